From an optimization exercise on the open Yosys and OpenROAD flow, aimed at small area and a short achievable clock period; shortcuts taken in it are not production practice.
RTL that was checked went through simulation tests only; none was proved equivalent to the original.
Order is by start time. A run may have started before the one above it ended, and the first run may already hold edits.
Not every run is shown, and edits may drop behaviour that the tests do not exercise.
No functional check of the RTL was part of runs 7, 8, 11, 12, 14, 15, 17 and 18.

==> flow/design.v <==
module alu_d #(parameter N = 32)
(
  input clk, rst,
  input [1:0] inp_valid,
  input mode, 
  input [3:0] cmd,
  input ce, cin,
  input [N-1:0] opa, opb,
  output reg err, oflow, cout, g, l, e,
  output reg [(2*N-1):0] res
);
  reg signed [N-1:0] signed_a, signed_b;
  reg signed [N:0] signed_res;
  localparam rotate_N = $clog2(N);
  reg [rotate_N-1:0] rotate_amt;
  reg invalid_rotate;
  reg [(2*N-1):0] res_t;
  reg err_t, oflow_t, cout_t, g_t, l_t, e_t;
  reg [N-1:0] opa_reg, opb_reg;
  reg mode_reg, ce_reg, cin_reg;
  reg [1:0] inp_valid_reg;
  reg [3:0] cmd_reg;
  reg [(2*N-1):0] temp1, temp2;
  parameter add       = 4'b0000;
  parameter sub       = 4'b0001;
  parameter add_cin   = 4'b0010;
  parameter sub_cin   = 4'b0011;
  parameter inc_a     = 4'b0100;
  parameter dec_a     = 4'b0101;
  parameter inc_b     = 4'b0110;
  parameter dec_b     = 4'b0111;
  parameter cmp       = 4'b1000;
  parameter mult      = 4'b1001;
  parameter mult1     = 4'b1010;
  parameter signed_add = 4'b1011;
  parameter signed_sub = 4'b1100;
  parameter and1      = 4'b0000;
  parameter nand1     = 4'b0001;
  parameter or1       = 4'b0010;
  parameter nor1      = 4'b0011;
  parameter xor1      = 4'b0100;
  parameter xnor1     = 4'b0101;
  parameter not_a     = 4'b0110;
  parameter not_b     = 4'b0111;
  parameter shr1_a    = 4'b1000;
  parameter shr1_b    = 4'b1001;
  parameter shl1_a    = 4'b1010;
  parameter shl1_b    = 4'b1011;
  parameter rol_a_b   = 4'b1100;
  parameter ror_a_b   = 4'b1101;
  always @(posedge clk) begin
    if (rst) begin
      opa_reg <= 0;
      opb_reg <= 0; 
      cmd_reg <= 0;
      mode_reg <= 0; 
      ce_reg <= 0; 
      cin_reg <= 0;
      inp_valid_reg <= 0;
    end 
    else begin
      opa_reg <= opa;
      opb_reg <= opb;
      cmd_reg <= cmd;
      mode_reg <= mode;
      ce_reg <= ce;
      cin_reg <= cin;
      inp_valid_reg <= inp_valid;
    end
  end
  always @(*) begin
    signed_a = 0;
    signed_b = 0;
    signed_res = 0;
    rotate_amt = 0;
    res_t = 0;
    err_t = 0;
    oflow_t = 0;
    cout_t = 0;
    g_t = 0;
    l_t = 0;
    e_t = 0;
    if (ce_reg) begin
      res_t = 0;
      err_t = 0;
      oflow_t = 0;
      cout_t = 0;
      g_t = 0;
      l_t = 0;
      e_t = 0;
      if (mode_reg) begin
        case (cmd_reg)
          add: if (inp_valid_reg == 2'b11) begin
            res_t = opa_reg + opb_reg;
            cout_t = res_t[N];
          end
          sub: if (inp_valid_reg == 2'b11) begin
            res_t = opa_reg - opb_reg;
            oflow_t = (opa_reg < opb_reg);
          end
          add_cin: if (inp_valid_reg == 2'b11) begin
            res_t = opa_reg + opb_reg + cin_reg;
            cout_t = res_t[N];
          end
          sub_cin: if (inp_valid_reg == 2'b11) begin
            res_t = opa_reg - opb_reg - cin_reg;
            cout_t = res_t[N];
          end
          inc_a: if (inp_valid_reg == 2'b11 || inp_valid_reg == 2'b01) begin
            res_t = opa_reg + 1;
          end
          dec_a: if (inp_valid_reg == 2'b11 || inp_valid_reg == 2'b01) begin
            res_t = opa_reg - 1;
          end
          inc_b: if (inp_valid_reg == 2'b11 || inp_valid_reg == 2'b10) begin
            res_t = opb_reg + 1;
          end
          dec_b: if (inp_valid_reg == 2'b11 || inp_valid_reg == 2'b10) begin
            res_t = opb_reg - 1;
          end
          cmp: if (inp_valid_reg == 2'b11) begin
            g_t = (opa_reg > opb_reg);
            l_t = (opa_reg < opb_reg);
            e_t = (opa_reg == opb_reg);
          end
          mult: if (inp_valid_reg == 2'b11) begin
            res_t = (opa_reg + 1) * (opb_reg + 1);
          end    
          mult1: if (inp_valid_reg == 2'b11) begin
            res_t = (opa_reg << 1) * opb_reg;
          end
          signed_add: if (inp_valid_reg == 2'b11) begin
            signed_a = $signed(opa_reg);
            signed_b = $signed(opb_reg);
            signed_res = signed_a + signed_b;
            res_t = signed_res;
            cout_t = signed_res[N];
            oflow_t = (signed_a[N-1] == signed_b[N-1]) && (signed_res[N-1] != signed_a[N-1]);
            g_t = (signed_a > signed_b);
            l_t = (signed_a < signed_b);
            e_t = (signed_a == signed_b);
          end
          signed_sub: if (inp_valid_reg == 2'b11) begin
            signed_a = $signed(opa_reg);
            signed_b = $signed(opb_reg);
            signed_res = signed_a - signed_b;
            res_t = signed_res;
            cout_t = signed_res[N];
            oflow_t = (signed_a[N-1] == signed_b[N-1]) && (signed_res[N-1] != signed_a[N-1]);
            g_t = (signed_a > signed_b);
            l_t = (signed_a < signed_b);
            e_t = (signed_a == signed_b);
          end
        endcase
      end else begin
        case (cmd_reg)
          and1: if (inp_valid_reg == 2'b11) 
                res_t = opa_reg & opb_reg;
          nand1: if (inp_valid_reg == 2'b11) 
                 res_t = ~(opa_reg & opb_reg);
          or1: if (inp_valid_reg == 2'b11) 
               res_t = opa_reg | opb_reg;
          nor1: if (inp_valid_reg == 2'b11) 
                res_t = ~(opa_reg | opb_reg);
          xor1: if (inp_valid_reg == 2'b11)  
                res_t = opa_reg ^ opb_reg;
          xnor1: if (inp_valid_reg == 2'b11) 
                 res_t = ~(opa_reg ^ opb_reg);
          not_a: if (inp_valid_reg[0])
                 res_t = ~opa_reg;
          not_b: if (inp_valid_reg[1])
                 res_t = ~opb_reg;
          shr1_a: if (inp_valid_reg[0])  
                  res_t = {{N{1'b0}}, opa_reg >> 1};
          shr1_b: if (inp_valid_reg[1]) 
                  res_t = {{N{1'b0}}, opb_reg >> 1};
          shl1_a: if (inp_valid_reg[0]) 
                  res_t = {{N{1'b0}}, opa_reg << 1};
          shl1_b: if (inp_valid_reg[1])
                  res_t = {{N{1'b0}}, opb_reg << 1};
          rol_a_b: if (inp_valid_reg == 2'b11) begin
                   rotate_amt = opb_reg[rotate_N-1:0];
                   if (|opb_reg[N-1:rotate_N])
                     err_t = 1'b1;
                   else if (rotate_amt == 0) begin
                     res_t = opa_reg;
                     res_t = ((opa_reg << rotate_amt) | (opa_reg >> (N - rotate_amt))) & {(N){1'b1}};
                   end else
                     res_t = ((opa_reg << rotate_amt) | (opa_reg >> (N - rotate_amt))) & {(N){1'b1}};
                 end
          ror_a_b: if (inp_valid_reg == 2'b11) begin
                    rotate_amt = opb_reg[rotate_N-1:0];
                    if (|opb_reg[N-1:rotate_N]) begin
                      err_t = 1'b1;
                      res_t = ((opa_reg >> rotate_amt) | (opa_reg << (N - rotate_amt))) & {(N){1'b1}};
                    end else if (rotate_amt == 0)
                      res_t = opa_reg;
                    else
                      res_t = ((opa_reg >> rotate_amt) | (opa_reg << (N - rotate_amt))) & {(N){1'b1}};
                  end
        endcase
      end
    end
  end
  always @(posedge clk) begin
    if (rst) begin
      res <= 0;
      err <= 0;
      oflow <= 0;
      cout <= 0;
      g <= 0;
      l <= 0;
      e <= 0;
    end else begin
      res <= res_t;
      err <= err_t;
      oflow <= oflow_t;
      cout <= cout_t;
      g <= g_t;
      l <= l_t;
      e <= e_t;
    end
  end
endmodule
==> flow/run.sh <==
#!/bin/bash
# synth_recipe.tcl (not shown) runs the flow's synth.tcl, then flattens the netlist and writes it again
# the make line also repeats each setting of config.mk as NAME=value (left out here)
make -C /OpenROAD-flow-scripts/flow DESIGN_CONFIG=/design/flow/config.mk WORK_HOME=/design/flow/orfs CLKGATE_MAP_FILE= SYNTH_SCRIPT=/design/flow/synth_recipe.tcl finish
==> flow/config.mk <==
export PLATFORM = sky130hd
export DESIGN_NAME = alu_d
export DESIGN_NICKNAME = alu_d
export VERILOG_FILES = /design/flow/design.v
export SDC_FILE = /design/flow/constraint.sdc
export NUM_CORES = 4
export LEC_CHECK = 0
export CAP_MARGIN = 20
export CORE_MARGIN = 2
export CORE_UTILIZATION = 40
export CTS_CLUSTER_DIAMETER = 60
export CTS_CLUSTER_SIZE = 10
export PLACE_DENSITY = 0.6
export SLEW_MARGIN = 20
==> flow/constraint.sdc <==
create_clock -name core_clock -period 11.0 [get_ports {clk}]
set_input_delay 2.2000 -clock core_clock [delete_from_list [all_inputs] [get_ports {clk}]]
set_output_delay 2.2000 -clock core_clock [all_outputs]
set_load 0.01 [all_outputs]
==> run_results.csv, run 1 <==
group,metric,value,unit
timing,worst_hold_slack,767,ps
critical_path,critPathSlowestCell,"sky130_fd_sc_hd__fa_1",
logic_synthesis,mean_instance_size_in_the_synthesized_netlist,7.99,sq um
layout,final_cell_mix,"sky130_fd_sc_hd__inv_1 (2065), sky130_fd_sc_hd__fa_1 (1854), sky130_fd_sc_hd__nand2_1 (1791)",
clock_tree,inserted_clock_buffers,17,
clock_tree,clkSlewWorstSetupHoldPaths,130,ps
clock_tree,tritoncts_clock_tree,"yes",
layout,post-route-cell-area,97800,sq um
critical_path,worst-r2r-setup-slack,210,ps
floorplanning,core_region_area,223000,sq um
layout,layout.cells.non_filler,14200,
logic_synthesis,post_synth_inst_count,11200,
placed_design,hpwlAfterDp,375000,um
layout,drive_above_1_share,7.85,%
logic_synthesis,mappedNetlistNets,13800,
logic_synthesis,synth_enable_flop_cells,0,
clock_tree,worstSkewPairLatency,590,ps
logic_synthesis,synth.yosys.seq_area_share,3.19,%
critical_path,rr_endpoint,"res[63]",
route,wl_met1,182000,um
critical_path,crit_type,"reg2reg",
timing,setup_repair_after_global_routing_missed_its_margin,"false",
critical_path,r2r.worst_path.cells,32,
grt,track_usage,40.2,%
route,ant_nets,0,
grt,wire_length_of_the_first_global_routing_pass,657000,um
logic_synthesis,synth_flop_cell,"sky130_fd_sc_hd__dfxtp_1",
clock_tree,postCtsSetupBuffers,0,
grt,global_route.overflow_total,0,
timing,worst_tran_pin_value,1280,ps
timing,finalCritPeriodShare,98.1,%
timing,number_of_setup_violations_in_the_final_report,0,
route,post_drt_via_cell_ratio,6.03,
layout,post-route-util,43.9,%
layout,nets,13700,
placed_design,place_inst,14100,
layout,largest_register_ffs,64,
route,num_vias,85500,
grt,first_global_vias,88000,
critical_path,crit_path_max_incr_delay,600,ps
placed_design,dpl-instance-area,97100,sq um
clock_tree,clock_tree_root_buffer_cell,"sky130_fd_sc_hd__clkbuf_16",
route,route.detailed.wl_per_inst,32.5,um
floorplanning,row_count,173,
worst_hold_path,hold_depth,2,
timing,fin_worst_skew,58.6,ps
floorplanning,die_x,478,um
floorplanning,design.die.area,228000,sq um
critical_path,critPathLaunchType,"flip-flop",
timing,timing.fmax,0.0927,GHz
critical_path,setup.worst_path.start,"opb_reg[10]",
placed_design,place.gp.congestion,1.09,
critical_path,setup.worst_path.end_class,"flip-flop",
run,drv_cap,0,
worst_hold_path,timing.hold.worst.class,"reg2reg",
critical_path,r2r-start,"opb_reg[10]",
worst_hold_path,timing.hold.worst.start,"cmd_reg[3]",
critical_path,path_max_fanout,34,
logic_synthesis,synth_cell_type_count,107,
floorplanning,start_util,40.3,%
route,wl_met3,47500,um
timing,slew_violations,0,
floorplanning,io-pin-count,145,
clock_tree,clockBufferDepth,2,
timing,final_hold_viol_count,0,
clock_tree,cts.sink_count,143,
critical_path,cp.arrival,11260,ps
grt,grt_antenna_before_repair,37,
grt,pin_count_of_the_biggest_net_entering_global_routing,98,
logic_synthesis,netlist_area,89800,sq um
critical_path,crit_path_frequent_cell,"sky130_fd_sc_hd__fa_1",
logic_synthesis,post-synth-top-area-cell,"sky130_fd_sc_hd__fa_1",
placed_design,numPortBuffers,144,
clock_tree,holdBufCountCts,0,
route,top_signal_layer_used,"met5",
clock_tree,htree_levels,4,
status,run_status,"timing/DRC/antenna clean",
timing,timing.final.crit_period,10790,ps
route,first_iter_violations,10100,
floorplanning,die_h,478,um
layout,layout.cells.most_common,"sky130_fd_sc_hd__inv_1",
logic_synthesis,ys_seq_elements,143,
logic_synthesis,yosysWarnings,1,
logic_synthesis,ys_async_sr_fraction,0,%
route,wirelength,462000,um
route,drt_pre_antenna_iters,9,
logic_synthesis,netlist_top_cells_area,"sky130_fd_sc_hd__fa_1 (41%), sky130_fd_sc_hd__inv_1 (8.6%), sky130_fd_sc_hd__ha_1 (8.6%)",
route,met2RoutedLength,196000,um
worst_hold_path,hold_end,"g",
logic_synthesis,synth_top_area_share,41.3,%
critical_path,worstPathRequired,11480,ps
timing,max-slew-margin-rel,14.2,%
route,drcViolationCount,0,
layout,syn2layout_area_growth,8.96,%
per-stage QoR:
stage,setup TNS (ps),setup slack [ps]
floorplan,0,126
global placement,-14.5,-14.5
detailed placement,0,57.3
CTS,0,92.1
global route,0,14.1
finish,0,214
Yosys cell counts (18+ instances only):
| cell type | instances |
|---|---|
| sky130_fd_sc_hd__inv_1 | 2066 |
| sky130_fd_sc_hd__fa_1 | 1854 |
| sky130_fd_sc_hd__nand2_1 | 1794 |
| sky130_fd_sc_hd__nor2_1 | 1105 |
| sky130_fd_sc_hd__ha_1 | 614 |
| sky130_fd_sc_hd__clkbuf_1 | 544 |
| sky130_fd_sc_hd__a21oi_1 | 402 |
| sky130_fd_sc_hd__xnor2_1 | 342 |
| sky130_fd_sc_hd__o21ai_0 | 316 |
| sky130_fd_sc_hd__buf_1 | 160 |
| sky130_fd_sc_hd__dfxtp_1 | 143 |
| sky130_fd_sc_hd__nand3_1 | 119 |
| sky130_fd_sc_hd__nor2b_1 | 112 |
| sky130_fd_sc_hd__mux2i_1 | 103 |
| sky130_fd_sc_hd__xor2_1 | 103 |
| sky130_fd_sc_hd__nor3_1 | 102 |
| sky130_fd_sc_hd__a21o_1 | 88 |
| sky130_fd_sc_hd__o22ai_1 | 88 |
| sky130_fd_sc_hd__a22oi_1 | 83 |
| sky130_fd_sc_hd__a221oi_1 | 76 |
| sky130_fd_sc_hd__a211oi_1 | 72 |
| sky130_fd_sc_hd__nand4_1 | 65 |
| sky130_fd_sc_hd__o221ai_1 | 62 |
| sky130_fd_sc_hd__and2_1 | 60 |
| sky130_fd_sc_hd__o211ai_1 | 59 |
| sky130_fd_sc_hd__a31oi_1 | 52 |
| sky130_fd_sc_hd__nor4_1 | 40 |
| sky130_fd_sc_hd__nand2b_1 | 37 |
| sky130_fd_sc_hd__and3_1 | 35 |
| sky130_fd_sc_hd__mux2_2 | 33 |
| sky130_fd_sc_hd__a221o_1 | 32 |
| sky130_fd_sc_hd__or3_1 | 29 |
| sky130_fd_sc_hd__o21a_1 | 27 |
| sky130_fd_sc_hd__clkinv_1 | 25 |
| sky130_fd_sc_hd__o21bai_1 | 23 |
| sky130_fd_sc_hd__buf_2 | 22 |
| sky130_fd_sc_hd__o31ai_1 | 21 |
| sky130_fd_sc_hd__mux4_2 | 18 |
layout make-up:
class                   count  area [sq um]
clock inverters            14           119
fillers                 22500        125000
diodes                     25          62.6
inverters                2106          7910
well taps                2975          3720
repair buffers            654          5480
clock buffers              18           429
flip-flops and latches    143          2950
multi-input cells        8249         77100
critical path: cells and delay by family (launching register included):
kind	cells	cell delay, ps
xor+xnor	1	130
buf+inv	5	780
simple gates	7	2460
compound gates	10	2270
fa+ha+maj	9	4450
flops	1	460
per-layer routing:
layer / GRT usage, % / vias to the layer above
li1: - / 34900
met1: 52.6 / 43800
met4: 25.8 / 28
met2: 60.1 / 5454
met5: 0 / -
met3: 9.09 / 1353
repair_timing:
item | 4_1_cts | 5_1_grt
resized for setup | 4 | 23
pin swaps | 0 | 0
endpoints found under the setup margin | 4 | 15
worst max path at each step:
stage | endpoint
detailed placement | res[58]
global placement | res[58]
finish | res[63]
floorplan | res[63]
CTS | res[63]
global route | res[56]
logic make-up (layout without fill, tap and decap cells):
family | Yosys count | after routing | synth area share, %
buffers and inverters | 2838 | 2792 | 11.9
muxes | 154 | 154 | 2.01
and+or+nand+nor | 3585 | 3585 | 16.8
adders and majority gates | 2468 | 2468 | 49.9
DFF | 143 | 143 | 3.19
other | 0 | 25 | 0
xor gates and xnor gates | 446 | 446 | 4.36
AOI/OAI and AO/OA | 1596 | 1596 | 11.8
Power of run 1 is not shown: the default activity estimate is doubtful for this run.
--- run 2: outline of the changes from run 1 ---
flow/design.v: 224 -> 2520 lines; modules unchanged: 0
  alu_d: edited, 224 -> 2520 lines, shown in part
==> module alu_d, changes in run 2, first 57 of 2728 lines <==
@@ -2,223 +2,2519 @@
 (
   input clk, rst,
   input [1:0] inp_valid,
-  input mode, 
+  input mode,
   input [3:0] cmd,
   input ce, cin,
   input [N-1:0] opa, opb,
   output reg err, oflow, cout, g, l, e,
   output reg [(2*N-1):0] res
 );
-  reg signed [N-1:0] signed_a, signed_b;
-  reg signed [N:0] signed_res;
-  localparam rotate_N = $clog2(N);
-  reg [rotate_N-1:0] rotate_amt;
-  reg invalid_rotate;
-  reg [(2*N-1):0] res_t;
-  reg err_t, oflow_t, cout_t, g_t, l_t, e_t;
-  reg [N-1:0] opa_reg, opb_reg;
-  reg mode_reg, ce_reg, cin_reg;
-  reg [1:0] inp_valid_reg;
-  reg [3:0] cmd_reg;
-  reg [(2*N-1):0] temp1, temp2;
-  parameter add       = 4'b0000;
-  parameter sub       = 4'b0001;
-  parameter add_cin   = 4'b0010;
-  parameter sub_cin   = 4'b0011;
-  parameter inc_a     = 4'b0100;
-  parameter dec_a     = 4'b0101;
-  parameter inc_b     = 4'b0110;
-  parameter dec_b     = 4'b0111;
-  parameter cmp       = 4'b1000;
-  parameter mult      = 4'b1001;
-  parameter mult1     = 4'b1010;
-  parameter signed_add = 4'b1011;
-  parameter signed_sub = 4'b1100;
-  parameter and1      = 4'b0000;
-  parameter nand1     = 4'b0001;
-  parameter or1       = 4'b0010;
-  parameter nor1      = 4'b0011;
-  parameter xor1      = 4'b0100;
-  parameter xnor1     = 4'b0101;
-  parameter not_a     = 4'b0110;
-  parameter not_b     = 4'b0111;
-  parameter shr1_a    = 4'b1000;
-  parameter shr1_b    = 4'b1001;
-  parameter shl1_a    = 4'b1010;
-  parameter shl1_b    = 4'b1011;
-  parameter rol_a_b   = 4'b1100;
-  parameter ror_a_b   = 4'b1101;
+  wire go   = ce & ~rst;
+  wire v3   = inp_valid[0] & inp_valid[1];
+  wire va   = inp_valid[0];
+  wire vb   = inp_valid[1];
+  wire am   = go & mode;
+  wire lm   = go & ~mode;
==> run_results.csv, run 2 <==
group,metric,value,unit
grt,global_route.overflow_total,0,
route,route.detailed.wl_per_inst,28.1,um
route,top_signal_layer_used,"met5",
floorplanning,die_h,303,um
timing,finalCritPeriodShare,77.0,%
logic_synthesis,synth_top_area_share,29.7,%
critical_path,r2r-start,"dneg[6]",
critical_path,r2r.worst_path.cells,21,
logic_synthesis,mappedNetlistNets,4694,
layout,sequential_cell_area,4050,sq um
critical_path,cp.arrival,8950,ps
clock_tree,clkSlewWorstSetupHoldPaths,60,ps
route,drcViolationCount,0,
placed_design,dpl-instance-area,37900,sq um
placed_design,place.gp.congestion,0.973,
timing,timing.final.crit_period,8470,ps
timing,setup_repair_after_global_routing_missed_its_margin,"false",
logic_synthesis,post-synth-top-area-cell,"sky130_fd_sc_hd__fa_1",
clock_tree,inserted_clock_buffers,28,
worst_hold_path,timing.hold.worst.start,"sel_t32",
layout,multi_input_comb_area,28000,sq um
critical_path,rr_endpoint,"res[63]",
critical_path,crit_buf_inv,2,
critical_path,timing.critical_path.max_delay_family,"adder cells",
critical_path,crit_type,"reg2reg",
timing,fin_worst_skew,17.0,ps
worst_hold_path,timing.hold.worst.class,"reg2reg",
worst_hold_path,hold_end,"res[32]",
floorplanning,row_count,109,
floorplanning,design.die.area,91700,sq um
logic_synthesis,synth.yosys.seq_area_share,11.3,%
floorplanning,start_util,40.4,%
logic_synthesis,post-synth-top-count-cell,"sky130_fd_sc_hd__inv_1",
logic_synthesis,netlist_top_cells_count,"sky130_fd_sc_hd__inv_1 (594), sky130_fd_sc_hd__a22oi_1 (538), sky130_fd_sc_hd__fa_1 (530)",
route,ant_nets,0,
layout,final_cell_mix,"sky130_fd_sc_hd__inv_1 (594), sky130_fd_sc_hd__a22oi_1 (538), sky130_fd_sc_hd__fa_1 (530)",
grt,pin_count_of_the_biggest_net_entering_global_routing,36,
status,run_status,"timing/DRC/antenna clean",
floorplanning,io-pin-count,145,
logic_synthesis,synth_flop_cell,"sky130_fd_sc_hd__dfxtp_1",
grt,first_global_vias,30700,
logic_synthesis,netlist_top_cells_area,"sky130_fd_sc_hd__fa_1 (30%), sky130_fd_sc_hd__a22oi_1 (11%), sky130_fd_sc_hd__dfxtp_1 (11%)",
clock_tree,htree_levels,1,
critical_path,setup.worst_path.end_class,"flip-flop",
route,num_vias,30400,
logic_synthesis,netlist_area,35700,sq um
layout,top_register,"res",
logic_synthesis,mean_instance_size_in_the_synthesized_netlist,9.12,sq um
route,met2RoutedLength,59400,um
route,post_drt_via_cell_ratio,6.09,
timing,worst_tran_pin_value,1160,ps
logic_synthesis,ys_async_sr_fraction,0,%
route,wl_met1,55800,um
layout,largest_register_ffs,64,
logic_synthesis,synth_enable_flop_cells,0,
timing,max-slew-margin-rel,22.5,%
route,wirelength,140000,um
critical_path,ordered_list_of_cells_on_the_worst_path,"inv_2 -> xnor2_1 -> fa_1 -> fa_1 -> fa_1 -> fa_1 -> fa_1 -> inv_1 -> fa_1 -> fa_1 -> ha_1 -> a21o_1 -> a21o_1 -> a21oi_1 -> nand2_1 -> a2111oi_1 -> o2111ai_1 -> nand2_1 -> o31a_2 -> mux2i_1 -> or2_1",
critical_path,worst-r2r-setup-slack,2530,ps
logic_synthesis,post_synth_inst_count,3915,
critical_path,worstPathRequired,11470,ps
clock_tree,worstSkewPairLatency,590,ps
worst_hold_path,hold_depth,1,
placed_design,hpwlAfterDp,100000,um
clock_tree,holdBufCountCts,0,
run,drv_cap,0,
critical_path,crit_path_max_incr_delay,970,ps
layout,layout.cells.most_common,"sky130_fd_sc_hd__inv_1",
route,first_iter_violations,3834,
clock_tree,clockBufferDepth,3,
floorplanning,core_region_area,88500,sq um
logic_synthesis,ys_seq_elements,201,
layout,nets,4594,
logic_synthesis,yosysWarnings,1,
critical_path,path_max_fanout,23,
critical_path,critPathLaunchType,"flip-flop",
timing,number_of_setup_violations_in_the_final_report,0,
grt,grt_antenna_before_repair,3,
route,wl_met3,19600,um
layout,post-route-cell-area,38800,sq um
clock_tree,postCtsSetupBuffers,0,
layout,drive_above_1_share,5.81,%
placed_design,numPortBuffers,144,
timing,setup_tns,0,ps
route,drt_pre_antenna_iters,30,
clock_tree,clock_tree_root_buffer_cell,"sky130_fd_sc_hd__clkbuf_16",
timing,final_hold_viol_count,0,
timing,timing.fmax,0.118,GHz
critical_path,crit_path_frequent_cell,"sky130_fd_sc_hd__fa_1",
layout,syn2layout_area_growth,8.49,%
critical_path,critPathSlowestCell,"sky130_fd_sc_hd__dfxtp_1",
grt,wire_length_of_the_first_global_routing_pass,207000,um
clock_tree,tritoncts_clock_tree,"yes",
floorplanning,die_x,303,um
clock_tree,cts_resized,0,
layout,nFillCells,8697,
clock_tree,cts.sink_count,201,
timing,slew_violations,0,
grt,track_usage,30.4,%
logic_synthesis,synth_cell_type_count,92,
run 2: cell types whose count changed after synthesis, moves of 290 or more:
cell,before,now
sky130_fd_sc_hd__nand2_1,1794,127
sky130_fd_sc_hd__inv_1,2066,594
sky130_fd_sc_hd__fa_1,1854,530
sky130_fd_sc_hd__nor2_1,1105,84
sky130_fd_sc_hd__a22oi_1,83,538
sky130_fd_sc_hd__ha_1,614,174
sky130_fd_sc_hd__a21oi_1,402,112
run 2: layer usage:
| layer | global-route usage, % | up-vias |
|---|---|---|
| li1 | - | 12900 |
| met1 | 40.5 | 15000 |
| met2 | 45.2 | 2145 |
| met3 | 11.6 | 370 |
| met4 | 10.4 | 4 |
| met5 | 0 | - |
run 2: final cells by class:
cell class,instances,share of cell area (%)
Tap cell,1165,3.76
Antenna cell,3,0.0194
Sequential cell,201,10.4
Multi-Input combinational cell,2742,72.2
Clock inverter,9,0.300
Clock buffer,30,1.85
Inverter,603,5.84
Timing Repair Buffer,239,5.56
run 2: worst max path at each step:
stage / cells past startpoint / from / slack (ps) / to
3_5_place_dp: 21 / dneg[6] / 2770 / res[27]
6_report: 21 / dneg[6] / 2530 / res[63]
4_1_cts: 21 / dneg[6] / 2750 / res[27]
3_3_place_gp: 21 / dneg[6] / 2940 / res[63]
5_1_grt: 21 / dneg[6] / 2290 / res[51]
2_1_floorplan: 24 / dneg[3] / 3910 / res[58]
run 2: logic make-up (layout without fill, tap and decap cells):
logic type	after synthesis	count (layout)	share of synthesized area (%)
AO/OA/AOI/OAI	1005	1005	20.2
XOR/XNOR	594	594	14.6
adder cells (fa/ha/maj)	704	704	35.8
buffers and inverters	972	881	10.4
flip-flops	201	201	11.3
multiplexers	40	40	2.25
other	0	3	0
AND/OR/NAND/NOR	399	399	5.46
run 2: through the flow:
stage	util (%)	worst slack [ps]	std cells	hold slack, ps
2_1_floorplan	-	3910	3915	406
5_1_grt	43.8	2290	4989	455
3_5_place_dp	42.8	2770	4950	429
4_1_cts	43.8	2750	4989	434
6_report	43.8	2530	4992	439
3_3_place_gp	42.8	2940	4950	428
Power of run 2 is not shown: the default activity estimate is doubtful for this run.
==> run 3, diff against run 2 <==
--- a/flow/design.v
+++ b/flow/design.v
@@ -6,8 +6,9 @@
   input [3:0] cmd,
   input ce, cin,
   input [N-1:0] opa, opb,
-  output reg err, oflow, cout, g, l, e,
-  output reg [(2*N-1):0] res
+  output reg err, g, l, e,
+  output oflow, cout,
+  output [(2*N-1):0] res
 );
   wire go   = ce & ~rst;
   wire v3   = inp_valid[0] & inp_valid[1];
@@ -2502,19 +2503,480 @@
   assign k1186 = (~dneg[15] & pp[16][31]) | (~dneg[15] & k1182) | (pp[16][31] & k1182);
   wire [63:0] ts = {k1184, k1180, k1176, k1170, k1164, k1156, k1148, k1138, k1128, k1116, k1104, k1090, k1076, k1060, k1044, k1026, k1008, k988, k968, k946, k924, k900, k876, k850, k824, k796, k768, k738, k708, k676, k642, k608, k574, k540, k508, k476, k446, k416, k388, k360, k334, k308, k284, k260, k238, k216, k196, s193, k158, k140, k124, k108, k94, k80, k68, k56, k46, k36, k28, k20, s17, s11, s5, pp[0][0]};
   wire [63:0] tc = {s1185, s1183, s1179, s1175, s1169, s1163, s1155, s1147, s1137, s1127, s1115, s1103, s1089, s1075, s1059, s1043, s1025, s1007, s987, s967, s945, s923, s899, s875, s849, s823, s795, s767, s737, s707, s675, s641, s607, s573, s539, s507, s475, s445, s415, s387, s359, s333, s307, s283, s259, s237, s215, s195, s175, s157, s139, s123, s107, s93, s79, s67, s55, s45, s35, s27, s19, s13, s7, s3};
-  wire [63:0] t = ts + tc;
   wire nr = ~rst;
-  wire [63:0] res_next;
-  assign res_next[31:0]  = ({32{sel_lo & nr}} & t[31:0]) | ({32{sel_hi & nr}} & t[63:32]);
-  assign res_next[32]    = sel_t32 & nr & t[32];
-  assign res_next[63:33] = ({31{sel_mul & nr}} & t[63:33]) | ({31{sel_ext & nr}} & {31{t[32]}});
+  reg [63:0] s_r, c_r;
+  reg o_lo, o_hi, o_t32, o_mul, o_ext, o_cout, o_subov, o_sov, o_sova;
   always @(posedge clk) begin
-    res   <= res_next;
-    cout  <= sel_cout & nr & t[32];
-    oflow <= nr & ((sel_subov & t[32]) | (sel_sov & (t[31] ^ a_r[N-1])));
+    s_r <= ts;
+    c_r <= tc;
+    o_lo    <= sel_lo & nr;
+    o_hi    <= sel_hi & nr;
+    o_t32   <= sel_t32 & nr;
+    o_mul   <= sel_mul & nr;
+    o_ext   <= sel_ext & nr;
+    o_cout  <= sel_cout & nr;
+    o_subov <= sel_subov & nr;
+    o_sov   <= sel_sov & nr;
+    o_sova  <= a_r[N-1];
     g     <= g_r & nr;
     l     <= l_r & nr;
     e     <= e_r & nr;
     err   <= err_r & nr;
   end
+  wire [63:0] t;
+  wire [63:0] pg_p = s_r ^ c_r;
+  wire [63:0] pg_g = s_r & c_r;
+  wire sg0_1 = pg_g[1] | (pg_p[1] & pg_g[0]);
+  wire sp0_1 = pg_p[1] & pg_p[0];
+  wire sg0_3 = pg_g[3] | (pg_p[3] & pg_g[2]);
+  wire sp0_3 = pg_p[3] & pg_p[2];
+  wire sg0_5 = pg_g[5] | (pg_p[5] & pg_g[4]);
+  wire sp0_5 = pg_p[5] & pg_p[4];
+  wire sg0_7 = pg_g[7] | (pg_p[7] & pg_g[6]);
+  wire sp0_7 = pg_p[7] & pg_p[6];
+  wire sg0_9 = pg_g[9] | (pg_p[9] & pg_g[8]);
+  wire sp0_9 = pg_p[9] & pg_p[8];
+  wire sg0_11 = pg_g[11] | (pg_p[11] & pg_g[10]);
+  wire sp0_11 = pg_p[11] & pg_p[10];
+  wire sg0_13 = pg_g[13] | (pg_p[13] & pg_g[12]);
+  wire sp0_13 = pg_p[13] & pg_p[12];
+  wire sg0_15 = pg_g[15] | (pg_p[15] & pg_g[14]);
+  wire sp0_15 = pg_p[15] & pg_p[14];
+  wire sg0_17 = pg_g[17] | (pg_p[17] & pg_g[16]);
+  wire sp0_17 = pg_p[17] & pg_p[16];
+  wire sg0_19 = pg_g[19] | (pg_p[19] & pg_g[18]);
+  wire sp0_19 = pg_p[19] & pg_p[18];
+  wire sg0_21 = pg_g[21] | (pg_p[21] & pg_g[20]);
+  wire sp0_21 = pg_p[21] & pg_p[20];
+  wire sg0_23 = pg_g[23] | (pg_p[23] & pg_g[22]);
+  wire sp0_23 = pg_p[23] & pg_p[22];
+  wire sg0_25 = pg_g[25] | (pg_p[25] & pg_g[24]);
+  wire sp0_25 = pg_p[25] & pg_p[24];
+  wire sg0_27 = pg_g[27] | (pg_p[27] & pg_g[26]);
+  wire sp0_27 = pg_p[27] & pg_p[26];
+  wire sg0_29 = pg_g[29] | (pg_p[29] & pg_g[28]);
+  wire sp0_29 = pg_p[29] & pg_p[28];
+  wire sg0_31 = pg_g[31] | (pg_p[31] & pg_g[30]);
+  wire sp0_31 = pg_p[31] & pg_p[30];
+  wire sg0_33 = pg_g[33] | (pg_p[33] & pg_g[32]);
+  wire sp0_33 = pg_p[33] & pg_p[32];
+  wire sg0_35 = pg_g[35] | (pg_p[35] & pg_g[34]);
+  wire sp0_35 = pg_p[35] & pg_p[34];
+  wire sg0_37 = pg_g[37] | (pg_p[37] & pg_g[36]);
+  wire sp0_37 = pg_p[37] & pg_p[36];
+  wire sg0_39 = pg_g[39] | (pg_p[39] & pg_g[38]);
+  wire sp0_39 = pg_p[39] & pg_p[38];
+  wire sg0_41 = pg_g[41] | (pg_p[41] & pg_g[40]);
+  wire sp0_41 = pg_p[41] & pg_p[40];
+  wire sg0_43 = pg_g[43] | (pg_p[43] & pg_g[42]);
+  wire sp0_43 = pg_p[43] & pg_p[42];
+  wire sg0_45 = pg_g[45] | (pg_p[45] & pg_g[44]);
+  wire sp0_45 = pg_p[45] & pg_p[44];
+  wire sg0_47 = pg_g[47] | (pg_p[47] & pg_g[46]);
+  wire sp0_47 = pg_p[47] & pg_p[46];
+  wire sg0_49 = pg_g[49] | (pg_p[49] & pg_g[48]);
+  wire sp0_49 = pg_p[49] & pg_p[48];
+  wire sg0_51 = pg_g[51] | (pg_p[51] & pg_g[50]);
+  wire sp0_51 = pg_p[51] & pg_p[50];
+  wire sg0_53 = pg_g[53] | (pg_p[53] & pg_g[52]);
+  wire sp0_53 = pg_p[53] & pg_p[52];
+  wire sg0_55 = pg_g[55] | (pg_p[55] & pg_g[54]);
+  wire sp0_55 = pg_p[55] & pg_p[54];
+  wire sg0_57 = pg_g[57] | (pg_p[57] & pg_g[56]);
+  wire sp0_57 = pg_p[57] & pg_p[56];
+  wire sg0_59 = pg_g[59] | (pg_p[59] & pg_g[58]);
+  wire sp0_59 = pg_p[59] & pg_p[58];
+  wire sg0_61 = pg_g[61] | (pg_p[61] & pg_g[60]);
+  wire sp0_61 = pg_p[61] & pg_p[60];
+  wire sg0_63 = pg_g[63] | (pg_p[63] & pg_g[62]);
+  wire sp0_63 = pg_p[63] & pg_p[62];
+  wire sg1_2 = pg_g[2] | (pg_p[2] & sg0_1);
+  wire sp1_2 = pg_p[2] & sp0_1;
+  wire sg1_3 = sg0_3 | (sp0_3 & sg0_1);
+  wire sp1_3 = sp0_3 & sp0_1;
+  wire sg1_6 = pg_g[6] | (pg_p[6] & sg0_5);
+  wire sp1_6 = pg_p[6] & sp0_5;
+  wire sg1_7 = sg0_7 | (sp0_7 & sg0_5);
+  wire sp1_7 = sp0_7 & sp0_5;
+  wire sg1_10 = pg_g[10] | (pg_p[10] & sg0_9);
+  wire sp1_10 = pg_p[10] & sp0_9;
+  wire sg1_11 = sg0_11 | (sp0_11 & sg0_9);
+  wire sp1_11 = sp0_11 & sp0_9;
+  wire sg1_14 = pg_g[14] | (pg_p[14] & sg0_13);
+  wire sp1_14 = pg_p[14] & sp0_13;
+  wire sg1_15 = sg0_15 | (sp0_15 & sg0_13);
+  wire sp1_15 = sp0_15 & sp0_13;
+  wire sg1_18 = pg_g[18] | (pg_p[18] & sg0_17);
+  wire sp1_18 = pg_p[18] & sp0_17;
+  wire sg1_19 = sg0_19 | (sp0_19 & sg0_17);
+  wire sp1_19 = sp0_19 & sp0_17;
+  wire sg1_22 = pg_g[22] | (pg_p[22] & sg0_21);
+  wire sp1_22 = pg_p[22] & sp0_21;
+  wire sg1_23 = sg0_23 | (sp0_23 & sg0_21);
+  wire sp1_23 = sp0_23 & sp0_21;
+  wire sg1_26 = pg_g[26] | (pg_p[26] & sg0_25);
+  wire sp1_26 = pg_p[26] & sp0_25;
+  wire sg1_27 = sg0_27 | (sp0_27 & sg0_25);
+  wire sp1_27 = sp0_27 & sp0_25;
+  wire sg1_30 = pg_g[30] | (pg_p[30] & sg0_29);
+  wire sp1_30 = pg_p[30] & sp0_29;
+  wire sg1_31 = sg0_31 | (sp0_31 & sg0_29);
+  wire sp1_31 = sp0_31 & sp0_29;
+  wire sg1_34 = pg_g[34] | (pg_p[34] & sg0_33);
+  wire sp1_34 = pg_p[34] & sp0_33;
+  wire sg1_35 = sg0_35 | (sp0_35 & sg0_33);
+  wire sp1_35 = sp0_35 & sp0_33;
+  wire sg1_38 = pg_g[38] | (pg_p[38] & sg0_37);
+  wire sp1_38 = pg_p[38] & sp0_37;
+  wire sg1_39 = sg0_39 | (sp0_39 & sg0_37);
+  wire sp1_39 = sp0_39 & sp0_37;
+  wire sg1_42 = pg_g[42] | (pg_p[42] & sg0_41);
+  wire sp1_42 = pg_p[42] & sp0_41;
+  wire sg1_43 = sg0_43 | (sp0_43 & sg0_41);
+  wire sp1_43 = sp0_43 & sp0_41;
+  wire sg1_46 = pg_g[46] | (pg_p[46] & sg0_45);
+  wire sp1_46 = pg_p[46] & sp0_45;
+  wire sg1_47 = sg0_47 | (sp0_47 & sg0_45);
+  wire sp1_47 = sp0_47 & sp0_45;
+  wire sg1_50 = pg_g[50] | (pg_p[50] & sg0_49);
+  wire sp1_50 = pg_p[50] & sp0_49;
+  wire sg1_51 = sg0_51 | (sp0_51 & sg0_49);
+  wire sp1_51 = sp0_51 & sp0_49;
+  wire sg1_54 = pg_g[54] | (pg_p[54] & sg0_53);
+  wire sp1_54 = pg_p[54] & sp0_53;
+  wire sg1_55 = sg0_55 | (sp0_55 & sg0_53);
+  wire sp1_55 = sp0_55 & sp0_53;
+  wire sg1_58 = pg_g[58] | (pg_p[58] & sg0_57);
+  wire sp1_58 = pg_p[58] & sp0_57;
+  wire sg1_59 = sg0_59 | (sp0_59 & sg0_57);
+  wire sp1_59 = sp0_59 & sp0_57;
+  wire sg1_62 = pg_g[62] | (pg_p[62] & sg0_61);
+  wire sp1_62 = pg_p[62] & sp0_61;
+  wire sg1_63 = sg0_63 | (sp0_63 & sg0_61);
+  wire sp1_63 = sp0_63 & sp0_61;
+  wire sg2_4 = pg_g[4] | (pg_p[4] & sg1_3);
+  wire sp2_4 = pg_p[4] & sp1_3;
+  wire sg2_5 = sg0_5 | (sp0_5 & sg1_3);
+  wire sp2_5 = sp0_5 & sp1_3;
+  wire sg2_6 = sg1_6 | (sp1_6 & sg1_3);
+  wire sp2_6 = sp1_6 & sp1_3;
+  wire sg2_7 = sg1_7 | (sp1_7 & sg1_3);
+  wire sp2_7 = sp1_7 & sp1_3;
+  wire sg2_12 = pg_g[12] | (pg_p[12] & sg1_11);
+  wire sp2_12 = pg_p[12] & sp1_11;
+  wire sg2_13 = sg0_13 | (sp0_13 & sg1_11);
+  wire sp2_13 = sp0_13 & sp1_11;
+  wire sg2_14 = sg1_14 | (sp1_14 & sg1_11);
+  wire sp2_14 = sp1_14 & sp1_11;
+  wire sg2_15 = sg1_15 | (sp1_15 & sg1_11);
+  wire sp2_15 = sp1_15 & sp1_11;
+  wire sg2_20 = pg_g[20] | (pg_p[20] & sg1_19);
+  wire sp2_20 = pg_p[20] & sp1_19;
+  wire sg2_21 = sg0_21 | (sp0_21 & sg1_19);
+  wire sp2_21 = sp0_21 & sp1_19;
+  wire sg2_22 = sg1_22 | (sp1_22 & sg1_19);
+  wire sp2_22 = sp1_22 & sp1_19;
+  wire sg2_23 = sg1_23 | (sp1_23 & sg1_19);
+  wire sp2_23 = sp1_23 & sp1_19;
+  wire sg2_28 = pg_g[28] | (pg_p[28] & sg1_27);
+  wire sp2_28 = pg_p[28] & sp1_27;
+  wire sg2_29 = sg0_29 | (sp0_29 & sg1_27);
+  wire sp2_29 = sp0_29 & sp1_27;
+  wire sg2_30 = sg1_30 | (sp1_30 & sg1_27);
+  wire sp2_30 = sp1_30 & sp1_27;
+  wire sg2_31 = sg1_31 | (sp1_31 & sg1_27);
+  wire sp2_31 = sp1_31 & sp1_27;
+  wire sg2_36 = pg_g[36] | (pg_p[36] & sg1_35);
+  wire sp2_36 = pg_p[36] & sp1_35;
+  wire sg2_37 = sg0_37 | (sp0_37 & sg1_35);
+  wire sp2_37 = sp0_37 & sp1_35;
+  wire sg2_38 = sg1_38 | (sp1_38 & sg1_35);
+  wire sp2_38 = sp1_38 & sp1_35;
+  wire sg2_39 = sg1_39 | (sp1_39 & sg1_35);
+  wire sp2_39 = sp1_39 & sp1_35;
+  wire sg2_44 = pg_g[44] | (pg_p[44] & sg1_43);
+  wire sp2_44 = pg_p[44] & sp1_43;
+  wire sg2_45 = sg0_45 | (sp0_45 & sg1_43);
+  wire sp2_45 = sp0_45 & sp1_43;
+  wire sg2_46 = sg1_46 | (sp1_46 & sg1_43);
+  wire sp2_46 = sp1_46 & sp1_43;
+  wire sg2_47 = sg1_47 | (sp1_47 & sg1_43);
+  wire sp2_47 = sp1_47 & sp1_43;
+  wire sg2_52 = pg_g[52] | (pg_p[52] & sg1_51);
+  wire sp2_52 = pg_p[52] & sp1_51;
+  wire sg2_53 = sg0_53 | (sp0_53 & sg1_51);
+  wire sp2_53 = sp0_53 & sp1_51;
+  wire sg2_54 = sg1_54 | (sp1_54 & sg1_51);
+  wire sp2_54 = sp1_54 & sp1_51;
+  wire sg2_55 = sg1_55 | (sp1_55 & sg1_51);
+  wire sp2_55 = sp1_55 & sp1_51;
+  wire sg2_60 = pg_g[60] | (pg_p[60] & sg1_59);
+  wire sp2_60 = pg_p[60] & sp1_59;
+  wire sg2_61 = sg0_61 | (sp0_61 & sg1_59);
+  wire sp2_61 = sp0_61 & sp1_59;
+  wire sg2_62 = sg1_62 | (sp1_62 & sg1_59);
+  wire sp2_62 = sp1_62 & sp1_59;
+  wire sg2_63 = sg1_63 | (sp1_63 & sg1_59);
+  wire sp2_63 = sp1_63 & sp1_59;
+  wire sg3_8 = pg_g[8] | (pg_p[8] & sg2_7);
+  wire sp3_8 = pg_p[8] & sp2_7;
+  wire sg3_9 = sg0_9 | (sp0_9 & sg2_7);
+  wire sp3_9 = sp0_9 & sp2_7;
+  wire sg3_10 = sg1_10 | (sp1_10 & sg2_7);
+  wire sp3_10 = sp1_10 & sp2_7;
+  wire sg3_11 = sg1_11 | (sp1_11 & sg2_7);
+  wire sp3_11 = sp1_11 & sp2_7;
+  wire sg3_12 = sg2_12 | (sp2_12 & sg2_7);
+  wire sp3_12 = sp2_12 & sp2_7;
+  wire sg3_13 = sg2_13 | (sp2_13 & sg2_7);
+  wire sp3_13 = sp2_13 & sp2_7;
+  wire sg3_14 = sg2_14 | (sp2_14 & sg2_7);
+  wire sp3_14 = sp2_14 & sp2_7;
+  wire sg3_15 = sg2_15 | (sp2_15 & sg2_7);
+  wire sp3_15 = sp2_15 & sp2_7;
+  wire sg3_24 = pg_g[24] | (pg_p[24] & sg2_23);
+  wire sp3_24 = pg_p[24] & sp2_23;
+  wire sg3_25 = sg0_25 | (sp0_25 & sg2_23);
+  wire sp3_25 = sp0_25 & sp2_23;
+  wire sg3_26 = sg1_26 | (sp1_26 & sg2_23);
+  wire sp3_26 = sp1_26 & sp2_23;
+  wire sg3_27 = sg1_27 | (sp1_27 & sg2_23);
+  wire sp3_27 = sp1_27 & sp2_23;
+  wire sg3_28 = sg2_28 | (sp2_28 & sg2_23);
+  wire sp3_28 = sp2_28 & sp2_23;
+  wire sg3_29 = sg2_29 | (sp2_29 & sg2_23);
+  wire sp3_29 = sp2_29 & sp2_23;
+  wire sg3_30 = sg2_30 | (sp2_30 & sg2_23);
+  wire sp3_30 = sp2_30 & sp2_23;
+  wire sg3_31 = sg2_31 | (sp2_31 & sg2_23);
+  wire sp3_31 = sp2_31 & sp2_23;
+  wire sg3_40 = pg_g[40] | (pg_p[40] & sg2_39);
+  wire sp3_40 = pg_p[40] & sp2_39;
+  wire sg3_41 = sg0_41 | (sp0_41 & sg2_39);
+  wire sp3_41 = sp0_41 & sp2_39;
+  wire sg3_42 = sg1_42 | (sp1_42 & sg2_39);
+  wire sp3_42 = sp1_42 & sp2_39;
+  wire sg3_43 = sg1_43 | (sp1_43 & sg2_39);
+  wire sp3_43 = sp1_43 & sp2_39;
+  wire sg3_44 = sg2_44 | (sp2_44 & sg2_39);
+  wire sp3_44 = sp2_44 & sp2_39;
+  wire sg3_45 = sg2_45 | (sp2_45 & sg2_39);
+  wire sp3_45 = sp2_45 & sp2_39;
+  wire sg3_46 = sg2_46 | (sp2_46 & sg2_39);
+  wire sp3_46 = sp2_46 & sp2_39;
+  wire sg3_47 = sg2_47 | (sp2_47 & sg2_39);
+  wire sp3_47 = sp2_47 & sp2_39;
+  wire sg3_56 = pg_g[56] | (pg_p[56] & sg2_55);
+  wire sp3_56 = pg_p[56] & sp2_55;
+  wire sg3_57 = sg0_57 | (sp0_57 & sg2_55);
+  wire sp3_57 = sp0_57 & sp2_55;
+  wire sg3_58 = sg1_58 | (sp1_58 & sg2_55);
+  wire sp3_58 = sp1_58 & sp2_55;
+  wire sg3_59 = sg1_59 | (sp1_59 & sg2_55);
+  wire sp3_59 = sp1_59 & sp2_55;
+  wire sg3_60 = sg2_60 | (sp2_60 & sg2_55);
+  wire sp3_60 = sp2_60 & sp2_55;
+  wire sg3_61 = sg2_61 | (sp2_61 & sg2_55);
+  wire sp3_61 = sp2_61 & sp2_55;
+  wire sg3_62 = sg2_62 | (sp2_62 & sg2_55);
+  wire sp3_62 = sp2_62 & sp2_55;
+  wire sg3_63 = sg2_63 | (sp2_63 & sg2_55);
+  wire sp3_63 = sp2_63 & sp2_55;
+  wire sg4_16 = pg_g[16] | (pg_p[16] & sg3_15);
+  wire sp4_16 = pg_p[16] & sp3_15;
+  wire sg4_17 = sg0_17 | (sp0_17 & sg3_15);
+  wire sp4_17 = sp0_17 & sp3_15;
+  wire sg4_18 = sg1_18 | (sp1_18 & sg3_15);
+  wire sp4_18 = sp1_18 & sp3_15;
+  wire sg4_19 = sg1_19 | (sp1_19 & sg3_15);
+  wire sp4_19 = sp1_19 & sp3_15;
+  wire sg4_20 = sg2_20 | (sp2_20 & sg3_15);
+  wire sp4_20 = sp2_20 & sp3_15;
+  wire sg4_21 = sg2_21 | (sp2_21 & sg3_15);
+  wire sp4_21 = sp2_21 & sp3_15;
+  wire sg4_22 = sg2_22 | (sp2_22 & sg3_15);
+  wire sp4_22 = sp2_22 & sp3_15;
+  wire sg4_23 = sg2_23 | (sp2_23 & sg3_15);
+  wire sp4_23 = sp2_23 & sp3_15;
+  wire sg4_24 = sg3_24 | (sp3_24 & sg3_15);
+  wire sp4_24 = sp3_24 & sp3_15;
+  wire sg4_25 = sg3_25 | (sp3_25 & sg3_15);
+  wire sp4_25 = sp3_25 & sp3_15;
+  wire sg4_26 = sg3_26 | (sp3_26 & sg3_15);
+  wire sp4_26 = sp3_26 & sp3_15;
+  wire sg4_27 = sg3_27 | (sp3_27 & sg3_15);
+  wire sp4_27 = sp3_27 & sp3_15;
+  wire sg4_28 = sg3_28 | (sp3_28 & sg3_15);
+  wire sp4_28 = sp3_28 & sp3_15;
+  wire sg4_29 = sg3_29 | (sp3_29 & sg3_15);
+  wire sp4_29 = sp3_29 & sp3_15;
+  wire sg4_30 = sg3_30 | (sp3_30 & sg3_15);
+  wire sp4_30 = sp3_30 & sp3_15;
+  wire sg4_31 = sg3_31 | (sp3_31 & sg3_15);
+  wire sp4_31 = sp3_31 & sp3_15;
+  wire sg4_48 = pg_g[48] | (pg_p[48] & sg3_47);
+  wire sp4_48 = pg_p[48] & sp3_47;
+  wire sg4_49 = sg0_49 | (sp0_49 & sg3_47);
+  wire sp4_49 = sp0_49 & sp3_47;
+  wire sg4_50 = sg1_50 | (sp1_50 & sg3_47);
+  wire sp4_50 = sp1_50 & sp3_47;
+  wire sg4_51 = sg1_51 | (sp1_51 & sg3_47);
+  wire sp4_51 = sp1_51 & sp3_47;
+  wire sg4_52 = sg2_52 | (sp2_52 & sg3_47);
+  wire sp4_52 = sp2_52 & sp3_47;
+  wire sg4_53 = sg2_53 | (sp2_53 & sg3_47);
+  wire sp4_53 = sp2_53 & sp3_47;
+  wire sg4_54 = sg2_54 | (sp2_54 & sg3_47);
+  wire sp4_54 = sp2_54 & sp3_47;
+  wire sg4_55 = sg2_55 | (sp2_55 & sg3_47);
+  wire sp4_55 = sp2_55 & sp3_47;
+  wire sg4_56 = sg3_56 | (sp3_56 & sg3_47);
+  wire sp4_56 = sp3_56 & sp3_47;
+  wire sg4_57 = sg3_57 | (sp3_57 & sg3_47);
+  wire sp4_57 = sp3_57 & sp3_47;
+  wire sg4_58 = sg3_58 | (sp3_58 & sg3_47);
+  wire sp4_58 = sp3_58 & sp3_47;
+  wire sg4_59 = sg3_59 | (sp3_59 & sg3_47);
+  wire sp4_59 = sp3_59 & sp3_47;
+  wire sg4_60 = sg3_60 | (sp3_60 & sg3_47);
+  wire sp4_60 = sp3_60 & sp3_47;
+  wire sg4_61 = sg3_61 | (sp3_61 & sg3_47);
+  wire sp4_61 = sp3_61 & sp3_47;
+  wire sg4_62 = sg3_62 | (sp3_62 & sg3_47);
+  wire sp4_62 = sp3_62 & sp3_47;
+  wire sg4_63 = sg3_63 | (sp3_63 & sg3_47);
+  wire sp4_63 = sp3_63 & sp3_47;
+  wire sg5_32 = pg_g[32] | (pg_p[32] & sg4_31);
+  wire sp5_32 = pg_p[32] & sp4_31;
+  wire sg5_33 = sg0_33 | (sp0_33 & sg4_31);
+  wire sp5_33 = sp0_33 & sp4_31;
+  wire sg5_34 = sg1_34 | (sp1_34 & sg4_31);
+  wire sp5_34 = sp1_34 & sp4_31;
+  wire sg5_35 = sg1_35 | (sp1_35 & sg4_31);
+  wire sp5_35 = sp1_35 & sp4_31;
+  wire sg5_36 = sg2_36 | (sp2_36 & sg4_31);
+  wire sp5_36 = sp2_36 & sp4_31;
+  wire sg5_37 = sg2_37 | (sp2_37 & sg4_31);
+  wire sp5_37 = sp2_37 & sp4_31;
+  wire sg5_38 = sg2_38 | (sp2_38 & sg4_31);
+  wire sp5_38 = sp2_38 & sp4_31;
+  wire sg5_39 = sg2_39 | (sp2_39 & sg4_31);
+  wire sp5_39 = sp2_39 & sp4_31;
+  wire sg5_40 = sg3_40 | (sp3_40 & sg4_31);
+  wire sp5_40 = sp3_40 & sp4_31;
+  wire sg5_41 = sg3_41 | (sp3_41 & sg4_31);
+  wire sp5_41 = sp3_41 & sp4_31;
+  wire sg5_42 = sg3_42 | (sp3_42 & sg4_31);
+  wire sp5_42 = sp3_42 & sp4_31;
+  wire sg5_43 = sg3_43 | (sp3_43 & sg4_31);
+  wire sp5_43 = sp3_43 & sp4_31;
+  wire sg5_44 = sg3_44 | (sp3_44 & sg4_31);
+  wire sp5_44 = sp3_44 & sp4_31;
+  wire sg5_45 = sg3_45 | (sp3_45 & sg4_31);
+  wire sp5_45 = sp3_45 & sp4_31;
+  wire sg5_46 = sg3_46 | (sp3_46 & sg4_31);
+  wire sp5_46 = sp3_46 & sp4_31;
+  wire sg5_47 = sg3_47 | (sp3_47 & sg4_31);
+  wire sp5_47 = sp3_47 & sp4_31;
+  wire sg5_48 = sg4_48 | (sp4_48 & sg4_31);
+  wire sp5_48 = sp4_48 & sp4_31;
+  wire sg5_49 = sg4_49 | (sp4_49 & sg4_31);
+  wire sp5_49 = sp4_49 & sp4_31;
+  wire sg5_50 = sg4_50 | (sp4_50 & sg4_31);
+  wire sp5_50 = sp4_50 & sp4_31;
+  wire sg5_51 = sg4_51 | (sp4_51 & sg4_31);
+  wire sp5_51 = sp4_51 & sp4_31;
+  wire sg5_52 = sg4_52 | (sp4_52 & sg4_31);
+  wire sp5_52 = sp4_52 & sp4_31;
+  wire sg5_53 = sg4_53 | (sp4_53 & sg4_31);
+  wire sp5_53 = sp4_53 & sp4_31;
+  wire sg5_54 = sg4_54 | (sp4_54 & sg4_31);
+  wire sp5_54 = sp4_54 & sp4_31;
+  wire sg5_55 = sg4_55 | (sp4_55 & sg4_31);
+  wire sp5_55 = sp4_55 & sp4_31;
+  wire sg5_56 = sg4_56 | (sp4_56 & sg4_31);
+  wire sp5_56 = sp4_56 & sp4_31;
+  wire sg5_57 = sg4_57 | (sp4_57 & sg4_31);
+  wire sp5_57 = sp4_57 & sp4_31;
+  wire sg5_58 = sg4_58 | (sp4_58 & sg4_31);
+  wire sp5_58 = sp4_58 & sp4_31;
+  wire sg5_59 = sg4_59 | (sp4_59 & sg4_31);
+  wire sp5_59 = sp4_59 & sp4_31;
+  wire sg5_60 = sg4_60 | (sp4_60 & sg4_31);
+  wire sp5_60 = sp4_60 & sp4_31;
+  wire sg5_61 = sg4_61 | (sp4_61 & sg4_31);
+  wire sp5_61 = sp4_61 & sp4_31;
+  wire sg5_62 = sg4_62 | (sp4_62 & sg4_31);
+  wire sp5_62 = sp4_62 & sp4_31;
+  wire sg5_63 = sg4_63 | (sp4_63 & sg4_31);
+  wire sp5_63 = sp4_63 & sp4_31;
+  assign t[0] = pg_p[0];
+  assign t[1] = pg_p[1] ^ pg_g[0];
+  assign t[2] = pg_p[2] ^ sg0_1;
+  assign t[3] = pg_p[3] ^ sg1_2;
+  assign t[4] = pg_p[4] ^ sg1_3;
+  assign t[5] = pg_p[5] ^ sg2_4;
+  assign t[6] = pg_p[6] ^ sg2_5;
+  assign t[7] = pg_p[7] ^ sg2_6;
+  assign t[8] = pg_p[8] ^ sg2_7;
+  assign t[9] = pg_p[9] ^ sg3_8;
+  assign t[10] = pg_p[10] ^ sg3_9;
+  assign t[11] = pg_p[11] ^ sg3_10;
+  assign t[12] = pg_p[12] ^ sg3_11;
+  assign t[13] = pg_p[13] ^ sg3_12;
+  assign t[14] = pg_p[14] ^ sg3_13;
+  assign t[15] = pg_p[15] ^ sg3_14;
+  assign t[16] = pg_p[16] ^ sg3_15;
+  assign t[17] = pg_p[17] ^ sg4_16;
+  assign t[18] = pg_p[18] ^ sg4_17;
+  assign t[19] = pg_p[19] ^ sg4_18;
+  assign t[20] = pg_p[20] ^ sg4_19;
+  assign t[21] = pg_p[21] ^ sg4_20;
+  assign t[22] = pg_p[22] ^ sg4_21;
+  assign t[23] = pg_p[23] ^ sg4_22;
+  assign t[24] = pg_p[24] ^ sg4_23;
+  assign t[25] = pg_p[25] ^ sg4_24;
+  assign t[26] = pg_p[26] ^ sg4_25;
+  assign t[27] = pg_p[27] ^ sg4_26;
+  assign t[28] = pg_p[28] ^ sg4_27;
+  assign t[29] = pg_p[29] ^ sg4_28;
+  assign t[30] = pg_p[30] ^ sg4_29;
+  assign t[31] = pg_p[31] ^ sg4_30;
+  assign t[32] = pg_p[32] ^ sg4_31;
+  assign t[33] = pg_p[33] ^ sg5_32;
+  assign t[34] = pg_p[34] ^ sg5_33;
+  assign t[35] = pg_p[35] ^ sg5_34;
+  assign t[36] = pg_p[36] ^ sg5_35;
+  assign t[37] = pg_p[37] ^ sg5_36;
+  assign t[38] = pg_p[38] ^ sg5_37;
+  assign t[39] = pg_p[39] ^ sg5_38;
+  assign t[40] = pg_p[40] ^ sg5_39;
+  assign t[41] = pg_p[41] ^ sg5_40;
+  assign t[42] = pg_p[42] ^ sg5_41;
+  assign t[43] = pg_p[43] ^ sg5_42;
+  assign t[44] = pg_p[44] ^ sg5_43;
+  assign t[45] = pg_p[45] ^ sg5_44;
+  assign t[46] = pg_p[46] ^ sg5_45;
+  assign t[47] = pg_p[47] ^ sg5_46;
+  assign t[48] = pg_p[48] ^ sg5_47;
+  assign t[49] = pg_p[49] ^ sg5_48;
+  assign t[50] = pg_p[50] ^ sg5_49;
+  assign t[51] = pg_p[51] ^ sg5_50;
+  assign t[52] = pg_p[52] ^ sg5_51;
+  assign t[53] = pg_p[53] ^ sg5_52;
+  assign t[54] = pg_p[54] ^ sg5_53;
+  assign t[55] = pg_p[55] ^ sg5_54;
+  assign t[56] = pg_p[56] ^ sg5_55;
+  assign t[57] = pg_p[57] ^ sg5_56;
+  assign t[58] = pg_p[58] ^ sg5_57;
+  assign t[59] = pg_p[59] ^ sg5_58;
+  assign t[60] = pg_p[60] ^ sg5_59;
+  assign t[61] = pg_p[61] ^ sg5_60;
+  assign t[62] = pg_p[62] ^ sg5_61;
+  assign t[63] = pg_p[63] ^ sg5_62;
+  assign res[31:0]  = ({32{o_lo}} & t[31:0]) | ({32{o_hi}} & t[63:32]);
+  assign res[32]    = o_t32 & t[32];
+  assign res[63:33] = ({31{o_mul}} & t[63:33]) | ({31{o_ext}} & {31{t[32]}});
+  assign cout  = o_cout & t[32];
+  assign oflow = (o_subov & t[32]) | (o_sov & (t[31] ^ o_sova));
 endmodule
==> run_results.csv, run 3 <==
group,metric,value,unit
logic_synthesis,netlist_top_cells_count,"sky130_fd_sc_hd__inv_1 (591), sky130_fd_sc_hd__fa_1 (535), sky130_fd_sc_hd__a22oi_1 (533)",
logic_synthesis,ys_async_sr_fraction,0,%
route,ant_nets,0,
logic_synthesis,mappedNetlistNets,4564,
timing,final_hold_viol_count,0,
run,drv_cap,0,
timing,setup_repair_after_global_routing_missed_its_margin,"false",
critical_path,crit_path_max_incr_delay,730,ps
layout,syn2layout_area_growth,9.96,%
clock_tree,worstSkewPairLatency,590,ps
clock_tree,cts.sink_count,272,
critical_path,worstPathRequired,8800,ps
logic_synthesis,netlist_area,36200,sq um
floorplanning,start_util,40.3,%
logic_synthesis,post_synth_inst_count,3781,
floorplanning,io-pin-count,145,
route,num_vias,29700,
critical_path,crit_type,"reg2out",
worst_hold_path,timing.hold.worst.class,"reg2reg",
grt,track_usage,29.5,%
logic_synthesis,post-synth-top-count-cell,"sky130_fd_sc_hd__inv_1",
layout,ant_diodes,0,
clock_tree,clock_tree_root_buffer_cell,"sky130_fd_sc_hd__clkbuf_16",
timing,finalCritPeriodShare,65.4,%
critical_path,timing.critical_path.max_delay_family,"compound AO/OA/AOI/OAI gates",
grt,grt_antenna_before_repair,3,
floorplanning,die_x,305,um
route,route.detailed.wl_per_inst,28.1,um
clock_tree,holdBufCountCts,0,
placed_design,place.gp.congestion,0.922,
layout,final_cell_mix,"sky130_fd_sc_hd__inv_1 (590), sky130_fd_sc_hd__fa_1 (535), sky130_fd_sc_hd__a22oi_1 (533)",
critical_path,critPathSlowestCell,"sky130_fd_sc_hd__fa_1",
critical_path,crit_buf_inv,1,
timing,slew_violations,0,
floorplanning,row_count,110,
route,drt_pre_antenna_iters,6,
critical_path,path_max_fanout,25,
route,drcViolationCount,0,
logic_synthesis,netlist_top_cells_area,"sky130_fd_sc_hd__fa_1 (30%), sky130_fd_sc_hd__dfxtp_1 (15%), sky130_fd_sc_hd__xnor2_1 (12%)",
grt,pin_count_of_the_biggest_net_entering_global_routing,37,
placed_design,hpwlAfterDp,92100,um
logic_synthesis,synth_top_area_share,29.6,%
placed_design,numPortBuffers,144,
critical_path,setup.worst_path.end_class,"output port",
timing,timing.final.crit_period,7190,ps
critical_path,ordered_list_of_cells_on_the_worst_path,"ha_1 -> a21oi_1 -> o21ai_0 -> a221oi_1 -> nand2_1 -> o21ai_0 -> nand2_1 -> a21oi_1 -> fa_1 -> nor2b_4 -> a31oi_1 -> o211ai_1 -> clkdlybuf4s50_1",
timing,worst_tran_pin_value,1110,ps
timing,fin_worst_skew,28.4,ps
route,first_iter_violations,3754,
logic_synthesis,synth_cell_type_count,75,
timing,number_of_setup_violations_in_the_final_report,0,
clock_tree,inserted_clock_buffers,38,
grt,global_route.overflow_total,0,
timing,timing.fmax,0.139,GHz
floorplanning,core_region_area,89900,sq um
timing,setup_tns,0,ps
route,wirelength,138000,um
clock_tree,clockBufferDepth,3,
clock_tree,clkSlewWorstSetupHoldPaths,60,ps
grt,first_global_vias,30500,
critical_path,cp.arrival,4990,ps
layout,layout.cells.most_common,"sky130_fd_sc_hd__inv_1",
logic_synthesis,mean_instance_size_in_the_synthesized_netlist,9.57,sq um
clock_tree,cts_resized,0,
status,run_status,"timing/DRC/antenna clean",
grt,wire_length_of_the_first_global_routing_pass,204000,um
layout,drive_above_1_share,6.61,%
clock_tree,tritoncts_clock_tree,"yes",
floorplanning,design.die.area,92900,sq um
logic_synthesis,synth.yosys.seq_area_share,15.0,%
floorplanning,die_h,305,um
timing,max-slew-margin-rel,25.7,%
route,post_drt_via_cell_ratio,6.05,
layout,nets,4506,
logic_synthesis,synth_enable_flop_cells,0,
logic_synthesis,synth_flop_cell,"sky130_fd_sc_hd__dfxtp_1",
critical_path,critPathLaunchType,"flip-flop",
clock_tree,htree_levels,2,
logic_synthesis,ys_seq_elements,272,
logic_synthesis,yosysWarnings,1,
logic_synthesis,post-synth-top-area-cell,"sky130_fd_sc_hd__fa_1",
clock_tree,postCtsSetupBuffers,0,
run 3: cell count changes after synthesis, sizes merged, moves of 20 or more:
cell   before  now
xor2      173   61
xnor2     421  512
dfxtp     201  272
o21ai      86   40
a21oi     115   74
nand2     127   97
nor2       84   61
o22ai      24    2
a22o       21   41
run 3: final cells by class:
type	instances	area, sq um
Fill cell	8701	50100
Multi-Input combinational cell	2565	27200
Sequential cell	272	5460
Inverter	601	2260
Timing Repair Buffer	245	2200
Tap cell	1176	1470
Clock buffer	42	976
Clock inverter	12	198
run 3: path summary, 6_finish.rpt:
check / cells after the start / to / start / slack, ps
setup / recovery: 13 / res[63] / s_r[15] / 3810
hold / removal: 1 / err / err_r / 430
setup reg to reg: 12 / c_r[34] / dneg[6] / 5520
hold reg to reg: 1 / err / err_r / 430
run 3: cell families (layout without fill, tap and decap cells):
| family | after synthesis | after routing | synth area share, % |
|---|---|---|---|
| buffers and inverters | 944 | 900 | 9.79 |
| AO/OA/AOI/OAI | 917 | 917 | 19.1 |
| adder cells (fa/ha/maj) | 708 | 708 | 35.6 |
| XOR/XNOR | 573 | 573 | 13.9 |
| AND/OR/NAND/NOR | 330 | 330 | 4.52 |
| flip-flops | 272 | 272 | 15.0 |
| multiplexers | 37 | 37 | 2.07 |
run 3: per-stage QoR:
step / utilization (%) / instance area, sq um / std cells / hold WS, ps / setup slack (ps)
after floorplan: - / 36200 / 3781 / 329 / 5550
after global placement: 43.0 / 38600 / 4859 / 417 / 4120
after detailed placement: 43.0 / 38600 / 4859 / 422 / 4110
after CTS: 44.3 / 39800 / 4913 / 436 / 3500
after global routing: 44.3 / 39800 / 4913 / 445 / 3410
final: 44.3 / 39800 / 4913 / 435 / 3810
run 3: layer usage:
| metal | up-vias | share of wire [%] | global-route usage (%) |
|---|---|---|---|
| li1 | 12400 | - | - |
| met5 | - | 0.020 | 0 |
| met3 | 405 | 14 | 10.5 |
| met4 | 4 | 4.3 | 10.8 |
| met1 | 14700 | 40 | 39.4 |
| met2 | 2206 | 42 | 43.8 |
Power of run 3 is not shown: the default activity estimate is doubtful for this run.
==> run 4, diff against run 3 <==
--- a/flow/config.mk
+++ b/flow/config.mk
@@ -5,10 +5,12 @@
 export SDC_FILE = /design/flow/constraint.sdc
 export NUM_CORES = 4
 export LEC_CHECK = 0
+export ABC_CLOCK_PERIOD_IN_PS = 5000
 export CAP_MARGIN = 20
 export CORE_MARGIN = 2
 export CORE_UTILIZATION = 40
 export CTS_CLUSTER_DIAMETER = 60
 export CTS_CLUSTER_SIZE = 10
 export PLACE_DENSITY = 0.6
+export SETUP_SLACK_MARGIN = 5
 export SLEW_MARGIN = 20
==> run_results.csv, run 4 <==
group,metric,value,unit
critical_path,crit_path_max_incr_delay,490,ps
logic_synthesis,post_synth_inst_count,3781,
critical_path,critPathLaunchType,"flip-flop",
grt,most_congested_layer_reported_by_global_routing,"met2",
logic_synthesis,synth_enable_flop_cells,0,
floorplanning,io-pin-count,145,
critical_path,destination_of_the_critical_timing_path,"res[10]",
route,wirelength,140000,um
route,num_vias,30100,
critical_path,cp.arrival,3890,ps
grt,track_usage,29.8,%
layout,ant_diodes,0,
placed_design,place.gp.congestion,0.922,
logic_synthesis,ys_async_sr_fraction,0,%
critical_path,crit_type,"reg2out",
grt,pin_count_of_the_biggest_net_entering_global_routing,37,
critical_path,r2r.worst_path.cells,12,
clock_tree,clock_tree_root_buffer_cell,"sky130_fd_sc_hd__clkbuf_16",
grt,first_global_vias,30900,
clock_tree,clkSlewWorstSetupHoldPaths,60,ps
status,run_status,"timing/DRC/antenna clean",
clock_tree,inserted_clock_buffers,38,
logic_synthesis,netlist_area,36200,sq um
timing,finalCritPeriodShare,55.3,%
placed_design,hpwlAfterDp,92100,um
logic_synthesis,synth_cell_type_count,75,
critical_path,setup.worst_path.end_class,"output port",
floorplanning,start_util,40.3,%
grt,use_met3,10.4,%
logic_synthesis,netlist_top_cells_area,"sky130_fd_sc_hd__fa_1 (30%), sky130_fd_sc_hd__dfxtp_1 (15%), sky130_fd_sc_hd__xnor2_1 (12%)",
grt,wire_length_of_the_first_global_routing_pass,207000,um
worst_hold_path,timing.hold.worst.class,"reg2reg",
route,route.detailed.wl_per_inst,28.2,um
layout,nFillCells,8606,
timing,fin_worst_skew,31.2,ps
timing,number_of_setup_violations_in_the_final_report,0,
floorplanning,design.die.area,92900,sq um
logic_synthesis,yosysWarnings,1,
grt,grt_antenna_before_repair,2,
logic_synthesis,mappedNetlistNets,4564,
critical_path,setup.worst_path.start,"c_r[0]",
grt,global_route.overflow_total,0,
grt,met1_usage,39.7,%
floorplanning,row_count,110,
layout,final_cell_mix,"sky130_fd_sc_hd__inv_1 (589), sky130_fd_sc_hd__a22oi_1 (533), sky130_fd_sc_hd__fa_1 (532)",
clock_tree,cts.sink_count,272,
placed_design,numPortBuffers,144,
timing,timing.final.crit_period,6090,ps
logic_synthesis,synth.yosys.seq_area_share,15.0,%
clock_tree,worstSkewPairLatency,590,ps
logic_synthesis,mean_instance_size_in_the_synthesized_netlist,9.57,sq um
critical_path,critPathSlowestCell,"sky130_fd_sc_hd__clkdlybuf4s50_1",
timing,setup_tns,0,ps
logic_synthesis,netlist_top_cells_count,"sky130_fd_sc_hd__inv_1 (591), sky130_fd_sc_hd__fa_1 (535), sky130_fd_sc_hd__a22oi_1 (533)",
critical_path,worst-r2r-setup-slack,5510,ps
route,ant_nets,0,
logic_synthesis,post-synth-top-count-cell,"sky130_fd_sc_hd__inv_1",
logic_synthesis,ys_seq_elements,272,
clock_tree,holdBufCountCts,0,
floorplanning,die_x,305,um
critical_path,r2r-start,"dneg[7]",
run,drv_cap,0,
timing,timing.fmax,0.164,GHz
layout,syn2layout_area_growth,13.2,%
layout,post-route-cell-area,41000,sq um
clock_tree,htree_levels,2,
timing,max-slew-margin-rel,24.8,%
route,first_iter_violations,3904,
route,drt_pre_antenna_iters,8,
timing,setup_repair_after_global_routing_missed_its_margin,"true",
timing,worst_tran_pin_value,1130,ps
critical_path,worstPathRequired,8800,ps
grt,groute.layer.met2.usage,44.4,%
floorplanning,core_region_area,89900,sq um
floorplanning,die_h,305,um
clock_tree,tritoncts_clock_tree,"yes",
logic_synthesis,synth_top_area_share,29.6,%
layout,nets,4569,
timing,slew_violations,0,
logic_synthesis,synth_flop_cell,"sky130_fd_sc_hd__dfxtp_1",
route,post_drt_via_cell_ratio,6.04,
layout,drive_above_1_share,11.5,%
timing,final_hold_viol_count,0,
critical_path,ordered_list_of_cells_on_the_worst_path,"ha_4 -> fa_2 -> a211oi_2 -> o21ai_2 -> o211ai_4 -> a21oi_4 -> o21ai_4 -> nand2_4 -> a21o_4 -> a211o_1 -> a32o_1 -> clkdlybuf4s50_1",
critical_path,path_max_fanout,5,
layout,layout.cells.most_common,"sky130_fd_sc_hd__inv_1",
logic_synthesis,post-synth-top-area-cell,"sky130_fd_sc_hd__fa_1",
clock_tree,clockBufferDepth,3,
critical_path,rr_endpoint,"c_r[34]",
placed_design,dpl-instance-area,38600,sq um
route,drcViolationCount,0,
==> run 4: cell count changes in the layout (fill, tap and decap cells not counted), sizes merged <==
cell and change:
nor2b +1, clkdlybuf4s50 -55, clkdlybuf4s15 +3, clkbuf +6
dlymetal6s2s +6, dlygate4sd2 +3, buf +99
==> run 4: worst min-delay path by stage <==
stage | slack [ps] | to | start | depth (start not counted)
after CTS | 440 | err | err_r | 1
after global routing | 440 | err | err_r | 1
after floorplan | 330 | o_sova | a_r[31] | 0
final | 430 | err | err_r | 1
after global placement | 420 | o_cout | sel_cout | 1
after detailed placement | 420 | err | err_r | 1
==> run 4: per-stage QoR <==
step | instances | setup slack (ps) | utilization [%] | hold slack, ps
3_3_place_gp | 4859 | 4120 | 43.0 | 417
5_1_grt | 4976 | 4780 | 45.6 | 445
2_1_floorplan | 3781 | 5550 | - | 329
3_5_place_dp | 4859 | 4110 | 43.0 | 422
4_1_cts | 4959 | 4790 | 45.1 | 436
6_report | 4976 | 4910 | 45.6 | 434
==> run 4: area by class of cell <==
class	instances	area [sq um]	share of cell area [%]
inverter	601	2260	5.50
tap	1176	1470	3.59
sequential	272	5470	13.3
timing repair buffer	307	2670	6.52
clock inverter	12	198	0.482
multi-input combinational	2566	27900	68.2
clock buffer	42	976	2.38
==> run 4: cells by family after synthesis <==
logic type	after synthesis	synth area share (%)
DFF	272	15.0
AOI/OAI and AO/OA	917	19.1
xor gates and xnor gates	573	13.9
and+or+nand+nor	330	4.52
buffers and inverters	944	9.79
muxes	37	2.07
adders and majority gates	708	35.6
==> run 4: what timing repair did <==
item | 4_1_cts | 5_1_grt
gates resized for setup | 214 | 123
buffers inserted | 44 | 16
endpoints found under the setup margin | 65 | 64
pin swaps | 36 | 32
endpoints found under the hold margin | 0 | 0
gates cloned | 2 | 1
==> run 4: critical path: cells and delay by family (launching register included) <==
family | cells | cell delay, ps
AND/OR/NAND/NOR | 1 | 110
adder cells (fa/ha/maj) | 2 | 520
AO/OA/AOI/OAI | 8 | 1830
buffers and inverters | 1 | 490
flip-flops | 1 | 320
==> run 4: routing by layer <==
metal / vias up / wire length, um
li1: 12600 / -
met1: 14900 / 55500
met2: 2195 / 58700
met3: 421 / 19500
met4: 2 / 6570
met5: - / 13
Power of run 4 is not shown: the default activity estimate is doubtful for this run.
==> run 5, diff against run 4 <==
==> flow/flow/run.sh (new file) <==
#!/bin/bash
# The standard layout, with the port buffers made of a plain buffer cell
# (buf_2) instead of the delay-cell buffers buffer_ports picks by default.
set -o pipefail
export BUFFER_PORTS_ARGS="-buffer_cell sky130_fd_sc_hd__buf_2"
bash standard.sh > standard.log 2>&1
==> flow/standard.sh (new file) <==
#!/bin/bash
# synth_recipe.tcl (not shown) runs the flow's synth.tcl, then flattens the netlist and writes it again
# the make line also repeats each setting of config.mk as NAME=value (left out here)
make -C /OpenROAD-flow-scripts/flow DESIGN_CONFIG=/design/flow/config.mk WORK_HOME=/design/flow/orfs CLKGATE_MAP_FILE= SYNTH_SCRIPT=/design/flow/synth_recipe.tcl "${@:-finish}"
removed: flow/run.sh
==> run_results.csv, run 5 <==
group,metric,value,unit
route,post_drt_via_cell_ratio,6.07,
worst_hold_path,hold_end,"o_t32",
critical_path,critPathLaunchType,"flip-flop",
timing,timing.fmax,0.168,GHz
route,ant_nets,0,
logic_synthesis,synth_flop_cell,"sky130_fd_sc_hd__dfxtp_1",
timing,timing.final.crit_period,5950,ps
layout,drive_above_1_share,12.2,%
placed_design,hpwlAfterDp,91900,um
logic_synthesis,mappedNetlistNets,4564,
grt,pin_count_of_the_biggest_net_entering_global_routing,37,
critical_path,ordered_list_of_cells_on_the_worst_path,"ha_4 -> fa_2 -> a211oi_2 -> o21ai_2 -> o211ai_4 -> a21oi_4 -> o21ai_1 -> nand2_1 -> a21oi_2 -> fa_2 -> buf_12 -> o21ai_0 -> buf_2",
layout,multi_input_comb_area,27600,sq um
critical_path,path_max_fanout,5,
logic_synthesis,synth_enable_flop_cells,0,
logic_synthesis,netlist_area,36200,sq um
route,drcViolationCount,0,
clock_tree,inserted_clock_buffers,38,
floorplanning,design.die.area,92900,sq um
timing,worst_tran_pin_value,1060,ps
grt,global_route.overflow_total,0,
grt,wire_length_of_the_first_global_routing_pass,209000,um
logic_synthesis,synth_top_area_share,29.6,%
logic_synthesis,ys_async_sr_fraction,0,%
logic_synthesis,yosysWarnings,1,
layout,final_cell_mix,"sky130_fd_sc_hd__inv_1 (591), sky130_fd_sc_hd__a22oi_1 (533), sky130_fd_sc_hd__fa_1 (533)",
critical_path,cp.arrival,3750,ps
logic_synthesis,mean_instance_size_in_the_synthesized_netlist,9.57,sq um
timing,finalCritPeriodShare,54.1,%
timing,setup_repair_after_global_routing_missed_its_margin,"true",
placed_design,place.gp.congestion,0.942,
clock_tree,cts.sink_count,272,
worst_hold_path,timing.hold.worst.class,"reg2reg",
timing,final_hold_viol_count,0,
critical_path,setup.worst_path.end_class,"output port",
timing,max-slew-margin-rel,29.4,%
critical_path,worst-r2r-setup-slack,5520,ps
grt,track_usage,30.0,%
floorplanning,core_region_area,89900,sq um
grt,grt_antenna_before_repair,4,
status,run_status,"timing/DRC/antenna clean",
route,num_vias,29900,
grt,first_global_vias,31100,
logic_synthesis,netlist_top_cells_count,"sky130_fd_sc_hd__inv_1 (591), sky130_fd_sc_hd__fa_1 (535), sky130_fd_sc_hd__a22oi_1 (533)",
critical_path,rr_endpoint,"c_r[29]",
clock_tree,worstSkewPairLatency,590,ps
run,drv_cap,0,
critical_path,setup.worst_path.start,"s_r[0]",
floorplanning,die_x,305,um
critical_path,r2r.worst_path.cells,12,
critical_path,critPathSlowestCell,"sky130_fd_sc_hd__fa_2",
logic_synthesis,synth.yosys.seq_area_share,15.0,%
layout,syn2layout_area_growth,9.53,%
clock_tree,clock_tree_root_buffer_cell,"sky130_fd_sc_hd__clkbuf_16",
timing,number_of_setup_violations_in_the_final_report,0,
clock_tree,clockBufferDepth,3,
route,first_iter_violations,4189,
timing,fin_worst_skew,23.7,ps
timing,slew_violations,0,
logic_synthesis,synth_cell_type_count,75,
logic_synthesis,post-synth-top-count-cell,"sky130_fd_sc_hd__inv_1",
floorplanning,row_count,110,
logic_synthesis,post_synth_inst_count,3781,
logic_synthesis,ys_seq_elements,272,
floorplanning,die_h,305,um
logic_synthesis,post-synth-top-area-cell,"sky130_fd_sc_hd__fa_1",
layout,nFillCells,8681,
floorplanning,start_util,40.3,%
clock_tree,clkSlewWorstSetupHoldPaths,50,ps
layout,nets,4522,
critical_path,r2r-start,"dneg[10]",
placed_design,numPortBuffers,144,
logic_synthesis,netlist_top_cells_area,"sky130_fd_sc_hd__fa_1 (30%), sky130_fd_sc_hd__dfxtp_1 (15%), sky130_fd_sc_hd__xnor2_1 (12%)",
layout,sequential_cell_area,5460,sq um
critical_path,crit_buf_inv,2,
floorplanning,io-pin-count,145,
route,drt_pre_antenna_iters,7,
critical_path,worstPathRequired,8800,ps
critical_path,crit_type,"reg2out",
critical_path,timing.critical_path.max_delay_family,"compound AO/OA/AOI/OAI gates",
worst_hold_path,timing.hold.worst.start,"sel_t32",
clock_tree,tritoncts_clock_tree,"yes",
route,route.detailed.wl_per_inst,28.5,um
timing,setup_tns,0,ps
worst_hold_path,hold_depth,1,
layout,layout.cells.most_common,"sky130_fd_sc_hd__inv_1",
critical_path,crit_path_max_incr_delay,520,ps
clock_tree,htree_levels,2,
route,wirelength,141000,um
critical_path,crit_path_frequent_cell,"sky130_fd_sc_hd__fa_2",
run 5: cell counts after synthesis:
Identical to the previous run, type by type.
run 5: per-layer routing:
metal	global-route usage, %	wire length [um]	up-vias
li1	-	-	12500
met1	40.0	55800	14700
met2	43.7	57400	2254
met3	10.8	19900	525
met4	13.1	7440	0
met5	0	0	-
run 5: cells by family after synthesis:
logic type | share of synthesized area (%)
XOR/XNOR | 13.9
flip-flops | 15.0
AND/OR/NAND/NOR | 4.52
buffers and inverters | 9.79
adder cells (fa/ha/maj) | 35.6
multiplexers | 2.07
AO/OA/AOI/OAI | 19.1
run 5: cell type report:
cell class                 count  share of cell area [%]
inverter                     601                    5.69
multi-input combinational   2566                    69.7
tap                         1176                    3.71
antenna                        2                  0.0126
sequential                   272                    13.8
clock buffer                  41                    2.45
clock inverter                13                   0.511
timing repair buffer         260                    4.17
run 5: worst max path at each step:
stage / to / slack (ps) / depth (start not counted)
final: res[0] / 5050 / 13
after global routing: res[39] / 4920 / 15
after CTS: res[19] / 4970 / 12
after detailed placement: res[63] / 4570 / 14
after global placement: res[63] / 4620 / 14
after floorplan: res[42] / 5550 / 14
run 5: per-stage QoR:
step	util [%]	setup WS, ps	area (sq um)	cells	hold WS [ps]
after global placement	42.1	4620	37900	4855	418
after global routing	44.1	4920	39600	4929	461
after CTS	43.8	4970	39300	4923	435
after floorplan	-	5550	36200	3781	329
final	44.1	5050	39600	4931	433
after detailed placement	42.1	4570	37900	4855	422
run 5: what timing repair did:
item,4_1_cts,5_1_grt
buffers inserted,13,6
endpoints found under the setup margin,57,53
resized for setup,29,40
hold buffers,0,0
pin swaps,11,21
gates cloned,1,0
Power of run 5 is not shown: the default activity estimate is doubtful for this run.
==> run 6, diff against run 5 <==
==> flow/flow/run.sh (replaced) <==
#!/bin/bash
# The standard layout, with the port buffers made of a plain buffer cell
# (buf_2) instead of the delay-cell buffers buffer_ports picks by default,
# and timing repair aimed at a larger setup slack.
set -o pipefail
export BUFFER_PORTS_ARGS="-buffer_cell sky130_fd_sc_hd__buf_2"
export SETUP_SLACK_MARGIN=6.5
bash standard.sh > standard.log 2>&1
--- a/flow/config.mk
+++ b/flow/config.mk
@@ -12,5 +12,4 @@
 export CTS_CLUSTER_DIAMETER = 60
 export CTS_CLUSTER_SIZE = 10
 export PLACE_DENSITY = 0.6
-export SETUP_SLACK_MARGIN = 5
 export SLEW_MARGIN = 20
==> run_results.csv, run 6 <==
group,metric,value,unit
floorplanning,io-pin-count,145,
layout,final_cell_mix,"sky130_fd_sc_hd__inv_1 (575), sky130_fd_sc_hd__a22oi_1 (517), sky130_fd_sc_hd__xnor2_1 (488)",
critical_path,timing.critical_path.max_delay_family,"compound AO/OA/AOI/OAI gates",
logic_synthesis,ys_async_sr_fraction,0,%
logic_synthesis,post_synth_inst_count,3781,
timing,worst_tran_pin_value,935,ps
floorplanning,start_util,40.3,%
logic_synthesis,synth_cell_type_count,75,
logic_synthesis,synth_compound_gate_area_share,19.1,%
logic_synthesis,yosysWarnings,1,
logic_synthesis,post_synth_mux_area_share,2.07,%
layout,syn2layout_area_growth,21.2,%
timing,timing.fmax,0.165,GHz
floorplanning,die_h,305,um
clock_tree,inserted_clock_buffers,38,
timing,setup_repair_after_global_routing_missed_its_margin,"true",
grt,wire_length_of_the_first_global_routing_pass,215000,um
route,drt_pre_antenna_iters,8,
logic_synthesis,post-synth-top-count-cell,"sky130_fd_sc_hd__inv_1",
timing,slew_violations,0,
floorplanning,die_x,305,um
critical_path,crit_type,"reg2out",
timing,setup_tns,0,ps
logic_synthesis,netlist_top_cells_count,"sky130_fd_sc_hd__inv_1 (591), sky130_fd_sc_hd__fa_1 (535), sky130_fd_sc_hd__a22oi_1 (533)",
timing,timing.final.crit_period,6060,ps
route,drcViolationCount,0,
grt,pin_count_of_the_biggest_net_entering_global_routing,37,
clock_tree,cts.sink_count,272,
grt,groute.layer.met2.usage,45.7,%
floorplanning,row_count,110,
critical_path,setup.worst_path.end_class,"output port",
clock_tree,clkSlewWorstSetupHoldPaths,60,ps
floorplanning,design.die.area,92900,sq um
critical_path,crit_buf_inv,3,
critical_path,cp.arrival,3860,ps
route,first_iter_violations,4739,
logic_synthesis,mappedNetlistNets,4564,
floorplanning,core_region_area,89900,sq um
route,ant_nets,0,
critical_path,path_max_fanout,13,
logic_synthesis,synth.yosys.seq_area_share,15.0,%
status,run_status,"timing/DRC/antenna clean",
logic_synthesis,main_combinational_cell_family_by_area_after_synthesis,"adder cells",
logic_synthesis,yosys.area_share.adder,35.6,%
route,post_drt_via_cell_ratio,6.18,
clock_tree,worstSkewPairLatency,600,ps
route,num_vias,31400,
grt,track_usage,31.3,%
critical_path,worstPathRequired,8800,ps
layout,drive_above_1_share,20.9,%
clock_tree,clockBufferDepth,3,
grt,first_global_vias,31500,
run,drv_cap,0,
logic_synthesis,synth_top_area_share,29.6,%
logic_synthesis,post-synth-top-area-cell,"sky130_fd_sc_hd__fa_1",
layout,layout.cells.most_common,"sky130_fd_sc_hd__inv_1",
grt,most_congested_layer_reported_by_global_routing,"met2",
clock_tree,htree_levels,2,
critical_path,critPathLaunchType,"flip-flop",
critical_path,crit_path_max_incr_delay,500,ps
placed_design,numPortBuffers,144,
grt,use_met3,11.4,%
logic_synthesis,ys_seq_elements,272,
logic_synthesis,netlist_area,36200,sq um
worst_hold_path,timing.hold.worst.class,"reg2reg",
placed_design,place.gp.congestion,0.939,
route,wirelength,154000,um
critical_path,ordered_list_of_cells_on_the_worst_path,"ha_4 -> fa_2 -> a211oi_2 -> o21ai_2 -> o211ai_4 -> a21oi_4 -> o21ai_2 -> nand2_2 -> a21oi_4 -> fa_2 -> buf_8 -> nor2b_4 -> buf_12 -> a31oi_1 -> o211ai_1 -> buf_2",
timing,fin_worst_skew,36.6,ps
logic_synthesis,xor_xnor_fraction_of_synth_area,13.9,%
grt,met1_usage,41.2,%
logic_synthesis,synth_flop_cell,"sky130_fd_sc_hd__dfxtp_1",
timing,final_hold_viol_count,0,
grt,global_route.overflow_total,0,
clock_tree,clock_tree_root_buffer_cell,"sky130_fd_sc_hd__clkbuf_16",
logic_synthesis,synth-simple-area-share,4.52,%
timing,max-slew-margin-rel,37.2,%
logic_synthesis,mean_instance_size_in_the_synthesized_netlist,9.57,sq um
route,route.detailed.wl_per_inst,30.3,um
clock_tree,tritoncts_clock_tree,"yes",
logic_synthesis,netlist_top_cells_area,"sky130_fd_sc_hd__fa_1 (30%), sky130_fd_sc_hd__dfxtp_1 (15%), sky130_fd_sc_hd__xnor2_1 (12%)",
clock_tree,holdBufCountCts,0,
critical_path,critPathSlowestCell,"sky130_fd_sc_hd__fa_2",
layout,nets,4683,
critical_path,worst-r2r-setup-slack,6470,ps
logic_synthesis,synth_enable_flop_cells,0,
timing,finalCritPeriodShare,55.1,%
grt,grt_antenna_before_repair,2,
placed_design,hpwlAfterDp,92100,um
timing,number_of_setup_violations_in_the_final_report,0,
layout,nFillCells,8220,
[run 6: final cells by class]
class	count	area, sq um	area share, %
multi-input combinational	2566	28400	64.8
sequential	272	5620	12.8
timing repair buffer	420	4780	10.9
inverter	601	2360	5.38
tap	1176	1470	3.36
clock buffer	43	1000	2.28
clock inverter	12	195	0.445
timing repair inverter	1	11.3	0.0257
antenna	1	2.50	0.00571
[run 6: final timing paths]
kind	start	end	cells past startpoint
worst min-delay path	sel_sov	o_sov	1
worst min register to register	sel_sov	o_sov	1
worst max register to register	dneg[15]	c_r[34]	12
worst max-delay path	s_r[0]	res[63]	16
[run 6: logic make-up after synthesis]
group | after synthesis
buffers and inverters | 944
and+or+nand+nor | 330
adders and majority gates | 708
muxes | 37
xor gates and xnor gates | 573
AOI/OAI and AO/OA | 917
DFF | 272
[run 6: layer usage]
metal  share of wire, %  vias to the layer above
li1                   -                    12800
met1                 37                    15400
met2                 40                     2607
met3                 15                      655
met4                7.0                        0
met5                  0                        -
[run 6: repair_timing]
| item | in CTS | in global routing |
|---|---|---|
| setup buffers | 101 | 47 |
| pin swaps | 50 | 94 |
| cloned | 19 | 19 |
| setup endpoints to repair | 181 | 134 |
| gates resized for setup | 367 | 205 |
[run 6: per-stage QoR]
| step | util [%] | setup WS (ps) | hold slack [ps] | cells | cell area (sq um) |
|---|---|---|---|---|---|
| 6_report | 48.8 | 4940 | 435 | 5092 | 43800 |
| 5_1_grt | 48.8 | 4850 | 460 | 5091 | 43800 |
| 4_1_cts | 46.9 | 4990 | 436 | 5025 | 42200 |
| 3_5_place_dp | 42.3 | 4720 | 424 | 4850 | 38000 |
| 3_3_place_gp | 42.3 | 4810 | 419 | 4850 | 38000 |
| 2_1_floorplan | - | 5940 | 329 | 3781 | 36500 |
Power of run 6 is not shown: the default activity estimate is doubtful for this run.
==> run 7: too many edits to list; what changed since run 6 <==
flow/design.v: 2982 -> 2994 lines; modules unchanged: 0
  alu_d: edited, 2982 -> 2994 lines, shown in part
==> module alu_d, changes in run 7, first 42 of 2553 lines <==
@@ -14,67 +14,74 @@
   wire v3   = inp_valid[0] & inp_valid[1];
   wire va   = inp_valid[0];
   wire vb   = inp_valid[1];
-  wire am   = go & mode;
-  wire lm   = go & ~mode;
   wire c0   = (cmd == 4'd0),  c1 = (cmd == 4'd1),  c2 = (cmd == 4'd2),  c3 = (cmd == 4'd3);
   wire c4   = (cmd == 4'd4),  c5 = (cmd == 4'd5),  c6 = (cmd == 4'd6),  c7 = (cmd == 4'd7);
   wire c8   = (cmd == 4'd8),  c9 = (cmd == 4'd9),  c10 = (cmd == 4'd10), c11 = (cmd == 4'd11);
   wire c12  = (cmd == 4'd12), c13 = (cmd == 4'd13);
-  wire m_add  = am & c0 & v3;
-  wire m_sub  = am & c1 & v3;
-  wire m_adc  = am & c2 & v3;
-  wire m_sbc  = am & c3 & v3;
-  wire m_inca = am & c4 & va;
-  wire m_deca = am & c5 & va;
-  wire m_incb = am & c6 & vb;
-  wire m_decb = am & c7 & vb;
-  wire m_cmp  = am & c8 & v3;
-  wire m_mul  = am & c9 & v3;
-  wire m_mul1 = am & c10 & v3;
-  wire m_sadd = am & c11 & v3;
-  wire m_ssub = am & c12 & v3;
-  wire l_and  = lm & c0 & v3;
-  wire l_nand = lm & c1 & v3;
-  wire l_or   = lm & c2 & v3;
-  wire l_nor  = lm & c3 & v3;
-  wire l_xor  = lm & c4 & v3;
-  wire l_xnor = lm & c5 & v3;
-  wire l_nota = lm & c6 & va;
-  wire l_notb = lm & c7 & vb;
-  wire l_shra = lm & c8 & va;
-  wire l_shrb = lm & c9 & vb;
-  wire l_shla = lm & c10 & va;
-  wire l_shlb = lm & c11 & vb;
-  wire l_rol  = lm & c12 & v3;
-  wire l_ror  = lm & c13 & v3;
+  wire u_add  = mode & c0,   u_sub  = mode & c1,   u_adc  = mode & c2,   u_sbc  = mode & c3;
+  wire u_inca = mode & c4,   u_deca = mode & c5,   u_incb = mode & c6,   u_decb = mode & c7;
+  wire u_cmp  = mode & c8,   u_mul  = mode & c9,   u_mul1 = mode & c10,  u_sadd = mode & c11;
+  wire u_ssub = mode & c12;
+  wire u_and  = ~mode & c0,  u_nand = ~mode & c1,  u_or   = ~mode & c2,  u_nor  = ~mode & c3;
==> flow/flow/run.sh (replaced) <==
#!/bin/bash
# The standard layout, with the port buffers made of a plain buffer cell
# (buf_2) instead of the delay-cell buffers buffer_ports picks by default.
set -o pipefail
export BUFFER_PORTS_ARGS="-buffer_cell sky130_fd_sc_hd__buf_2"
bash standard.sh > standard.log 2>&1
--- a/flow/config.mk
+++ b/flow/config.mk
@@ -12,4 +12,5 @@
 export CTS_CLUSTER_DIAMETER = 60
 export CTS_CLUSTER_SIZE = 10
 export PLACE_DENSITY = 0.6
+export SETUP_SLACK_MARGIN = 5
 export SLEW_MARGIN = 20
==> run_results.csv, run 7 <==
group,metric,value,unit
logic_synthesis,synth_cell_type_count,73,
floorplanning,row_count,110,
grt,wire_length_of_the_first_global_routing_pass,206000,um
timing,setup_repair_after_global_routing_missed_its_margin,"true",
run,drv_cap,0,
critical_path,crit_path_frequent_cell,"sky130_fd_sc_hd__a21oi_4",
logic_synthesis,netlist_top_cells_count,"sky130_fd_sc_hd__inv_1 (719), sky130_fd_sc_hd__fa_1 (534), sky130_fd_sc_hd__a22oi_1 (529)",
logic_synthesis,post-synth-top-count-cell,"sky130_fd_sc_hd__inv_1",
layout,top_register,"s_r",
grt,grt_antenna_before_repair,2,
placed_design,place.gp.congestion,0.927,
timing,setup_tns,0,ps
timing,slew_violations,0,
timing,number_of_setup_violations_in_the_final_report,0,
logic_synthesis,xor_xnor_fraction_of_synth_area,14.0,%
timing,timing.final.crit_period,5920,ps
route,num_vias,30000,
floorplanning,die_h,306,um
clock_tree,cts.sink_count,271,
placed_design,dpl-instance-area,38200,sq um
critical_path,critPathSlowestCell,"sky130_fd_sc_hd__a211o_1",
logic_synthesis,synth-simple-area-share,4.55,%
layout,largest_register_ffs,64,
floorplanning,die_x,306,um
critical_path,path_max_fanout,4,
grt,global_route.overflow_total,0,
route,ant_nets,0,
layout,ant_diodes,0,
clock_tree,worstSkewPairLatency,580,ps
placed_design,place_ws,5110,ps
logic_synthesis,netlist_top_cells_area,"sky130_fd_sc_hd__fa_1 (29%), sky130_fd_sc_hd__dfxtp_1 (15%), sky130_fd_sc_hd__xnor2_1 (12%)",
route,post_drt_via_cell_ratio,5.93,
clock_tree,clkSlewWorstSetupHoldPaths,50,ps
logic_synthesis,ys_async_sr_fraction,0,%
logic_synthesis,ys_seq_elements,271,
layout,layout.cells.most_common,"sky130_fd_sc_hd__inv_1",
critical_path,worstPathRequired,8800,ps
timing,fin_worst_skew,29.1,ps
logic_synthesis,synth.yosys.seq_area_share,14.8,%
critical_path,r2r-start,"dneg[4]",
layout,final_cell_mix,"sky130_fd_sc_hd__inv_1 (719), sky130_fd_sc_hd__fa_1 (534), sky130_fd_sc_hd__a22oi_1 (529)",
critical_path,r2r.worst_path.cells,13,
layout,drive_above_1_share,10.3,%
route,wirelength,139000,um
grt,first_global_vias,30800,
logic_synthesis,synth_top_area_share,29.3,%
placed_design,numPortBuffers,144,
floorplanning,io-pin-count,145,
logic_synthesis,mappedNetlistNets,4702,
layout,nets,4645,
critical_path,crit_type,"reg2out",
floorplanning,design.die.area,93800,sq um
logic_synthesis,mean_instance_size_in_the_synthesized_netlist,9.32,sq um
critical_path,critPathLaunchType,"flip-flop",
grt,pin_count_of_the_biggest_net_entering_global_routing,38,
route,route.detailed.wl_per_inst,27.5,um
timing,timing.fmax,0.169,GHz
clock_tree,tritoncts_clock_tree,"yes",
critical_path,worst-r2r-setup-slack,5640,ps
logic_synthesis,post_synth_inst_count,3922,
route,drt_pre_antenna_iters,6,
critical_path,setup.worst_path.end_class,"output port",
placed_design,hpwlAfterDp,94100,um
logic_synthesis,netlist_area,36500,sq um
clock_tree,inserted_clock_buffers,38,
critical_path,cp.arrival,3720,ps
layout,syn2layout_area_growth,8.24,%
timing,max-slew-margin-rel,28.2,%
clock_tree,clock_tree_root_buffer_cell,"sky130_fd_sc_hd__clkbuf_16",
route,drcViolationCount,0,
grt,track_usage,29.6,%
critical_path,ordered_list_of_cells_on_the_worst_path,"ha_1 -> o211ai_1 -> a21boi_1 -> a211o_1 -> a21oi_4 -> inv_2 -> a21oi_4 -> buf_4 -> o21ai_2 -> a221oi_4 -> o21ai_1 -> xor2_1 -> a22o_1 -> buf_2",
logic_synthesis,synth_compound_gate_area_share,18.4,%
floorplanning,core_region_area,90300,sq um
timing,final_hold_viol_count,0,
logic_synthesis,yosysWarnings,1,
critical_path,setup.worst_path.start,"c_r[0]",
logic_synthesis,main_combinational_cell_family_by_area_after_synthesis,"adder cells",
logic_synthesis,post_synth_mux_area_share,2.05,%
logic_synthesis,synth_flop_cell,"sky130_fd_sc_hd__dfxtp_1",
clock_tree,htree_levels,2,
logic_synthesis,synth_enable_flop_cells,0,
timing,worst_tran_pin_value,1080,ps
critical_path,destination_of_the_critical_timing_path,"res[26]",
timing,postLayoutSetupSlackWorst,5080,ps
logic_synthesis,yosys.area_share.adder,35.1,%
critical_path,crit_path_max_incr_delay,350,ps
floorplanning,start_util,40.5,%
route,first_iter_violations,3986,
logic_synthesis,post-synth-top-area-cell,"sky130_fd_sc_hd__fa_1",
layout,post-route-util,43.8,%
layout,post-route-cell-area,39600,sq um
clock_tree,clockBufferDepth,3,
timing,finalCritPeriodShare,53.8,%
status,run_status,"timing/DRC/antenna clean",
critical_path,rr_endpoint,"s_r[30]",
worst_hold_path,timing.hold.worst.class,"reg2reg",
-- run 7: changes by cell type after synthesis, moves of 6 or more --
cell	before	now
sky130_fd_sc_hd__nor3_1	26	17
sky130_fd_sc_hd__nand2_1	97	123
sky130_fd_sc_hd__xnor2_1	512	519
sky130_fd_sc_hd__buf_1	35	41
sky130_fd_sc_hd__clkbuf_1	308	301
sky130_fd_sc_hd__inv_1	591	719
sky130_fd_sc_hd__nor2b_1	32	23
sky130_fd_sc_hd__a21o_1	62	54
sky130_fd_sc_hd__nor2_1	60	69
sky130_fd_sc_hd__a22o_1	41	58
sky130_fd_sc_hd__a32oi_1	6	0
-- run 7: logic make-up (layout without fill, tap and decap cells) --
| group | count (synthesis) | after routing |
|---|---|---|
| xor+xnor | 582 | 582 |
| fa+ha+maj | 705 | 705 |
| buf+inv | 1079 | 1037 |
| mux | 37 | 37 |
| simple gates | 348 | 348 |
| flops | 271 | 271 |
| compound gates | 900 | 900 |
-- run 7: cell type report --
type	instances	area [sq um]
clock inverters	14	254
fillers	8797	50700
clock buffers	41	972
well taps	1176	1470
flip-flops and latches	271	5450
multi-input cells	2572	27100
repair buffers	248	1500
inverters	734	2760
-- run 7: worst max-delay path, delay by kind of cell (launching register included) --
kind | cells | cell delay [ps]
AO/OA/AOI/OAI | 9 | 1910
buffers and inverters | 3 | 380
XOR/XNOR | 1 | 340
flip-flops | 1 | 300
adder cells (fa/ha/maj) | 1 | 190
-- run 7: what timing repair did --
action                     4_1_cts  5_1_grt
pin swaps                        3        3
setup endpoints to repair       32       13
setup buffers                    1        2
resized for setup                3        5
hold buffers                     0        0
-- run 7: worst min-delay path by stage --
stage          startpoint     end  cells after the start
3_3_place_gp       sel_lo    o_lo                      1
3_5_place_dp     sel_cout  o_cout                      1
5_1_grt            sel_lo    o_lo                      1
4_1_cts          sel_cout  o_cout                      1
6_report         sel_cout  o_cout                      1
2_1_floorplan     a_r[31]  o_sova                      0
-- run 7: metal layers --
layer,vias up,global-route usage [%],part of all wire [%]
met2,2250,42.9,41
met3,422,11.3,14
met4,2,11.5,4.5
li1,12700,-,-
met5,-,0,0.0050
met1,14700,39.6,40
-- run 7: per-stage QoR --
stage | instances | hold WS, ps
floorplan | 3922 | 329
global placement | 4998 | 423
detailed placement | 4998 | 423
CTS | 5054 | 436
global route | 5056 | 465
finish | 5056 | 435
Power of run 7 is not shown: the default activity estimate is doubtful for this run.
==> run 8, diff against run 7 <==
--- a/flow/config.mk
+++ b/flow/config.mk
@@ -12,5 +12,5 @@
 export CTS_CLUSTER_DIAMETER = 60
 export CTS_CLUSTER_SIZE = 10
 export PLACE_DENSITY = 0.6
-export SETUP_SLACK_MARGIN = 5
+export SETUP_SLACK_MARGIN = 4
 export SLEW_MARGIN = 20
==> run_results.csv, run 8 <==
group,metric,value,unit
status,run_status,"timing/DRC/antenna clean",
timing,finalCritPeriodShare,59.6,%
clock_tree,clock_tree_root_buffer_cell,"sky130_fd_sc_hd__clkbuf_16",
logic_synthesis,netlist_area,36500,sq um
clock_tree,holdBufCountCts,0,
logic_synthesis,synth_flop_cell,"sky130_fd_sc_hd__dfxtp_1",
timing,setup_repair_after_global_routing_missed_its_margin,"false",
route,route.detailed.wl_per_inst,27.6,um
route,drt_pre_antenna_iters,6,
layout,final_cell_mix,"sky130_fd_sc_hd__inv_1 (719), sky130_fd_sc_hd__fa_1 (534), sky130_fd_sc_hd__a22oi_1 (529)",
timing,setup_tns,0,ps
clock_tree,inserted_clock_buffers,38,
timing,timing.final.crit_period,6550,ps
grt,pin_count_of_the_biggest_net_entering_global_routing,38,
worst_hold_path,timing.hold.worst.class,"reg2reg",
logic_synthesis,synth_cell_type_count,73,
critical_path,r2r.worst_path.cells,13,
placed_design,numPortBuffers,144,
clock_tree,cts.sink_count,271,
placed_design,place.gp.congestion,0.927,
floorplanning,design.die.area,93800,sq um
logic_synthesis,ys_seq_elements,271,
layout,nets,4642,
grt,wire_length_of_the_first_global_routing_pass,206000,um
critical_path,cp.arrival,4350,ps
layout,ant_diodes,0,
layout,syn2layout_area_growth,8.06,%
logic_synthesis,ys_async_sr_fraction,0,%
placed_design,place_ws,5110,ps
logic_synthesis,netlist_top_cells_area,"sky130_fd_sc_hd__fa_1 (29%), sky130_fd_sc_hd__dfxtp_1 (15%), sky130_fd_sc_hd__xnor2_1 (12%)",
critical_path,setup.worst_path.end_class,"output port",
clock_tree,clockBufferDepth,3,
grt,track_usage,29.6,%
clock_tree,cts_resized,0,
grt,global_route.overflow_total,0,
placed_design,hpwlAfterDp,94100,um
critical_path,critPathLaunchType,"flip-flop",
logic_synthesis,post-synth-top-area-cell,"sky130_fd_sc_hd__fa_1",
layout,top_register,"s_r",
clock_tree,worstSkewPairLatency,590,ps
timing,number_of_setup_violations_in_the_final_report,0,
route,drcViolationCount,0,
floorplanning,start_util,40.5,%
route,ant_nets,0,
layout,drive_above_1_share,10.1,%
run,drv_cap,0,
route,first_iter_violations,4046,
clock_tree,clkSlewWorstSetupHoldPaths,50,ps
timing,fin_worst_skew,30.4,ps
critical_path,path_max_fanout,20,
floorplanning,row_count,110,
route,wirelength,139000,um
logic_synthesis,synth.yosys.seq_area_share,14.8,%
clock_tree,htree_levels,2,
timing,postLayoutSetupSlackWorst,4450,ps
grt,first_global_vias,30800,
timing,timing.fmax,0.153,GHz
timing,worst_hold_slack,435,ps
timing,max-slew-margin-rel,27.7,%
floorplanning,io-pin-count,145,
logic_synthesis,yosysWarnings,1,
clock_tree,tritoncts_clock_tree,"yes",
timing,slew_violations,0,
logic_synthesis,mean_instance_size_in_the_synthesized_netlist,9.32,sq um
placed_design,dpl-instance-area,38200,sq um
floorplanning,die_x,306,um
timing,final_hold_viol_count,0,
floorplanning,die_h,306,um
logic_synthesis,netlist_top_cells_count,"sky130_fd_sc_hd__inv_1 (719), sky130_fd_sc_hd__fa_1 (534), sky130_fd_sc_hd__a22oi_1 (529)",
logic_synthesis,post-synth-top-count-cell,"sky130_fd_sc_hd__inv_1",
clock_tree,postCtsSetupBuffers,0,
floorplanning,core_region_area,90300,sq um
timing,worst_tran_pin_value,1080,ps
logic_synthesis,synth_top_area_share,29.3,%
logic_synthesis,mappedNetlistNets,4702,
route,post_drt_via_cell_ratio,5.95,
grt,grt_antenna_before_repair,2,
logic_synthesis,synth_enable_flop_cells,0,
critical_path,crit_type,"reg2out",
layout,largest_register_ffs,64,
route,num_vias,30100,
layout,nFillCells,8806,
logic_synthesis,post_synth_inst_count,3922,
worst_hold_path,hold_depth,1,
layout,post-route-cell-area,39500,sq um
critical_path,worstPathRequired,8800,ps
layout,layout.cells.most_common,"sky130_fd_sc_hd__inv_1",
==> run 8: layout make-up <==
class | count | area, sq um | area share (%)
Multi-Input combinational cell | 2572 | 27100 | 68.6
Sequential cell | 271 | 5450 | 13.8
Inverter | 734 | 2760 | 6.98
Timing Repair Buffer | 245 | 1480 | 3.75
Tap cell | 1176 | 1470 | 3.73
Clock buffer | 41 | 972 | 2.46
Clock inverter | 14 | 254 | 0.643
==> run 8: critical path: stages (launching register included) <==
cell and delay, ps:
sky130_fd_sc_hd__dfxtp_1 300, sky130_fd_sc_hd__ha_1 190, sky130_fd_sc_hd__o211ai_1 200, sky130_fd_sc_hd__a21boi_1 140
sky130_fd_sc_hd__a211o_1 350, sky130_fd_sc_hd__a21oi_4 240, sky130_fd_sc_hd__inv_2 90, sky130_fd_sc_hd__a21oi_4 250
sky130_fd_sc_hd__inv_1 100, sky130_fd_sc_hd__ha_1 760, sky130_fd_sc_hd__nand2_1 600, sky130_fd_sc_hd__o311a_1 260
sky130_fd_sc_hd__o211ai_1 100, sky130_fd_sc_hd__buf_2 160
==> run 8: logic make-up after synthesis <==
logic type	share of synthesized area, %
xor gates and xnor gates	14.0
buffers and inverters	11.1
and+or+nand+nor	4.55
adders and majority gates	35.1
muxes	2.05
DFF	14.8
AOI/OAI and AO/OA	18.4
==> run 8: layer usage <==
metal / GRT usage [%] / wire, um
met1: 39.6 / 55500
met2: 43.1 / 57400
met3: 11.2 / 20400
met4: 11.3 / 6020
met5: 0 / 7
==> run 8: final timing paths <==
path                               start  endpoint  slack (ps)
worst max-delay path              c_r[0]   res[63]        4450
worst max register to register   dneg[4]   s_r[30]        5650
worst min register to register  sel_cout    o_cout         440
worst min-delay path            sel_cout    o_cout         440
==> run 8: through the flow <==
stage | util, % | std cells
after floorplan | - | 3922
after global placement | 42.4 | 4998
after detailed placement | 42.4 | 4998
after CTS | 43.7 | 5053
after global routing | 43.7 | 5053
final | 43.7 | 5053
Power of run 8 is not shown: the default activity estimate is doubtful for this run.
--- run 9: outline of the changes from run 8 ---
flow/design.v: 2994 -> 4086 lines; modules unchanged: 0
  alu_d: edited, 2994 -> 4086 lines, shown in part
==> module alu_d, changes in run 9, first 138 of 5412 lines <==
@@ -143,218 +143,218 @@
   wire k4;
   wire s5;
   wire k6;
-  wire s7;
-  wire k8;
-  wire s9;
-  wire k10;
-  wire s11;
-  wire k12;
+  wire p7;
+  wire s8;
+  wire k9;
+  wire s10;
+  wire k11;
+  wire p12;
   wire s13;
   wire k14;
   wire s15;
   wire k16;
-  wire s17;
-  wire k18;
-  wire s19;
-  wire k20;
+  wire p17;
+  wire s18;
+  wire k19;
+  wire p20;
   wire s21;
   wire k22;
   wire s23;
   wire k24;
-  wire s25;
-  wire k26;
-  wire s27;
-  wire k28;
+  wire p25;
+  wire s26;
+  wire k27;
+  wire p28;
   wire s29;
   wire k30;
   wire s31;
   wire k32;
-  wire s33;
-  wire k34;
-  wire s35;
-  wire k36;
+  wire p33;
+  wire s34;
+  wire k35;
+  wire p36;
   wire s37;
   wire k38;
-  wire s39;
-  wire k40;
-  wire s41;
-  wire k42;
-  wire s43;
-  wire k44;
+  wire p39;
+  wire s40;
+  wire k41;
+  wire s42;
+  wire k43;
+  wire p44;
   wire s45;
   wire k46;
-  wire s47;
-  wire k48;
-  wire s49;
-  wire k50;
+  wire p47;
+  wire s48;
+  wire k49;
+  wire p50;
   wire s51;
   wire k52;
   wire s53;
   wire k54;
-  wire s55;
-  wire k56;
-  wire s57;
-  wire k58;
+  wire p55;
+  wire s56;
+  wire k57;
+  wire p58;
   wire s59;
   wire k60;
-  wire s61;
-  wire k62;
-  wire s63;
-  wire k64;
+  wire p61;
+  wire s62;
+  wire k63;
+  wire p64;
   wire s65;
   wire k66;
   wire s67;
   wire k68;
-  wire s69;
-  wire k70;
-  wire s71;
-  wire k72;
+  wire p69;
+  wire s70;
+  wire k71;
+  wire p72;
   wire s73;
   wire k74;
-  wire s75;
-  wire k76;
-  wire s77;
-  wire k78;
+  wire p75;
+  wire s76;
+  wire k77;
+  wire p78;
   wire s79;
   wire k80;
   wire s81;
   wire k82;
-  wire s83;
-  wire k84;
-  wire s85;
-  wire k86;
+  wire p83;
+  wire s84;
+  wire k85;
+  wire p86;
   wire s87;
   wire k88;
-  wire s89;
-  wire k90;
-  wire s91;
-  wire k92;
--- a/flow/config.mk
+++ b/flow/config.mk
@@ -12,5 +12,5 @@
 export CTS_CLUSTER_DIAMETER = 60
 export CTS_CLUSTER_SIZE = 10
 export PLACE_DENSITY = 0.6
-export SETUP_SLACK_MARGIN = 4
+export SETUP_SLACK_MARGIN = 5
 export SLEW_MARGIN = 20
==> run_results.csv, run 9 <==
group,metric,value,unit
clock_tree,clkSlewWorstSetupHoldPaths,50,ps
floorplanning,start_util,40.5,%
logic_synthesis,post_synth_mux_area_share,2.04,%
grt,grt_antenna_before_repair,7,
timing,number_of_setup_violations_in_the_final_report,0,
logic_synthesis,netlist_top_cells_area,"sky130_fd_sc_hd__fa_1 (30%), sky130_fd_sc_hd__dfxtp_1 (15%), sky130_fd_sc_hd__a22oi_1 (11%)",
clock_tree,worstSkewPairLatency,560,ps
layout,nets,4276,
timing,finalCritPeriodShare,53.3,%
worst_hold_path,timing.hold.worst.class,"reg2reg",
route,route.detailed.wl_per_inst,28.7,um
run,drv_cap,0,
grt,wire_length_of_the_first_global_routing_pass,198000,um
critical_path,r2r-start,"dneg[9]",
route,wirelength,134000,um
logic_synthesis,ys_async_sr_fraction,0,%
grt,first_global_vias,29400,
route,drt_pre_antenna_iters,8,
clock_tree,tritoncts_clock_tree,"yes",
clock_tree,cts.sink_count,271,
timing,final_hold_viol_count,0,
logic_synthesis,netlist_top_cells_count,"sky130_fd_sc_hd__fa_1 (534), sky130_fd_sc_hd__a22oi_1 (531), sky130_fd_sc_hd__xnor2_1 (380)",
layout,drive_above_1_share,10.7,%
critical_path,crit_type,"reg2out",
floorplanning,io-pin-count,145,
logic_synthesis,synth_cell_type_count,75,
logic_synthesis,synth.yosys.seq_area_share,15.4,%
logic_synthesis,synth_flop_cell,"sky130_fd_sc_hd__dfxtp_1",
timing,fin_worst_skew,30.0,ps
logic_synthesis,post-synth-top-area-cell,"sky130_fd_sc_hd__fa_1",
logic_synthesis,synth-simple-area-share,5.15,%
clock_tree,clock_tree_root_buffer_cell,"sky130_fd_sc_hd__clkbuf_16",
timing,timing.final.crit_period,5870,ps
floorplanning,design.die.area,90300,sq um
critical_path,setup.worst_path.start,"c_r[0]",
logic_synthesis,netlist_area,35200,sq um
logic_synthesis,xor_xnor_fraction_of_synth_area,14.6,%
logic_synthesis,post_synth_inst_count,3574,
timing,setup_tns,0,ps
grt,global_route.overflow_total,0,
critical_path,setup.worst_path.end_class,"output port",
timing,worst_tran_pin_value,1060,ps
grt,track_usage,29.6,%
logic_synthesis,mean_instance_size_in_the_synthesized_netlist,9.84,sq um
critical_path,worst-r2r-setup-slack,5130,ps
logic_synthesis,post-synth-top-count-cell,"sky130_fd_sc_hd__fa_1",
route,ant_nets,0,
status,run_status,"timing/DRC/antenna clean",
layout,layout.cells.most_common,"sky130_fd_sc_hd__fa_1",
timing,slew_violations,0,
placed_design,place_inst,4611,
critical_path,path_max_fanout,4,
logic_synthesis,synth_enable_flop_cells,0,
logic_synthesis,yosys.area_share.adder,36.5,%
logic_synthesis,yosysWarnings,1,
route,drcViolationCount,0,
route,first_iter_violations,3568,
layout,top_register,"s_r",
critical_path,cp.arrival,3670,ps
floorplanning,row_count,108,
layout,largest_register_ffs,64,
critical_path,worstPathRequired,8800,ps
floorplanning,die_h,300,um
worst_hold_path,timing.hold.worst.start,"sel_subov",
logic_synthesis,mappedNetlistNets,4354,
layout,final_cell_mix,"sky130_fd_sc_hd__fa_1 (534), sky130_fd_sc_hd__a22oi_1 (531), sky130_fd_sc_hd__xnor2_1 (376)",
timing,max-slew-margin-rel,28.9,%
route,num_vias,28600,
layout,layout.cells.non_filler,4668,
layout,sequential_cell_area,5450,sq um
floorplanning,die_x,300,um
timing,setup_repair_after_global_routing_missed_its_margin,"true",
clock_tree,holdBufCountCts,0,
grt,pin_count_of_the_biggest_net_entering_global_routing,38,
layout,multi_input_comb_area,27100,sq um
layout,nFillCells,8349,
floorplanning,core_region_area,86900,sq um
clock_tree,htree_levels,2,
placed_design,hpwlAfterDp,91000,um
placed_design,numPortBuffers,144,
logic_synthesis,ys_seq_elements,271,
logic_synthesis,synth_top_area_share,30.4,%
clock_tree,inserted_clock_buffers,37,
clock_tree,clockBufferDepth,3,
critical_path,critPathLaunchType,"flip-flop",
timing,timing.fmax,0.170,GHz
route,post_drt_via_cell_ratio,6.13,
layout,syn2layout_area_growth,7.62,%
logic_synthesis,synth_compound_gate_area_share,18.7,%
logic_synthesis,main_combinational_cell_family_by_area_after_synthesis,"adder cells",
placed_design,place.gp.congestion,0.943,
## run 9: area by class of cell
type	instances	area share, %
diodes	4	0.0265
clock buffers	42	2.52
clock inverters	10	0.314
inverters	361	3.58
multi-input cells	2595	71.7
flip-flops and latches	271	14.4
well taps	1155	3.82
repair buffers	230	3.61
## run 9: metal layers
| metal | GRT usage, % | wire [um] |
|---|---|---|
| met5 | 0.635 | 97 |
| met4 | 10.3 | 5270 |
| met3 | 14.3 | 21500 |
| met2 | 41.1 | 53900 |
| met1 | 39.7 | 53400 |
## run 9: timing repair
action,CTS,global route
endpoints found under the hold margin,0,0
pin swaps,0,1
endpoints found under the setup margin,29,34
buffers inserted,0,1
resized for setup,3,4
## run 9: stage by stage
step | setup slack [ps] | util, % | hold slack (ps) | instance area, sq um
floorplan | 5960 | - | 329 | 35200
global route | 4900 | 43.5 | 449 | 37800
detailed placement | 5180 | 42.2 | 422 | 36700
finish | 5130 | 43.5 | 434 | 37800
global placement | 5300 | 42.2 | 422 | 36700
CTS | 4990 | 43.5 | 435 | 37800
## run 9: worst paths after layout
kind         endpoint  cells after the start
max             oflow                     11
min           o_subov                      1
max reg2reg   s_r[36]                     11
min reg2reg   o_subov                      1
## run 9: kinds of logic (layout without fill, tap and decap cells)
family / count (synthesis) / after routing
AO/OA/AOI/OAI: 883 / 883
flip-flops: 271 / 271
buffers and inverters: 708 / 643
other: 0 / 4
adder cells (fa/ha/maj): 705 / 705
AND/OR/NAND/NOR: 388 / 388
XOR/XNOR: 585 / 585
multiplexers: 34 / 34
## run 9: critical path, cell delays in order (launching register included)
cell and delay, ps:
sky130_fd_sc_hd__dfxtp_1 310, sky130_fd_sc_hd__ha_1 150, sky130_fd_sc_hd__o211ai_1 110, sky130_fd_sc_hd__a21oi_1 380, sky130_fd_sc_hd__o31ai_4 160, sky130_fd_sc_hd__a21oi_1 310, sky130_fd_sc_hd__o21ai_1 150, sky130_fd_sc_hd__o31a_1 290
sky130_fd_sc_hd__xnor2_2 620, sky130_fd_sc_hd__xor2_1 200, sky130_fd_sc_hd__a22o_1 290, sky130_fd_sc_hd__buf_2 150
Power of run 9 is not shown: the default activity estimate is doubtful for this run.
==> run 10, diff against run 9 <==
==> flow/flow/run.sh (replaced) <==
#!/bin/bash
# The standard layout, with the port buffers made of a plain buffer cell
# (buf_2) instead of the delay-cell buffers buffer_ports picks by default,
# and timing repair aimed at a larger setup slack.
set -o pipefail
export BUFFER_PORTS_ARGS="-buffer_cell sky130_fd_sc_hd__buf_2"
export SETUP_SLACK_MARGIN=6
bash standard.sh > standard.log 2>&1
--- a/flow/config.mk
+++ b/flow/config.mk
@@ -12,5 +12,4 @@
 export CTS_CLUSTER_DIAMETER = 60
 export CTS_CLUSTER_SIZE = 10
 export PLACE_DENSITY = 0.6
-export SETUP_SLACK_MARGIN = 5
 export SLEW_MARGIN = 20
==> run_results.csv, run 10 <==
group,metric,value,unit
critical_path,path_max_fanout,4,
logic_synthesis,mappedNetlistNets,4354,
logic_synthesis,synth_top_area_share,30.4,%
placed_design,numPortBuffers,144,
floorplanning,row_count,108,
logic_synthesis,synth.yosys.seq_area_share,15.4,%
logic_synthesis,netlist_area,35200,sq um
timing,number_of_setup_violations_in_the_final_report,0,
clock_tree,worstSkewPairLatency,540,ps
timing,setup_repair_after_global_routing_missed_its_margin,"true",
clock_tree,clockBufferDepth,3,
logic_synthesis,ys_async_sr_fraction,0,%
grt,track_usage,29.6,%
layout,final_cell_mix,"sky130_fd_sc_hd__fa_1 (534), sky130_fd_sc_hd__a22oi_1 (531), sky130_fd_sc_hd__xnor2_1 (359)",
floorplanning,die_h,300,um
status,run_status,"timing/DRC/antenna clean",
critical_path,critPathLaunchType,"flip-flop",
floorplanning,design.die.area,90300,sq um
placed_design,dpl-instance-area,36700,sq um
clock_tree,htree_levels,2,
clock_tree,tritoncts_clock_tree,"yes",
critical_path,setup.worst_path.end_class,"output port",
clock_tree,cts.sink_count,271,
layout,drive_above_1_share,15.0,%
logic_synthesis,netlist_top_cells_area,"sky130_fd_sc_hd__fa_1 (30%), sky130_fd_sc_hd__dfxtp_1 (15%), sky130_fd_sc_hd__a22oi_1 (11%)",
timing,worst_hold_slack,435,ps
logic_synthesis,synth_enable_flop_cells,0,
timing,fin_worst_skew,23.5,ps
logic_synthesis,post-synth-top-area-cell,"sky130_fd_sc_hd__fa_1",
layout,largest_register_ffs,64,
floorplanning,start_util,40.5,%
route,first_iter_violations,3741,
run,drv_cap,0,
placed_design,place.gp.congestion,0.970,
logic_synthesis,netlist_top_cells_count,"sky130_fd_sc_hd__fa_1 (534), sky130_fd_sc_hd__a22oi_1 (531), sky130_fd_sc_hd__xnor2_1 (380)",
logic_synthesis,mean_instance_size_in_the_synthesized_netlist,9.84,sq um
logic_synthesis,synth_cell_type_count,75,
logic_synthesis,post_synth_inst_count,3574,
critical_path,cp.arrival,3350,ps
route,post_drt_via_cell_ratio,6.17,
critical_path,worstPathRequired,8800,ps
critical_path,worst-r2r-setup-slack,5970,ps
floorplanning,core_region_area,86900,sq um
grt,grt_antenna_before_repair,4,
floorplanning,io-pin-count,145,
logic_synthesis,yosysWarnings,1,
route,drcViolationCount,0,
layout,nets,4317,
logic_synthesis,post-synth-top-count-cell,"sky130_fd_sc_hd__fa_1",
timing,worst_tran_pin_value,1090,ps
timing,max-slew-margin-rel,27.4,%
placed_design,hpwlAfterDp,90500,um
timing,setup_tns,0,ps
grt,pin_count_of_the_biggest_net_entering_global_routing,38,
layout,ant_diodes,0,
route,num_vias,29000,
timing,finalCritPeriodShare,50.5,%
logic_synthesis,synth_flop_cell,"sky130_fd_sc_hd__dfxtp_1",
layout,syn2layout_area_growth,11.8,%
layout,layout.cells.most_common,"sky130_fd_sc_hd__fa_1",
grt,global_route.overflow_total,0,
grt,wire_length_of_the_first_global_routing_pass,199000,um
route,ant_nets,0,
critical_path,crit_type,"reg2out",
route,drt_pre_antenna_iters,12,
timing,slew_violations,0,
route,route.detailed.wl_per_inst,28.9,um
layout,post-route-cell-area,39300,sq um
floorplanning,die_x,300,um
route,wirelength,136000,um
timing,timing.final.crit_period,5550,ps
clock_tree,holdBufCountCts,0,
clock_tree,clkSlewWorstSetupHoldPaths,50,ps
logic_synthesis,ys_seq_elements,271,
timing,final_hold_viol_count,0,
worst_hold_path,timing.hold.worst.class,"reg2reg",
timing,timing.fmax,0.180,GHz
layout,top_register,"s_r",
clock_tree,inserted_clock_buffers,36,
clock_tree,clock_tree_root_buffer_cell,"sky130_fd_sc_hd__clkbuf_16",
grt,first_global_vias,29500,
## run 10: cell counts after synthesis
No cell type changed its count.
## run 10: cells by family (layout without fill, tap and decap cells)
group / count (synthesis) / count (layout) / synth area share (%)
flops: 271 / 271 / 15.4
simple gates: 388 / 391 / 5.15
xor+xnor: 585 / 585 / 14.6
buf+inv: 708 / 680 / 7.61
fa+ha+maj: 705 / 705 / 36.5
mux: 34 / 34 / 2.04
compound gates: 883 / 883 / 18.7
## run 10: routing by layer
layer	wire length (um)	track usage (%)	part of all wire, %
met5	52	0	0.038
met4	5570	9.90	4.1
met3	21600	14.0	16
met2	55100	42.0	41
met1	53600	39.4	39
## run 10: what timing repair did
| item | in CTS | in global routing |
|---|---|---|
| gates cloned | 1 | 2 |
| setup buffers | 27 | 15 |
| resized for setup | 143 | 93 |
| pin swaps | 57 | 49 |
| endpoints found under the setup margin | 128 | 75 |
## run 10: worst paths after layout
check           from       to  cells after the start
max           s_r[1]  res[14]                     13
min          sel_t32    o_t32                      1
max reg2reg  a_r[24]  s_r[30]                     11
min reg2reg  sel_t32    o_t32                      1
## run 10: area by class of cell
class                           instances  area (sq um)
Fill cell                            8184         47600
Multi-Input combinational cell       2598         28100
Sequential cell                       271          5490
Timing Repair Buffer                  269          1840
Tap cell                             1155          1450
Inverter                              361          1380
Clock buffer                           42           965
Clock inverter                          8           108
## run 10: worst max-delay path: stages, from the launching register on
cell	delay (ps)
sky130_fd_sc_hd__dfxtp_1	320
sky130_fd_sc_hd__ha_4	150
sky130_fd_sc_hd__o211ai_1	270
sky130_fd_sc_hd__a21oi_2	130
sky130_fd_sc_hd__o31ai_4	220
sky130_fd_sc_hd__buf_12	170
sky130_fd_sc_hd__a211oi_4	70
sky130_fd_sc_hd__o211ai_2	280
sky130_fd_sc_hd__a31oi_4	180
sky130_fd_sc_hd__a221oi_4	340
sky130_fd_sc_hd__o21ba_4	200
sky130_fd_sc_hd__xor2_4	220
sky130_fd_sc_hd__o22ai_1	90
sky130_fd_sc_hd__buf_2	170
## run 10: through the flow
stage                     std cells  util (%)  setup WS (ps)
after global placement         4609      42.2           5280
after global routing           4704      45.2           5280
after floorplan                3574         -           6110
final                          4704      45.2           5450
after CTS                      4687      44.6           5400
after detailed placement       4609      42.2           5260
Power of run 10 is not shown: the default activity estimate is doubtful for this run.
==> run 11, diff against run 10 <==
--- a/flow/design.v
+++ b/flow/design.v
@@ -3607,12 +3607,143 @@
   assign k1733 = (~dneg[15] & pp[16][31]) | (p1734 & k1543);
   wire [63:0] ts = {s1732, s1729, s1726, s1723, s1720, s1717, s1714, s1711, s1708, s1705, s1702, s1699, s1696, s1693, s1690, s1687, s1684, s1681, s1678, s1675, s1672, s1669, s1666, s1663, s1660, s1657, s1654, s1651, s1648, s1645, s1642, s1639, s1636, s1633, s1630, s1627, s1624, s1621, s1618, s1615, s1612, s1609, s1606, s1603, s1600, s1597, s1594, s1591, s1588, s1585, s1582, s1579, s1576, s1573, s1570, s1567, s1564, s1561, s1558, s1555, s1552, s1549, s1546, pp[0][0]};
   wire [63:0] tc = {k1730, k1727, k1724, k1721, k1718, k1715, k1712, k1709, k1706, k1703, k1700, k1697, k1694, k1691, k1688, k1685, k1682, k1679, k1676, k1673, k1670, k1667, k1664, k1661, k1658, k1655, k1652, k1649, k1646, k1643, k1640, k1637, k1634, k1631, k1628, k1625, k1622, k1619, k1616, k1613, k1610, k1607, k1604, k1601, k1598, k1595, k1592, k1589, k1586, k1583, k1580, k1577, k1574, k1571, k1568, k1565, k1562, k1559, k1556, k1553, k1550, k1547, k1545, s1544};
+  wire [63:0] lp_p = ts ^ tc;
+  wire [63:0] lp_g = ts & tc;
+  wire lg0_1 = lp_g[1] | (lp_p[1] & lp_g[0]);
+  wire lq0_1 = lp_p[1] & lp_p[0];
+  wire lg0_3 = lp_g[3] | (lp_p[3] & lp_g[2]);
+  wire lq0_3 = lp_p[3] & lp_p[2];
+  wire lg0_5 = lp_g[5] | (lp_p[5] & lp_g[4]);
+  wire lq0_5 = lp_p[5] & lp_p[4];
+  wire lg0_7 = lp_g[7] | (lp_p[7] & lp_g[6]);
+  wire lq0_7 = lp_p[7] & lp_p[6];
+  wire lg0_9 = lp_g[9] | (lp_p[9] & lp_g[8]);
+  wire lq0_9 = lp_p[9] & lp_p[8];
+  wire lg0_11 = lp_g[11] | (lp_p[11] & lp_g[10]);
+  wire lq0_11 = lp_p[11] & lp_p[10];
+  wire lg0_13 = lp_g[13] | (lp_p[13] & lp_g[12]);
+  wire lq0_13 = lp_p[13] & lp_p[12];
+  wire lg0_15 = lp_g[15] | (lp_p[15] & lp_g[14]);
+  wire lq0_15 = lp_p[15] & lp_p[14];
+  wire lg0_17 = lp_g[17] | (lp_p[17] & lp_g[16]);
+  wire lq0_17 = lp_p[17] & lp_p[16];
+  wire lg0_19 = lp_g[19] | (lp_p[19] & lp_g[18]);
+  wire lq0_19 = lp_p[19] & lp_p[18];
+  wire lg0_21 = lp_g[21] | (lp_p[21] & lp_g[20]);
+  wire lq0_21 = lp_p[21] & lp_p[20];
+  wire lg0_23 = lp_g[23] | (lp_p[23] & lp_g[22]);
+  wire lq0_23 = lp_p[23] & lp_p[22];
+  wire lg0_25 = lp_g[25] | (lp_p[25] & lp_g[24]);
+  wire lq0_25 = lp_p[25] & lp_p[24];
+  wire lg0_27 = lp_g[27] | (lp_p[27] & lp_g[26]);
+  wire lq0_27 = lp_p[27] & lp_p[26];
+  wire lg0_29 = lp_g[29] | (lp_p[29] & lp_g[28]);
+  wire lq0_29 = lp_p[29] & lp_p[28];
+  wire lg0_31 = lp_g[31] | (lp_p[31] & lp_g[30]);
+  wire lq0_31 = lp_p[31] & lp_p[30];
+  wire lg0_33 = lp_g[33] | (lp_p[33] & lp_g[32]);
+  wire lq0_33 = lp_p[33] & lp_p[32];
+  wire lg0_35 = lp_g[35] | (lp_p[35] & lp_g[34]);
+  wire lq0_35 = lp_p[35] & lp_p[34];
+  wire lg0_37 = lp_g[37] | (lp_p[37] & lp_g[36]);
+  wire lq0_37 = lp_p[37] & lp_p[36];
+  wire lg0_39 = lp_g[39] | (lp_p[39] & lp_g[38]);
+  wire lq0_39 = lp_p[39] & lp_p[38];
+  wire lg0_41 = lp_g[41] | (lp_p[41] & lp_g[40]);
+  wire lq0_41 = lp_p[41] & lp_p[40];
+  wire lg0_43 = lp_g[43] | (lp_p[43] & lp_g[42]);
+  wire lq0_43 = lp_p[43] & lp_p[42];
+  wire lg0_45 = lp_g[45] | (lp_p[45] & lp_g[44]);
+  wire lq0_45 = lp_p[45] & lp_p[44];
+  wire lg0_47 = lp_g[47] | (lp_p[47] & lp_g[46]);
+  wire lq0_47 = lp_p[47] & lp_p[46];
+  wire lg0_49 = lp_g[49] | (lp_p[49] & lp_g[48]);
+  wire lq0_49 = lp_p[49] & lp_p[48];
+  wire lg0_51 = lp_g[51] | (lp_p[51] & lp_g[50]);
+  wire lq0_51 = lp_p[51] & lp_p[50];
+  wire lg0_53 = lp_g[53] | (lp_p[53] & lp_g[52]);
+  wire lq0_53 = lp_p[53] & lp_p[52];
+  wire lg0_55 = lp_g[55] | (lp_p[55] & lp_g[54]);
+  wire lq0_55 = lp_p[55] & lp_p[54];
+  wire lg0_57 = lp_g[57] | (lp_p[57] & lp_g[56]);
+  wire lq0_57 = lp_p[57] & lp_p[56];
+  wire lg0_59 = lp_g[59] | (lp_p[59] & lp_g[58]);
+  wire lq0_59 = lp_p[59] & lp_p[58];
+  wire lg0_61 = lp_g[61] | (lp_p[61] & lp_g[60]);
+  wire lq0_61 = lp_p[61] & lp_p[60];
+  wire lg0_63 = lp_g[63] | (lp_p[63] & lp_g[62]);
+  wire lq0_63 = lp_p[63] & lp_p[62];
+  wire lg1_2 = lp_g[2] | (lp_p[2] & lg0_1);
+  wire lq1_2 = lp_p[2] & lq0_1;
+  wire lg1_3 = lg0_3 | (lq0_3 & lg0_1);
+  wire lq1_3 = lq0_3 & lq0_1;
+  wire lg1_6 = lp_g[6] | (lp_p[6] & lg0_5);
+  wire lq1_6 = lp_p[6] & lq0_5;
+  wire lg1_7 = lg0_7 | (lq0_7 & lg0_5);
+  wire lq1_7 = lq0_7 & lq0_5;
+  wire lg1_10 = lp_g[10] | (lp_p[10] & lg0_9);
+  wire lq1_10 = lp_p[10] & lq0_9;
+  wire lg1_11 = lg0_11 | (lq0_11 & lg0_9);
+  wire lq1_11 = lq0_11 & lq0_9;
+  wire lg1_14 = lp_g[14] | (lp_p[14] & lg0_13);
+  wire lq1_14 = lp_p[14] & lq0_13;
+  wire lg1_15 = lg0_15 | (lq0_15 & lg0_13);
+  wire lq1_15 = lq0_15 & lq0_13;
+  wire lg1_18 = lp_g[18] | (lp_p[18] & lg0_17);
+  wire lq1_18 = lp_p[18] & lq0_17;
+  wire lg1_19 = lg0_19 | (lq0_19 & lg0_17);
+  wire lq1_19 = lq0_19 & lq0_17;
+  wire lg1_22 = lp_g[22] | (lp_p[22] & lg0_21);
+  wire lq1_22 = lp_p[22] & lq0_21;
+  wire lg1_23 = lg0_23 | (lq0_23 & lg0_21);
+  wire lq1_23 = lq0_23 & lq0_21;
+  wire lg1_26 = lp_g[26] | (lp_p[26] & lg0_25);
+  wire lq1_26 = lp_p[26] & lq0_25;
+  wire lg1_27 = lg0_27 | (lq0_27 & lg0_25);
+  wire lq1_27 = lq0_27 & lq0_25;
+  wire lg1_30 = lp_g[30] | (lp_p[30] & lg0_29);
+  wire lq1_30 = lp_p[30] & lq0_29;
+  wire lg1_31 = lg0_31 | (lq0_31 & lg0_29);
+  wire lq1_31 = lq0_31 & lq0_29;
+  wire lg1_34 = lp_g[34] | (lp_p[34] & lg0_33);
+  wire lq1_34 = lp_p[34] & lq0_33;
+  wire lg1_35 = lg0_35 | (lq0_35 & lg0_33);
+  wire lq1_35 = lq0_35 & lq0_33;
+  wire lg1_38 = lp_g[38] | (lp_p[38] & lg0_37);
+  wire lq1_38 = lp_p[38] & lq0_37;
+  wire lg1_39 = lg0_39 | (lq0_39 & lg0_37);
+  wire lq1_39 = lq0_39 & lq0_37;
+  wire lg1_42 = lp_g[42] | (lp_p[42] & lg0_41);
+  wire lq1_42 = lp_p[42] & lq0_41;
+  wire lg1_43 = lg0_43 | (lq0_43 & lg0_41);
+  wire lq1_43 = lq0_43 & lq0_41;
+  wire lg1_46 = lp_g[46] | (lp_p[46] & lg0_45);
+  wire lq1_46 = lp_p[46] & lq0_45;
+  wire lg1_47 = lg0_47 | (lq0_47 & lg0_45);
+  wire lq1_47 = lq0_47 & lq0_45;
+  wire lg1_50 = lp_g[50] | (lp_p[50] & lg0_49);
+  wire lq1_50 = lp_p[50] & lq0_49;
+  wire lg1_51 = lg0_51 | (lq0_51 & lg0_49);
+  wire lq1_51 = lq0_51 & lq0_49;
+  wire lg1_54 = lp_g[54] | (lp_p[54] & lg0_53);
+  wire lq1_54 = lp_p[54] & lq0_53;
+  wire lg1_55 = lg0_55 | (lq0_55 & lg0_53);
+  wire lq1_55 = lq0_55 & lq0_53;
+  wire lg1_58 = lp_g[58] | (lp_p[58] & lg0_57);
+  wire lq1_58 = lp_p[58] & lq0_57;
+  wire lg1_59 = lg0_59 | (lq0_59 & lg0_57);
+  wire lq1_59 = lq0_59 & lq0_57;
+  wire lg1_62 = lp_g[62] | (lp_p[62] & lg0_61);
+  wire lq1_62 = lp_p[62] & lq0_61;
+  wire lg1_63 = lg0_63 | (lq0_63 & lg0_61);
+  wire lq1_63 = lq0_63 & lq0_61;
+  wire [63:0] lp_gb = {lg1_63, lg1_62, lg0_61, lp_g[60], lg1_59, lg1_58, lg0_57, lp_g[56], lg1_55, lg1_54, lg0_53, lp_g[52], lg1_51, lg1_50, lg0_49, lp_g[48], lg1_47, lg1_46, lg0_45, lp_g[44], lg1_43, lg1_42, lg0_41, lp_g[40], lg1_39, lg1_38, lg0_37, lp_g[36], lg1_35, lg1_34, lg0_33, lp_g[32], lg1_31, lg1_30, lg0_29, lp_g[28], lg1_27, lg1_26, lg0_25, lp_g[24], lg1_23, lg1_22, lg0_21, lp_g[20], lg1_19, lg1_18, lg0_17, lp_g[16], lg1_15, lg1_14, lg0_13, lp_g[12], lg1_11, lg1_10, lg0_9, lp_g[8], lg1_7, lg1_6, lg0_5, lp_g[4], lg1_3, lg1_2, lg0_1, lp_g[0]};
   wire nr = ~rst;
   reg [63:0] s_r, c_r;
   reg o_lo, o_hi, o_t32, o_mul, o_ext, o_cout, o_subov, o_sov, o_sova;
   always @(posedge clk) begin
-    s_r <= ts ^ tc;
-    c_r <= ts & tc;
+    s_r <= lp_p;
+    c_r <= lp_gb;
     o_lo    <= sel_lo & nr;
     o_hi    <= sel_hi & nr;
     o_t32   <= sel_t32 & nr;
@@ -3630,206 +3761,126 @@
   wire [63:0] t;
   wire [63:0] pg_p = s_r;
   wire [63:0] pg_g = c_r;
-  wire sg0_1 = pg_g[1] | (pg_p[1] & pg_g[0]);
-  wire sp0_1 = pg_p[1] & pg_p[0];
-  wire sg0_3 = pg_g[3] | (pg_p[3] & pg_g[2]);
-  wire sp0_3 = pg_p[3] & pg_p[2];
-  wire sg0_5 = pg_g[5] | (pg_p[5] & pg_g[4]);
-  wire sp0_5 = pg_p[5] & pg_p[4];
-  wire sg0_7 = pg_g[7] | (pg_p[7] & pg_g[6]);
-  wire sp0_7 = pg_p[7] & pg_p[6];
-  wire sg0_9 = pg_g[9] | (pg_p[9] & pg_g[8]);
-  wire sp0_9 = pg_p[9] & pg_p[8];
-  wire sg0_11 = pg_g[11] | (pg_p[11] & pg_g[10]);
-  wire sp0_11 = pg_p[11] & pg_p[10];
-  wire sg0_13 = pg_g[13] | (pg_p[13] & pg_g[12]);
-  wire sp0_13 = pg_p[13] & pg_p[12];
-  wire sg0_15 = pg_g[15] | (pg_p[15] & pg_g[14]);
-  wire sp0_15 = pg_p[15] & pg_p[14];
-  wire sg0_17 = pg_g[17] | (pg_p[17] & pg_g[16]);
-  wire sp0_17 = pg_p[17] & pg_p[16];
-  wire sg0_19 = pg_g[19] | (pg_p[19] & pg_g[18]);
-  wire sp0_19 = pg_p[19] & pg_p[18];
-  wire sg0_21 = pg_g[21] | (pg_p[21] & pg_g[20]);
-  wire sp0_21 = pg_p[21] & pg_p[20];
-  wire sg0_23 = pg_g[23] | (pg_p[23] & pg_g[22]);
-  wire sp0_23 = pg_p[23] & pg_p[22];
-  wire sg0_25 = pg_g[25] | (pg_p[25] & pg_g[24]);
-  wire sp0_25 = pg_p[25] & pg_p[24];
-  wire sg0_27 = pg_g[27] | (pg_p[27] & pg_g[26]);
-  wire sp0_27 = pg_p[27] & pg_p[26];
-  wire sg0_29 = pg_g[29] | (pg_p[29] & pg_g[28]);
-  wire sp0_29 = pg_p[29] & pg_p[28];
-  wire sg0_31 = pg_g[31] | (pg_p[31] & pg_g[30]);
-  wire sp0_31 = pg_p[31] & pg_p[30];
-  wire sg0_33 = pg_g[33] | (pg_p[33] & pg_g[32]);
-  wire sp0_33 = pg_p[33] & pg_p[32];
-  wire sg0_35 = pg_g[35] | (pg_p[35] & pg_g[34]);
-  wire sp0_35 = pg_p[35] & pg_p[34];
-  wire sg0_37 = pg_g[37] | (pg_p[37] & pg_g[36]);
-  wire sp0_37 = pg_p[37] & pg_p[36];
-  wire sg0_39 = pg_g[39] | (pg_p[39] & pg_g[38]);
-  wire sp0_39 = pg_p[39] & pg_p[38];
-  wire sg0_41 = pg_g[41] | (pg_p[41] & pg_g[40]);
-  wire sp0_41 = pg_p[41] & pg_p[40];
-  wire sg0_43 = pg_g[43] | (pg_p[43] & pg_g[42]);
-  wire sp0_43 = pg_p[43] & pg_p[42];
-  wire sg0_45 = pg_g[45] | (pg_p[45] & pg_g[44]);
-  wire sp0_45 = pg_p[45] & pg_p[44];
-  wire sg0_47 = pg_g[47] | (pg_p[47] & pg_g[46]);
-  wire sp0_47 = pg_p[47] & pg_p[46];
-  wire sg0_49 = pg_g[49] | (pg_p[49] & pg_g[48]);
-  wire sp0_49 = pg_p[49] & pg_p[48];
-  wire sg0_51 = pg_g[51] | (pg_p[51] & pg_g[50]);
-  wire sp0_51 = pg_p[51] & pg_p[50];
-  wire sg0_53 = pg_g[53] | (pg_p[53] & pg_g[52]);
-  wire sp0_53 = pg_p[53] & pg_p[52];
-  wire sg0_55 = pg_g[55] | (pg_p[55] & pg_g[54]);
-  wire sp0_55 = pg_p[55] & pg_p[54];
-  wire sg0_57 = pg_g[57] | (pg_p[57] & pg_g[56]);
-  wire sp0_57 = pg_p[57] & pg_p[56];
-  wire sg0_59 = pg_g[59] | (pg_p[59] & pg_g[58]);
-  wire sp0_59 = pg_p[59] & pg_p[58];
-  wire sg0_61 = pg_g[61] | (pg_p[61] & pg_g[60]);
-  wire sp0_61 = pg_p[61] & pg_p[60];
-  wire sg0_63 = pg_g[63] | (pg_p[63] & pg_g[62]);
-  wire sp0_63 = pg_p[63] & pg_p[62];
-  wire sg1_2 = pg_g[2] | (pg_p[2] & sg0_1);
-  wire sp1_2 = pg_p[2] & sp0_1;
-  wire sg1_3 = sg0_3 | (sp0_3 & sg0_1);
-  wire sp1_3 = sp0_3 & sp0_1;
-  wire sg1_6 = pg_g[6] | (pg_p[6] & sg0_5);
-  wire sp1_6 = pg_p[6] & sp0_5;
-  wire sg1_7 = sg0_7 | (sp0_7 & sg0_5);
-  wire sp1_7 = sp0_7 & sp0_5;
-  wire sg1_10 = pg_g[10] | (pg_p[10] & sg0_9);
-  wire sp1_10 = pg_p[10] & sp0_9;
-  wire sg1_11 = sg0_11 | (sp0_11 & sg0_9);
-  wire sp1_11 = sp0_11 & sp0_9;
-  wire sg1_14 = pg_g[14] | (pg_p[14] & sg0_13);
-  wire sp1_14 = pg_p[14] & sp0_13;
-  wire sg1_15 = sg0_15 | (sp0_15 & sg0_13);
-  wire sp1_15 = sp0_15 & sp0_13;
-  wire sg1_18 = pg_g[18] | (pg_p[18] & sg0_17);
-  wire sp1_18 = pg_p[18] & sp0_17;
-  wire sg1_19 = sg0_19 | (sp0_19 & sg0_17);
-  wire sp1_19 = sp0_19 & sp0_17;
-  wire sg1_22 = pg_g[22] | (pg_p[22] & sg0_21);
-  wire sp1_22 = pg_p[22] & sp0_21;
-  wire sg1_23 = sg0_23 | (sp0_23 & sg0_21);
-  wire sp1_23 = sp0_23 & sp0_21;
-  wire sg1_26 = pg_g[26] | (pg_p[26] & sg0_25);
-  wire sp1_26 = pg_p[26] & sp0_25;
-  wire sg1_27 = sg0_27 | (sp0_27 & sg0_25);
-  wire sp1_27 = sp0_27 & sp0_25;
-  wire sg1_30 = pg_g[30] | (pg_p[30] & sg0_29);
-  wire sp1_30 = pg_p[30] & sp0_29;
-  wire sg1_31 = sg0_31 | (sp0_31 & sg0_29);
-  wire sp1_31 = sp0_31 & sp0_29;
-  wire sg1_34 = pg_g[34] | (pg_p[34] & sg0_33);
-  wire sp1_34 = pg_p[34] & sp0_33;
-  wire sg1_35 = sg0_35 | (sp0_35 & sg0_33);
-  wire sp1_35 = sp0_35 & sp0_33;
-  wire sg1_38 = pg_g[38] | (pg_p[38] & sg0_37);
-  wire sp1_38 = pg_p[38] & sp0_37;
-  wire sg1_39 = sg0_39 | (sp0_39 & sg0_37);
-  wire sp1_39 = sp0_39 & sp0_37;
-  wire sg1_42 = pg_g[42] | (pg_p[42] & sg0_41);
-  wire sp1_42 = pg_p[42] & sp0_41;
-  wire sg1_43 = sg0_43 | (sp0_43 & sg0_41);
-  wire sp1_43 = sp0_43 & sp0_41;
-  wire sg1_46 = pg_g[46] | (pg_p[46] & sg0_45);
-  wire sp1_46 = pg_p[46] & sp0_45;
-  wire sg1_47 = sg0_47 | (sp0_47 & sg0_45);
-  wire sp1_47 = sp0_47 & sp0_45;
-  wire sg1_50 = pg_g[50] | (pg_p[50] & sg0_49);
-  wire sp1_50 = pg_p[50] & sp0_49;
-  wire sg1_51 = sg0_51 | (sp0_51 & sg0_49);
-  wire sp1_51 = sp0_51 & sp0_49;
-  wire sg1_54 = pg_g[54] | (pg_p[54] & sg0_53);
-  wire sp1_54 = pg_p[54] & sp0_53;
-  wire sg1_55 = sg0_55 | (sp0_55 & sg0_53);
-  wire sp1_55 = sp0_55 & sp0_53;
-  wire sg1_58 = pg_g[58] | (pg_p[58] & sg0_57);
-  wire sp1_58 = pg_p[58] & sp0_57;
-  wire sg1_59 = sg0_59 | (sp0_59 & sg0_57);
-  wire sp1_59 = sp0_59 & sp0_57;
-  wire sg1_62 = pg_g[62] | (pg_p[62] & sg0_61);
-  wire sp1_62 = pg_p[62] & sp0_61;
-  wire sg1_63 = sg0_63 | (sp0_63 & sg0_61);
-  wire sp1_63 = sp0_63 & sp0_61;
-  wire sg2_4 = pg_g[4] | (pg_p[4] & sg1_3);
-  wire sp2_4 = pg_p[4] & sp1_3;
-  wire sg2_5 = sg0_5 | (sp0_5 & sg1_3);
-  wire sp2_5 = sp0_5 & sp1_3;
-  wire sg2_6 = sg1_6 | (sp1_6 & sg1_3);
-  wire sp2_6 = sp1_6 & sp1_3;
-  wire sg2_7 = sg1_7 | (sp1_7 & sg1_3);
-  wire sp2_7 = sp1_7 & sp1_3;
-  wire sg2_12 = pg_g[12] | (pg_p[12] & sg1_11);
-  wire sp2_12 = pg_p[12] & sp1_11;
-  wire sg2_13 = sg0_13 | (sp0_13 & sg1_11);
-  wire sp2_13 = sp0_13 & sp1_11;
-  wire sg2_14 = sg1_14 | (sp1_14 & sg1_11);
-  wire sp2_14 = sp1_14 & sp1_11;
-  wire sg2_15 = sg1_15 | (sp1_15 & sg1_11);
-  wire sp2_15 = sp1_15 & sp1_11;
-  wire sg2_20 = pg_g[20] | (pg_p[20] & sg1_19);
-  wire sp2_20 = pg_p[20] & sp1_19;
-  wire sg2_21 = sg0_21 | (sp0_21 & sg1_19);
-  wire sp2_21 = sp0_21 & sp1_19;
-  wire sg2_22 = sg1_22 | (sp1_22 & sg1_19);
-  wire sp2_22 = sp1_22 & sp1_19;
-  wire sg2_23 = sg1_23 | (sp1_23 & sg1_19);
-  wire sp2_23 = sp1_23 & sp1_19;
-  wire sg2_28 = pg_g[28] | (pg_p[28] & sg1_27);
-  wire sp2_28 = pg_p[28] & sp1_27;
-  wire sg2_29 = sg0_29 | (sp0_29 & sg1_27);
-  wire sp2_29 = sp0_29 & sp1_27;
-  wire sg2_30 = sg1_30 | (sp1_30 & sg1_27);
-  wire sp2_30 = sp1_30 & sp1_27;
-  wire sg2_31 = sg1_31 | (sp1_31 & sg1_27);
-  wire sp2_31 = sp1_31 & sp1_27;
-  wire sg2_36 = pg_g[36] | (pg_p[36] & sg1_35);
-  wire sp2_36 = pg_p[36] & sp1_35;
-  wire sg2_37 = sg0_37 | (sp0_37 & sg1_35);
-  wire sp2_37 = sp0_37 & sp1_35;
-  wire sg2_38 = sg1_38 | (sp1_38 & sg1_35);
-  wire sp2_38 = sp1_38 & sp1_35;
-  wire sg2_39 = sg1_39 | (sp1_39 & sg1_35);
-  wire sp2_39 = sp1_39 & sp1_35;
-  wire sg2_44 = pg_g[44] | (pg_p[44] & sg1_43);
-  wire sp2_44 = pg_p[44] & sp1_43;
-  wire sg2_45 = sg0_45 | (sp0_45 & sg1_43);
-  wire sp2_45 = sp0_45 & sp1_43;
-  wire sg2_46 = sg1_46 | (sp1_46 & sg1_43);
-  wire sp2_46 = sp1_46 & sp1_43;
-  wire sg2_47 = sg1_47 | (sp1_47 & sg1_43);
-  wire sp2_47 = sp1_47 & sp1_43;
-  wire sg2_52 = pg_g[52] | (pg_p[52] & sg1_51);
-  wire sp2_52 = pg_p[52] & sp1_51;
-  wire sg2_53 = sg0_53 | (sp0_53 & sg1_51);
-  wire sp2_53 = sp0_53 & sp1_51;
-  wire sg2_54 = sg1_54 | (sp1_54 & sg1_51);
-  wire sp2_54 = sp1_54 & sp1_51;
-  wire sg2_55 = sg1_55 | (sp1_55 & sg1_51);
-  wire sp2_55 = sp1_55 & sp1_51;
-  wire sg2_60 = pg_g[60] | (pg_p[60] & sg1_59);
-  wire sp2_60 = pg_p[60] & sp1_59;
-  wire sg2_61 = sg0_61 | (sp0_61 & sg1_59);
-  wire sp2_61 = sp0_61 & sp1_59;
-  wire sg2_62 = sg1_62 | (sp1_62 & sg1_59);
-  wire sp2_62 = sp1_62 & sp1_59;
-  wire sg2_63 = sg1_63 | (sp1_63 & sg1_59);
-  wire sp2_63 = sp1_63 & sp1_59;
+  wire bp_1 = pg_p[0] & pg_p[1];
+  wire bp_2 = pg_p[0] & pg_p[1] & pg_p[2];
+  wire bp_3 = pg_p[0] & pg_p[1] & pg_p[2] & pg_p[3];
+  wire bp_5 = pg_p[4] & pg_p[5];
+  wire bp_6 = pg_p[4] & pg_p[5] & pg_p[6];
+  wire bp_7 = pg_p[4] & pg_p[5] & pg_p[6] & pg_p[7];
+  wire bp_9 = pg_p[8] & pg_p[9];
+  wire bp_10 = pg_p[8] & pg_p[9] & pg_p[10];
+  wire bp_11 = pg_p[8] & pg_p[9] & pg_p[10] & pg_p[11];
+  wire bp_13 = pg_p[12] & pg_p[13];
+  wire bp_14 = pg_p[12] & pg_p[13] & pg_p[14];
+  wire bp_15 = pg_p[12] & pg_p[13] & pg_p[14] & pg_p[15];
+  wire bp_17 = pg_p[16] & pg_p[17];
+  wire bp_18 = pg_p[16] & pg_p[17] & pg_p[18];
+  wire bp_19 = pg_p[16] & pg_p[17] & pg_p[18] & pg_p[19];
+  wire bp_21 = pg_p[20] & pg_p[21];
+  wire bp_22 = pg_p[20] & pg_p[21] & pg_p[22];
+  wire bp_23 = pg_p[20] & pg_p[21] & pg_p[22] & pg_p[23];
+  wire bp_25 = pg_p[24] & pg_p[25];
+  wire bp_26 = pg_p[24] & pg_p[25] & pg_p[26];
+  wire bp_27 = pg_p[24] & pg_p[25] & pg_p[26] & pg_p[27];
+  wire bp_29 = pg_p[28] & pg_p[29];
+  wire bp_30 = pg_p[28] & pg_p[29] & pg_p[30];
+  wire bp_31 = pg_p[28] & pg_p[29] & pg_p[30] & pg_p[31];
+  wire bp_33 = pg_p[32] & pg_p[33];
+  wire bp_34 = pg_p[32] & pg_p[33] & pg_p[34];
+  wire bp_35 = pg_p[32] & pg_p[33] & pg_p[34] & pg_p[35];
+  wire bp_37 = pg_p[36] & pg_p[37];
+  wire bp_38 = pg_p[36] & pg_p[37] & pg_p[38];
+  wire bp_39 = pg_p[36] & pg_p[37] & pg_p[38] & pg_p[39];
+  wire bp_41 = pg_p[40] & pg_p[41];
+  wire bp_42 = pg_p[40] & pg_p[41] & pg_p[42];
+  wire bp_43 = pg_p[40] & pg_p[41] & pg_p[42] & pg_p[43];
+  wire bp_45 = pg_p[44] & pg_p[45];
+  wire bp_46 = pg_p[44] & pg_p[45] & pg_p[46];
+  wire bp_47 = pg_p[44] & pg_p[45] & pg_p[46] & pg_p[47];
+  wire bp_49 = pg_p[48] & pg_p[49];
+  wire bp_50 = pg_p[48] & pg_p[49] & pg_p[50];
+  wire bp_51 = pg_p[48] & pg_p[49] & pg_p[50] & pg_p[51];
+  wire bp_53 = pg_p[52] & pg_p[53];
+  wire bp_54 = pg_p[52] & pg_p[53] & pg_p[54];
+  wire bp_55 = pg_p[52] & pg_p[53] & pg_p[54] & pg_p[55];
+  wire bp_57 = pg_p[56] & pg_p[57];
+  wire bp_58 = pg_p[56] & pg_p[57] & pg_p[58];
+  wire bp_59 = pg_p[56] & pg_p[57] & pg_p[58] & pg_p[59];
+  wire bp_61 = pg_p[60] & pg_p[61];
+  wire bp_62 = pg_p[60] & pg_p[61] & pg_p[62];
+  wire bp_63 = pg_p[60] & pg_p[61] & pg_p[62] & pg_p[63];
+  wire sg2_4 = pg_g[4] | (pg_p[4] & pg_g[3]);
+  wire sp2_4 = pg_p[4] & bp_3;
+  wire sg2_5 = pg_g[5] | (bp_5 & pg_g[3]);
+  wire sp2_5 = bp_5 & bp_3;
+  wire sg2_6 = pg_g[6] | (bp_6 & pg_g[3]);
+  wire sp2_6 = bp_6 & bp_3;
+  wire sg2_7 = pg_g[7] | (bp_7 & pg_g[3]);
+  wire sp2_7 = bp_7 & bp_3;
+  wire sg2_12 = pg_g[12] | (pg_p[12] & pg_g[11]);
+  wire sp2_12 = pg_p[12] & bp_11;
+  wire sg2_13 = pg_g[13] | (bp_13 & pg_g[11]);
+  wire sp2_13 = bp_13 & bp_11;
+  wire sg2_14 = pg_g[14] | (bp_14 & pg_g[11]);
+  wire sp2_14 = bp_14 & bp_11;
+  wire sg2_15 = pg_g[15] | (bp_15 & pg_g[11]);
+  wire sp2_15 = bp_15 & bp_11;
+  wire sg2_20 = pg_g[20] | (pg_p[20] & pg_g[19]);
+  wire sp2_20 = pg_p[20] & bp_19;
+  wire sg2_21 = pg_g[21] | (bp_21 & pg_g[19]);
+  wire sp2_21 = bp_21 & bp_19;
+  wire sg2_22 = pg_g[22] | (bp_22 & pg_g[19]);
+  wire sp2_22 = bp_22 & bp_19;
+  wire sg2_23 = pg_g[23] | (bp_23 & pg_g[19]);
+  wire sp2_23 = bp_23 & bp_19;
+  wire sg2_28 = pg_g[28] | (pg_p[28] & pg_g[27]);
+  wire sp2_28 = pg_p[28] & bp_27;
+  wire sg2_29 = pg_g[29] | (bp_29 & pg_g[27]);
+  wire sp2_29 = bp_29 & bp_27;
+  wire sg2_30 = pg_g[30] | (bp_30 & pg_g[27]);
+  wire sp2_30 = bp_30 & bp_27;
+  wire sg2_31 = pg_g[31] | (bp_31 & pg_g[27]);
+  wire sp2_31 = bp_31 & bp_27;
+  wire sg2_36 = pg_g[36] | (pg_p[36] & pg_g[35]);
+  wire sp2_36 = pg_p[36] & bp_35;
+  wire sg2_37 = pg_g[37] | (bp_37 & pg_g[35]);
+  wire sp2_37 = bp_37 & bp_35;
+  wire sg2_38 = pg_g[38] | (bp_38 & pg_g[35]);
+  wire sp2_38 = bp_38 & bp_35;
+  wire sg2_39 = pg_g[39] | (bp_39 & pg_g[35]);
+  wire sp2_39 = bp_39 & bp_35;
+  wire sg2_44 = pg_g[44] | (pg_p[44] & pg_g[43]);
+  wire sp2_44 = pg_p[44] & bp_43;
+  wire sg2_45 = pg_g[45] | (bp_45 & pg_g[43]);
+  wire sp2_45 = bp_45 & bp_43;
+  wire sg2_46 = pg_g[46] | (bp_46 & pg_g[43]);
+  wire sp2_46 = bp_46 & bp_43;
+  wire sg2_47 = pg_g[47] | (bp_47 & pg_g[43]);
+  wire sp2_47 = bp_47 & bp_43;
+  wire sg2_52 = pg_g[52] | (pg_p[52] & pg_g[51]);
+  wire sp2_52 = pg_p[52] & bp_51;
+  wire sg2_53 = pg_g[53] | (bp_53 & pg_g[51]);
+  wire sp2_53 = bp_53 & bp_51;
+  wire sg2_54 = pg_g[54] | (bp_54 & pg_g[51]);
+  wire sp2_54 = bp_54 & bp_51;
+  wire sg2_55 = pg_g[55] | (bp_55 & pg_g[51]);
+  wire sp2_55 = bp_55 & bp_51;
+  wire sg2_60 = pg_g[60] | (pg_p[60] & pg_g[59]);
+  wire sp2_60 = pg_p[60] & bp_59;
+  wire sg2_61 = pg_g[61] | (bp_61 & pg_g[59]);
+  wire sp2_61 = bp_61 & bp_59;
+  wire sg2_62 = pg_g[62] | (bp_62 & pg_g[59]);
+  wire sp2_62 = bp_62 & bp_59;
+  wire sg2_63 = pg_g[63] | (bp_63 & pg_g[59]);
+  wire sp2_63 = bp_63 & bp_59;
   wire sg3_8 = pg_g[8] | (pg_p[8] & sg2_7);
   wire sp3_8 = pg_p[8] & sp2_7;
-  wire sg3_9 = sg0_9 | (sp0_9 & sg2_7);
-  wire sp3_9 = sp0_9 & sp2_7;
-  wire sg3_10 = sg1_10 | (sp1_10 & sg2_7);
-  wire sp3_10 = sp1_10 & sp2_7;
-  wire sg3_11 = sg1_11 | (sp1_11 & sg2_7);
-  wire sp3_11 = sp1_11 & sp2_7;
+  wire sg3_9 = pg_g[9] | (bp_9 & sg2_7);
+  wire sp3_9 = bp_9 & sp2_7;
+  wire sg3_10 = pg_g[10] | (bp_10 & sg2_7);
+  wire sp3_10 = bp_10 & sp2_7;
+  wire sg3_11 = pg_g[11] | (bp_11 & sg2_7);
+  wire sp3_11 = bp_11 & sp2_7;
   wire sg3_12 = sg2_12 | (sp2_12 & sg2_7);
   wire sp3_12 = sp2_12 & sp2_7;
   wire sg3_13 = sg2_13 | (sp2_13 & sg2_7);
@@ -3840,12 +3891,12 @@
   wire sp3_15 = sp2_15 & sp2_7;
   wire sg3_24 = pg_g[24] | (pg_p[24] & sg2_23);
   wire sp3_24 = pg_p[24] & sp2_23;
-  wire sg3_25 = sg0_25 | (sp0_25 & sg2_23);
-  wire sp3_25 = sp0_25 & sp2_23;
-  wire sg3_26 = sg1_26 | (sp1_26 & sg2_23);
-  wire sp3_26 = sp1_26 & sp2_23;
-  wire sg3_27 = sg1_27 | (sp1_27 & sg2_23);
-  wire sp3_27 = sp1_27 & sp2_23;
+  wire sg3_25 = pg_g[25] | (bp_25 & sg2_23);
+  wire sp3_25 = bp_25 & sp2_23;
+  wire sg3_26 = pg_g[26] | (bp_26 & sg2_23);
+  wire sp3_26 = bp_26 & sp2_23;
+  wire sg3_27 = pg_g[27] | (bp_27 & sg2_23);
+  wire sp3_27 = bp_27 & sp2_23;
   wire sg3_28 = sg2_28 | (sp2_28 & sg2_23);
   wire sp3_28 = sp2_28 & sp2_23;
   wire sg3_29 = sg2_29 | (sp2_29 & sg2_23);
@@ -3856,12 +3907,12 @@
   wire sp3_31 = sp2_31 & sp2_23;
   wire sg3_40 = pg_g[40] | (pg_p[40] & sg2_39);
   wire sp3_40 = pg_p[40] & sp2_39;
-  wire sg3_41 = sg0_41 | (sp0_41 & sg2_39);
-  wire sp3_41 = sp0_41 & sp2_39;
-  wire sg3_42 = sg1_42 | (sp1_42 & sg2_39);
-  wire sp3_42 = sp1_42 & sp2_39;
-  wire sg3_43 = sg1_43 | (sp1_43 & sg2_39);
-  wire sp3_43 = sp1_43 & sp2_39;
+  wire sg3_41 = pg_g[41] | (bp_41 & sg2_39);
+  wire sp3_41 = bp_41 & sp2_39;
+  wire sg3_42 = pg_g[42] | (bp_42 & sg2_39);
+  wire sp3_42 = bp_42 & sp2_39;
+  wire sg3_43 = pg_g[43] | (bp_43 & sg2_39);
+  wire sp3_43 = bp_43 & sp2_39;
   wire sg3_44 = sg2_44 | (sp2_44 & sg2_39);
   wire sp3_44 = sp2_44 & sp2_39;
   wire sg3_45 = sg2_45 | (sp2_45 & sg2_39);
@@ -3872,12 +3923,12 @@
   wire sp3_47 = sp2_47 & sp2_39;
   wire sg3_56 = pg_g[56] | (pg_p[56] & sg2_55);
   wire sp3_56 = pg_p[56] & sp2_55;
-  wire sg3_57 = sg0_57 | (sp0_57 & sg2_55);
-  wire sp3_57 = sp0_57 & sp2_55;
-  wire sg3_58 = sg1_58 | (sp1_58 & sg2_55);
-  wire sp3_58 = sp1_58 & sp2_55;
-  wire sg3_59 = sg1_59 | (sp1_59 & sg2_55);
-  wire sp3_59 = sp1_59 & sp2_55;
+  wire sg3_57 = pg_g[57] | (bp_57 & sg2_55);
+  wire sp3_57 = bp_57 & sp2_55;
+  wire sg3_58 = pg_g[58] | (bp_58 & sg2_55);
+  wire sp3_58 = bp_58 & sp2_55;
+  wire sg3_59 = pg_g[59] | (bp_59 & sg2_55);
+  wire sp3_59 = bp_59 & sp2_55;
   wire sg3_60 = sg2_60 | (sp2_60 & sg2_55);
   wire sp3_60 = sp2_60 & sp2_55;
   wire sg3_61 = sg2_61 | (sp2_61 & sg2_55);
@@ -3888,12 +3939,12 @@
   wire sp3_63 = sp2_63 & sp2_55;
   wire sg4_16 = pg_g[16] | (pg_p[16] & sg3_15);
   wire sp4_16 = pg_p[16] & sp3_15;
-  wire sg4_17 = sg0_17 | (sp0_17 & sg3_15);
-  wire sp4_17 = sp0_17 & sp3_15;
-  wire sg4_18 = sg1_18 | (sp1_18 & sg3_15);
-  wire sp4_18 = sp1_18 & sp3_15;
-  wire sg4_19 = sg1_19 | (sp1_19 & sg3_15);
-  wire sp4_19 = sp1_19 & sp3_15;
+  wire sg4_17 = pg_g[17] | (bp_17 & sg3_15);
+  wire sp4_17 = bp_17 & sp3_15;
+  wire sg4_18 = pg_g[18] | (bp_18 & sg3_15);
+  wire sp4_18 = bp_18 & sp3_15;
+  wire sg4_19 = pg_g[19] | (bp_19 & sg3_15);
+  wire sp4_19 = bp_19 & sp3_15;
   wire sg4_20 = sg2_20 | (sp2_20 & sg3_15);
   wire sp4_20 = sp2_20 & sp3_15;
   wire sg4_21 = sg2_21 | (sp2_21 & sg3_15);
@@ -3920,12 +3971,12 @@
   wire sp4_31 = sp3_31 & sp3_15;
   wire sg4_48 = pg_g[48] | (pg_p[48] & sg3_47);
   wire sp4_48 = pg_p[48] & sp3_47;
-  wire sg4_49 = sg0_49 | (sp0_49 & sg3_47);
-  wire sp4_49 = sp0_49 & sp3_47;
-  wire sg4_50 = sg1_50 | (sp1_50 & sg3_47);
-  wire sp4_50 = sp1_50 & sp3_47;
-  wire sg4_51 = sg1_51 | (sp1_51 & sg3_47);
-  wire sp4_51 = sp1_51 & sp3_47;
+  wire sg4_49 = pg_g[49] | (bp_49 & sg3_47);
+  wire sp4_49 = bp_49 & sp3_47;
+  wire sg4_50 = pg_g[50] | (bp_50 & sg3_47);
+  wire sp4_50 = bp_50 & sp3_47;
+  wire sg4_51 = pg_g[51] | (bp_51 & sg3_47);
+  wire sp4_51 = bp_51 & sp3_47;
   wire sg4_52 = sg2_52 | (sp2_52 & sg3_47);
   wire sp4_52 = sp2_52 & sp3_47;
   wire sg4_53 = sg2_53 | (sp2_53 & sg3_47);
@@ -3952,12 +4003,12 @@
   wire sp4_63 = sp3_63 & sp3_47;
   wire sg5_32 = pg_g[32] | (pg_p[32] & sg4_31);
   wire sp5_32 = pg_p[32] & sp4_31;
-  wire sg5_33 = sg0_33 | (sp0_33 & sg4_31);
-  wire sp5_33 = sp0_33 & sp4_31;
-  wire sg5_34 = sg1_34 | (sp1_34 & sg4_31);
-  wire sp5_34 = sp1_34 & sp4_31;
-  wire sg5_35 = sg1_35 | (sp1_35 & sg4_31);
-  wire sp5_35 = sp1_35 & sp4_31;
+  wire sg5_33 = pg_g[33] | (bp_33 & sg4_31);
+  wire sp5_33 = bp_33 & sp4_31;
+  wire sg5_34 = pg_g[34] | (bp_34 & sg4_31);
+  wire sp5_34 = bp_34 & sp4_31;
+  wire sg5_35 = pg_g[35] | (bp_35 & sg4_31);
+  wire sp5_35 = bp_35 & sp4_31;
   wire sg5_36 = sg2_36 | (sp2_36 & sg4_31);
   wire sp5_36 = sp2_36 & sp4_31;
   wire sg5_37 = sg2_37 | (sp2_37 & sg4_31);
@@ -4016,9 +4067,9 @@
   wire sp5_63 = sp4_63 & sp4_31;
   assign t[0] = pg_p[0];
   assign t[1] = pg_p[1] ^ pg_g[0];
-  assign t[2] = pg_p[2] ^ sg0_1;
-  assign t[3] = pg_p[3] ^ sg1_2;
-  assign t[4] = pg_p[4] ^ sg1_3;
+  assign t[2] = pg_p[2] ^ pg_g[1];
+  assign t[3] = pg_p[3] ^ pg_g[2];
+  assign t[4] = pg_p[4] ^ pg_g[3];
   assign t[5] = pg_p[5] ^ sg2_4;
   assign t[6] = pg_p[6] ^ sg2_5;
   assign t[7] = pg_p[7] ^ sg2_6;
==> run_results.csv, run 11 <==
group,metric,value,unit
placed_design,place_inst,4594,
logic_synthesis,ys_async_sr_fraction,0,%
layout,layout.cells.non_filler,4825,
logic_synthesis,yosysWarnings,1,
worst_hold_path,timing.hold.worst.class,"reg2reg",
run,drv_cap,0,
logic_synthesis,post_synth_inst_count,3550,
timing,final_hold_viol_count,0,
timing,slew_violations,0,
floorplanning,die_x,301,um
timing,finalCritPeriodShare,48.7,%
logic_synthesis,post-synth-top-count-cell,"sky130_fd_sc_hd__fa_1",
clock_tree,cts.sink_count,271,
route,num_vias,30500,
logic_synthesis,post-synth-top-area-cell,"sky130_fd_sc_hd__fa_1",
route,first_iter_violations,4684,
route,ant_nets,0,
floorplanning,io-pin-count,145,
route,wirelength,149000,um
logic_synthesis,synth_top_area_share,30.3,%
placed_design,numPortBuffers,144,
clock_tree,inserted_clock_buffers,36,
layout,layout.cells.most_common,"sky130_fd_sc_hd__fa_1",
grt,pin_count_of_the_biggest_net_entering_global_routing,36,
layout,final_cell_mix,"sky130_fd_sc_hd__fa_1 (502), sky130_fd_sc_hd__a22oi_1 (489), sky130_fd_sc_hd__inv_1 (359)",
logic_synthesis,ys_seq_elements,271,
route,post_drt_via_cell_ratio,6.32,
logic_synthesis,netlist_area,35300,sq um
route,drt_pre_antenna_iters,8,
logic_synthesis,mappedNetlistNets,4328,
floorplanning,die_h,301,um
floorplanning,design.die.area,90700,sq um
critical_path,worstPathRequired,8800,ps
timing,setup_repair_after_global_routing_missed_its_margin,"true",
critical_path,critPathLaunchType,"flip-flop",
grt,first_global_vias,29700,
logic_synthesis,synth_enable_flop_cells,0,
layout,top_register,"s_r",
logic_synthesis,netlist_top_cells_count,"sky130_fd_sc_hd__fa_1 (534), sky130_fd_sc_hd__a22oi_1 (529), sky130_fd_sc_hd__inv_1 (366)",
logic_synthesis,synth_cell_type_count,75,
layout,syn2layout_area_growth,20.8,%
critical_path,crit_type,"reg2out",
timing,max-slew-margin-rel,28.9,%
clock_tree,worstSkewPairLatency,590,ps
clock_tree,clock_tree_root_buffer_cell,"sky130_fd_sc_hd__clkbuf_16",
timing,worst_tran_pin_value,1060,ps
logic_synthesis,mean_instance_size_in_the_synthesized_netlist,9.95,sq um
status,run_status,"timing/DRC/antenna clean",
clock_tree,htree_levels,2,
timing,fin_worst_skew,29.5,ps
critical_path,path_max_fanout,6,
grt,grt_antenna_before_repair,8,
grt,wire_length_of_the_first_global_routing_pass,200000,um
route,drcViolationCount,0,
placed_design,hpwlAfterDp,88600,um
floorplanning,start_util,40.2,%
logic_synthesis,netlist_top_cells_area,"sky130_fd_sc_hd__fa_1 (30%), sky130_fd_sc_hd__dfxtp_1 (15%), sky130_fd_sc_hd__a22oi_1 (11%)",
clock_tree,tritoncts_clock_tree,"yes",
critical_path,cp.arrival,3150,ps
floorplanning,core_region_area,88000,sq um
timing,timing.final.crit_period,5350,ps
timing,setup_tns,0,ps
clock_tree,holdBufCountCts,0,
layout,nFillCells,7961,
layout,largest_register_ffs,64,
timing,timing.fmax,0.187,GHz
critical_path,setup.worst_path.end_class,"output port",
timing,number_of_setup_violations_in_the_final_report,0,
clock_tree,clockBufferDepth,3,
grt,global_route.overflow_total,0,
layout,drive_above_1_share,21.1,%
logic_synthesis,synth_flop_cell,"sky130_fd_sc_hd__dfxtp_1",
placed_design,place.gp.congestion,0.926,
clock_tree,clkSlewWorstSetupHoldPaths,50,ps
layout,nets,4423,
logic_synthesis,synth.yosys.seq_area_share,15.4,%
route,route.detailed.wl_per_inst,30.9,um
floorplanning,row_count,109,
grt,track_usage,29.7,%
==> run 11: worst max-delay path: stages, from the launching register on <==
cell and delay, ps:
sky130_fd_sc_hd__dfxtp_1 420, sky130_fd_sc_hd__and3_1 230, sky130_fd_sc_hd__a31oi_1 270, sky130_fd_sc_hd__o31ai_2 140, sky130_fd_sc_hd__a31o_4 250, sky130_fd_sc_hd__or2_4 270
sky130_fd_sc_hd__a221o_1 370, sky130_fd_sc_hd__xor2_4 280, sky130_fd_sc_hd__a22o_1 200, sky130_fd_sc_hd__buf_2 140
==> run 11: logic make-up after synthesis <==
| family | count (synthesis) | synth area share, % |
|---|---|---|
| AO/OA/AOI/OAI | 915 | 19.6 |
| XOR/XNOR | 586 | 14.5 |
| adder cells (fa/ha/maj) | 703 | 36.2 |
| buffers and inverters | 729 | 7.79 |
| flip-flops | 271 | 15.4 |
| multiplexers | 34 | 2.04 |
| AND/OR/NAND/NOR | 312 | 4.45 |
==> run 11: worst paths after layout <==
kind	from	to	slack, ps	depth (start not counted)
hold reg to reg	sel_hi	o_hi	430	1
setup / recovery	s_r[44]	res[21]	5650	9
hold / removal	sel_hi	o_hi	430	1
setup reg to reg	a_r[30]	c_r[51]	5950	15
==> run 11: per-layer routing <==
layer	GRT usage [%]	wire (um)	vias to the layer above
li1	-	-	12300
met1	38.5	54100	14800
met2	43.1	59800	2638
met3	12.2	24400	723
met4	13.2	10300	20
met5	1.75	443	-
==> run 11: through the flow <==
step	setup WS [ps]	util, %	hold slack (ps)	area (sq um)
after floorplan	6000	-	329	35400
after global placement	5220	41.9	422	36900
after detailed placement	5130	41.9	420	36900
after CTS	5720	45.4	432	39900
after global routing	5570	48.5	453	42700
final	5650	48.5	431	42700
==> run 11: repair_timing <==
action	4_1_cts	5_1_grt
setup buffers	41	88
pin swaps	56	91
cloned	8	41
gates resized for setup	317	283
endpoints found under the setup margin	108	67
==> run 11: final cells by class <==
type | instances | area [sq um] | area share, %
multi-input combinational | 2551 | 28300 | 66.4
sequential | 271 | 5630 | 13.2
timing repair buffer | 414 | 4760 | 11.2
tap | 1165 | 1460 | 3.42
inverter | 371 | 1420 | 3.33
clock buffer | 39 | 922 | 2.16
clock inverter | 11 | 153 | 0.358
antenna | 3 | 7.51 | 0.0176
Power of run 11 is not shown: the default activity estimate is doubtful for this run.
==> run 12, diff against run 11 <==
--- a/flow/design.v
+++ b/flow/design.v
@@ -3607,143 +3607,12 @@
   assign k1733 = (~dneg[15] & pp[16][31]) | (p1734 & k1543);
   wire [63:0] ts = {s1732, s1729, s1726, s1723, s1720, s1717, s1714, s1711, s1708, s1705, s1702, s1699, s1696, s1693, s1690, s1687, s1684, s1681, s1678, s1675, s1672, s1669, s1666, s1663, s1660, s1657, s1654, s1651, s1648, s1645, s1642, s1639, s1636, s1633, s1630, s1627, s1624, s1621, s1618, s1615, s1612, s1609, s1606, s1603, s1600, s1597, s1594, s1591, s1588, s1585, s1582, s1579, s1576, s1573, s1570, s1567, s1564, s1561, s1558, s1555, s1552, s1549, s1546, pp[0][0]};
   wire [63:0] tc = {k1730, k1727, k1724, k1721, k1718, k1715, k1712, k1709, k1706, k1703, k1700, k1697, k1694, k1691, k1688, k1685, k1682, k1679, k1676, k1673, k1670, k1667, k1664, k1661, k1658, k1655, k1652, k1649, k1646, k1643, k1640, k1637, k1634, k1631, k1628, k1625, k1622, k1619, k1616, k1613, k1610, k1607, k1604, k1601, k1598, k1595, k1592, k1589, k1586, k1583, k1580, k1577, k1574, k1571, k1568, k1565, k1562, k1559, k1556, k1553, k1550, k1547, k1545, s1544};
-  wire [63:0] lp_p = ts ^ tc;
-  wire [63:0] lp_g = ts & tc;
-  wire lg0_1 = lp_g[1] | (lp_p[1] & lp_g[0]);
-  wire lq0_1 = lp_p[1] & lp_p[0];
-  wire lg0_3 = lp_g[3] | (lp_p[3] & lp_g[2]);
-  wire lq0_3 = lp_p[3] & lp_p[2];
-  wire lg0_5 = lp_g[5] | (lp_p[5] & lp_g[4]);
-  wire lq0_5 = lp_p[5] & lp_p[4];
-  wire lg0_7 = lp_g[7] | (lp_p[7] & lp_g[6]);
-  wire lq0_7 = lp_p[7] & lp_p[6];
-  wire lg0_9 = lp_g[9] | (lp_p[9] & lp_g[8]);
-  wire lq0_9 = lp_p[9] & lp_p[8];
-  wire lg0_11 = lp_g[11] | (lp_p[11] & lp_g[10]);
-  wire lq0_11 = lp_p[11] & lp_p[10];
-  wire lg0_13 = lp_g[13] | (lp_p[13] & lp_g[12]);
-  wire lq0_13 = lp_p[13] & lp_p[12];
-  wire lg0_15 = lp_g[15] | (lp_p[15] & lp_g[14]);
-  wire lq0_15 = lp_p[15] & lp_p[14];
-  wire lg0_17 = lp_g[17] | (lp_p[17] & lp_g[16]);
-  wire lq0_17 = lp_p[17] & lp_p[16];
-  wire lg0_19 = lp_g[19] | (lp_p[19] & lp_g[18]);
-  wire lq0_19 = lp_p[19] & lp_p[18];
-  wire lg0_21 = lp_g[21] | (lp_p[21] & lp_g[20]);
-  wire lq0_21 = lp_p[21] & lp_p[20];
-  wire lg0_23 = lp_g[23] | (lp_p[23] & lp_g[22]);
-  wire lq0_23 = lp_p[23] & lp_p[22];
-  wire lg0_25 = lp_g[25] | (lp_p[25] & lp_g[24]);
-  wire lq0_25 = lp_p[25] & lp_p[24];
-  wire lg0_27 = lp_g[27] | (lp_p[27] & lp_g[26]);
-  wire lq0_27 = lp_p[27] & lp_p[26];
-  wire lg0_29 = lp_g[29] | (lp_p[29] & lp_g[28]);
-  wire lq0_29 = lp_p[29] & lp_p[28];
-  wire lg0_31 = lp_g[31] | (lp_p[31] & lp_g[30]);
-  wire lq0_31 = lp_p[31] & lp_p[30];
-  wire lg0_33 = lp_g[33] | (lp_p[33] & lp_g[32]);
-  wire lq0_33 = lp_p[33] & lp_p[32];
-  wire lg0_35 = lp_g[35] | (lp_p[35] & lp_g[34]);
-  wire lq0_35 = lp_p[35] & lp_p[34];
-  wire lg0_37 = lp_g[37] | (lp_p[37] & lp_g[36]);
-  wire lq0_37 = lp_p[37] & lp_p[36];
-  wire lg0_39 = lp_g[39] | (lp_p[39] & lp_g[38]);
-  wire lq0_39 = lp_p[39] & lp_p[38];
-  wire lg0_41 = lp_g[41] | (lp_p[41] & lp_g[40]);
-  wire lq0_41 = lp_p[41] & lp_p[40];
-  wire lg0_43 = lp_g[43] | (lp_p[43] & lp_g[42]);
-  wire lq0_43 = lp_p[43] & lp_p[42];
-  wire lg0_45 = lp_g[45] | (lp_p[45] & lp_g[44]);
-  wire lq0_45 = lp_p[45] & lp_p[44];
-  wire lg0_47 = lp_g[47] | (lp_p[47] & lp_g[46]);
-  wire lq0_47 = lp_p[47] & lp_p[46];
-  wire lg0_49 = lp_g[49] | (lp_p[49] & lp_g[48]);
-  wire lq0_49 = lp_p[49] & lp_p[48];
-  wire lg0_51 = lp_g[51] | (lp_p[51] & lp_g[50]);
-  wire lq0_51 = lp_p[51] & lp_p[50];
-  wire lg0_53 = lp_g[53] | (lp_p[53] & lp_g[52]);
-  wire lq0_53 = lp_p[53] & lp_p[52];
-  wire lg0_55 = lp_g[55] | (lp_p[55] & lp_g[54]);
-  wire lq0_55 = lp_p[55] & lp_p[54];
-  wire lg0_57 = lp_g[57] | (lp_p[57] & lp_g[56]);
-  wire lq0_57 = lp_p[57] & lp_p[56];
-  wire lg0_59 = lp_g[59] | (lp_p[59] & lp_g[58]);
-  wire lq0_59 = lp_p[59] & lp_p[58];
-  wire lg0_61 = lp_g[61] | (lp_p[61] & lp_g[60]);
-  wire lq0_61 = lp_p[61] & lp_p[60];
-  wire lg0_63 = lp_g[63] | (lp_p[63] & lp_g[62]);
-  wire lq0_63 = lp_p[63] & lp_p[62];
-  wire lg1_2 = lp_g[2] | (lp_p[2] & lg0_1);
-  wire lq1_2 = lp_p[2] & lq0_1;
-  wire lg1_3 = lg0_3 | (lq0_3 & lg0_1);
-  wire lq1_3 = lq0_3 & lq0_1;
-  wire lg1_6 = lp_g[6] | (lp_p[6] & lg0_5);
-  wire lq1_6 = lp_p[6] & lq0_5;
-  wire lg1_7 = lg0_7 | (lq0_7 & lg0_5);
-  wire lq1_7 = lq0_7 & lq0_5;
-  wire lg1_10 = lp_g[10] | (lp_p[10] & lg0_9);
-  wire lq1_10 = lp_p[10] & lq0_9;
-  wire lg1_11 = lg0_11 | (lq0_11 & lg0_9);
-  wire lq1_11 = lq0_11 & lq0_9;
-  wire lg1_14 = lp_g[14] | (lp_p[14] & lg0_13);
-  wire lq1_14 = lp_p[14] & lq0_13;
-  wire lg1_15 = lg0_15 | (lq0_15 & lg0_13);
-  wire lq1_15 = lq0_15 & lq0_13;
-  wire lg1_18 = lp_g[18] | (lp_p[18] & lg0_17);
-  wire lq1_18 = lp_p[18] & lq0_17;
-  wire lg1_19 = lg0_19 | (lq0_19 & lg0_17);
-  wire lq1_19 = lq0_19 & lq0_17;
-  wire lg1_22 = lp_g[22] | (lp_p[22] & lg0_21);
-  wire lq1_22 = lp_p[22] & lq0_21;
-  wire lg1_23 = lg0_23 | (lq0_23 & lg0_21);
-  wire lq1_23 = lq0_23 & lq0_21;
-  wire lg1_26 = lp_g[26] | (lp_p[26] & lg0_25);
-  wire lq1_26 = lp_p[26] & lq0_25;
-  wire lg1_27 = lg0_27 | (lq0_27 & lg0_25);
-  wire lq1_27 = lq0_27 & lq0_25;
-  wire lg1_30 = lp_g[30] | (lp_p[30] & lg0_29);
-  wire lq1_30 = lp_p[30] & lq0_29;
-  wire lg1_31 = lg0_31 | (lq0_31 & lg0_29);
-  wire lq1_31 = lq0_31 & lq0_29;
-  wire lg1_34 = lp_g[34] | (lp_p[34] & lg0_33);
-  wire lq1_34 = lp_p[34] & lq0_33;
-  wire lg1_35 = lg0_35 | (lq0_35 & lg0_33);
-  wire lq1_35 = lq0_35 & lq0_33;
-  wire lg1_38 = lp_g[38] | (lp_p[38] & lg0_37);
-  wire lq1_38 = lp_p[38] & lq0_37;
-  wire lg1_39 = lg0_39 | (lq0_39 & lg0_37);
-  wire lq1_39 = lq0_39 & lq0_37;
-  wire lg1_42 = lp_g[42] | (lp_p[42] & lg0_41);
-  wire lq1_42 = lp_p[42] & lq0_41;
-  wire lg1_43 = lg0_43 | (lq0_43 & lg0_41);
-  wire lq1_43 = lq0_43 & lq0_41;
-  wire lg1_46 = lp_g[46] | (lp_p[46] & lg0_45);
-  wire lq1_46 = lp_p[46] & lq0_45;
-  wire lg1_47 = lg0_47 | (lq0_47 & lg0_45);
-  wire lq1_47 = lq0_47 & lq0_45;
-  wire lg1_50 = lp_g[50] | (lp_p[50] & lg0_49);
-  wire lq1_50 = lp_p[50] & lq0_49;
-  wire lg1_51 = lg0_51 | (lq0_51 & lg0_49);
-  wire lq1_51 = lq0_51 & lq0_49;
-  wire lg1_54 = lp_g[54] | (lp_p[54] & lg0_53);
-  wire lq1_54 = lp_p[54] & lq0_53;
-  wire lg1_55 = lg0_55 | (lq0_55 & lg0_53);
-  wire lq1_55 = lq0_55 & lq0_53;
-  wire lg1_58 = lp_g[58] | (lp_p[58] & lg0_57);
-  wire lq1_58 = lp_p[58] & lq0_57;
-  wire lg1_59 = lg0_59 | (lq0_59 & lg0_57);
-  wire lq1_59 = lq0_59 & lq0_57;
-  wire lg1_62 = lp_g[62] | (lp_p[62] & lg0_61);
-  wire lq1_62 = lp_p[62] & lq0_61;
-  wire lg1_63 = lg0_63 | (lq0_63 & lg0_61);
-  wire lq1_63 = lq0_63 & lq0_61;
-  wire [63:0] lp_gb = {lg1_63, lg1_62, lg0_61, lp_g[60], lg1_59, lg1_58, lg0_57, lp_g[56], lg1_55, lg1_54, lg0_53, lp_g[52], lg1_51, lg1_50, lg0_49, lp_g[48], lg1_47, lg1_46, lg0_45, lp_g[44], lg1_43, lg1_42, lg0_41, lp_g[40], lg1_39, lg1_38, lg0_37, lp_g[36], lg1_35, lg1_34, lg0_33, lp_g[32], lg1_31, lg1_30, lg0_29, lp_g[28], lg1_27, lg1_26, lg0_25, lp_g[24], lg1_23, lg1_22, lg0_21, lp_g[20], lg1_19, lg1_18, lg0_17, lp_g[16], lg1_15, lg1_14, lg0_13, lp_g[12], lg1_11, lg1_10, lg0_9, lp_g[8], lg1_7, lg1_6, lg0_5, lp_g[4], lg1_3, lg1_2, lg0_1, lp_g[0]};
   wire nr = ~rst;
   reg [63:0] s_r, c_r;
   reg o_lo, o_hi, o_t32, o_mul, o_ext, o_cout, o_subov, o_sov, o_sova;
   always @(posedge clk) begin
-    s_r <= lp_p;
-    c_r <= lp_gb;
+    s_r <= ts ^ tc;
+    c_r <= ts & tc;
     o_lo    <= sel_lo & nr;
     o_hi    <= sel_hi & nr;
     o_t32   <= sel_t32 & nr;
@@ -3761,315 +3630,590 @@
   wire [63:0] t;
   wire [63:0] pg_p = s_r;
   wire [63:0] pg_g = c_r;
-  wire bp_1 = pg_p[0] & pg_p[1];
-  wire bp_2 = pg_p[0] & pg_p[1] & pg_p[2];
-  wire bp_3 = pg_p[0] & pg_p[1] & pg_p[2] & pg_p[3];
-  wire bp_5 = pg_p[4] & pg_p[5];
-  wire bp_6 = pg_p[4] & pg_p[5] & pg_p[6];
-  wire bp_7 = pg_p[4] & pg_p[5] & pg_p[6] & pg_p[7];
-  wire bp_9 = pg_p[8] & pg_p[9];
-  wire bp_10 = pg_p[8] & pg_p[9] & pg_p[10];
-  wire bp_11 = pg_p[8] & pg_p[9] & pg_p[10] & pg_p[11];
-  wire bp_13 = pg_p[12] & pg_p[13];
-  wire bp_14 = pg_p[12] & pg_p[13] & pg_p[14];
-  wire bp_15 = pg_p[12] & pg_p[13] & pg_p[14] & pg_p[15];
-  wire bp_17 = pg_p[16] & pg_p[17];
-  wire bp_18 = pg_p[16] & pg_p[17] & pg_p[18];
-  wire bp_19 = pg_p[16] & pg_p[17] & pg_p[18] & pg_p[19];
-  wire bp_21 = pg_p[20] & pg_p[21];
-  wire bp_22 = pg_p[20] & pg_p[21] & pg_p[22];
-  wire bp_23 = pg_p[20] & pg_p[21] & pg_p[22] & pg_p[23];
-  wire bp_25 = pg_p[24] & pg_p[25];
-  wire bp_26 = pg_p[24] & pg_p[25] & pg_p[26];
-  wire bp_27 = pg_p[24] & pg_p[25] & pg_p[26] & pg_p[27];
-  wire bp_29 = pg_p[28] & pg_p[29];
-  wire bp_30 = pg_p[28] & pg_p[29] & pg_p[30];
-  wire bp_31 = pg_p[28] & pg_p[29] & pg_p[30] & pg_p[31];
-  wire bp_33 = pg_p[32] & pg_p[33];
-  wire bp_34 = pg_p[32] & pg_p[33] & pg_p[34];
-  wire bp_35 = pg_p[32] & pg_p[33] & pg_p[34] & pg_p[35];
-  wire bp_37 = pg_p[36] & pg_p[37];
-  wire bp_38 = pg_p[36] & pg_p[37] & pg_p[38];
-  wire bp_39 = pg_p[36] & pg_p[37] & pg_p[38] & pg_p[39];
-  wire bp_41 = pg_p[40] & pg_p[41];
-  wire bp_42 = pg_p[40] & pg_p[41] & pg_p[42];
-  wire bp_43 = pg_p[40] & pg_p[41] & pg_p[42] & pg_p[43];
-  wire bp_45 = pg_p[44] & pg_p[45];
-  wire bp_46 = pg_p[44] & pg_p[45] & pg_p[46];
-  wire bp_47 = pg_p[44] & pg_p[45] & pg_p[46] & pg_p[47];
-  wire bp_49 = pg_p[48] & pg_p[49];
-  wire bp_50 = pg_p[48] & pg_p[49] & pg_p[50];
-  wire bp_51 = pg_p[48] & pg_p[49] & pg_p[50] & pg_p[51];
-  wire bp_53 = pg_p[52] & pg_p[53];
-  wire bp_54 = pg_p[52] & pg_p[53] & pg_p[54];
-  wire bp_55 = pg_p[52] & pg_p[53] & pg_p[54] & pg_p[55];
-  wire bp_57 = pg_p[56] & pg_p[57];
-  wire bp_58 = pg_p[56] & pg_p[57] & pg_p[58];
-  wire bp_59 = pg_p[56] & pg_p[57] & pg_p[58] & pg_p[59];
-  wire bp_61 = pg_p[60] & pg_p[61];
-  wire bp_62 = pg_p[60] & pg_p[61] & pg_p[62];
-  wire bp_63 = pg_p[60] & pg_p[61] & pg_p[62] & pg_p[63];
-  wire sg2_4 = pg_g[4] | (pg_p[4] & pg_g[3]);
-  wire sp2_4 = pg_p[4] & bp_3;
-  wire sg2_5 = pg_g[5] | (bp_5 & pg_g[3]);
-  wire sp2_5 = bp_5 & bp_3;
-  wire sg2_6 = pg_g[6] | (bp_6 & pg_g[3]);
-  wire sp2_6 = bp_6 & bp_3;
-  wire sg2_7 = pg_g[7] | (bp_7 & pg_g[3]);
-  wire sp2_7 = bp_7 & bp_3;
-  wire sg2_12 = pg_g[12] | (pg_p[12] & pg_g[11]);
-  wire sp2_12 = pg_p[12] & bp_11;
-  wire sg2_13 = pg_g[13] | (bp_13 & pg_g[11]);
-  wire sp2_13 = bp_13 & bp_11;
-  wire sg2_14 = pg_g[14] | (bp_14 & pg_g[11]);
-  wire sp2_14 = bp_14 & bp_11;
-  wire sg2_15 = pg_g[15] | (bp_15 & pg_g[11]);
-  wire sp2_15 = bp_15 & bp_11;
-  wire sg2_20 = pg_g[20] | (pg_p[20] & pg_g[19]);
-  wire sp2_20 = pg_p[20] & bp_19;
-  wire sg2_21 = pg_g[21] | (bp_21 & pg_g[19]);
-  wire sp2_21 = bp_21 & bp_19;
-  wire sg2_22 = pg_g[22] | (bp_22 & pg_g[19]);
-  wire sp2_22 = bp_22 & bp_19;
-  wire sg2_23 = pg_g[23] | (bp_23 & pg_g[19]);
-  wire sp2_23 = bp_23 & bp_19;
-  wire sg2_28 = pg_g[28] | (pg_p[28] & pg_g[27]);
-  wire sp2_28 = pg_p[28] & bp_27;
-  wire sg2_29 = pg_g[29] | (bp_29 & pg_g[27]);
-  wire sp2_29 = bp_29 & bp_27;
-  wire sg2_30 = pg_g[30] | (bp_30 & pg_g[27]);
-  wire sp2_30 = bp_30 & bp_27;
-  wire sg2_31 = pg_g[31] | (bp_31 & pg_g[27]);
-  wire sp2_31 = bp_31 & bp_27;
-  wire sg2_36 = pg_g[36] | (pg_p[36] & pg_g[35]);
-  wire sp2_36 = pg_p[36] & bp_35;
-  wire sg2_37 = pg_g[37] | (bp_37 & pg_g[35]);
-  wire sp2_37 = bp_37 & bp_35;
-  wire sg2_38 = pg_g[38] | (bp_38 & pg_g[35]);
-  wire sp2_38 = bp_38 & bp_35;
-  wire sg2_39 = pg_g[39] | (bp_39 & pg_g[35]);
-  wire sp2_39 = bp_39 & bp_35;
-  wire sg2_44 = pg_g[44] | (pg_p[44] & pg_g[43]);
-  wire sp2_44 = pg_p[44] & bp_43;
-  wire sg2_45 = pg_g[45] | (bp_45 & pg_g[43]);
-  wire sp2_45 = bp_45 & bp_43;
-  wire sg2_46 = pg_g[46] | (bp_46 & pg_g[43]);
-  wire sp2_46 = bp_46 & bp_43;
-  wire sg2_47 = pg_g[47] | (bp_47 & pg_g[43]);
-  wire sp2_47 = bp_47 & bp_43;
-  wire sg2_52 = pg_g[52] | (pg_p[52] & pg_g[51]);
-  wire sp2_52 = pg_p[52] & bp_51;
-  wire sg2_53 = pg_g[53] | (bp_53 & pg_g[51]);
-  wire sp2_53 = bp_53 & bp_51;
-  wire sg2_54 = pg_g[54] | (bp_54 & pg_g[51]);
-  wire sp2_54 = bp_54 & bp_51;
-  wire sg2_55 = pg_g[55] | (bp_55 & pg_g[51]);
-  wire sp2_55 = bp_55 & bp_51;
-  wire sg2_60 = pg_g[60] | (pg_p[60] & pg_g[59]);
-  wire sp2_60 = pg_p[60] & bp_59;
-  wire sg2_61 = pg_g[61] | (bp_61 & pg_g[59]);
-  wire sp2_61 = bp_61 & bp_59;
-  wire sg2_62 = pg_g[62] | (bp_62 & pg_g[59]);
-  wire sp2_62 = bp_62 & bp_59;
-  wire sg2_63 = pg_g[63] | (bp_63 & pg_g[59]);
-  wire sp2_63 = bp_63 & bp_59;
-  wire sg3_8 = pg_g[8] | (pg_p[8] & sg2_7);
-  wire sp3_8 = pg_p[8] & sp2_7;
-  wire sg3_9 = pg_g[9] | (bp_9 & sg2_7);
-  wire sp3_9 = bp_9 & sp2_7;
-  wire sg3_10 = pg_g[10] | (bp_10 & sg2_7);
-  wire sp3_10 = bp_10 & sp2_7;
-  wire sg3_11 = pg_g[11] | (bp_11 & sg2_7);
-  wire sp3_11 = bp_11 & sp2_7;
-  wire sg3_12 = sg2_12 | (sp2_12 & sg2_7);
-  wire sp3_12 = sp2_12 & sp2_7;
-  wire sg3_13 = sg2_13 | (sp2_13 & sg2_7);
-  wire sp3_13 = sp2_13 & sp2_7;
-  wire sg3_14 = sg2_14 | (sp2_14 & sg2_7);
-  wire sp3_14 = sp2_14 & sp2_7;
+  wire sg0_1 = pg_g[1] | (pg_p[1] & pg_g[0]);
+  wire sg0_2 = pg_g[2] | (pg_p[2] & pg_g[1]);
+  wire sp0_2 = pg_p[2] & pg_p[1];
+  wire sg0_3 = pg_g[3] | (pg_p[3] & pg_g[2]);
+  wire sp0_3 = pg_p[3] & pg_p[2];
+  wire sg0_4 = pg_g[4] | (pg_p[4] & pg_g[3]);
+  wire sp0_4 = pg_p[4] & pg_p[3];
+  wire sg0_5 = pg_g[5] | (pg_p[5] & pg_g[4]);
+  wire sp0_5 = pg_p[5] & pg_p[4];
+  wire sg0_6 = pg_g[6] | (pg_p[6] & pg_g[5]);
+  wire sp0_6 = pg_p[6] & pg_p[5];
+  wire sg0_7 = pg_g[7] | (pg_p[7] & pg_g[6]);
+  wire sp0_7 = pg_p[7] & pg_p[6];
+  wire sg0_8 = pg_g[8] | (pg_p[8] & pg_g[7]);
+  wire sp0_8 = pg_p[8] & pg_p[7];
+  wire sg0_9 = pg_g[9] | (pg_p[9] & pg_g[8]);
+  wire sp0_9 = pg_p[9] & pg_p[8];
+  wire sg0_10 = pg_g[10] | (pg_p[10] & pg_g[9]);
+  wire sp0_10 = pg_p[10] & pg_p[9];
+  wire sg0_11 = pg_g[11] | (pg_p[11] & pg_g[10]);
+  wire sp0_11 = pg_p[11] & pg_p[10];
+  wire sg0_12 = pg_g[12] | (pg_p[12] & pg_g[11]);
+  wire sp0_12 = pg_p[12] & pg_p[11];
+  wire sg0_13 = pg_g[13] | (pg_p[13] & pg_g[12]);
+  wire sp0_13 = pg_p[13] & pg_p[12];
+  wire sg0_14 = pg_g[14] | (pg_p[14] & pg_g[13]);
+  wire sp0_14 = pg_p[14] & pg_p[13];
+  wire sg0_15 = pg_g[15] | (pg_p[15] & pg_g[14]);
+  wire sp0_15 = pg_p[15] & pg_p[14];
+  wire sg0_16 = pg_g[16] | (pg_p[16] & pg_g[15]);
+  wire sp0_16 = pg_p[16] & pg_p[15];
+  wire sg0_17 = pg_g[17] | (pg_p[17] & pg_g[16]);
+  wire sp0_17 = pg_p[17] & pg_p[16];
+  wire sg0_18 = pg_g[18] | (pg_p[18] & pg_g[17]);
+  wire sp0_18 = pg_p[18] & pg_p[17];
+  wire sg0_19 = pg_g[19] | (pg_p[19] & pg_g[18]);
+  wire sp0_19 = pg_p[19] & pg_p[18];
+  wire sg0_20 = pg_g[20] | (pg_p[20] & pg_g[19]);
+  wire sp0_20 = pg_p[20] & pg_p[19];
+  wire sg0_21 = pg_g[21] | (pg_p[21] & pg_g[20]);
+  wire sp0_21 = pg_p[21] & pg_p[20];
+  wire sg0_22 = pg_g[22] | (pg_p[22] & pg_g[21]);
+  wire sp0_22 = pg_p[22] & pg_p[21];
+  wire sg0_23 = pg_g[23] | (pg_p[23] & pg_g[22]);
+  wire sp0_23 = pg_p[23] & pg_p[22];
+  wire sg0_24 = pg_g[24] | (pg_p[24] & pg_g[23]);
+  wire sp0_24 = pg_p[24] & pg_p[23];
+  wire sg0_25 = pg_g[25] | (pg_p[25] & pg_g[24]);
+  wire sp0_25 = pg_p[25] & pg_p[24];
+  wire sg0_26 = pg_g[26] | (pg_p[26] & pg_g[25]);
+  wire sp0_26 = pg_p[26] & pg_p[25];
+  wire sg0_27 = pg_g[27] | (pg_p[27] & pg_g[26]);
+  wire sp0_27 = pg_p[27] & pg_p[26];
+  wire sg0_28 = pg_g[28] | (pg_p[28] & pg_g[27]);
+  wire sp0_28 = pg_p[28] & pg_p[27];
+  wire sg0_29 = pg_g[29] | (pg_p[29] & pg_g[28]);
+  wire sp0_29 = pg_p[29] & pg_p[28];
+  wire sg0_30 = pg_g[30] | (pg_p[30] & pg_g[29]);
+  wire sp0_30 = pg_p[30] & pg_p[29];
+  wire sg0_31 = pg_g[31] | (pg_p[31] & pg_g[30]);
+  wire sp0_31 = pg_p[31] & pg_p[30];
+  wire sg0_32 = pg_g[32] | (pg_p[32] & pg_g[31]);
+  wire sp0_32 = pg_p[32] & pg_p[31];
+  wire sg0_33 = pg_g[33] | (pg_p[33] & pg_g[32]);
+  wire sp0_33 = pg_p[33] & pg_p[32];
+  wire sg0_34 = pg_g[34] | (pg_p[34] & pg_g[33]);
+  wire sp0_34 = pg_p[34] & pg_p[33];
+  wire sg0_35 = pg_g[35] | (pg_p[35] & pg_g[34]);
+  wire sp0_35 = pg_p[35] & pg_p[34];
+  wire sg0_36 = pg_g[36] | (pg_p[36] & pg_g[35]);
+  wire sp0_36 = pg_p[36] & pg_p[35];
+  wire sg0_37 = pg_g[37] | (pg_p[37] & pg_g[36]);
+  wire sp0_37 = pg_p[37] & pg_p[36];
+  wire sg0_38 = pg_g[38] | (pg_p[38] & pg_g[37]);
+  wire sp0_38 = pg_p[38] & pg_p[37];
+  wire sg0_39 = pg_g[39] | (pg_p[39] & pg_g[38]);
+  wire sp0_39 = pg_p[39] & pg_p[38];
+  wire sg0_40 = pg_g[40] | (pg_p[40] & pg_g[39]);
+  wire sp0_40 = pg_p[40] & pg_p[39];
+  wire sg0_41 = pg_g[41] | (pg_p[41] & pg_g[40]);
+  wire sp0_41 = pg_p[41] & pg_p[40];
+  wire sg0_42 = pg_g[42] | (pg_p[42] & pg_g[41]);
+  wire sp0_42 = pg_p[42] & pg_p[41];
+  wire sg0_43 = pg_g[43] | (pg_p[43] & pg_g[42]);
+  wire sp0_43 = pg_p[43] & pg_p[42];
+  wire sg0_44 = pg_g[44] | (pg_p[44] & pg_g[43]);
+  wire sp0_44 = pg_p[44] & pg_p[43];
+  wire sg0_45 = pg_g[45] | (pg_p[45] & pg_g[44]);
+  wire sp0_45 = pg_p[45] & pg_p[44];
+  wire sg0_46 = pg_g[46] | (pg_p[46] & pg_g[45]);
+  wire sp0_46 = pg_p[46] & pg_p[45];
+  wire sg0_47 = pg_g[47] | (pg_p[47] & pg_g[46]);
+  wire sp0_47 = pg_p[47] & pg_p[46];
+  wire sg0_48 = pg_g[48] | (pg_p[48] & pg_g[47]);
+  wire sp0_48 = pg_p[48] & pg_p[47];
+  wire sg0_49 = pg_g[49] | (pg_p[49] & pg_g[48]);
+  wire sp0_49 = pg_p[49] & pg_p[48];
+  wire sg0_50 = pg_g[50] | (pg_p[50] & pg_g[49]);
+  wire sp0_50 = pg_p[50] & pg_p[49];
+  wire sg0_51 = pg_g[51] | (pg_p[51] & pg_g[50]);
+  wire sp0_51 = pg_p[51] & pg_p[50];
+  wire sg0_52 = pg_g[52] | (pg_p[52] & pg_g[51]);
+  wire sp0_52 = pg_p[52] & pg_p[51];
+  wire sg0_53 = pg_g[53] | (pg_p[53] & pg_g[52]);
+  wire sp0_53 = pg_p[53] & pg_p[52];
+  wire sg0_54 = pg_g[54] | (pg_p[54] & pg_g[53]);
+  wire sp0_54 = pg_p[54] & pg_p[53];
+  wire sg0_55 = pg_g[55] | (pg_p[55] & pg_g[54]);
+  wire sp0_55 = pg_p[55] & pg_p[54];
+  wire sg0_56 = pg_g[56] | (pg_p[56] & pg_g[55]);
+  wire sp0_56 = pg_p[56] & pg_p[55];
+  wire sg0_57 = pg_g[57] | (pg_p[57] & pg_g[56]);
+  wire sp0_57 = pg_p[57] & pg_p[56];
+  wire sg0_58 = pg_g[58] | (pg_p[58] & pg_g[57]);
+  wire sp0_58 = pg_p[58] & pg_p[57];
+  wire sg0_59 = pg_g[59] | (pg_p[59] & pg_g[58]);
+  wire sp0_59 = pg_p[59] & pg_p[58];
+  wire sg0_60 = pg_g[60] | (pg_p[60] & pg_g[59]);
+  wire sp0_60 = pg_p[60] & pg_p[59];
+  wire sg0_61 = pg_g[61] | (pg_p[61] & pg_g[60]);
+  wire sp0_61 = pg_p[61] & pg_p[60];
+  wire sg0_62 = pg_g[62] | (pg_p[62] & pg_g[61]);
+  wire sp0_62 = pg_p[62] & pg_p[61];
+  wire sg0_63 = pg_g[63] | (pg_p[63] & pg_g[62]);
+  wire sp0_63 = pg_p[63] & pg_p[62];
+  wire sg1_2 = sg0_2 | (sp0_2 & pg_g[0]);
+  wire sg1_3 = sg0_3 | (sp0_3 & sg0_1);
+  wire sg1_4 = sg0_4 | (sp0_4 & sg0_2);
+  wire sp1_4 = sp0_4 & sp0_2;
+  wire sg1_5 = sg0_5 | (sp0_5 & sg0_3);
+  wire sp1_5 = sp0_5 & sp0_3;
+  wire sg1_6 = sg0_6 | (sp0_6 & sg0_4);
+  wire sp1_6 = sp0_6 & sp0_4;
+  wire sg1_7 = sg0_7 | (sp0_7 & sg0_5);
+  wire sp1_7 = sp0_7 & sp0_5;
+  wire sg1_8 = sg0_8 | (sp0_8 & sg0_6);
+  wire sp1_8 = sp0_8 & sp0_6;
+  wire sg1_9 = sg0_9 | (sp0_9 & sg0_7);
+  wire sp1_9 = sp0_9 & sp0_7;
+  wire sg1_10 = sg0_10 | (sp0_10 & sg0_8);
+  wire sp1_10 = sp0_10 & sp0_8;
+  wire sg1_11 = sg0_11 | (sp0_11 & sg0_9);
+  wire sp1_11 = sp0_11 & sp0_9;
+  wire sg1_12 = sg0_12 | (sp0_12 & sg0_10);
+  wire sp1_12 = sp0_12 & sp0_10;
+  wire sg1_13 = sg0_13 | (sp0_13 & sg0_11);
+  wire sp1_13 = sp0_13 & sp0_11;
+  wire sg1_14 = sg0_14 | (sp0_14 & sg0_12);
+  wire sp1_14 = sp0_14 & sp0_12;
+  wire sg1_15 = sg0_15 | (sp0_15 & sg0_13);
+  wire sp1_15 = sp0_15 & sp0_13;
+  wire sg1_16 = sg0_16 | (sp0_16 & sg0_14);
+  wire sp1_16 = sp0_16 & sp0_14;
+  wire sg1_17 = sg0_17 | (sp0_17 & sg0_15);
+  wire sp1_17 = sp0_17 & sp0_15;
+  wire sg1_18 = sg0_18 | (sp0_18 & sg0_16);
+  wire sp1_18 = sp0_18 & sp0_16;
+  wire sg1_19 = sg0_19 | (sp0_19 & sg0_17);
+  wire sp1_19 = sp0_19 & sp0_17;
+  wire sg1_20 = sg0_20 | (sp0_20 & sg0_18);
+  wire sp1_20 = sp0_20 & sp0_18;
+  wire sg1_21 = sg0_21 | (sp0_21 & sg0_19);
+  wire sp1_21 = sp0_21 & sp0_19;
+  wire sg1_22 = sg0_22 | (sp0_22 & sg0_20);
+  wire sp1_22 = sp0_22 & sp0_20;
+  wire sg1_23 = sg0_23 | (sp0_23 & sg0_21);
+  wire sp1_23 = sp0_23 & sp0_21;
+  wire sg1_24 = sg0_24 | (sp0_24 & sg0_22);
+  wire sp1_24 = sp0_24 & sp0_22;
+  wire sg1_25 = sg0_25 | (sp0_25 & sg0_23);
+  wire sp1_25 = sp0_25 & sp0_23;
+  wire sg1_26 = sg0_26 | (sp0_26 & sg0_24);
+  wire sp1_26 = sp0_26 & sp0_24;
+  wire sg1_27 = sg0_27 | (sp0_27 & sg0_25);
+  wire sp1_27 = sp0_27 & sp0_25;
+  wire sg1_28 = sg0_28 | (sp0_28 & sg0_26);
+  wire sp1_28 = sp0_28 & sp0_26;
+  wire sg1_29 = sg0_29 | (sp0_29 & sg0_27);
+  wire sp1_29 = sp0_29 & sp0_27;
+  wire sg1_30 = sg0_30 | (sp0_30 & sg0_28);
+  wire sp1_30 = sp0_30 & sp0_28;
+  wire sg1_31 = sg0_31 | (sp0_31 & sg0_29);
+  wire sp1_31 = sp0_31 & sp0_29;
+  wire sg1_32 = sg0_32 | (sp0_32 & sg0_30);
+  wire sp1_32 = sp0_32 & sp0_30;
+  wire sg1_33 = sg0_33 | (sp0_33 & sg0_31);
+  wire sp1_33 = sp0_33 & sp0_31;
+  wire sg1_34 = sg0_34 | (sp0_34 & sg0_32);
+  wire sp1_34 = sp0_34 & sp0_32;
+  wire sg1_35 = sg0_35 | (sp0_35 & sg0_33);
+  wire sp1_35 = sp0_35 & sp0_33;
+  wire sg1_36 = sg0_36 | (sp0_36 & sg0_34);
+  wire sp1_36 = sp0_36 & sp0_34;
+  wire sg1_37 = sg0_37 | (sp0_37 & sg0_35);
+  wire sp1_37 = sp0_37 & sp0_35;
+  wire sg1_38 = sg0_38 | (sp0_38 & sg0_36);
+  wire sp1_38 = sp0_38 & sp0_36;
+  wire sg1_39 = sg0_39 | (sp0_39 & sg0_37);
+  wire sp1_39 = sp0_39 & sp0_37;
+  wire sg1_40 = sg0_40 | (sp0_40 & sg0_38);
+  wire sp1_40 = sp0_40 & sp0_38;
+  wire sg1_41 = sg0_41 | (sp0_41 & sg0_39);
+  wire sp1_41 = sp0_41 & sp0_39;
+  wire sg1_42 = sg0_42 | (sp0_42 & sg0_40);
+  wire sp1_42 = sp0_42 & sp0_40;
+  wire sg1_43 = sg0_43 | (sp0_43 & sg0_41);
+  wire sp1_43 = sp0_43 & sp0_41;
+  wire sg1_44 = sg0_44 | (sp0_44 & sg0_42);
+  wire sp1_44 = sp0_44 & sp0_42;
+  wire sg1_45 = sg0_45 | (sp0_45 & sg0_43);
+  wire sp1_45 = sp0_45 & sp0_43;
+  wire sg1_46 = sg0_46 | (sp0_46 & sg0_44);
+  wire sp1_46 = sp0_46 & sp0_44;
+  wire sg1_47 = sg0_47 | (sp0_47 & sg0_45);
+  wire sp1_47 = sp0_47 & sp0_45;
+  wire sg1_48 = sg0_48 | (sp0_48 & sg0_46);
+  wire sp1_48 = sp0_48 & sp0_46;
+  wire sg1_49 = sg0_49 | (sp0_49 & sg0_47);
+  wire sp1_49 = sp0_49 & sp0_47;
+  wire sg1_50 = sg0_50 | (sp0_50 & sg0_48);
+  wire sp1_50 = sp0_50 & sp0_48;
+  wire sg1_51 = sg0_51 | (sp0_51 & sg0_49);
+  wire sp1_51 = sp0_51 & sp0_49;
+  wire sg1_52 = sg0_52 | (sp0_52 & sg0_50);
+  wire sp1_52 = sp0_52 & sp0_50;
+  wire sg1_53 = sg0_53 | (sp0_53 & sg0_51);
+  wire sp1_53 = sp0_53 & sp0_51;
+  wire sg1_54 = sg0_54 | (sp0_54 & sg0_52);
+  wire sp1_54 = sp0_54 & sp0_52;
+  wire sg1_55 = sg0_55 | (sp0_55 & sg0_53);
+  wire sp1_55 = sp0_55 & sp0_53;
+  wire sg1_56 = sg0_56 | (sp0_56 & sg0_54);
+  wire sp1_56 = sp0_56 & sp0_54;
+  wire sg1_57 = sg0_57 | (sp0_57 & sg0_55);
+  wire sp1_57 = sp0_57 & sp0_55;
+  wire sg1_58 = sg0_58 | (sp0_58 & sg0_56);
+  wire sp1_58 = sp0_58 & sp0_56;
+  wire sg1_59 = sg0_59 | (sp0_59 & sg0_57);
+  wire sp1_59 = sp0_59 & sp0_57;
+  wire sg1_60 = sg0_60 | (sp0_60 & sg0_58);
+  wire sp1_60 = sp0_60 & sp0_58;
+  wire sg1_61 = sg0_61 | (sp0_61 & sg0_59);
+  wire sp1_61 = sp0_61 & sp0_59;
+  wire sg1_62 = sg0_62 | (sp0_62 & sg0_60);
+  wire sp1_62 = sp0_62 & sp0_60;
+  wire sg1_63 = sg0_63 | (sp0_63 & sg0_61);
+  wire sp1_63 = sp0_63 & sp0_61;
+  wire sg2_4 = sg1_4 | (sp1_4 & pg_g[0]);
+  wire sg2_5 = sg1_5 | (sp1_5 & sg0_1);
+  wire sg2_6 = sg1_6 | (sp1_6 & sg1_2);
+  wire sg2_7 = sg1_7 | (sp1_7 & sg1_3);
+  wire sg2_8 = sg1_8 | (sp1_8 & sg1_4);
+  wire sp2_8 = sp1_8 & sp1_4;
+  wire sg2_9 = sg1_9 | (sp1_9 & sg1_5);
+  wire sp2_9 = sp1_9 & sp1_5;
+  wire sg2_10 = sg1_10 | (sp1_10 & sg1_6);
+  wire sp2_10 = sp1_10 & sp1_6;
+  wire sg2_11 = sg1_11 | (sp1_11 & sg1_7);
+  wire sp2_11 = sp1_11 & sp1_7;
+  wire sg2_12 = sg1_12 | (sp1_12 & sg1_8);
+  wire sp2_12 = sp1_12 & sp1_8;
+  wire sg2_13 = sg1_13 | (sp1_13 & sg1_9);
+  wire sp2_13 = sp1_13 & sp1_9;
+  wire sg2_14 = sg1_14 | (sp1_14 & sg1_10);
+  wire sp2_14 = sp1_14 & sp1_10;
+  wire sg2_15 = sg1_15 | (sp1_15 & sg1_11);
+  wire sp2_15 = sp1_15 & sp1_11;
+  wire sg2_16 = sg1_16 | (sp1_16 & sg1_12);
+  wire sp2_16 = sp1_16 & sp1_12;
+  wire sg2_17 = sg1_17 | (sp1_17 & sg1_13);
+  wire sp2_17 = sp1_17 & sp1_13;
+  wire sg2_18 = sg1_18 | (sp1_18 & sg1_14);
+  wire sp2_18 = sp1_18 & sp1_14;
+  wire sg2_19 = sg1_19 | (sp1_19 & sg1_15);
+  wire sp2_19 = sp1_19 & sp1_15;
+  wire sg2_20 = sg1_20 | (sp1_20 & sg1_16);
+  wire sp2_20 = sp1_20 & sp1_16;
+  wire sg2_21 = sg1_21 | (sp1_21 & sg1_17);
+  wire sp2_21 = sp1_21 & sp1_17;
+  wire sg2_22 = sg1_22 | (sp1_22 & sg1_18);
+  wire sp2_22 = sp1_22 & sp1_18;
+  wire sg2_23 = sg1_23 | (sp1_23 & sg1_19);
+  wire sp2_23 = sp1_23 & sp1_19;
+  wire sg2_24 = sg1_24 | (sp1_24 & sg1_20);
+  wire sp2_24 = sp1_24 & sp1_20;
+  wire sg2_25 = sg1_25 | (sp1_25 & sg1_21);
+  wire sp2_25 = sp1_25 & sp1_21;
+  wire sg2_26 = sg1_26 | (sp1_26 & sg1_22);
+  wire sp2_26 = sp1_26 & sp1_22;
+  wire sg2_27 = sg1_27 | (sp1_27 & sg1_23);
+  wire sp2_27 = sp1_27 & sp1_23;
+  wire sg2_28 = sg1_28 | (sp1_28 & sg1_24);
+  wire sp2_28 = sp1_28 & sp1_24;
+  wire sg2_29 = sg1_29 | (sp1_29 & sg1_25);
+  wire sp2_29 = sp1_29 & sp1_25;
+  wire sg2_30 = sg1_30 | (sp1_30 & sg1_26);
+  wire sp2_30 = sp1_30 & sp1_26;
+  wire sg2_31 = sg1_31 | (sp1_31 & sg1_27);
+  wire sp2_31 = sp1_31 & sp1_27;
+  wire sg2_32 = sg1_32 | (sp1_32 & sg1_28);
+  wire sp2_32 = sp1_32 & sp1_28;
+  wire sg2_33 = sg1_33 | (sp1_33 & sg1_29);
+  wire sp2_33 = sp1_33 & sp1_29;
+  wire sg2_34 = sg1_34 | (sp1_34 & sg1_30);
+  wire sp2_34 = sp1_34 & sp1_30;
+  wire sg2_35 = sg1_35 | (sp1_35 & sg1_31);
+  wire sp2_35 = sp1_35 & sp1_31;
+  wire sg2_36 = sg1_36 | (sp1_36 & sg1_32);
+  wire sp2_36 = sp1_36 & sp1_32;
+  wire sg2_37 = sg1_37 | (sp1_37 & sg1_33);
+  wire sp2_37 = sp1_37 & sp1_33;
+  wire sg2_38 = sg1_38 | (sp1_38 & sg1_34);
+  wire sp2_38 = sp1_38 & sp1_34;
+  wire sg2_39 = sg1_39 | (sp1_39 & sg1_35);
+  wire sp2_39 = sp1_39 & sp1_35;
+  wire sg2_40 = sg1_40 | (sp1_40 & sg1_36);
+  wire sp2_40 = sp1_40 & sp1_36;
+  wire sg2_41 = sg1_41 | (sp1_41 & sg1_37);
+  wire sp2_41 = sp1_41 & sp1_37;
+  wire sg2_42 = sg1_42 | (sp1_42 & sg1_38);
+  wire sp2_42 = sp1_42 & sp1_38;
+  wire sg2_43 = sg1_43 | (sp1_43 & sg1_39);
+  wire sp2_43 = sp1_43 & sp1_39;
+  wire sg2_44 = sg1_44 | (sp1_44 & sg1_40);
+  wire sp2_44 = sp1_44 & sp1_40;
+  wire sg2_45 = sg1_45 | (sp1_45 & sg1_41);
+  wire sp2_45 = sp1_45 & sp1_41;
+  wire sg2_46 = sg1_46 | (sp1_46 & sg1_42);
+  wire sp2_46 = sp1_46 & sp1_42;
+  wire sg2_47 = sg1_47 | (sp1_47 & sg1_43);
+  wire sp2_47 = sp1_47 & sp1_43;
+  wire sg2_48 = sg1_48 | (sp1_48 & sg1_44);
+  wire sp2_48 = sp1_48 & sp1_44;
+  wire sg2_49 = sg1_49 | (sp1_49 & sg1_45);
+  wire sp2_49 = sp1_49 & sp1_45;
+  wire sg2_50 = sg1_50 | (sp1_50 & sg1_46);
+  wire sp2_50 = sp1_50 & sp1_46;
+  wire sg2_51 = sg1_51 | (sp1_51 & sg1_47);
+  wire sp2_51 = sp1_51 & sp1_47;
+  wire sg2_52 = sg1_52 | (sp1_52 & sg1_48);
+  wire sp2_52 = sp1_52 & sp1_48;
+  wire sg2_53 = sg1_53 | (sp1_53 & sg1_49);
+  wire sp2_53 = sp1_53 & sp1_49;
+  wire sg2_54 = sg1_54 | (sp1_54 & sg1_50);
+  wire sp2_54 = sp1_54 & sp1_50;
+  wire sg2_55 = sg1_55 | (sp1_55 & sg1_51);
+  wire sp2_55 = sp1_55 & sp1_51;
+  wire sg2_56 = sg1_56 | (sp1_56 & sg1_52);
+  wire sp2_56 = sp1_56 & sp1_52;
+  wire sg2_57 = sg1_57 | (sp1_57 & sg1_53);
+  wire sp2_57 = sp1_57 & sp1_53;
+  wire sg2_58 = sg1_58 | (sp1_58 & sg1_54);
+  wire sp2_58 = sp1_58 & sp1_54;
+  wire sg2_59 = sg1_59 | (sp1_59 & sg1_55);
+  wire sp2_59 = sp1_59 & sp1_55;
+  wire sg2_60 = sg1_60 | (sp1_60 & sg1_56);
+  wire sp2_60 = sp1_60 & sp1_56;
+  wire sg2_61 = sg1_61 | (sp1_61 & sg1_57);
+  wire sp2_61 = sp1_61 & sp1_57;
+  wire sg2_62 = sg1_62 | (sp1_62 & sg1_58);
+  wire sp2_62 = sp1_62 & sp1_58;
+  wire sg2_63 = sg1_63 | (sp1_63 & sg1_59);
+  wire sp2_63 = sp1_63 & sp1_59;
+  wire sg3_8 = sg2_8 | (sp2_8 & pg_g[0]);
+  wire sg3_9 = sg2_9 | (sp2_9 & sg0_1);
+  wire sg3_10 = sg2_10 | (sp2_10 & sg1_2);
+  wire sg3_11 = sg2_11 | (sp2_11 & sg1_3);
+  wire sg3_12 = sg2_12 | (sp2_12 & sg2_4);
+  wire sg3_13 = sg2_13 | (sp2_13 & sg2_5);
+  wire sg3_14 = sg2_14 | (sp2_14 & sg2_6);
   wire sg3_15 = sg2_15 | (sp2_15 & sg2_7);
-  wire sp3_15 = sp2_15 & sp2_7;
-  wire sg3_24 = pg_g[24] | (pg_p[24] & sg2_23);
-  wire sp3_24 = pg_p[24] & sp2_23;
-  wire sg3_25 = pg_g[25] | (bp_25 & sg2_23);
-  wire sp3_25 = bp_25 & sp2_23;
-  wire sg3_26 = pg_g[26] | (bp_26 & sg2_23);
-  wire sp3_26 = bp_26 & sp2_23;
-  wire sg3_27 = pg_g[27] | (bp_27 & sg2_23);
-  wire sp3_27 = bp_27 & sp2_23;
-  wire sg3_28 = sg2_28 | (sp2_28 & sg2_23);
-  wire sp3_28 = sp2_28 & sp2_23;
-  wire sg3_29 = sg2_29 | (sp2_29 & sg2_23);
-  wire sp3_29 = sp2_29 & sp2_23;
-  wire sg3_30 = sg2_30 | (sp2_30 & sg2_23);
-  wire sp3_30 = sp2_30 & sp2_23;
+  wire sg3_16 = sg2_16 | (sp2_16 & sg2_8);
+  wire sp3_16 = sp2_16 & sp2_8;
+  wire sg3_17 = sg2_17 | (sp2_17 & sg2_9);
+  wire sp3_17 = sp2_17 & sp2_9;
+  wire sg3_18 = sg2_18 | (sp2_18 & sg2_10);
+  wire sp3_18 = sp2_18 & sp2_10;
+  wire sg3_19 = sg2_19 | (sp2_19 & sg2_11);
+  wire sp3_19 = sp2_19 & sp2_11;
+  wire sg3_20 = sg2_20 | (sp2_20 & sg2_12);
+  wire sp3_20 = sp2_20 & sp2_12;
+  wire sg3_21 = sg2_21 | (sp2_21 & sg2_13);
+  wire sp3_21 = sp2_21 & sp2_13;
+  wire sg3_22 = sg2_22 | (sp2_22 & sg2_14);
+  wire sp3_22 = sp2_22 & sp2_14;
+  wire sg3_23 = sg2_23 | (sp2_23 & sg2_15);
+  wire sp3_23 = sp2_23 & sp2_15;
+  wire sg3_24 = sg2_24 | (sp2_24 & sg2_16);
+  wire sp3_24 = sp2_24 & sp2_16;
+  wire sg3_25 = sg2_25 | (sp2_25 & sg2_17);
+  wire sp3_25 = sp2_25 & sp2_17;
+  wire sg3_26 = sg2_26 | (sp2_26 & sg2_18);
+  wire sp3_26 = sp2_26 & sp2_18;
+  wire sg3_27 = sg2_27 | (sp2_27 & sg2_19);
+  wire sp3_27 = sp2_27 & sp2_19;
+  wire sg3_28 = sg2_28 | (sp2_28 & sg2_20);
+  wire sp3_28 = sp2_28 & sp2_20;
+  wire sg3_29 = sg2_29 | (sp2_29 & sg2_21);
+  wire sp3_29 = sp2_29 & sp2_21;
+  wire sg3_30 = sg2_30 | (sp2_30 & sg2_22);
+  wire sp3_30 = sp2_30 & sp2_22;
   wire sg3_31 = sg2_31 | (sp2_31 & sg2_23);
   wire sp3_31 = sp2_31 & sp2_23;
-  wire sg3_40 = pg_g[40] | (pg_p[40] & sg2_39);
-  wire sp3_40 = pg_p[40] & sp2_39;
-  wire sg3_41 = pg_g[41] | (bp_41 & sg2_39);
-  wire sp3_41 = bp_41 & sp2_39;
-  wire sg3_42 = pg_g[42] | (bp_42 & sg2_39);
-  wire sp3_42 = bp_42 & sp2_39;
-  wire sg3_43 = pg_g[43] | (bp_43 & sg2_39);
-  wire sp3_43 = bp_43 & sp2_39;
-  wire sg3_44 = sg2_44 | (sp2_44 & sg2_39);
-  wire sp3_44 = sp2_44 & sp2_39;
-  wire sg3_45 = sg2_45 | (sp2_45 & sg2_39);
-  wire sp3_45 = sp2_45 & sp2_39;
-  wire sg3_46 = sg2_46 | (sp2_46 & sg2_39);
-  wire sp3_46 = sp2_46 & sp2_39;
+  wire sg3_32 = sg2_32 | (sp2_32 & sg2_24);
+  wire sp3_32 = sp2_32 & sp2_24;
+  wire sg3_33 = sg2_33 | (sp2_33 & sg2_25);
+  wire sp3_33 = sp2_33 & sp2_25;
+  wire sg3_34 = sg2_34 | (sp2_34 & sg2_26);
+  wire sp3_34 = sp2_34 & sp2_26;
+  wire sg3_35 = sg2_35 | (sp2_35 & sg2_27);
+  wire sp3_35 = sp2_35 & sp2_27;
+  wire sg3_36 = sg2_36 | (sp2_36 & sg2_28);
+  wire sp3_36 = sp2_36 & sp2_28;
+  wire sg3_37 = sg2_37 | (sp2_37 & sg2_29);
+  wire sp3_37 = sp2_37 & sp2_29;
+  wire sg3_38 = sg2_38 | (sp2_38 & sg2_30);
+  wire sp3_38 = sp2_38 & sp2_30;
+  wire sg3_39 = sg2_39 | (sp2_39 & sg2_31);
+  wire sp3_39 = sp2_39 & sp2_31;
+  wire sg3_40 = sg2_40 | (sp2_40 & sg2_32);
+  wire sp3_40 = sp2_40 & sp2_32;
+  wire sg3_41 = sg2_41 | (sp2_41 & sg2_33);
+  wire sp3_41 = sp2_41 & sp2_33;
+  wire sg3_42 = sg2_42 | (sp2_42 & sg2_34);
+  wire sp3_42 = sp2_42 & sp2_34;
+  wire sg3_43 = sg2_43 | (sp2_43 & sg2_35);
+  wire sp3_43 = sp2_43 & sp2_35;
+  wire sg3_44 = sg2_44 | (sp2_44 & sg2_36);
+  wire sp3_44 = sp2_44 & sp2_36;
+  wire sg3_45 = sg2_45 | (sp2_45 & sg2_37);
+  wire sp3_45 = sp2_45 & sp2_37;
+  wire sg3_46 = sg2_46 | (sp2_46 & sg2_38);
+  wire sp3_46 = sp2_46 & sp2_38;
   wire sg3_47 = sg2_47 | (sp2_47 & sg2_39);
   wire sp3_47 = sp2_47 & sp2_39;
-  wire sg3_56 = pg_g[56] | (pg_p[56] & sg2_55);
-  wire sp3_56 = pg_p[56] & sp2_55;
-  wire sg3_57 = pg_g[57] | (bp_57 & sg2_55);
-  wire sp3_57 = bp_57 & sp2_55;
-  wire sg3_58 = pg_g[58] | (bp_58 & sg2_55);
-  wire sp3_58 = bp_58 & sp2_55;
-  wire sg3_59 = pg_g[59] | (bp_59 & sg2_55);
-  wire sp3_59 = bp_59 & sp2_55;
-  wire sg3_60 = sg2_60 | (sp2_60 & sg2_55);
-  wire sp3_60 = sp2_60 & sp2_55;
-  wire sg3_61 = sg2_61 | (sp2_61 & sg2_55);
-  wire sp3_61 = sp2_61 & sp2_55;
-  wire sg3_62 = sg2_62 | (sp2_62 & sg2_55);
-  wire sp3_62 = sp2_62 & sp2_55;
+  wire sg3_48 = sg2_48 | (sp2_48 & sg2_40);
+  wire sp3_48 = sp2_48 & sp2_40;
+  wire sg3_49 = sg2_49 | (sp2_49 & sg2_41);
+  wire sp3_49 = sp2_49 & sp2_41;
+  wire sg3_50 = sg2_50 | (sp2_50 & sg2_42);
+  wire sp3_50 = sp2_50 & sp2_42;
+  wire sg3_51 = sg2_51 | (sp2_51 & sg2_43);
+  wire sp3_51 = sp2_51 & sp2_43;
+  wire sg3_52 = sg2_52 | (sp2_52 & sg2_44);
+  wire sp3_52 = sp2_52 & sp2_44;
+  wire sg3_53 = sg2_53 | (sp2_53 & sg2_45);
+  wire sp3_53 = sp2_53 & sp2_45;
+  wire sg3_54 = sg2_54 | (sp2_54 & sg2_46);
+  wire sp3_54 = sp2_54 & sp2_46;
+  wire sg3_55 = sg2_55 | (sp2_55 & sg2_47);
+  wire sp3_55 = sp2_55 & sp2_47;
+  wire sg3_56 = sg2_56 | (sp2_56 & sg2_48);
+  wire sp3_56 = sp2_56 & sp2_48;
+  wire sg3_57 = sg2_57 | (sp2_57 & sg2_49);
+  wire sp3_57 = sp2_57 & sp2_49;
+  wire sg3_58 = sg2_58 | (sp2_58 & sg2_50);
+  wire sp3_58 = sp2_58 & sp2_50;
+  wire sg3_59 = sg2_59 | (sp2_59 & sg2_51);
+  wire sp3_59 = sp2_59 & sp2_51;
+  wire sg3_60 = sg2_60 | (sp2_60 & sg2_52);
+  wire sp3_60 = sp2_60 & sp2_52;
+  wire sg3_61 = sg2_61 | (sp2_61 & sg2_53);
+  wire sp3_61 = sp2_61 & sp2_53;
+  wire sg3_62 = sg2_62 | (sp2_62 & sg2_54);
+  wire sp3_62 = sp2_62 & sp2_54;
   wire sg3_63 = sg2_63 | (sp2_63 & sg2_55);
   wire sp3_63 = sp2_63 & sp2_55;
-  wire sg4_16 = pg_g[16] | (pg_p[16] & sg3_15);
-  wire sp4_16 = pg_p[16] & sp3_15;
-  wire sg4_17 = pg_g[17] | (bp_17 & sg3_15);
-  wire sp4_17 = bp_17 & sp3_15;
-  wire sg4_18 = pg_g[18] | (bp_18 & sg3_15);
-  wire sp4_18 = bp_18 & sp3_15;
-  wire sg4_19 = pg_g[19] | (bp_19 & sg3_15);
-  wire sp4_19 = bp_19 & sp3_15;
-  wire sg4_20 = sg2_20 | (sp2_20 & sg3_15);
-  wire sp4_20 = sp2_20 & sp3_15;
-  wire sg4_21 = sg2_21 | (sp2_21 & sg3_15);
-  wire sp4_21 = sp2_21 & sp3_15;
-  wire sg4_22 = sg2_22 | (sp2_22 & sg3_15);
-  wire sp4_22 = sp2_22 & sp3_15;
-  wire sg4_23 = sg2_23 | (sp2_23 & sg3_15);
-  wire sp4_23 = sp2_23 & sp3_15;
-  wire sg4_24 = sg3_24 | (sp3_24 & sg3_15);
-  wire sp4_24 = sp3_24 & sp3_15;
-  wire sg4_25 = sg3_25 | (sp3_25 & sg3_15);
-  wire sp4_25 = sp3_25 & sp3_15;
-  wire sg4_26 = sg3_26 | (sp3_26 & sg3_15);
-  wire sp4_26 = sp3_26 & sp3_15;
-  wire sg4_27 = sg3_27 | (sp3_27 & sg3_15);
-  wire sp4_27 = sp3_27 & sp3_15;
-  wire sg4_28 = sg3_28 | (sp3_28 & sg3_15);
-  wire sp4_28 = sp3_28 & sp3_15;
-  wire sg4_29 = sg3_29 | (sp3_29 & sg3_15);
-  wire sp4_29 = sp3_29 & sp3_15;
-  wire sg4_30 = sg3_30 | (sp3_30 & sg3_15);
-  wire sp4_30 = sp3_30 & sp3_15;
+  wire sg4_16 = sg3_16 | (sp3_16 & pg_g[0]);
+  wire sg4_17 = sg3_17 | (sp3_17 & sg0_1);
+  wire sg4_18 = sg3_18 | (sp3_18 & sg1_2);
+  wire sg4_19 = sg3_19 | (sp3_19 & sg1_3);
+  wire sg4_20 = sg3_20 | (sp3_20 & sg2_4);
+  wire sg4_21 = sg3_21 | (sp3_21 & sg2_5);
+  wire sg4_22 = sg3_22 | (sp3_22 & sg2_6);
+  wire sg4_23 = sg3_23 | (sp3_23 & sg2_7);
+  wire sg4_24 = sg3_24 | (sp3_24 & sg3_8);
+  wire sg4_25 = sg3_25 | (sp3_25 & sg3_9);
+  wire sg4_26 = sg3_26 | (sp3_26 & sg3_10);
+  wire sg4_27 = sg3_27 | (sp3_27 & sg3_11);
+  wire sg4_28 = sg3_28 | (sp3_28 & sg3_12);
+  wire sg4_29 = sg3_29 | (sp3_29 & sg3_13);
+  wire sg4_30 = sg3_30 | (sp3_30 & sg3_14);
   wire sg4_31 = sg3_31 | (sp3_31 & sg3_15);
-  wire sp4_31 = sp3_31 & sp3_15;
-  wire sg4_48 = pg_g[48] | (pg_p[48] & sg3_47);
-  wire sp4_48 = pg_p[48] & sp3_47;
-  wire sg4_49 = pg_g[49] | (bp_49 & sg3_47);
-  wire sp4_49 = bp_49 & sp3_47;
-  wire sg4_50 = pg_g[50] | (bp_50 & sg3_47);
-  wire sp4_50 = bp_50 & sp3_47;
-  wire sg4_51 = pg_g[51] | (bp_51 & sg3_47);
-  wire sp4_51 = bp_51 & sp3_47;
-  wire sg4_52 = sg2_52 | (sp2_52 & sg3_47);
-  wire sp4_52 = sp2_52 & sp3_47;
-  wire sg4_53 = sg2_53 | (sp2_53 & sg3_47);
-  wire sp4_53 = sp2_53 & sp3_47;
-  wire sg4_54 = sg2_54 | (sp2_54 & sg3_47);
-  wire sp4_54 = sp2_54 & sp3_47;
-  wire sg4_55 = sg2_55 | (sp2_55 & sg3_47);
-  wire sp4_55 = sp2_55 & sp3_47;
-  wire sg4_56 = sg3_56 | (sp3_56 & sg3_47);
-  wire sp4_56 = sp3_56 & sp3_47;
-  wire sg4_57 = sg3_57 | (sp3_57 & sg3_47);
-  wire sp4_57 = sp3_57 & sp3_47;
-  wire sg4_58 = sg3_58 | (sp3_58 & sg3_47);
-  wire sp4_58 = sp3_58 & sp3_47;
-  wire sg4_59 = sg3_59 | (sp3_59 & sg3_47);
-  wire sp4_59 = sp3_59 & sp3_47;
-  wire sg4_60 = sg3_60 | (sp3_60 & sg3_47);
-  wire sp4_60 = sp3_60 & sp3_47;
-  wire sg4_61 = sg3_61 | (sp3_61 & sg3_47);
-  wire sp4_61 = sp3_61 & sp3_47;
-  wire sg4_62 = sg3_62 | (sp3_62 & sg3_47);
-  wire sp4_62 = sp3_62 & sp3_47;
+  wire sg4_32 = sg3_32 | (sp3_32 & sg3_16);
+  wire sp4_32 = sp3_32 & sp3_16;
+  wire sg4_33 = sg3_33 | (sp3_33 & sg3_17);
+  wire sp4_33 = sp3_33 & sp3_17;
+  wire sg4_34 = sg3_34 | (sp3_34 & sg3_18);
+  wire sp4_34 = sp3_34 & sp3_18;
+  wire sg4_35 = sg3_35 | (sp3_35 & sg3_19);
+  wire sp4_35 = sp3_35 & sp3_19;
+  wire sg4_36 = sg3_36 | (sp3_36 & sg3_20);
+  wire sp4_36 = sp3_36 & sp3_20;
+  wire sg4_37 = sg3_37 | (sp3_37 & sg3_21);
+  wire sp4_37 = sp3_37 & sp3_21;
+  wire sg4_38 = sg3_38 | (sp3_38 & sg3_22);
+  wire sp4_38 = sp3_38 & sp3_22;
+  wire sg4_39 = sg3_39 | (sp3_39 & sg3_23);
+  wire sp4_39 = sp3_39 & sp3_23;
+  wire sg4_40 = sg3_40 | (sp3_40 & sg3_24);
+  wire sp4_40 = sp3_40 & sp3_24;
+  wire sg4_41 = sg3_41 | (sp3_41 & sg3_25);
+  wire sp4_41 = sp3_41 & sp3_25;
+  wire sg4_42 = sg3_42 | (sp3_42 & sg3_26);
+  wire sp4_42 = sp3_42 & sp3_26;
+  wire sg4_43 = sg3_43 | (sp3_43 & sg3_27);
+  wire sp4_43 = sp3_43 & sp3_27;
+  wire sg4_44 = sg3_44 | (sp3_44 & sg3_28);
+  wire sp4_44 = sp3_44 & sp3_28;
+  wire sg4_45 = sg3_45 | (sp3_45 & sg3_29);
+  wire sp4_45 = sp3_45 & sp3_29;
+  wire sg4_46 = sg3_46 | (sp3_46 & sg3_30);
+  wire sp4_46 = sp3_46 & sp3_30;
+  wire sg4_47 = sg3_47 | (sp3_47 & sg3_31);
+  wire sp4_47 = sp3_47 & sp3_31;
+  wire sg4_48 = sg3_48 | (sp3_48 & sg3_32);
+  wire sp4_48 = sp3_48 & sp3_32;
+  wire sg4_49 = sg3_49 | (sp3_49 & sg3_33);
+  wire sp4_49 = sp3_49 & sp3_33;
+  wire sg4_50 = sg3_50 | (sp3_50 & sg3_34);
+  wire sp4_50 = sp3_50 & sp3_34;
+  wire sg4_51 = sg3_51 | (sp3_51 & sg3_35);
+  wire sp4_51 = sp3_51 & sp3_35;
+  wire sg4_52 = sg3_52 | (sp3_52 & sg3_36);
+  wire sp4_52 = sp3_52 & sp3_36;
+  wire sg4_53 = sg3_53 | (sp3_53 & sg3_37);
+  wire sp4_53 = sp3_53 & sp3_37;
+  wire sg4_54 = sg3_54 | (sp3_54 & sg3_38);
+  wire sp4_54 = sp3_54 & sp3_38;
+  wire sg4_55 = sg3_55 | (sp3_55 & sg3_39);
+  wire sp4_55 = sp3_55 & sp3_39;
+  wire sg4_56 = sg3_56 | (sp3_56 & sg3_40);
+  wire sp4_56 = sp3_56 & sp3_40;
+  wire sg4_57 = sg3_57 | (sp3_57 & sg3_41);
+  wire sp4_57 = sp3_57 & sp3_41;
+  wire sg4_58 = sg3_58 | (sp3_58 & sg3_42);
+  wire sp4_58 = sp3_58 & sp3_42;
+  wire sg4_59 = sg3_59 | (sp3_59 & sg3_43);
+  wire sp4_59 = sp3_59 & sp3_43;
+  wire sg4_60 = sg3_60 | (sp3_60 & sg3_44);
+  wire sp4_60 = sp3_60 & sp3_44;
+  wire sg4_61 = sg3_61 | (sp3_61 & sg3_45);
+  wire sp4_61 = sp3_61 & sp3_45;
+  wire sg4_62 = sg3_62 | (sp3_62 & sg3_46);
+  wire sp4_62 = sp3_62 & sp3_46;
   wire sg4_63 = sg3_63 | (sp3_63 & sg3_47);
   wire sp4_63 = sp3_63 & sp3_47;
-  wire sg5_32 = pg_g[32] | (pg_p[32] & sg4_31);
-  wire sp5_32 = pg_p[32] & sp4_31;
-  wire sg5_33 = pg_g[33] | (bp_33 & sg4_31);
-  wire sp5_33 = bp_33 & sp4_31;
-  wire sg5_34 = pg_g[34] | (bp_34 & sg4_31);
-  wire sp5_34 = bp_34 & sp4_31;
-  wire sg5_35 = pg_g[35] | (bp_35 & sg4_31);
-  wire sp5_35 = bp_35 & sp4_31;
-  wire sg5_36 = sg2_36 | (sp2_36 & sg4_31);
-  wire sp5_36 = sp2_36 & sp4_31;
-  wire sg5_37 = sg2_37 | (sp2_37 & sg4_31);
-  wire sp5_37 = sp2_37 & sp4_31;
-  wire sg5_38 = sg2_38 | (sp2_38 & sg4_31);
-  wire sp5_38 = sp2_38 & sp4_31;
-  wire sg5_39 = sg2_39 | (sp2_39 & sg4_31);
-  wire sp5_39 = sp2_39 & sp4_31;
-  wire sg5_40 = sg3_40 | (sp3_40 & sg4_31);
-  wire sp5_40 = sp3_40 & sp4_31;
-  wire sg5_41 = sg3_41 | (sp3_41 & sg4_31);
-  wire sp5_41 = sp3_41 & sp4_31;
-  wire sg5_42 = sg3_42 | (sp3_42 & sg4_31);
-  wire sp5_42 = sp3_42 & sp4_31;
-  wire sg5_43 = sg3_43 | (sp3_43 & sg4_31);
-  wire sp5_43 = sp3_43 & sp4_31;
-  wire sg5_44 = sg3_44 | (sp3_44 & sg4_31);
-  wire sp5_44 = sp3_44 & sp4_31;
-  wire sg5_45 = sg3_45 | (sp3_45 & sg4_31);
-  wire sp5_45 = sp3_45 & sp4_31;
-  wire sg5_46 = sg3_46 | (sp3_46 & sg4_31);
-  wire sp5_46 = sp3_46 & sp4_31;
-  wire sg5_47 = sg3_47 | (sp3_47 & sg4_31);
-  wire sp5_47 = sp3_47 & sp4_31;
-  wire sg5_48 = sg4_48 | (sp4_48 & sg4_31);
-  wire sp5_48 = sp4_48 & sp4_31;
-  wire sg5_49 = sg4_49 | (sp4_49 & sg4_31);
-  wire sp5_49 = sp4_49 & sp4_31;
-  wire sg5_50 = sg4_50 | (sp4_50 & sg4_31);
-  wire sp5_50 = sp4_50 & sp4_31;
-  wire sg5_51 = sg4_51 | (sp4_51 & sg4_31);
-  wire sp5_51 = sp4_51 & sp4_31;
-  wire sg5_52 = sg4_52 | (sp4_52 & sg4_31);
-  wire sp5_52 = sp4_52 & sp4_31;
-  wire sg5_53 = sg4_53 | (sp4_53 & sg4_31);
-  wire sp5_53 = sp4_53 & sp4_31;
-  wire sg5_54 = sg4_54 | (sp4_54 & sg4_31);
-  wire sp5_54 = sp4_54 & sp4_31;
-  wire sg5_55 = sg4_55 | (sp4_55 & sg4_31);
-  wire sp5_55 = sp4_55 & sp4_31;
-  wire sg5_56 = sg4_56 | (sp4_56 & sg4_31);
-  wire sp5_56 = sp4_56 & sp4_31;
-  wire sg5_57 = sg4_57 | (sp4_57 & sg4_31);
-  wire sp5_57 = sp4_57 & sp4_31;
-  wire sg5_58 = sg4_58 | (sp4_58 & sg4_31);
-  wire sp5_58 = sp4_58 & sp4_31;
-  wire sg5_59 = sg4_59 | (sp4_59 & sg4_31);
-  wire sp5_59 = sp4_59 & sp4_31;
-  wire sg5_60 = sg4_60 | (sp4_60 & sg4_31);
-  wire sp5_60 = sp4_60 & sp4_31;
-  wire sg5_61 = sg4_61 | (sp4_61 & sg4_31);
-  wire sp5_61 = sp4_61 & sp4_31;
-  wire sg5_62 = sg4_62 | (sp4_62 & sg4_31);
-  wire sp5_62 = sp4_62 & sp4_31;
+  wire sg5_32 = sg4_32 | (sp4_32 & pg_g[0]);
+  wire sg5_33 = sg4_33 | (sp4_33 & sg0_1);
+  wire sg5_34 = sg4_34 | (sp4_34 & sg1_2);
+  wire sg5_35 = sg4_35 | (sp4_35 & sg1_3);
+  wire sg5_36 = sg4_36 | (sp4_36 & sg2_4);
+  wire sg5_37 = sg4_37 | (sp4_37 & sg2_5);
+  wire sg5_38 = sg4_38 | (sp4_38 & sg2_6);
+  wire sg5_39 = sg4_39 | (sp4_39 & sg2_7);
+  wire sg5_40 = sg4_40 | (sp4_40 & sg3_8);
+  wire sg5_41 = sg4_41 | (sp4_41 & sg3_9);
+  wire sg5_42 = sg4_42 | (sp4_42 & sg3_10);
+  wire sg5_43 = sg4_43 | (sp4_43 & sg3_11);
+  wire sg5_44 = sg4_44 | (sp4_44 & sg3_12);
+  wire sg5_45 = sg4_45 | (sp4_45 & sg3_13);
+  wire sg5_46 = sg4_46 | (sp4_46 & sg3_14);
+  wire sg5_47 = sg4_47 | (sp4_47 & sg3_15);
+  wire sg5_48 = sg4_48 | (sp4_48 & sg4_16);
+  wire sg5_49 = sg4_49 | (sp4_49 & sg4_17);
+  wire sg5_50 = sg4_50 | (sp4_50 & sg4_18);
+  wire sg5_51 = sg4_51 | (sp4_51 & sg4_19);
+  wire sg5_52 = sg4_52 | (sp4_52 & sg4_20);
+  wire sg5_53 = sg4_53 | (sp4_53 & sg4_21);
+  wire sg5_54 = sg4_54 | (sp4_54 & sg4_22);
+  wire sg5_55 = sg4_55 | (sp4_55 & sg4_23);
+  wire sg5_56 = sg4_56 | (sp4_56 & sg4_24);
+  wire sg5_57 = sg4_57 | (sp4_57 & sg4_25);
+  wire sg5_58 = sg4_58 | (sp4_58 & sg4_26);
+  wire sg5_59 = sg4_59 | (sp4_59 & sg4_27);
+  wire sg5_60 = sg4_60 | (sp4_60 & sg4_28);
+  wire sg5_61 = sg4_61 | (sp4_61 & sg4_29);
+  wire sg5_62 = sg4_62 | (sp4_62 & sg4_30);
   wire sg5_63 = sg4_63 | (sp4_63 & sg4_31);
-  wire sp5_63 = sp4_63 & sp4_31;
   assign t[0] = pg_p[0];
   assign t[1] = pg_p[1] ^ pg_g[0];
-  assign t[2] = pg_p[2] ^ pg_g[1];
-  assign t[3] = pg_p[3] ^ pg_g[2];
-  assign t[4] = pg_p[4] ^ pg_g[3];
+  assign t[2] = pg_p[2] ^ sg0_1;
+  assign t[3] = pg_p[3] ^ sg1_2;
+  assign t[4] = pg_p[4] ^ sg1_3;
   assign t[5] = pg_p[5] ^ sg2_4;
   assign t[6] = pg_p[6] ^ sg2_5;
   assign t[7] = pg_p[7] ^ sg2_6;
--- a/flow/config.mk
+++ b/flow/config.mk
@@ -5,7 +5,7 @@
 export SDC_FILE = /design/flow/constraint.sdc
 export NUM_CORES = 4
 export LEC_CHECK = 0
-export ABC_CLOCK_PERIOD_IN_PS = 5000
+export ABC_AREA = 1
 export CAP_MARGIN = 20
 export CORE_MARGIN = 2
 export CORE_UTILIZATION = 40
==> run_results.csv, run 12 <==
group,metric,value,unit
status,run_status,"timing/DRC/antenna clean",
layout,drive_above_1_share,9.55,%
clock_tree,inserted_clock_buffers,38,
critical_path,cp.arrival,2730,ps
layout,top_register,"s_r",
timing,max-slew-margin-rel,24.6,%
layout,nets,5619,
critical_path,crit_path_frequent_cell,"sky130_fd_sc_hd__nand2_1",
grt,first_global_vias,35200,
worst_hold_path,timing.hold.worst.class,"reg2reg",
critical_path,worstPathRequired,8800,ps
timing,setup_repair_after_global_routing_missed_its_margin,"true",
worst_hold_path,hold_depth,2,
clock_tree,htree_levels,2,
floorplanning,design.die.area,98200,sq um
critical_path,path_max_fanout,5,
layout,largest_register_ffs,64,
layout,layout.cells.most_common,"sky130_fd_sc_hd__nand2_1",
logic_synthesis,post-synth-top-area-cell,"sky130_fd_sc_hd__fa_1",
clock_tree,clock_tree_root_buffer_cell,"sky130_fd_sc_hd__clkbuf_16",
logic_synthesis,netlist_top_cells_area,"sky130_fd_sc_hd__fa_1 (28%), sky130_fd_sc_hd__dfxtp_1 (14%), sky130_fd_sc_hd__xor2_1 (12%)",
placed_design,place.gp.congestion,0.992,
logic_synthesis,mappedNetlistNets,5624,
logic_synthesis,netlist_top_cells_count,"sky130_fd_sc_hd__nand2_1 (872), sky130_fd_sc_hd__inv_1 (775), sky130_fd_sc_hd__o22ai_1 (578)",
timing,timing.fmax,0.203,GHz
route,drt_pre_antenna_iters,8,
layout,syn2layout_area_growth,8.99,%
logic_synthesis,ys_seq_elements,271,
timing,fin_worst_skew,35.3,ps
route,num_vias,35300,
timing,slew_violations,0,
logic_synthesis,yosysWarnings,1,
clock_tree,worstSkewPairLatency,600,ps
timing,setup_tns,0,ps
logic_synthesis,netlist_area,38300,sq um
route,drcViolationCount,0,
timing,finalCritPeriodShare,44.8,%
critical_path,crit_path_max_incr_delay,500,ps
route,ant_nets,0,
logic_synthesis,mean_instance_size_in_the_synthesized_netlist,7.90,sq um
critical_path,rr_endpoint,"s_r[37]",
placed_design,numPortBuffers,144,
logic_synthesis,synth.yosys.seq_area_share,14.2,%
clock_tree,holdBufCountCts,0,
floorplanning,start_util,40.3,%
floorplanning,die_x,313,um
clock_tree,cts.sink_count,271,
layout,final_cell_mix,"sky130_fd_sc_hd__nand2_1 (848), sky130_fd_sc_hd__inv_1 (770), sky130_fd_sc_hd__o22ai_1 (578)",
route,route.detailed.wl_per_inst,25.9,um
clock_tree,clkSlewWorstSetupHoldPaths,60,ps
clock_tree,clockBufferDepth,3,
worst_hold_path,timing.hold.worst.start,"g_r",
logic_synthesis,synth_flop_cell,"sky130_fd_sc_hd__dfxtp_1",
floorplanning,core_region_area,95000,sq um
timing,final_hold_viol_count,0,
critical_path,crit_type,"reg2out",
critical_path,r2r.worst_path.cells,11,
critical_path,ordered_list_of_cells_on_the_worst_path,"nand2_1 -> inv_1 -> nand2_1 -> nor2_1 -> nand2_1 -> inv_1 -> nand2_1 -> nand3_1 -> nand3_1 -> nand2_1 -> buf_2",
logic_synthesis,ys_async_sr_fraction,0,%
grt,grt_antenna_before_repair,1,
logic_synthesis,synth_cell_type_count,44,
grt,wire_length_of_the_first_global_routing_pass,231000,um
critical_path,critPathLaunchType,"flip-flop",
floorplanning,row_count,113,
floorplanning,io-pin-count,145,
critical_path,setup.worst_path.end_class,"output port",
placed_design,hpwlAfterDp,111000,um
floorplanning,die_h,313,um
grt,pin_count_of_the_biggest_net_entering_global_routing,36,
logic_synthesis,synth_enable_flop_cells,0,
logic_synthesis,post_synth_inst_count,4849,
grt,global_route.overflow_total,0,
clock_tree,tritoncts_clock_tree,"yes",
grt,track_usage,31.7,%
critical_path,r2r-start,"dneg[12]",
route,first_iter_violations,4243,
worst_hold_path,hold_end,"g",
critical_path,critPathSlowestCell,"sky130_fd_sc_hd__dfxtp_1",
critical_path,worst-r2r-setup-slack,6080,ps
run,drv_cap,0,
route,wirelength,158000,um
logic_synthesis,synth_top_area_share,27.9,%
timing,worst_tran_pin_value,1130,ps
timing,timing.final.crit_period,4930,ps
logic_synthesis,post-synth-top-count-cell,"sky130_fd_sc_hd__nand2_1",
timing,number_of_setup_violations_in_the_final_report,0,
route,post_drt_via_cell_ratio,5.77,
==> run 12: changes by cell type after synthesis, sizes merged, moves of 111 or more <==
| cell | delta |
|---|---|
| inv | +434 |
| nand2 | +784 |
| nand3 | +133 |
| a21o | -111 |
| nor2 | +141 |
| xor2 | +304 |
| xnor2 | -358 |
| a22oi | -528 |
| o22ai | +587 |
==> run 12: worst max path at each step <==
stage               startpoint       to  slack [ps]
finish                 s_r[32]  res[11]        6070
detailed placement     a_r[31]  s_r[40]        5340
CTS                     s_r[9]  res[11]        5960
global route           s_r[12]   res[6]        5880
floorplan              dneg[7]  s_r[38]        6250
global placement       a_r[31]  s_r[38]        5430
==> run 12: cell families (layout without fill, tap and decap cells) <==
| kind of cell | Yosys count | in the layout | synth area share (%) |
|---|---|---|---|
| DFF | 271 | 271 | 14.2 |
| and+or+nand+nor | 1321 | 1324 | 14.3 |
| other | 0 | 2 | 0 |
| adders and majority gates | 700 | 700 | 33.3 |
| xor gates and xnor gates | 532 | 532 | 12.2 |
| AOI/OAI and AO/OA | 867 | 867 | 14.3 |
| buffers and inverters | 1158 | 1165 | 11.7 |
==> run 12: layout make-up <==
type,count,area [sq um]
Tap cell,1265,1580
Antenna cell,2,5.00
Multi-Input combinational cell,3423,28700
Clock buffer,41,982
Sequential cell,271,5460
Fill cell,9619,53300
Timing Repair Buffer,251,1580
Inverter,859,3250
Clock inverter,14,226
==> run 12: per-stage QoR <==
stage / hold slack, ps / util [%] / setup WS [ps] / cell area, sq um / std cells
after CTS: 410 / 43.6 / 5960 / 41500 / 6115
after detailed placement: 396 / 42.2 / 5340 / 40100 / 6053
after global placement: 401 / 42.2 / 5430 / 40100 / 6053
after global routing: 431 / 43.9 / 5880 / 41700 / 6124
final: 407 / 43.9 / 6070 / 41700 / 6126
after floorplan: 329 / - / 6250 / 38300 / 4849
==> run 12: per-layer routing <==
metal	part of all wire, %	vias up	wire length [um]	global-route usage [%]
met2	42	2496	66100	47.1
met5	0	-	0	0
met3	13	598	21400	11.1
met1	39	16800	61100	40.7
li1	-	15500	-	-
met4	6.3	0	9930	16.1
==> run 12: what timing repair did <==
action	in CTS	in global routing
resized for setup	31	76
setup buffers	5	7
gates cloned	2	1
endpoints found under the setup margin	93	83
pin swaps	3	13
==> run 12: worst max-delay path, delay by kind of cell, from the launching register on <==
family | cells | cell delay, ps
flops | 1 | 500
buf+inv | 3 | 310
simple gates | 8 | 1340
Power of run 12 is not shown: the default activity estimate is doubtful for this run.
==> run 13, diff against run 12 <==
==> flow/design.v: back to that of run 9 <==
--- a/flow/flow/run.sh
+++ b/flow/flow/run.sh
@@ -4,5 +4,5 @@
 # and timing repair aimed at a larger setup slack.
 set -o pipefail
 export BUFFER_PORTS_ARGS="-buffer_cell sky130_fd_sc_hd__buf_2"
-export SETUP_SLACK_MARGIN=6
+export SETUP_SLACK_MARGIN=6.5
 bash standard.sh > standard.log 2>&1
==> run_results.csv, run 13 <==
group,metric,value,unit
floorplanning,start_util,40.2,%
grt,global_route.overflow_total,0,
critical_path,rr_endpoint,"s_r[33]",
critical_path,crit_path_max_incr_delay,320,ps
critical_path,path_max_fanout,8,
timing,timing.fmax,0.205,GHz
timing,slew_violations,0,
worst_hold_path,timing.hold.worst.class,"reg2reg",
grt,grt_antenna_before_repair,1,
logic_synthesis,ys_async_sr_fraction,0,%
critical_path,crit_path_frequent_cell,"sky130_fd_sc_hd__nand2_2",
route,route.detailed.wl_per_inst,27.7,um
timing,max-slew-margin-rel,28.6,%
clock_tree,htree_levels,2,
floorplanning,row_count,110,
timing,number_of_setup_violations_in_the_final_report,0,
placed_design,dpl-instance-area,37700,sq um
logic_synthesis,mappedNetlistNets,5026,
critical_path,destination_of_the_critical_timing_path,"res[19]",
placed_design,numPortBuffers,144,
logic_synthesis,yosysWarnings,1,
route,drcViolationCount,0,
clock_tree,clockBufferDepth,3,
grt,wire_length_of_the_first_global_routing_pass,216000,um
floorplanning,die_h,304,um
logic_synthesis,mean_instance_size_in_the_synthesized_netlist,8.50,sq um
timing,setup_repair_after_global_routing_missed_its_margin,"true",
critical_path,r2r-start,"dtwo[4]",
layout,nets,5131,
route,wirelength,154000,um
route,num_vias,33400,
route,post_drt_via_cell_ratio,6.03,
critical_path,cp.arrival,2670,ps
logic_synthesis,ys_seq_elements,271,
grt,track_usage,31.3,%
logic_synthesis,netlist_top_cells_area,"sky130_fd_sc_hd__fa_1 (30%), sky130_fd_sc_hd__dfxtp_1 (15%), sky130_fd_sc_hd__xor2_1 (13%)",
logic_synthesis,synth.yosys.seq_area_share,15.0,%
timing,fin_worst_skew,35.5,ps
layout,post-route-util,49.4,%
layout,drive_above_1_share,23.0,%
logic_synthesis,netlist_top_cells_count,"sky130_fd_sc_hd__o22ai_1 (575), sky130_fd_sc_hd__inv_1 (562), sky130_fd_sc_hd__fa_1 (534)",
logic_synthesis,synth_flop_cell,"sky130_fd_sc_hd__dfxtp_1",
critical_path,critPathSlowestCell,"sky130_fd_sc_hd__dfxtp_2",
clock_tree,clkSlewWorstSetupHoldPaths,50,ps
status,run_status,"timing/DRC/antenna clean",
layout,layout.cells.non_filler,5545,
critical_path,r2r.worst_path.cells,13,
critical_path,worst-r2r-setup-slack,6380,ps
placed_design,place_inst,5352,
clock_tree,holdBufCountCts,0,
logic_synthesis,netlist_area,36100,sq um
critical_path,ordered_list_of_cells_on_the_worst_path,"ha_4 -> inv_2 -> nand2_2 -> nand2_2 -> nand2_2 -> nand2_2 -> nand2_2 -> nand2_2 -> nand2_4 -> nand2_8 -> buf_12 -> nand2_8 -> nand2_4 -> nand2_2 -> nand2_2 -> nand3_4 -> nand2_4 -> buf_6",
floorplanning,design.die.area,92700,sq um
run,drv_cap,0,
critical_path,crit_type,"reg2out",
logic_synthesis,post-synth-top-count-cell,"sky130_fd_sc_hd__o22ai_1",
logic_synthesis,post_synth_inst_count,4246,
timing,setup_tns,0,ps
timing,timing.final.crit_period,4870,ps
timing,worst_tran_pin_value,1070,ps
grt,first_global_vias,32800,
timing,final_hold_viol_count,0,
clock_tree,cts.sink_count,271,
clock_tree,inserted_clock_buffers,39,
logic_synthesis,synth_top_area_share,29.6,%
floorplanning,die_x,304,um
route,first_iter_violations,4414,
clock_tree,tritoncts_clock_tree,"yes",
route,drt_pre_antenna_iters,7,
critical_path,critPathLaunchType,"flip-flop",
worst_hold_path,hold_depth,2,
floorplanning,core_region_area,89700,sq um
layout,post-route-cell-area,44300,sq um
route,ant_nets,0,
placed_design,hpwlAfterDp,98000,um
clock_tree,worstSkewPairLatency,600,ps
layout,layout.cells.most_common,"sky130_fd_sc_hd__inv_1",
logic_synthesis,post-synth-top-area-cell,"sky130_fd_sc_hd__fa_1",
layout,top_register,"s_r",
logic_synthesis,synth_cell_type_count,48,
layout,largest_register_ffs,64,
clock_tree,clock_tree_root_buffer_cell,"sky130_fd_sc_hd__clkbuf_16",
critical_path,setup.worst_path.end_class,"output port",
critical_path,worstPathRequired,8800,ps
logic_synthesis,synth_enable_flop_cells,0,
layout,syn2layout_area_growth,22.8,%
critical_path,setup.worst_path.start,"c_r[0]",
floorplanning,io-pin-count,145,
placed_design,place.gp.congestion,0.961,
grt,pin_count_of_the_biggest_net_entering_global_routing,36,
layout,final_cell_mix,"sky130_fd_sc_hd__inv_1 (536), sky130_fd_sc_hd__o22ai_1 (513), sky130_fd_sc_hd__xor2_1 (510)",
timing,finalCritPeriodShare,44.3,%
[run 13: through the flow]
| stage | hold WS, ps | worst slack [ps] |
|---|---|---|
| after floorplan | 330 | 6480 |
| after global placement | 407 | 5180 |
| after detailed placement | 399 | 5110 |
| after CTS | 412 | 6060 |
| after global routing | 428 | 6050 |
| final | 411 | 6130 |
[run 13: final cells by class]
class | instances | area (sq um)
Clock buffer | 45 | 1040
Timing Repair Buffer | 362 | 3940
Antenna cell | 1 | 2.50
Clock inverter | 13 | 193
Fill cell | 8285 | 45400
Timing Repair inverter | 1 | 8.76
Multi-Input combinational cell | 3038 | 29500
Tap cell | 1176 | 1470
Sequential cell | 271 | 5530
Inverter | 638 | 2670
[run 13: per-layer routing]
metal | vias to the layer above | GRT usage (%) | routed length [um]
met2 | 2496 | 46.4 | 64600
met3 | 671 | 13.2 | 22600
met5 | - | 0.827 | 216
li1 | 14100 | - | -
met4 | 8 | 15.1 | 10400
met1 | 16100 | 39.1 | 56000
[run 13: kinds of logic (layout without fill, tap and decap cells)]
| kind of cell | after synthesis | after routing | share of synthesized area, % |
|---|---|---|---|
| AOI/OAI and AO/OA | 842 | 842 | 14.9 |
| and+or+nand+nor | 955 | 960 | 11.6 |
| adders and majority gates | 705 | 705 | 35.5 |
| DFF | 271 | 271 | 15.0 |
| buffers and inverters | 942 | 1059 | 10.1 |
| xor gates and xnor gates | 531 | 531 | 12.9 |
| other | 0 | 1 | 0 |
[run 13: how the worst min path moves through the flow]
stage	slack [ps]	end	from
after floorplan	330	o_sova	a_r[31]
after global placement	410	g	g_r
after detailed placement	400	l	l_r
after CTS	410	o_sov	sel_sov
after global routing	430	o_sov	sel_sov
final	410	e	e_r
[run 13: critical path, delay by kind of cell (launching register included)]
kind,cells,cell delay [ps]
buffers and inverters,3,290
adders and majority gates,1,150
and+or+nand+nor,14,1280
DFF,1,320
[run 13: timing repair]
action,in CTS,in global routing
buffers inserted,46,61
gates cloned,12,15
endpoints found under the setup margin,135,101
resized for setup,538,415
endpoints found under the hold margin,0,0
pin swaps,82,217
Power of run 13 is not shown: the default activity estimate is doubtful for this run.
## Run 14: large edit since run 13, in outline
flow/design.v: 4086 -> 2954 lines; modules unchanged: 0
  alu_d: edited, 4086 -> 2954 lines, shown in part
==> module alu_d, changes in run 14, first 30 of 5390 lines <==
@@ -57,7 +57,7 @@
   wire l_rolok = l_rol & ~rot_err;
   wire inv_log = l_nand | l_nor | l_xnor | l_nota | l_notb;
   wire sgn     = m_sadd | m_ssub;
-  wire [3:0] tt = ({4{u_add | u_adc | u_incb | u_decb | u_mul | u_sadd}} & 4'b1010)
+  wire [3:0] tt = ({4{u_add | u_adc | u_incb | u_decb | u_sadd}} & 4'b1010)
                 | ({4{u_sub | u_sbc | u_ssub}} & 4'b0101)
                 | ({4{u_deca}} & 4'b1111)
                 | ({4{u_and}}  & 4'b1000)
@@ -69,29 +69,38 @@
                 | ({4{u_nota}} & 4'b0011)
                 | ({4{u_notb}} & 4'b0101);
   wire [N:0] b_next;
+  wire [N:0] yinc = {1'b0, opb} + 1'b1;
   genvar gi;
   generate for (gi = 0; gi < N; gi = gi + 1) begin : brow
     wire sl = (gi > 0)   ? opb[(gi > 0) ? gi - 1 : 0] : 1'b0;
     wire sr = (gi < N-1) ? opb[(gi < N-1) ? gi + 1 : 0] : 1'b0;
-    assign b_next[gi] = tt[{opa[gi], opb[gi]}] | (u_shlb & sl) | (u_shrb & sr);
+    assign b_next[gi] = tt[{opa[gi], opb[gi]}] | (u_shlb & sl) | (u_shrb & sr) | (u_mul & yinc[gi]);
   end endgenerate
   assign b_next[N] = u_sub | u_sbc | u_deca | u_nand | u_nor | u_xnor | u_nota | u_notb
-                   | (u_sadd & opb[N-1]) | (u_ssub & ~opb[N-1]);
-  wire c0_next = u_sub | u_ssub | u_inca | u_incb | u_mul | (u_adc & cin) | (u_sbc & ~cin);
-  wire [33:0] y = ({34{u_mul}} & {2'b00, opb}) | ({34{u_mul1}} & {1'b0, opb, 1'b0});
+                   | u_decb | (u_mul & yinc[N])
+                   | (u_sadd & (opb[N-1] ^ opa[N-1])) | (u_ssub & ~(opb[N-1] ^ opa[N-1]));
+  wire c0_next = u_sub | u_ssub | u_inca | u_incb | (u_adc & cin) | (u_sbc & ~cin);
+  wire aone = u_add | u_sub | u_adc | u_sbc | u_inca | u_deca | u_sadd | u_ssub | u_decb;
+  wire [35:0] y = ({36{u_mul}} & {3'b000, yinc}) | ({36{u_mul1}} & {3'b000, opb, 1'b0});
--- a/flow/flow/run.sh
+++ b/flow/flow/run.sh
@@ -4,5 +4,5 @@
 # and timing repair aimed at a larger setup slack.
 set -o pipefail
 export BUFFER_PORTS_ARGS="-buffer_cell sky130_fd_sc_hd__buf_2"
-export SETUP_SLACK_MARGIN=6.5
+export SETUP_SLACK_MARGIN=6
 bash standard.sh > standard.log 2>&1
==> run_results.csv, run 14 <==
group,metric,value,unit
status,run_status,"timing/DRC/antenna clean",
critical_path,crit_buf_inv,3,
critical_path,crit_path_frequent_cell,"sky130_fd_sc_hd__fa_1",
clock_tree,clockBufferDepth,3,
placed_design,hpwlAfterDp,122000,um
clock_tree,clkSlewWorstSetupHoldPaths,50,ps
critical_path,setup.worst_path.end_class,"flip-flop",
critical_path,cp.arrival,5500,ps
clock_tree,clock_tree_root_buffer_cell,"sky130_fd_sc_hd__clkbuf_16",
layout,nets,5417,
placed_design,place.gp.congestion,1.02,
critical_path,r2r-start,"a_r[22]",
timing,timing.fmax,0.199,GHz
timing,max-slew-margin-rel,29.3,%
route,ant_nets,0,
logic_synthesis,netlist_area,36900,sq um
grt,grt_antenna_before_repair,5,
clock_tree,worstSkewPairLatency,620,ps
critical_path,r2r.worst_path.cells,12,
route,num_vias,37900,
layout,top_register,"s_r",
logic_synthesis,ys_async_sr_fraction,0,%
grt,track_usage,34.8,%
grt,global_route.overflow_total,0,
layout,drive_above_1_share,12.0,%
critical_path,worstPathRequired,11470,ps
run,drv_cap,0,
route,post_drt_via_cell_ratio,6.30,
logic_synthesis,mappedNetlistNets,5470,
clock_tree,tritoncts_clock_tree,"yes",
logic_synthesis,synth_enable_flop_cells,0,
timing,slew_violations,0,
critical_path,path_max_fanout,22,
route,route.detailed.wl_per_inst,28.2,um
logic_synthesis,netlist_top_cells_area,"sky130_fd_sc_hd__fa_1 (18%), sky130_fd_sc_hd__dfxtp_1 (17%), sky130_fd_sc_hd__xor2_1 (9.6%)",
critical_path,rr_endpoint,"s_r[36]",
worst_hold_path,timing.hold.worst.start,"sel_t32",
timing,finalCritPeriodShare,45.7,%
logic_synthesis,synth_flop_cell,"sky130_fd_sc_hd__dfxtp_1",
timing,number_of_setup_violations_in_the_final_report,0,
layout,largest_register_ffs,64,
worst_hold_path,timing.hold.worst.class,"reg2reg",
timing,fin_worst_skew,38.7,ps
layout,nFillCells,9209,
floorplanning,die_x,308,um
floorplanning,design.die.area,94600,sq um
timing,setup_repair_after_global_routing_missed_its_margin,"true",
layout,layout.cells.most_common,"sky130_fd_sc_hd__nand2_1",
worst_hold_path,hold_depth,2,
timing,setup_tns,0,ps
layout,syn2layout_area_growth,11.0,%
logic_synthesis,ys_seq_elements,308,
critical_path,critPathSlowestCell,"sky130_fd_sc_hd__fa_1",
logic_synthesis,netlist_top_cells_count,"sky130_fd_sc_hd__nand2_1 (859), sky130_fd_sc_hd__inv_1 (617), sky130_fd_sc_hd__xor2_1 (403)",
grt,wire_length_of_the_first_global_routing_pass,245000,um
logic_synthesis,post_synth_inst_count,4863,
grt,first_global_vias,36300,
logic_synthesis,post-synth-top-area-cell,"sky130_fd_sc_hd__fa_1",
clock_tree,cts.sink_count,308,
critical_path,ordered_list_of_cells_on_the_worst_path,"buf_4 -> clkinvlp_4 -> o22ai_1 -> a221oi_1 -> xor2_1 -> fa_1 -> fa_1 -> fa_1 -> fa_1 -> fa_1 -> inv_1 -> ha_1",
critical_path,crit_type,"reg2reg",
route,drcViolationCount,0,
route,wirelength,169000,um
critical_path,critPathLaunchType,"flip-flop",
logic_synthesis,synth_cell_type_count,56,
floorplanning,die_h,308,um
logic_synthesis,synth.yosys.seq_area_share,16.7,%
logic_synthesis,post-synth-top-count-cell,"sky130_fd_sc_hd__nand2_1",
timing,timing.final.crit_period,5020,ps
critical_path,worst-r2r-setup-slack,5980,ps
clock_tree,htree_levels,2,
logic_synthesis,mean_instance_size_in_the_synthesized_netlist,7.58,sq um
clock_tree,inserted_clock_buffers,41,
route,drt_pre_antenna_iters,13,
floorplanning,row_count,111,
logic_synthesis,synth_top_area_share,18.3,%
logic_synthesis,yosysWarnings,1,
critical_path,crit_path_max_incr_delay,710,ps
floorplanning,io-pin-count,145,
timing,worst_tran_pin_value,1060,ps
grt,pin_count_of_the_biggest_net_entering_global_routing,37,
timing,final_hold_viol_count,0,
layout,final_cell_mix,"sky130_fd_sc_hd__nand2_1 (795), sky130_fd_sc_hd__inv_1 (600), sky130_fd_sc_hd__xor2_1 (402)",
floorplanning,core_region_area,91500,sq um
critical_path,timing.critical_path.max_delay_family,"adder cells",
placed_design,numPortBuffers,144,
critical_path,setup.worst_path.start,"a_r[22]",
worst_hold_path,hold_end,"o_t32",
floorplanning,start_util,40.3,%
route,first_iter_violations,5973,
==> run 14: changes by cell type after synthesis, sizes merged, moves of 56 or more <==
cell / previous run / this run
nand2: 533 / 874
a221oi: 3 / 335
o22ai: 589 / 368
fa: 534 / 338
xor2: 531 / 406
nor2: 153 / 250
clkbuf: 233 / 319
nand3: 174 / 242
a21oi: 92 / 148
inv: 587 / 643
==> run 14: worst reg2reg max path, delay by kind of cell, from the launching register on <==
kind	cells	cell delay, ps
adder cells (fa/ha/maj)	6	3020
XOR/XNOR	1	220
buffers and inverters	3	960
flip-flops	1	310
AO/OA/AOI/OAI	2	400
==> run 14: kinds of logic after synthesis <==
family / count (synthesis) / synth area share, %
AO/OA/AOI/OAI: 1102 / 20.8
XOR/XNOR: 427 / 10.2
adder cells (fa/ha/maj): 532 / 24.9
buffers and inverters: 1035 / 10.8
flip-flops: 308 / 16.7
AND/OR/NAND/NOR: 1459 / 16.6
==> run 14: cell type report <==
type                            instances  area [sq um]  share of cell area [%]
Timing Repair inverter                  9          50.0                   0.122
Clock buffer                           43          1040                    2.55
Antenna cell                            5          12.5                  0.0306
Timing Repair Buffer                  273          1910                    4.67
Sequential cell                       308          6190                    15.1
Tap cell                             1186          1480                    3.62
Clock inverter                         11           154                   0.376
Multi-Input combinational cell       3521         27600                    67.3
Inverter                              656          2520                    6.17
==> run 14: repair_timing <==
item                                    in CTS  in global routing
hold endpoints to repair                     0                  0
endpoints found under the setup margin      90                104
pin swaps                                   18                 26
resized for setup                          117                134
hold buffers                                 0                  0
setup buffers                                6                  5
cloned                                       5                 10
==> run 14: worst max path at each step <==
stage                         end  depth (start not counted)
after floorplan           res[34]                         16
after global placement    res[21]                         17
after detailed placement  res[33]                         16
after CTS                 res[33]                         16
after global routing      res[40]                         16
final                     s_r[36]                         12
==> run 14: per-stage QoR <==
stage / instances / setup slack, ps / util (%) / area, sq um / hold slack [ps]
after floorplan: 4863 / 6600 / - / 36900 / 331
after global placement: 5927 / 5740 / 42.0 / 38500 / 392
after detailed placement: 5927 / 5690 / 42.0 / 38500 / 394
after CTS: 5992 / 5970 / 44.0 / 40300 / 402
after global routing: 6008 / 5910 / 44.7 / 40900 / 426
final: 6012 / 5980 / 44.7 / 41000 / 401
==> run 14: per-layer routing <==
layer	share of wire, %	GRT usage, %	vias to the layer above	wire length (um)
li1	-	-	16500	-
met1	39	44.5	17600	65900
met2	39	48.9	2940	66500
met3	14	14.8	833	23800
met4	7.7	19.0	10	13000
met5	0.16	2.12	-	278
Power of run 14 is not shown: the default activity estimate is doubtful for this run.
## Run 15: large edit since run 14, in outline
flow/design.v: 2954 -> 3887 lines; modules unchanged: 0
  alu_d: edited, 2954 -> 3887 lines, shown in part
==> module alu_d, changes in run 15, first 32 of 5111 lines <==
@@ -81,26 +81,20 @@
                    | (u_sadd & (opb[N-1] ^ opa[N-1])) | (u_ssub & ~(opb[N-1] ^ opa[N-1]));
   wire c0_next = u_sub | u_ssub | u_inca | u_incb | (u_adc & cin) | (u_sbc & ~cin);
   wire aone = u_add | u_sub | u_adc | u_sbc | u_inca | u_deca | u_sadd | u_ssub | u_decb;
-  wire [35:0] y = ({36{u_mul}} & {3'b000, yinc}) | ({36{u_mul1}} & {3'b000, opb, 1'b0});
+  wire [33:0] y = ({34{u_mul}} & {1'b0, yinc}) | ({34{u_mul1}} & {1'b0, opb, 1'b0});
   wire [4:0] ramt = ({5{u_rol}} & opb[4:0]) | ({5{u_ror}} & (5'd0 - opb[4:0]))
                   | ({5{u_shla}} & 5'd1) | ({5{u_shra}} & 5'd31);
   wire rsel = u_rol | u_ror | u_shla | u_shra;
-  wire [11:0] neg_next, s1_next, s2_next, s3_next, s4_next;
-  generate for (gi = 0; gi < 12; gi = gi + 1) begin : benc
-    wire y2 = y[3*gi+2];
-    wire z1 = y[3*gi+1] ^ y2;
-    wire z0 = y[3*gi] ^ y2;
-    wire zm = ((gi > 0) ? y[(gi > 0) ? 3*gi-1 : 0] : 1'b0) ^ y2;
-    wire h0 = rsel & (ramt == 3*gi);
-    wire h1 = rsel & (ramt == 3*gi+1);
-    wire h2 = rsel & (ramt == 3*gi+2);
-    assign neg_next[gi] = y2 & ~(~z1 & ~z0 & ~zm);
-    assign s1_next[gi] = (~z1 & (z0 ^ zm)) | h0 | ((gi == 0) & aone);
-    assign s2_next[gi] = (~z1 & z0 & zm) | (z1 & ~z0 & ~zm) | h1;
-    assign s3_next[gi] = z1 & (z0 ^ zm);
-    assign s4_next[gi] = (z1 & z0 & zm) | h2;
+  wire [16:0] neg_next, one_next, two_next;
+  generate for (gi = 0; gi < 17; gi = gi + 1) begin : benc
+    wire yh = y[2*gi+1];
+    wire ym = y[2*gi];
+    wire yl = (gi > 0) ? y[(gi > 0) ? 2*gi-1 : 0] : 1'b0;
+    wire hit = rsel & (ramt[4:1] == gi);
+    assign neg_next[gi] = yh & ~(ym & yl);
+    assign one_next[gi] = (ym ^ yl) | (hit & ~ramt[0]) | ((gi == 0) & aone);
+    assign two_next[gi] = (yh & ~ym & ~yl) | (~yh & ym & yl) | (hit & ramt[0]);
==> run_results.csv, run 15 <==
group,metric,value,unit
status,run_status,"timing/DRC/antenna clean",
route,wirelength,146000,um
logic_synthesis,ys_seq_elements,268,
layout,nets,5197,
grt,global_route.overflow_total,0,
route,num_vias,33200,
floorplanning,io-pin-count,145,
timing,slew_violations,0,
layout,largest_register_ffs,64,
worst_hold_path,hold_end,"o_lo",
critical_path,r2r-start,"dneg[11]",
logic_synthesis,synth_flop_cell,"sky130_fd_sc_hd__dfxtp_1",
grt,grt_antenna_before_repair,1,
logic_synthesis,ys_async_sr_fraction,0,%
run,drv_cap,0,
clock_tree,inserted_clock_buffers,35,
timing,finalCritPeriodShare,44.8,%
logic_synthesis,synth_enable_flop_cells,0,
clock_tree,clockBufferDepth,3,
clock_tree,tritoncts_clock_tree,"yes",
critical_path,crit_type,"reg2reg",
layout,layout.cells.most_common,"sky130_fd_sc_hd__nand2_1",
grt,wire_length_of_the_first_global_routing_pass,214000,um
layout,layout.cells.non_filler,5640,
grt,track_usage,30.7,%
logic_synthesis,mappedNetlistNets,5225,
layout,drive_above_1_share,10.0,%
timing,fin_worst_skew,22.6,ps
layout,final_cell_mix,"sky130_fd_sc_hd__nand2_1 (620), sky130_fd_sc_hd__inv_1 (580), sky130_fd_sc_hd__o22ai_1 (543)",
critical_path,rr_endpoint,"s_r[36]",
timing,setup_repair_after_global_routing_missed_its_margin,"true",
timing,final_hold_viol_count,0,
critical_path,crit_path_frequent_cell,"sky130_fd_sc_hd__fa_1",
critical_path,worst-r2r-setup-slack,6070,ps
route,post_drt_via_cell_ratio,5.89,
grt,first_global_vias,32700,
critical_path,path_max_fanout,14,
timing,worst_tran_pin_value,1040,ps
logic_synthesis,synth_cell_type_count,46,
placed_design,numPortBuffers,144,
critical_path,critPathSlowestCell,"sky130_fd_sc_hd__fa_1",
worst_hold_path,timing.hold.worst.class,"reg2reg",
timing,setup_tns,0,ps
route,drcViolationCount,0,
clock_tree,clock_tree_root_buffer_cell,"sky130_fd_sc_hd__clkbuf_16",
logic_synthesis,yosysWarnings,1,
logic_synthesis,synth.yosys.seq_area_share,14.8,%
logic_synthesis,synth_top_area_share,27.7,%
layout,top_register,"s_r",
floorplanning,start_util,40.3,%
clock_tree,clkSlewWorstSetupHoldPaths,50,ps
critical_path,cp.arrival,5370,ps
logic_synthesis,post_synth_inst_count,4478,
logic_synthesis,post-synth-top-count-cell,"sky130_fd_sc_hd__nand2_1",
logic_synthesis,post-synth-top-area-cell,"sky130_fd_sc_hd__fa_1",
timing,timing.final.crit_period,4930,ps
clock_tree,htree_levels,2,
placed_design,place.gp.congestion,0.999,
logic_synthesis,netlist_top_cells_count,"sky130_fd_sc_hd__nand2_1 (645), sky130_fd_sc_hd__inv_1 (584), sky130_fd_sc_hd__o22ai_1 (543)",
floorplanning,design.die.area,93000,sq um
route,first_iter_violations,4664,
timing,number_of_setup_violations_in_the_final_report,0,
route,drt_pre_antenna_iters,9,
layout,syn2layout_area_growth,8.83,%
clock_tree,worstSkewPairLatency,560,ps
floorplanning,die_x,305,um
logic_synthesis,netlist_area,36200,sq um
critical_path,worstPathRequired,11440,ps
route,route.detailed.wl_per_inst,25.8,um
placed_design,place_inst,5574,
logic_synthesis,netlist_top_cells_area,"sky130_fd_sc_hd__fa_1 (28%), sky130_fd_sc_hd__dfxtp_1 (15%), sky130_fd_sc_hd__xor2_1 (13%)",
floorplanning,die_h,305,um
grt,pin_count_of_the_biggest_net_entering_global_routing,36,
critical_path,crit_path_max_incr_delay,590,ps
clock_tree,holdBufCountCts,0,
critical_path,timing.critical_path.max_delay_family,"adder cells",
clock_tree,cts.sink_count,268,
placed_design,hpwlAfterDp,102000,um
timing,timing.fmax,0.203,GHz
critical_path,critPathLaunchType,"flip-flop",
critical_path,crit_buf_inv,4,
worst_hold_path,timing.hold.worst.start,"sel_lo",
critical_path,setup.worst_path.end_class,"flip-flop",
floorplanning,row_count,110,
timing,max-slew-margin-rel,29.6,%
floorplanning,core_region_area,89900,sq um
critical_path,r2r.worst_path.cells,12,
critical_path,ordered_list_of_cells_on_the_worst_path,"buf_4 -> inv_6 -> buf_4 -> xor2_1 -> fa_1 -> fa_1 -> fa_1 -> fa_1 -> fa_1 -> fa_1 -> inv_1 -> ha_1",
logic_synthesis,mean_instance_size_in_the_synthesized_netlist,8.09,sq um
route,ant_nets,0,
worst_hold_path,hold_depth,2,
run 15: changes by cell type in the layout (fill, tap and decap cells not counted), moves of 43 or more:
cell | before | now
sky130_fd_sc_hd__a21oi_1 | 139 | 79
sky130_fd_sc_hd__nor2_1 | 237 | 194
sky130_fd_sc_hd__xor2_1 | 402 | 532
sky130_fd_sc_hd__o22ai_1 | 368 | 543
sky130_fd_sc_hd__a221oi_1 | 334 | 6
sky130_fd_sc_hd__fa_1 | 338 | 501
sky130_fd_sc_hd__nand3_1 | 194 | 271
sky130_fd_sc_hd__nand2_1 | 795 | 620
sky130_fd_sc_hd__o21ai_0 | 78 | 35
run 15: how the worst max path moves through the flow:
stage | slack, ps | endpoint | depth (start not counted) | start
2_1_floorplan | 6210 | s_r[35] | 12 | dneg[5]
5_1_grt | 5940 | res[20] | 13 | s_r[33]
3_5_place_dp | 4510 | res[42] | 15 | c_r[0]
4_1_cts | 5990 | res[0] | 10 | s_r[25]
3_3_place_gp | 4590 | res[33] | 15 | c_r[0]
6_report | 6070 | s_r[36] | 12 | dneg[11]
run 15: timing repair:
| action | CTS | global route |
|---|---|---|
| gates cloned | 2 | 1 |
| setup endpoints to repair | 115 | 84 |
| resized for setup | 64 | 62 |
| pin swaps | 5 | 9 |
| setup buffers | 5 | 7 |
run 15: logic make-up (layout without fill, tap and decap cells):
family | Yosys count | in the layout | synth area share [%]
xor gates and xnor gates | 533 | 533 | 12.9
adders and majority gates | 672 | 672 | 33.6
DFF | 268 | 268 | 14.8
buffers and inverters | 968 | 948 | 10.3
AOI/OAI and AO/OA | 786 | 786 | 13.6
other | 0 | 3 | 0
and+or+nand+nor | 1251 | 1254 | 14.8
run 15: area by class of cell:
| class | instances | area, sq um |
|---|---|---|
| multi-input cells | 3245 | 27500 |
| repair buffers | 247 | 1550 |
| well taps | 1176 | 1470 |
| diodes | 3 | 7.51 |
| clock inverters | 8 | 87.6 |
| clock buffers | 40 | 925 |
| flip-flops and latches | 268 | 5390 |
| inverters | 653 | 2500 |
| fillers | 8968 | 50500 |
run 15: metal layers:
metal / track usage, % / vias up / routed length (um) / part of all wire, %
met5: 0 / - / 0 / 0
met4: 14.2 / 0 / 7980 / 5.5
met3: 9.84 / 484 / 19600 / 13
met2: 45.4 / 2333 / 61300 / 42
met1: 40.7 / 15800 / 56800 / 39
li1: - / 14600 / - / -
run 15: per-stage QoR:
step	util, %	hold slack (ps)	area (sq um)	worst slack [ps]
after floorplan	-	329	36200	6210
after CTS	43.6	404	39200	5990
after detailed placement	42.1	392	37800	4510
after global placement	42.1	398	37800	4590
final	43.9	403	39400	6070
after global routing	43.9	417	39400	5940
run 15: tightest hold or removal path, stage by stage (launching register included):
cell                      delay [ps]
sky130_fd_sc_hd__dfxtp_1         290
sky130_fd_sc_hd__inv_1            40
sky130_fd_sc_hd__nor2_1           30
Power of run 15 is not shown: the default activity estimate is doubtful for this run.
==> run 16, diff against run 15 <==
==> flow/design.v: back to that of run 9 <==
==> run_results.csv, run 16 <==
group,metric,value,unit
logic_synthesis,post-synth-top-count-cell,"sky130_fd_sc_hd__o22ai_1",
clock_tree,tritoncts_clock_tree,"yes",
critical_path,path_max_fanout,24,
floorplanning,start_util,40.2,%
grt,track_usage,30.4,%
grt,use_met3,13.1,%
grt,most_congested_layer_reported_by_global_routing,"met2",
layout,syn2layout_area_growth,10.0,%
logic_synthesis,ys_async_sr_fraction,0,%
critical_path,worstPathRequired,11460,ps
clock_tree,clock_tree_root_buffer_cell,"sky130_fd_sc_hd__clkbuf_16",
logic_synthesis,netlist_top_cells_count,"sky130_fd_sc_hd__o22ai_1 (575), sky130_fd_sc_hd__inv_1 (562), sky130_fd_sc_hd__fa_1 (534)",
clock_tree,worstSkewPairLatency,590,ps
route,first_iter_violations,3964,
route,drt_pre_antenna_iters,6,
clock_tree,htree_levels,2,
route,drcViolationCount,0,
logic_synthesis,mappedNetlistNets,5026,
logic_synthesis,synth_enable_flop_cells,0,
grt,first_global_vias,32200,
logic_synthesis,synth_flop_cell,"sky130_fd_sc_hd__dfxtp_1",
logic_synthesis,post_synth_inst_count,4246,
logic_synthesis,synth.yosys.seq_area_share,15.0,%
timing,setup_tns,0,ps
grt,global_route.overflow_total,0,
logic_synthesis,netlist_top_cells_area,"sky130_fd_sc_hd__fa_1 (30%), sky130_fd_sc_hd__dfxtp_1 (15%), sky130_fd_sc_hd__xor2_1 (13%)",
clock_tree,clockBufferDepth,3,
timing,timing.fmax,0.203,GHz
clock_tree,holdBufCountCts,0,
timing,fin_worst_skew,24.8,ps
placed_design,hpwlAfterDp,97800,um
clock_tree,clkSlewWorstSetupHoldPaths,50,ps
grt,groute.layer.met2.usage,45.6,%
critical_path,setup.worst_path.end_class,"flip-flop",
route,num_vias,32000,
logic_synthesis,yosysWarnings,1,
timing,finalCritPeriodShare,44.9,%
grt,grt_antenna_before_repair,3,
logic_synthesis,netlist_area,36100,sq um
layout,final_cell_mix,"sky130_fd_sc_hd__o22ai_1 (575), sky130_fd_sc_hd__inv_1 (549), sky130_fd_sc_hd__fa_1 (534)",
floorplanning,design.die.area,92700,sq um
route,wirelength,144000,um
clock_tree,inserted_clock_buffers,39,
timing,slew_violations,0,
layout,drive_above_1_share,11.9,%
floorplanning,die_h,304,um
placed_design,place.gp.congestion,0.947,
logic_synthesis,synth_cell_type_count,48,
layout,nFillCells,8843,
route,ant_nets,0,
layout,post-route-cell-area,39700,sq um
grt,wire_length_of_the_first_global_routing_pass,211000,um
layout,largest_register_ffs,64,
critical_path,crit_type,"reg2reg",
timing,worst_hold_slack,403,ps
run,drv_cap,0,
timing,timing.final.crit_period,4940,ps
logic_synthesis,mean_instance_size_in_the_synthesized_netlist,8.50,sq um
worst_hold_path,timing.hold.worst.class,"reg2reg",
critical_path,cp.arrival,5390,ps
timing,max-slew-margin-rel,40.7,%
floorplanning,io-pin-count,145,
layout,layout.cells.most_common,"sky130_fd_sc_hd__o22ai_1",
layout,top_register,"s_r",
clock_tree,cts.sink_count,271,
route,route.detailed.wl_per_inst,26.4,um
timing,worst_tran_pin_value,889,ps
grt,pin_count_of_the_biggest_net_entering_global_routing,36,
timing,setup_repair_after_global_routing_missed_its_margin,"true",
layout,nets,5030,
placed_design,numPortBuffers,144,
layout,post-route-util,44.3,%
floorplanning,core_region_area,89700,sq um
status,run_status,"timing/DRC/antenna clean",
logic_synthesis,synth_top_area_share,29.6,%
logic_synthesis,post-synth-top-area-cell,"sky130_fd_sc_hd__fa_1",
floorplanning,die_x,304,um
timing,number_of_setup_violations_in_the_final_report,0,
placed_design,dpl-instance-area,37800,sq um
critical_path,critPathLaunchType,"flip-flop",
grt,met1_usage,37.6,%
logic_synthesis,ys_seq_elements,271,
floorplanning,row_count,110,
timing,final_hold_viol_count,0,
route,post_drt_via_cell_ratio,5.89,
## run 16: final cells by class
type | count | area (sq um) | area share (%)
Multi-Input combinational cell | 3040 | 27600 | 69.4
Clock buffer | 41 | 983 | 2.48
Inverter | 638 | 2430 | 6.12
Timing Repair inverter | 1 | 5.00 | 0.0126
Timing Repair Buffer | 259 | 1670 | 4.20
Sequential cell | 271 | 5450 | 13.7
Antenna cell | 1 | 2.50 | 0.00630
Tap cell | 1176 | 1470 | 3.70
Clock inverter | 13 | 134 | 0.337
## run 16: timing repair
action / CTS / global route
pin swaps: 10 / 13
setup buffers: 12 / 9
cloned: 7 / 1
setup endpoints to repair: 97 / 84
resized for setup: 87 / 63
## run 16: worst max-delay path, stage by stage (launching register included)
cell	delay (ps)
sky130_fd_sc_hd__dfxtp_1	330
sky130_fd_sc_hd__buf_6	380
sky130_fd_sc_hd__inv_1	80
sky130_fd_sc_hd__buf_4	250
sky130_fd_sc_hd__xor2_1	220
sky130_fd_sc_hd__fa_1	540
sky130_fd_sc_hd__fa_1	600
sky130_fd_sc_hd__fa_1	460
sky130_fd_sc_hd__fa_1	400
sky130_fd_sc_hd__fa_1	510
sky130_fd_sc_hd__fa_1	650
sky130_fd_sc_hd__inv_1	80
sky130_fd_sc_hd__ha_1	290
## run 16: metrics by stage
step	cells	setup WS [ps]
after floorplan	4246	6250
after global placement	5355	5180
after detailed placement	5355	5130
after CTS	5428	6000
after global routing	5439	5970
final	5440	6060
## run 16: final timing paths
check | startpoint | endpoint | slack [ps] | cells past startpoint
setup reg to reg | dneg[0] | s_r[31] | 6060 | 12
hold reg to reg | sel_lo | o_lo | 400 | 2
hold / removal | sel_lo | o_lo | 400 | 2
setup / recovery | dneg[0] | s_r[31] | 6060 | 12
## run 16: cell families after synthesis
logic type | share of synthesized area (%)
xor+xnor | 12.9
buf+inv | 10.1
compound gates | 14.9
simple gates | 11.6
fa+ha+maj | 35.5
flops | 15.0
## run 16: per-layer routing
layer / vias up / wire, um / share of wire, %
met5: - / 38 / 0.026
met4: 6 / 7620 / 5.3
met3: 528 / 20000 / 14
met2: 2207 / 61500 / 43
met1: 15400 / 54800 / 38
li1: 13900 / - / -
Power of run 16 is not shown: the default activity estimate is doubtful for this run.
==> run 17, diff against run 16 <==
==> flow/design.v: back to that of run 15 <==
--- a/flow/config.mk
+++ b/flow/config.mk
@@ -9,6 +9,7 @@
 export CAP_MARGIN = 20
 export CORE_MARGIN = 2
 export CORE_UTILIZATION = 40
+export CTS_BUF_LIST = sky130_fd_sc_hd__clkbuf_8
 export CTS_CLUSTER_DIAMETER = 60
 export CTS_CLUSTER_SIZE = 10
 export PLACE_DENSITY = 0.6
==> run_results.csv, run 17 <==
group,metric,value,unit
clock_tree,htree_levels,2,
logic_synthesis,mean_instance_size_in_the_synthesized_netlist,8.09,sq um
clock_tree,worstSkewPairLatency,630,ps
logic_synthesis,ys_seq_elements,268,
logic_synthesis,yosys.area_share.adder,33.6,%
grt,pin_count_of_the_biggest_net_entering_global_routing,36,
route,wl_met3,19400,um
logic_synthesis,synth-simple-area-share,14.8,%
timing,timing.fmax,0.203,GHz
critical_path,critPathSlowestCell,"sky130_fd_sc_hd__fa_1",
route,ant_nets,0,
critical_path,crit_path_frequent_cell,"sky130_fd_sc_hd__fa_1",
layout,nets,5203,
logic_synthesis,ys_async_sr_fraction,0,%
logic_synthesis,mappedNetlistNets,5225,
critical_path,cp.arrival,5450,ps
grt,global_route.overflow_total,0,
critical_path,worstPathRequired,11520,ps
layout,sequential_cell_area,5390,sq um
route,first_iter_violations,4550,
layout,nFillCells,9001,
clock_tree,clock_tree_root_buffer_cell,"sky130_fd_sc_hd__clkbuf_8",
placed_design,place.gp.congestion,0.999,
placed_design,numPortBuffers,144,
layout,multi_input_comb_area,27700,sq um
route,drt_pre_antenna_iters,8,
route,wl_met1,57000,um
clock_tree,clkSlewWorstSetupHoldPaths,70,ps
logic_synthesis,synth.yosys.seq_area_share,14.8,%
status,run_status,"timing/DRC/antenna clean",
logic_synthesis,synth_cell_type_count,46,
timing,timing.final.crit_period,4930,ps
critical_path,r2r-start,"dneg[10]",
critical_path,crit_path_max_incr_delay,560,ps
logic_synthesis,post-synth-top-area-cell,"sky130_fd_sc_hd__fa_1",
timing,postLayoutSetupSlackWorst,6070,ps
grt,wire_length_of_the_first_global_routing_pass,215000,um
floorplanning,die_h,305,um
critical_path,setup.worst_path.end_class,"flip-flop",
critical_path,rr_endpoint,"s_r[34]",
placed_design,hpwlAfterDp,102000,um
clock_tree,cts.sink_count,268,
clock_tree,clockBufferDepth,3,
timing,fin_worst_skew,52.1,ps
run,drv_cap,0,
route,route.detailed.wl_per_inst,25.9,um
clock_tree,inserted_clock_buffers,35,
timing,final_hold_viol_count,0,
timing,worst_tran_pin_value,1040,ps
floorplanning,core_region_area,89900,sq um
layout,largest_register_ffs,64,
clock_tree,holdBufCountCts,0,
layout,syn2layout_area_growth,8.31,%
layout,final_cell_mix,"sky130_fd_sc_hd__nand2_1 (607), sky130_fd_sc_hd__inv_1 (580), sky130_fd_sc_hd__o22ai_1 (543)",
logic_synthesis,synth_flop_cell,"sky130_fd_sc_hd__dfxtp_1",
route,top_signal_layer_used,"met4",
route,wirelength,146000,um
floorplanning,die_x,305,um
critical_path,r2r.worst_path.cells,12,
logic_synthesis,synth_enable_flop_cells,0,
layout,drive_above_1_share,11.0,%
logic_synthesis,post_synth_inst_count,4478,
layout,layout.cells.most_common,"sky130_fd_sc_hd__nand2_1",
timing,setup_repair_after_global_routing_missed_its_margin,"true",
floorplanning,row_count,110,
timing,slew_violations,0,
logic_synthesis,netlist_top_cells_area,"sky130_fd_sc_hd__fa_1 (28%), sky130_fd_sc_hd__dfxtp_1 (15%), sky130_fd_sc_hd__xor2_1 (13%)",
logic_synthesis,synth_top_area_share,27.7,%
route,post_drt_via_cell_ratio,5.89,
logic_synthesis,netlist_area,36200,sq um
worst_hold_path,timing.hold.worst.start,"sel_lo",
floorplanning,design.die.area,93000,sq um
logic_synthesis,main_combinational_cell_family_by_area_after_synthesis,"adder cells",
critical_path,worst-r2r-setup-slack,6070,ps
layout,top_register,"s_r",
logic_synthesis,xor_xnor_fraction_of_synth_area,12.9,%
route,num_vias,33300,
critical_path,destination_of_the_critical_timing_path,"s_r[34]",
grt,track_usage,30.8,%
timing,setup_tns,0,ps
logic_synthesis,yosysWarnings,1,
floorplanning,start_util,40.3,%
logic_synthesis,post-synth-top-count-cell,"sky130_fd_sc_hd__nand2_1",
route,drcViolationCount,0,
logic_synthesis,post_synth_mux_area_share,0,%
route,met2RoutedLength,61200,um
critical_path,crit_type,"reg2reg",
grt,grt_antenna_before_repair,1,
grt,first_global_vias,32700,
timing,max-slew-margin-rel,29.3,%
worst_hold_path,timing.hold.worst.class,"reg2reg",
floorplanning,io-pin-count,145,
critical_path,setup.worst_path.start,"dneg[10]",
critical_path,path_max_fanout,15,
logic_synthesis,synth_compound_gate_area_share,13.6,%
clock_tree,tritoncts_clock_tree,"yes",
critical_path,ordered_list_of_cells_on_the_worst_path,"buf_4 -> inv_6 -> buf_8 -> xor2_1 -> fa_1 -> fa_1 -> fa_1 -> fa_1 -> fa_1 -> fa_1 -> inv_1 -> ha_1",
logic_synthesis,netlist_top_cells_count,"sky130_fd_sc_hd__nand2_1 (645), sky130_fd_sc_hd__inv_1 (584), sky130_fd_sc_hd__o22ai_1 (543)",
timing,number_of_setup_violations_in_the_final_report,0,
placed_design,place_ws,4510,ps
timing,finalCritPeriodShare,44.8,%
critical_path,critPathLaunchType,"flip-flop",
-- run 17: cell count changes after synthesis, sizes merged, moves of 16 or more --
cell,delta
nand2,+119
nand3,+115
nor2,+56
o22ai,-45
fa,-33
nand3b,-30
inv,+27
o211ai,-23
nand4,+18
nor3,+16
-- run 17: per-layer routing --
metal,vias to the layer above,track usage [%]
li1,14600,-
met1,15800,40.5
met2,2400,45.7
met3,501,9.95
met4,0,14.3
met5,-,0
-- run 17: cell families after synthesis --
| group | count (synthesis) |
|---|---|
| flops | 268 |
| compound gates | 786 |
| simple gates | 1251 |
| buf+inv | 968 |
| xor+xnor | 533 |
| fa+ha+maj | 672 |
-- run 17: what timing repair did --
action | 4_1_cts | 5_1_grt
endpoints found under the setup margin | 115 | 82
resized for setup | 85 | 92
cloned | 3 | 2
setup buffers | 12 | 4
pin swaps | 10 | 11
-- run 17: layout make-up --
type | count | share of cell area [%]
clock inverter | 10 | 0.182
inverter | 653 | 6.37
sequential | 268 | 13.7
multi-input combinational | 3247 | 70.6
antenna | 4 | 0.0255
timing repair buffer | 251 | 4.02
clock buffer | 38 | 1.33
tap | 1176 | 3.75
-- run 17: worst min-delay path by stage --
stage / endpoint / slack [ps] / depth (start not counted)
2_1_floorplan: o_sova / 330 / 0
3_3_place_gp: o_lo / 400 / 2
3_5_place_dp: e / 390 / 2
4_1_cts: o_cout / 410 / 2
5_1_grt: o_lo / 420 / 2
6_report: o_lo / 400 / 2
-- run 17: per-stage QoR --
step	std cells	util (%)	area [sq um]	hold WS, ps
floorplan	4478	-	36200	329
global placement	5574	42.1	37800	398
detailed placement	5574	42.1	37800	392
CTS	5637	43.3	38900	405
global route	5644	43.6	39200	420
finish	5647	43.7	39200	405
-- run 17: worst max-delay path: cells and delay by family (launching register included) --
family | cells | cell delay, ps
xor gates and xnor gates | 1 | 200
adders and majority gates | 7 | 3340
buffers and inverters | 4 | 710
DFF | 1 | 550
Power of run 17 is not shown: the default activity estimate is doubtful for this run.
==> run 18, diff against run 17 <==
--- a/flow/config.mk
+++ b/flow/config.mk
@@ -9,8 +9,7 @@
 export CAP_MARGIN = 20
 export CORE_MARGIN = 2
 export CORE_UTILIZATION = 40
-export CTS_BUF_LIST = sky130_fd_sc_hd__clkbuf_8
 export CTS_CLUSTER_DIAMETER = 60
 export CTS_CLUSTER_SIZE = 10
-export PLACE_DENSITY = 0.6
+export PLACE_DENSITY = 0.75
 export SLEW_MARGIN = 20
==> run_results.csv, run 18 <==
group,metric,value,unit
logic_synthesis,synth_top_area_share,27.7,%
critical_path,crit_type,"reg2out",
floorplanning,die_h,305,um
timing,timing.fmax,0.203,GHz
grt,pin_count_of_the_biggest_net_entering_global_routing,36,
layout,final_cell_mix,"sky130_fd_sc_hd__nand2_1 (611), sky130_fd_sc_hd__inv_1 (579), sky130_fd_sc_hd__o22ai_1 (543)",
grt,global_route.overflow_total,0,
timing,max-slew-margin-rel,30.7,%
layout,top_register,"s_r",
floorplanning,design.die.area,93000,sq um
logic_synthesis,post_synth_inst_count,4478,
timing,number_of_setup_violations_in_the_final_report,0,
clock_tree,inserted_clock_buffers,39,
timing,fin_worst_skew,19.8,ps
floorplanning,row_count,110,
layout,post-route-cell-area,39800,sq um
placed_design,place_inst,5579,
logic_synthesis,netlist_top_cells_area,"sky130_fd_sc_hd__fa_1 (28%), sky130_fd_sc_hd__dfxtp_1 (15%), sky130_fd_sc_hd__xor2_1 (13%)",
clock_tree,htree_levels,2,
logic_synthesis,netlist_area,36200,sq um
layout,nets,5220,
status,run_status,"timing/DRC/antenna clean",
run,drv_cap,0,
layout,drive_above_1_share,10.8,%
clock_tree,cts.sink_count,268,
placed_design,dpl-instance-area,37900,sq um
layout,syn2layout_area_growth,9.97,%
floorplanning,io-pin-count,145,
clock_tree,clkSlewWorstSetupHoldPaths,60,ps
critical_path,path_max_fanout,8,
worst_hold_path,hold_end,"o_sov",
timing,slew_violations,0,
logic_synthesis,mappedNetlistNets,5225,
floorplanning,core_region_area,89900,sq um
layout,layout.cells.most_common,"sky130_fd_sc_hd__nand2_1",
layout,multi_input_comb_area,27600,sq um
critical_path,crit_path_max_incr_delay,390,ps
logic_synthesis,netlist_top_cells_count,"sky130_fd_sc_hd__nand2_1 (645), sky130_fd_sc_hd__inv_1 (584), sky130_fd_sc_hd__o22ai_1 (543)",
layout,largest_register_ffs,64,
critical_path,worstPathRequired,8800,ps
logic_synthesis,ys_seq_elements,268,
critical_path,timing.critical_path.max_delay_family,"simple AND/OR/NAND/NOR gates",
timing,final_hold_viol_count,0,
floorplanning,die_x,305,um
layout,layout.cells.non_filler,5667,
placed_design,numPortBuffers,144,
clock_tree,clock_tree_root_buffer_cell,"sky130_fd_sc_hd__clkbuf_16",
timing,finalCritPeriodShare,44.8,%
worst_hold_path,timing.hold.worst.class,"reg2reg",
layout,sequential_cell_area,5390,sq um
critical_path,critPathLaunchType,"flip-flop",
logic_synthesis,yosysWarnings,1,
grt,first_global_vias,34000,
clock_tree,clockBufferDepth,3,
critical_path,crit_path_frequent_cell,"sky130_fd_sc_hd__nand2_8",
logic_synthesis,post-synth-top-area-cell,"sky130_fd_sc_hd__fa_1",
grt,grt_antenna_before_repair,2,
route,route.detailed.wl_per_inst,25.0,um
critical_path,r2r.worst_path.cells,11,
critical_path,crit_buf_inv,2,
clock_tree,tritoncts_clock_tree,"yes",
layout,nFillCells,8657,
logic_synthesis,mean_instance_size_in_the_synthesized_netlist,8.09,sq um
timing,timing.final.crit_period,4930,ps
floorplanning,start_util,40.3,%
critical_path,setup.worst_path.end_class,"output port",
logic_synthesis,synth_enable_flop_cells,0,
critical_path,rr_endpoint,"s_r[27]",
critical_path,r2r-start,"dneg[0]",
route,num_vias,34200,
timing,worst_tran_pin_value,1040,ps
grt,wire_length_of_the_first_global_routing_pass,211000,um
timing,worst_hold_slack,399,ps
route,first_iter_violations,4855,
route,ant_nets,0,
logic_synthesis,synth_cell_type_count,46,
logic_synthesis,synth_flop_cell,"sky130_fd_sc_hd__dfxtp_1",
critical_path,cp.arrival,2730,ps
critical_path,ordered_list_of_cells_on_the_worst_path,"nand2_1 -> nor2_4 -> nand2_2 -> nor3_4 -> nand2_8 -> nand2_8 -> ha_4 -> buf_12 -> a22o_1 -> buf_2",
critical_path,critPathSlowestCell,"sky130_fd_sc_hd__dfxtp_1",
critical_path,worst-r2r-setup-slack,6080,ps
logic_synthesis,post-synth-top-count-cell,"sky130_fd_sc_hd__nand2_1",
timing,setup_repair_after_global_routing_missed_its_margin,"true",
route,drcViolationCount,0,
grt,track_usage,29.9,%
route,post_drt_via_cell_ratio,6.03,
logic_synthesis,ys_async_sr_fraction,0,%
worst_hold_path,timing.hold.worst.start,"sel_sov",
worst_hold_path,hold_depth,2,
logic_synthesis,synth.yosys.seq_area_share,14.8,%
clock_tree,worstSkewPairLatency,610,ps
route,wirelength,142000,um
timing,setup_tns,0,ps
route,drt_pre_antenna_iters,10,
placed_design,place.gp.congestion,1.01,
placed_design,hpwlAfterDp,99600,um
[run 18: cell types whose count changed in the layout (fill, tap and decap cells not counted), moves of 4 or more]
cell,change
sky130_fd_sc_hd__clkbuf_16,+39
sky130_fd_sc_hd__buf_4,+14
sky130_fd_sc_hd__inv_4,-7
sky130_fd_sc_hd__clkinvlp_4,+6
sky130_fd_sc_hd__clkbuf_8,-34
sky130_fd_sc_hd__nand3_2,-4
sky130_fd_sc_hd__clkinv_1,+8
sky130_fd_sc_hd__nand3_1,+4
sky130_fd_sc_hd__nand2_2,-7
sky130_fd_sc_hd__dfxtp_2,-7
sky130_fd_sc_hd__inv_2,-4
sky130_fd_sc_hd__nand2_1,+4
sky130_fd_sc_hd__dfxtp_1,+5
[run 18: final cells by class]
| type | instances | area share [%] |
|---|---|---|
| inverter | 653 | 6.26 |
| multi-input combinational | 3245 | 69.3 |
| clock inverter | 13 | 0.396 |
| clock buffer | 45 | 2.61 |
| tap | 1176 | 3.69 |
| sequential | 268 | 13.5 |
| antenna | 1 | 0.00628 |
| timing repair buffer | 266 | 4.21 |
[run 18: stage by stage]
| step | util [%] | worst slack, ps |
|---|---|---|
| 2_1_floorplan | - | 6210 |
| 3_3_place_gp | 42.1 | 4470 |
| 3_5_place_dp | 42.1 | 4460 |
| 4_1_cts | 43.8 | 5980 |
| 5_1_grt | 44.3 | 5980 |
| 6_report | 44.3 | 6070 |
[run 18: tightest hold or removal path, delay by kind of cell, from the launching register on]
kind	cells	cell delay (ps)
flops	1	290
simple gates	1	30
buf+inv	1	40
[run 18: cells by family (layout without fill, tap and decap cells)]
| group | count (synthesis) | count (layout) | synth area share, % |
|---|---|---|---|
| buf+inv | 968 | 977 | 10.3 |
| fa+ha+maj | 672 | 672 | 33.6 |
| compound gates | 786 | 786 | 13.6 |
| simple gates | 1251 | 1254 | 14.8 |
| other cells | 0 | 1 | 0 |
| xor+xnor | 533 | 533 | 12.9 |
| flops | 268 | 268 | 14.8 |
[run 18: what timing repair did]
action / CTS / global route
hold buffers: 0 / 0
setup buffers: 6 / 20
pin swaps: 6 / 13
gates resized for setup: 63 / 82
cloned: 2 / 1
setup endpoints to repair: 120 / 86
endpoints found under the hold margin: 0 / 0
[run 18: worst max path at each step]
stage                 start       to  slack (ps)  depth (start not counted)
floorplan           dneg[5]  s_r[35]        6210                         12
global placement     c_r[0]  res[33]        4470                         15
detailed placement   c_r[0]  res[33]        4460                         15
CTS                  c_r[0]  res[33]        5980                         15
global route        s_r[36]  res[19]        5980                         11
finish              s_r[25]   res[0]        6070                         10
[run 18: routing by layer]
metal	GRT usage (%)	vias to the layer above	wire [um]
met5	0.103	-	26
met4	18.9	4	11800
met3	10.7	810	20100
met2	44.7	2727	59200
met1	36.5	16000	50600
li1	-	14600	-
Power of run 18 is not shown: the default activity estimate is doubtful for this run.
==> run 19, diff against run 18 <==
--- a/flow/design.v
+++ b/flow/design.v
@@ -3408,12 +3408,117 @@
   assign k1632 = (~dneg[15] & pp[16][31]) | (p1633 & k1442);
   wire [63:0] ts = {s1631, s1628, s1625, s1622, s1619, s1616, s1613, s1610, s1607, s1604, s1601, s1598, s1595, s1592, s1589, s1586, s1583, s1580, s1577, s1574, s1571, s1568, s1565, s1562, s1559, s1556, s1553, s1550, s1547, s1544, s1541, s1538, s1535, s1532, s1529, s1526, s1523, s1520, s1517, s1514, s1511, s1508, s1505, s1502, s1499, s1496, s1493, s1490, s1487, s1484, s1481, s1478, s1475, s1472, s1469, s1466, s1463, s1460, s1457, s1454, s1451, s1448, s1445, pp[0][0]};
   wire [63:0] tc = {k1629, k1626, k1623, k1620, k1617, k1614, k1611, k1608, k1605, k1602, k1599, k1596, k1593, k1590, k1587, k1584, k1581, k1578, k1575, k1572, k1569, k1566, k1563, k1560, k1557, k1554, k1551, k1548, k1545, k1542, k1539, k1536, k1533, k1530, k1527, k1524, k1521, k1518, k1515, k1512, k1509, k1506, k1503, k1500, k1497, k1494, k1491, k1488, k1485, k1482, k1479, k1476, k1473, k1470, k1467, k1464, k1461, k1458, k1455, k1452, k1449, k1446, k1444, s1443};
+  wire [63:0] lp_p = ts ^ tc;
+  wire [63:0] lp_g = ts & tc;
+  wire lg0_1 = lp_g[1] | (lp_p[1] & lp_g[0]);
+  wire lq0_1 = lp_p[1] & lp_p[0];
+  wire lg0_3 = lp_g[3] | (lp_p[3] & lp_g[2]);
+  wire lq0_3 = lp_p[3] & lp_p[2];
+  wire lg0_5 = lp_g[5] | (lp_p[5] & lp_g[4]);
+  wire lq0_5 = lp_p[5] & lp_p[4];
+  wire lg0_7 = lp_g[7] | (lp_p[7] & lp_g[6]);
+  wire lq0_7 = lp_p[7] & lp_p[6];
+  wire lg0_9 = lp_g[9] | (lp_p[9] & lp_g[8]);
+  wire lq0_9 = lp_p[9] & lp_p[8];
+  wire lg0_11 = lp_g[11] | (lp_p[11] & lp_g[10]);
+  wire lq0_11 = lp_p[11] & lp_p[10];
+  wire lg0_13 = lp_g[13] | (lp_p[13] & lp_g[12]);
+  wire lq0_13 = lp_p[13] & lp_p[12];
+  wire lg0_15 = lp_g[15] | (lp_p[15] & lp_g[14]);
+  wire lq0_15 = lp_p[15] & lp_p[14];
+  wire lg0_17 = lp_g[17] | (lp_p[17] & lp_g[16]);
+  wire lq0_17 = lp_p[17] & lp_p[16];
+  wire lg0_19 = lp_g[19] | (lp_p[19] & lp_g[18]);
+  wire lq0_19 = lp_p[19] & lp_p[18];
+  wire lg1_2 = lp_g[2] | (lp_p[2] & lg0_1);
+  wire lq1_2 = lp_p[2] & lq0_1;
+  wire lg1_3 = lg0_3 | (lq0_3 & lg0_1);
+  wire lq1_3 = lq0_3 & lq0_1;
+  wire lg1_6 = lp_g[6] | (lp_p[6] & lg0_5);
+  wire lq1_6 = lp_p[6] & lq0_5;
+  wire lg1_7 = lg0_7 | (lq0_7 & lg0_5);
+  wire lq1_7 = lq0_7 & lq0_5;
+  wire lg1_10 = lp_g[10] | (lp_p[10] & lg0_9);
+  wire lq1_10 = lp_p[10] & lq0_9;
+  wire lg1_11 = lg0_11 | (lq0_11 & lg0_9);
+  wire lq1_11 = lq0_11 & lq0_9;
+  wire lg1_14 = lp_g[14] | (lp_p[14] & lg0_13);
+  wire lq1_14 = lp_p[14] & lq0_13;
+  wire lg1_15 = lg0_15 | (lq0_15 & lg0_13);
+  wire lq1_15 = lq0_15 & lq0_13;
+  wire lg1_18 = lp_g[18] | (lp_p[18] & lg0_17);
+  wire lq1_18 = lp_p[18] & lq0_17;
+  wire lg1_19 = lg0_19 | (lq0_19 & lg0_17);
+  wire lq1_19 = lq0_19 & lq0_17;
+  wire lg2_4 = lp_g[4] | (lp_p[4] & lg1_3);
+  wire lq2_4 = lp_p[4] & lq1_3;
+  wire lg2_5 = lg0_5 | (lq0_5 & lg1_3);
+  wire lq2_5 = lq0_5 & lq1_3;
+  wire lg2_6 = lg1_6 | (lq1_6 & lg1_3);
+  wire lq2_6 = lq1_6 & lq1_3;
+  wire lg2_7 = lg1_7 | (lq1_7 & lg1_3);
+  wire lq2_7 = lq1_7 & lq1_3;
+  wire lg2_12 = lp_g[12] | (lp_p[12] & lg1_11);
+  wire lq2_12 = lp_p[12] & lq1_11;
+  wire lg2_13 = lg0_13 | (lq0_13 & lg1_11);
+  wire lq2_13 = lq0_13 & lq1_11;
+  wire lg2_14 = lg1_14 | (lq1_14 & lg1_11);
+  wire lq2_14 = lq1_14 & lq1_11;
+  wire lg2_15 = lg1_15 | (lq1_15 & lg1_11);
+  wire lq2_15 = lq1_15 & lq1_11;
+  wire lg3_8 = lp_g[8] | (lp_p[8] & lg2_7);
+  wire lq3_8 = lp_p[8] & lq2_7;
+  wire lg3_9 = lg0_9 | (lq0_9 & lg2_7);
+  wire lq3_9 = lq0_9 & lq2_7;
+  wire lg3_10 = lg1_10 | (lq1_10 & lg2_7);
+  wire lq3_10 = lq1_10 & lq2_7;
+  wire lg3_11 = lg1_11 | (lq1_11 & lg2_7);
+  wire lq3_11 = lq1_11 & lq2_7;
+  wire lg3_12 = lg2_12 | (lq2_12 & lg2_7);
+  wire lq3_12 = lq2_12 & lq2_7;
+  wire lg3_13 = lg2_13 | (lq2_13 & lg2_7);
+  wire lq3_13 = lq2_13 & lq2_7;
+  wire lg3_14 = lg2_14 | (lq2_14 & lg2_7);
+  wire lq3_14 = lq2_14 & lq2_7;
+  wire lg3_15 = lg2_15 | (lq2_15 & lg2_7);
+  wire lq3_15 = lq2_15 & lq2_7;
+  wire lg4_16 = lp_g[16] | (lp_p[16] & lg3_15);
+  wire lq4_16 = lp_p[16] & lq3_15;
+  wire lg4_17 = lg0_17 | (lq0_17 & lg3_15);
+  wire lq4_17 = lq0_17 & lq3_15;
+  wire lg4_18 = lg1_18 | (lq1_18 & lg3_15);
+  wire lq4_18 = lq1_18 & lq3_15;
+  wire lg4_19 = lg1_19 | (lq1_19 & lg3_15);
+  wire lq4_19 = lq1_19 & lq3_15;
+  wire [19:0] lo_t;
+  assign lo_t[0] = lp_p[0];
+  assign lo_t[1] = lp_p[1] ^ lp_g[0];
+  assign lo_t[2] = lp_p[2] ^ lg0_1;
+  assign lo_t[3] = lp_p[3] ^ lg1_2;
+  assign lo_t[4] = lp_p[4] ^ lg1_3;
+  assign lo_t[5] = lp_p[5] ^ lg2_4;
+  assign lo_t[6] = lp_p[6] ^ lg2_5;
+  assign lo_t[7] = lp_p[7] ^ lg2_6;
+  assign lo_t[8] = lp_p[8] ^ lg2_7;
+  assign lo_t[9] = lp_p[9] ^ lg3_8;
+  assign lo_t[10] = lp_p[10] ^ lg3_9;
+  assign lo_t[11] = lp_p[11] ^ lg3_10;
+  assign lo_t[12] = lp_p[12] ^ lg3_11;
+  assign lo_t[13] = lp_p[13] ^ lg3_12;
+  assign lo_t[14] = lp_p[14] ^ lg3_13;
+  assign lo_t[15] = lp_p[15] ^ lg3_14;
+  assign lo_t[16] = lp_p[16] ^ lg3_15;
+  assign lo_t[17] = lp_p[17] ^ lg4_16;
+  assign lo_t[18] = lp_p[18] ^ lg4_17;
+  assign lo_t[19] = lp_p[19] ^ lg4_18;
+  wire [63:0] lo_s = {lp_p[63:20], lo_t};
+  wire [63:0] lo_c = {lp_g[63:20], lg4_19, 19'b0};
   wire nr = ~rst;
   reg [63:0] s_r, c_r;
   reg o_lo, o_hi, o_t32, o_mul, o_ext, o_cout, o_subov, o_sov, o_sova;
   always @(posedge clk) begin
-    s_r <= ts ^ tc;
-    c_r <= ts & tc;
+    s_r <= lo_s;
+    c_r <= lo_c;
     o_lo    <= sel_lo & nr;
     o_hi    <= sel_hi & nr;
     o_t32   <= sel_t32 & nr;
@@ -3428,9 +3533,11 @@
     e     <= e_r & nr;
     err   <= err_r & nr;
   end
-  wire [63:0] t;
-  wire [63:0] pg_p = s_r;
-  wire [63:0] pg_g = c_r;
+  wire [63:0] hs_r = {s_r[63:20], 20'b0};
+  wire [63:0] hc_r = {c_r[63:19], 19'b0};
+  wire [63:0] th;
+  wire [63:0] pg_p = hs_r;
+  wire [63:0] pg_g = hc_r;
   wire sg0_1 = pg_g[1] | (pg_p[1] & pg_g[0]);
   wire sp0_1 = pg_p[1] & pg_p[0];
   wire sg0_3 = pg_g[3] | (pg_p[3] & pg_g[2]);
@@ -3815,70 +3922,71 @@
   wire sp5_62 = sp4_62 & sp4_31;
   wire sg5_63 = sg4_63 | (sp4_63 & sg4_31);
   wire sp5_63 = sp4_63 & sp4_31;
-  assign t[0] = pg_p[0];
-  assign t[1] = pg_p[1] ^ pg_g[0];
-  assign t[2] = pg_p[2] ^ sg0_1;
-  assign t[3] = pg_p[3] ^ sg1_2;
-  assign t[4] = pg_p[4] ^ sg1_3;
-  assign t[5] = pg_p[5] ^ sg2_4;
-  assign t[6] = pg_p[6] ^ sg2_5;
-  assign t[7] = pg_p[7] ^ sg2_6;
-  assign t[8] = pg_p[8] ^ sg2_7;
-  assign t[9] = pg_p[9] ^ sg3_8;
-  assign t[10] = pg_p[10] ^ sg3_9;
-  assign t[11] = pg_p[11] ^ sg3_10;
-  assign t[12] = pg_p[12] ^ sg3_11;
-  assign t[13] = pg_p[13] ^ sg3_12;
-  assign t[14] = pg_p[14] ^ sg3_13;
-  assign t[15] = pg_p[15] ^ sg3_14;
-  assign t[16] = pg_p[16] ^ sg3_15;
-  assign t[17] = pg_p[17] ^ sg4_16;
-  assign t[18] = pg_p[18] ^ sg4_17;
-  assign t[19] = pg_p[19] ^ sg4_18;
-  assign t[20] = pg_p[20] ^ sg4_19;
-  assign t[21] = pg_p[21] ^ sg4_20;
-  assign t[22] = pg_p[22] ^ sg4_21;
-  assign t[23] = pg_p[23] ^ sg4_22;
-  assign t[24] = pg_p[24] ^ sg4_23;
-  assign t[25] = pg_p[25] ^ sg4_24;
-  assign t[26] = pg_p[26] ^ sg4_25;
-  assign t[27] = pg_p[27] ^ sg4_26;
-  assign t[28] = pg_p[28] ^ sg4_27;
-  assign t[29] = pg_p[29] ^ sg4_28;
-  assign t[30] = pg_p[30] ^ sg4_29;
-  assign t[31] = pg_p[31] ^ sg4_30;
-  assign t[32] = pg_p[32] ^ sg4_31;
-  assign t[33] = pg_p[33] ^ sg5_32;
-  assign t[34] = pg_p[34] ^ sg5_33;
-  assign t[35] = pg_p[35] ^ sg5_34;
-  assign t[36] = pg_p[36] ^ sg5_35;
-  assign t[37] = pg_p[37] ^ sg5_36;
-  assign t[38] = pg_p[38] ^ sg5_37;
-  assign t[39] = pg_p[39] ^ sg5_38;
-  assign t[40] = pg_p[40] ^ sg5_39;
-  assign t[41] = pg_p[41] ^ sg5_40;
-  assign t[42] = pg_p[42] ^ sg5_41;
-  assign t[43] = pg_p[43] ^ sg5_42;
-  assign t[44] = pg_p[44] ^ sg5_43;
-  assign t[45] = pg_p[45] ^ sg5_44;
-  assign t[46] = pg_p[46] ^ sg5_45;
-  assign t[47] = pg_p[47] ^ sg5_46;
-  assign t[48] = pg_p[48] ^ sg5_47;
-  assign t[49] = pg_p[49] ^ sg5_48;
-  assign t[50] = pg_p[50] ^ sg5_49;
-  assign t[51] = pg_p[51] ^ sg5_50;
-  assign t[52] = pg_p[52] ^ sg5_51;
-  assign t[53] = pg_p[53] ^ sg5_52;
-  assign t[54] = pg_p[54] ^ sg5_53;
-  assign t[55] = pg_p[55] ^ sg5_54;
-  assign t[56] = pg_p[56] ^ sg5_55;
-  assign t[57] = pg_p[57] ^ sg5_56;
-  assign t[58] = pg_p[58] ^ sg5_57;
-  assign t[59] = pg_p[59] ^ sg5_58;
-  assign t[60] = pg_p[60] ^ sg5_59;
-  assign t[61] = pg_p[61] ^ sg5_60;
-  assign t[62] = pg_p[62] ^ sg5_61;
-  assign t[63] = pg_p[63] ^ sg5_62;
+  assign th[0] = pg_p[0];
+  assign th[1] = pg_p[1] ^ pg_g[0];
+  assign th[2] = pg_p[2] ^ sg0_1;
+  assign th[3] = pg_p[3] ^ sg1_2;
+  assign th[4] = pg_p[4] ^ sg1_3;
+  assign th[5] = pg_p[5] ^ sg2_4;
+  assign th[6] = pg_p[6] ^ sg2_5;
+  assign th[7] = pg_p[7] ^ sg2_6;
+  assign th[8] = pg_p[8] ^ sg2_7;
+  assign th[9] = pg_p[9] ^ sg3_8;
+  assign th[10] = pg_p[10] ^ sg3_9;
+  assign th[11] = pg_p[11] ^ sg3_10;
+  assign th[12] = pg_p[12] ^ sg3_11;
+  assign th[13] = pg_p[13] ^ sg3_12;
+  assign th[14] = pg_p[14] ^ sg3_13;
+  assign th[15] = pg_p[15] ^ sg3_14;
+  assign th[16] = pg_p[16] ^ sg3_15;
+  assign th[17] = pg_p[17] ^ sg4_16;
+  assign th[18] = pg_p[18] ^ sg4_17;
+  assign th[19] = pg_p[19] ^ sg4_18;
+  assign th[20] = pg_p[20] ^ sg4_19;
+  assign th[21] = pg_p[21] ^ sg4_20;
+  assign th[22] = pg_p[22] ^ sg4_21;
+  assign th[23] = pg_p[23] ^ sg4_22;
+  assign th[24] = pg_p[24] ^ sg4_23;
+  assign th[25] = pg_p[25] ^ sg4_24;
+  assign th[26] = pg_p[26] ^ sg4_25;
+  assign th[27] = pg_p[27] ^ sg4_26;
+  assign th[28] = pg_p[28] ^ sg4_27;
+  assign th[29] = pg_p[29] ^ sg4_28;
+  assign th[30] = pg_p[30] ^ sg4_29;
+  assign th[31] = pg_p[31] ^ sg4_30;
+  assign th[32] = pg_p[32] ^ sg4_31;
+  assign th[33] = pg_p[33] ^ sg5_32;
+  assign th[34] = pg_p[34] ^ sg5_33;
+  assign th[35] = pg_p[35] ^ sg5_34;
+  assign th[36] = pg_p[36] ^ sg5_35;
+  assign th[37] = pg_p[37] ^ sg5_36;
+  assign th[38] = pg_p[38] ^ sg5_37;
+  assign th[39] = pg_p[39] ^ sg5_38;
+  assign th[40] = pg_p[40] ^ sg5_39;
+  assign th[41] = pg_p[41] ^ sg5_40;
+  assign th[42] = pg_p[42] ^ sg5_41;
+  assign th[43] = pg_p[43] ^ sg5_42;
+  assign th[44] = pg_p[44] ^ sg5_43;
+  assign th[45] = pg_p[45] ^ sg5_44;
+  assign th[46] = pg_p[46] ^ sg5_45;
+  assign th[47] = pg_p[47] ^ sg5_46;
+  assign th[48] = pg_p[48] ^ sg5_47;
+  assign th[49] = pg_p[49] ^ sg5_48;
+  assign th[50] = pg_p[50] ^ sg5_49;
+  assign th[51] = pg_p[51] ^ sg5_50;
+  assign th[52] = pg_p[52] ^ sg5_51;
+  assign th[53] = pg_p[53] ^ sg5_52;
+  assign th[54] = pg_p[54] ^ sg5_53;
+  assign th[55] = pg_p[55] ^ sg5_54;
+  assign th[56] = pg_p[56] ^ sg5_55;
+  assign th[57] = pg_p[57] ^ sg5_56;
+  assign th[58] = pg_p[58] ^ sg5_57;
+  assign th[59] = pg_p[59] ^ sg5_58;
+  assign th[60] = pg_p[60] ^ sg5_59;
+  assign th[61] = pg_p[61] ^ sg5_60;
+  assign th[62] = pg_p[62] ^ sg5_61;
+  assign th[63] = pg_p[63] ^ sg5_62;
+  wire [63:0] t = {th[63:20], s_r[19:0]};
   assign res[31:0]  = ({32{o_lo}} & t[31:0]) | ({32{o_hi}} & t[63:32]);
   assign res[32]    = o_t32 & t[32];
   assign res[63:33] = ({31{o_mul}} & t[63:33]) | ({31{o_ext}} & {31{t[32]}});
--- a/flow/config.mk
+++ b/flow/config.mk
@@ -9,7 +9,8 @@
 export CAP_MARGIN = 20
 export CORE_MARGIN = 2
 export CORE_UTILIZATION = 40
+export CTS_BUF_LIST = sky130_fd_sc_hd__clkbuf_8
 export CTS_CLUSTER_DIAMETER = 60
 export CTS_CLUSTER_SIZE = 10
-export PLACE_DENSITY = 0.75
+export PLACE_DENSITY = 0.6
 export SLEW_MARGIN = 20
==> run_results.csv, run 19 <==
group,metric,value,unit
layout,final_cell_mix,"sky130_fd_sc_hd__nand2_1 (678), sky130_fd_sc_hd__inv_1 (575), sky130_fd_sc_hd__o22ai_1 (546)",
critical_path,setup.worst_path.end_class,"output port",
logic_synthesis,yosysWarnings,1,
logic_synthesis,synth_flop_cell,"sky130_fd_sc_hd__dfxtp_1",
floorplanning,core_region_area,89600,sq um
floorplanning,row_count,110,
critical_path,critPathLaunchType,"flip-flop",
placed_design,numPortBuffers,144,
critical_path,crit_type,"reg2out",
floorplanning,die_x,304,um
route,first_iter_violations,4271,
grt,track_usage,30.4,%
grt,wire_length_of_the_first_global_routing_pass,211000,um
critical_path,cp.arrival,2740,ps
logic_synthesis,synth_compound_gate_area_share,12.6,%
clock_tree,clock_tree_root_buffer_cell,"sky130_fd_sc_hd__clkbuf_8",
route,num_vias,33000,
placed_design,hpwlAfterDp,102000,um
logic_synthesis,mappedNetlistNets,5224,
grt,first_global_vias,32500,
logic_synthesis,main_combinational_cell_family_by_area_after_synthesis,"adder cells",
timing,setup_repair_after_global_routing_missed_its_margin,"true",
critical_path,critPathSlowestCell,"sky130_fd_sc_hd__dfxtp_1",
route,drt_pre_antenna_iters,6,
route,ant_nets,0,
timing,finalCritPeriodShare,44.9,%
logic_synthesis,synth-simple-area-share,15.9,%
logic_synthesis,netlist_area,36000,sq um
timing,number_of_setup_violations_in_the_final_report,0,
timing,slew_violations,0,
grt,grt_antenna_before_repair,4,
timing,setup_tns,0,ps
worst_hold_path,timing.hold.worst.class,"reg2reg",
clock_tree,clkSlewWorstSetupHoldPaths,70,ps
layout,layout.cells.most_common,"sky130_fd_sc_hd__nand2_1",
critical_path,ordered_list_of_cells_on_the_worst_path,"nand2_2 -> nor2_2 -> and2_1 -> nand2_1 -> nand2_1 -> buf_12 -> nand3_1 -> nand3_1 -> nand3_1 -> nand2_1 -> buf_2",
critical_path,crit_path_max_incr_delay,390,ps
placed_design,place.gp.congestion,0.948,
run,drv_cap,0,
grt,global_route.overflow_total,0,
clock_tree,worstSkewPairLatency,660,ps
clock_tree,clockBufferDepth,3,
grt,pin_count_of_the_biggest_net_entering_global_routing,35,
floorplanning,die_h,304,um
timing,fin_worst_skew,43.2,ps
logic_synthesis,synth_enable_flop_cells,0,
clock_tree,inserted_clock_buffers,38,
timing,max-slew-margin-rel,34.3,%
timing,timing.final.crit_period,4940,ps
status,run_status,"timing/DRC/antenna clean",
layout,syn2layout_area_growth,7.54,%
timing,final_hold_viol_count,0,
logic_synthesis,netlist_top_cells_count,"sky130_fd_sc_hd__nand2_1 (685), sky130_fd_sc_hd__inv_1 (578), sky130_fd_sc_hd__o22ai_1 (546)",
route,wirelength,144000,um
layout,nets,5190,
route,drcViolationCount,0,
layout,top_register,"s_r",
layout,largest_register_ffs,64,
logic_synthesis,synth.yosys.seq_area_share,13.8,%
logic_synthesis,netlist_top_cells_area,"sky130_fd_sc_hd__fa_1 (28%), sky130_fd_sc_hd__dfxtp_1 (14%), sky130_fd_sc_hd__xor2_1 (13%)",
logic_synthesis,post-synth-top-area-cell,"sky130_fd_sc_hd__fa_1",
layout,drive_above_1_share,9.82,%
logic_synthesis,xor_xnor_fraction_of_synth_area,13.2,%
logic_synthesis,post_synth_inst_count,4476,
logic_synthesis,synth_cell_type_count,54,
clock_tree,htree_levels,2,
floorplanning,io-pin-count,145,
logic_synthesis,mean_instance_size_in_the_synthesized_netlist,8.05,sq um
timing,worst_tran_pin_value,983,ps
logic_synthesis,synth_top_area_share,28.1,%
logic_synthesis,ys_seq_elements,249,
clock_tree,tritoncts_clock_tree,"yes",
floorplanning,design.die.area,92400,sq um
timing,timing.fmax,0.202,GHz
critical_path,path_max_fanout,31,
logic_synthesis,yosys.area_share.adder,33.9,%
clock_tree,cts.sink_count,249,
layout,nFillCells,8995,
floorplanning,start_util,40.2,%
critical_path,worstPathRequired,8800,ps
route,route.detailed.wl_per_inst,25.5,um
logic_synthesis,post-synth-top-count-cell,"sky130_fd_sc_hd__nand2_1",
logic_synthesis,post_synth_mux_area_share,0,%
route,post_drt_via_cell_ratio,5.85,
logic_synthesis,ys_async_sr_fraction,0,%
## run 19: path summary, 6_finish.rpt
path                              start       to  slack, ps  cells after the start
worst min-delay path            sel_t32    o_t32        400                      2
worst max register to register  dneg[4]  s_r[39]       6080                     11
worst min register to register  sel_t32    o_t32        400                      2
worst max-delay path            s_r[27]  res[12]       6060                     11
## run 19: cell type report
type,instances,area (sq um),area share [%]
antenna,3,7.51,0.0194
tap,1176,1470,3.80
clock inverter,16,165,0.426
timing repair buffer,243,1560,4.04
sequential,249,5020,13.0
multi-input combinational,3265,27400,70.9
clock buffer,43,592,1.53
inverter,645,2470,6.37
## run 19: kinds of logic after synthesis
group,count (synthesis)
buf+inv,963
compound gates,729
xor+xnor,544
flops,249
simple gates,1318
fa+ha+maj,673
## run 19: worst max-delay path, delay by kind of cell (launching register included)
kind / cells / cell delay, ps
DFF: 1 / 390
buffers and inverters: 2 / 370
and+or+nand+nor: 9 / 1340
## run 19: what timing repair did
item	4_1_cts	5_1_grt
resized for setup	47	61
setup endpoints to repair	121	54
hold buffers	0	0
cloned	0	1
pin swaps	1	2
buffers inserted	4	5
## run 19: per-layer routing
metal	GRT usage, %	share of wire [%]	vias up
li1	-	-	14400
met5	0	0.012	-
met3	9.42	13	479
met1	39.7	39	15800
met2	45.6	43	2303
met4	14.4	5.6	2
## run 19: per-stage QoR
stage                     hold slack [ps]  worst slack [ps]  instance area, sq um  util [%]  instances
after floorplan                       329              6220                 36000         -       4476
after detailed placement              392              5250                 37500      41.9       5568
final                                 400              6060                 38700      43.2       5640
after global routing                  426              5960                 38700      43.2       5639
after CTS                             408              6000                 38500      43.0       5631
after global placement                392              5300                 37500      41.9       5568
Power of run 19 is not shown: the default activity estimate is doubtful for this run.
==> run 20, diff against run 19 <==
--- a/flow/flow/run.sh
+++ b/flow/flow/run.sh
@@ -4,5 +4,5 @@
 # and timing repair aimed at a larger setup slack.
 set -o pipefail
 export BUFFER_PORTS_ARGS="-buffer_cell sky130_fd_sc_hd__buf_2"
-export SETUP_SLACK_MARGIN=6
+export SETUP_SLACK_MARGIN=6.25
 bash standard.sh > standard.log 2>&1
==> run_results.csv, run 20 <==
group,metric,value,unit
grt,first_global_vias,32700,
route,first_iter_violations,4471,
timing,worst_tran_pin_value,1120,ps
clock_tree,clock_tree_root_buffer_cell,"sky130_fd_sc_hd__clkbuf_8",
clock_tree,tritoncts_clock_tree,"yes",
logic_synthesis,synth.yosys.seq_area_share,13.8,%
logic_synthesis,yosysWarnings,1,
placed_design,hpwlAfterDp,103000,um
critical_path,cp.arrival,2530,ps
grt,track_usage,31.1,%
timing,worst_hold_slack,401,ps
logic_synthesis,netlist_top_cells_area,"sky130_fd_sc_hd__fa_1 (28%), sky130_fd_sc_hd__dfxtp_1 (14%), sky130_fd_sc_hd__xor2_1 (13%)",
route,wirelength,148000,um
layout,top_register,"s_r",
logic_synthesis,synth_enable_flop_cells,0,
grt,grt_antenna_before_repair,4,
critical_path,setup.worst_path.start,"s_r[25]",
timing,setup_tns,0,ps
placed_design,place.gp.congestion,0.987,
floorplanning,core_region_area,89600,sq um
timing,setup_repair_after_global_routing_missed_its_margin,"true",
timing,number_of_setup_violations_in_the_final_report,0,
route,drt_pre_antenna_iters,6,
timing,timing.final.crit_period,4730,ps
clock_tree,inserted_clock_buffers,37,
layout,post-route-util,45.3,%
layout,nFillCells,8856,
layout,syn2layout_area_growth,12.6,%
placed_design,numPortBuffers,144,
logic_synthesis,post-synth-top-count-cell,"sky130_fd_sc_hd__nand2_1",
route,route.detailed.wl_per_inst,26.1,um
route,post_drt_via_cell_ratio,5.90,
timing,max-slew-margin-rel,25.4,%
layout,drive_above_1_share,14.9,%
layout,layout.cells.most_common,"sky130_fd_sc_hd__nand2_1",
clock_tree,worstSkewPairLatency,660,ps
worst_hold_path,timing.hold.worst.start,"l_r",
clock_tree,clkSlewWorstSetupHoldPaths,70,ps
clock_tree,clockBufferDepth,3,
layout,largest_register_ffs,64,
floorplanning,die_x,304,um
grt,wire_length_of_the_first_global_routing_pass,216000,um
timing,fin_worst_skew,37.0,ps
logic_synthesis,ys_seq_elements,249,
clock_tree,cts.sink_count,249,
logic_synthesis,synth_top_area_share,28.1,%
timing,slew_violations,0,
timing,finalCritPeriodShare,43.0,%
route,ant_nets,0,
route,drcViolationCount,0,
clock_tree,htree_levels,2,
logic_synthesis,netlist_area,36000,sq um
grt,pin_count_of_the_biggest_net_entering_global_routing,35,
timing,timing.fmax,0.211,GHz
critical_path,crit_type,"reg2out",
run,drv_cap,0,
logic_synthesis,synth_cell_type_count,54,
critical_path,critPathLaunchType,"flip-flop",
critical_path,setup.worst_path.end_class,"output port",
logic_synthesis,netlist_top_cells_count,"sky130_fd_sc_hd__nand2_1 (685), sky130_fd_sc_hd__inv_1 (578), sky130_fd_sc_hd__o22ai_1 (546)",
worst_hold_path,timing.hold.worst.class,"reg2reg",
logic_synthesis,synth_flop_cell,"sky130_fd_sc_hd__dfxtp_1",
floorplanning,io-pin-count,145,
logic_synthesis,mappedNetlistNets,5224,
placed_design,place_ws,5610,ps
floorplanning,start_util,40.2,%
floorplanning,design.die.area,92400,sq um
logic_synthesis,ys_async_sr_fraction,0,%
critical_path,path_max_fanout,8,
critical_path,worstPathRequired,8800,ps
grt,global_route.overflow_total,0,
timing,final_hold_viol_count,0,
layout,final_cell_mix,"sky130_fd_sc_hd__nand2_1 (589), sky130_fd_sc_hd__inv_1 (573), sky130_fd_sc_hd__xor2_1 (535)",
floorplanning,die_h,304,um
status,run_status,"timing/DRC/antenna clean",
timing,postLayoutSetupSlackWorst,6270,ps
logic_synthesis,post-synth-top-area-cell,"sky130_fd_sc_hd__fa_1",
floorplanning,row_count,110,
layout,nets,5236,
logic_synthesis,mean_instance_size_in_the_synthesized_netlist,8.05,sq um
logic_synthesis,post_synth_inst_count,4476,
critical_path,r2r-start,"dneg[1]",
route,num_vias,33500,
run 20: changes by cell type in the layout (fill, tap and decap cells not counted), moves of 18 or more:
cell	before	now
sky130_fd_sc_hd__nand2_2	14	86
sky130_fd_sc_hd__buf_6	18	51
sky130_fd_sc_hd__nand2_1	678	589
sky130_fd_sc_hd__dfxtp_1	233	203
sky130_fd_sc_hd__buf_12	2	23
sky130_fd_sc_hd__nand3_2	10	28
sky130_fd_sc_hd__dfxtp_2	11	29
sky130_fd_sc_hd__nand3_1	295	267
run 20: worst max-delay path, cell delays in order (launching register included):
cell and delay [ps]:
sky130_fd_sc_hd__dfxtp_2 340, sky130_fd_sc_hd__nand2_2 60, sky130_fd_sc_hd__nand2_2 70, sky130_fd_sc_hd__nand2_2 90, sky130_fd_sc_hd__nand2_4 70, sky130_fd_sc_hd__a21oi_4 140, sky130_fd_sc_hd__nand2_4 90, sky130_fd_sc_hd__buf_12 160
sky130_fd_sc_hd__ha_4 290, sky130_fd_sc_hd__buf_12 150, sky130_fd_sc_hd__nand2_8 120, sky130_fd_sc_hd__nand2_4 150, sky130_fd_sc_hd__buf_6 110
run 20: cells by family after synthesis:
kind of cell | share of synthesized area, %
AO/OA/AOI/OAI | 12.6
XOR/XNOR | 13.2
adder cells (fa/ha/maj) | 33.9
buffers and inverters | 10.5
flip-flops | 13.8
AND/OR/NAND/NOR | 15.9
run 20: area by class of cell:
class / instances / area, sq um / area share, %
Inverter: 645 / 2500 / 6.16
Multi-Input combinational cell: 3269 / 28300 / 69.8
Timing Repair Buffer: 286 / 2460 / 6.07
Sequential cell: 249 / 5080 / 12.5
Clock buffer: 38 / 523 / 1.29
Tap cell: 1176 / 1470 / 3.63
Antenna cell: 1 / 2.50 / 0.00617
Clock inverter: 18 / 198 / 0.487
run 20: final timing paths:
path,to,slack (ps),depth (start not counted)
min reg2reg,l,400,2
min,l,400,2
max,res[51],6270,12
max reg2reg,s_r[28],6310,12
run 20: metal layers:
layer	vias up	wire length, um	global-route usage [%]
li1	14500	-	-
met2	2443	62400	45.3
met4	6	8590	15.7
met3	499	19800	10.2
met5	-	180	1.19
met1	16000	57300	41.0
run 20: metrics by stage:
stage	area, sq um	cells
5_1_grt	40600	5682
6_report	40600	5682
3_5_place_dp	37600	5572
4_1_cts	39100	5657
2_1_floorplan	36000	4476
3_3_place_gp	37600	5572
run 20: repair_timing:
action,4_1_cts,5_1_grt
pin swaps,29,67
hold endpoints to repair,0,0
gates resized for setup,162,327
setup endpoints to repair,121,94
buffers inserted,23,21
cloned,6,3
hold buffers,0,0
Power of run 20 is not shown: the default activity estimate is doubtful for this run.
==> run 21, diff against run 20 <==
--- a/flow/flow/run.sh
+++ b/flow/flow/run.sh
@@ -4,5 +4,5 @@
 # and timing repair aimed at a larger setup slack.
 set -o pipefail
 export BUFFER_PORTS_ARGS="-buffer_cell sky130_fd_sc_hd__buf_2"
-export SETUP_SLACK_MARGIN=6.25
+export SETUP_SLACK_MARGIN=6
 bash standard.sh > standard.log 2>&1
--- a/flow/config.mk
+++ b/flow/config.mk
@@ -11,6 +11,6 @@
 export CORE_UTILIZATION = 40
 export CTS_BUF_LIST = sky130_fd_sc_hd__clkbuf_8
 export CTS_CLUSTER_DIAMETER = 60
-export CTS_CLUSTER_SIZE = 10
+export CTS_CLUSTER_SIZE = 14
 export PLACE_DENSITY = 0.6
 export SLEW_MARGIN = 20
==> run_results.csv, run 21 <==
group,metric,value,unit
route,first_iter_violations,4155,
timing,timing.fmax,0.201,GHz
critical_path,worstPathRequired,8800,ps
timing,slew_violations,0,
placed_design,hpwlAfterDp,102000,um
logic_synthesis,post-synth-top-area-cell,"sky130_fd_sc_hd__fa_1",
grt,pin_count_of_the_biggest_net_entering_global_routing,35,
route,post_drt_via_cell_ratio,5.87,
layout,top_register,"s_r",
clock_tree,clock_tree_root_buffer_cell,"sky130_fd_sc_hd__clkbuf_8",
critical_path,timing.critical_path.max_delay_family,"buffers and inverters",
layout,layout.cells.most_common,"sky130_fd_sc_hd__nand2_1",
clock_tree,worstSkewPairLatency,700,ps
clock_tree,htree_levels,1,
clock_tree,cts.sink_count,249,
grt,global_route.overflow_total,0,
layout,drive_above_1_share,10.1,%
logic_synthesis,ys_async_sr_fraction,0,%
layout,nets,5189,
logic_synthesis,synth_flop_cell,"sky130_fd_sc_hd__dfxtp_1",
critical_path,ordered_list_of_cells_on_the_worst_path,"nand2_2 -> inv_1 -> nand2_1 -> nand2_2 -> a21oi_2 -> nand2_4 -> buf_12 -> ha_4 -> nor2_4 -> xor2_2 -> buf_4 -> o21ai_0 -> buf_2",
critical_path,crit_path_max_incr_delay,350,ps
floorplanning,row_count,110,
layout,final_cell_mix,"sky130_fd_sc_hd__nand2_1 (671), sky130_fd_sc_hd__inv_1 (576), sky130_fd_sc_hd__o22ai_1 (546)",
logic_synthesis,netlist_top_cells_count,"sky130_fd_sc_hd__nand2_1 (685), sky130_fd_sc_hd__inv_1 (578), sky130_fd_sc_hd__o22ai_1 (546)",
logic_synthesis,mean_instance_size_in_the_synthesized_netlist,8.05,sq um
clock_tree,clkSlewWorstSetupHoldPaths,90,ps
route,drt_pre_antenna_iters,6,
floorplanning,design.die.area,92400,sq um
route,drcViolationCount,0,
grt,wire_length_of_the_first_global_routing_pass,211000,um
timing,worst_tran_pin_value,1040,ps
placed_design,numPortBuffers,144,
grt,first_global_vias,32400,
critical_path,critPathSlowestCell,"sky130_fd_sc_hd__dfxtp_1",
layout,post-route-util,43.3,%
critical_path,path_max_fanout,8,
critical_path,setup.worst_path.end_class,"output port",
clock_tree,clockBufferDepth,3,
clock_tree,inserted_clock_buffers,31,
clock_tree,holdBufCountCts,0,
logic_synthesis,post-synth-top-count-cell,"sky130_fd_sc_hd__nand2_1",
status,run_status,"timing/DRC/antenna clean",
timing,setup_tns,0,ps
critical_path,crit_buf_inv,4,
logic_synthesis,netlist_top_cells_area,"sky130_fd_sc_hd__fa_1 (28%), sky130_fd_sc_hd__dfxtp_1 (14%), sky130_fd_sc_hd__xor2_1 (13%)",
logic_synthesis,synth_enable_flop_cells,0,
grt,track_usage,30.3,%
logic_synthesis,post_synth_inst_count,4476,
grt,grt_antenna_before_repair,5,
floorplanning,start_util,40.2,%
floorplanning,die_h,304,um
placed_design,place.gp.congestion,0.948,
timing,timing.final.crit_period,4960,ps
timing,setup_repair_after_global_routing_missed_its_margin,"true",
clock_tree,tritoncts_clock_tree,"yes",
critical_path,critPathLaunchType,"flip-flop",
critical_path,crit_type,"reg2out",
layout,syn2layout_area_growth,7.68,%
timing,finalCritPeriodShare,45.1,%
floorplanning,core_region_area,89600,sq um
layout,largest_register_ffs,64,
route,ant_nets,0,
logic_synthesis,ys_seq_elements,249,
logic_synthesis,synth_cell_type_count,54,
critical_path,cp.arrival,2760,ps
logic_synthesis,yosysWarnings,1,
floorplanning,die_x,304,um
timing,fin_worst_skew,34.0,ps
logic_synthesis,synth_top_area_share,28.1,%
logic_synthesis,netlist_area,36000,sq um
worst_hold_path,timing.hold.worst.class,"reg2reg",
run,drv_cap,0,
route,num_vias,33100,
floorplanning,io-pin-count,145,
timing,final_hold_viol_count,0,
critical_path,crit_path_frequent_cell,"sky130_fd_sc_hd__nand2_2",
route,wirelength,144000,um
logic_synthesis,mappedNetlistNets,5224,
logic_synthesis,synth.yosys.seq_area_share,13.8,%
timing,max-slew-margin-rel,30.2,%
route,route.detailed.wl_per_inst,25.6,um
timing,number_of_setup_violations_in_the_final_report,0,
## run 21: cell count changes in the layout (fill, tap and decap cells not counted), sizes merged
cell    before  now
buf        283  247
diode        1    2
bufinv       3    1
clkbuf      40   34
inv        620  624
clkinv      35   36
bufbuf       1    0
nand2      703  699
## run 21: metrics by stage
step / cells / hold WS, ps / worst slack, ps / area (sq um)
4_1_cts: 5630 / 400 / 5970 / 38400
5_1_grt: 5639 / 421 / 5970 / 38800
6_report: 5639 / 395 / 6040 / 38800
3_5_place_dp: 5568 / 392 / 5250 / 37500
3_3_place_gp: 5568 / 392 / 5300 / 37500
2_1_floorplan: 4476 / 329 / 6220 / 36000
## run 21: final timing paths
path | start | to | slack [ps] | cells after the start
worst max register to register | dtwo[5] | s_r[37] | 6100 | 12
worst max-delay path | s_r[27] | res[33] | 6040 | 13
worst min-delay path | sel_t32 | o_t32 | 400 | 2
worst min register to register | sel_t32 | o_t32 | 400 | 2
## run 21: cell type report
cell class | count | area [sq um]
fillers | 9017 | 50800
multi-input cells | 3265 | 27500
clock buffers | 32 | 440
diodes | 2 | 5.00
clock inverters | 21 | 210
well taps | 1176 | 1470
flip-flops and latches | 249 | 5020
inverters | 645 | 2470
repair buffers | 249 | 1650
## run 21: kinds of logic (layout without fill, tap and decap cells)
| logic type | count (synthesis) | in the layout | share of synthesized area (%) |
|---|---|---|---|
| flip-flops | 249 | 249 | 13.8 |
| XOR/XNOR | 544 | 544 | 13.2 |
| other | 0 | 2 | 0 |
| AND/OR/NAND/NOR | 1318 | 1319 | 15.9 |
| buffers and inverters | 963 | 947 | 10.5 |
| adder cells (fa/ha/maj) | 673 | 673 | 33.9 |
| AO/OA/AOI/OAI | 729 | 729 | 12.6 |
## run 21: worst register-to-register path, stage by stage (launching register included)
cell                         delay [ps]
sky130_fd_sc_hd__dfxtp_2            460
sky130_fd_sc_hd__clkinvlp_4         220
sky130_fd_sc_hd__buf_4              280
sky130_fd_sc_hd__o22ai_1            180
sky130_fd_sc_hd__xor2_1             230
sky130_fd_sc_hd__fa_1               480
sky130_fd_sc_hd__fa_1               520
sky130_fd_sc_hd__fa_1               520
sky130_fd_sc_hd__fa_1               480
sky130_fd_sc_hd__fa_1               540
sky130_fd_sc_hd__fa_1               580
sky130_fd_sc_hd__inv_1               50
sky130_fd_sc_hd__ha_1               260
## run 21: repair_timing
action | 4_1_cts | 5_1_grt
pin swaps | 1 | 7
gates resized for setup | 54 | 79
setup endpoints to repair | 123 | 63
cloned | 0 | 3
setup buffers | 9 | 4
## run 21: metal layers
metal | track usage [%] | up-vias | wire (um)
met3 | 8.83 | 483 | 18300
met4 | 14.0 | 4 | 7970
met1 | 40.1 | 15900 | 56300
met5 | 0 | - | 32
met2 | 45.5 | 2266 | 61600
li1 | - | 14400 | -
Power of run 21 is not shown: the default activity estimate is doubtful for this run.
==> run 22, diff against run 21 <==
--- a/flow/config.mk
+++ b/flow/config.mk
@@ -8,9 +8,9 @@
 export ABC_AREA = 1
 export CAP_MARGIN = 20
 export CORE_MARGIN = 2
-export CORE_UTILIZATION = 40
+export CORE_UTILIZATION = 50
 export CTS_BUF_LIST = sky130_fd_sc_hd__clkbuf_8
 export CTS_CLUSTER_DIAMETER = 60
-export CTS_CLUSTER_SIZE = 14
+export CTS_CLUSTER_SIZE = 10
 export PLACE_DENSITY = 0.6
 export SLEW_MARGIN = 20
==> run_results.csv, run 22 <==
group,metric,value,unit
clock_tree,holdBufCountCts,0,
critical_path,timing.critical_path.max_delay_family,"simple AND/OR/NAND/NOR gates",
grt,global_route.overflow_total,0,
logic_synthesis,ys_async_sr_fraction,0,%
floorplanning,start_util,50.5,%
clock_tree,worstSkewPairLatency,650,ps
status,run_status,"timing/DRC/antenna clean",
floorplanning,design.die.area,74200,sq um
critical_path,crit_path_max_incr_delay,340,ps
timing,final_hold_viol_count,0,
route,ant_nets,0,
critical_path,critPathSlowestCell,"sky130_fd_sc_hd__dfxtp_1",
layout,final_cell_mix,"sky130_fd_sc_hd__nand2_1 (673), sky130_fd_sc_hd__inv_1 (570), sky130_fd_sc_hd__o22ai_1 (545)",
grt,track_usage,38.0,%
grt,wire_length_of_the_first_global_routing_pass,210000,um
clock_tree,clock_tree_root_buffer_cell,"sky130_fd_sc_hd__clkbuf_8",
timing,setup_repair_after_global_routing_missed_its_margin,"true",
logic_synthesis,yosysWarnings,1,
timing,finalCritPeriodShare,45.2,%
critical_path,crit_buf_inv,2,
grt,grt_antenna_before_repair,3,
route,route.detailed.wl_per_inst,26.3,um
logic_synthesis,synth_enable_flop_cells,0,
logic_synthesis,synth_flop_cell,"sky130_fd_sc_hd__dfxtp_1",
timing,max-slew-margin-rel,31.1,%
worst_hold_path,timing.hold.worst.class,"reg2reg",
critical_path,setup.worst_path.start,"s_r[51]",
critical_path,cp.arrival,2770,ps
critical_path,r2r-start,"dneg[9]",
logic_synthesis,mean_instance_size_in_the_synthesized_netlist,8.05,sq um
timing,timing.fmax,0.201,GHz
timing,timing.final.crit_period,4970,ps
critical_path,crit_path_frequent_cell,"sky130_fd_sc_hd__nand2_1",
critical_path,r2r.worst_path.cells,12,
floorplanning,die_h,272,um
layout,top_register,"s_r",
logic_synthesis,ys_seq_elements,249,
clock_tree,inserted_clock_buffers,37,
critical_path,worst-r2r-setup-slack,6100,ps
logic_synthesis,synth_cell_type_count,54,
critical_path,crit_type,"reg2out",
floorplanning,core_region_area,71400,sq um
timing,worst_tran_pin_value,1030,ps
logic_synthesis,netlist_top_cells_area,"sky130_fd_sc_hd__fa_1 (28%), sky130_fd_sc_hd__dfxtp_1 (14%), sky130_fd_sc_hd__xor2_1 (13%)",
timing,slew_violations,0,
timing,setup_tns,0,ps
logic_synthesis,post-synth-top-area-cell,"sky130_fd_sc_hd__fa_1",
logic_synthesis,post_synth_inst_count,4476,
logic_synthesis,mappedNetlistNets,5224,
route,post_drt_via_cell_ratio,6.10,
route,drt_pre_antenna_iters,6,
critical_path,critPathLaunchType,"flip-flop",
route,num_vias,33200,
critical_path,ordered_list_of_cells_on_the_worst_path,"nand2_1 -> inv_1 -> nand2_1 -> nand2_1 -> nand2_1 -> nand2_1 -> a21oi_1 -> nand3_1 -> nand2_1 -> nand3_1 -> nand2_1 -> buf_2",
floorplanning,io-pin-count,145,
logic_synthesis,netlist_top_cells_count,"sky130_fd_sc_hd__nand2_1 (685), sky130_fd_sc_hd__inv_1 (578), sky130_fd_sc_hd__o22ai_1 (546)",
critical_path,worstPathRequired,8800,ps
clock_tree,htree_levels,2,
route,first_iter_violations,3930,
layout,largest_register_ffs,64,
logic_synthesis,post-synth-top-count-cell,"sky130_fd_sc_hd__nand2_1",
logic_synthesis,netlist_area,36000,sq um
worst_hold_path,timing.hold.worst.start,"sel_subov",
grt,pin_count_of_the_biggest_net_entering_global_routing,35,
critical_path,worst-path-stages,12,
route,wirelength,143000,um
floorplanning,die_x,272,um
grt,first_global_vias,32800,
timing,worst_hold_slack,395,ps
clock_tree,tritoncts_clock_tree,"yes",
layout,syn2layout_area_growth,7.60,%
route,drcViolationCount,0,
placed_design,place.gp.congestion,0.984,
critical_path,rr_endpoint,"s_r[36]",
critical_path,destination_of_the_critical_timing_path,"res[29]",
timing,fin_worst_skew,52.7,ps
logic_synthesis,synth_top_area_share,28.1,%
clock_tree,cts.sink_count,249,
timing,number_of_setup_violations_in_the_final_report,0,
clock_tree,clockBufferDepth,3,
placed_design,hpwlAfterDp,99600,um
layout,layout.cells.most_common,"sky130_fd_sc_hd__nand2_1",
floorplanning,row_count,98,
run,drv_cap,0,
critical_path,path_max_fanout,8,
logic_synthesis,synth.yosys.seq_area_share,13.8,%
placed_design,numPortBuffers,144,
layout,nets,5213,
layout,drive_above_1_share,10.7,%
clock_tree,clkSlewWorstSetupHoldPaths,70,ps
layout,nFillCells,6905,
critical_path,setup.worst_path.end_class,"output port",
-- run 22: cell types whose count changed in the layout (fill, tap and decap cells not counted), sizes merged --
cell      previous run  this run
buf                247       263
bufinv               1         5
clkbuf              34        42
clkinv              36        29
and2                 3         4
nand2              699       700
inv                624       616
clkinvlp             5        13
-- run 22: worst min path at each step --
stage               to  slack (ps)  cells after the start
3_3_place_gp     o_t32         390                      2
6_report       o_subov         390                      2
2_1_floorplan   o_sova         330                      0
5_1_grt           o_lo         420                      2
4_1_cts        o_subov         400                      2
3_5_place_dp   o_subov         400                      2
-- run 22: final cells by class --
| class | count | area (sq um) | share of cell area [%] |
|---|---|---|---|
| antenna | 2 | 5.00 | 0.0129 |
| clock buffer | 41 | 564 | 1.46 |
| clock inverter | 17 | 231 | 0.597 |
| inverter | 645 | 2510 | 6.48 |
| multi-input combinational | 3267 | 27500 | 71.0 |
| sequential | 249 | 5020 | 13.0 |
| tap | 950 | 1190 | 3.07 |
| timing repair buffer | 264 | 1710 | 4.42 |
| timing repair inverter | 1 | 7.51 | 0.0194 |
-- run 22: cell families (layout without fill, tap and decap cells) --
family | after synthesis | after routing | share of synthesized area (%)
compound gates | 729 | 729 | 12.6
buf+inv | 963 | 968 | 10.5
other cells | 0 | 2 | 0
flops | 249 | 249 | 13.8
xor+xnor | 544 | 544 | 13.2
fa+ha+maj | 673 | 673 | 33.9
simple gates | 1318 | 1321 | 15.9
-- run 22: stage by stage --
stage / utilization [%] / std cells / cell area (sq um) / setup WS [ps]
6_report: 54.3 / 5436 / 38700 / 6030
5_1_grt: 54.3 / 5435 / 38700 / 5920
4_1_cts: 53.5 / 5391 / 38200 / 5990
3_5_place_dp: 52.1 / 5332 / 37200 / 5020
3_3_place_gp: 52.1 / 5332 / 37200 / 5170
2_1_floorplan: - / 4476 / 36000 / 6220
-- run 22: layer usage --
| layer | up-vias | GRT usage (%) | routed length [um] |
|---|---|---|---|
| met3 | 514 | 11.5 | 18600 |
| met5 | - | 0.193 | 0 |
| met4 | 0 | 24.6 | 10900 |
| met1 | 15800 | 48.9 | 54000 |
| li1 | 14500 | - | - |
| met2 | 2390 | 55.5 | 59600 |
-- run 22: timing repair --
item | CTS | global route
pin swaps | 3 | 10
cloned | 1 | 3
endpoints found under the setup margin | 128 | 85
setup buffers | 0 | 40
resized for setup | 55 | 81
-- run 22: tightest hold or removal path, cell delays in order (launching register included) --
cell	delay [ps]
sky130_fd_sc_hd__dfxtp_1	300
sky130_fd_sc_hd__inv_1	40
sky130_fd_sc_hd__nor2_1	30
Power of run 22 is not shown: the default activity estimate is doubtful for this run.
==> run 23, diff against run 22 <==
--- a/flow/config.mk
+++ b/flow/config.mk
@@ -6,11 +6,11 @@
 export NUM_CORES = 4
 export LEC_CHECK = 0
 export ABC_AREA = 1
-export CAP_MARGIN = 20
+export CAP_MARGIN = 0
 export CORE_MARGIN = 2
-export CORE_UTILIZATION = 50
+export CORE_UTILIZATION = 40
 export CTS_BUF_LIST = sky130_fd_sc_hd__clkbuf_8
 export CTS_CLUSTER_DIAMETER = 60
 export CTS_CLUSTER_SIZE = 10
 export PLACE_DENSITY = 0.6
-export SLEW_MARGIN = 20
+export SLEW_MARGIN = 0
==> run_results.csv, run 23 <==
group,metric,value,unit
grt,track_usage,30.4,%
logic_synthesis,post_synth_inst_count,4476,
critical_path,timing.critical_path.max_delay_family,"simple AND/OR/NAND/NOR gates",
critical_path,crit_type,"reg2out",
grt,first_global_vias,32500,
critical_path,setup.worst_path.end_class,"output port",
layout,layout.cells.non_filler,5640,
run,drv_cap,0,
placed_design,place.gp.congestion,0.948,
timing,final_hold_viol_count,0,
logic_synthesis,netlist_top_cells_area,"sky130_fd_sc_hd__fa_1 (28%), sky130_fd_sc_hd__dfxtp_1 (14%), sky130_fd_sc_hd__xor2_1 (13%)",
clock_tree,clkSlewWorstSetupHoldPaths,70,ps
floorplanning,die_x,304,um
grt,grt_antenna_before_repair,4,
grt,wire_length_of_the_first_global_routing_pass,211000,um
layout,syn2layout_area_growth,7.54,%
timing,number_of_setup_violations_in_the_final_report,0,
floorplanning,die_h,304,um
layout,final_cell_mix,"sky130_fd_sc_hd__nand2_1 (678), sky130_fd_sc_hd__inv_1 (575), sky130_fd_sc_hd__o22ai_1 (546)",
logic_synthesis,netlist_top_cells_count,"sky130_fd_sc_hd__nand2_1 (685), sky130_fd_sc_hd__inv_1 (578), sky130_fd_sc_hd__o22ai_1 (546)",
layout,post-route-util,43.2,%
timing,fin_worst_skew,43.2,ps
layout,drive_above_1_share,9.82,%
layout,nFillCells,8995,
logic_synthesis,mappedNetlistNets,5224,
placed_design,numPortBuffers,144,
logic_synthesis,netlist_area,36000,sq um
timing,slew_violations,0,
clock_tree,htree_levels,2,
placed_design,place_inst,5568,
clock_tree,inserted_clock_buffers,38,
timing,timing.fmax,0.202,GHz
route,num_vias,33000,
route,wirelength,144000,um
logic_synthesis,synth_enable_flop_cells,0,
clock_tree,clock_tree_root_buffer_cell,"sky130_fd_sc_hd__clkbuf_8",
floorplanning,row_count,110,
floorplanning,core_region_area,89600,sq um
logic_synthesis,ys_seq_elements,249,
timing,timing.final.crit_period,4940,ps
clock_tree,tritoncts_clock_tree,"yes",
route,first_iter_violations,4271,
critical_path,worstPathRequired,8800,ps
logic_synthesis,post-synth-top-count-cell,"sky130_fd_sc_hd__nand2_1",
grt,pin_count_of_the_biggest_net_entering_global_routing,35,
timing,worst_tran_pin_value,983,ps
layout,layout.cells.most_common,"sky130_fd_sc_hd__nand2_1",
floorplanning,io-pin-count,145,
floorplanning,design.die.area,92400,sq um
clock_tree,holdBufCountCts,0,
route,route.detailed.wl_per_inst,25.5,um
route,ant_nets,0,
critical_path,cp.arrival,2740,ps
grt,global_route.overflow_total,0,
placed_design,place_ws,5250,ps
route,drcViolationCount,0,
timing,max-slew-margin-rel,34.3,%
clock_tree,cts.sink_count,249,
timing,postLayoutSetupSlackWorst,6060,ps
layout,largest_register_ffs,64,
clock_tree,worstSkewPairLatency,660,ps
placed_design,hpwlAfterDp,102000,um
layout,top_register,"s_r",
route,drt_pre_antenna_iters,6,
logic_synthesis,mean_instance_size_in_the_synthesized_netlist,8.05,sq um
critical_path,crit_buf_inv,2,
layout,nets,5190,
critical_path,critPathLaunchType,"flip-flop",
timing,finalCritPeriodShare,44.9,%
critical_path,path_max_fanout,31,
worst_hold_path,timing.hold.worst.class,"reg2reg",
logic_synthesis,yosysWarnings,1,
timing,setup_repair_after_global_routing_missed_its_margin,"true",
timing,setup_tns,0,ps
critical_path,ordered_list_of_cells_on_the_worst_path,"nand2_2 -> nor2_2 -> and2_1 -> nand2_1 -> nand2_1 -> buf_12 -> nand3_1 -> nand3_1 -> nand3_1 -> nand2_1 -> buf_2",
status,run_status,"timing/DRC/antenna clean",
critical_path,critPathSlowestCell,"sky130_fd_sc_hd__dfxtp_1",
route,post_drt_via_cell_ratio,5.85,
logic_synthesis,ys_async_sr_fraction,0,%
critical_path,crit_path_max_incr_delay,390,ps
floorplanning,start_util,40.2,%
clock_tree,clockBufferDepth,3,
logic_synthesis,synth.yosys.seq_area_share,13.8,%
logic_synthesis,synth_top_area_share,28.1,%
logic_synthesis,synth_cell_type_count,54,
logic_synthesis,synth_flop_cell,"sky130_fd_sc_hd__dfxtp_1",
logic_synthesis,post-synth-top-area-cell,"sky130_fd_sc_hd__fa_1",
==> run 23: metal layers <==
metal	share of wire (%)	track usage (%)	vias to the layer above
met2	43	45.6	2303
met1	39	39.7	15800
met5	0.012	0	-
met3	13	9.42	479
met4	5.6	14.4	2
li1	-	-	14400
==> run 23: stage by stage <==
| step | cell area [sq um] | hold slack, ps |
|---|---|---|
| global route | 38700 | 426 |
| floorplan | 36000 | 329 |
| CTS | 38500 | 408 |
| finish | 38700 | 400 |
| global placement | 37500 | 392 |
| detailed placement | 37500 | 392 |
==> run 23: layout make-up <==
cell class                      instances  area [sq um]  share of cell area (%)
Multi-Input combinational cell       3265         27400                    70.9
Sequential cell                       249          5020                    13.0
Inverter                              645          2470                    6.37
Timing Repair Buffer                  243          1560                    4.04
Tap cell                             1176          1470                    3.80
Clock buffer                           43           592                    1.53
Clock inverter                         16           165                   0.426
Antenna cell                            3          7.51                  0.0194
==> run 23: worst reg2reg max path: cells and delay by family, from the launching register on <==
family | cells | cell delay (ps)
DFF | 1 | 310
xor gates and xnor gates | 1 | 280
buffers and inverters | 3 | 710
adders and majority gates | 7 | 3520
==> run 23: cells by family (layout without fill, tap and decap cells) <==
group           count (synthesis)  after routing  share of synthesized area [%]
compound gates                729            729                           12.6
xor+xnor                      544            544                           13.2
fa+ha+maj                     673            673                           33.9
buf+inv                       963            947                           10.5
flops                         249            249                           13.8
other cells                     0              3                              0
simple gates                 1318           1319                           15.9
==> run 23: repair_timing <==
action,CTS,global route
pin swaps,1,2
setup endpoints to repair,121,54
setup buffers,4,5
resized for setup,47,61
cloned,0,1
==> run 23: worst paths after layout <==
path	startpoint	to	slack [ps]	cells after the start
worst max-delay path	s_r[27]	res[12]	6060	11
worst min-delay path	sel_t32	o_t32	400	2
worst max register to register	dneg[4]	s_r[39]	6080	11
worst min register to register	sel_t32	o_t32	400	2
Power of run 23 is not shown: the default activity estimate is doubtful for this run.
==> run 24, diff against run 23 <==
--- a/flow/design.v
+++ b/flow/design.v
@@ -101,18 +101,19 @@
   wire [N-1:0] bx = {opb[N-1] ^ usg, opb[N-2:0]};
   wire lt = ax < bx;
   wire eq = opa == opb;
-  reg [N-1:0] a_r;
+  reg [N-1:0] an_r;
+  wire [N-1:0] a_r = ~an_r;
   reg [N:0]   b_r;
-  reg [16:0]  dneg, done, dtwo;
+  reg [16:0]  dneg, donen, dtwon;
   reg c0_r, ena_r, seta_r, sxa_r;
   reg sel_lo, sel_hi, sel_t32, sel_mul, sel_ext, sel_cout, sel_subov, sel_sov;
   reg g_r, l_r, e_r, err_r;
   always @(posedge clk) begin
-    a_r  <= opa | {N{u_decb}};
+    an_r <= ~(opa | {N{u_decb}});
     b_r  <= b_next;
     dneg <= neg_next;
-    done <= one_next;
-    dtwo <= two_next;
+    donen <= ~one_next;
+    dtwon <= ~two_next;
     c0_r <= c0_next;
     ena_r  <= u_add | u_sub | u_adc | u_sbc | u_inca | u_deca | u_mul | u_sadd | u_ssub;
     seta_r <= u_decb;
@@ -134,10 +135,10 @@
   wire [N:0] arow = {(a_r[N-1] & sxa_r) | seta_r, (a_r & {N{ena_r}}) | {N{seta_r}}};
   wire [32:0] pp [0:16];
   generate for (gi = 0; gi < 17; gi = gi + 1) begin : ppg
-    wire [33:0] ax2 = {1'b0, a_r, 1'b0};
+    wire [33:0] ax2n = {1'b1, an_r, 1'b1};
     genvar gj;
     for (gj = 0; gj < 33; gj = gj + 1) begin : ppb
-      assign pp[gi][gj] = ((ax2[gj+1] & done[gi]) | (ax2[gj] & dtwo[gi])) ^ dneg[gi];
+      assign pp[gi][gj] = ~((ax2n[gj+1] | donen[gi]) & (ax2n[gj] | dtwon[gi])) ^ dneg[gi];
     end
   end endgenerate
   wire s1;
--- a/flow/config.mk
+++ b/flow/config.mk
@@ -6,11 +6,11 @@
 export NUM_CORES = 4
 export LEC_CHECK = 0
 export ABC_AREA = 1
-export CAP_MARGIN = 0
+export CAP_MARGIN = 20
 export CORE_MARGIN = 2
 export CORE_UTILIZATION = 40
 export CTS_BUF_LIST = sky130_fd_sc_hd__clkbuf_8
 export CTS_CLUSTER_DIAMETER = 60
 export CTS_CLUSTER_SIZE = 10
 export PLACE_DENSITY = 0.6
-export SLEW_MARGIN = 0
+export SLEW_MARGIN = 20
==> run_results.csv, run 24 <==
group,metric,value,unit
clock_tree,worstSkewPairLatency,660,ps
timing,timing.fmax,0.203,GHz
timing,number_of_setup_violations_in_the_final_report,0,
timing,finalCritPeriodShare,44.7,%
clock_tree,cts.sink_count,249,
placed_design,hpwlAfterDp,99700,um
logic_synthesis,synth_enable_flop_cells,0,
critical_path,path_max_fanout,28,
floorplanning,die_x,304,um
route,route.detailed.wl_per_inst,26.0,um
timing,max-slew-margin-rel,32.8,%
route,drt_pre_antenna_iters,7,
critical_path,r2r.worst_path.cells,10,
clock_tree,inserted_clock_buffers,36,
logic_synthesis,netlist_area,36000,sq um
logic_synthesis,post_synth_inst_count,4500,
grt,track_usage,30.7,%
critical_path,crit_type,"reg2reg",
logic_synthesis,synth_flop_cell,"sky130_fd_sc_hd__dfxtp_1",
timing,setup_tns,0,ps
grt,first_global_vias,33100,
logic_synthesis,netlist_top_cells_count,"sky130_fd_sc_hd__nand2_1 (673), sky130_fd_sc_hd__inv_1 (584), sky130_fd_sc_hd__xor2_1 (538)",
clock_tree,clock_tree_root_buffer_cell,"sky130_fd_sc_hd__clkbuf_8",
logic_synthesis,yosysWarnings,1,
layout,final_cell_mix,"sky130_fd_sc_hd__nand2_1 (661), sky130_fd_sc_hd__inv_1 (582), sky130_fd_sc_hd__xor2_1 (537)",
critical_path,rr_endpoint,"s_r[46]",
critical_path,crit_buf_inv,3,
logic_synthesis,mean_instance_size_in_the_synthesized_netlist,8.01,sq um
floorplanning,core_region_area,89600,sq um
timing,final_hold_viol_count,0,
critical_path,destination_of_the_critical_timing_path,"s_r[46]",
logic_synthesis,synth_cell_type_count,55,
critical_path,setup.worst_path.end_class,"flip-flop",
status,run_status,"timing/DRC/antenna clean",
logic_synthesis,post-synth-top-area-cell,"sky130_fd_sc_hd__fa_1",
route,ant_nets,0,
timing,worst_tran_pin_value,1010,ps
layout,top_register,"s_r",
grt,wire_length_of_the_first_global_routing_pass,214000,um
logic_synthesis,synth_top_area_share,28.1,%
logic_synthesis,mappedNetlistNets,5248,
route,first_iter_violations,4473,
critical_path,critPathSlowestCell,"sky130_fd_sc_hd__dfxtp_1",
layout,drive_above_1_share,9.78,%
clock_tree,tritoncts_clock_tree,"yes",
floorplanning,die_h,304,um
floorplanning,io-pin-count,145,
layout,layout.cells.most_common,"sky130_fd_sc_hd__nand2_1",
logic_synthesis,ys_async_sr_fraction,0,%
critical_path,crit_path_frequent_cell,"sky130_fd_sc_hd__fa_1",
grt,grt_antenna_before_repair,6,
critical_path,worstPathRequired,11550,ps
route,post_drt_via_cell_ratio,5.94,
layout,nets,5154,
route,drcViolationCount,0,
timing,fin_worst_skew,39.0,ps
run,drv_cap,0,
layout,syn2layout_area_growth,6.37,%
floorplanning,start_util,40.2,%
critical_path,worst-r2r-setup-slack,6090,ps
logic_synthesis,ys_seq_elements,249,
route,num_vias,33200,
timing,slew_violations,0,
critical_path,timing.critical_path.max_delay_family,"adder cells",
grt,pin_count_of_the_biggest_net_entering_global_routing,35,
timing,setup_repair_after_global_routing_missed_its_margin,"true",
floorplanning,design.die.area,92500,sq um
critical_path,ordered_list_of_cells_on_the_worst_path,"clkinv_1 -> buf_4 -> xor2_1 -> fa_1 -> fa_1 -> fa_1 -> fa_1 -> fa_1 -> inv_1 -> ha_1",
worst_hold_path,timing.hold.worst.class,"reg2reg",
clock_tree,clockBufferDepth,3,
placed_design,place_inst,5540,
placed_design,numPortBuffers,144,
critical_path,critPathLaunchType,"flip-flop",
logic_synthesis,synth.yosys.seq_area_share,13.8,%
grt,global_route.overflow_total,0,
floorplanning,row_count,110,
timing,timing.final.crit_period,4910,ps
critical_path,cp.arrival,5460,ps
layout,layout.cells.non_filler,5594,
placed_design,place.gp.congestion,1.02,
route,wirelength,146000,um
clock_tree,htree_levels,2,
clock_tree,clkSlewWorstSetupHoldPaths,70,ps
critical_path,worst-path-stages,10,
logic_synthesis,netlist_top_cells_area,"sky130_fd_sc_hd__fa_1 (28%), sky130_fd_sc_hd__dfxtp_1 (14%), sky130_fd_sc_hd__xor2_1 (13%)",
critical_path,crit_path_max_incr_delay,740,ps
layout,largest_register_ffs,64,
critical_path,setup.worst_path.start,"dneg[14]",
critical_path,r2r-start,"dneg[14]",
logic_synthesis,post-synth-top-count-cell,"sky130_fd_sc_hd__nand2_1",
run 24: worst min path at each step:
stage | slack [ps] | cells past startpoint | start | to
floorplan | 390 | 2 | e_r | e
global placement | 390 | 2 | sel_sov | o_sov
detailed placement | 400 | 2 | g_r | g
CTS | 410 | 2 | sel_sov | o_sov
global route | 440 | 2 | g_r | g
finish | 410 | 2 | g_r | g
run 24: worst reg2reg max path: stages, from the launching register on:
cell and delay (ps):
sky130_fd_sc_hd__dfxtp_1 740, sky130_fd_sc_hd__clkinv_1 330, sky130_fd_sc_hd__buf_4 400, sky130_fd_sc_hd__xor2_1 270, sky130_fd_sc_hd__fa_1 560, sky130_fd_sc_hd__fa_1 540, sky130_fd_sc_hd__fa_1 540, sky130_fd_sc_hd__fa_1 460
sky130_fd_sc_hd__fa_1 630, sky130_fd_sc_hd__inv_1 80, sky130_fd_sc_hd__ha_1 270
run 24: metrics by stage:
stage	setup slack [ps]	hold WS, ps	cell area [sq um]	utilization, %
2_1_floorplan	6230	388	36000	-
3_3_place_gp	5780	394	37300	41.7
3_5_place_dp	5750	400	37300	41.7
4_1_cts	5960	410	38100	42.5
5_1_grt	5980	436	38300	42.8
6_report	6090	407	38300	42.8
run 24: layer usage:
metal  GRT usage (%)  vias up  share of wire (%)
met5               0        -              0.031
met4            14.5        6                5.8
met3            11.4      563                 15
met2            45.0     2561                 41
met1            39.9    15700                 39
li1                -    14400                  -
run 24: final cells by class:
class	instances	area, sq um
well taps	1176	1470
multi-input cells	3282	27500
flip-flops and latches	249	5060
inverters	617	2340
repair buffers	220	1350
clock inverters	12	115
fillers	9027	51300
diodes	1	2.50
clock buffers	37	509
run 24: repair_timing:
| action | CTS | global route |
|---|---|---|
| hold endpoints to repair | 0 | 0 |
| pin swaps | 0 | 7 |
| gates resized for setup | 39 | 72 |
| hold buffers | 0 | 0 |
| buffers inserted | 0 | 2 |
| endpoints found under the setup margin | 94 | 70 |
| gates cloned | 0 | 2 |
run 24: cells by family after synthesis:
family	after synthesis	synth area share (%)
AOI/OAI and AO/OA	736	12.7
and+or+nand+nor	1331	15.9
buffers and inverters	970	10.6
adders and majority gates	673	33.9
DFF	249	13.8
xor gates and xnor gates	541	13.1
Power of run 24 is not shown: the default activity estimate is doubtful for this run.
==> run 25, diff against run 24 <==
==> flow/flow/run.sh (replaced) <==
#!/bin/bash
# The standard layout, with the port buffers made of a plain buffer cell
# (buf_1) instead of the delay-cell buffers buffer_ports picks by default,
# and timing repair aimed at a larger setup slack.
set -o pipefail
export BUFFER_PORTS_ARGS="-buffer_cell sky130_fd_sc_hd__buf_1"
export SETUP_SLACK_MARGIN=6
bash standard.sh > standard.log 2>&1
==> run_results.csv, run 25 <==
group,metric,value,unit
timing,worst_tran_pin_value,1040,ps
logic_synthesis,mean_instance_size_in_the_synthesized_netlist,8.01,sq um
worst_hold_path,hold_end,"e",
clock_tree,htree_levels,2,
clock_tree,clock_tree_root_buffer_cell,"sky130_fd_sc_hd__clkbuf_8",
route,route.detailed.wl_per_inst,26.2,um
logic_synthesis,mappedNetlistNets,5248,
critical_path,r2r.worst_path.cells,10,
logic_synthesis,netlist_top_cells_area,"sky130_fd_sc_hd__fa_1 (28%), sky130_fd_sc_hd__dfxtp_1 (14%), sky130_fd_sc_hd__xor2_1 (13%)",
worst_hold_path,timing.hold.worst.class,"reg2reg",
floorplanning,start_util,40.2,%
floorplanning,die_h,304,um
logic_synthesis,synth_flop_cell,"sky130_fd_sc_hd__dfxtp_1",
floorplanning,io-pin-count,145,
critical_path,path_max_fanout,34,
clock_tree,clkSlewWorstSetupHoldPaths,70,ps
route,drcViolationCount,0,
clock_tree,cts.sink_count,249,
critical_path,setup.worst_path.end_class,"flip-flop",
clock_tree,worstSkewPairLatency,640,ps
timing,slew_violations,0,
route,first_iter_violations,4277,
floorplanning,core_region_area,89600,sq um
critical_path,r2r-start,"an_r[24]",
critical_path,critPathLaunchType,"flip-flop",
logic_synthesis,netlist_area,36000,sq um
logic_synthesis,ys_async_sr_fraction,0,%
layout,largest_register_ffs,64,
grt,grt_antenna_before_repair,4,
logic_synthesis,post-synth-top-area-cell,"sky130_fd_sc_hd__fa_1",
timing,final_hold_viol_count,0,
grt,pin_count_of_the_biggest_net_entering_global_routing,35,
placed_design,hpwlAfterDp,101000,um
logic_synthesis,ys_seq_elements,249,
layout,nets,5154,
timing,finalCritPeriodShare,44.6,%
floorplanning,die_x,304,um
grt,first_global_vias,33400,
logic_synthesis,synth_top_area_share,28.1,%
timing,max-slew-margin-rel,30.4,%
worst_hold_path,timing.hold.worst.start,"e_r",
logic_synthesis,synth_enable_flop_cells,0,
logic_synthesis,post-synth-top-count-cell,"sky130_fd_sc_hd__nand2_1",
grt,wire_length_of_the_first_global_routing_pass,217000,um
clock_tree,clockBufferDepth,3,
timing,timing.fmax,0.204,GHz
timing,number_of_setup_violations_in_the_final_report,0,
logic_synthesis,post_synth_inst_count,4500,
critical_path,rr_endpoint,"s_r[41]",
logic_synthesis,netlist_top_cells_count,"sky130_fd_sc_hd__nand2_1 (673), sky130_fd_sc_hd__inv_1 (584), sky130_fd_sc_hd__xor2_1 (538)",
logic_synthesis,yosysWarnings,1,
critical_path,cp.arrival,5400,ps
route,ant_nets,0,
logic_synthesis,synth.yosys.seq_area_share,13.8,%
status,run_status,"timing/DRC/antenna clean",
layout,final_cell_mix,"sky130_fd_sc_hd__nand2_1 (664), sky130_fd_sc_hd__inv_1 (586), sky130_fd_sc_hd__xor2_1 (537)",
layout,syn2layout_area_growth,5.78,%
worst_hold_path,hold_depth,2,
placed_design,numPortBuffers,144,
route,drt_pre_antenna_iters,6,
critical_path,crit_type,"reg2reg",
route,num_vias,33400,
timing,timing.final.crit_period,4900,ps
critical_path,worst-r2r-setup-slack,6100,ps
route,post_drt_via_cell_ratio,5.96,
grt,track_usage,31.1,%
layout,drive_above_1_share,6.59,%
timing,setup_tns,0,ps
timing,fin_worst_skew,54.4,ps
route,wirelength,146000,um
placed_design,place.gp.congestion,0.998,
floorplanning,design.die.area,92500,sq um
critical_path,worstPathRequired,11490,ps
clock_tree,tritoncts_clock_tree,"yes",
layout,layout.cells.most_common,"sky130_fd_sc_hd__nand2_1",
floorplanning,row_count,110,
layout,top_register,"s_r",
layout,nFillCells,8993,
timing,setup_repair_after_global_routing_missed_its_margin,"true",
clock_tree,inserted_clock_buffers,35,
logic_synthesis,synth_cell_type_count,55,
grt,global_route.overflow_total,0,
run,drv_cap,0,
## run 25: cell type report
cell class,count,area [sq um],share of cell area (%)
clock inverters,12,83.8,0.220
clock buffers,38,523,1.37
well taps,1176,1470,3.86
repair buffers,222,1190,3.11
inverters,617,2330,6.11
diodes,1,2.50,0.00656
multi-input cells,3281,27500,72.0
flip-flops and latches,249,5080,13.3
## run 25: how the worst max path moves through the flow
stage	start	end	slack, ps	depth (start not counted)
CTS	s_r[26]	res[36]	6020	10
global route	s_r[51]	res[27]	5970	12
floorplan	dneg[2]	s_r[17]	6230	19
finish	an_r[24]	s_r[41]	6100	10
global placement	dneg[2]	s_r[16]	5740	17
detailed placement	dneg[2]	s_r[17]	5680	17
## run 25: cell families after synthesis
logic type                 after synthesis  share of synthesized area [%]
adders and majority gates              673                           33.9
and+or+nand+nor                       1331                           15.9
AOI/OAI and AO/OA                      736                           12.7
xor gates and xnor gates               541                           13.1
DFF                                    249                           13.8
buffers and inverters                  970                           10.6
## run 25: routing by layer
layer | GRT usage, % | share of wire [%]
met2 | 45.2 | 41
met3 | 12.3 | 15
met4 | 14.6 | 5.7
met5 | 0.362 | 0
met1 | 40.2 | 39
## run 25: critical path: stages, from the launching register on
cell                      delay (ps)
sky130_fd_sc_hd__dfxtp_2         970
sky130_fd_sc_hd__o22ai_1         170
sky130_fd_sc_hd__xor2_1          220
sky130_fd_sc_hd__fa_1            470
sky130_fd_sc_hd__fa_1            530
sky130_fd_sc_hd__fa_1            530
sky130_fd_sc_hd__fa_1            480
sky130_fd_sc_hd__fa_1            520
sky130_fd_sc_hd__fa_1            550
sky130_fd_sc_hd__inv_1            40
sky130_fd_sc_hd__ha_1            250
## run 25: what timing repair did
item / CTS / global route
endpoints found under the hold margin: 0 / 0
setup buffers: 0 / 9
hold buffers: 0 / 0
pin swaps: 0 / 5
gates resized for setup: 38 / 68
setup endpoints to repair: 89 / 85
## run 25: per-stage QoR
| stage | setup slack, ps | utilization (%) | area [sq um] | cells | hold WS (ps) |
|---|---|---|---|---|---|
| after global routing | 5970 | 42.6 | 38100 | 5596 | 446 |
| after floorplan | 6230 | - | 36000 | 4500 | 388 |
| after CTS | 6020 | 42.3 | 37900 | 5586 | 414 |
| after global placement | 5740 | 41.4 | 37100 | 5536 | 397 |
| final | 6100 | 42.6 | 38100 | 5596 | 415 |
| after detailed placement | 5680 | 41.4 | 37100 | 5536 | 404 |
Power of run 25 is not shown: the default activity estimate is doubtful for this run.
==> run 26, diff against run 25 <==
--- a/flow/config.mk
+++ b/flow/config.mk
@@ -9,7 +9,7 @@
 export CAP_MARGIN = 20
 export CORE_MARGIN = 2
 export CORE_UTILIZATION = 40
-export CTS_BUF_LIST = sky130_fd_sc_hd__clkbuf_8
+export CTS_BUF_LIST = sky130_fd_sc_hd__clkbuf_8 sky130_fd_sc_hd__clkbuf_16
 export CTS_CLUSTER_DIAMETER = 60
 export CTS_CLUSTER_SIZE = 10
 export PLACE_DENSITY = 0.6
==> run_results.csv, run 26 <==
group,metric,value,unit
status,run_status,"timing/DRC/antenna clean",
timing,fin_worst_skew,21.4,ps
route,num_vias,33300,
logic_synthesis,synth_cell_type_count,55,
floorplanning,die_h,304,um
floorplanning,start_util,40.2,%
timing,final_hold_viol_count,0,
run,drv_cap,0,
critical_path,crit_path_frequent_cell,"sky130_fd_sc_hd__fa_1",
placed_design,hpwlAfterDp,101000,um
route,post_drt_via_cell_ratio,5.95,
logic_synthesis,ys_seq_elements,249,
logic_synthesis,synth_enable_flop_cells,0,
logic_synthesis,synth-simple-area-share,15.9,%
critical_path,worstPathRequired,11460,ps
logic_synthesis,netlist_area,36000,sq um
layout,final_cell_mix,"sky130_fd_sc_hd__nand2_1 (666), sky130_fd_sc_hd__inv_1 (586), sky130_fd_sc_hd__xor2_1 (538)",
critical_path,crit_buf_inv,1,
logic_synthesis,synth_flop_cell,"sky130_fd_sc_hd__dfxtp_1",
logic_synthesis,xor_xnor_fraction_of_synth_area,13.1,%
grt,global_route.overflow_total,0,
floorplanning,row_count,110,
floorplanning,io-pin-count,145,
clock_tree,holdBufCountCts,0,
logic_synthesis,post_synth_inst_count,4500,
timing,finalCritPeriodShare,44.7,%
floorplanning,die_x,304,um
timing,timing.final.crit_period,4920,ps
logic_synthesis,post_synth_mux_area_share,0,%
floorplanning,design.die.area,92500,sq um
timing,number_of_setup_violations_in_the_final_report,0,
critical_path,crit_type,"reg2reg",
critical_path,timing.critical_path.max_delay_family,"adder cells",
route,wirelength,147000,um
clock_tree,cts.sink_count,249,
logic_synthesis,synth_top_area_share,28.1,%
route,drcViolationCount,0,
timing,worst_tran_pin_value,1060,ps
route,ant_nets,0,
critical_path,setup.worst_path.end_class,"flip-flop",
logic_synthesis,ys_async_sr_fraction,0,%
worst_hold_path,timing.hold.worst.class,"reg2reg",
logic_synthesis,main_combinational_cell_family_by_area_after_synthesis,"adder cells",
route,first_iter_violations,4073,
logic_synthesis,netlist_top_cells_count,"sky130_fd_sc_hd__nand2_1 (673), sky130_fd_sc_hd__inv_1 (584), sky130_fd_sc_hd__xor2_1 (538)",
clock_tree,clkSlewWorstSetupHoldPaths,50,ps
logic_synthesis,yosys.area_share.adder,33.9,%
placed_design,numPortBuffers,144,
logic_synthesis,mappedNetlistNets,5248,
floorplanning,core_region_area,89600,sq um
clock_tree,tritoncts_clock_tree,"yes",
clock_tree,htree_levels,2,
critical_path,path_max_fanout,34,
grt,grt_antenna_before_repair,4,
grt,wire_length_of_the_first_global_routing_pass,217000,um
logic_synthesis,post-synth-top-count-cell,"sky130_fd_sc_hd__nand2_1",
critical_path,cp.arrival,5380,ps
clock_tree,inserted_clock_buffers,35,
placed_design,place.gp.congestion,0.998,
logic_synthesis,yosysWarnings,1,
critical_path,critPathLaunchType,"flip-flop",
logic_synthesis,mean_instance_size_in_the_synthesized_netlist,8.01,sq um
timing,timing.fmax,0.203,GHz
grt,pin_count_of_the_biggest_net_entering_global_routing,35,
layout,top_register,"s_r",
grt,track_usage,31.1,%
timing,setup_repair_after_global_routing_missed_its_margin,"false",
critical_path,critPathSlowestCell,"sky130_fd_sc_hd__dfxtp_2",
route,drt_pre_antenna_iters,7,
critical_path,crit_path_max_incr_delay,970,ps
layout,nets,5153,
timing,setup_tns,0,ps
timing,max-slew-margin-rel,29.2,%
timing,slew_violations,0,
layout,largest_register_ffs,64,
layout,drive_above_1_share,6.13,%
logic_synthesis,synth.yosys.seq_area_share,13.8,%
logic_synthesis,netlist_top_cells_area,"sky130_fd_sc_hd__fa_1 (28%), sky130_fd_sc_hd__dfxtp_1 (14%), sky130_fd_sc_hd__xor2_1 (13%)",
clock_tree,clockBufferDepth,3,
layout,syn2layout_area_growth,6.70,%
grt,first_global_vias,33400,
route,route.detailed.wl_per_inst,26.2,um
clock_tree,worstSkewPairLatency,570,ps
logic_synthesis,post-synth-top-area-cell,"sky130_fd_sc_hd__fa_1",
layout,layout.cells.most_common,"sky130_fd_sc_hd__nand2_1",
critical_path,ordered_list_of_cells_on_the_worst_path,"o22ai_1 -> xor2_1 -> fa_1 -> fa_1 -> fa_1 -> fa_1 -> fa_1 -> fa_1 -> inv_1 -> ha_1",
logic_synthesis,synth_compound_gate_area_share,12.7,%
clock_tree,clock_tree_root_buffer_cell,"sky130_fd_sc_hd__clkbuf_16",
==> run 26: cell counts after synthesis <==
No cell type changed its count.
==> run 26: metrics by stage <==
stage	setup slack [ps]	cells	instance area (sq um)	util [%]	hold slack (ps)
after global placement	5740	5536	37100	41.4	397
after CTS	6000	5586	38200	42.7	412
after global routing	5990	5595	38500	42.9	440
after detailed placement	5680	5536	37100	41.4	404
final	6080	5595	38500	42.9	412
after floorplan	6230	4500	36000	-	388
==> run 26: worst min-delay path, stage by stage (launching register included) <==
cell                      delay (ps)
sky130_fd_sc_hd__dfxtp_1         290
sky130_fd_sc_hd__inv_1            40
sky130_fd_sc_hd__nor2_1           40
==> run 26: layer usage <==
| layer | wire [um] | vias to the layer above | global-route usage, % | share of wire (%) |
|---|---|---|---|---|
| met3 | 22000 | 539 | 12.3 | 15 |
| met2 | 59800 | 2577 | 45.2 | 41 |
| met1 | 56400 | 15800 | 40.2 | 38 |
| met4 | 8160 | 4 | 14.6 | 5.6 |
| li1 | - | 14400 | - | - |
| met5 | 251 | - | 2.17 | 0.17 |
==> run 26: final cells by class <==
type | instances | area (sq um)
diodes | 1 | 2.50
clock buffers | 38 | 928
clock inverters | 12 | 92.6
multi-input cells | 3281 | 27400
well taps | 1176 | 1470
fillers | 8971 | 51100
inverters | 617 | 2330
repair buffers | 221 | 1160
flip-flops and latches | 249 | 5080
==> run 26: worst paths after layout <==
check	from	endpoint	slack, ps	cells after the start
worst max register to register	an_r[27]	s_r[30]	6080	10
worst min register to register	sel_sov	o_sov	410	2
worst max-delay path	an_r[27]	s_r[30]	6080	10
worst min-delay path	sel_sov	o_sov	410	2
==> run 26: what timing repair did <==
action                     CTS  global route
setup endpoints to repair   83            82
resized for setup           28            54
pin swaps                    0             1
buffers inserted             0             8
==> run 26: cell families (layout without fill, tap and decap cells) <==
logic type      Yosys count  in the layout
compound gates          736            736
xor+xnor                541            541
fa+ha+maj               673            673
buf+inv                 970            888
flops                   249            249
other cells               0              1
simple gates           1331           1331
Power of run 26 is not shown: the default activity estimate is doubtful for this run.
==> run 27, diff against run 26 <==
==> flow/run.sh (new file) <==
#!/bin/bash
# synth_recipe.tcl (not shown) runs the flow's synth.tcl, then flattens the netlist and writes it again
# the make line also repeats each setting of config.mk as NAME=value (left out here)
make -C /OpenROAD-flow-scripts/flow DESIGN_CONFIG=/design/flow/config.mk WORK_HOME=/design/flow/orfs CLKGATE_MAP_FILE= SYNTH_SCRIPT=/design/flow/synth_recipe.tcl finish
--- a/flow/config.mk
+++ b/flow/config.mk
@@ -9,8 +9,9 @@
 export CAP_MARGIN = 20
 export CORE_MARGIN = 2
 export CORE_UTILIZATION = 40
-export CTS_BUF_LIST = sky130_fd_sc_hd__clkbuf_8 sky130_fd_sc_hd__clkbuf_16
+export CTS_BUF_LIST = sky130_fd_sc_hd__clkbuf_8
 export CTS_CLUSTER_DIAMETER = 60
 export CTS_CLUSTER_SIZE = 10
 export PLACE_DENSITY = 0.6
+export SETUP_SLACK_MARGIN = 5
 export SLEW_MARGIN = 20
removed: flow/flow/run.sh
removed: flow/standard.sh
==> run_results.csv, run 27 <==
group,metric,value,unit
status,run_status,"timing/DRC/antenna clean",
grt,wire_length_of_the_first_global_routing_pass,214000,um
grt,global_route.overflow_total,0,
timing,timing.final.crit_period,5730,ps
critical_path,ordered_list_of_cells_on_the_worst_path,"nand2_1 -> nor2_1 -> and2_1 -> nand2_2 -> nor2_1 -> nand2_1 -> nand4_1 -> nand3_1 -> nand2_1 -> clkdlybuf4s50_1",
clock_tree,clock_tree_root_buffer_cell,"sky130_fd_sc_hd__clkbuf_8",
logic_synthesis,netlist_top_cells_area,"sky130_fd_sc_hd__fa_1 (28%), sky130_fd_sc_hd__dfxtp_1 (14%), sky130_fd_sc_hd__xor2_1 (13%)",
critical_path,worstPathRequired,8800,ps
route,route.detailed.wl_per_inst,26.1,um
logic_synthesis,synth_top_area_share,28.1,%
critical_path,critPathSlowestCell,"sky130_fd_sc_hd__clkdlybuf4s50_1",
logic_synthesis,post-synth-top-area-cell,"sky130_fd_sc_hd__fa_1",
layout,layout.cells.non_filler,5583,
floorplanning,core_region_area,89600,sq um
critical_path,worst-r2r-setup-slack,5440,ps
clock_tree,worstSkewPairLatency,660,ps
clock_tree,holdBufCountCts,0,
logic_synthesis,synth_enable_flop_cells,0,
route,ant_nets,0,
layout,top_register,"s_r",
critical_path,crit_path_frequent_cell,"sky130_fd_sc_hd__nand2_1",
clock_tree,cts.sink_count,249,
floorplanning,row_count,110,
logic_synthesis,synth.yosys.seq_area_share,13.8,%
timing,worst_tran_pin_value,1140,ps
worst_hold_path,timing.hold.worst.class,"reg2reg",
clock_tree,htree_levels,2,
layout,final_cell_mix,"sky130_fd_sc_hd__nand2_1 (670), sky130_fd_sc_hd__inv_1 (586), sky130_fd_sc_hd__xor2_1 (538)",
route,num_vias,32800,
grt,track_usage,30.8,%
run,drv_cap,0,
layout,drive_above_1_share,5.13,%
timing,worst_hold_slack,399,ps
timing,fin_worst_skew,69.2,ps
logic_synthesis,mappedNetlistNets,5248,
clock_tree,inserted_clock_buffers,35,
floorplanning,io-pin-count,145,
timing,final_hold_viol_count,0,
logic_synthesis,yosysWarnings,1,
clock_tree,tritoncts_clock_tree,"yes",
logic_synthesis,post_synth_inst_count,4500,
clock_tree,clkSlewWorstSetupHoldPaths,70,ps
critical_path,path_max_fanout,16,
timing,setup_repair_after_global_routing_missed_its_margin,"false",
critical_path,crit_path_max_incr_delay,560,ps
floorplanning,start_util,40.2,%
logic_synthesis,netlist_top_cells_count,"sky130_fd_sc_hd__nand2_1 (673), sky130_fd_sc_hd__inv_1 (584), sky130_fd_sc_hd__xor2_1 (538)",
timing,slew_violations,0,
layout,nFillCells,8982,
route,drcViolationCount,0,
layout,post-route-cell-area,38700,sq um
critical_path,cp.arrival,3530,ps
timing,number_of_setup_violations_in_the_final_report,0,
logic_synthesis,post-synth-top-count-cell,"sky130_fd_sc_hd__nand2_1",
placed_design,hpwlAfterDp,100000,um
placed_design,numPortBuffers,144,
route,post_drt_via_cell_ratio,5.87,
layout,layout.cells.most_common,"sky130_fd_sc_hd__nand2_1",
floorplanning,design.die.area,92500,sq um
logic_synthesis,synth_cell_type_count,55,
timing,finalCritPeriodShare,52.1,%
route,drt_pre_antenna_iters,7,
floorplanning,die_h,304,um
route,wirelength,145000,um
critical_path,crit_type,"reg2out",
critical_path,setup.worst_path.end_class,"output port",
clock_tree,clockBufferDepth,3,
floorplanning,die_x,304,um
layout,syn2layout_area_growth,7.24,%
timing,max-slew-margin-rel,23.9,%
route,first_iter_violations,4278,
timing,setup_tns,0,ps
logic_synthesis,mean_instance_size_in_the_synthesized_netlist,8.01,sq um
layout,largest_register_ffs,64,
placed_design,dpl-instance-area,38000,sq um
layout,nets,5142,
grt,first_global_vias,32700,
timing,timing.fmax,0.174,GHz
logic_synthesis,synth_flop_cell,"sky130_fd_sc_hd__dfxtp_1",
grt,pin_count_of_the_biggest_net_entering_global_routing,35,
placed_design,place_inst,5533,
logic_synthesis,netlist_area,36000,sq um
placed_design,place.gp.congestion,0.981,
critical_path,critPathLaunchType,"flip-flop",
grt,grt_antenna_before_repair,4,
logic_synthesis,ys_seq_elements,249,
logic_synthesis,ys_async_sr_fraction,0,%
-- run 27: cell count changes in the layout (fill, tap and decap cells not counted), sizes merged --
| cell | before | now |
|---|---|---|
| bufinv | 0 | 2 |
| inv | 621 | 620 |
| clkinvlp | 2 | 1 |
| buf | 217 | 66 |
| clkdlybuf4s50 | 0 | 144 |
| clkinv | 6 | 7 |
| clkbuf | 42 | 36 |
-- run 27: logic make-up after synthesis --
| logic type | share of synthesized area (%) |
|---|---|
| xor gates and xnor gates | 13.1 |
| adders and majority gates | 33.9 |
| DFF | 13.8 |
| buffers and inverters | 10.6 |
| AOI/OAI and AO/OA | 12.7 |
| and+or+nand+nor | 15.9 |
-- run 27: layout make-up --
type,count,area (sq um),area share (%)
antenna,1,2.50,0.00647
clock buffer,36,495,1.28
clock inverter,13,138,0.356
inverter,617,2320,6.00
multi-input combinational,3281,27300,70.5
sequential,249,5030,13.0
tap,1176,1470,3.81
timing repair buffer,210,1940,5.01
-- run 27: final timing paths --
path | start | end | cells after the start
setup / recovery | s_r[35] | res[23] | 10
hold / removal | sel_sov | o_sov | 2
setup reg to reg | dneg[8] | s_r[33] | 10
hold reg to reg | sel_sov | o_sov | 2
-- run 27: routing by layer --
layer / vias up / part of all wire, % / GRT usage [%] / wire (um)
met2: 2349 / 42 / 46.0 / 61000
met4: 2 / 5.3 / 13.8 / 7770
met1: 15600 / 40 / 40.8 / 57700
li1: 14300 / - / - / -
met3: 509 / 13 / 9.59 / 19000
met5: - / 0.0076 / 0.155 / 11
-- run 27: critical path, delay by kind of cell, from the launching register on --
kind | cells | cell delay (ps)
buffers and inverters | 1 | 560
flip-flops | 1 | 450
AND/OR/NAND/NOR | 9 | 1900
-- run 27: repair_timing --
action | CTS | global route
setup buffers | 0 | 0
endpoints found under the setup margin | 31 | 41
resized for setup | 1 | 3
-- run 27: metrics by stage --
stage / setup slack (ps) / util, %
floorplan: 6230 / -
finish: 5270 / 43.1
global route: 5070 / 43.1
detailed placement: 5450 / 42.4
CTS: 5050 / 43.1
global placement: 5550 / 42.4
Power of run 27 is not shown: the default activity estimate is doubtful for this run.
==> run 28, diff against run 27 <==
==> flow/flow/run.sh (new file) <==
#!/bin/bash
# The standard layout, with the port buffers made of a plain buffer cell
# (buf_1) instead of the delay-cell buffers buffer_ports picks by default,
# and timing repair aimed at a larger setup slack.
set -o pipefail
export BUFFER_PORTS_ARGS="-buffer_cell sky130_fd_sc_hd__buf_1"
export SETUP_SLACK_MARGIN=6
bash standard.sh > standard.log 2>&1
==> flow/standard.sh (new file) <==
#!/bin/bash
# synth_recipe.tcl (not shown) runs the flow's synth.tcl, then flattens the netlist and writes it again
# the make line also repeats each setting of config.mk as NAME=value (left out here)
make -C /OpenROAD-flow-scripts/flow DESIGN_CONFIG=/design/flow/config.mk WORK_HOME=/design/flow/orfs CLKGATE_MAP_FILE= SYNTH_SCRIPT=/design/flow/synth_recipe.tcl "${@:-finish}"
--- a/flow/config.mk
+++ b/flow/config.mk
@@ -12,6 +12,6 @@
 export CTS_BUF_LIST = sky130_fd_sc_hd__clkbuf_8
 export CTS_CLUSTER_DIAMETER = 60
 export CTS_CLUSTER_SIZE = 10
+export GPL_ROUTABILITY_DRIVEN = 0
 export PLACE_DENSITY = 0.6
-export SETUP_SLACK_MARGIN = 5
 export SLEW_MARGIN = 20
removed: flow/run.sh
==> run_results.csv, run 28 <==
group,metric,value,unit
layout,nFillCells,9087,
timing,timing.fmax,0.203,GHz
layout,post-route-util,42.5,%
logic_synthesis,synth_enable_flop_cells,0,
logic_synthesis,netlist_area,36000,sq um
placed_design,hpwlAfterDp,99200,um
critical_path,setup.worst_path.start,"an_r[24]",
logic_synthesis,mean_instance_size_in_the_synthesized_netlist,8.01,sq um
floorplanning,io-pin-count,145,
clock_tree,clockBufferDepth,3,
run,drv_cap,0,
route,drt_pre_antenna_iters,7,
layout,drive_above_1_share,6.50,%
logic_synthesis,synth.yosys.seq_area_share,13.8,%
timing,fin_worst_skew,33.2,ps
clock_tree,worstSkewPairLatency,640,ps
clock_tree,clkSlewWorstSetupHoldPaths,70,ps
layout,top_register,"s_r",
critical_path,critPathLaunchType,"flip-flop",
floorplanning,core_region_area,89600,sq um
grt,track_usage,30.4,%
route,first_iter_violations,4176,
route,ant_nets,0,
critical_path,ordered_list_of_cells_on_the_worst_path,"o22ai_1 -> xor2_1 -> fa_1 -> fa_1 -> fa_1 -> fa_1 -> fa_1 -> fa_1 -> inv_1 -> ha_1",
critical_path,cp.arrival,5440,ps
timing,final_hold_viol_count,0,
layout,syn2layout_area_growth,5.73,%
logic_synthesis,mappedNetlistNets,5248,
clock_tree,tritoncts_clock_tree,"yes",
critical_path,setup.worst_path.end_class,"flip-flop",
layout,layout.cells.most_common,"sky130_fd_sc_hd__nand2_1",
logic_synthesis,synth_top_area_share,28.1,%
status,run_status,"timing/DRC/antenna clean",
critical_path,crit_type,"reg2reg",
logic_synthesis,ys_async_sr_fraction,0,%
grt,grt_antenna_before_repair,3,
timing,worst_tran_pin_value,1060,ps
critical_path,crit_buf_inv,1,
timing,finalCritPeriodShare,44.8,%
placed_design,place_ws,5480,ps
placed_design,numPortBuffers,144,
timing,postLayoutSetupSlackWorst,6070,ps
worst_hold_path,timing.hold.worst.class,"reg2reg",
layout,largest_register_ffs,64,
floorplanning,start_util,40.2,%
logic_synthesis,post-synth-top-count-cell,"sky130_fd_sc_hd__nand2_1",
critical_path,timing.critical_path.max_delay_family,"adder cells",
logic_synthesis,synth_flop_cell,"sky130_fd_sc_hd__dfxtp_1",
route,wirelength,143000,um
logic_synthesis,post-synth-top-area-cell,"sky130_fd_sc_hd__fa_1",
clock_tree,htree_levels,2,
floorplanning,design.die.area,92500,sq um
layout,final_cell_mix,"sky130_fd_sc_hd__nand2_1 (663), sky130_fd_sc_hd__inv_1 (583), sky130_fd_sc_hd__xor2_1 (538)",
grt,pin_count_of_the_biggest_net_entering_global_routing,35,
route,drcViolationCount,0,
clock_tree,holdBufCountCts,0,
logic_synthesis,synth_cell_type_count,55,
critical_path,path_max_fanout,34,
timing,number_of_setup_violations_in_the_final_report,0,
critical_path,critPathSlowestCell,"sky130_fd_sc_hd__dfxtp_2",
timing,timing.final.crit_period,4930,ps
floorplanning,die_x,304,um
timing,setup_repair_after_global_routing_missed_its_margin,"true",
critical_path,r2r-start,"an_r[24]",
worst_hold_path,timing.hold.worst.start,"sel_sov",
layout,nets,5154,
logic_synthesis,ys_seq_elements,249,
clock_tree,clock_tree_root_buffer_cell,"sky130_fd_sc_hd__clkbuf_8",
grt,met1_usage,39.5,%
critical_path,crit_path_frequent_cell,"sky130_fd_sc_hd__fa_1",
grt,groute.layer.met2.usage,43.6,%
logic_synthesis,yosysWarnings,1,
critical_path,worstPathRequired,11500,ps
floorplanning,die_h,304,um
logic_synthesis,post_synth_inst_count,4500,
grt,first_global_vias,33000,
grt,most_congested_layer_reported_by_global_routing,"met2",
grt,global_route.overflow_total,0,
timing,setup_tns,0,ps
clock_tree,cts.sink_count,249,
timing,slew_violations,0,
clock_tree,inserted_clock_buffers,35,
logic_synthesis,netlist_top_cells_area,"sky130_fd_sc_hd__fa_1 (28%), sky130_fd_sc_hd__dfxtp_1 (14%), sky130_fd_sc_hd__xor2_1 (13%)",
route,post_drt_via_cell_ratio,5.92,
route,num_vias,33100,
grt,wire_length_of_the_first_global_routing_pass,212000,um
timing,max-slew-margin-rel,29.3,%
floorplanning,row_count,110,
grt,use_met3,12.3,%
critical_path,crit_path_max_incr_delay,1000,ps
logic_synthesis,netlist_top_cells_count,"sky130_fd_sc_hd__nand2_1 (673), sky130_fd_sc_hd__inv_1 (584), sky130_fd_sc_hd__xor2_1 (538)",
route,route.detailed.wl_per_inst,25.6,um
-- run 28: cell counts after synthesis --
No cell type changed its count.
-- run 28: cells by family after synthesis --
group	Yosys count	synth area share [%]
AO/OA/AOI/OAI	736	12.7
buffers and inverters	970	10.6
AND/OR/NAND/NOR	1331	15.9
flip-flops	249	13.8
adder cells (fa/ha/maj)	673	33.9
XOR/XNOR	541	13.1
-- run 28: timing repair --
action | CTS | global route
setup endpoints to repair | 82 | 85
gates cloned | 0 | 2
buffers inserted | 0 | 7
pin swaps | 0 | 4
resized for setup | 38 | 65
-- run 28: cell type report --
class | count | area (sq um) | share of cell area, %
repair buffers | 220 | 1150 | 3.02
well taps | 1176 | 1470 | 3.86
clock buffers | 35 | 482 | 1.26
diodes | 2 | 5.00 | 0.0131
clock inverters | 14 | 105 | 0.276
flip-flops and latches | 249 | 5060 | 13.3
inverters | 617 | 2330 | 6.13
multi-input cells | 3283 | 27500 | 72.2
-- run 28: path summary, 6_finish.rpt --
path | slack, ps | cells past startpoint | endpoint
max | 6070 | 10 | s_r[31]
min | 400 | 2 | o_sov
max reg2reg | 6070 | 10 | s_r[31]
min reg2reg | 400 | 2 | o_sov
-- run 28: per-layer routing --
metal,part of all wire [%],wire length (um),up-vias
li1,-,-,14400
met1,39,55300,15600
met2,40,57900,2584
met3,15,21900,543
met4,5.9,8440,0
met5,0,0,-
-- run 28: worst min-delay path: cells and delay by family (launching register included) --
| family | cells | cell delay [ps] |
|---|---|---|
| buffers and inverters | 1 | 40 |
| and+or+nand+nor | 1 | 30 |
| DFF | 1 | 300 |
-- run 28: metrics by stage --
step | hold slack, ps | instances | cell area, sq um
final | 400 | 5596 | 38100
after global routing | 428 | 5595 | 38100
after CTS | 403 | 5585 | 37900
after detailed placement | 396 | 5536 | 37100
after global placement | 394 | 5536 | 37100
after floorplan | 388 | 4500 | 36000
Power of run 28 is not shown: the default activity estimate is doubtful for this run.
==> run 29, diff against run 28 <==
--- a/flow/flow/run.sh
+++ b/flow/flow/run.sh
@@ -4,5 +4,5 @@
 # and timing repair aimed at a larger setup slack.
 set -o pipefail
 export BUFFER_PORTS_ARGS="-buffer_cell sky130_fd_sc_hd__buf_1"
-export SETUP_SLACK_MARGIN=6
+export SETUP_SLACK_MARGIN=5.85
 bash standard.sh > standard.log 2>&1
--- a/flow/config.mk
+++ b/flow/config.mk
@@ -12,6 +12,5 @@
 export CTS_BUF_LIST = sky130_fd_sc_hd__clkbuf_8
 export CTS_CLUSTER_DIAMETER = 60
 export CTS_CLUSTER_SIZE = 10
-export GPL_ROUTABILITY_DRIVEN = 0
 export PLACE_DENSITY = 0.6
 export SLEW_MARGIN = 20
==> run_results.csv, run 29 <==
group,metric,value,unit
status,run_status,"timing/DRC/antenna clean",
layout,post-route-util,42.3,%
critical_path,critPathLaunchType,"flip-flop",
placed_design,place.gp.congestion,0.998,
critical_path,crit_path_max_incr_delay,560,ps
grt,wire_length_of_the_first_global_routing_pass,217000,um
clock_tree,worstSkewPairLatency,640,ps
placed_design,hpwlAfterDp,101000,um
timing,max-slew-margin-rel,27.8,%
critical_path,path_max_fanout,22,
floorplanning,die_x,304,um
clock_tree,inserted_clock_buffers,35,
logic_synthesis,netlist_top_cells_count,"sky130_fd_sc_hd__nand2_1 (673), sky130_fd_sc_hd__inv_1 (584), sky130_fd_sc_hd__xor2_1 (538)",
critical_path,r2r.worst_path.cells,12,
clock_tree,htree_levels,2,
grt,most_congested_layer_reported_by_global_routing,"met2",
logic_synthesis,synth_top_area_share,28.1,%
layout,syn2layout_area_growth,5.16,%
timing,timing.fmax,0.198,GHz
timing,finalCritPeriodShare,45.9,%
grt,pin_count_of_the_biggest_net_entering_global_routing,35,
logic_synthesis,netlist_area,36000,sq um
logic_synthesis,ys_async_sr_fraction,0,%
timing,final_hold_viol_count,0,
logic_synthesis,netlist_top_cells_area,"sky130_fd_sc_hd__fa_1 (28%), sky130_fd_sc_hd__dfxtp_1 (14%), sky130_fd_sc_hd__xor2_1 (13%)",
critical_path,critPathSlowestCell,"sky130_fd_sc_hd__buf_4",
layout,layout.cells.most_common,"sky130_fd_sc_hd__nand2_1",
route,post_drt_via_cell_ratio,5.96,
grt,met1_usage,40.3,%
logic_synthesis,post-synth-top-count-cell,"sky130_fd_sc_hd__nand2_1",
grt,global_route.overflow_total,0,
timing,setup_tns,0,ps
floorplanning,start_util,40.2,%
clock_tree,tritoncts_clock_tree,"yes",
critical_path,ordered_list_of_cells_on_the_worst_path,"buf_4 -> inv_2 -> buf_4 -> xor2_1 -> fa_1 -> fa_1 -> fa_1 -> fa_1 -> fa_1 -> fa_1 -> inv_1 -> ha_1",
critical_path,worstPathRequired,11490,ps
timing,setup_repair_after_global_routing_missed_its_margin,"true",
route,wirelength,146000,um
floorplanning,die_h,304,um
clock_tree,clockBufferDepth,3,
logic_synthesis,mean_instance_size_in_the_synthesized_netlist,8.01,sq um
layout,nFillCells,9018,
layout,top_register,"s_r",
layout,drive_above_1_share,5.75,%
floorplanning,design.die.area,92500,sq um
route,num_vias,33400,
critical_path,cp.arrival,5550,ps
critical_path,crit_path_frequent_cell,"sky130_fd_sc_hd__fa_1",
critical_path,crit_type,"reg2reg",
grt,first_global_vias,33400,
logic_synthesis,mappedNetlistNets,5248,
logic_synthesis,post-synth-top-area-cell,"sky130_fd_sc_hd__fa_1",
route,route.detailed.wl_per_inst,26.2,um
logic_synthesis,synth_flop_cell,"sky130_fd_sc_hd__dfxtp_1",
floorplanning,core_region_area,89600,sq um
route,ant_nets,0,
logic_synthesis,yosysWarnings,1,
grt,grt_antenna_before_repair,4,
layout,final_cell_mix,"sky130_fd_sc_hd__nand2_1 (668), sky130_fd_sc_hd__inv_1 (587), sky130_fd_sc_hd__xor2_1 (538)",
worst_hold_path,hold_depth,2,
placed_design,numPortBuffers,144,
logic_synthesis,ys_seq_elements,249,
clock_tree,clkSlewWorstSetupHoldPaths,70,ps
clock_tree,clock_tree_root_buffer_cell,"sky130_fd_sc_hd__clkbuf_8",
logic_synthesis,synth.yosys.seq_area_share,13.8,%
clock_tree,holdBufCountCts,0,
timing,number_of_setup_violations_in_the_final_report,0,
layout,nets,5151,
layout,largest_register_ffs,64,
floorplanning,row_count,110,
timing,worst_hold_slack,415,ps
logic_synthesis,synth_enable_flop_cells,0,
grt,use_met3,12.3,%
grt,groute.layer.met2.usage,45.4,%
timing,worst_tran_pin_value,1080,ps
route,drcViolationCount,0,
route,drt_pre_antenna_iters,9,
timing,timing.final.crit_period,5050,ps
logic_synthesis,post_synth_inst_count,4500,
run,drv_cap,0,
logic_synthesis,synth_cell_type_count,55,
route,first_iter_violations,4277,
floorplanning,io-pin-count,145,
grt,track_usage,31.1,%
worst_hold_path,timing.hold.worst.class,"reg2reg",
timing,slew_violations,0,
timing,fin_worst_skew,54.2,ps
clock_tree,cts.sink_count,249,
critical_path,setup.worst_path.end_class,"flip-flop",
-- run 29: logic make-up (layout without fill, tap and decap cells) --
| group | Yosys count | in the layout | synth area share, % |
|---|---|---|---|
| flops | 249 | 249 | 13.8 |
| compound gates | 736 | 736 | 12.7 |
| xor+xnor | 541 | 541 | 13.1 |
| simple gates | 1331 | 1332 | 15.9 |
| other cells | 0 | 2 | 0 |
| fa+ha+maj | 673 | 673 | 33.9 |
| buf+inv | 970 | 885 | 10.6 |
-- run 29: timing repair --
item | in CTS | in global routing
pin swaps | 0 | 2
cloned | 0 | 1
buffers inserted | 0 | 5
setup endpoints to repair | 57 | 71
hold endpoints to repair | 0 | 0
gates resized for setup | 15 | 30
-- run 29: cell type report --
cell class	count	area [sq um]	share of cell area [%]
multi-input cells	3282	27300	72.1
flip-flops and latches	249	5040	13.3
inverters	617	2330	6.14
well taps	1176	1470	3.88
repair buffers	218	1110	2.93
clock buffers	38	523	1.38
clock inverters	12	83.8	0.221
diodes	2	5.00	0.0132
-- run 29: path summary, 6_finish.rpt --
check,startpoint,slack [ps],end
worst min register to register,e_r,410,e
worst min-delay path,e_r,410,e
worst max register to register,dneg[8],5950,s_r[41]
worst max-delay path,dneg[8],5950,s_r[41]
-- run 29: critical path, delay by kind of cell, from the launching register on --
family / cells / cell delay [ps]
fa+ha+maj: 7 / 3370
buf+inv: 4 / 1050
flops: 1 / 310
xor+xnor: 1 / 190
-- run 29: per-stage QoR --
stage / instance area, sq um / setup slack, ps / instances
final: 37900 / 5950 / 5594
after global routing: 37900 / 5800 / 5593
after CTS: 37800 / 5850 / 5586
after detailed placement: 37100 / 5680 / 5536
after global placement: 37100 / 5740 / 5536
after floorplan: 36000 / 6230 / 4500
-- run 29: per-layer routing --
| layer | share of wire (%) | wire length, um |
|---|---|---|
| met3 | 15 | 22200 |
| met2 | 41 | 60000 |
| met5 | 0 | 0 |
| met4 | 5.4 | 7850 |
| met1 | 39 | 56400 |
Power of run 29 is not shown: the default activity estimate is doubtful for this run.
==> run 30, diff against run 29 <==
--- a/flow/flow/run.sh
+++ b/flow/flow/run.sh
@@ -4,5 +4,5 @@
 # and timing repair aimed at a larger setup slack.
 set -o pipefail
 export BUFFER_PORTS_ARGS="-buffer_cell sky130_fd_sc_hd__buf_1"
-export SETUP_SLACK_MARGIN=5.85
+export SETUP_SLACK_MARGIN=6.3
 bash standard.sh > standard.log 2>&1
==> run_results.csv, run 30 <==
group,metric,value,unit
critical_path,worst-r2r-setup-slack,6390,ps
critical_path,crit_buf_inv,3,
layout,layout.cells.most_common,"sky130_fd_sc_hd__nand2_1",
critical_path,ordered_list_of_cells_on_the_worst_path,"nand2_2 -> nand2_2 -> nand2_2 -> nand2_2 -> a21oi_4 -> nand2_4 -> buf_12 -> ha_4 -> buf_12 -> nand2_8 -> nand2_2 -> clkbuf_2",
grt,pin_count_of_the_biggest_net_entering_global_routing,35,
worst_hold_path,timing.hold.worst.class,"reg2reg",
clock_tree,tritoncts_clock_tree,"yes",
timing,setup_tns,0,ps
critical_path,setup.worst_path.end_class,"output port",
clock_tree,cts.sink_count,249,
floorplanning,row_count,110,
floorplanning,die_h,304,um
floorplanning,die_x,304,um
clock_tree,worstSkewPairLatency,640,ps
critical_path,timing.critical_path.max_delay_family,"simple AND/OR/NAND/NOR gates",
critical_path,crit_path_max_incr_delay,360,ps
route,ant_nets,0,
route,num_vias,33600,
clock_tree,holdBufCountCts,0,
timing,max-slew-margin-rel,37.1,%
timing,number_of_setup_violations_in_the_final_report,0,
floorplanning,io-pin-count,145,
critical_path,critPathLaunchType,"flip-flop",
timing,fin_worst_skew,40.9,ps
clock_tree,clockBufferDepth,3,
critical_path,r2r-start,"an_r[31]",
route,first_iter_violations,4545,
floorplanning,core_region_area,89600,sq um
run,drv_cap,0,
timing,timing.fmax,0.213,GHz
logic_synthesis,synth_flop_cell,"sky130_fd_sc_hd__dfxtp_1",
logic_synthesis,synth_enable_flop_cells,0,
logic_synthesis,post-synth-top-area-cell,"sky130_fd_sc_hd__fa_1",
logic_synthesis,post-synth-top-count-cell,"sky130_fd_sc_hd__nand2_1",
worst_hold_path,timing.hold.worst.start,"g_r",
placed_design,place.gp.congestion,1.01,
clock_tree,htree_levels,2,
critical_path,crit_path_frequent_cell,"sky130_fd_sc_hd__nand2_2",
layout,largest_register_ffs,64,
grt,use_met3,11.6,%
timing,slew_violations,0,
grt,grt_antenna_before_repair,3,
grt,groute.layer.met2.usage,44.8,%
logic_synthesis,netlist_top_cells_count,"sky130_fd_sc_hd__nand2_1 (673), sky130_fd_sc_hd__inv_1 (584), sky130_fd_sc_hd__xor2_1 (538)",
status,run_status,"timing/DRC/antenna clean",
layout,syn2layout_area_growth,10.9,%
logic_synthesis,mappedNetlistNets,5248,
layout,top_register,"s_r",
route,drt_pre_antenna_iters,8,
critical_path,cp.arrival,2500,ps
placed_design,numPortBuffers,144,
logic_synthesis,synth.yosys.seq_area_share,13.8,%
grt,track_usage,30.8,%
layout,post-route-util,44.6,%
placed_design,hpwlAfterDp,99500,um
clock_tree,clock_tree_root_buffer_cell,"sky130_fd_sc_hd__clkbuf_8",
timing,timing.final.crit_period,4700,ps
layout,final_cell_mix,"sky130_fd_sc_hd__nand2_1 (588), sky130_fd_sc_hd__inv_1 (586), sky130_fd_sc_hd__xor2_1 (538)",
floorplanning,start_util,40.2,%
logic_synthesis,synth_top_area_share,28.1,%
logic_synthesis,mean_instance_size_in_the_synthesized_netlist,8.01,sq um
grt,most_congested_layer_reported_by_global_routing,"met2",
clock_tree,inserted_clock_buffers,35,
critical_path,setup.worst_path.start,"s_r[29]",
critical_path,worstPathRequired,8800,ps
logic_synthesis,ys_seq_elements,249,
logic_synthesis,netlist_area,36000,sq um
timing,finalCritPeriodShare,42.7,%
critical_path,path_max_fanout,15,
logic_synthesis,ys_async_sr_fraction,0,%
floorplanning,design.die.area,92500,sq um
route,route.detailed.wl_per_inst,26.2,um
logic_synthesis,synth_cell_type_count,55,
grt,global_route.overflow_total,0,
route,drcViolationCount,0,
clock_tree,clkSlewWorstSetupHoldPaths,70,ps
route,wirelength,148000,um
logic_synthesis,post_synth_inst_count,4500,
timing,setup_repair_after_global_routing_missed_its_margin,"true",
layout,drive_above_1_share,11.9,%
logic_synthesis,yosysWarnings,1,
logic_synthesis,netlist_top_cells_area,"sky130_fd_sc_hd__fa_1 (28%), sky130_fd_sc_hd__dfxtp_1 (14%), sky130_fd_sc_hd__xor2_1 (13%)",
grt,wire_length_of_the_first_global_routing_pass,215000,um
critical_path,crit_type,"reg2out",
grt,first_global_vias,33500,
route,post_drt_via_cell_ratio,5.96,
layout,nets,5196,
critical_path,critPathSlowestCell,"sky130_fd_sc_hd__dfxtp_4",
grt,met1_usage,40.0,%
timing,worst_tran_pin_value,942,ps
timing,final_hold_viol_count,0,
run 30: cell counts after synthesis:
Identical to the previous run, type by type.
run 30: cell families (layout without fill, tap and decap cells):
logic type	after synthesis	count (layout)	share of synthesized area, %
AND/OR/NAND/NOR	1331	1336	15.9
buffers and inverters	970	926	10.6
AO/OA/AOI/OAI	736	736	12.7
adder cells (fa/ha/maj)	673	673	33.9
XOR/XNOR	541	541	13.1
flip-flops	249	249	13.8
other	0	3	0
run 30: timing repair:
item,CTS,global route
cloned,4,5
setup buffers,12,30
setup endpoints to repair,125,105
pin swaps,21,52
resized for setup,196,326
endpoints found under the hold margin,0,0
run 30: final cells by class:
class	count	area, sq um
tap	1176	1470
fill	8850	49600
timing repair buffer	259	2130
antenna	3	7.51
clock inverter	14	91.3
clock buffer	36	495
inverter	617	2350
sequential	249	5170
multi-input combinational	3286	28200
run 30: metal layers:
| layer | routed length (um) | vias up |
|---|---|---|
| met5 | 21 | - |
| li1 | - | 14500 |
| met2 | 60000 | 2614 |
| met3 | 21600 | 577 |
| met4 | 9120 | 4 |
| met1 | 56900 | 15900 |
run 30: tightest hold or removal path, stage by stage (launching register included):
cell and delay, ps:
sky130_fd_sc_hd__dfxtp_1 300, sky130_fd_sc_hd__inv_1 40, sky130_fd_sc_hd__nor2_1 30
run 30: final timing paths:
check | depth (start not counted) | endpoint
max | 12 | res[38]
min | 2 | g
max reg2reg | 12 | s_r[32]
min reg2reg | 2 | g
run 30: per-stage QoR:
step                      setup slack (ps)  instance area [sq um]  hold slack, ps  instances
after floorplan                       6310                  36000             388       4500
after global placement                5750                  37100             398       5536
after detailed placement              5680                  37100             401       5536
after CTS                             6270                  38500             410       5602
after global routing                  6230                  40000             433       5638
final                                 6300                  40000             409       5640
Power of run 30 is not shown: the default activity estimate is doubtful for this run.
==> run 31, diff against run 30 <==
--- a/flow/flow/run.sh
+++ b/flow/flow/run.sh
@@ -4,5 +4,5 @@
 # and timing repair aimed at a larger setup slack.
 set -o pipefail
 export BUFFER_PORTS_ARGS="-buffer_cell sky130_fd_sc_hd__buf_1"
-export SETUP_SLACK_MARGIN=6.3
+export SETUP_SLACK_MARGIN=6.45
 bash standard.sh > standard.log 2>&1
==> run_results.csv, run 31 <==
group,metric,value,unit
layout,drive_above_1_share,16.7,%
worst_hold_path,hold_end,"o_sov",
route,route.detailed.wl_per_inst,27.4,um
critical_path,r2r-start,"dneg[8]",
critical_path,worst-r2r-setup-slack,6520,ps
clock_tree,htree_levels,2,
clock_tree,worstSkewPairLatency,680,ps
layout,nets,5287,
floorplanning,core_region_area,89600,sq um
route,first_iter_violations,4403,
placed_design,place.gp.congestion,0.996,
logic_synthesis,netlist_top_cells_count,"sky130_fd_sc_hd__nand2_1 (673), sky130_fd_sc_hd__inv_1 (584), sky130_fd_sc_hd__xor2_1 (538)",
critical_path,crit_type,"reg2out",
critical_path,cp.arrival,2580,ps
timing,slew_violations,0,
grt,grt_antenna_before_repair,5,
grt,wire_length_of_the_first_global_routing_pass,217000,um
clock_tree,tritoncts_clock_tree,"yes",
status,run_status,"timing/DRC/antenna clean",
logic_synthesis,netlist_area,36000,sq um
timing,number_of_setup_violations_in_the_final_report,0,
clock_tree,clock_tree_root_buffer_cell,"sky130_fd_sc_hd__clkbuf_8",
critical_path,setup.worst_path.end_class,"output port",
critical_path,r2r.worst_path.cells,12,
worst_hold_path,timing.hold.worst.start,"sel_sov",
grt,global_route.overflow_total,0,
logic_synthesis,synth.yosys.seq_area_share,13.8,%
route,wirelength,157000,um
route,post_drt_via_cell_ratio,5.98,
logic_synthesis,synth_cell_type_count,55,
critical_path,path_max_fanout,8,
timing,timing.fmax,0.209,GHz
logic_synthesis,synth_top_area_share,28.1,%
layout,final_cell_mix,"sky130_fd_sc_hd__inv_1 (577), sky130_fd_sc_hd__xor2_1 (537), sky130_fd_sc_hd__nand2_1 (532)",
worst_hold_path,hold_depth,2,
logic_synthesis,synth_flop_cell,"sky130_fd_sc_hd__dfxtp_1",
clock_tree,clkSlewWorstSetupHoldPaths,70,ps
placed_design,numPortBuffers,144,
timing,timing.final.crit_period,4780,ps
logic_synthesis,synth_enable_flop_cells,0,
logic_synthesis,post-synth-top-area-cell,"sky130_fd_sc_hd__fa_1",
route,drt_pre_antenna_iters,6,
floorplanning,io-pin-count,145,
critical_path,rr_endpoint,"s_r[41]",
layout,syn2layout_area_growth,17.2,%
clock_tree,clockBufferDepth,3,
floorplanning,die_h,304,um
placed_design,hpwlAfterDp,101000,um
floorplanning,row_count,110,
route,drcViolationCount,0,
route,num_vias,34300,
timing,max-slew-margin-rel,38.3,%
floorplanning,start_util,40.2,%
timing,fin_worst_skew,40.7,ps
floorplanning,die_x,304,um
clock_tree,holdBufCountCts,0,
route,ant_nets,0,
logic_synthesis,netlist_top_cells_area,"sky130_fd_sc_hd__fa_1 (28%), sky130_fd_sc_hd__dfxtp_1 (14%), sky130_fd_sc_hd__xor2_1 (13%)",
timing,final_hold_viol_count,0,
critical_path,critPathLaunchType,"flip-flop",
logic_synthesis,post_synth_inst_count,4500,
layout,layout.cells.most_common,"sky130_fd_sc_hd__inv_1",
timing,finalCritPeriodShare,43.5,%
logic_synthesis,ys_seq_elements,249,
logic_synthesis,mappedNetlistNets,5248,
run,drv_cap,0,
timing,setup_tns,0,ps
floorplanning,design.die.area,92500,sq um
logic_synthesis,mean_instance_size_in_the_synthesized_netlist,8.01,sq um
logic_synthesis,post-synth-top-count-cell,"sky130_fd_sc_hd__nand2_1",
logic_synthesis,yosysWarnings,1,
worst_hold_path,timing.hold.worst.class,"reg2reg",
grt,first_global_vias,33200,
grt,pin_count_of_the_biggest_net_entering_global_routing,35,
grt,track_usage,31.3,%
timing,worst_tran_pin_value,922,ps
critical_path,worstPathRequired,8800,ps
logic_synthesis,ys_async_sr_fraction,0,%
layout,largest_register_ffs,64,
timing,setup_repair_after_global_routing_missed_its_margin,"true",
clock_tree,inserted_clock_buffers,37,
clock_tree,cts.sink_count,249,
layout,top_register,"s_r",
==> run 31: cell counts after synthesis <==
No cell type changed its count.
==> run 31: metrics by stage <==
stage,setup slack (ps),cell area [sq um],hold slack (ps),utilization [%],std cells
after floorplan,6470,36100,388,-,4500
after global placement,5660,37200,398,41.5,5545
after detailed placement,5540,37200,399,41.5,5545
after CTS,6240,39600,408,44.2,5644
after global routing,6140,42200,423,47.1,5730
final,6220,42200,406,47.1,5730
==> run 31: worst max path at each step <==
stage,end,start
final,res[55],s_r[30]
after global routing,res[31],s_r[61]
after CTS,res[22],s_r[31]
after detailed placement,s_r[17],dneg[2]
after global placement,s_r[16],dneg[2]
after floorplan,s_r[40],dneg[5]
==> run 31: cell families after synthesis <==
| group | share of synthesized area (%) |
|---|---|
| xor gates and xnor gates | 13.1 |
| adders and majority gates | 33.9 |
| AOI/OAI and AO/OA | 12.7 |
| buffers and inverters | 10.6 |
| DFF | 13.8 |
| and+or+nand+nor | 15.9 |
==> run 31: final cells by class <==
type	instances	area (sq um)
Antenna cell	1	2.50
Clock buffer	37	509
Inverter	617	2350
Fill cell	8580	47400
Sequential cell	249	5200
Tap cell	1176	1470
Timing Repair Buffer	349	3670
Multi-Input combinational cell	3285	28900
Clock inverter	16	114
==> run 31: what timing repair did <==
item | in CTS | in global routing
setup buffers | 40 | 70
endpoints found under the setup margin | 142 | 104
pin swaps | 60 | 118
cloned | 6 | 15
gates resized for setup | 428 | 410
==> run 31: worst max-delay path, cell delays in order, from the launching register on <==
cell	delay (ps)
sky130_fd_sc_hd__dfxtp_4	390
sky130_fd_sc_hd__nand2_4	90
sky130_fd_sc_hd__inv_2	30
sky130_fd_sc_hd__nand2_2	50
sky130_fd_sc_hd__nand2_2	50
sky130_fd_sc_hd__a21oi_4	170
sky130_fd_sc_hd__nand2_8	120
sky130_fd_sc_hd__buf_16	170
sky130_fd_sc_hd__ha_4	300
sky130_fd_sc_hd__buf_12	160
sky130_fd_sc_hd__nand2_8	120
sky130_fd_sc_hd__nand2_4	130
sky130_fd_sc_hd__buf_6	100
==> run 31: metal layers <==
layer,up-vias,track usage (%),part of all wire (%)
met5,-,0,0.035
met4,6,16.4,7.1
met3,648,10.5,14
met2,2660,45.7,41
met1,16300,40.9,38
li1,14600,-,-
Power of run 31 is not shown: the default activity estimate is doubtful for this run.
==> run 32, diff against run 31 <==
--- a/flow/flow/run.sh
+++ b/flow/flow/run.sh
@@ -4,5 +4,5 @@
 # and timing repair aimed at a larger setup slack.
 set -o pipefail
 export BUFFER_PORTS_ARGS="-buffer_cell sky130_fd_sc_hd__buf_1"
-export SETUP_SLACK_MARGIN=6.45
+export SETUP_SLACK_MARGIN=6.15
 bash standard.sh > standard.log 2>&1
==> run_results.csv, run 32 <==
group,metric,value,unit
logic_synthesis,synth_top_area_share,28.1,%
timing,timing.fmax,0.209,GHz
floorplanning,row_count,110,
logic_synthesis,synth-simple-area-share,15.9,%
clock_tree,clock_tree_root_buffer_cell,"sky130_fd_sc_hd__clkbuf_8",
clock_tree,clockBufferDepth,3,
timing,setup_tns,0,ps
layout,post-route-util,43.0,%
critical_path,setup.worst_path.end_class,"flip-flop",
logic_synthesis,ys_seq_elements,249,
logic_synthesis,post_synth_mux_area_share,0,%
critical_path,worstPathRequired,11530,ps
status,run_status,"timing/DRC/antenna clean",
critical_path,path_max_fanout,32,
layout,largest_register_ffs,64,
grt,global_route.overflow_total,0,
critical_path,r2r-start,"dtwon[11]",
logic_synthesis,synth_enable_flop_cells,0,
logic_synthesis,post-synth-top-count-cell,"sky130_fd_sc_hd__nand2_1",
critical_path,destination_of_the_critical_timing_path,"s_r[34]",
floorplanning,die_x,304,um
clock_tree,worstSkewPairLatency,640,ps
floorplanning,core_region_area,89600,sq um
layout,nets,5160,
logic_synthesis,netlist_area,36000,sq um
critical_path,crit_path_max_incr_delay,970,ps
floorplanning,start_util,40.2,%
route,drcViolationCount,0,
timing,final_hold_viol_count,0,
layout,layout.cells.non_filler,5603,
clock_tree,holdBufCountCts,0,
critical_path,worst-r2r-setup-slack,6210,ps
route,num_vias,33400,
floorplanning,die_h,304,um
grt,wire_length_of_the_first_global_routing_pass,218000,um
logic_synthesis,post_synth_inst_count,4500,
layout,drive_above_1_share,7.89,%
run,drv_cap,0,
layout,syn2layout_area_growth,6.95,%
logic_synthesis,synth_flop_cell,"sky130_fd_sc_hd__dfxtp_1",
layout,post-route-cell-area,38500,sq um
route,ant_nets,0,
worst_hold_path,timing.hold.worst.start,"e_r",
critical_path,critPathLaunchType,"flip-flop",
logic_synthesis,yosys.area_share.adder,33.9,%
clock_tree,cts.sink_count,249,
grt,pin_count_of_the_biggest_net_entering_global_routing,35,
placed_design,dpl-instance-area,37100,sq um
timing,timing.final.crit_period,4790,ps
logic_synthesis,main_combinational_cell_family_by_area_after_synthesis,"adder cells",
timing,worst_tran_pin_value,983,ps
clock_tree,clkSlewWorstSetupHoldPaths,70,ps
layout,final_cell_mix,"sky130_fd_sc_hd__nand2_1 (648), sky130_fd_sc_hd__inv_1 (586), sky130_fd_sc_hd__xor2_1 (537)",
timing,finalCritPeriodShare,43.5,%
critical_path,crit_path_frequent_cell,"sky130_fd_sc_hd__fa_1",
grt,track_usage,31.2,%
logic_synthesis,ys_async_sr_fraction,0,%
logic_synthesis,post-synth-top-area-cell,"sky130_fd_sc_hd__fa_1",
logic_synthesis,mappedNetlistNets,5248,
grt,grt_antenna_before_repair,3,
route,route.detailed.wl_per_inst,26.3,um
logic_synthesis,synth_cell_type_count,55,
layout,layout.cells.most_common,"sky130_fd_sc_hd__nand2_1",
critical_path,cp.arrival,5310,ps
placed_design,place_inst,5536,
logic_synthesis,synth.yosys.seq_area_share,13.8,%
clock_tree,tritoncts_clock_tree,"yes",
route,drt_pre_antenna_iters,6,
logic_synthesis,netlist_top_cells_count,"sky130_fd_sc_hd__nand2_1 (673), sky130_fd_sc_hd__inv_1 (584), sky130_fd_sc_hd__xor2_1 (538)",
floorplanning,design.die.area,92500,sq um
floorplanning,io-pin-count,145,
route,first_iter_violations,4213,
logic_synthesis,xor_xnor_fraction_of_synth_area,13.1,%
logic_synthesis,netlist_top_cells_area,"sky130_fd_sc_hd__fa_1 (28%), sky130_fd_sc_hd__dfxtp_1 (14%), sky130_fd_sc_hd__xor2_1 (13%)",
logic_synthesis,yosysWarnings,1,
critical_path,ordered_list_of_cells_on_the_worst_path,"o22ai_1 -> xor2_1 -> fa_1 -> fa_1 -> fa_1 -> fa_1 -> fa_1 -> fa_1 -> inv_1 -> ha_1",
timing,max-slew-margin-rel,34.5,%
timing,number_of_setup_violations_in_the_final_report,0,
critical_path,r2r.worst_path.cells,10,
worst_hold_path,timing.hold.worst.class,"reg2reg",
placed_design,hpwlAfterDp,101000,um
grt,first_global_vias,33500,
clock_tree,htree_levels,2,
timing,setup_repair_after_global_routing_missed_its_margin,"true",
route,wirelength,148000,um
timing,fin_worst_skew,51.2,ps
critical_path,critPathSlowestCell,"sky130_fd_sc_hd__dfxtp_2",
layout,top_register,"s_r",
placed_design,numPortBuffers,144,
placed_design,place.gp.congestion,0.998,
route,post_drt_via_cell_ratio,5.96,
logic_synthesis,synth_compound_gate_area_share,12.7,%
critical_path,rr_endpoint,"s_r[34]",
clock_tree,inserted_clock_buffers,35,
logic_synthesis,mean_instance_size_in_the_synthesized_netlist,8.01,sq um
critical_path,setup.worst_path.start,"dtwon[11]",
timing,slew_violations,0,
critical_path,crit_type,"reg2reg",
## run 32: changes by cell type in the layout (fill, tap and decap cells not counted), sizes merged
cell / change
clkinv: -3
diode: +1
clkbuf: +6
inv: +2
clkinvlp: -3
buf: -130
## run 32: logic make-up (layout without fill, tap and decap cells)
kind of cell | after synthesis | after routing
AO/OA/AOI/OAI | 736 | 736
flip-flops | 249 | 249
XOR/XNOR | 541 | 541
buffers and inverters | 970 | 891
AND/OR/NAND/NOR | 1331 | 1335
adder cells (fa/ha/maj) | 673 | 673
other | 0 | 2
## run 32: routing by layer
metal	routed length (um)	global-route usage (%)	vias to the layer above
li1	-	-	14400
met1	56800	40.3	15900
met2	61000	45.6	2604
met3	22000	12.4	521
met4	7750	14.5	0
met5	0	0.362	-
## run 32: critical path, delay by kind of cell, from the launching register on
kind | cells | cell delay [ps]
adder cells (fa/ha/maj) | 7 | 3210
flip-flops | 1 | 970
AO/OA/AOI/OAI | 1 | 260
XOR/XNOR | 1 | 210
buffers and inverters | 1 | 50
## run 32: how the worst min path moves through the flow
stage,to,cells after the start
after global routing,e,2
final,e,2
after global placement,l,2
after CTS,e,2
after floorplan,e,2
after detailed placement,e,2
## run 32: timing repair
action | 4_1_cts | 5_1_grt
pin swaps | 6 | 15
cloned | 3 | 2
endpoints found under the setup margin | 103 | 88
buffers inserted | 3 | 7
gates resized for setup | 82 | 122
## run 32: cell type report
type	instances	area, sq um
Multi-Input combinational cell	3285	27700
Sequential cell	249	5100
Clock buffer	38	523
Fill cell	8984	51000
Timing Repair Buffer	224	1350
Inverter	617	2330
Clock inverter	12	83.8
Antenna cell	2	5.00
Tap cell	1176	1470
## run 32: per-stage QoR
step	hold WS, ps	worst slack (ps)
3_5_place_dp	404	5680
5_1_grt	446	6080
6_report	415	6210
3_3_place_gp	397	5740
2_1_floorplan	388	6230
4_1_cts	414	6150
Power of run 32 is not shown: the default activity estimate is doubtful for this run.
==> run 33, diff against run 32 <==
--- a/flow/flow/run.sh
+++ b/flow/flow/run.sh
@@ -4,5 +4,5 @@
 # and timing repair aimed at a larger setup slack.
 set -o pipefail
 export BUFFER_PORTS_ARGS="-buffer_cell sky130_fd_sc_hd__buf_1"
-export SETUP_SLACK_MARGIN=6.15
+export SETUP_SLACK_MARGIN=6.22
 bash standard.sh > standard.log 2>&1
==> run_results.csv, run 33 <==
group,metric,value,unit
logic_synthesis,mappedNetlistNets,5248,
timing,timing.final.crit_period,4810,ps
layout,largest_register_ffs,64,
logic_synthesis,synth.yosys.seq_area_share,13.8,%
logic_synthesis,synth_cell_type_count,55,
critical_path,critPathLaunchType,"flip-flop",
critical_path,setup.worst_path.start,"s_r[27]",
run,drv_cap,0,
floorplanning,row_count,110,
placed_design,place_inst,5536,
layout,layout.cells.non_filler,5618,
grt,first_global_vias,33500,
timing,setup_repair_after_global_routing_missed_its_margin,"true",
critical_path,critPathSlowestCell,"sky130_fd_sc_hd__ha_4",
timing,setup_tns,0,ps
floorplanning,design.die.area,92500,sq um
clock_tree,clock_tree_root_buffer_cell,"sky130_fd_sc_hd__clkbuf_8",
placed_design,numPortBuffers,144,
logic_synthesis,ys_seq_elements,249,
logic_synthesis,mean_instance_size_in_the_synthesized_netlist,8.01,sq um
route,post_drt_via_cell_ratio,5.98,
timing,finalCritPeriodShare,43.7,%
clock_tree,clockBufferDepth,3,
logic_synthesis,netlist_top_cells_count,"sky130_fd_sc_hd__nand2_1 (673), sky130_fd_sc_hd__inv_1 (584), sky130_fd_sc_hd__xor2_1 (538)",
timing,timing.fmax,0.208,GHz
layout,layout.cells.most_common,"sky130_fd_sc_hd__nand2_1",
clock_tree,tritoncts_clock_tree,"yes",
timing,slew_violations,0,
placed_design,place.gp.congestion,0.998,
floorplanning,io-pin-count,145,
logic_synthesis,post-synth-top-area-cell,"sky130_fd_sc_hd__fa_1",
critical_path,crit_path_max_incr_delay,400,ps
critical_path,path_max_fanout,8,
grt,grt_antenna_before_repair,4,
logic_synthesis,synth_enable_flop_cells,0,
floorplanning,die_h,304,um
floorplanning,die_x,304,um
clock_tree,cts.sink_count,249,
critical_path,worst-path-stages,12,
grt,global_route.overflow_total,0,
layout,top_register,"s_r",
timing,number_of_setup_violations_in_the_final_report,0,
clock_tree,inserted_clock_buffers,35,
route,wirelength,149000,um
route,ant_nets,0,
logic_synthesis,netlist_area,36000,sq um
worst_hold_path,timing.hold.worst.class,"reg2reg",
critical_path,worstPathRequired,8800,ps
critical_path,worst-r2r-setup-slack,6300,ps
critical_path,rr_endpoint,"s_r[41]",
timing,worst_tran_pin_value,984,ps
clock_tree,clkSlewWorstSetupHoldPaths,70,ps
logic_synthesis,synth_flop_cell,"sky130_fd_sc_hd__dfxtp_1",
logic_synthesis,post-synth-top-count-cell,"sky130_fd_sc_hd__nand2_1",
critical_path,crit_path_frequent_cell,"sky130_fd_sc_hd__nand2_4",
timing,fin_worst_skew,54.3,ps
route,num_vias,33600,
route,first_iter_violations,4458,
logic_synthesis,yosysWarnings,1,
critical_path,cp.arrival,2610,ps
route,drcViolationCount,0,
grt,pin_count_of_the_biggest_net_entering_global_routing,35,
layout,nets,5175,
critical_path,r2r-start,"dneg[7]",
clock_tree,holdBufCountCts,0,
status,run_status,"timing/DRC/antenna clean",
timing,final_hold_viol_count,0,
layout,final_cell_mix,"sky130_fd_sc_hd__nand2_1 (615), sky130_fd_sc_hd__inv_1 (585), sky130_fd_sc_hd__xor2_1 (537)",
logic_synthesis,post_synth_inst_count,4500,
logic_synthesis,synth_top_area_share,28.1,%
placed_design,dpl-instance-area,37100,sq um
logic_synthesis,netlist_top_cells_area,"sky130_fd_sc_hd__fa_1 (28%), sky130_fd_sc_hd__dfxtp_1 (14%), sky130_fd_sc_hd__xor2_1 (13%)",
clock_tree,htree_levels,2,
placed_design,hpwlAfterDp,101000,um
layout,drive_above_1_share,9.98,%
critical_path,r2r.worst_path.cells,11,
layout,syn2layout_area_growth,8.83,%
route,route.detailed.wl_per_inst,26.5,um
grt,track_usage,31.2,%
logic_synthesis,ys_async_sr_fraction,0,%
floorplanning,start_util,40.2,%
route,drt_pre_antenna_iters,6,
critical_path,timing.critical_path.max_delay_family,"simple AND/OR/NAND/NOR gates",
critical_path,setup.worst_path.end_class,"output port",
clock_tree,worstSkewPairLatency,640,ps
grt,wire_length_of_the_first_global_routing_pass,218000,um
timing,max-slew-margin-rel,34.4,%
critical_path,crit_buf_inv,4,
layout,post-route-cell-area,39200,sq um
critical_path,ordered_list_of_cells_on_the_worst_path,"nand2_4 -> inv_1 -> nand2_2 -> nand2_4 -> a21oi_4 -> nand2_4 -> clkbuf_16 -> ha_4 -> buf_12 -> nand2_8 -> nand2_1 -> clkbuf_2",
critical_path,destination_of_the_critical_timing_path,"res[40]",
floorplanning,core_region_area,89600,sq um
critical_path,crit_type,"reg2out",
run 33: cell families after synthesis:
kind of cell,synth area share (%)
flops,13.8
xor+xnor,13.1
fa+ha+maj,33.9
compound gates,12.7
simple gates,15.9
buf+inv,10.6
run 33: worst min-delay path by stage:
stage | start | endpoint | slack [ps] | cells past startpoint
after detailed placement | e_r | e | 400 | 2
after CTS | e_r | e | 410 | 2
after global placement | l_r | l | 400 | 2
after global routing | e_r | e | 450 | 2
after floorplan | e_r | e | 390 | 2
final | e_r | e | 410 | 2
run 33: worst min-delay path, cell delays in order (launching register included):
cell	delay [ps]
sky130_fd_sc_hd__dfxtp_1	300
sky130_fd_sc_hd__inv_1	40
sky130_fd_sc_hd__nor2_1	30
run 33: per-stage QoR:
step | hold WS (ps) | setup slack (ps) | util, %
2_1_floorplan | 388 | 6230 | -
3_3_place_gp | 397 | 5740 | 41.4
3_5_place_dp | 404 | 5680 | 41.4
4_1_cts | 414 | 6150 | 42.6
5_1_grt | 446 | 6080 | 43.8
6_report | 415 | 6190 | 43.8
run 33: what timing repair did:
item,CTS,global route
buffers inserted,4,18
pin swaps,8,42
gates cloned,2,6
endpoints found under the hold margin,0,0
setup endpoints to repair,108,92
gates resized for setup,121,248
run 33: routing by layer:
layer	vias up	share of wire, %	track usage [%]
met1	16000	38	40.4
met4	4	5.5	14.4
li1	14400	-	-
met3	540	15	12.3
met2	2664	42	45.5
met5	-	0.12	0.362
run 33: cell type report:
cell class	instances	area (sq um)
timing repair buffer	238	1720
fill	8908	50400
clock inverter	12	83.8
antenna	2	5.00
inverter	617	2340
sequential	249	5140
clock buffer	38	523
multi-input combinational	3286	27900
tap	1176	1470
Power of run 33 is not shown: the default activity estimate is doubtful for this run.

## static timing again, ports no longer ideal
No port has a modelled driver above. Below, the same layouts with a new extraction and two added sets of constraints.
Step 1 assumes that a clkbuf_16 drives the clock port and a buf_2 every other input.
Step 2 moves the port delays by t, midway between the first and last clock arrival at a register: inputs arrive t later, outputs are due t later. That takes back most of the time a late clock gives input paths.
a / b / c = no drivers / after step 1 / after step 2; a / b = the first two.
run | shift t [ns] | setup WS [ns] | latest minus earliest clock arrival (ns) | worst slew at a driven data input, ns
run 1 | 0.631 | 0.214 / 0.214 / 0.214 | 0.059 / 0.058 | 0.16
run 2 | 0.657 | 2.529 / 2.529 / 2.529 | 0.019 / 0.019 | 0.06
run 3 | 0.643 | 3.806 / 3.738 / 4.381 | 0.029 / 0.029 | 0.06
run 4 | 0.645 | 4.914 / 4.848 / 5.077 | 0.032 / 0.031 | 0.06
run 5 | 0.639 | 5.049 / 4.986 / 5.522 | 0.025 / 0.025 | 0.07
run 6 | 0.651 | 4.943 / 4.877 / 5.528 | 0.040 / 0.040 | 0.06
run 7 | 0.638 | 5.084 / 5.016 / 5.644 | 0.030 / 0.030 | 0.07
run 8 | 0.637 | 4.447 / 4.379 / 5.017 | 0.030 / 0.031 | 0.07
run 9 | 0.621 | 5.132 / 5.058 / 5.133 | 0.033 / 0.033 | 0.05
run 10 | 0.595 | 5.449 / 5.383 / 5.972 | 0.023 / 0.023 | 0.05
run 11 | 0.638 | 5.648 / 5.581 / 5.947 | 0.030 / 0.030 | 0.07
run 12 | 0.653 | 6.070 / 6.005 / 6.081 | 0.036 / 0.035 | 0.06
run 13 | 0.655 | 6.132 / 6.064 / 6.382 | 0.036 / 0.037 | 0.04
run 14 | 0.665 | 5.976 / 5.971 / 5.976 | 0.041 / 0.041 | 0.06
run 15 | 0.623 | 6.071 / 6.002 / 5.633 | 0.027 / 0.027 | 0.04
run 16 | 0.651 | 6.063 / 6.033 / 6.063 | 0.028 / 0.028 | 0.07
run 17 | 0.671 | 6.070 / 6.018 / 5.672 | 0.052 / 0.052 | 0.04
run 18 | 0.655 | 6.068 / 6.009 / 5.721 | 0.025 / 0.025 | 0.05
run 19 | 0.695 | 6.060 / 5.999 / 5.851 | 0.047 / 0.046 | 0.07
run 20 | 0.702 | 6.271 / 6.209 / 5.775 | 0.037 / 0.037 | 0.05
run 21 | 0.741 | 6.037 / 5.978 / 5.839 | 0.034 / 0.034 | 0.07
run 22 | 0.690 | 6.030 / 5.961 / 5.793 | 0.056 / 0.055 | 0.05
run 23 | 0.695 | 6.060 / 5.999 / 5.851 | 0.047 / 0.046 | 0.07
run 24 | 0.712 | 6.085 / 6.076 / 6.054 | 0.040 / 0.040 | 0.04
run 25 | 0.675 | 6.096 / 6.080 / 5.912 | 0.056 / 0.056 | 0.04
run 26 | 0.625 | 6.080 / 6.065 / 5.894 | 0.022 / 0.021 | 0.05
run 27 | 0.693 | 5.266 / 5.203 / 5.435 | 0.069 / 0.069 | 0.04
run 28 | 0.681 | 6.069 / 6.014 / 5.890 | 0.037 / 0.037 | 0.05
run 29 | 0.674 | 5.946 / 5.946 / 5.923 | 0.056 / 0.056 | 0.05
run 30 | 0.684 | 6.301 / 6.237 / 5.878 | 0.041 / 0.042 | 0.05
run 31 | 0.717 | 6.215 / 6.156 / 5.930 | 0.042 / 0.042 | 0.04
run 32 | 0.675 | 6.213 / 6.173 / 5.929 | 0.053 / 0.052 | 0.04
run 33 | 0.678 | 6.189 / 6.129 / 5.903 | 0.056 / 0.056 | 0.05
After both steps setup and hold are still met in every run listed. For run 20, which loses most, drivers alone change the setup slack by -0.062 ns; drivers and shift together by -0.496 ns.
